This is an optimization exercise on Yosys and OpenROAD, whose aim is small area, not a production implementation.
Where RTL was checked, it was by simulation tests only, not by an equivalence proof against the original.
The runs stand in the order in which they began. Some may have run side by side, so a run need not build on the results above it, and the first need not be the original design.
Some runs may be left out. An edit can pass the tests and still lose a function that they never use.
Only the layout flow was run in runs 4 to 10, 13 to 15, 18, 24 and 25; the RTL was not checked for function there.

[flow/design.v]
`timescale 1ns / 100ps
module Cordic(clk,rst,phase_step,xin,yin,xout,yout);
parameter IN_WIDTH	= 16; 
parameter EXTRA_BITS	= 6; 
localparam WI			= IN_WIDTH;
localparam WXY			= IN_WIDTH+EXTRA_BITS; 
localparam STG			= WXY; 
input clk;
input rst; 
input signed  [31:0]    phase_step; 
input signed  [WI-1:0]  xin,yin;
output signed [WXY-1:0] xout,yout;
wire signed [31:0] atan_table [0:31];
                 assign atan_table[00] = 32'b0010_0000_0000_0000_0000_0000_0000_0000;
						assign atan_table[01] = 32'b0001_0010_1110_0100_0000_0101_0001_1110;
						assign atan_table[02] = 32'b0000_1001_1111_1011_0011_1000_0101_1011;
						assign atan_table[03] = 32'b0000_0101_0001_0001_0001_0001_1101_0100;
						assign atan_table[04] = 32'b0000_0010_1000_1011_0000_1101_0100_0011;
						assign atan_table[05] = 32'b0000_0001_0100_0101_1101_0111_1110_0001;
						assign atan_table[06] = 32'b0000_0000_1010_0010_1111_0110_0001_1110;
						assign atan_table[07] = 32'b0000_0000_0101_0001_0111_1100_0101_0101;
						assign atan_table[08] = 32'b0000_0000_0010_1000_1011_1110_0101_0011;
						assign atan_table[09] = 32'b0000_0000_0001_0100_0101_1111_0010_1111;
						assign atan_table[10] = 32'b0000_0000_0000_1010_0010_1111_1001_1000;
						assign atan_table[11] = 32'b0000_0000_0000_0101_0001_0111_1100_1100;
						assign atan_table[12] = 32'b0000_0000_0000_0010_1000_1011_1110_0110;
						assign atan_table[13] = 32'b0000_0000_0000_0001_0100_0101_1111_0011;
						assign atan_table[14] = 32'b0000_0000_0000_0000_1010_0010_1111_1010;
						assign atan_table[15] = 32'b0000_0000_0000_0000_0101_0001_0111_1101;
						assign atan_table[16] = 32'b0000_0000_0000_0000_0010_1000_1011_1110;
						assign atan_table[17] = 32'b0000_0000_0000_0000_0001_0100_0101_1111;
						assign atan_table[18] = 32'b0000_0000_0000_0000_0000_1010_0011_0000;
						assign atan_table[19] = 32'b0000_0000_0000_0000_0000_0101_0001_1000;
						assign atan_table[20] = 32'b0000_0000_0000_0000_0000_0010_1000_1100;
						assign atan_table[21] = 32'b0000_0000_0000_0000_0000_0001_0100_0110;
						assign atan_table[22] = 32'b0000_0000_0000_0000_0000_0000_1010_0011;
						assign atan_table[23] = 32'b0000_0000_0000_0000_0000_0000_0101_0001;
						assign atan_table[24] = 32'b0000_0000_0000_0000_0000_0000_0010_1001;
						assign atan_table[25] = 32'b0000_0000_0000_0000_0000_0000_0001_0100;
						assign atan_table[26] = 32'b0000_0000_0000_0000_0000_0000_0000_1010;
						assign atan_table[27] = 32'b0000_0000_0000_0000_0000_0000_0000_0101;
						assign atan_table[28] = 32'b0000_0000_0000_0000_0000_0000_0000_0011;
						assign atan_table[29] = 32'b0000_0000_0000_0000_0000_0000_0000_0010;
						assign atan_table[30] = 32'b0000_0000_0000_0000_0000_0000_0000_0001;
						assign atan_table[31] = 32'b0000_0000_0000_0000_0000_0000_0000_0000;
reg signed [WXY-1:0] X [0:STG-1];
reg signed [WXY-1:0] Y [0:STG-1];
reg signed [31:0]    Z [0:STG-1]; 
reg [31:0] phase_acc;
wire [1:0]  quadrant = phase_acc [31:30]; 
wire signed [WI-1:0] nxin,nyin;
assign nxin = -xin;
assign nyin = -yin;
always @(posedge clk)
	begin
		case(quadrant)
			2'b00,2'b11: 
				begin  
					X[0] <= {xin[WI-1],xin}<<{EXTRA_BITS-1};
					Y[0] <= {yin[WI-1],yin}<<{EXTRA_BITS-1};
					Z[0] <= phase_acc ;
				end
			2'b01:
				begin
					X[0] <= {nyin[WI-1],nyin}<<{EXTRA_BITS-1};
					Y[0] <= {xin[WI-1],xin}<<{EXTRA_BITS-1};
					Z[0] <= {2'b00,phase_acc[29:0]}; 
				end
			2'b10:
				begin
					X[0] <= {yin[WI-1],yin}<<{EXTRA_BITS-1};
					Y[0] <= {nxin[WI-1],nxin}<<{EXTRA_BITS-1};
					Z[0] <= {2'b11,phase_acc[29:0]};
				end
			default:;
		endcase
		if(rst) phase_acc<=32'd0; else phase_acc<=phase_acc+phase_step;
	end
genvar i;
generate
	for(i=0;i<(STG-1);i=i+1)
	begin:ITERATION
	wire z_sign;
	wire signed [WXY-1:0] x_shr,y_shr;
	assign x_shr=X[i]>>>i;
	assign y_shr=Y[i]>>>i;
	assign z_sign=Z[i][31];
	always @ (posedge clk)
			begin
				X[i+1] <= z_sign?(X[i]+y_shr):(X[i]-y_shr);
				Y[i+1] <= z_sign?(Y[i]-x_shr):(Y[i]+x_shr);
				Z[i+1] <= z_sign?(Z[i]+atan_table[i]):(Z[i]-atan_table[i]);
				end
	end
endgenerate
assign xout	=	X[STG-1];
assign yout	=	Y[STG-1];
endmodule
[flow/run.sh]
#!/bin/bash
# synth_recipe.tcl (not shown) runs the flow's synth.tcl, then flattens the netlist and writes it again
# the make line also repeats each setting of config.mk as NAME=value (left out here)
make -C /OpenROAD-flow-scripts/flow DESIGN_CONFIG=/design/flow/config.mk WORK_HOME=/design/flow/orfs CLKGATE_MAP_FILE= SYNTH_SCRIPT=/design/flow/synth_recipe.tcl finish
[flow/config.mk]
export PLATFORM = sky130hd
export DESIGN_NAME = Cordic
export DESIGN_NICKNAME = Cordic
export VERILOG_FILES = /design/flow/design.v
export SDC_FILE = /design/flow/constraint.sdc
export NUM_CORES = 4
export LEC_CHECK = 0
export CAP_MARGIN = 20
export CORE_MARGIN = 2
export CORE_UTILIZATION = 40
export SLEW_MARGIN = 20
[flow/constraint.sdc]
create_clock -name core_clock -period 5.0 [get_ports {clk}]
set_input_delay 1.0000 -clock core_clock [delete_from_list [all_inputs] [get_ports {clk}]]
set_output_delay 1.0000 -clock core_clock [all_outputs]
set_load 0.01 [all_outputs]
==> results of run 1 <==
==> sequential cells by signal, summed over array words and instances (netlist names) <==
register   count
phase_acc     32
X            466
Z            635
Y            465
==> per-layer routing <==
| layer | track usage | part of all wire | vias to the layer above |
|---|---|---|---|
| met1 | 0.2275 | 0.48 | 38680 |
| met4 | 0.05076 | 0.029 | 0 |
| li1 | - | - | 45610 |
| met5 | 0 | 0 | - |
| met2 | 0.2949 | 0.46 | 1314 |
| met3 | 0.02080 | 0.035 | 373 |
==> worst paths after layout <==
| check | startpoint | endpoint | slack, ns | depth (start not counted) |
|---|---|---|---|---|
| worst max-delay path | Z[12][31] | Z[13][31] | 0.75 | 12 |
| worst min-delay path | Z[0][23] | Z[1][23] | 0.33 | 0 |
| worst max register to register | Z[12][31] | Z[13][31] | 0.75 | 12 |
| worst min register to register | Z[0][23] | Z[1][23] | 0.33 | 0 |
==> kinds of logic (layout without fill, tap and decap cells) <==
logic type                 count (synthesis)  count (layout)  share of synthesized area
adders and majority gates               1655            1655                     0.1920
and+or+nand+nor                         2925            2925                     0.1282
buffers and inverters                    824            1178                    0.02808
other                                      0               9                          0
AOI/OAI and AO/OA                       3827            3827                     0.2201
xor gates and xnor gates                1638            1638                     0.1305
DFF                                     1598            1598                     0.2905
muxes                                    111             111                    0.01066
==> synthesized netlist by cell type, types with 91 or more instances <==
| cell type | n | area [µm²] |
|---|---|---|
| sky130_fd_sc_hd__xor2_1 | 516 | 4519 |
| sky130_fd_sc_hd__dfxtp_1 | 1598 | 31990 |
| sky130_fd_sc_hd__inv_1 | 645 | 2421 |
| sky130_fd_sc_hd__nand4_1 | 91 | 569.3 |
| sky130_fd_sc_hd__clkbuf_1 | 161 | 604.3 |
| sky130_fd_sc_hd__xnor2_1 | 1120 | 9809 |
| sky130_fd_sc_hd__o21a_1 | 214 | 1607 |
| sky130_fd_sc_hd__nor2b_1 | 189 | 1182 |
| sky130_fd_sc_hd__o21bai_1 | 194 | 1456 |
| sky130_fd_sc_hd__nand3_1 | 208 | 1041 |
| sky130_fd_sc_hd__nand2_1 | 588 | 2207 |
| sky130_fd_sc_hd__a21o_1 | 623 | 4677 |
| sky130_fd_sc_hd__nor2_1 | 930 | 3491 |
| sky130_fd_sc_hd__a211oi_1 | 97 | 728.2 |
| sky130_fd_sc_hd__ha_1 | 1596 | 19970 |
| sky130_fd_sc_hd__nor3_1 | 303 | 1516 |
| sky130_fd_sc_hd__nand2b_1 | 199 | 1245 |
| sky130_fd_sc_hd__a31oi_1 | 116 | 725.7 |
| sky130_fd_sc_hd__o21ai_0 | 596 | 2983 |
| sky130_fd_sc_hd__a21oi_1 | 1338 | 6696 |
==> per-stage QoR <==
stage	hold slack [ns]	cells
after floorplan	0.3096	12580
after global routing	0.3300	16530
after global placement	0.3111	16180
after CTS	0.3256	16520
after detailed placement	0.3121	16180
final	0.3251	16530
==> worst max-delay path, delay by kind of cell (launching register included) <==
kind | cells | cell delay, ns
adders and majority gates | 1 | 0.38
and+or+nand+nor | 1 | 0.10
buffers and inverters | 2 | 0.76
AOI/OAI and AO/OA | 8 | 2.23
DFF | 1 | 0.58
==> layout by cell type (no fill, tap or decap), types with 59 or more instances in the layout <==
cell type,Yosys,final
sky130_fd_sc_hd__ha_1,1596,1596
sky130_fd_sc_hd__dfxtp_1,1598,1586
sky130_fd_sc_hd__a21oi_1,1338,1338
sky130_fd_sc_hd__xnor2_1,1120,1120
sky130_fd_sc_hd__nor2_1,930,930
sky130_fd_sc_hd__inv_1,645,645
sky130_fd_sc_hd__a21o_1,623,623
sky130_fd_sc_hd__o21ai_0,596,596
sky130_fd_sc_hd__nand2_1,588,588
sky130_fd_sc_hd__xor2_1,516,516
sky130_fd_sc_hd__nor3_1,303,303
sky130_fd_sc_hd__o21a_1,214,214
sky130_fd_sc_hd__nand3_1,208,208
sky130_fd_sc_hd__nand2b_1,199,199
sky130_fd_sc_hd__o21bai_1,194,194
sky130_fd_sc_hd__clkbuf_16,0,194
sky130_fd_sc_hd__nor2b_1,189,189
sky130_fd_sc_hd__a31oi_1,116,116
sky130_fd_sc_hd__clkdlybuf4s50_1,0,109
sky130_fd_sc_hd__a211oi_1,97,97
sky130_fd_sc_hd__nand4_1,91,91
sky130_fd_sc_hd__and3_1,82,82
sky130_fd_sc_hd__o21ai_1,80,80
sky130_fd_sc_hd__buf_4,0,79
sky130_fd_sc_hd__or3_1,73,73
sky130_fd_sc_hd__mux2i_1,61,60
sky130_fd_sc_hd__fa_1,59,59
==> cell type report <==
class / instances / share of cell area
antenna: 9 / 0.0001843
clock buffer: 260 / 0.04469
clock inverter: 81 / 0.008486
inverter: 647 / 0.01987
multi-input combinational: 10160 / 0.6141
sequential: 1598 / 0.2619
tap: 3589 / 0.03674
timing repair buffer: 190 / 0.01411
==> out/results.txt, run 1 <==
The run finished with no timing, DRC or antenna violations. The floorplan step defined a core boundary enclosing 0.2739 mm². The layout has 26.98k filler cells. The via density per instance is 5.202, and the area used by sequential logic in the layout is 0.03201 mm². Setup violations remaining at the end of the flow were counted as 0.

Setup repair after global routing left no endpoint under its margin. The launching element type of the critical path is a flop. The die footprint is 0.2796 mm².

The total overflow left after global routing is 0. The number of antenna violations at the first check in global routing is 8, and the sequential cell area fraction in the yosys report is 0.2905. Before CTS, the worst setup slack after placement is 0.7007 ns. The maximum single-stage delay on the critical path was 0.58 ns. The via count was 85.98k. The biggest fanout along the worst timing path works out to 20. The largest individual stage delay along the critical path comes from the cell sky130_fd_sc_hd__dfxtp_2. The root buffer cell was sky130_fd_sc_hd__clkbuf_16. Post-CTS timing repair inserted 0 buffers for setup. The number of placement rows was 192; the count of flip-flops with a built-in enable after synthesis was 0.

The per-cell routed wire length came out at 14.99 µm. TritonCTS built the clock tree. The cts-stage hold buffer count is 0. The min-delay analysis places its worst path in the category reg -> reg.

Summed over all layers, the routed wires come to 247800 µm. The final design utilization was 0.4463. After layout, the worst setup slack is 0.7519 ns. The buffer levels on the longest clock path is 4.

After clock tree synthesis, the clock-pin slew on the worst setup and hold paths is 0.06 ns. For the pin with the worst max-slew slack, the measured transition is 1.022 ns. The path type of the worst setup path is reg -> reg.

Cell count after synthesis: 12.58k. A synthesized cell averages 8.756 µm². The tools report the area after detailed placement as 0.1157 mm².

Total track usage: 0.1730. For the number of max-slew violations in the final report, the log shows 0. The clock latency of the later-clocked register in the worst-skew pair is 0.89 ns, and the async set-or-reset flop fraction in the synthesized netlist is 0. In this run, distinct cell masters in the synthesized netlist total 96. The tools report the cell area after technology mapping as 0.1101 mm². The most common flop cell mapped by yosys is sky130_fd_sc_hd__dfxtp_1. The portion of the clock cycle consumed by the worst path in the final layout was 0.8496. For this run, design rule violations remaining after detail routing come to 0. The vertical die dimension came out at 528.7 µm. The share of cells above drive strength 1 was 0.04299; the total iterations of the first detailed-routing run was 6. The count of buffers added on input and output ports is 109. The setup skew after layout is 0.09374 ns. The area taken by multi-input logic gates was 0.07505 mm². The worst setup path is captured at a flop.

For this run, the number of Yosys warnings is 4. Weighted congestion at the end of routability-driven global placement: 0.8731. The critical path goes through inv_1 -> buf_4 -> ha_1 -> o21ai_0 -> nand2b_1 -> a21oi_1 -> o2111ai_1 -> a41o_1 -> o41ai_2 -> o21ba_2 -> o211ai_1 -> a21oi_1. Entering global routing, the biggest net connects 53 pins. Based on the critical path, the design can be clocked at up to 235.4 MHz.

From synthesis to final layout, the design area changed by 10.98%. The via count of the first global-routing pass is 82.10k. The final layout contains 14.51k nets.

Detailed placement ended at an HPWL of 198800 µm. The hold violation count in the final report is 0. Post-CTS repair changed the size of 0 cells. The boundary pin count came out at 110. The tightest slew margin relative to the limit was 0.3177. Once detail routing completed, the nets flagged for antenna violations numbered 0. The synthesized design contains 1598 register bits. The initial core utilization was 0.4022. At the worst endpoint, the arrival time is 4.93 ns.

The tools report the max-cap violation count as 0. For the total non-filler cell area in the finished layout, the log shows 0.1222 mm². In this design, the critical path's most frequently occurring cell is sky130_fd_sc_hd__a21oi_1. The die is 528.7 µm wide.

The worst path needs 4.248 ns of the cycle, external delays included. In the final timing run, aggregate negative setup slack is 0 ns. CTS built an H-tree with a depth of 4. In this run, CTS created clock tree buffers numbering 191. The count of routing violations after the opening detailed-route iteration was 4232; the critical path data required time was 5.69 ns. The global-route wire length before repair is 410200 µm. Number of clock sinks: 1598.
Power of run 1 is not shown: default switching activity piles up to over one toggle a cycle in this logic, so the estimate is an artifact.
==> inputs of run 2 (changes only) <==
==> flow/design.v (replaced) <==
module Cordic(clk,rst,phase_step,xin,yin,xout,yout);
input clk;
input rst;
input signed [31:0] phase_step;
input signed [15:0] xin,yin;
output signed [21:0] xout,yout;
reg [31:0] phase_acc;
always @(posedge clk) if (rst) phase_acc <= 32'd0; else phase_acc <= phase_acc + phase_step;
wire [15:0] nxin = -xin;
wire [15:0] nyin = -yin;
reg [21:0] X0, Y0;
reg [21:0] X1, Y1;
reg [21:0] X2, Y2;
reg [21:0] X3, Y3;
reg [21:0] X4, Y4;
reg [21:0] X5, Y5;
reg [21:0] X6, Y6;
reg [21:0] X7, Y7;
reg [21:0] X8, Y8;
reg [21:0] X9, Y9;
reg [21:0] X10, Y10;
reg [21:0] X11, Y11;
reg [21:0] X12, Y12;
reg [21:0] X13, Y13;
reg [21:0] X14, Y14;
reg [21:0] X15, Y15;
reg [21:0] X16, Y16;
reg [21:0] X17, Y17;
reg [21:0] X18, Y18;
reg [21:0] X19, Y19;
reg [21:0] X20, Y20;
reg [21:0] X21, Y21;
reg [30:0] Z0;
reg [29:0] Z1;
reg [29:0] Z2;
reg [28:0] Z3;
reg [27:0] Z4;
reg [26:0] Z5;
reg [25:0] Z6;
reg [24:0] Z7;
reg [23:0] Z8;
reg [22:0] Z9;
reg [21:0] Z10;
reg [20:0] Z11;
reg [19:0] Z12;
reg [18:0] Z13;
reg [17:0] Z14;
reg [16:0] Z15;
reg [15:0] Z16;
reg [14:0] Z17;
reg [13:0] Z18;
reg [12:0] Z19;
reg [11:0] Z20;
always @(posedge clk) begin
  case (phase_acc[31:30])
    2'b01: begin X0 <= {{6{nyin[15]}},nyin}<<5; Y0 <= {{6{xin[15]}},xin}<<5; end
    2'b10: begin X0 <= {{6{yin[15]}},yin}<<5; Y0 <= {{6{nxin[15]}},nxin}<<5; end
    default: begin X0 <= {{6{xin[15]}},xin}<<5; Y0 <= {{6{yin[15]}},yin}<<5; end
  endcase
  Z0 <= {phase_acc[31],phase_acc[29:0]};
end
wire d0 = Z0[30];
wire [21:0] ax0_s;
assign ax0_s = {X0[21] ,X0[20] ,X0[19] ,X0[18] ,X0[17] ,X0[16] ,X0[15] ,X0[14] ,X0[13] ,X0[12] ,X0[11] ,X0[10] ,X0[9] ,X0[8] ,X0[7] ,X0[6] ,X0[5] ,X0[4] ,X0[3] ,X0[2] ,X0[1] ,X0[0]} + {(Y0[21] ^ ~d0),(Y0[20] ^ ~d0),(Y0[19] ^ ~d0),(Y0[18] ^ ~d0),(Y0[17] ^ ~d0),(Y0[16] ^ ~d0),(Y0[15] ^ ~d0),(Y0[14] ^ ~d0),(Y0[13] ^ ~d0),(Y0[12] ^ ~d0),(Y0[11] ^ ~d0),(Y0[10] ^ ~d0),(Y0[9] ^ ~d0),(Y0[8] ^ ~d0),(Y0[7] ^ ~d0),(Y0[6] ^ ~d0),(Y0[5] ^ ~d0),(Y0[4] ^ ~d0),(Y0[3] ^ ~d0),(Y0[2] ^ ~d0),(Y0[1] ^ ~d0),(Y0[0] ^ ~d0)} + {~d0};
wire [21:0] ay0_s;
assign ay0_s = {Y0[21] ,Y0[20] ,Y0[19] ,Y0[18] ,Y0[17] ,Y0[16] ,Y0[15] ,Y0[14] ,Y0[13] ,Y0[12] ,Y0[11] ,Y0[10] ,Y0[9] ,Y0[8] ,Y0[7] ,Y0[6] ,Y0[5] ,Y0[4] ,Y0[3] ,Y0[2] ,Y0[1] ,Y0[0]} + {(X0[21] ^ d0),(X0[20] ^ d0),(X0[19] ^ d0),(X0[18] ^ d0),(X0[17] ^ d0),(X0[16] ^ d0),(X0[15] ^ d0),(X0[14] ^ d0),(X0[13] ^ d0),(X0[12] ^ d0),(X0[11] ^ d0),(X0[10] ^ d0),(X0[9] ^ d0),(X0[8] ^ d0),(X0[7] ^ d0),(X0[6] ^ d0),(X0[5] ^ d0),(X0[4] ^ d0),(X0[3] ^ d0),(X0[2] ^ d0),(X0[1] ^ d0),(X0[0] ^ d0)} + {d0};
always @(posedge clk) begin X1 <= ax0_s; Y1 <= ay0_s; end
wire [30:0] az0_s;
assign az0_s = {Z0[30] ,Z0[29] ,Z0[28] ,Z0[27] ,Z0[26] ,Z0[25] ,Z0[24] ,Z0[23] ,Z0[22] ,Z0[21] ,Z0[20] ,Z0[19] ,Z0[18] ,Z0[17] ,Z0[16] ,Z0[15] ,Z0[14] ,Z0[13] ,Z0[12] ,Z0[11] ,Z0[10] ,Z0[9] ,Z0[8] ,Z0[7] ,Z0[6] ,Z0[5] ,Z0[4] ,Z0[3] ,Z0[2] ,Z0[1] ,Z0[0]} + {~d0,d0,~d0,~d0,~d0,~d0,~d0,~d0,~d0,~d0,~d0,~d0,~d0,~d0,~d0,~d0,~d0,~d0,~d0,~d0,~d0,~d0,~d0,~d0,~d0,~d0,~d0,~d0,~d0,~d0,~d0} + {~d0};
always @(posedge clk) Z1 <= az0_s[29:0];
wire d1 = Z1[29];
wire [21:0] ax1_s;
assign ax1_s = {X1[21] ,X1[20] ,X1[19] ,X1[18] ,X1[17] ,X1[16] ,X1[15] ,X1[14] ,X1[13] ,X1[12] ,X1[11] ,X1[10] ,X1[9] ,X1[8] ,X1[7] ,X1[6] ,X1[5] ,X1[4] ,X1[3] ,X1[2] ,X1[1] ,X1[0]} + {(Y1[21] ^ ~d1),(Y1[21] ^ ~d1),(Y1[20] ^ ~d1),(Y1[19] ^ ~d1),(Y1[18] ^ ~d1),(Y1[17] ^ ~d1),(Y1[16] ^ ~d1),(Y1[15] ^ ~d1),(Y1[14] ^ ~d1),(Y1[13] ^ ~d1),(Y1[12] ^ ~d1),(Y1[11] ^ ~d1),(Y1[10] ^ ~d1),(Y1[9] ^ ~d1),(Y1[8] ^ ~d1),(Y1[7] ^ ~d1),(Y1[6] ^ ~d1),(Y1[5] ^ ~d1),(Y1[4] ^ ~d1),(Y1[3] ^ ~d1),(Y1[2] ^ ~d1),(Y1[1] ^ ~d1)} + {~d1};
wire [21:0] ay1_s;
assign ay1_s = {Y1[21] ,Y1[20] ,Y1[19] ,Y1[18] ,Y1[17] ,Y1[16] ,Y1[15] ,Y1[14] ,Y1[13] ,Y1[12] ,Y1[11] ,Y1[10] ,Y1[9] ,Y1[8] ,Y1[7] ,Y1[6] ,Y1[5] ,Y1[4] ,Y1[3] ,Y1[2] ,Y1[1] ,Y1[0]} + {(X1[21] ^ d1),(X1[21] ^ d1),(X1[20] ^ d1),(X1[19] ^ d1),(X1[18] ^ d1),(X1[17] ^ d1),(X1[16] ^ d1),(X1[15] ^ d1),(X1[14] ^ d1),(X1[13] ^ d1),(X1[12] ^ d1),(X1[11] ^ d1),(X1[10] ^ d1),(X1[9] ^ d1),(X1[8] ^ d1),(X1[7] ^ d1),(X1[6] ^ d1),(X1[5] ^ d1),(X1[4] ^ d1),(X1[3] ^ d1),(X1[2] ^ d1),(X1[1] ^ d1)} + {d1};
always @(posedge clk) begin X2 <= ax1_s; Y2 <= ay1_s; end
wire [29:0] az1_s;
assign az1_s = {Z1[29] ,Z1[28] ,Z1[27] ,Z1[26] ,Z1[25] ,Z1[24] ,Z1[23] ,Z1[22] ,Z1[21] ,Z1[20] ,Z1[19] ,Z1[18] ,Z1[17] ,Z1[16] ,Z1[15] ,Z1[14] ,Z1[13] ,Z1[12] ,Z1[11] ,Z1[10] ,Z1[9] ,Z1[8] ,Z1[7] ,Z1[6] ,Z1[5] ,Z1[4] ,Z1[3] ,Z1[2] ,Z1[1] ,Z1[0]} + {~d1,d1,~d1,~d1,d1,~d1,d1,d1,d1,~d1,~d1,d1,~d1,~d1,~d1,~d1,~d1,~d1,~d1,d1,~d1,d1,~d1,~d1,~d1,d1,d1,d1,d1,~d1} + {~d1};
always @(posedge clk) Z2 <= az1_s[29:0];
wire d2 = Z2[29];
wire [21:0] ax2_s;
assign ax2_s = {X2[21] ,X2[20] ,X2[19] ,X2[18] ,X2[17] ,X2[16] ,X2[15] ,X2[14] ,X2[13] ,X2[12] ,X2[11] ,X2[10] ,X2[9] ,X2[8] ,X2[7] ,X2[6] ,X2[5] ,X2[4] ,X2[3] ,X2[2] ,X2[1] ,X2[0]} + {(Y2[21] ^ ~d2),(Y2[21] ^ ~d2),(Y2[21] ^ ~d2),(Y2[20] ^ ~d2),(Y2[19] ^ ~d2),(Y2[18] ^ ~d2),(Y2[17] ^ ~d2),(Y2[16] ^ ~d2),(Y2[15] ^ ~d2),(Y2[14] ^ ~d2),(Y2[13] ^ ~d2),(Y2[12] ^ ~d2),(Y2[11] ^ ~d2),(Y2[10] ^ ~d2),(Y2[9] ^ ~d2),(Y2[8] ^ ~d2),(Y2[7] ^ ~d2),(Y2[6] ^ ~d2),(Y2[5] ^ ~d2),(Y2[4] ^ ~d2),(Y2[3] ^ ~d2),(Y2[2] ^ ~d2)} + {~d2};
wire [21:0] ay2_s;
assign ay2_s = {Y2[21] ,Y2[20] ,Y2[19] ,Y2[18] ,Y2[17] ,Y2[16] ,Y2[15] ,Y2[14] ,Y2[13] ,Y2[12] ,Y2[11] ,Y2[10] ,Y2[9] ,Y2[8] ,Y2[7] ,Y2[6] ,Y2[5] ,Y2[4] ,Y2[3] ,Y2[2] ,Y2[1] ,Y2[0]} + {(X2[21] ^ d2),(X2[21] ^ d2),(X2[21] ^ d2),(X2[20] ^ d2),(X2[19] ^ d2),(X2[18] ^ d2),(X2[17] ^ d2),(X2[16] ^ d2),(X2[15] ^ d2),(X2[14] ^ d2),(X2[13] ^ d2),(X2[12] ^ d2),(X2[11] ^ d2),(X2[10] ^ d2),(X2[9] ^ d2),(X2[8] ^ d2),(X2[7] ^ d2),(X2[6] ^ d2),(X2[5] ^ d2),(X2[4] ^ d2),(X2[3] ^ d2),(X2[2] ^ d2)} + {d2};
always @(posedge clk) begin X3 <= ax2_s; Y3 <= ay2_s; end
wire [29:0] az2_s;
assign az2_s = {Z2[29] ,Z2[28] ,Z2[27] ,Z2[26] ,Z2[25] ,Z2[24] ,Z2[23] ,Z2[22] ,Z2[21] ,Z2[20] ,Z2[19] ,Z2[18] ,Z2[17] ,Z2[16] ,Z2[15] ,Z2[14] ,Z2[13] ,Z2[12] ,Z2[11] ,Z2[10] ,Z2[9] ,Z2[8] ,Z2[7] ,Z2[6] ,Z2[5] ,Z2[4] ,Z2[3] ,Z2[2] ,Z2[1] ,Z2[0]} + {~d2,~d2,d2,~d2,~d2,d2,d2,d2,d2,d2,d2,~d2,d2,d2,~d2,~d2,d2,d2,d2,~d2,~d2,~d2,~d2,d2,~d2,d2,d2,~d2,d2,d2} + {~d2};
always @(posedge clk) Z3 <= az2_s[28:0];
wire d3 = Z3[28];
wire [21:0] ax3_s;
assign ax3_s = {X3[21] ,X3[20] ,X3[19] ,X3[18] ,X3[17] ,X3[16] ,X3[15] ,X3[14] ,X3[13] ,X3[12] ,X3[11] ,X3[10] ,X3[9] ,X3[8] ,X3[7] ,X3[6] ,X3[5] ,X3[4] ,X3[3] ,X3[2] ,X3[1] ,X3[0]} + {(Y3[21] ^ ~d3),(Y3[21] ^ ~d3),(Y3[21] ^ ~d3),(Y3[21] ^ ~d3),(Y3[20] ^ ~d3),(Y3[19] ^ ~d3),(Y3[18] ^ ~d3),(Y3[17] ^ ~d3),(Y3[16] ^ ~d3),(Y3[15] ^ ~d3),(Y3[14] ^ ~d3),(Y3[13] ^ ~d3),(Y3[12] ^ ~d3),(Y3[11] ^ ~d3),(Y3[10] ^ ~d3),(Y3[9] ^ ~d3),(Y3[8] ^ ~d3),(Y3[7] ^ ~d3),(Y3[6] ^ ~d3),(Y3[5] ^ ~d3),(Y3[4] ^ ~d3),(Y3[3] ^ ~d3)} + {~d3};
wire [21:0] ay3_s;
assign ay3_s = {Y3[21] ,Y3[20] ,Y3[19] ,Y3[18] ,Y3[17] ,Y3[16] ,Y3[15] ,Y3[14] ,Y3[13] ,Y3[12] ,Y3[11] ,Y3[10] ,Y3[9] ,Y3[8] ,Y3[7] ,Y3[6] ,Y3[5] ,Y3[4] ,Y3[3] ,Y3[2] ,Y3[1] ,Y3[0]} + {(X3[21] ^ d3),(X3[21] ^ d3),(X3[21] ^ d3),(X3[21] ^ d3),(X3[20] ^ d3),(X3[19] ^ d3),(X3[18] ^ d3),(X3[17] ^ d3),(X3[16] ^ d3),(X3[15] ^ d3),(X3[14] ^ d3),(X3[13] ^ d3),(X3[12] ^ d3),(X3[11] ^ d3),(X3[10] ^ d3),(X3[9] ^ d3),(X3[8] ^ d3),(X3[7] ^ d3),(X3[6] ^ d3),(X3[5] ^ d3),(X3[4] ^ d3),(X3[3] ^ d3)} + {d3};
always @(posedge clk) begin X4 <= ax3_s; Y4 <= ay3_s; end
wire [28:0] az3_s;
assign az3_s = {Z3[28] ,Z3[27] ,Z3[26] ,Z3[25] ,Z3[24] ,Z3[23] ,Z3[22] ,Z3[21] ,Z3[20] ,Z3[19] ,Z3[18] ,Z3[17] ,Z3[16] ,Z3[15] ,Z3[14] ,Z3[13] ,Z3[12] ,Z3[11] ,Z3[10] ,Z3[9] ,Z3[8] ,Z3[7] ,Z3[6] ,Z3[5] ,Z3[4] ,Z3[3] ,Z3[2] ,Z3[1] ,Z3[0]} + {~d3,~d3,d3,~d3,d3,~d3,~d3,~d3,d3,~d3,~d3,~d3,d3,~d3,~d3,~d3,d3,~d3,~d3,~d3,d3,d3,d3,~d3,d3,~d3,d3,~d3,~d3} + {~d3};
always @(posedge clk) Z4 <= az3_s[27:0];
wire d4 = Z4[27];
wire [21:0] ax4_s;
assign ax4_s = {X4[21] ,X4[20] ,X4[19] ,X4[18] ,X4[17] ,X4[16] ,X4[15] ,X4[14] ,X4[13] ,X4[12] ,X4[11] ,X4[10] ,X4[9] ,X4[8] ,X4[7] ,X4[6] ,X4[5] ,X4[4] ,X4[3] ,X4[2] ,X4[1] ,X4[0]} + {(Y4[21] ^ ~d4),(Y4[21] ^ ~d4),(Y4[21] ^ ~d4),(Y4[21] ^ ~d4),(Y4[21] ^ ~d4),(Y4[20] ^ ~d4),(Y4[19] ^ ~d4),(Y4[18] ^ ~d4),(Y4[17] ^ ~d4),(Y4[16] ^ ~d4),(Y4[15] ^ ~d4),(Y4[14] ^ ~d4),(Y4[13] ^ ~d4),(Y4[12] ^ ~d4),(Y4[11] ^ ~d4),(Y4[10] ^ ~d4),(Y4[9] ^ ~d4),(Y4[8] ^ ~d4),(Y4[7] ^ ~d4),(Y4[6] ^ ~d4),(Y4[5] ^ ~d4),(Y4[4] ^ ~d4)} + {~d4};
wire [21:0] ay4_s;
assign ay4_s = {Y4[21] ,Y4[20] ,Y4[19] ,Y4[18] ,Y4[17] ,Y4[16] ,Y4[15] ,Y4[14] ,Y4[13] ,Y4[12] ,Y4[11] ,Y4[10] ,Y4[9] ,Y4[8] ,Y4[7] ,Y4[6] ,Y4[5] ,Y4[4] ,Y4[3] ,Y4[2] ,Y4[1] ,Y4[0]} + {(X4[21] ^ d4),(X4[21] ^ d4),(X4[21] ^ d4),(X4[21] ^ d4),(X4[21] ^ d4),(X4[20] ^ d4),(X4[19] ^ d4),(X4[18] ^ d4),(X4[17] ^ d4),(X4[16] ^ d4),(X4[15] ^ d4),(X4[14] ^ d4),(X4[13] ^ d4),(X4[12] ^ d4),(X4[11] ^ d4),(X4[10] ^ d4),(X4[9] ^ d4),(X4[8] ^ d4),(X4[7] ^ d4),(X4[6] ^ d4),(X4[5] ^ d4),(X4[4] ^ d4)} + {d4};
always @(posedge clk) begin X5 <= ax4_s; Y5 <= ay4_s; end
wire [27:0] az4_s;
assign az4_s = {Z4[27] ,Z4[26] ,Z4[25] ,Z4[24] ,Z4[23] ,Z4[22] ,Z4[21] ,Z4[20] ,Z4[19] ,Z4[18] ,Z4[17] ,Z4[16] ,Z4[15] ,Z4[14] ,Z4[13] ,Z4[12] ,Z4[11] ,Z4[10] ,Z4[9] ,Z4[8] ,Z4[7] ,Z4[6] ,Z4[5] ,Z4[4] ,Z4[3] ,Z4[2] ,Z4[1] ,Z4[0]} + {~d4,~d4,d4,~d4,d4,~d4,~d4,~d4,d4,~d4,d4,d4,~d4,~d4,~d4,~d4,d4,d4,~d4,d4,~d4,d4,~d4,~d4,~d4,~d4,d4,d4} + {~d4};
always @(posedge clk) Z5 <= az4_s[26:0];
wire d5 = Z5[26];
wire [21:0] ax5_s;
assign ax5_s = {X5[21] ,X5[20] ,X5[19] ,X5[18] ,X5[17] ,X5[16] ,X5[15] ,X5[14] ,X5[13] ,X5[12] ,X5[11] ,X5[10] ,X5[9] ,X5[8] ,X5[7] ,X5[6] ,X5[5] ,X5[4] ,X5[3] ,X5[2] ,X5[1] ,X5[0]} + {(Y5[21] ^ ~d5),(Y5[21] ^ ~d5),(Y5[21] ^ ~d5),(Y5[21] ^ ~d5),(Y5[21] ^ ~d5),(Y5[21] ^ ~d5),(Y5[20] ^ ~d5),(Y5[19] ^ ~d5),(Y5[18] ^ ~d5),(Y5[17] ^ ~d5),(Y5[16] ^ ~d5),(Y5[15] ^ ~d5),(Y5[14] ^ ~d5),(Y5[13] ^ ~d5),(Y5[12] ^ ~d5),(Y5[11] ^ ~d5),(Y5[10] ^ ~d5),(Y5[9] ^ ~d5),(Y5[8] ^ ~d5),(Y5[7] ^ ~d5),(Y5[6] ^ ~d5),(Y5[5] ^ ~d5)} + {~d5};
wire [21:0] ay5_s;
assign ay5_s = {Y5[21] ,Y5[20] ,Y5[19] ,Y5[18] ,Y5[17] ,Y5[16] ,Y5[15] ,Y5[14] ,Y5[13] ,Y5[12] ,Y5[11] ,Y5[10] ,Y5[9] ,Y5[8] ,Y5[7] ,Y5[6] ,Y5[5] ,Y5[4] ,Y5[3] ,Y5[2] ,Y5[1] ,Y5[0]} + {(X5[21] ^ d5),(X5[21] ^ d5),(X5[21] ^ d5),(X5[21] ^ d5),(X5[21] ^ d5),(X5[21] ^ d5),(X5[20] ^ d5),(X5[19] ^ d5),(X5[18] ^ d5),(X5[17] ^ d5),(X5[16] ^ d5),(X5[15] ^ d5),(X5[14] ^ d5),(X5[13] ^ d5),(X5[12] ^ d5),(X5[11] ^ d5),(X5[10] ^ d5),(X5[9] ^ d5),(X5[8] ^ d5),(X5[7] ^ d5),(X5[6] ^ d5),(X5[5] ^ d5)} + {d5};
always @(posedge clk) begin X6 <= ax5_s; Y6 <= ay5_s; end
wire [26:0] az5_s;
assign az5_s = {Z5[26] ,Z5[25] ,Z5[24] ,Z5[23] ,Z5[22] ,Z5[21] ,Z5[20] ,Z5[19] ,Z5[18] ,Z5[17] ,Z5[16] ,Z5[15] ,Z5[14] ,Z5[13] ,Z5[12] ,Z5[11] ,Z5[10] ,Z5[9] ,Z5[8] ,Z5[7] ,Z5[6] ,Z5[5] ,Z5[4] ,Z5[3] ,Z5[2] ,Z5[1] ,Z5[0]} + {~d5,~d5,d5,~d5,d5,~d5,~d5,~d5,d5,~d5,d5,d5,d5,~d5,d5,~d5,d5,d5,d5,d5,d5,d5,~d5,~d5,~d5,~d5,d5} + {~d5};
always @(posedge clk) Z6 <= az5_s[25:0];
wire d6 = Z6[25];
wire [21:0] ax6_s;
assign ax6_s = {X6[21] ,X6[20] ,X6[19] ,X6[18] ,X6[17] ,X6[16] ,X6[15] ,X6[14] ,X6[13] ,X6[12] ,X6[11] ,X6[10] ,X6[9] ,X6[8] ,X6[7] ,X6[6] ,X6[5] ,X6[4] ,X6[3] ,X6[2] ,X6[1] ,X6[0]} + {(Y6[21] ^ ~d6),(Y6[21] ^ ~d6),(Y6[21] ^ ~d6),(Y6[21] ^ ~d6),(Y6[21] ^ ~d6),(Y6[21] ^ ~d6),(Y6[21] ^ ~d6),(Y6[20] ^ ~d6),(Y6[19] ^ ~d6),(Y6[18] ^ ~d6),(Y6[17] ^ ~d6),(Y6[16] ^ ~d6),(Y6[15] ^ ~d6),(Y6[14] ^ ~d6),(Y6[13] ^ ~d6),(Y6[12] ^ ~d6),(Y6[11] ^ ~d6),(Y6[10] ^ ~d6),(Y6[9] ^ ~d6),(Y6[8] ^ ~d6),(Y6[7] ^ ~d6),(Y6[6] ^ ~d6)} + {~d6};
wire [21:0] ay6_s;
assign ay6_s = {Y6[21] ,Y6[20] ,Y6[19] ,Y6[18] ,Y6[17] ,Y6[16] ,Y6[15] ,Y6[14] ,Y6[13] ,Y6[12] ,Y6[11] ,Y6[10] ,Y6[9] ,Y6[8] ,Y6[7] ,Y6[6] ,Y6[5] ,Y6[4] ,Y6[3] ,Y6[2] ,Y6[1] ,Y6[0]} + {(X6[21] ^ d6),(X6[21] ^ d6),(X6[21] ^ d6),(X6[21] ^ d6),(X6[21] ^ d6),(X6[21] ^ d6),(X6[21] ^ d6),(X6[20] ^ d6),(X6[19] ^ d6),(X6[18] ^ d6),(X6[17] ^ d6),(X6[16] ^ d6),(X6[15] ^ d6),(X6[14] ^ d6),(X6[13] ^ d6),(X6[12] ^ d6),(X6[11] ^ d6),(X6[10] ^ d6),(X6[9] ^ d6),(X6[8] ^ d6),(X6[7] ^ d6),(X6[6] ^ d6)} + {d6};
always @(posedge clk) begin X7 <= ax6_s; Y7 <= ay6_s; end
wire [25:0] az6_s;
assign az6_s = {Z6[25] ,Z6[24] ,Z6[23] ,Z6[22] ,Z6[21] ,Z6[20] ,Z6[19] ,Z6[18] ,Z6[17] ,Z6[16] ,Z6[15] ,Z6[14] ,Z6[13] ,Z6[12] ,Z6[11] ,Z6[10] ,Z6[9] ,Z6[8] ,Z6[7] ,Z6[6] ,Z6[5] ,Z6[4] ,Z6[3] ,Z6[2] ,Z6[1] ,Z6[0]} + {~d6,~d6,d6,~d6,d6,~d6,~d6,~d6,d6,~d6,d6,d6,d6,d6,~d6,d6,d6,~d6,~d6,~d6,~d6,d6,d6,d6,d6,~d6} + {~d6};
always @(posedge clk) Z7 <= az6_s[24:0];
wire d7 = Z7[24];
wire [21:0] ax7_s;
assign ax7_s = {X7[21] ,X7[20] ,X7[19] ,X7[18] ,X7[17] ,X7[16] ,X7[15] ,X7[14] ,X7[13] ,X7[12] ,X7[11] ,X7[10] ,X7[9] ,X7[8] ,X7[7] ,X7[6] ,X7[5] ,X7[4] ,X7[3] ,X7[2] ,X7[1] ,X7[0]} + {(Y7[21] ^ ~d7),(Y7[21] ^ ~d7),(Y7[21] ^ ~d7),(Y7[21] ^ ~d7),(Y7[21] ^ ~d7),(Y7[21] ^ ~d7),(Y7[21] ^ ~d7),(Y7[21] ^ ~d7),(Y7[20] ^ ~d7),(Y7[19] ^ ~d7),(Y7[18] ^ ~d7),(Y7[17] ^ ~d7),(Y7[16] ^ ~d7),(Y7[15] ^ ~d7),(Y7[14] ^ ~d7),(Y7[13] ^ ~d7),(Y7[12] ^ ~d7),(Y7[11] ^ ~d7),(Y7[10] ^ ~d7),(Y7[9] ^ ~d7),(Y7[8] ^ ~d7),(Y7[7] ^ ~d7)} + {~d7};
wire [21:0] ay7_s;
assign ay7_s = {Y7[21] ,Y7[20] ,Y7[19] ,Y7[18] ,Y7[17] ,Y7[16] ,Y7[15] ,Y7[14] ,Y7[13] ,Y7[12] ,Y7[11] ,Y7[10] ,Y7[9] ,Y7[8] ,Y7[7] ,Y7[6] ,Y7[5] ,Y7[4] ,Y7[3] ,Y7[2] ,Y7[1] ,Y7[0]} + {(X7[21] ^ d7),(X7[21] ^ d7),(X7[21] ^ d7),(X7[21] ^ d7),(X7[21] ^ d7),(X7[21] ^ d7),(X7[21] ^ d7),(X7[21] ^ d7),(X7[20] ^ d7),(X7[19] ^ d7),(X7[18] ^ d7),(X7[17] ^ d7),(X7[16] ^ d7),(X7[15] ^ d7),(X7[14] ^ d7),(X7[13] ^ d7),(X7[12] ^ d7),(X7[11] ^ d7),(X7[10] ^ d7),(X7[9] ^ d7),(X7[8] ^ d7),(X7[7] ^ d7)} + {d7};
always @(posedge clk) begin X8 <= ax7_s; Y8 <= ay7_s; end
wire [24:0] az7_s;
assign az7_s = {Z7[24] ,Z7[23] ,Z7[22] ,Z7[21] ,Z7[20] ,Z7[19] ,Z7[18] ,Z7[17] ,Z7[16] ,Z7[15] ,Z7[14] ,Z7[13] ,Z7[12] ,Z7[11] ,Z7[10] ,Z7[9] ,Z7[8] ,Z7[7] ,Z7[6] ,Z7[5] ,Z7[4] ,Z7[3] ,Z7[2] ,Z7[1] ,Z7[0]} + {~d7,~d7,d7,~d7,d7,~d7,~d7,~d7,d7,~d7,d7,d7,d7,d7,d7,~d7,~d7,~d7,d7,~d7,d7,~d7,d7,~d7,d7} + {~d7};
always @(posedge clk) Z8 <= az7_s[23:0];
wire d8 = Z8[23];
wire [21:0] ax8_s;
assign ax8_s = {X8[21] ,X8[20] ,X8[19] ,X8[18] ,X8[17] ,X8[16] ,X8[15] ,X8[14] ,X8[13] ,X8[12] ,X8[11] ,X8[10] ,X8[9] ,X8[8] ,X8[7] ,X8[6] ,X8[5] ,X8[4] ,X8[3] ,X8[2] ,X8[1] ,X8[0]} + {(Y8[21] ^ ~d8),(Y8[21] ^ ~d8),(Y8[21] ^ ~d8),(Y8[21] ^ ~d8),(Y8[21] ^ ~d8),(Y8[21] ^ ~d8),(Y8[21] ^ ~d8),(Y8[21] ^ ~d8),(Y8[21] ^ ~d8),(Y8[20] ^ ~d8),(Y8[19] ^ ~d8),(Y8[18] ^ ~d8),(Y8[17] ^ ~d8),(Y8[16] ^ ~d8),(Y8[15] ^ ~d8),(Y8[14] ^ ~d8),(Y8[13] ^ ~d8),(Y8[12] ^ ~d8),(Y8[11] ^ ~d8),(Y8[10] ^ ~d8),(Y8[9] ^ ~d8),(Y8[8] ^ ~d8)} + {~d8};
wire [21:0] ay8_s;
assign ay8_s = {Y8[21] ,Y8[20] ,Y8[19] ,Y8[18] ,Y8[17] ,Y8[16] ,Y8[15] ,Y8[14] ,Y8[13] ,Y8[12] ,Y8[11] ,Y8[10] ,Y8[9] ,Y8[8] ,Y8[7] ,Y8[6] ,Y8[5] ,Y8[4] ,Y8[3] ,Y8[2] ,Y8[1] ,Y8[0]} + {(X8[21] ^ d8),(X8[21] ^ d8),(X8[21] ^ d8),(X8[21] ^ d8),(X8[21] ^ d8),(X8[21] ^ d8),(X8[21] ^ d8),(X8[21] ^ d8),(X8[21] ^ d8),(X8[20] ^ d8),(X8[19] ^ d8),(X8[18] ^ d8),(X8[17] ^ d8),(X8[16] ^ d8),(X8[15] ^ d8),(X8[14] ^ d8),(X8[13] ^ d8),(X8[12] ^ d8),(X8[11] ^ d8),(X8[10] ^ d8),(X8[9] ^ d8),(X8[8] ^ d8)} + {d8};
always @(posedge clk) begin X9 <= ax8_s; Y9 <= ay8_s; end
wire [23:0] az8_s;
assign az8_s = {Z8[23] ,Z8[22] ,Z8[21] ,Z8[20] ,Z8[19] ,Z8[18] ,Z8[17] ,Z8[16] ,Z8[15] ,Z8[14] ,Z8[13] ,Z8[12] ,Z8[11] ,Z8[10] ,Z8[9] ,Z8[8] ,Z8[7] ,Z8[6] ,Z8[5] ,Z8[4] ,Z8[3] ,Z8[2] ,Z8[1] ,Z8[0]} + {~d8,~d8,d8,~d8,d8,~d8,~d8,~d8,d8,~d8,d8,d8,d8,d8,d8,~d8,~d8,d8,~d8,d8,~d8,~d8,d8,d8} + {~d8};
always @(posedge clk) Z9 <= az8_s[22:0];
wire d9 = Z9[22];
wire [21:0] ax9_s;
assign ax9_s = {X9[21] ,X9[20] ,X9[19] ,X9[18] ,X9[17] ,X9[16] ,X9[15] ,X9[14] ,X9[13] ,X9[12] ,X9[11] ,X9[10] ,X9[9] ,X9[8] ,X9[7] ,X9[6] ,X9[5] ,X9[4] ,X9[3] ,X9[2] ,X9[1] ,X9[0]} + {(Y9[21] ^ ~d9),(Y9[21] ^ ~d9),(Y9[21] ^ ~d9),(Y9[21] ^ ~d9),(Y9[21] ^ ~d9),(Y9[21] ^ ~d9),(Y9[21] ^ ~d9),(Y9[21] ^ ~d9),(Y9[21] ^ ~d9),(Y9[21] ^ ~d9),(Y9[20] ^ ~d9),(Y9[19] ^ ~d9),(Y9[18] ^ ~d9),(Y9[17] ^ ~d9),(Y9[16] ^ ~d9),(Y9[15] ^ ~d9),(Y9[14] ^ ~d9),(Y9[13] ^ ~d9),(Y9[12] ^ ~d9),(Y9[11] ^ ~d9),(Y9[10] ^ ~d9),(Y9[9] ^ ~d9)} + {~d9};
wire [21:0] ay9_s;
assign ay9_s = {Y9[21] ,Y9[20] ,Y9[19] ,Y9[18] ,Y9[17] ,Y9[16] ,Y9[15] ,Y9[14] ,Y9[13] ,Y9[12] ,Y9[11] ,Y9[10] ,Y9[9] ,Y9[8] ,Y9[7] ,Y9[6] ,Y9[5] ,Y9[4] ,Y9[3] ,Y9[2] ,Y9[1] ,Y9[0]} + {(X9[21] ^ d9),(X9[21] ^ d9),(X9[21] ^ d9),(X9[21] ^ d9),(X9[21] ^ d9),(X9[21] ^ d9),(X9[21] ^ d9),(X9[21] ^ d9),(X9[21] ^ d9),(X9[21] ^ d9),(X9[20] ^ d9),(X9[19] ^ d9),(X9[18] ^ d9),(X9[17] ^ d9),(X9[16] ^ d9),(X9[15] ^ d9),(X9[14] ^ d9),(X9[13] ^ d9),(X9[12] ^ d9),(X9[11] ^ d9),(X9[10] ^ d9),(X9[9] ^ d9)} + {d9};
always @(posedge clk) begin X10 <= ax9_s; Y10 <= ay9_s; end
wire [22:0] az9_s;
assign az9_s = {Z9[22] ,Z9[21] ,Z9[20] ,Z9[19] ,Z9[18] ,Z9[17] ,Z9[16] ,Z9[15] ,Z9[14] ,Z9[13] ,Z9[12] ,Z9[11] ,Z9[10] ,Z9[9] ,Z9[8] ,Z9[7] ,Z9[6] ,Z9[5] ,Z9[4] ,Z9[3] ,Z9[2] ,Z9[1] ,Z9[0]} + {~d9,~d9,d9,~d9,d9,~d9,~d9,~d9,d9,~d9,d9,d9,d9,d9,d9,~d9,~d9,d9,~d9,d9,d9,d9,d9} + {~d9};
always @(posedge clk) Z10 <= az9_s[21:0];
wire d10 = Z10[21];
wire [21:0] ax10_s;
assign ax10_s = {X10[21] ,X10[20] ,X10[19] ,X10[18] ,X10[17] ,X10[16] ,X10[15] ,X10[14] ,X10[13] ,X10[12] ,X10[11] ,X10[10] ,X10[9] ,X10[8] ,X10[7] ,X10[6] ,X10[5] ,X10[4] ,X10[3] ,X10[2] ,X10[1] ,X10[0]} + {(Y10[21] ^ ~d10),(Y10[21] ^ ~d10),(Y10[21] ^ ~d10),(Y10[21] ^ ~d10),(Y10[21] ^ ~d10),(Y10[21] ^ ~d10),(Y10[21] ^ ~d10),(Y10[21] ^ ~d10),(Y10[21] ^ ~d10),(Y10[21] ^ ~d10),(Y10[21] ^ ~d10),(Y10[20] ^ ~d10),(Y10[19] ^ ~d10),(Y10[18] ^ ~d10),(Y10[17] ^ ~d10),(Y10[16] ^ ~d10),(Y10[15] ^ ~d10),(Y10[14] ^ ~d10),(Y10[13] ^ ~d10),(Y10[12] ^ ~d10),(Y10[11] ^ ~d10),(Y10[10] ^ ~d10)} + {~d10};
wire [21:0] ay10_s;
assign ay10_s = {Y10[21] ,Y10[20] ,Y10[19] ,Y10[18] ,Y10[17] ,Y10[16] ,Y10[15] ,Y10[14] ,Y10[13] ,Y10[12] ,Y10[11] ,Y10[10] ,Y10[9] ,Y10[8] ,Y10[7] ,Y10[6] ,Y10[5] ,Y10[4] ,Y10[3] ,Y10[2] ,Y10[1] ,Y10[0]} + {(X10[21] ^ d10),(X10[21] ^ d10),(X10[21] ^ d10),(X10[21] ^ d10),(X10[21] ^ d10),(X10[21] ^ d10),(X10[21] ^ d10),(X10[21] ^ d10),(X10[21] ^ d10),(X10[21] ^ d10),(X10[21] ^ d10),(X10[20] ^ d10),(X10[19] ^ d10),(X10[18] ^ d10),(X10[17] ^ d10),(X10[16] ^ d10),(X10[15] ^ d10),(X10[14] ^ d10),(X10[13] ^ d10),(X10[12] ^ d10),(X10[11] ^ d10),(X10[10] ^ d10)} + {d10};
always @(posedge clk) begin X11 <= ax10_s; Y11 <= ay10_s; end
wire [21:0] az10_s;
assign az10_s = {Z10[21] ,Z10[20] ,Z10[19] ,Z10[18] ,Z10[17] ,Z10[16] ,Z10[15] ,Z10[14] ,Z10[13] ,Z10[12] ,Z10[11] ,Z10[10] ,Z10[9] ,Z10[8] ,Z10[7] ,Z10[6] ,Z10[5] ,Z10[4] ,Z10[3] ,Z10[2] ,Z10[1] ,Z10[0]} + {~d10,~d10,d10,~d10,d10,~d10,~d10,~d10,d10,~d10,d10,d10,d10,d10,d10,~d10,~d10,d10,d10,~d10,~d10,~d10} + {~d10};
always @(posedge clk) Z11 <= az10_s[20:0];
wire d11 = Z11[20];
wire [21:0] ax11_s;
assign ax11_s = {X11[21] ,X11[20] ,X11[19] ,X11[18] ,X11[17] ,X11[16] ,X11[15] ,X11[14] ,X11[13] ,X11[12] ,X11[11] ,X11[10] ,X11[9] ,X11[8] ,X11[7] ,X11[6] ,X11[5] ,X11[4] ,X11[3] ,X11[2] ,X11[1] ,X11[0]} + {(Y11[21] ^ ~d11),(Y11[21] ^ ~d11),(Y11[21] ^ ~d11),(Y11[21] ^ ~d11),(Y11[21] ^ ~d11),(Y11[21] ^ ~d11),(Y11[21] ^ ~d11),(Y11[21] ^ ~d11),(Y11[21] ^ ~d11),(Y11[21] ^ ~d11),(Y11[21] ^ ~d11),(Y11[21] ^ ~d11),(Y11[20] ^ ~d11),(Y11[19] ^ ~d11),(Y11[18] ^ ~d11),(Y11[17] ^ ~d11),(Y11[16] ^ ~d11),(Y11[15] ^ ~d11),(Y11[14] ^ ~d11),(Y11[13] ^ ~d11),(Y11[12] ^ ~d11),(Y11[11] ^ ~d11)} + {~d11};
wire [21:0] ay11_s;
assign ay11_s = {Y11[21] ,Y11[20] ,Y11[19] ,Y11[18] ,Y11[17] ,Y11[16] ,Y11[15] ,Y11[14] ,Y11[13] ,Y11[12] ,Y11[11] ,Y11[10] ,Y11[9] ,Y11[8] ,Y11[7] ,Y11[6] ,Y11[5] ,Y11[4] ,Y11[3] ,Y11[2] ,Y11[1] ,Y11[0]} + {(X11[21] ^ d11),(X11[21] ^ d11),(X11[21] ^ d11),(X11[21] ^ d11),(X11[21] ^ d11),(X11[21] ^ d11),(X11[21] ^ d11),(X11[21] ^ d11),(X11[21] ^ d11),(X11[21] ^ d11),(X11[21] ^ d11),(X11[21] ^ d11),(X11[20] ^ d11),(X11[19] ^ d11),(X11[18] ^ d11),(X11[17] ^ d11),(X11[16] ^ d11),(X11[15] ^ d11),(X11[14] ^ d11),(X11[13] ^ d11),(X11[12] ^ d11),(X11[11] ^ d11)} + {d11};
always @(posedge clk) begin X12 <= ax11_s; Y12 <= ay11_s; end
wire [20:0] az11_s;
assign az11_s = {Z11[20] ,Z11[19] ,Z11[18] ,Z11[17] ,Z11[16] ,Z11[15] ,Z11[14] ,Z11[13] ,Z11[12] ,Z11[11] ,Z11[10] ,Z11[9] ,Z11[8] ,Z11[7] ,Z11[6] ,Z11[5] ,Z11[4] ,Z11[3] ,Z11[2] ,Z11[1] ,Z11[0]} + {~d11,~d11,d11,~d11,d11,~d11,~d11,~d11,d11,~d11,d11,d11,d11,d11,d11,~d11,~d11,d11,d11,~d11,~d11} + {~d11};
always @(posedge clk) Z12 <= az11_s[19:0];
wire d12 = Z12[19];
wire [21:0] ax12_s;
assign ax12_s = {X12[21] ,X12[20] ,X12[19] ,X12[18] ,X12[17] ,X12[16] ,X12[15] ,X12[14] ,X12[13] ,X12[12] ,X12[11] ,X12[10] ,X12[9] ,X12[8] ,X12[7] ,X12[6] ,X12[5] ,X12[4] ,X12[3] ,X12[2] ,X12[1] ,X12[0]} + {(Y12[21] ^ ~d12),(Y12[21] ^ ~d12),(Y12[21] ^ ~d12),(Y12[21] ^ ~d12),(Y12[21] ^ ~d12),(Y12[21] ^ ~d12),(Y12[21] ^ ~d12),(Y12[21] ^ ~d12),(Y12[21] ^ ~d12),(Y12[21] ^ ~d12),(Y12[21] ^ ~d12),(Y12[21] ^ ~d12),(Y12[21] ^ ~d12),(Y12[20] ^ ~d12),(Y12[19] ^ ~d12),(Y12[18] ^ ~d12),(Y12[17] ^ ~d12),(Y12[16] ^ ~d12),(Y12[15] ^ ~d12),(Y12[14] ^ ~d12),(Y12[13] ^ ~d12),(Y12[12] ^ ~d12)} + {~d12};
wire [21:0] ay12_s;
assign ay12_s = {Y12[21] ,Y12[20] ,Y12[19] ,Y12[18] ,Y12[17] ,Y12[16] ,Y12[15] ,Y12[14] ,Y12[13] ,Y12[12] ,Y12[11] ,Y12[10] ,Y12[9] ,Y12[8] ,Y12[7] ,Y12[6] ,Y12[5] ,Y12[4] ,Y12[3] ,Y12[2] ,Y12[1] ,Y12[0]} + {(X12[21] ^ d12),(X12[21] ^ d12),(X12[21] ^ d12),(X12[21] ^ d12),(X12[21] ^ d12),(X12[21] ^ d12),(X12[21] ^ d12),(X12[21] ^ d12),(X12[21] ^ d12),(X12[21] ^ d12),(X12[21] ^ d12),(X12[21] ^ d12),(X12[21] ^ d12),(X12[20] ^ d12),(X12[19] ^ d12),(X12[18] ^ d12),(X12[17] ^ d12),(X12[16] ^ d12),(X12[15] ^ d12),(X12[14] ^ d12),(X12[13] ^ d12),(X12[12] ^ d12)} + {d12};
always @(posedge clk) begin X13 <= ax12_s; Y13 <= ay12_s; end
wire [19:0] az12_s;
assign az12_s = {Z12[19] ,Z12[18] ,Z12[17] ,Z12[16] ,Z12[15] ,Z12[14] ,Z12[13] ,Z12[12] ,Z12[11] ,Z12[10] ,Z12[9] ,Z12[8] ,Z12[7] ,Z12[6] ,Z12[5] ,Z12[4] ,Z12[3] ,Z12[2] ,Z12[1] ,Z12[0]} + {~d12,~d12,d12,~d12,d12,~d12,~d12,~d12,d12,~d12,d12,d12,d12,d12,d12,~d12,~d12,d12,d12,~d12} + {~d12};
always @(posedge clk) Z13 <= az12_s[18:0];
wire d13 = Z13[18];
wire [21:0] ax13_s;
assign ax13_s = {X13[21] ,X13[20] ,X13[19] ,X13[18] ,X13[17] ,X13[16] ,X13[15] ,X13[14] ,X13[13] ,X13[12] ,X13[11] ,X13[10] ,X13[9] ,X13[8] ,X13[7] ,X13[6] ,X13[5] ,X13[4] ,X13[3] ,X13[2] ,X13[1] ,X13[0]} + {(Y13[21] ^ ~d13),(Y13[21] ^ ~d13),(Y13[21] ^ ~d13),(Y13[21] ^ ~d13),(Y13[21] ^ ~d13),(Y13[21] ^ ~d13),(Y13[21] ^ ~d13),(Y13[21] ^ ~d13),(Y13[21] ^ ~d13),(Y13[21] ^ ~d13),(Y13[21] ^ ~d13),(Y13[21] ^ ~d13),(Y13[21] ^ ~d13),(Y13[21] ^ ~d13),(Y13[20] ^ ~d13),(Y13[19] ^ ~d13),(Y13[18] ^ ~d13),(Y13[17] ^ ~d13),(Y13[16] ^ ~d13),(Y13[15] ^ ~d13),(Y13[14] ^ ~d13),(Y13[13] ^ ~d13)} + {~d13};
wire [21:0] ay13_s;
assign ay13_s = {Y13[21] ,Y13[20] ,Y13[19] ,Y13[18] ,Y13[17] ,Y13[16] ,Y13[15] ,Y13[14] ,Y13[13] ,Y13[12] ,Y13[11] ,Y13[10] ,Y13[9] ,Y13[8] ,Y13[7] ,Y13[6] ,Y13[5] ,Y13[4] ,Y13[3] ,Y13[2] ,Y13[1] ,Y13[0]} + {(X13[21] ^ d13),(X13[21] ^ d13),(X13[21] ^ d13),(X13[21] ^ d13),(X13[21] ^ d13),(X13[21] ^ d13),(X13[21] ^ d13),(X13[21] ^ d13),(X13[21] ^ d13),(X13[21] ^ d13),(X13[21] ^ d13),(X13[21] ^ d13),(X13[21] ^ d13),(X13[21] ^ d13),(X13[20] ^ d13),(X13[19] ^ d13),(X13[18] ^ d13),(X13[17] ^ d13),(X13[16] ^ d13),(X13[15] ^ d13),(X13[14] ^ d13),(X13[13] ^ d13)} + {d13};
always @(posedge clk) begin X14 <= ax13_s; Y14 <= ay13_s; end
wire [18:0] az13_s;
assign az13_s = {Z13[18] ,Z13[17] ,Z13[16] ,Z13[15] ,Z13[14] ,Z13[13] ,Z13[12] ,Z13[11] ,Z13[10] ,Z13[9] ,Z13[8] ,Z13[7] ,Z13[6] ,Z13[5] ,Z13[4] ,Z13[3] ,Z13[2] ,Z13[1] ,Z13[0]} + {~d13,~d13,d13,~d13,d13,~d13,~d13,~d13,d13,~d13,d13,d13,d13,d13,d13,~d13,~d13,d13,d13} + {~d13};
always @(posedge clk) Z14 <= az13_s[17:0];
wire d14 = Z14[17];
wire [21:0] ax14_s;
assign ax14_s = {X14[21] ,X14[20] ,X14[19] ,X14[18] ,X14[17] ,X14[16] ,X14[15] ,X14[14] ,X14[13] ,X14[12] ,X14[11] ,X14[10] ,X14[9] ,X14[8] ,X14[7] ,X14[6] ,X14[5] ,X14[4] ,X14[3] ,X14[2] ,X14[1] ,X14[0]} + {(Y14[21] ^ ~d14),(Y14[21] ^ ~d14),(Y14[21] ^ ~d14),(Y14[21] ^ ~d14),(Y14[21] ^ ~d14),(Y14[21] ^ ~d14),(Y14[21] ^ ~d14),(Y14[21] ^ ~d14),(Y14[21] ^ ~d14),(Y14[21] ^ ~d14),(Y14[21] ^ ~d14),(Y14[21] ^ ~d14),(Y14[21] ^ ~d14),(Y14[21] ^ ~d14),(Y14[21] ^ ~d14),(Y14[20] ^ ~d14),(Y14[19] ^ ~d14),(Y14[18] ^ ~d14),(Y14[17] ^ ~d14),(Y14[16] ^ ~d14),(Y14[15] ^ ~d14),(Y14[14] ^ ~d14)} + {~d14};
wire [21:0] ay14_s;
assign ay14_s = {Y14[21] ,Y14[20] ,Y14[19] ,Y14[18] ,Y14[17] ,Y14[16] ,Y14[15] ,Y14[14] ,Y14[13] ,Y14[12] ,Y14[11] ,Y14[10] ,Y14[9] ,Y14[8] ,Y14[7] ,Y14[6] ,Y14[5] ,Y14[4] ,Y14[3] ,Y14[2] ,Y14[1] ,Y14[0]} + {(X14[21] ^ d14),(X14[21] ^ d14),(X14[21] ^ d14),(X14[21] ^ d14),(X14[21] ^ d14),(X14[21] ^ d14),(X14[21] ^ d14),(X14[21] ^ d14),(X14[21] ^ d14),(X14[21] ^ d14),(X14[21] ^ d14),(X14[21] ^ d14),(X14[21] ^ d14),(X14[21] ^ d14),(X14[21] ^ d14),(X14[20] ^ d14),(X14[19] ^ d14),(X14[18] ^ d14),(X14[17] ^ d14),(X14[16] ^ d14),(X14[15] ^ d14),(X14[14] ^ d14)} + {d14};
always @(posedge clk) begin X15 <= ax14_s; Y15 <= ay14_s; end
wire [17:0] az14_s;
assign az14_s = {Z14[17] ,Z14[16] ,Z14[15] ,Z14[14] ,Z14[13] ,Z14[12] ,Z14[11] ,Z14[10] ,Z14[9] ,Z14[8] ,Z14[7] ,Z14[6] ,Z14[5] ,Z14[4] ,Z14[3] ,Z14[2] ,Z14[1] ,Z14[0]} + {~d14,~d14,d14,~d14,d14,~d14,~d14,~d14,d14,~d14,d14,d14,d14,d14,d14,~d14,d14,~d14} + {~d14};
always @(posedge clk) Z15 <= az14_s[16:0];
wire d15 = Z15[16];
wire [21:0] ax15_s;
assign ax15_s = {X15[21] ,X15[20] ,X15[19] ,X15[18] ,X15[17] ,X15[16] ,X15[15] ,X15[14] ,X15[13] ,X15[12] ,X15[11] ,X15[10] ,X15[9] ,X15[8] ,X15[7] ,X15[6] ,X15[5] ,X15[4] ,X15[3] ,X15[2] ,X15[1] ,X15[0]} + {(Y15[21] ^ ~d15),(Y15[21] ^ ~d15),(Y15[21] ^ ~d15),(Y15[21] ^ ~d15),(Y15[21] ^ ~d15),(Y15[21] ^ ~d15),(Y15[21] ^ ~d15),(Y15[21] ^ ~d15),(Y15[21] ^ ~d15),(Y15[21] ^ ~d15),(Y15[21] ^ ~d15),(Y15[21] ^ ~d15),(Y15[21] ^ ~d15),(Y15[21] ^ ~d15),(Y15[21] ^ ~d15),(Y15[21] ^ ~d15),(Y15[20] ^ ~d15),(Y15[19] ^ ~d15),(Y15[18] ^ ~d15),(Y15[17] ^ ~d15),(Y15[16] ^ ~d15),(Y15[15] ^ ~d15)} + {~d15};
wire [21:0] ay15_s;
assign ay15_s = {Y15[21] ,Y15[20] ,Y15[19] ,Y15[18] ,Y15[17] ,Y15[16] ,Y15[15] ,Y15[14] ,Y15[13] ,Y15[12] ,Y15[11] ,Y15[10] ,Y15[9] ,Y15[8] ,Y15[7] ,Y15[6] ,Y15[5] ,Y15[4] ,Y15[3] ,Y15[2] ,Y15[1] ,Y15[0]} + {(X15[21] ^ d15),(X15[21] ^ d15),(X15[21] ^ d15),(X15[21] ^ d15),(X15[21] ^ d15),(X15[21] ^ d15),(X15[21] ^ d15),(X15[21] ^ d15),(X15[21] ^ d15),(X15[21] ^ d15),(X15[21] ^ d15),(X15[21] ^ d15),(X15[21] ^ d15),(X15[21] ^ d15),(X15[21] ^ d15),(X15[21] ^ d15),(X15[20] ^ d15),(X15[19] ^ d15),(X15[18] ^ d15),(X15[17] ^ d15),(X15[16] ^ d15),(X15[15] ^ d15)} + {d15};
always @(posedge clk) begin X16 <= ax15_s; Y16 <= ay15_s; end
wire [16:0] az15_s;
assign az15_s = {Z15[16] ,Z15[15] ,Z15[14] ,Z15[13] ,Z15[12] ,Z15[11] ,Z15[10] ,Z15[9] ,Z15[8] ,Z15[7] ,Z15[6] ,Z15[5] ,Z15[4] ,Z15[3] ,Z15[2] ,Z15[1] ,Z15[0]} + {~d15,~d15,d15,~d15,d15,~d15,~d15,~d15,d15,~d15,d15,d15,d15,d15,d15,~d15,d15} + {~d15};
always @(posedge clk) Z16 <= az15_s[15:0];
wire d16 = Z16[15];
wire [21:0] ax16_s;
assign ax16_s = {X16[21] ,X16[20] ,X16[19] ,X16[18] ,X16[17] ,X16[16] ,X16[15] ,X16[14] ,X16[13] ,X16[12] ,X16[11] ,X16[10] ,X16[9] ,X16[8] ,X16[7] ,X16[6] ,X16[5] ,X16[4] ,X16[3] ,X16[2] ,X16[1] ,X16[0]} + {(Y16[21] ^ ~d16),(Y16[21] ^ ~d16),(Y16[21] ^ ~d16),(Y16[21] ^ ~d16),(Y16[21] ^ ~d16),(Y16[21] ^ ~d16),(Y16[21] ^ ~d16),(Y16[21] ^ ~d16),(Y16[21] ^ ~d16),(Y16[21] ^ ~d16),(Y16[21] ^ ~d16),(Y16[21] ^ ~d16),(Y16[21] ^ ~d16),(Y16[21] ^ ~d16),(Y16[21] ^ ~d16),(Y16[21] ^ ~d16),(Y16[21] ^ ~d16),(Y16[20] ^ ~d16),(Y16[19] ^ ~d16),(Y16[18] ^ ~d16),(Y16[17] ^ ~d16),(Y16[16] ^ ~d16)} + {~d16};
wire [21:0] ay16_s;
assign ay16_s = {Y16[21] ,Y16[20] ,Y16[19] ,Y16[18] ,Y16[17] ,Y16[16] ,Y16[15] ,Y16[14] ,Y16[13] ,Y16[12] ,Y16[11] ,Y16[10] ,Y16[9] ,Y16[8] ,Y16[7] ,Y16[6] ,Y16[5] ,Y16[4] ,Y16[3] ,Y16[2] ,Y16[1] ,Y16[0]} + {(X16[21] ^ d16),(X16[21] ^ d16),(X16[21] ^ d16),(X16[21] ^ d16),(X16[21] ^ d16),(X16[21] ^ d16),(X16[21] ^ d16),(X16[21] ^ d16),(X16[21] ^ d16),(X16[21] ^ d16),(X16[21] ^ d16),(X16[21] ^ d16),(X16[21] ^ d16),(X16[21] ^ d16),(X16[21] ^ d16),(X16[21] ^ d16),(X16[21] ^ d16),(X16[20] ^ d16),(X16[19] ^ d16),(X16[18] ^ d16),(X16[17] ^ d16),(X16[16] ^ d16)} + {d16};
always @(posedge clk) begin X17 <= ax16_s; Y17 <= ay16_s; end
wire [15:0] az16_s;
assign az16_s = {Z16[15] ,Z16[14] ,Z16[13] ,Z16[12] ,Z16[11] ,Z16[10] ,Z16[9] ,Z16[8] ,Z16[7] ,Z16[6] ,Z16[5] ,Z16[4] ,Z16[3] ,Z16[2] ,Z16[1] ,Z16[0]} + {~d16,~d16,d16,~d16,d16,~d16,~d16,~d16,d16,~d16,d16,d16,d16,d16,d16,~d16} + {~d16};
always @(posedge clk) Z17 <= az16_s[14:0];
wire d17 = Z17[14];
wire [21:0] ax17_s;
assign ax17_s = {X17[21] ,X17[20] ,X17[19] ,X17[18] ,X17[17] ,X17[16] ,X17[15] ,X17[14] ,X17[13] ,X17[12] ,X17[11] ,X17[10] ,X17[9] ,X17[8] ,X17[7] ,X17[6] ,X17[5] ,X17[4] ,X17[3] ,X17[2] ,X17[1] ,X17[0]} + {(Y17[21] ^ ~d17),(Y17[21] ^ ~d17),(Y17[21] ^ ~d17),(Y17[21] ^ ~d17),(Y17[21] ^ ~d17),(Y17[21] ^ ~d17),(Y17[21] ^ ~d17),(Y17[21] ^ ~d17),(Y17[21] ^ ~d17),(Y17[21] ^ ~d17),(Y17[21] ^ ~d17),(Y17[21] ^ ~d17),(Y17[21] ^ ~d17),(Y17[21] ^ ~d17),(Y17[21] ^ ~d17),(Y17[21] ^ ~d17),(Y17[21] ^ ~d17),(Y17[21] ^ ~d17),(Y17[20] ^ ~d17),(Y17[19] ^ ~d17),(Y17[18] ^ ~d17),(Y17[17] ^ ~d17)} + {~d17};
wire [21:0] ay17_s;
assign ay17_s = {Y17[21] ,Y17[20] ,Y17[19] ,Y17[18] ,Y17[17] ,Y17[16] ,Y17[15] ,Y17[14] ,Y17[13] ,Y17[12] ,Y17[11] ,Y17[10] ,Y17[9] ,Y17[8] ,Y17[7] ,Y17[6] ,Y17[5] ,Y17[4] ,Y17[3] ,Y17[2] ,Y17[1] ,Y17[0]} + {(X17[21] ^ d17),(X17[21] ^ d17),(X17[21] ^ d17),(X17[21] ^ d17),(X17[21] ^ d17),(X17[21] ^ d17),(X17[21] ^ d17),(X17[21] ^ d17),(X17[21] ^ d17),(X17[21] ^ d17),(X17[21] ^ d17),(X17[21] ^ d17),(X17[21] ^ d17),(X17[21] ^ d17),(X17[21] ^ d17),(X17[21] ^ d17),(X17[21] ^ d17),(X17[21] ^ d17),(X17[20] ^ d17),(X17[19] ^ d17),(X17[18] ^ d17),(X17[17] ^ d17)} + {d17};
always @(posedge clk) begin X18 <= ax17_s; Y18 <= ay17_s; end
wire [14:0] az17_s;
assign az17_s = {Z17[14] ,Z17[13] ,Z17[12] ,Z17[11] ,Z17[10] ,Z17[9] ,Z17[8] ,Z17[7] ,Z17[6] ,Z17[5] ,Z17[4] ,Z17[3] ,Z17[2] ,Z17[1] ,Z17[0]} + {~d17,~d17,d17,~d17,d17,~d17,~d17,~d17,d17,~d17,d17,d17,d17,d17,d17} + {~d17};
always @(posedge clk) Z18 <= az17_s[13:0];
wire d18 = Z18[13];
wire [21:0] ax18_s;
assign ax18_s = {X18[21] ,X18[20] ,X18[19] ,X18[18] ,X18[17] ,X18[16] ,X18[15] ,X18[14] ,X18[13] ,X18[12] ,X18[11] ,X18[10] ,X18[9] ,X18[8] ,X18[7] ,X18[6] ,X18[5] ,X18[4] ,X18[3] ,X18[2] ,X18[1] ,X18[0]} + {(Y18[21] ^ ~d18),(Y18[21] ^ ~d18),(Y18[21] ^ ~d18),(Y18[21] ^ ~d18),(Y18[21] ^ ~d18),(Y18[21] ^ ~d18),(Y18[21] ^ ~d18),(Y18[21] ^ ~d18),(Y18[21] ^ ~d18),(Y18[21] ^ ~d18),(Y18[21] ^ ~d18),(Y18[21] ^ ~d18),(Y18[21] ^ ~d18),(Y18[21] ^ ~d18),(Y18[21] ^ ~d18),(Y18[21] ^ ~d18),(Y18[21] ^ ~d18),(Y18[21] ^ ~d18),(Y18[21] ^ ~d18),(Y18[20] ^ ~d18),(Y18[19] ^ ~d18),(Y18[18] ^ ~d18)} + {~d18};
wire [21:0] ay18_s;
assign ay18_s = {Y18[21] ,Y18[20] ,Y18[19] ,Y18[18] ,Y18[17] ,Y18[16] ,Y18[15] ,Y18[14] ,Y18[13] ,Y18[12] ,Y18[11] ,Y18[10] ,Y18[9] ,Y18[8] ,Y18[7] ,Y18[6] ,Y18[5] ,Y18[4] ,Y18[3] ,Y18[2] ,Y18[1] ,Y18[0]} + {(X18[21] ^ d18),(X18[21] ^ d18),(X18[21] ^ d18),(X18[21] ^ d18),(X18[21] ^ d18),(X18[21] ^ d18),(X18[21] ^ d18),(X18[21] ^ d18),(X18[21] ^ d18),(X18[21] ^ d18),(X18[21] ^ d18),(X18[21] ^ d18),(X18[21] ^ d18),(X18[21] ^ d18),(X18[21] ^ d18),(X18[21] ^ d18),(X18[21] ^ d18),(X18[21] ^ d18),(X18[21] ^ d18),(X18[20] ^ d18),(X18[19] ^ d18),(X18[18] ^ d18)} + {d18};
always @(posedge clk) begin X19 <= ax18_s; Y19 <= ay18_s; end
wire [13:0] az18_s;
assign az18_s = {Z18[13] ,Z18[12] ,Z18[11] ,Z18[10] ,Z18[9] ,Z18[8] ,Z18[7] ,Z18[6] ,Z18[5] ,Z18[4] ,Z18[3] ,Z18[2] ,Z18[1] ,Z18[0]} + {~d18,~d18,d18,~d18,d18,~d18,~d18,~d18,d18,d18,~d18,~d18,~d18,~d18} + {~d18};
always @(posedge clk) Z19 <= az18_s[12:0];
wire d19 = Z19[12];
wire [21:0] ax19_s;
assign ax19_s = {X19[21] ,X19[20] ,X19[19] ,X19[18] ,X19[17] ,X19[16] ,X19[15] ,X19[14] ,X19[13] ,X19[12] ,X19[11] ,X19[10] ,X19[9] ,X19[8] ,X19[7] ,X19[6] ,X19[5] ,X19[4] ,X19[3] ,X19[2] ,X19[1] ,X19[0]} + {(Y19[21] ^ ~d19),(Y19[21] ^ ~d19),(Y19[21] ^ ~d19),(Y19[21] ^ ~d19),(Y19[21] ^ ~d19),(Y19[21] ^ ~d19),(Y19[21] ^ ~d19),(Y19[21] ^ ~d19),(Y19[21] ^ ~d19),(Y19[21] ^ ~d19),(Y19[21] ^ ~d19),(Y19[21] ^ ~d19),(Y19[21] ^ ~d19),(Y19[21] ^ ~d19),(Y19[21] ^ ~d19),(Y19[21] ^ ~d19),(Y19[21] ^ ~d19),(Y19[21] ^ ~d19),(Y19[21] ^ ~d19),(Y19[21] ^ ~d19),(Y19[20] ^ ~d19),(Y19[19] ^ ~d19)} + {~d19};
wire [21:0] ay19_s;
assign ay19_s = {Y19[21] ,Y19[20] ,Y19[19] ,Y19[18] ,Y19[17] ,Y19[16] ,Y19[15] ,Y19[14] ,Y19[13] ,Y19[12] ,Y19[11] ,Y19[10] ,Y19[9] ,Y19[8] ,Y19[7] ,Y19[6] ,Y19[5] ,Y19[4] ,Y19[3] ,Y19[2] ,Y19[1] ,Y19[0]} + {(X19[21] ^ d19),(X19[21] ^ d19),(X19[21] ^ d19),(X19[21] ^ d19),(X19[21] ^ d19),(X19[21] ^ d19),(X19[21] ^ d19),(X19[21] ^ d19),(X19[21] ^ d19),(X19[21] ^ d19),(X19[21] ^ d19),(X19[21] ^ d19),(X19[21] ^ d19),(X19[21] ^ d19),(X19[21] ^ d19),(X19[21] ^ d19),(X19[21] ^ d19),(X19[21] ^ d19),(X19[21] ^ d19),(X19[21] ^ d19),(X19[20] ^ d19),(X19[19] ^ d19)} + {d19};
always @(posedge clk) begin X20 <= ax19_s; Y20 <= ay19_s; end
wire [12:0] az19_s;
assign az19_s = {Z19[12] ,Z19[11] ,Z19[10] ,Z19[9] ,Z19[8] ,Z19[7] ,Z19[6] ,Z19[5] ,Z19[4] ,Z19[3] ,Z19[2] ,Z19[1] ,Z19[0]} + {~d19,~d19,d19,~d19,d19,~d19,~d19,~d19,d19,d19,~d19,~d19,~d19} + {~d19};
always @(posedge clk) Z20 <= az19_s[11:0];
wire d20 = Z20[11];
wire [21:0] ax20_s;
assign ax20_s = {X20[21] ,X20[20] ,X20[19] ,X20[18] ,X20[17] ,X20[16] ,X20[15] ,X20[14] ,X20[13] ,X20[12] ,X20[11] ,X20[10] ,X20[9] ,X20[8] ,X20[7] ,X20[6] ,X20[5] ,X20[4] ,X20[3] ,X20[2] ,X20[1] ,X20[0]} + {(Y20[21] ^ ~d20),(Y20[21] ^ ~d20),(Y20[21] ^ ~d20),(Y20[21] ^ ~d20),(Y20[21] ^ ~d20),(Y20[21] ^ ~d20),(Y20[21] ^ ~d20),(Y20[21] ^ ~d20),(Y20[21] ^ ~d20),(Y20[21] ^ ~d20),(Y20[21] ^ ~d20),(Y20[21] ^ ~d20),(Y20[21] ^ ~d20),(Y20[21] ^ ~d20),(Y20[21] ^ ~d20),(Y20[21] ^ ~d20),(Y20[21] ^ ~d20),(Y20[21] ^ ~d20),(Y20[21] ^ ~d20),(Y20[21] ^ ~d20),(Y20[21] ^ ~d20),(Y20[20] ^ ~d20)} + {~d20};
wire [21:0] ay20_s;
assign ay20_s = {Y20[21] ,Y20[20] ,Y20[19] ,Y20[18] ,Y20[17] ,Y20[16] ,Y20[15] ,Y20[14] ,Y20[13] ,Y20[12] ,Y20[11] ,Y20[10] ,Y20[9] ,Y20[8] ,Y20[7] ,Y20[6] ,Y20[5] ,Y20[4] ,Y20[3] ,Y20[2] ,Y20[1] ,Y20[0]} + {(X20[21] ^ d20),(X20[21] ^ d20),(X20[21] ^ d20),(X20[21] ^ d20),(X20[21] ^ d20),(X20[21] ^ d20),(X20[21] ^ d20),(X20[21] ^ d20),(X20[21] ^ d20),(X20[21] ^ d20),(X20[21] ^ d20),(X20[21] ^ d20),(X20[21] ^ d20),(X20[21] ^ d20),(X20[21] ^ d20),(X20[21] ^ d20),(X20[21] ^ d20),(X20[21] ^ d20),(X20[21] ^ d20),(X20[21] ^ d20),(X20[21] ^ d20),(X20[20] ^ d20)} + {d20};
always @(posedge clk) begin X21 <= ax20_s; Y21 <= ay20_s; end
assign xout = X21;
assign yout = Y21;
endmodule
==> run 2 against run 1 <==
  * Final area down 15%
  * Synthesized cell count decreased by 19%
  * Global-route usage is 0.074 points lower
  * Via count fell by 16%
  * Routed wire length is 16% lower
  * Clock skew fell by 0.049 ns
  * First-iteration DRC count fell by 26%
  * Sequential share of layout area grew 0.95 points
  * Die area decreased by 15%
  * Area after synthesis down 15%
  * Fmax grew 2.2%
==> out/results.txt, run 2 <==
The root buffer cell is sky130_fd_sc_hd__clkbuf_16 (unchanged). The tools report the post-CTS setup repair buffer count as 0 (unchanged). Path type of the worst setup path: reg -> reg (unchanged). The average size of a mapped cell is 9.133 µm² (was 8.756 µm²), and the sum of overflow across all layers after global routing is 0 (unchanged). The worst-case reg-to-reg path depth is 12 (unchanged), and the buffer levels on the longest clock path is 3 (was 4).

For the setup slack after placement, the log shows 0.5084 ns (was 0.7007 ns). Largest registers: phase_acc: 32 flops, Z0: 31 flops (was Z: 635 flops, X: 466 flops, Y: 465 flops). For the count of unresolved DRC violations after routing, the log shows 0 (unchanged). The share of cells above drive strength 1 was 0.04454 (was 0.04299).

Via count of the first global-routing pass: 71.77k (was 82.10k). Maximum single-stage delay on the critical path: 0.79 ns (was 0.58 ns). The run gives 0.8433 ns (was 0.7519 ns) as the worst setup margin.

The biggest fanout along the worst timing path is 13 (was 20). The slew at the pin closest to its max-slew limit is 0.9808 ns (was 1.022 ns). TritonCTS built the clock tree. Most common library cells after synthesis: sky130_fd_sc_hd__dfxtp_1 (1414), sky130_fd_sc_hd__ha_1 (1369), sky130_fd_sc_hd__xnor2_1 (1022), sky130_fd_sc_hd__a21oi_1 (846), sky130_fd_sc_hd__nor2_1 (765) (was sky130_fd_sc_hd__dfxtp_1 (1598), sky130_fd_sc_hd__ha_1 (1596), sky130_fd_sc_hd__a21oi_1 (1338), sky130_fd_sc_hd__xnor2_1 (1120), sky130_fd_sc_hd__nor2_1 (930)). The tools report the critical path endpoint as Y17[20] (was Z[13][31]).

The data arrival time of the worst path is 4.86 ns (was 4.93 ns), and the flip-flop count of the largest register after layout is 32 (was 635). The run gives 0 ns (unchanged) as the final setup TNS. The number of clock sinks came out at 1414 (was 1598). Vertical die dimension: 486.8 µm (was 528.7 µm).

The logs give 1 (was 4) for the number of synthesis warnings and 0.8560 (was 0.8731) for the weighted congestion at the end of routability-driven global placement. The run finished with no timing, DRC or antenna violations. Post-cts repair resize count: 0 (unchanged).

The clock latency of the later-clocked register in the worst-skew pair was 0.84 ns (was 0.89 ns). The portion of the clock cycle consumed by the worst path in the final layout works out to 0.8313 (was 0.8496). The tools report the hold violation count in the final report as 0 (unchanged).

The total track usage was 0.1723 (was 0.1730). Most common cell after layout, fill and taps aside: sky130_fd_sc_hd__dfxtp_1 (was sky130_fd_sc_hd__ha_1). The logs give 0.2370 mm² (was 0.2796 mm²) for the die footprint and 0 (unchanged) for the setup-violating endpoint count in the final report. The tools report the startpoint of the most critical register-to-register path as Z16[15] (was Z[12][31]). The wire length after detailed routing came out at 209000 µm (was 247800 µm).

The worst hold path class was reg -> reg (unchanged). The most common cell in the netlist was sky130_fd_sc_hd__dfxtp_1 (unchanged). The tools report the tightest slew margin relative to the limit as 0.3439 (was 0.3177). The half-perimeter wire length after placement is 166100 µm (was 198800 µm). The cts-stage hold buffer count is 0 (unchanged), and the number of placement rows is 177 (was 192). The via density per instance came out at 5.288 (was 5.202). The number of nets in the final layout came out at 11.92k (was 14.51k).

For the floorplan core area, the log shows 0.2321 mm² (was 0.2739 mm²). The timing startpoint of the critical path was Z16[15] (was Z[12][31]). For the maximum level of the CTS H-tree, the log shows 4 (unchanged). The setup skew after layout is 0.04502 ns (was 0.09374 ns).

Cell with the largest stage delay on the worst path: sky130_fd_sc_hd__dfxtp_1 (was sky130_fd_sc_hd__dfxtp_2). The boundary pin count is 110 (unchanged). The global-route wire length before repair was 347000 µm (was 410200 µm); the die width was 486.8 µm (was 528.7 µm). The destination of the worst register-to-register timing path is Y17[20] (was Z[13][31]). Setup repair after global routing left no endpoint under its margin.

The logs give 80 (was 96) for the count of different cell masters after synthesis and 1 (was 8) for the number of antenna violations at the first check in global routing. The top register by number of flip-flops was phase_acc (was Z). For the slack of the worst reg-to-reg path, the log shows 0.84 ns (was 0.75 ns).

The initial core utilization came out at 0.4017 (was 0.4022). The logs give 3130 (was 4232) for the count of routing violations after the opening detailed-route iteration and 0 (unchanged) for the number of antenna-violating nets in the routed design. The tools report the number of max-slew violations in the final report as 0 (unchanged). The cell count after synthesis was 10.21k (was 12.58k); the per-cell routed wire length was 15.35 µm (was 14.99 µm).

The count of flip-flops with a built-in enable after synthesis came out at 0 (unchanged). The total of buffers placed on input and output ports works out to 109 (unchanged). The proportion of netlist area held by the largest area contributor came out at 0.3036 (was 0.2905). The run gives 0 (unchanged) as the max-cap violation count. Top cells by area, synth: sky130_fd_sc_hd__dfxtp_1 (30%), sky130_fd_sc_hd__ha_1 (18%), sky130_fd_sc_hd__xnor2_1 (9.6%) (was sky130_fd_sc_hd__dfxtp_1 (29%), sky130_fd_sc_hd__ha_1 (18%), sky130_fd_sc_hd__xnor2_1 (8.9%)). The critical path data required time is 5.71 ns (was 5.69 ns).

The logs give 6 (unchanged) for the total iterations of the first detailed-routing run and 64 (was 53) for the pin count of the biggest net entering global routing. The clock slew at the register clock pins of the worst setup and hold paths is 0.06 ns (about the same), and the number of fillers in the final layout is 22.16k (was 26.98k). The sequential cell area fraction in the yosys report is 0.3036 (was 0.2905).

The most common flop cell mapped by yosys is sky130_fd_sc_hd__dfxtp_1 (unchanged). The synthesis-stage register bit count was 1414 (was 1598). Library cell occupying the most area in the post-synthesis netlist: sky130_fd_sc_hd__dfxtp_1 (unchanged). The tools report the launching element type of the critical path as a flop (unchanged). Commonest non-fill, non-tap cells in the layout: sky130_fd_sc_hd__dfxtp_1 (1401), sky130_fd_sc_hd__ha_1 (1369), sky130_fd_sc_hd__xnor2_1 (1020), sky130_fd_sc_hd__a21oi_1 (846), sky130_fd_sc_hd__nor2_1 (765) (was sky130_fd_sc_hd__ha_1 (1596), sky130_fd_sc_hd__dfxtp_1 (1586), sky130_fd_sc_hd__a21oi_1 (1338), sky130_fd_sc_hd__xnor2_1 (1120), sky130_fd_sc_hd__nor2_1 (930)).

Crit-path cells: xor2_1 -> fa_1 -> a21o_1 -> a21oi_1 -> o21bai_1 -> a21oi_1 -> nor2b_1 -> o41ai_1 -> o31ai_1 -> o41ai_1 -> nor3_1 -> a311o_1 (was inv_1 -> buf_4 -> ha_1 -> o21ai_0 -> nand2b_1 -> a21oi_1 -> o2111ai_1 -> a41o_1 -> o41ai_2 -> o21ba_2 -> o211ai_1 -> a21oi_1). The tools report the nature of the critical path endpoint as a flop (unchanged). The number of buffers created by CTS came out at 168 (was 191). The logs give 72.02k (was 85.98k) for the via count and 0.09323 mm² (was 0.1101 mm²) for the cell area after technology mapping. The async set-or-reset flop fraction in the synthesized netlist is 0 (unchanged), and the area growth from synthesis to layout is 11.96% (was 10.98%).

The clock period minus final worst setup slack is 4.157 ns (was 4.248 ns). The run gives 240.6 MHz (was 235.4 MHz) as the achievable clock frequency.
run 2: final cells by class:
| cell class | instances | area, µm² | area share |
|---|---|---|---|
| clock buffers | 219 | 4687 | 0.04490 |
| well taps | 3043 | 3807 | 0.03648 |
| clock inverters | 93 | 1511 | 0.01448 |
| flip-flops and latches | 1414 | 28320 | 0.2713 |
| multi-input cells | 8389 | 63410 | 0.6075 |
| diodes | 2 | 5.005 | 0.00004795 |
| inverters | 291 | 1092 | 0.01046 |
| repair buffers | 169 | 1541 | 0.01477 |
run 2: kinds of logic (layout without fill, tap and decap cells):
group,count (synthesis),in the layout,synth area share
AOI/OAI and AO/OA,2931,2931,0.2052
xor gates and xnor gates,1608,1608,0.1511
adders and majority gates,1416,1416,0.1938
buffers and inverters,405,772,0.01643
DFF,1414,1414,0.3036
muxes,32,32,0.003650
other,0,2,0
and+or+nand+nor,2402,2402,0.1262
run 2: how the worst min path moves through the flow:
stage                             start  endpoint  slack (ns)  depth (start not counted)
after floorplan            phase_acc[0]     Z0[0]        0.33                          0
after global placement    phase_acc[23]    Z0[23]        0.35                          0
after detailed placement   phase_acc[0]     Z0[0]        0.35                          0
after CTS                 phase_acc[20]    Z0[20]        0.36                          0
after global routing      phase_acc[20]    Z0[20]        0.36                          0
final                     phase_acc[20]    Z0[20]        0.36                          0
run 2: per-layer routing:
| layer | routed length (µm) | share of wire | global-route usage | vias up |
|---|---|---|---|---|
| met2 | 103300 | 0.49 | 0.3169 | 1063 |
| li1 | - | - | - | 37310 |
| met3 | 6220 | 0.030 | 0.02241 | 325 |
| met4 | 5872 | 0.028 | 0.05424 | 0 |
| met1 | 93630 | 0.45 | 0.2057 | 33330 |
| met5 | 0 | 0 | 0 | - |
run 2: critical path: cells and delay by family, from the launching register on:
kind | cells | cell delay (ns)
AO/OA/AOI/OAI | 8 | 2.37
XOR/XNOR | 1 | 0.22
adder cells (fa/ha/maj) | 1 | 0.45
flip-flops | 1 | 0.79
AND/OR/NAND/NOR | 2 | 0.21
run 2: metrics by stage:
step / instance area, µm² / std cells / hold WS (ns) / util
after floorplan: 93230 / 10210 / 0.3345 / -
after global placement: 98170 / 13310 / 0.3533 / 0.4230
after detailed placement: 98170 / 13310 / 0.3550 / 0.4230
after CTS: 104400 / 13620 / 0.3595 / 0.4497
after global routing: 104400 / 13620 / 0.3605 / 0.4497
final: 104400 / 13620 / 0.3622 / 0.4497
Power of run 2 is left out for the same reason.
--- run 3: outline of the changes from run 2 ---
flow/design.v: 250 -> 4882 lines; modules unchanged: 0
  Cordic: edited, 250 -> 4882 lines, not shown
==> run 3 against run 2 <==
  * Setup slack worse by 0.58 ns
  * Clock skew is 0.0071 ns lower
  * Die area is 8.3% lower
  * Sequential share of layout area is 2.2 points higher
  * Synthesized cell count is 25% lower
  * Worst hold slack worse by 0.00088 ns
  * Non-clock buffer count is 74 higher
  * Critical path depth is 2 higher
  * First-iteration DRC count is 61% lower
==> out/results.txt, run 3 <==
The number of antenna violations at the first check in global routing was 0 (was 1); the number of antenna repair diodes was 0 (was 2). The run finished with no timing, DRC or antenna violations. Number of antenna-violating nets in the routed design: 0 (unchanged). The pin count of the biggest net entering global routing is 65 (was 64), and the count of flip-flops with a built-in enable after synthesis is 0 (unchanged).

The clock period minus final worst setup slack works out to 4.738 ns (was 4.157 ns). The hold violation count in the final report is 0 (unchanged). The tools report the buffer levels on the longest clock path as 3 (unchanged).

Total of buffers placed on input and output ports: 109 (unchanged). The hold path startpoint is phase_acc[29] (was phase_acc[20]). For the initial core utilization, the log shows 0.4025 (was 0.4017).

The max-cap violation count is 0 (unchanged). Sequential cell area fraction in the yosys report: 0.3313 (was 0.3036). The number of max-slew violations in the final report was 0 (unchanged); the clock latency of the later-clocked register in the worst-skew pair was 0.80 ns (was 0.84 ns). Worst-case reg-to-reg path depth: 14 (was 12). The most common flop cell mapped by yosys was sky130_fd_sc_hd__dfxtp_1 (unchanged). The synthesis-stage register bit count works out to 1414 (unchanged). For the die footprint, the log shows 0.2173 mm² (was 0.2370 mm²).

The worst hold path class was reg -> reg (unchanged). Commonest non-fill, non-tap cells in the layout: sky130_fd_sc_hd__inv_1 (1508), sky130_fd_sc_hd__dfxtp_1 (1392), sky130_fd_sc_hd__fa_1 (1052), sky130_fd_sc_hd__ha_1 (784), sky130_fd_sc_hd__xor2_1 (720) (was sky130_fd_sc_hd__dfxtp_1 (1401), sky130_fd_sc_hd__ha_1 (1369), sky130_fd_sc_hd__xnor2_1 (1020), sky130_fd_sc_hd__a21oi_1 (846), sky130_fd_sc_hd__nor2_1 (765)). Count of routing violations after the opening detailed-route iteration: 1227 (was 3130).

Proportion of netlist area held by the largest area contributor: 0.3313 (was 0.3036). The setup skew after layout was 0.03795 ns (was 0.04502 ns). The critical path data required time was 5.66 ns (was 5.71 ns); the async set-or-reset flop fraction in the synthesized netlist was 0 (unchanged).

Setup repair after global routing left no endpoint under its margin. The cell area after technology mapping is 0.08545 mm² (was 0.09323 mm²), and the number of placement rows is 169 (was 177). The clock slew at the register clock pins of the worst setup and hold paths works out to 0.06 ns (about the same).

The most common cell after layout, fill and taps aside was sky130_fd_sc_hd__inv_1 (was sky130_fd_sc_hd__dfxtp_1). The global-route wire length before repair is 253100 µm (was 347000 µm). The weighted congestion at the end of routability-driven global placement was 0.8703 (was 0.8560). The tightest slew margin relative to the limit is 0.3867 (was 0.3439). The number of clock sinks was 1414 (unchanged); the die width was 466.2 µm (was 486.8 µm). The per-cell routed wire length is 13.70 µm (was 15.35 µm), and the cell count after synthesis is 7616 (was 10.21k). The floorplan core area was 0.2123 mm² (was 0.2321 mm²).

The startpoint of the most critical register-to-register path was Z7[24] (was Z16[15]). The achievable clock frequency came out at 211.0 MHz (was 240.6 MHz). The portion of the clock cycle consumed by the worst path in the final layout came out at 0.9477 (was 0.8313). Largest registers: phase_acc: 32 flops, Z0: 31 flops (unchanged).

The launching element type of the critical path was a flop (unchanged). The flip-flop count of the largest register after layout is 32 (unchanged). The area growth from synthesis to layout is 13.34% (was 11.96%).

For the slack of the worst reg-to-reg path, the log shows 0.26 ns (was 0.84 ns). The path type of the worst setup path is reg -> reg (unchanged). Data arrival time of the worst path: 5.40 ns (was 4.86 ns). TritonCTS built the clock tree. The average size of a mapped cell works out to 11.22 µm² (was 9.133 µm²). The share of cells above drive strength 1 was 0.06477 (was 0.04454).

The root buffer cell is sky130_fd_sc_hd__clkbuf_16 (unchanged). The final worst hold slack came out at 0.3613 ns (was 0.3622 ns). The slew at the pin closest to its max-slew limit is 0.9168 ns (was 0.9808 ns). Total non-filler cell area in the finished layout: 0.09685 mm² (was 0.1044 mm²). Vertical die dimension: 466.2 µm (was 486.8 µm). The number of buffers created by CTS is 160 (was 168).

The boundary pin count is 110 (unchanged). Most common library cells after synthesis: sky130_fd_sc_hd__inv_1 (1524), sky130_fd_sc_hd__dfxtp_1 (1414), sky130_fd_sc_hd__fa_1 (1074), sky130_fd_sc_hd__ha_1 (797), sky130_fd_sc_hd__xor2_1 (735) (was sky130_fd_sc_hd__dfxtp_1 (1414), sky130_fd_sc_hd__ha_1 (1369), sky130_fd_sc_hd__xnor2_1 (1022), sky130_fd_sc_hd__a21oi_1 (846), sky130_fd_sc_hd__nor2_1 (765)). Instance count along the most critical hold path: 0 (unchanged). The most common cell in the netlist is sky130_fd_sc_hd__inv_1 (was sky130_fd_sc_hd__dfxtp_1).

The via density per instance was 4.336 (was 5.288). The library cell occupying the most area in the post-synthesis netlist is sky130_fd_sc_hd__dfxtp_1 (unchanged). The nature of the critical path endpoint was a flop (unchanged). The destination of the worst register-to-register timing path was Y8[21] (was Y17[20]). The count of unresolved DRC violations after routing was 0 (unchanged); the area after detailed placement was 0.09126 mm² (was 0.09817 mm²). The maximum level of the CTS H-tree is 4 (unchanged). For the number of nets in the final layout, the log shows 9874 (was 11.92k). For the wire length after detailed routing, the log shows 149100 µm (was 209000 µm). The run gives 47.18k (was 72.02k) as the via count. Top cells by area, synth: sky130_fd_sc_hd__dfxtp_1 (33%), sky130_fd_sc_hd__fa_1 (25%), sky130_fd_sc_hd__ha_1 (12%) (was sky130_fd_sc_hd__dfxtp_1 (30%), sky130_fd_sc_hd__ha_1 (18%), sky130_fd_sc_hd__xnor2_1 (9.6%)). The number of synthesis warnings was 1 (unchanged); the setup-violating endpoint count in the final report was 0 (unchanged).

Biggest fanout along the worst timing path: 10 (was 13). The run gives 72 (was 80) as the count of different cell masters after synthesis. The top register by number of flip-flops was phase_acc (unchanged).

The tools report the worst hold path endpoint as Z0[29] (was Z0[20]). The via count of the first global-routing pass is 51.95k (was 71.77k), and the sum of overflow across all layers after global routing is 0 (unchanged). The total iterations of the first detailed-routing run is 5 (was 6), and the half-perimeter wire length after placement is 123700 µm (was 166100 µm).

The run gives 0.1429 (was 0.1723) as the total track usage.
-- run 3: cell count changes in the layout (fill, tap and decap cells not counted), sizes merged, moves of 149 or more --
cell	previous run	this run
a21o	480	60
a21oi	846	54
fa	47	1074
ha	1369	797
inv	299	1517
nand2b	190	8
nor2	765	139
nor2b	188	15
nor3	231	37
o21a	246	18
o21ai	471	63
xnor2	1022	669
xor2	586	735
-- run 3: cell type report --
cell class / count / area [µm²]
Tap cell: 2821 / 3530
Inverter: 1524 / 5781
Clock inverter: 69 / 1056
Clock buffer: 215 / 4471
Sequential cell: 1414 / 28360
Multi-Input combinational cell: 4594 / 51530
Timing Repair Buffer: 243 / 2126
Fill cell: 19620 / 115400
-- run 3: how the worst max path moves through the flow --
stage,slack (ns),startpoint,cells past startpoint,end
after floorplan,-0.23,Z0[30],17,Z1[28]
after global placement,0.23,Z15[16],14,Y16[21]
after detailed placement,0.17,Z17[14],14,Y18[21]
after CTS,0.17,Z17[14],14,Y18[21]
after global routing,0.02,Z19[12],15,Y20[21]
final,0.26,Z7[24],14,Y8[21]
-- run 3: kinds of logic after synthesis --
| group | after synthesis | synth area share |
|---|---|---|
| adders and majority gates | 1871 | 0.3683 |
| buffers and inverters | 1608 | 0.07071 |
| DFF | 1414 | 0.3313 |
| xor gates and xnor gates | 1404 | 0.1439 |
| and+or+nand+nor | 1022 | 0.06135 |
| AOI/OAI and AO/OA | 268 | 0.02098 |
| muxes | 29 | 0.003470 |
-- run 3: timing repair --
action                                  in CTS  in global routing
endpoints found under the setup margin       0                  3
setup buffers                                0                  7
hold buffers                                 0                  0
gates resized for setup                      0                  2
-- run 3: metrics by stage --
step	TNS, ns	utilization	instances	worst slack [ns]
2_1_floorplan	-1.150	-	7616	-0.2303
6_report	0	0.4562	10880	0.2617
3_5_place_dp	0	0.4299	10590	0.1730
5_1_grt	0	0.4562	10880	0.01717
3_3_place_gp	0	0.4299	10590	0.2293
4_1_cts	0	0.4559	10870	0.1664
-- run 3: worst max-delay path: stages (launching register included) --
cell,delay (ns)
sky130_fd_sc_hd__dfxtp_2,0.49
sky130_fd_sc_hd__xnor2_1,0.14
sky130_fd_sc_hd__fa_1,0.41
sky130_fd_sc_hd__fa_1,0.39
sky130_fd_sc_hd__fa_1,0.39
sky130_fd_sc_hd__fa_1,0.40
sky130_fd_sc_hd__fa_1,0.40
sky130_fd_sc_hd__fa_1,0.43
sky130_fd_sc_hd__nor4_1,0.44
sky130_fd_sc_hd__a21o_1,0.27
sky130_fd_sc_hd__and3_1,0.21
sky130_fd_sc_hd__and2_1,0.17
sky130_fd_sc_hd__and3_1,0.22
sky130_fd_sc_hd__nand3_1,0.11
sky130_fd_sc_hd__xnor2_1,0.13
-- run 3: routing by layer --
metal / vias up / global-route usage / share of wire
met5: - / 0 / 0
met4: 0 / 0.05168 / 0.036
met3: 296 / 0.02248 / 0.027
met2: 482 / 0.2780 / 0.54
met1: 22870 / 0.1538 / 0.39
li1: 23530 / - / -
Power of run 3 is left out for the same reason.
--- run 4: outline of the changes from run 3 ---
flow/design.v: 4882 -> 4687 lines; modules unchanged: 0
  Cordic: edited, 4882 -> 4675 lines, not shown
  FA: new, 6 lines
  HA: new, 6 lines
==> module FA as of run 4 <==
module FA(a,b,c,s,co);
input a,b,c;
output s,co;
assign s = a ^ b ^ c;
assign co = (a & b) | (c & (a ^ b));
endmodule
==> module HA as of run 4 <==
module HA(a,b,s,co);
input a,b;
output s,co;
assign s = a ^ b;
assign co = a & b;
endmodule
--- a/flow/config.mk
+++ b/flow/config.mk
@@ -10,2 +10,4 @@
 export CORE_UTILIZATION = 40
 export SLEW_MARGIN = 20
+export SYNTH_HIERARCHICAL = 1
+export SYNTH_MINIMUM_KEEP_SIZE = 0
==> run 4 against run 3 <==
  * The layout now fails its checks (negative setup slack)
  * Core utilization is 5.4 points higher
  * Die area is 13% lower
  * Clock skew is 0.0062 ns lower
  * Register-to-register slack worse by 0.37 ns
  * Highest routed layer unchanged
  * Worst hold slack hardly changed
  * Non-clock buffer count is 220 higher
==> out/results.txt, run 4 <==
The portion of the clock cycle consumed by the worst path in the final layout came out at 1.022 (was 0.9477). The setup-violating endpoint count in the final report was 5 (was 0); the per-cell routed wire length was 16.59 µm (was 13.70 µm). The slack of the worst reg-to-reg path was -0.11 ns (was 0.26 ns). The number of antenna-violating nets in the routed design is 0 (unchanged). Timing startpoint of the critical path: Z14[17] (was Z7[24]). Final setup TNS: -0.1762 ns (was 0 ns).

The total iterations of the first detailed-routing run was 5 (unchanged); the die width was 434.8 µm (was 466.2 µm). The vertical die dimension was 434.8 µm (was 466.2 µm); the via count of the first global-routing pass was 44.87k (was 51.95k). Pin count of the biggest net entering global routing: 66 (was 65). TritonCTS built the clock tree.

The run gives 1415 (was 1414) as the number of clock sinks. The sequential cell area fraction in the yosys report was 0.3816 (was 0.3313). The run gives 0 (unchanged) as the hold violation count in the final report. The total of buffers placed on input and output ports was 109 (unchanged); the number of fillers in the final layout was 15.45k (was 19.62k). The critical path endpoint was Y15[21] (was Y8[21]). The logs give 110 (unchanged) for the boundary pin count and 0.09429 mm² (was 0.09685 mm²) for the total non-filler cell area in the finished layout.

For the achievable clock frequency, the log shows 195.7 MHz (was 211.0 MHz). Most common flop cell mapped by yosys: sky130_fd_sc_hd__dfxtp_1 (unchanged). The worst hold path class is reg -> reg (unchanged). Setup slack after placement: -0.2580 ns (was 0.1730 ns). The launching element type of the critical path is a flop (unchanged). The most common cell after layout, fill and taps aside is sky130_fd_sc_hd__dfxtp_1 (was sky130_fd_sc_hd__inv_1). Count of flip-flops with a built-in enable after synthesis: 0 (unchanged). The tools report the number of placement rows as 158 (was 169). Number of synthesis warnings: 7 (was 1). The run finished, with violations left.

The half-perimeter wire length after placement came out at 111200 µm (was 123700 µm). For the total track usage, the log shows 0.1521 (was 0.1429). The buffer levels on the longest clock path was 3 (unchanged).

The clock slew at the register clock pins of the worst setup and hold paths came out at 0.06 ns (about the same). The initial core utilization is 0.4017 (was 0.4025). The sum of overflow across all layers after global routing is 0 (unchanged), and the cell count after synthesis is 5122 (was 7616). The area taken by multi-input logic gates is 0.05251 mm² (was 0.05153 mm²), and the data arrival time of the worst path is 5.76 ns (was 5.40 ns).

The floorplan core area came out at 0.1848 mm² (was 0.2123 mm²). Most common library cells after synthesis: sky130_fd_sc_hd__dfxtp_1 (1415), sky130_fd_sc_hd__fa_1 (1144), sky130_fd_sc_hd__ha_1 (926), sky130_fd_sc_hd__xnor2_1 (380), sky130_fd_sc_hd__xor2_1 (363) (was sky130_fd_sc_hd__inv_1 (1524), sky130_fd_sc_hd__dfxtp_1 (1414), sky130_fd_sc_hd__fa_1 (1074), sky130_fd_sc_hd__ha_1 (797), sky130_fd_sc_hd__xor2_1 (735)). Share of cells above drive strength 1: 0.3196 (was 0.06477). The library cell occupying the most area in the post-synthesis netlist was sky130_fd_sc_hd__dfxtp_1 (unchanged). Maximum level of the CTS H-tree: 4 (unchanged). The setup skew after layout was 0.03174 ns (was 0.03795 ns). Slew at the pin closest to its max-slew limit: 0.8851 ns (was 0.9168 ns). Root buffer cell: sky130_fd_sc_hd__clkbuf_16 (unchanged).

Startpoint of the most critical register-to-register path: Z14[17] (was Z7[24]). For the area used by sequential logic in the layout, the log shows 0.02841 mm² (was 0.02836 mm²). The tools report the critical path data required time as 5.65 ns (was 5.66 ns). The top register by number of flip-flops was phase_acc (unchanged). The cell area after technology mapping is 0.07424 mm² (was 0.08545 mm²).

Number of placed instances with taps included: 7876 (was 10.59k). The global-route wire length before repair is 231600 µm (was 253100 µm). The number of max-slew violations in the final report came out at 0 (unchanged). The layout checks failed on negative setup slack.

The weighted congestion at the end of routability-driven global placement was 0.8273 (was 0.8703). The biggest fanout along the worst timing path works out to 4 (was 10). The worst setup margin was -0.1089 ns (was 0.2617 ns); the worst-case reg-to-reg path depth was 20 (was 14).

The number of antenna repair diodes was 0 (unchanged). The nature of the critical path endpoint was a flop (unchanged). The max-cap violation count was 0 (unchanged).

The tightest slew margin relative to the limit was 0.4057 (was 0.3867); the flip-flop count of the largest register after layout was 32 (unchanged). The count of routing violations after the opening detailed-route iteration is 1104 (was 1227), and the number of nets in the final layout is 7796 (was 9874). The area growth from synthesis to layout is 27.01% (was 13.34%). The clock latency of the later-clocked register in the worst-skew pair was 0.79 ns (was 0.80 ns).

Via count: 38.32k (was 47.18k). The die footprint is 0.1891 mm² (was 0.2173 mm²), and the average size of a mapped cell is 14.49 µm² (was 11.22 µm²). The tools report the number of buffers created by CTS as 163 (was 160).

The logs give 8277 (was 10.88k) for the number of standard cells in the layout, taps in and fillers out and 66 (was 72) for the count of different cell masters after synthesis. Setup repair after global routing could not meet its margin everywhere. Top cells by area, synth: sky130_fd_sc_hd__dfxtp_1 (38%), sky130_fd_sc_hd__fa_1 (31%), sky130_fd_sc_hd__ha_1 (16%) (was sky130_fd_sc_hd__dfxtp_1 (33%), sky130_fd_sc_hd__fa_1 (25%), sky130_fd_sc_hd__ha_1 (12%)).

Proportion of netlist area held by the largest area contributor: 0.3816 (was 0.3313). The async set-or-reset flop fraction in the synthesized netlist works out to 0 (unchanged). Destination of the worst register-to-register timing path: Y15[21] (was Y8[21]).

The number of antenna violations at the first check in global routing is 0 (unchanged), and the synthesis-stage register bit count is 1415 (was 1414). The path type of the worst setup path was reg -> reg (unchanged). The wire length after detailed routing is 137300 µm (was 149100 µm), and the clock period minus final worst setup slack is 5.109 ns (was 4.738 ns).

Most common cell in the netlist: sky130_fd_sc_hd__dfxtp_1 (was sky130_fd_sc_hd__inv_1). The area after detailed placement came out at 0.08636 mm² (was 0.09126 mm²). Largest registers: phase_acc: 32 flops, Z0: 31 flops (unchanged). The via density per instance is 4.629 (was 4.336). The run gives 0 (unchanged) as the count of unresolved DRC violations after routing.

Commonest non-fill, non-tap cells in the layout: sky130_fd_sc_hd__dfxtp_1 (1390), sky130_fd_sc_hd__fa_2 (589), sky130_fd_sc_hd__fa_1 (555), sky130_fd_sc_hd__ha_1 (448), sky130_fd_sc_hd__ha_4 (362) (was sky130_fd_sc_hd__inv_1 (1508), sky130_fd_sc_hd__dfxtp_1 (1392), sky130_fd_sc_hd__fa_1 (1052), sky130_fd_sc_hd__ha_1 (784), sky130_fd_sc_hd__xor2_1 (720)). The instance count along the most critical hold path works out to 0 (unchanged).
[run 4: final cells by class]
cell class | count | area share
tap | 2480 | 0.03291
inverter | 53 | 0.003145
timing repair buffer | 463 | 0.04535
clock buffer | 250 | 0.05305
clock inverter | 52 | 0.007378
multi-input combinational | 3564 | 0.5569
sequential | 1415 | 0.3013
[run 4: per-module statistics from Yosys, one instance, submodules excluded]
module / cell area (µm²) / cells inside / flops+latches / copies in the design
Cordic: 49780 / 3853 / 1415 / 1
FA: 20.02 / 1 / 0 / 1143
HA: 12.51 / 1 / 0 / 126
[run 4: timing repair]
item                                    in CTS  in global routing
pin swaps                                   15                 58
buffers inserted                            26                 73
hold buffers                                 0                  0
endpoints found under the setup margin      46                 70
resized for setup                          102                240
gates cloned                                 0                  2
[run 4: how the worst min path moves through the flow]
stage | from | end | slack (ns)
floorplan | phase_acc[0] | Z0[0] | 0.33
global placement | phase_acc[0] | Z0[0] | 0.35
detailed placement | phase_acc[4] | Z0[4] | 0.35
CTS | phase_acc[4] | Z0[4] | 0.36
global route | phase_acc[5] | Z0[5] | 0.37
finish | phase_acc[12] | Z0[12] | 0.36
[run 4: worst max-delay path, cell delays in order, from the launching register on]
cell and delay [ns]:
sky130_fd_sc_hd__dfxtp_4 0.35, sky130_fd_sc_hd__buf_12 0.14, sky130_fd_sc_hd__xor2_2 0.15, sky130_fd_sc_hd__fa_2 0.36, sky130_fd_sc_hd__fa_2 0.41, sky130_fd_sc_hd__fa_2 0.41
sky130_fd_sc_hd__fa_2 0.41, sky130_fd_sc_hd__fa_2 0.40, sky130_fd_sc_hd__fa_2 0.41, sky130_fd_sc_hd__fa_2 0.40, sky130_fd_sc_hd__inv_2 0.07, sky130_fd_sc_hd__o21bai_4 0.08
sky130_fd_sc_hd__ha_4 0.18, sky130_fd_sc_hd__ha_4 0.16, sky130_fd_sc_hd__ha_4 0.15, sky130_fd_sc_hd__ha_4 0.15, sky130_fd_sc_hd__ha_4 0.16, sky130_fd_sc_hd__ha_4 0.15
sky130_fd_sc_hd__ha_4 0.15, sky130_fd_sc_hd__xor2_1 0.14, sky130_fd_sc_hd__xnor2_1 0.13
[run 4: cell families (layout without fill, tap and decap cells)]
family                     after synthesis  in the layout  share of synthesized area
AOI/OAI and AO/OA                      382            382                    0.03325
xor gates and xnor gates               743            743                    0.08765
buffers and inverters                  152            818                   0.007837
other                                    1             10                 0.00005051
adders and majority gates             2070           2070                     0.4645
and+or+nand+nor                        354            354                    0.02437
muxes                                    5              5                  0.0007415
DFF                                   1415           1415                     0.3816
[run 4: metrics by stage]
step | util | hold WS, ns
detailed placement | 0.4672 | 0.3533
finish | 0.5101 | 0.3609
global route | 0.5101 | 0.3688
floorplan | - | 0.3345
global placement | 0.4672 | 0.3459
CTS | 0.5013 | 0.3626
[run 4: layer usage]
metal	track usage	routed length [µm]	vias up
li1	-	-	18250
met1	0.1654	52140	19360
met3	0.02404	4007	239
met5	0	0	-
met2	0.2965	77260	473
met4	0.04895	3913	0
Power of run 4 is left out for the same reason.
## Run 5: large edit since run 4, in outline
flow/design.v: 4687 -> 6230 lines; modules unchanged: 2
  Cordic: edited, 4675 -> 6213 lines, not shown
  XO: new, 5 lines
==> module XO as of run 5 <==
module XO(a,b,y);
input a,b;
output y;
assign y = a ^ b;
endmodule
--- a/flow/config.mk
+++ b/flow/config.mk
@@ -9,4 +9,6 @@
 export CORE_MARGIN = 2
 export CORE_UTILIZATION = 40
+export CTS_BUF_LIST = sky130_fd_sc_hd__clkbuf_4 sky130_fd_sc_hd__clkbuf_8
+export CTS_CLUSTER_SIZE = 40
 export SLEW_MARGIN = 20
 export SYNTH_HIERARCHICAL = 1
==> run 5 against run 4 <==
  * Now clean on timing, DRC and antenna
  * Count of clock-buffer cells in the layout up 120
  * First-iteration DRC count up 5.4%
  * Via count up 11%
  * Critical path depth is 6 lower
  * Core utilization shrank 4.6 points
  * Die area rose by 4.0%
  * Area after synthesis up 4.0%
  * Sequential share of layout area up 1.7 points
  * Setup slack improved by 0.23 ns
  * Final area decreased by 5.4%
  * Largest cell class unchanged
  * Highest routed layer unchanged
==> out/results.txt, run 5 <==
Largest registers: phase_acc: 32 flops, Z0: 31 flops (unchanged). The critical path data required time is 5.82 ns (was 5.65 ns), and the weighted congestion at the end of routability-driven global placement is 0.8541 (was 0.8273). The met1 routing resource usage after global routing is 0.1314 (was 0.1654), and the number of nets in the final layout is 7899 (was 7796). The clock latency of the later-clocked register in the worst-skew pair came out at 0.98 ns (was 0.79 ns). Worst-case reg-to-reg path depth: 14 (was 20). The async set-or-reset flop fraction in the synthesized netlist works out to 0 (unchanged). The tools report the cts-stage hold buffer count as 0 (unchanged). Number of clock sinks: 1415 (unchanged). The tightest slew margin relative to the limit is 0.3399 (was 0.4057).

The tools report the sequential cell area fraction in the yosys report as 0.3669 (was 0.3816). The tools report the met3 usage in global routing as 0.02415 (was 0.02404). The count of flip-flops with a built-in enable after synthesis is 0 (unchanged), and the number of placed instances with taps included is 8792 (was 7876). The run gives 7 (unchanged) as the number of synthesis warnings. Setup repair after global routing left no endpoint under its margin. The top register by number of flip-flops was phase_acc (unchanged). The slack of the worst reg-to-reg path is 0.12 ns (was -0.11 ns), and the number of buffers created by CTS is 234 (was 163). Hold path startpoint: phase_acc[0] (was phase_acc[12]). The launching element type of the critical path was a flop (unchanged).

The floorplan core area is 0.1922 mm² (was 0.1848 mm²), and the number of antenna-violating nets in the routed design is 0 (unchanged). The average size of a mapped cell was 12.70 µm² (was 14.49 µm²); the clock slew at the register clock pins of the worst setup and hold paths was 0.06 ns (about the same). The via density per instance was 4.609 (was 4.629); the setup skew after layout was 0.08884 ns (was 0.03174 ns). Total iterations of the first detailed-routing run: 5 (unchanged). Root buffer cell: sky130_fd_sc_hd__clkbuf_8 (was sky130_fd_sc_hd__clkbuf_16). The tools report the die footprint as 0.1965 mm² (was 0.1891 mm²). The proportion of netlist area held by the largest area contributor came out at 0.3669 (was 0.3816). Vertical die dimension: 443.3 µm (was 434.8 µm). The startpoint of the most critical register-to-register path is Z8[23] (was Z14[17]). The most common cell after layout, fill and taps aside is sky130_fd_sc_hd__dfxtp_1 (unchanged).

The run gives 0.04881 mm² (was 0.05251 mm²) as the area taken by multi-input logic gates. The total of buffers placed on input and output ports is 109 (unchanged), and the number of antenna violations at the first check in global routing is 2 (was 0). The synthesis-stage register bit count was 1415 (unchanged). The per-cell routed wire length is 14.56 µm (was 16.59 µm), and the area growth from synthesis to layout is 15.54% (was 27.01%). The tools report the via count of the first global-routing pass as 47.31k (was 44.87k).

The number of standard cells in the layout, taps in and fillers out was 9260 (was 8277). For the half-perimeter wire length after placement, the log shows 110800 µm (was 111200 µm). The tools report the sum of overflow across all layers after global routing as 0 (unchanged). The most common flop cell mapped by yosys is sky130_fd_sc_hd__dfxtp_1 (unchanged). The number of placement rows was 161 (was 158); the via count was 42.68k (was 38.32k). Commonest non-fill, non-tap cells in the layout: sky130_fd_sc_hd__dfxtp_1 (1391), sky130_fd_sc_hd__xor2_1 (1162), sky130_fd_sc_hd__fa_1 (1039), sky130_fd_sc_hd__and2_1 (374), sky130_fd_sc_hd__and3_1 (346) (was sky130_fd_sc_hd__dfxtp_1 (1390), sky130_fd_sc_hd__fa_2 (589), sky130_fd_sc_hd__fa_1 (555), sky130_fd_sc_hd__ha_1 (448), sky130_fd_sc_hd__ha_4 (362)). The maximum level of the CTS H-tree is 4 (unchanged), and the achievable clock frequency is 205.0 MHz (was 195.7 MHz).

The count of unresolved DRC violations after routing was 0 (unchanged); the met2 track demand over resource in global routing was 0.2982 (was 0.2965). For the max-cap violation count, the log shows 0 (unchanged). Slew at the pin closest to its max-slew limit: 0.9902 ns (was 0.8851 ns).

Top cells by area, synth: sky130_fd_sc_hd__dfxtp_1 (37%), sky130_fd_sc_hd__fa_1 (30%), sky130_fd_sc_hd__xor2_1 (13%) (was sky130_fd_sc_hd__dfxtp_1 (38%), sky130_fd_sc_hd__fa_1 (31%), sky130_fd_sc_hd__ha_1 (16%)). The boundary pin count was 110 (unchanged); the share of cells above drive strength 1 was 0.1275 (was 0.3196). The destination of the worst register-to-register timing path was Y9[21] (was Y15[21]). Library cell occupying the most area in the post-synthesis netlist: sky130_fd_sc_hd__dfxtp_1 (unchanged). TritonCTS built the clock tree. Cell with the largest stage delay on the worst path: sky130_fd_sc_hd__fa_1 (was sky130_fd_sc_hd__fa_2). The hold violation count in the final report was 0 (unchanged). The pin count of the biggest net entering global routing was 62 (was 66).

Most common cell in the netlist: sky130_fd_sc_hd__dfxtp_1 (unchanged). The biggest fanout along the worst timing path was 6 (was 4). The flow ran to the end and the layout has no timing, DRC or antenna violations. The tools report the final design utilization as 0.4642 (was 0.5101).

Total track usage: 0.1420 (was 0.1521). Number of max-slew violations in the final report: 0 (unchanged). The worst hold path class is reg -> reg (unchanged).

The logs give 5.70 ns (was 5.76 ns) for the data arrival time of the worst path and 227200 µm (was 231600 µm) for the global-route wire length before repair. The tools report the cell count after synthesis as 6078 (was 5122). The portion of the clock cycle consumed by the worst path in the final layout is 0.9755 (was 1.022). The final setup TNS is 0 ns (was -0.1762 ns), and the area used by sequential logic in the layout is 0.02841 mm² (about the same). The instance count along the most critical hold path works out to 0 (unchanged). In this design, the critical path's most frequently occurring cell is sky130_fd_sc_hd__fa_1.

The most used routing layer in global routing is met2 (unchanged). For the number of fillers in the final layout, the log shows 17.34k (was 15.45k). Most common library cells after synthesis: sky130_fd_sc_hd__dfxtp_1 (1415), sky130_fd_sc_hd__xor2_1 (1179), sky130_fd_sc_hd__fa_1 (1144), sky130_fd_sc_hd__and2_1 (381), sky130_fd_sc_hd__and3_1 (361) (was sky130_fd_sc_hd__dfxtp_1 (1415), sky130_fd_sc_hd__fa_1 (1144), sky130_fd_sc_hd__ha_1 (926), sky130_fd_sc_hd__xnor2_1 (380), sky130_fd_sc_hd__xor2_1 (363)). The run gives 134800 µm (was 137300 µm) as the wire length after detailed routing.

Nature of the critical path endpoint: a flop (unchanged). The flip-flop count of the largest register after layout is 32 (unchanged), and the maximum single-stage delay on the critical path is 0.53 ns (was 0.41 ns). The cell area after technology mapping came out at 0.07721 mm² (was 0.07424 mm²). Crit-path cells: xor2_1 -> fa_1 -> fa_1 -> fa_1 -> fa_1 -> fa_1 -> fa_1 -> fa_1 -> o21ai_0 -> o21bai_1 -> and4_1 -> and4_1 -> and2_1 -> xor2_1 (was buf_12 -> xor2_2 -> fa_2 -> fa_2 -> fa_2 -> fa_2 -> fa_2 -> fa_2 -> fa_2 -> inv_2 -> o21bai_4 -> ha_4 -> ha_4 -> ha_4 -> ha_4 -> ha_4 -> ha_4 -> ha_4 -> xor2_1 -> xnor2_1). The die width was 443.3 µm (was 434.8 µm). Path type of the worst setup path: reg -> reg (unchanged).

For the count of different cell masters after synthesis, the log shows 65 (was 66). The buffer levels on the longest clock path is 3 (unchanged), and the setup-violating endpoint count in the final report is 0 (was 5). Worst hold path endpoint: Z0[0] (was Z0[12]).

The initial core utilization is 0.4017 (about the same), and the clock period minus final worst setup slack is 4.877 ns (was 5.109 ns). The count of routing violations after the opening detailed-route iteration is 1164 (was 1104).
[run 5: cell types whose count changed in the layout (fill, tap and decap cells not counted), sizes merged, moves of 112 or more]
cell,delta
xor2,+816
inv,+112
clkbuf,+119
ha,-765
buf,-167
and3,+357
and2,+378
[run 5: worst max path at each step]
| stage | from | endpoint | slack, ns |
|---|---|---|---|
| CTS | Z9[22] | Y10[21] | 0.01 |
| floorplan | Z0[30] | Z1[29] | -0.29 |
| global route | Z15[16] | Y16[21] | 0.002 |
| detailed placement | X9[9] | Y10[21] | -0.35 |
| finish | Z8[23] | Y9[21] | 0.12 |
| global placement | X9[9] | Y10[21] | -0.33 |
[run 5: metal layers]
| layer | up-vias | share of wire | wire length (µm) |
|---|---|---|---|
| met5 | - | 0 | 0 |
| met4 | 0 | 0.034 | 4582 |
| met3 | 296 | 0.029 | 3941 |
| met2 | 576 | 0.59 | 79560 |
| met1 | 21010 | 0.35 | 46700 |
| li1 | 20800 | - | - |
[run 5: layout make-up]
cell class / count / area share
inverters: 151 / 0.006985
diodes: 2 / 0.00005611
repair buffers: 295 / 0.02863
multi-input cells: 4431 / 0.5472
well taps: 2526 / 0.03543
clock buffers: 370 / 0.05302
flip-flops and latches: 1415 / 0.3185
clock inverters: 70 / 0.01021
[run 5: what timing repair did]
action	CTS	global route
pin swaps	0	1
cloned	0	0
resized for setup	5	15
setup endpoints to repair	6	23
hold endpoints to repair	0	0
buffers inserted	2	24
[run 5: per-stage QoR]
stage	instance area (µm²)	hold WS, ns	setup WS, ns
6_report	89200	0.3593	0.1226
5_1_grt	89200	0.3666	0.002132
4_1_cts	88940	0.3600	0.01153
3_5_place_dp	83260	0.3492	-0.3528
3_3_place_gp	83260	0.3423	-0.3297
2_1_floorplan	78340	0.3345	-0.2852
[run 5: modules after synthesis, one instance, submodules excluded]
module | flip-flops and latches | area (µm²) | times used | cells
Cordic | 1415 | 44930 | 1 | 3916
FA | 0 | 20.02 | 1143 | 1
HA | 0 | 12.51 | 126 | 1
XO | 0 | 8.758 | 893 | 1
[run 5: cells by family (layout without fill, tap and decap cells)]
logic type      after synthesis  count (layout)  synth area share
fa+ha+maj                  1305            1305            0.3227
buf+inv                     241             886           0.01191
xor+xnor                   1496            1496            0.1697
compound gates              465             465           0.03917
other cells                   1              12        0.00004857
flops                      1415            1415            0.3669
mux                          10              10          0.001459
simple gates               1145            1145           0.08806
[run 5: worst max-delay path, delay by kind of cell (launching register included)]
kind / cells / cell delay (ns)
flops: 1 / 0.41
xor+xnor: 2 / 0.34
simple gates: 3 / 0.71
compound gates: 2 / 0.36
fa+ha+maj: 7 / 2.95
Power of run 5 is left out for the same reason.
==> inputs of run 6 (changes only) <==
--- a/flow/config.mk
+++ b/flow/config.mk
@@ -9,6 +9,4 @@
 export CORE_MARGIN = 2
 export CORE_UTILIZATION = 40
-export CTS_BUF_LIST = sky130_fd_sc_hd__clkbuf_4 sky130_fd_sc_hd__clkbuf_8
-export CTS_CLUSTER_SIZE = 40
 export SLEW_MARGIN = 20
 export SYNTH_HIERARCHICAL = 1
==> run 6 against run 5 <==
  * Core utilization shrank 0.13 points
  * First-iteration DRC count shrank 3.6%
  * Sequential cell count unchanged
  * Count of clock-buffer cells in the layout down 144
  * Setup slack improved by 0.032 ns
  * Non-clock buffer count up 5
  * Final area is 0.29% lower
  * Area after synthesis is the same
  * Routed wire length shrank 0.78%
  * Via count fell by 1.1%
  * Clock skew down 0.041 ns
  * Critical path type unchanged
  * Largest cell class unchanged
  * Highest routed layer unchanged
==> out/results.txt, run 6 <==
Share of cells above drive strength 1: 0.1027 (was 0.1275). The tools report the number of fillers in the final layout as 17.28k (was 17.34k). The root buffer cell is sky130_fd_sc_hd__clkbuf_16 (was sky130_fd_sc_hd__clkbuf_8).

Weighted congestion at the end of routability-driven global placement: 0.8541 (unchanged). The floorplan core area came out at 0.1922 mm² (unchanged). Commonest non-fill, non-tap cells in the layout: sky130_fd_sc_hd__dfxtp_1 (1391), sky130_fd_sc_hd__xor2_1 (1162), sky130_fd_sc_hd__fa_1 (1037), sky130_fd_sc_hd__and2_1 (374), sky130_fd_sc_hd__and3_1 (346) (was sky130_fd_sc_hd__dfxtp_1 (1391), sky130_fd_sc_hd__xor2_1 (1162), sky130_fd_sc_hd__fa_1 (1039), sky130_fd_sc_hd__and2_1 (374), sky130_fd_sc_hd__and3_1 (346)).

Tightest slew margin relative to the limit: 0.3258 (was 0.3399). The flow ran to the end and the layout has no timing, DRC or antenna violations. The tools report the hold path startpoint as phase_acc[4] (was phase_acc[0]). The run gives 0.3669 (unchanged) as the sequential cell area fraction in the yosys report. The worst hold path class was reg -> reg (unchanged). Launching element type of the critical path: a flop (unchanged). The via count is 42.21k (was 42.68k), and the setup-violating endpoint count in the final report is 0 (unchanged). Async set-or-reset flop fraction in the synthesized netlist: 0 (unchanged). Maximum single-stage delay on the critical path: 0.51 ns (was 0.53 ns). The global-route wire length before repair was 225500 µm (was 227200 µm). The die width was 443.3 µm (unchanged).

The critical path data required time was 5.67 ns (was 5.82 ns); the average size of a mapped cell was 12.70 µm² (unchanged). The tools report the total track usage as 0.1411 (was 0.1420). Uppermost layer routed: met4 (unchanged).

The most common flop cell mapped by yosys was sky130_fd_sc_hd__dfxtp_1 (unchanged). The vertical die dimension was 443.3 µm (unchanged). The pin count of the biggest net entering global routing was 62 (unchanged).

The run gives 8792 (unchanged) as the number of placed instances with taps included. The cell count after synthesis came out at 6078 (unchanged). The tools report the count of unresolved DRC violations after routing as 0 (unchanged). Top cells by area, synth: sky130_fd_sc_hd__dfxtp_1 (37%), sky130_fd_sc_hd__fa_1 (30%), sky130_fd_sc_hd__xor2_1 (13%) (unchanged). Largest registers: phase_acc: 32 flops, Z0: 31 flops (unchanged).

Most common library cells after synthesis: sky130_fd_sc_hd__dfxtp_1 (1415), sky130_fd_sc_hd__xor2_1 (1179), sky130_fd_sc_hd__fa_1 (1144), sky130_fd_sc_hd__and2_1 (381), sky130_fd_sc_hd__and3_1 (361) (unchanged). The worst-case reg-to-reg path depth came out at 14 (unchanged). The count of flip-flops with a built-in enable after synthesis was 0 (unchanged); the sum of overflow across all layers after global routing was 0 (unchanged). The library cell occupying the most area in the post-synthesis netlist was sky130_fd_sc_hd__dfxtp_1 (unchanged).

The biggest fanout along the worst timing path was 6 (unchanged); the area growth from synthesis to layout was 15.21% (was 15.54%). The tools report the slack of the worst reg-to-reg path as 0.15 ns (was 0.12 ns). TritonCTS built the clock tree. The number of antenna violations at the first check in global routing came out at 1 (was 2). The cell area after technology mapping was 0.07721 mm² (unchanged); the instance count along the most critical hold path was 0 (unchanged).

Nature of the critical path endpoint: a flop (unchanged). Setup repair after global routing left no endpoint under its margin. The max-cap violation count came out at 0 (unchanged). The clock period minus final worst setup slack came out at 4.845 ns (was 4.877 ns). The most common cell after layout, fill and taps aside was sky130_fd_sc_hd__dfxtp_1 (unchanged). The slew at the pin closest to its max-slew limit works out to 1.011 ns (was 0.9902 ns). The tools report the number of standard cells in the layout, taps in and fillers out as 9109 (was 9260).

The top register by number of flip-flops is phase_acc (unchanged). The logs give 1122 (was 1164) for the count of routing violations after the opening detailed-route iteration and 5.52 ns (was 5.70 ns) for the data arrival time of the worst path. The startpoint of the most critical register-to-register path was Z11[20] (was Z8[23]). The met3 wire length came out at 3704 µm (was 3941 µm). Cell with the largest stage delay on the worst path: sky130_fd_sc_hd__fa_1 (unchanged). The number of antenna-violating nets in the routed design came out at 0 (unchanged). The clock latency of the later-clocked register in the worst-skew pair is 0.78 ns (was 0.98 ns). The worst setup margin came out at 0.1549 ns (was 0.1226 ns). The most common cell in the netlist is sky130_fd_sc_hd__dfxtp_1 (unchanged). Number of max-slew violations in the final report: 0 (unchanged).

The run gives 0.04766 ns (was 0.08884 ns) as the setup skew after layout. The via count of the first global-routing pass was 46.48k (was 47.31k); the clock slew at the register clock pins of the worst setup and hold paths was 0.06 ns (about the same). Crit-path cells: buf_4 -> xnor2_1 -> fa_1 -> fa_1 -> fa_1 -> fa_1 -> fa_1 -> fa_1 -> fa_1 -> a31oi_1 -> nor2_1 -> and3_1 -> and2_1 -> xor2_1 (was xor2_1 -> fa_1 -> fa_1 -> fa_1 -> fa_1 -> fa_1 -> fa_1 -> fa_1 -> o21ai_0 -> o21bai_1 -> and4_1 -> and4_1 -> and2_1 -> xor2_1). Worst hold path endpoint: Z0[4] (was Z0[0]).

The cell occurring most often along the worst timing path is sky130_fd_sc_hd__fa_1 (unchanged). The logs give 79190 µm (was 79560 µm) for the total met2 wirelength after detailed routing and 46480 µm (was 46700 µm) for the routed metal-1 wirelength. The total of buffers placed on input and output ports was 109 (unchanged).

The buffer levels on the longest clock path is 3 (unchanged). The number of buffers created by CTS was 158 (was 234). Number of synthesis warnings: 7 (unchanged).

The tools report the half-perimeter wire length after placement as 110800 µm (unchanged). For the hold violation count in the final report, the log shows 0 (unchanged). The count of different cell masters after synthesis was 65 (unchanged); the portion of the clock cycle consumed by the worst path in the final layout was 0.9690 (was 0.9755). The setup slack after placement is -0.3528 ns (unchanged), and the maximum level of the CTS H-tree is 4 (unchanged). The path type of the worst setup path was reg -> reg (unchanged). The number of clock sinks is 1415 (unchanged).

Die footprint: 0.1965 mm² (unchanged). Per-cell routed wire length: 14.68 µm (was 14.56 µm). The proportion of netlist area held by the largest area contributor was 0.3669 (unchanged). The flip-flop count of the largest register after layout is 32 (unchanged). The wire length after detailed routing was 133700 µm (was 134800 µm); the initial core utilization was 0.4017 (unchanged). The run gives 7828 (was 7899) as the number of nets in the final layout. The total iterations of the first detailed-routing run came out at 5 (unchanged).

The number of placement rows was 161 (unchanged); the boundary pin count was 110 (unchanged). The destination of the worst register-to-register timing path was X12[19] (was Y9[21]). The via density per instance came out at 4.634 (was 4.609). For the achievable clock frequency, the log shows 206.4 MHz (was 205.0 MHz). The run gives 0 (unchanged) as the cts-stage hold buffer count. The synthesis-stage register bit count works out to 1415 (unchanged).
run 6: cell counts after synthesis:
Identical to the previous run, type by type.
run 6: routing by layer:
layer / GRT usage / up-vias
met1: 0.1324 / 20860
met3: 0.02367 / 266
li1: - / 20600
met4: 0.04789 / 0
met5: 0 / -
met2: 0.2975 / 488
run 6: how the worst max path moves through the flow:
stage / from / end / cells after the start
after CTS: Z9[22] / X10[21] / 15
after global placement: X9[9] / Y10[21] / 15
final: Z11[20] / X12[19] / 14
after floorplan: Z0[30] / Z1[29] / 15
after global routing: Z13[18] / X14[21] / 15
after detailed placement: X9[9] / Y10[21] / 15
run 6: final cells by class:
type                       instances  area (µm²)  share of cell area
timing repair buffer             300        2601             0.02925
multi-input combinational       4431       48820              0.5489
tap                             2526        3161             0.03553
clock buffer                     226        4573             0.05142
clock inverter                    59       757.0            0.008511
sequential                      1415       28410              0.3194
inverter                         151       623.1            0.007005
antenna                            1       2.502          0.00002813
run 6: modules after synthesis, one instance, submodules excluded:
module,flops+latches,cells,cell area [µm²]
Cordic,1415,3916,44930
FA,0,1,20.02
HA,0,1,12.51
XO,0,1,8.758
run 6: through the flow:
step	hold WS, ns	utilization	setup TNS (ns)	cell area [µm²]
2_1_floorplan	0.3345	-	-1.950	78340
3_5_place_dp	0.3492	0.4332	-0.8736	83260
3_3_place_gp	0.3423	0.4332	-0.8370	83260
5_1_grt	0.3665	0.4628	0	88950
6_report	0.3607	0.4628	0	88950
4_1_cts	0.3599	0.4612	0	88630
run 6: critical path, delay by kind of cell (launching register included):
kind,cells,cell delay (ns)
xor gates and xnor gates,2,0.30
DFF,1,0.34
adders and majority gates,7,2.96
and+or+nand+nor,3,0.56
AOI/OAI and AO/OA,1,0.37
buffers and inverters,1,0.17
run 6: kinds of logic (layout without fill, tap and decap cells):
kind of cell | Yosys count | in the layout | synth area share
xor+xnor | 1496 | 1496 | 0.1697
compound gates | 465 | 465 | 0.03917
fa+ha+maj | 1305 | 1305 | 0.3227
mux | 10 | 10 | 0.001459
buf+inv | 241 | 736 | 0.01191
other cells | 1 | 11 | 0.00004857
flops | 1415 | 1415 | 0.3669
simple gates | 1145 | 1145 | 0.08806
run 6: repair_timing:
action                     CTS  global route
buffers inserted             2            29
pin swaps                    0             1
setup endpoints to repair    6            23
gates resized for setup      6            17
Power of run 6 is left out for the same reason.
==> inputs of run 7 (changes only) <==
--- a/flow/config.mk
+++ b/flow/config.mk
@@ -9,4 +9,6 @@
 export CORE_MARGIN = 2
 export CORE_UTILIZATION = 40
+export CTS_CLUSTER_DIAMETER = 100
+export CTS_CLUSTER_SIZE = 30
 export SLEW_MARGIN = 20
 export SYNTH_HIERARCHICAL = 1
==> run 7 against run 6 <==
  * Non-clock buffer count is 3 lower
  * Core utilization is 1.6 points lower
  * Register-to-register slack hardly changed
  * Via count is 1.7% lower
  * Critical endpoint is now Y15[21]
==> out/results.txt, run 7 <==
The setup-violating endpoint count in the final report is 0 (unchanged), and the boundary pin count is 110 (unchanged). The die width is 443.3 µm (unchanged), and the half-perimeter wire length after placement is 110800 µm (unchanged). Commonest non-fill, non-tap cells in the layout: sky130_fd_sc_hd__dfxtp_1 (1389), sky130_fd_sc_hd__xor2_1 (1162), sky130_fd_sc_hd__fa_1 (1036), sky130_fd_sc_hd__and2_1 (374), sky130_fd_sc_hd__and3_1 (346) (was sky130_fd_sc_hd__dfxtp_1 (1391), sky130_fd_sc_hd__xor2_1 (1162), sky130_fd_sc_hd__fa_1 (1037), sky130_fd_sc_hd__and2_1 (374), sky130_fd_sc_hd__and3_1 (346)). The worst hold path class was reg -> reg (unchanged). Area used by sequential logic in the layout: 0.02841 mm² (about the same). The achievable clock frequency was 206.0 MHz (was 206.4 MHz). The proportion of netlist area held by the largest area contributor came out at 0.3669 (unchanged). The run gives 0 (unchanged) as the count of unresolved DRC violations after routing. The vertical die dimension is 443.3 µm (unchanged), and the portion of the clock cycle consumed by the worst path in the final layout is 0.9709 (was 0.9690). The tightest slew margin relative to the limit is 0.3366 (was 0.3258), and the cell area after technology mapping is 0.07721 mm² (unchanged). The flip-flop count of the largest register after layout came out at 32 (unchanged).

The cell with the largest stage delay on the worst path was sky130_fd_sc_hd__dfxtp_4 (was sky130_fd_sc_hd__fa_1). The logs give 0 (unchanged) for the max-cap violation count and 0 (was 1) for the number of antenna violations at the first check in global routing. The run gives 66 (was 158) as the number of buffers created by CTS.

The run finished with no timing, DRC or antenna violations. Via count of the first global-routing pass: 45.59k (was 46.48k). For the data arrival time of the worst path, the log shows 5.47 ns (was 5.52 ns).

For the via count, the log shows 41.49k (was 42.21k). Most common cell after layout, fill and taps aside: sky130_fd_sc_hd__dfxtp_1 (unchanged). The sequential cell area fraction in the yosys report is 0.3669 (unchanged). The total iterations of the first detailed-routing run was 7 (was 5); the number of antenna-violating nets in the routed design was 0 (unchanged).

The run gives 0.4469 (was 0.4628) as the final design utilization. Synthesis-stage register bit count: 1415 (unchanged). The share of cells above drive strength 1 is 0.08288 (was 0.1027), and the critical path data required time is 5.61 ns (was 5.67 ns). Async set-or-reset flop fraction in the synthesized netlist: 0 (unchanged). The initial core utilization was 0.4017 (unchanged); the floorplan core area was 0.1922 mm² (unchanged). The tools report the sum of overflow across all layers after global routing as 0 (unchanged). Per-cell routed wire length: 14.75 µm (was 14.68 µm). The run gives 7 (unchanged) as the number of synthesis warnings. The wire length after detailed routing is 131800 µm (was 133700 µm), and the area growth from synthesis to layout is 11.23% (was 15.21%). Largest registers: phase_acc: 32 flops, Z0: 31 flops (unchanged).

Number of standard cells in the layout, taps in and fillers out: 8933 (was 9109). Most common library cells after synthesis: sky130_fd_sc_hd__dfxtp_1 (1415), sky130_fd_sc_hd__xor2_1 (1179), sky130_fd_sc_hd__fa_1 (1144), sky130_fd_sc_hd__and2_1 (381), sky130_fd_sc_hd__and3_1 (361) (unchanged). The setup skew after layout was 0.04299 ns (was 0.04766 ns); the maximum level of the CTS H-tree was 3 (was 4). The number of clock sinks was 1415 (unchanged).

The logs give 0.72 ns (was 0.78 ns) for the clock latency of the later-clocked register in the worst-skew pair and 0.8541 (unchanged) for the weighted congestion at the end of routability-driven global placement. The total track usage came out at 0.1384 (was 0.1411). TritonCTS built the clock tree.

The number of placed instances with taps included was 8792 (unchanged); the clock slew at the register clock pins of the worst setup and hold paths was 0.11 ns (was 0.06 ns). The total of buffers placed on input and output ports was 109 (unchanged); the maximum single-stage delay on the critical path was 0.42 ns (was 0.51 ns). The run gives 0.1965 mm² (unchanged) as the die footprint. Hold violation count in the final report: 0 (unchanged). The count of buffering cells on the critical path with inverters included is 3 (was 1). The root buffer cell was sky130_fd_sc_hd__clkbuf_16 (unchanged).

The kind of cell adding the most delay to the critical path was adder cells (unchanged). The most common cell in the netlist is sky130_fd_sc_hd__dfxtp_1 (unchanged). Top cells by area, synth: sky130_fd_sc_hd__dfxtp_1 (37%), sky130_fd_sc_hd__fa_1 (30%), sky130_fd_sc_hd__xor2_1 (13%) (unchanged).

Nature of the critical path endpoint: a flop (unchanged). The path type of the worst setup path is reg -> reg (unchanged). The count of routing violations after the opening detailed-route iteration is 1195 (was 1122).

The cell count after synthesis is 6078 (unchanged). The instance count along the most critical hold path is 0 (unchanged), and the clock period minus final worst setup slack is 4.855 ns (was 4.845 ns). The area taken by multi-input logic gates is 0.04883 mm² (was 0.04882 mm²). Number of max-slew violations in the final report: 0 (unchanged). The number of placement rows is 161 (unchanged), and the number of antenna repair diodes is 0 (was 1). The tools report the number of fillers in the final layout as 17.54k (was 17.28k). Setup repair after global routing could not meet its margin everywhere.

The tools report the number of nets in the final layout as 7733 (was 7828). The cell occurring most often along the worst timing path was sky130_fd_sc_hd__fa_1 (unchanged). The number of logic stages on the critical path including buffering came out at 16 (was 14). The count of flip-flops with a built-in enable after synthesis works out to 0 (unchanged). Top register by number of flip-flops: phase_acc (unchanged). The library cell occupying the most area in the post-synthesis netlist was sky130_fd_sc_hd__dfxtp_1 (unchanged).

The pin count of the biggest net entering global routing is 62 (unchanged), and the buffer levels on the longest clock path is 3 (unchanged). Crit-path cells: clkbuf_4 -> buf_4 -> fa_1 -> fa_1 -> fa_1 -> fa_1 -> fa_1 -> fa_1 -> fa_2 -> inv_1 -> o21bai_1 -> and3_1 -> and3_1 -> and3_1 -> and2_1 -> xor2_1 (was buf_4 -> xnor2_1 -> fa_1 -> fa_1 -> fa_1 -> fa_1 -> fa_1 -> fa_1 -> fa_1 -> a31oi_1 -> nor2_1 -> and3_1 -> and2_1 -> xor2_1). Via density per instance: 4.645 (was 4.634). The launching element type of the critical path is a flop (unchanged).

Worst-case reg-to-reg path depth: 16 (was 14). The slew at the pin closest to its max-slew limit came out at 0.9951 ns (was 1.011 ns). The global-route wire length before repair is 222200 µm (was 225500 µm), and the average size of a mapped cell is 12.70 µm² (unchanged). For the count of different cell masters after synthesis, the log shows 65 (unchanged).

The most common flop cell mapped by yosys was sky130_fd_sc_hd__dfxtp_1 (unchanged). The biggest fanout along the worst timing path came out at 7 (was 6).
==> run 7: cell counts after synthesis <==
Identical to the previous run, type by type.
==> run 7: area by class of cell <==
class                      count  share of cell area
clock buffer                  78             0.02011
clock inverter                35            0.006687
inverter                     151            0.007256
multi-input combinational   4431              0.5686
sequential                  1415              0.3308
tap                         2526             0.03680
timing repair buffer         297             0.02974
==> run 7: final timing paths <==
path,slack (ns),endpoint,start
max reg2reg,0.15,Y15[21],Z14[17]
min reg2reg,0.35,Z0[2],phase_acc[2]
min,0.35,Z0[2],phase_acc[2]
max,0.15,Y15[21],Z14[17]
==> run 7: kinds of logic (layout without fill, tap and decap cells) <==
logic type	Yosys count	in the layout	synth area share
XOR/XNOR	1496	1496	0.1697
adder cells (fa/ha/maj)	1305	1305	0.3227
multiplexers	10	10	0.001459
AND/OR/NAND/NOR	1145	1145	0.08806
AO/OA/AOI/OAI	465	465	0.03917
other	1	10	0.00004857
buffers and inverters	241	561	0.01191
flip-flops	1415	1415	0.3669
==> run 7: worst register-to-register path, delay by kind of cell, from the launching register on <==
kind | cells | cell delay, ns
xor+xnor | 1 | 0.15
compound gates | 1 | 0.11
simple gates | 4 | 0.84
flops | 1 | 0.42
buf+inv | 3 | 0.45
fa+ha+maj | 7 | 2.80
==> run 7: per-layer routing <==
layer	up-vias	GRT usage	wire length, µm
met2	412	0.2973	78940
met5	-	0	0
li1	20320	-	-
met1	20590	0.1327	46530
met3	176	0.01653	2717
met4	0	0.03884	3587
==> run 7: metrics by stage <==
stage / setup WS [ns] / setup TNS, ns / instance area (µm²) / hold slack (ns)
after CTS: 0.01575 / 0 / 85610 / 0.3535
after floorplan: -0.2852 / -1.950 / 78340 / 0.3345
final: 0.1453 / 0 / 85880 / 0.3462
after global placement: -0.3297 / -0.8370 / 83260 / 0.3423
after global routing: -0.03939 / -0.03939 / 85880 / 0.3666
after detailed placement: -0.3528 / -0.8736 / 83260 / 0.3492
==> run 7: timing repair <==
action                     CTS  global route
resized for setup            7            20
setup endpoints to repair    7            28
buffers inserted             2            26
hold buffers                 0             0
pin swaps                    0             1
==> run 7: modules after synthesis (local to each module, per instance) <==
module | flip-flops and latches | cell area (µm²)
HA | 0 | 12.51
XO | 0 | 8.758
FA | 0 | 20.02
Cordic | 1415 | 44930
Power of run 7 is left out for the same reason.
==> inputs of run 8 (changes only) <==
--- a/flow/config.mk
+++ b/flow/config.mk
@@ -8,5 +8,5 @@
 export CAP_MARGIN = 20
 export CORE_MARGIN = 2
-export CORE_UTILIZATION = 40
+export CORE_UTILIZATION = 60
 export CTS_CLUSTER_DIAMETER = 100
 export CTS_CLUSTER_SIZE = 30
==> run 8 against run 7 <==
  * Still clean
  * Via count is 0.36% higher
  * Sequential cell count stayed put
  * Sequential share of layout area is 0.75 points higher
  * Area after synthesis stayed put
  * First-iteration DRC count is 35% higher
  * Clock skew is 0.014 ns lower
  * Critical path type unchanged
==> out/results.txt, run 8 <==
The run finished with no timing, DRC or antenna violations. Cell with the largest stage delay on the worst path: sky130_fd_sc_hd__fa_1 (was sky130_fd_sc_hd__dfxtp_4). The tools report the number of fillers in the final layout as 9762 (was 17.54k). The logs give 0.6575 (was 0.4469) for the final design utilization and 5.59 ns (was 5.61 ns) for the critical path data required time. The portion of the clock cycle consumed by the worst path in the final layout was 0.9694 (was 0.9709); the area used by sequential logic in the layout was 0.02840 mm² (was 0.02841 mm²).

The tools report the launching element type of the critical path as a flop (unchanged). Commonest non-fill, non-tap cells in the layout: sky130_fd_sc_hd__dfxtp_1 (1395), sky130_fd_sc_hd__xor2_1 (1163), sky130_fd_sc_hd__fa_1 (1038), sky130_fd_sc_hd__and2_1 (374), sky130_fd_sc_hd__and3_1 (345) (was sky130_fd_sc_hd__dfxtp_1 (1389), sky130_fd_sc_hd__xor2_1 (1162), sky130_fd_sc_hd__fa_1 (1036), sky130_fd_sc_hd__and2_1 (374), sky130_fd_sc_hd__and3_1 (346)). The count of flip-flops with a built-in enable after synthesis works out to 0 (unchanged). Library cell occupying the most area in the post-synthesis netlist: sky130_fd_sc_hd__dfxtp_1 (unchanged). The cell count after synthesis is 6078 (unchanged), and the synthesis-stage register bit count is 1415 (unchanged).

The flip-flop count of the largest register after layout was 32 (unchanged). The setup-violating endpoint count in the final report was 0 (unchanged). The die width is 362.7 µm (was 443.3 µm), and the cell area after technology mapping is 0.07721 mm² (unchanged). The data arrival time of the worst path came out at 5.44 ns (was 5.47 ns).

The tools report the wire length after detailed routing as 139300 µm (was 131800 µm). The slew at the pin closest to its max-slew limit was 0.9631 ns (was 0.9951 ns); the number of antenna-violating nets in the routed design was 0 (unchanged). The compound-cell area share of the yosys netlist was 0.03917 (unchanged); the maximum single-stage delay on the critical path was 0.49 ns (was 0.42 ns). Path type of the worst setup path: reg -> reg (unchanged). The per-cell routed wire length was 17.39 µm (was 14.75 µm); the number of buffers created by CTS was 55 (was 66). The via count was 41.64k (was 41.49k); the final worst hold slack was 0.3660 ns (was 0.3462 ns). The number of nets in the final layout came out at 7696 (was 7733).

Main combinational cell family by area after synthesis: adder cells (unchanged). The tools report the via count of the first global-routing pass as 45.94k (was 45.59k). The top register by number of flip-flops is phase_acc (unchanged). The number of antenna violations at the first check in global routing was 1 (was 0); the async set-or-reset flop fraction in the synthesized netlist was 0 (unchanged). For the setup skew after layout, the log shows 0.02948 ns (was 0.04299 ns). Count of buffering cells on the critical path with inverters included: 1 (was 3).

The half-perimeter wire length after placement was 115400 µm (was 110800 µm). Largest registers: phase_acc: 32 flops, Z0: 31 flops (unchanged). Crit-path cells: clkinvlp_4 -> fa_1 -> fa_1 -> fa_1 -> fa_1 -> fa_1 -> fa_1 -> fa_1 -> o21ai_0 -> o21bai_1 -> and3_1 -> and4_1 -> and2_1 -> xor2_1 (was clkbuf_4 -> buf_4 -> fa_1 -> fa_1 -> fa_1 -> fa_1 -> fa_1 -> fa_1 -> fa_2 -> inv_1 -> o21bai_1 -> and3_1 -> and3_1 -> and3_1 -> and2_1 -> xor2_1). For the total iterations of the first detailed-routing run, the log shows 5 (was 7). The sequential cell area fraction in the yosys report was 0.3669 (unchanged); the instance count along the most critical hold path was 0 (unchanged).

The share of cells above drive strength 1 was 0.07246 (was 0.08288); the number of antenna repair diodes was 0 (unchanged). The startpoint of the most critical register-to-register path is Z6[25] (was Z14[17]). The tools report the timing startpoint of the critical path as Z6[25] (was Z14[17]). The tools report the slack of the worst reg-to-reg path as 0.15 ns (about the same). The most common flop cell mapped by yosys is sky130_fd_sc_hd__dfxtp_1 (unchanged). The total of buffers placed on input and output ports was 109 (unchanged). The worst-case reg-to-reg path depth was 14 (was 16). The run gives 0.2226 (was 0.1384) as the total track usage. The most common cell after layout, fill and taps aside is sky130_fd_sc_hd__dfxtp_1 (unchanged). The tools report the global-route wire length before repair as 235600 µm (was 222200 µm).

Root buffer cell: sky130_fd_sc_hd__clkbuf_16 (unchanged). Vertical die dimension: 362.7 µm (was 443.3 µm). Number of clock sinks: 1415 (unchanged).

The via density per instance is 5.199 (was 4.645), and the buffer levels on the longest clock path is 3 (unchanged). The tools report the pin count of the biggest net entering global routing as 62 (unchanged). The run gives 0.1316 mm² (was 0.1965 mm²) as the die footprint. For the number of standard cells in the layout, taps in and fillers out, the log shows 8010 (was 8933). Setup repair after global routing left no endpoint under its margin. The worst hold path class was reg -> reg (unchanged).

The proportion of netlist area held by the largest area contributor is 0.3669 (unchanged), and the initial core utilization is 0.6047 (was 0.4017). The count of unresolved DRC violations after routing was 0 (unchanged). The number of logic stages on the critical path including buffering was 14 (was 16).

The max-cap violation count is 0 (unchanged), and the area growth from synthesis to layout is 8.733% (was 11.23%). The kind of cell adding the most delay to the critical path is adder cells (unchanged). The clock slew at the register clock pins of the worst setup and hold paths was 0.11 ns (about the same). Top cells by area, synth: sky130_fd_sc_hd__dfxtp_1 (37%), sky130_fd_sc_hd__fa_1 (30%), sky130_fd_sc_hd__xor2_1 (13%) (unchanged). The hold violation count in the final report was 0 (unchanged); the number of max-slew violations in the final report was 0 (unchanged). The cell occurring most often along the worst timing path was sky130_fd_sc_hd__fa_1 (unchanged). For the boundary pin count, the log shows 110 (unchanged).

The count of routing violations after the opening detailed-route iteration was 1615 (was 1195). The nature of the critical path endpoint was a flop (unchanged). The synthesized-area fraction occupied by and/or/nand/nor cells was 0.08806 (unchanged); the tightest slew margin relative to the limit was 0.3559 (was 0.3366). The adder-cell share of the synthesized area was 0.3227 (unchanged); the biggest fanout along the worst timing path was 6 (was 7).

The sum of overflow across all layers after global routing is 0 (unchanged), and the post-synthesis share of cell area spent on xor and xnor gates is 0.1697 (unchanged). TritonCTS built the clock tree. The maximum level of the CTS H-tree is 2 (was 3), and the number of placement rows is 131 (was 161). The number of placed instances with taps included came out at 7900 (was 8792). The most common cell in the netlist was sky130_fd_sc_hd__dfxtp_1 (unchanged). The hold path startpoint is phase_acc[22] (was phase_acc[2]). The clock period minus final worst setup slack is 4.847 ns (was 4.855 ns). The number of synthesis warnings is 7 (unchanged). The area taken by multi-input logic gates was 0.04880 mm² (was 0.04883 mm²); the floorplan core area was 0.1277 mm² (was 0.1922 mm²).

The average size of a mapped cell works out to 12.70 µm² (unchanged). The multiplexer share of the synthesized area was 0.001459 (unchanged); the count of different cell masters after synthesis was 65 (unchanged). The achievable clock frequency came out at 206.3 MHz (was 206.0 MHz).

Most common library cells after synthesis: sky130_fd_sc_hd__dfxtp_1 (1415), sky130_fd_sc_hd__xor2_1 (1179), sky130_fd_sc_hd__fa_1 (1144), sky130_fd_sc_hd__and2_1 (381), sky130_fd_sc_hd__and3_1 (361) (unchanged). Weighted congestion at the end of routability-driven global placement: 0.8815 (was 0.8541). The tools report the clock latency of the later-clocked register in the worst-skew pair as 0.70 ns (was 0.72 ns).
-- run 8: layout make-up --
| type | instances | area share |
|---|---|---|
| tap | 1662 | 0.02477 |
| multi-input combinational | 4431 | 0.5813 |
| sequential | 1415 | 0.3383 |
| clock inverter | 8 | 0.001401 |
| timing repair buffer | 271 | 0.02862 |
| inverter | 151 | 0.007378 |
| clock buffer | 72 | 0.01826 |
-- run 8: final timing paths --
| kind | end |
|---|---|
| hold reg to reg | Z0[22] |
| setup reg to reg | X7[21] |
| hold / removal | Z0[22] |
| setup / recovery | X7[21] |
-- run 8: through the flow --
stage,cell area [µm²],setup TNS (ns),setup WS [ns]
2_1_floorplan,78340,-1.950,-0.2852
3_3_place_gp,81980,0,0.03963
3_5_place_dp,81980,-0.004376,-0.004376
4_1_cts,83650,0,0.03484
5_1_grt,83950,0,0.007088
6_report,83950,0,0.1530
-- run 8: what timing repair did --
action,4_1_cts,5_1_grt
setup endpoints to repair,1,36
resized for setup,0,16
hold buffers,0,0
setup buffers,2,27
pin swaps,0,0
endpoints found under the hold margin,0,0
cloned,0,1
-- run 8: per-layer routing --
metal,vias up,track usage,share of wire
li1,20150,-,-
met3,155,0.01969,0.023
met5,-,0,0
met2,449,0.4084,0.52
met1,20890,0.2843,0.43
met4,0,0.05313,0.024
-- run 8: kinds of logic after synthesis --
logic type               count (synthesis)
flip-flops                            1415
multiplexers                            10
AO/OA/AOI/OAI                          465
other                                    1
adder cells (fa/ha/maj)               1305
AND/OR/NAND/NOR                       1145
XOR/XNOR                              1496
buffers and inverters                  241
-- run 8: worst register-to-register path: stages (launching register included) --
cell	delay, ns
sky130_fd_sc_hd__dfxtp_4	0.44
sky130_fd_sc_hd__clkinvlp_4	0.23
sky130_fd_sc_hd__fa_1	0.44
sky130_fd_sc_hd__fa_1	0.39
sky130_fd_sc_hd__fa_1	0.39
sky130_fd_sc_hd__fa_1	0.38
sky130_fd_sc_hd__fa_1	0.39
sky130_fd_sc_hd__fa_1	0.39
sky130_fd_sc_hd__fa_1	0.49
sky130_fd_sc_hd__o21ai_0	0.15
sky130_fd_sc_hd__o21bai_1	0.20
sky130_fd_sc_hd__and3_1	0.29
sky130_fd_sc_hd__and4_1	0.23
sky130_fd_sc_hd__and2_1	0.17
sky130_fd_sc_hd__xor2_1	0.17
-- run 8: Yosys stat by module (local to each module, per instance) --
| module | copies in the design | flip-flops and latches | cells inside |
|---|---|---|---|
| Cordic | 1 | 1415 | 3916 |
| FA | 1143 | 0 | 1 |
| XO | 893 | 0 | 1 |
| HA | 126 | 0 | 1 |
Power of run 8 is left out for the same reason.
--- run 9: outline of the changes from run 8 ---
flow/design.v: 6230 -> 5191 lines; modules unchanged: 3
  Cordic: edited, 6213 -> 5174 lines, not shown
==> run 9 against run 8 <==
  * Clock skew shrank 0.0013 ns
  * Core utilization barely moved
  * Routed wire length is 0.17% lower
  * First-iteration DRC count increased by 36%
  * Via count rose by 7.4%
  * Cell count rose by 5.2%
  * Global-route usage rose by 0.22 points
  * Die area is 4.1% lower
  * Setup slack lost 0.0082 ns
  * Worst hold slack worse by 0.062 ns
  * Synthesized cell count rose by 8.2%
  * Register-to-register slack hardly changed
==> out/results.txt, run 9 <==
The achievable clock frequency was 206.0 MHz (was 206.3 MHz). Synthesis-stage register bit count: 1415 (unchanged). The number of buffers created by CTS was 54 (was 55); the via count of the first global-routing pass was 45.81k (was 45.94k). The run gives 0.6578 (was 0.6575) as the final design utilization. Sum of overflow across all layers after global routing: 0 (unchanged). The number of antenna repair diodes was 0 (unchanged); the cell count after synthesis was 6574 (was 6078).

The portion of the clock cycle consumed by the worst path in the final layout works out to 0.9710 (was 0.9694). Most common library cells after synthesis: sky130_fd_sc_hd__dfxtp_1 (1415), sky130_fd_sc_hd__xor2_1 (1218), sky130_fd_sc_hd__fa_1 (802), sky130_fd_sc_hd__xnor2_1 (355), sky130_fd_sc_hd__inv_1 (274) (was sky130_fd_sc_hd__dfxtp_1 (1415), sky130_fd_sc_hd__xor2_1 (1179), sky130_fd_sc_hd__fa_1 (1144), sky130_fd_sc_hd__and2_1 (381), sky130_fd_sc_hd__and3_1 (361)). The tools report the hold path startpoint as Z0[11] (was phase_acc[22]).

Top cells by area, synth: sky130_fd_sc_hd__dfxtp_1 (38%), sky130_fd_sc_hd__fa_1 (22%), sky130_fd_sc_hd__xor2_1 (14%) (was sky130_fd_sc_hd__dfxtp_1 (37%), sky130_fd_sc_hd__fa_1 (30%), sky130_fd_sc_hd__xor2_1 (13%)). The wire length after detailed routing was 139100 µm (was 139300 µm). The boundary pin count came out at 110 (unchanged).

The data arrival time of the worst path was 5.49 ns (was 5.44 ns); the via density per instance was 5.309 (was 5.199). The path type of the worst setup path was reg -> reg (unchanged). The die footprint is 0.1262 mm² (was 0.1316 mm²), and the critical path data required time is 5.64 ns (was 5.59 ns).

The root buffer cell is sky130_fd_sc_hd__clkbuf_16 (unchanged). The tools report the worst hold path endpoint as Z1[11] (was Z0[22]). For the number of clock sinks, the log shows 1415 (unchanged).

The maximum single-stage delay on the critical path works out to 0.44 ns (was 0.49 ns). The run gives 0 (unchanged) as the max-cap violation count. The tools report the buffer levels on the longest clock path as 3 (unchanged). The count of unresolved DRC violations after routing is 0 (unchanged).

The share of cells above drive strength 1 is 0.07015 (was 0.07246). The setup skew after layout is 0.02823 ns (was 0.02948 ns), and the hold violation count in the final report is 0 (unchanged). The global-route wire length before repair was 231800 µm (was 235600 µm). The async set-or-reset flop fraction in the synthesized netlist works out to 0 (unchanged).

The tools report the destination of the worst register-to-register timing path as Y6[20] (was X7[21]). The tools report the half-perimeter wire length after placement as 110900 µm (was 115400 µm). The tools report the launching element type of the critical path as a flop (unchanged). The tools report the nature of the critical path endpoint as a flop (unchanged).

The run gives 80 (was 65) as the count of different cell masters after synthesis. The vertical die dimension works out to 355.2 µm (was 362.7 µm). The flow ran to the end and the layout has no timing, DRC or antenna violations. The count of flip-flops with a built-in enable after synthesis was 0 (unchanged). Top register by number of flip-flops: phase_acc (unchanged). The logs give 0.6064 (was 0.6047) for the initial core utilization and 128 (was 131) for the number of placement rows. The area growth from synthesis to layout is 8.470% (was 8.733%), and the clock slew at the register clock pins of the worst setup and hold paths is 0.11 ns (about the same). The average size of a mapped cell works out to 11.26 µm² (was 12.70 µm²). The biggest fanout along the worst timing path was 8 (was 6). The clock latency of the later-clocked register in the worst-skew pair was 0.71 ns (was 0.70 ns). Pin count of the biggest net entering global routing: 63 (was 62).

The cell occurring most often along the worst timing path is sky130_fd_sc_hd__fa_1 (unchanged). Number of synthesis warnings: 7 (unchanged). The floorplan core area was 0.1220 mm² (was 0.1277 mm²); the worst-case reg-to-reg path depth was 13 (was 14).

The weighted congestion at the end of routability-driven global placement was 0.8643 (was 0.8815). The number of antenna violations at the first check in global routing came out at 0 (was 1). The startpoint of the most critical register-to-register path is Z5[26] (was Z6[25]).

Cell with the largest stage delay on the worst path: sky130_fd_sc_hd__fa_1 (unchanged). The most common cell in the netlist was sky130_fd_sc_hd__dfxtp_1 (unchanged). The count of routing violations after the opening detailed-route iteration is 2190 (was 1615). Commonest non-fill, non-tap cells in the layout: sky130_fd_sc_hd__dfxtp_1 (1394), sky130_fd_sc_hd__xor2_1 (1216), sky130_fd_sc_hd__fa_1 (703), sky130_fd_sc_hd__xnor2_1 (353), sky130_fd_sc_hd__nor2_1 (265) (was sky130_fd_sc_hd__dfxtp_1 (1395), sky130_fd_sc_hd__xor2_1 (1163), sky130_fd_sc_hd__fa_1 (1038), sky130_fd_sc_hd__and2_1 (374), sky130_fd_sc_hd__and3_1 (345)). TritonCTS built the clock tree.

The tools report the slack of the worst reg-to-reg path as 0.14 ns (was 0.15 ns). Crit-path cells: xor2_1 -> fa_1 -> fa_1 -> fa_1 -> fa_1 -> fa_1 -> fa_1 -> fa_1 -> o21ai_0 -> o311ai_0 -> or3_1 -> o21ai_0 -> xor2_1 (was clkinvlp_4 -> fa_1 -> fa_1 -> fa_1 -> fa_1 -> fa_1 -> fa_1 -> fa_1 -> o21ai_0 -> o21bai_1 -> and3_1 -> and4_1 -> and2_1 -> xor2_1). The cell area after technology mapping was 0.07400 mm² (was 0.07721 mm²). The worst hold path class was reg -> reg (unchanged).

The setup-violating endpoint count in the final report is 0 (unchanged), and the instance count along the most critical hold path is 0 (unchanged). The maximum level of the CTS H-tree came out at 2 (unchanged). The proportion of netlist area held by the largest area contributor is 0.3828 (was 0.3669), and the sequential cell area fraction in the yosys report is 0.3828 (was 0.3669). For the final worst hold slack, the log shows 0.3040 ns (was 0.3660 ns). The run gives 0.3227 (was 0.3559) as the tightest slew margin relative to the limit.

The total track usage was 0.2248 (was 0.2226). Largest registers: phase_acc: 32 flops, Z0: 31 flops (unchanged). The clock period minus final worst setup slack came out at 4.855 ns (was 4.847 ns). The count of buffering cells on the critical path with inverters included came out at 0 (was 1). The flip-flop count of the largest register after layout works out to 32 (unchanged). The number of logic stages on the critical path including buffering was 13 (was 14).

The area after detailed placement came out at 0.07822 mm² (was 0.08198 mm²). Library cell occupying the most area in the post-synthesis netlist: sky130_fd_sc_hd__dfxtp_1 (unchanged). The total iterations of the first detailed-routing run is 5 (unchanged), and the number of antenna-violating nets in the routed design is 0 (unchanged). The number of max-slew violations in the final report was 0 (unchanged); the total non-filler cell area in the finished layout was 0.08027 mm² (was 0.08395 mm²). The per-cell routed wire length came out at 16.51 µm (was 17.39 µm). The kind of cell adding the most delay to the critical path is adder cells (unchanged). For the via count, the log shows 44.73k (was 41.64k). The slew at the pin closest to its max-slew limit was 1.016 ns (was 0.9631 ns). The die width is 355.2 µm (was 362.7 µm), and the number of nets in the final layout is 7741 (was 7696).

The most common flop cell mapped by yosys is sky130_fd_sc_hd__dfxtp_1 (unchanged). The total of buffers placed on input and output ports works out to 109 (unchanged). The most common cell after layout, fill and taps aside was sky130_fd_sc_hd__dfxtp_1 (unchanged).
[run 9: worst max path at each step]
stage / from / to / slack [ns]
6_report: Z5[26] / Y6[20] / 0.14
3_3_place_gp: phase_step[11] / phase_acc[31] / -0.49
3_5_place_dp: phase_step[18] / phase_acc[31] / -0.53
4_1_cts: Z9[22] / Z10[21] / 0.03
2_1_floorplan: Z5[26] / X6[21] / -0.14
5_1_grt: Z9[22] / X10[20] / -0.03
[run 9: worst register-to-register path, stage by stage (launching register included)]
cell and delay (ns):
sky130_fd_sc_hd__dfxtp_4 0.41, sky130_fd_sc_hd__xor2_1 0.19, sky130_fd_sc_hd__fa_1 0.41, sky130_fd_sc_hd__fa_1 0.40, sky130_fd_sc_hd__fa_1 0.39, sky130_fd_sc_hd__fa_1 0.41
sky130_fd_sc_hd__fa_1 0.40, sky130_fd_sc_hd__fa_1 0.39, sky130_fd_sc_hd__fa_1 0.44, sky130_fd_sc_hd__o21ai_0 0.24, sky130_fd_sc_hd__o311ai_0 0.35, sky130_fd_sc_hd__or3_1 0.43
sky130_fd_sc_hd__o21ai_0 0.13, sky130_fd_sc_hd__xor2_1 0.20
[run 9: kinds of logic after synthesis]
family                   share of synthesized area
AND/OR/NAND/NOR                             0.1173
XOR/XNOR                                    0.1864
flip-flops                                  0.3828
adder cells (fa/ha/maj)                     0.2327
AO/OA/AOI/OAI                              0.05424
buffers and inverters                      0.02117
multiplexers                              0.005444
other                                   0.00005067
[run 9: repair_timing]
action | in CTS | in global routing
hold buffers | 0 | 0
resized for setup | 0 | 44
buffers inserted | 0 | 40
setup endpoints to repair | 0 | 73
[run 9: area by class of cell]
cell class              instances  area [µm²]
clock buffers                  70        1495
clock inverters                 6       80.08
fillers                      9662       41760
inverters                     279        1092
multi-input cells            4757       44790
flip-flops and latches       1415       28390
well taps                    1625        2033
repair buffers                273        2392
[run 9: metrics by stage]
stage	setup TNS (ns)	cells	worst slack, ns
floorplan	-0.9817	6584	-0.1410
global placement	-2.251	8309	-0.4921
detailed placement	-2.627	8309	-0.5285
CTS	0	8385	0.02506
global route	-0.09737	8425	-0.03165
finish	0	8425	0.1448
[run 9: Yosys stat by module, one instance, submodules excluded]
module / copies in the design / flops+latches
HA: 89 / 0
FA: 802 / 0
Cordic: 1 / 1415
XO: 927 / 0
[run 9: routing by layer]
layer / up-vias / track usage / share of wire
met2: 618 / 0.3946 / 0.50
li1: 22010 / - / -
met4: 0 / 0.05017 / 0.021
met5: - / 0 / 0
met1: 21960 / 0.3002 / 0.45
met3: 145 / 0.02426 / 0.033
Power of run 9 is left out for the same reason.
==> inputs of run 10 (changes only) <==
--- a/flow/config.mk
+++ b/flow/config.mk
@@ -8,7 +8,7 @@
 export CAP_MARGIN = 20
 export CORE_MARGIN = 2
-export CORE_UTILIZATION = 60
-export CTS_CLUSTER_DIAMETER = 100
-export CTS_CLUSTER_SIZE = 30
+export CORE_UTILIZATION = 70
+export CTS_CLUSTER_DIAMETER = 80
+export CTS_CLUSTER_SIZE = 25
 export SLEW_MARGIN = 20
 export SYNTH_HIERARCHICAL = 1
==> run 10 against run 9 <==
  * Area after synthesis unchanged
  * Core utilization up 10 points
  * Fmax down 0.73%
  * Routed wire length up 0.80%
  * Global-route usage up 4.1 points
  * Count of clock-buffer cells in the layout up 14
  * Via count up 1.8%
  * Final area down 0.12%
  * Worst hold slack better by 0.028 ns
  * Setup slack worse by 0.036 ns
  * Sequential cell count unchanged
==> out/results.txt, run 10 <==
The worst hold path class is reg -> reg (unchanged). The number of clock sinks came out at 1415 (unchanged). The max-cap violation count was 0 (unchanged). The buffer levels on the longest clock path is 3 (unchanged), and the via count of the first global-routing pass is 46.94k (was 45.81k). The number of nets in the final layout was 7734 (was 7741); the number of placement rows was 119 (was 128). The tools report the total non-filler cell area in the finished layout as 0.08018 mm² (was 0.08027 mm²). Most common flop cell mapped by yosys: sky130_fd_sc_hd__dfxtp_1 (unchanged).

Half-perimeter wire length after placement: 111300 µm (was 110900 µm). The proportion of netlist area held by the largest area contributor was 0.3828 (unchanged); the number of placed instances with taps included was 8069 (was 8309). The count of flip-flops with a built-in enable after synthesis came out at 0 (unchanged). The per-cell routed wire length was 17.12 µm (was 16.51 µm); the number of standard cells in the layout, taps in and fillers out was 8188 (was 8425). The wire length after detailed routing is 140200 µm (was 139100 µm), and the total iterations of the first detailed-routing run is 7 (was 5). The die footprint is 0.1083 mm² (was 0.1262 mm²), and the data arrival time of the worst path is 5.48 ns (was 5.49 ns). The logs give 0 (unchanged) for the sum of overflow across all layers after global routing and 0 (unchanged) for the number of antenna-violating nets in the routed design.

The number of antenna violations at the first check in global routing was 0 (unchanged). The tools report the timing startpoint of the critical path as Z7[24] (was Z5[26]). The kind of cell adding the most delay to the critical path was adder cells (unchanged). The clock period minus final worst setup slack is 4.891 ns (was 4.855 ns). The cell count after synthesis was 6574 (unchanged).

The logs give 0.7040 (was 0.6064) for the initial core utilization and 0.3049 (was 0.3227) for the tightest slew margin relative to the limit. Total track usage: 0.2659 (was 0.2248). The number of logic stages on the critical path including buffering works out to 14 (was 13).

The vertical die dimension was 329.1 µm (was 355.2 µm). The maximum single-stage delay on the critical path came out at 0.52 ns (was 0.44 ns). The clock slew at the register clock pins of the worst setup and hold paths works out to 0.09 ns (was 0.11 ns). The startpoint of the most critical register-to-register path was Z7[24] (was Z5[26]). The boundary pin count is 110 (unchanged), and the setup skew after layout is 0.02810 ns (was 0.02823 ns). The run gives 5.59 ns (was 5.64 ns) as the critical path data required time.

The area after detailed placement came out at 0.07789 mm² (was 0.07822 mm²). Destination of the worst register-to-register timing path: Y8[20] (was Y6[20]). Most common cell in the netlist: sky130_fd_sc_hd__dfxtp_1 (unchanged). TritonCTS built the clock tree.

The flow ran to the end and the layout has no timing, DRC or antenna violations. Largest registers: phase_acc: 32 flops, Z0: 31 flops (unchanged). The tools report the number of synthesis warnings as 7 (unchanged). The tools report the setup-violating endpoint count in the final report as 0 (unchanged). The share of cells above drive strength 1 is 0.06856 (was 0.07015). Pin count of the biggest net entering global routing: 63 (unchanged).

Critical path endpoint: Y8[20] (was Y6[20]). Most common cell after layout, fill and taps aside: sky130_fd_sc_hd__dfxtp_1 (unchanged). The biggest fanout along the worst timing path came out at 9 (was 8). The number of buffers created by CTS is 68 (was 54). Weighted congestion at the end of routability-driven global placement: 0.8960 (was 0.8643). The final design utilization is 0.7628 (was 0.6578), and the cts-stage hold buffer count is 0 (unchanged). Average size of a mapped cell: 11.26 µm² (unchanged).

The tools report the maximum level of the CTS H-tree as 3 (was 2). Setup repair after global routing could not meet its margin everywhere. The total of buffers placed on input and output ports is 109 (unchanged). Worst-case reg-to-reg path depth: 14 (was 13).

The launching element type of the critical path is a flop (unchanged). The clock latency of the later-clocked register in the worst-skew pair came out at 0.68 ns (was 0.71 ns). The cell occurring most often along the worst timing path is sky130_fd_sc_hd__fa_1 (unchanged).

The slew at the pin closest to its max-slew limit came out at 1.043 ns (was 1.016 ns). Commonest non-fill, non-tap cells in the layout: sky130_fd_sc_hd__dfxtp_1 (1391), sky130_fd_sc_hd__xor2_1 (1217), sky130_fd_sc_hd__fa_1 (711), sky130_fd_sc_hd__xnor2_1 (353), sky130_fd_sc_hd__nor2_1 (265) (was sky130_fd_sc_hd__dfxtp_1 (1394), sky130_fd_sc_hd__xor2_1 (1216), sky130_fd_sc_hd__fa_1 (703), sky130_fd_sc_hd__xnor2_1 (353), sky130_fd_sc_hd__nor2_1 (265)). The achievable clock frequency came out at 204.5 MHz (was 206.0 MHz). The run gives 0 (unchanged) as the hold violation count in the final report.

Via density per instance: 5.561 (was 5.309). The async set-or-reset flop fraction in the synthesized netlist was 0 (unchanged). The nature of the critical path endpoint is a flop (unchanged). Count of routing violations after the opening detailed-route iteration: 2553 (was 2190).

The count of unresolved DRC violations after routing was 0 (unchanged). Crit-path cells: xor2_1 -> fa_1 -> fa_1 -> fa_1 -> fa_1 -> fa_1 -> fa_1 -> fa_2 -> o21ai_0 -> o21bai_2 -> or4_4 -> o32ai_4 -> a21boi_2 -> xor2_1 (was xor2_1 -> fa_1 -> fa_1 -> fa_1 -> fa_1 -> fa_1 -> fa_1 -> fa_1 -> o21ai_0 -> o311ai_0 -> or3_1 -> o21ai_0 -> xor2_1). Portion of the clock cycle consumed by the worst path in the final layout: 0.9782 (was 0.9710). Top register by number of flip-flops: phase_acc (unchanged). The slack of the worst reg-to-reg path is 0.11 ns (was 0.14 ns). The library cell occupying the most area in the post-synthesis netlist is sky130_fd_sc_hd__dfxtp_1 (unchanged).

The sequential cell area fraction in the yosys report is 0.3828 (unchanged), and the count of buffering cells on the critical path with inverters included is 0 (unchanged). Path type of the worst setup path: reg -> reg (unchanged). The cell area after technology mapping is 0.07400 mm² (unchanged), and the area growth from synthesis to layout is 8.344% (was 8.470%). The logs give 0.1051 mm² (was 0.1220 mm²) for the floorplan core area and 80 (unchanged) for the count of different cell masters after synthesis. Most common library cells after synthesis: sky130_fd_sc_hd__dfxtp_1 (1415), sky130_fd_sc_hd__xor2_1 (1218), sky130_fd_sc_hd__fa_1 (802), sky130_fd_sc_hd__xnor2_1 (355), sky130_fd_sc_hd__inv_1 (274) (unchanged). The synthesis-stage register bit count works out to 1415 (unchanged).

The number of max-slew violations in the final report is 0 (unchanged). Root buffer cell: sky130_fd_sc_hd__clkbuf_16 (unchanged). Top cells by area, synth: sky130_fd_sc_hd__dfxtp_1 (38%), sky130_fd_sc_hd__fa_1 (22%), sky130_fd_sc_hd__xor2_1 (14%) (unchanged). The via count was 45.54k (was 44.73k); the final worst hold slack was 0.3322 ns (was 0.3040 ns). The tools report the global-route wire length before repair as 234200 µm (was 231800 µm). The die width works out to 329.1 µm (was 355.2 µm). Cell with the largest stage delay on the worst path: sky130_fd_sc_hd__or4_4 (was sky130_fd_sc_hd__fa_1). The number of antenna repair diodes came out at 0 (unchanged). The flip-flop count of the largest register after layout works out to 32 (unchanged).
## run 10: cell count changes in the layout (fill, tap and decap cells not counted), moves of 3 or more
cell                        before   now
sky130_fd_sc_hd__fa_2           99    91
sky130_fd_sc_hd__fa_1          703   711
sky130_fd_sc_hd__dfxtp_2         6     9
sky130_fd_sc_hd__buf_4         154   137
sky130_fd_sc_hd__dfxtp_1      1394  1391
sky130_fd_sc_hd__buf_6           4     0
sky130_fd_sc_hd__clkbuf_16      57    71
## run 10: logic make-up after synthesis
kind of cell | synth area share
other | 0.00005067
flip-flops | 0.3828
AND/OR/NAND/NOR | 0.1173
multiplexers | 0.005444
AO/OA/AOI/OAI | 0.05424
buffers and inverters | 0.02117
XOR/XNOR | 0.1864
adder cells (fa/ha/maj) | 0.2327
## run 10: worst min-delay path by stage
stage	startpoint	cells after the start	endpoint	slack (ns)
finish	Z0[18]	0	Z1[18]	0.33
global route	Z0[18]	0	Z1[18]	0.34
CTS	Z0[7]	0	Z1[7]	0.33
detailed placement	Z0[14]	0	Z1[14]	0.31
global placement	Z0[14]	0	Z1[14]	0.31
floorplan	Z0[0]	0	Z1[0]	0.31
## run 10: modules after synthesis, one instance, submodules excluded
module / cells / times used / flip-flops and latches / cell area (µm²)
XO: 1 / 927 / 0 / 8.758
HA: 1 / 89 / 0 / 12.51
FA: 1 / 802 / 0 / 20.02
Cordic: 4756 / 1 / 1415 / 48720
## run 10: metrics by stage
step / worst slack (ns) / TNS [ns]
floorplan: -0.1410 / -0.9817
global placement: -0.4507 / -1.906
detailed placement: -0.4437 / -2.035
CTS: 0.01115 / 0
global route: -0.05572 / -0.1243
finish: 0.1091 / 0
## run 10: timing repair
item | in CTS | in global routing
resized for setup | 1 | 28
pin swaps | 1 | 4
setup buffers | 1 | 24
endpoints found under the setup margin | 1 | 59
## run 10: layout make-up
| type | count | area [µm²] |
|---|---|---|
| Tap cell | 1391 | 1740 |
| Multi-Input combinational cell | 4757 | 44720 |
| Fill cell | 7115 | 24940 |
| Inverter | 279 | 1092 |
| Timing Repair Buffer | 252 | 2235 |
| Clock buffer | 84 | 1866 |
| Sequential cell | 1415 | 28390 |
| Clock inverter | 10 | 127.6 |
## run 10: worst reg2reg max path, delay by kind of cell (launching register included)
family	cells	cell delay (ns)
adder cells (fa/ha/maj)	7	2.87
AO/OA/AOI/OAI	4	0.68
AND/OR/NAND/NOR	1	0.53
flip-flops	1	0.41
XOR/XNOR	2	0.36
## run 10: layer usage
| metal | share of wire | track usage | wire length, µm | vias to the layer above |
|---|---|---|---|---|
| li1 | - | - | - | 22020 |
| met1 | 0.43 | 0.3476 | 60690 | 22470 |
| met2 | 0.51 | 0.4747 | 71370 | 847 |
| met3 | 0.036 | 0.02776 | 5087 | 201 |
| met4 | 0.022 | 0.06759 | 3037 | 0 |
| met5 | 0 | 0 | 0 | - |
Power of run 10 is left out for the same reason.
==> run 11: too many edits to list; what changed since run 10 <==
flow/design.v: 5191 -> 5161 lines; modules unchanged: 3
  Cordic: edited, 5174 -> 5144 lines, not shown
==> run 11 against run 10 <==
  * Register-to-register slack better by 0.03 ns
  * Fmax is 0.54% higher
  * Non-clock buffer count stayed put
  * Via count is 2.8% lower
  * Sequential cell count is 3 lower
  * Synthesized cell count is 5.2% lower
  * Setup slack better by 0.026 ns
  * Core utilization is 0.075 points higher
  * Sequential share of layout area is 0.39 points higher
  * Final area is 1.3% lower
  * Cell count is 4.3% lower
  * Clock skew is 0.0040 ns lower
==> out/results.txt, run 11 <==
The run gives 0.67 ns (was 0.68 ns) as the clock latency of the later-clocked register in the worst-skew pair. The run gives 0 (unchanged) as the count of unresolved DRC violations after routing. Number of buffers created by CTS: 68 (unchanged). Crit-path cells: xnor2_1 -> fa_2 -> fa_1 -> fa_1 -> fa_1 -> fa_1 -> fa_1 -> fa_2 -> o221ai_1 -> o21bai_2 -> or2_2 -> or3_1 -> a21o_1 -> inv_1 -> xor2_1 (was xor2_1 -> fa_1 -> fa_1 -> fa_1 -> fa_1 -> fa_1 -> fa_1 -> fa_2 -> o21ai_0 -> o21bai_2 -> or4_4 -> o32ai_4 -> a21boi_2 -> xor2_1). The via count was 44.26k (was 45.54k); the die footprint was 0.1071 mm² (was 0.1083 mm²). Count of flip-flops with a built-in enable after synthesis: 0 (unchanged). The multiplexer share of the synthesized area is 0.005079 (was 0.005444). The die width was 327.3 µm (was 329.1 µm); the setup-violating endpoint count in the final report was 0 (unchanged). The area taken by multi-input logic gates is 0.04374 mm² (was 0.04472 mm²), and the slew at the pin closest to its max-slew limit is 0.7833 ns (was 1.043 ns).

Top cells by area, synth: sky130_fd_sc_hd__dfxtp_1 (39%), sky130_fd_sc_hd__fa_1 (22%), sky130_fd_sc_hd__xor2_1 (11%) (was sky130_fd_sc_hd__dfxtp_1 (38%), sky130_fd_sc_hd__fa_1 (22%), sky130_fd_sc_hd__xor2_1 (14%)). Commonest non-fill, non-tap cells in the layout: sky130_fd_sc_hd__dfxtp_1 (1390), sky130_fd_sc_hd__xor2_1 (914), sky130_fd_sc_hd__fa_1 (759), sky130_fd_sc_hd__ha_1 (388), sky130_fd_sc_hd__xnor2_1 (350) (was sky130_fd_sc_hd__dfxtp_1 (1391), sky130_fd_sc_hd__xor2_1 (1217), sky130_fd_sc_hd__fa_1 (711), sky130_fd_sc_hd__xnor2_1 (353), sky130_fd_sc_hd__nor2_1 (265)). The number of placement rows is 118 (was 119).

The number of placed instances with taps included is 7702 (was 8069). The compound-cell area share of the yosys netlist came out at 0.05467 (was 0.05424). The synthesis-stage register bit count was 1412 (was 1415). Clock period minus final worst setup slack: 4.865 ns (was 4.891 ns).

The cell occurring most often along the worst timing path was sky130_fd_sc_hd__fa_1 (unchanged). The global-route wire length before repair came out at 231700 µm (was 234200 µm). Main combinational cell family by area after synthesis: adder cells (unchanged). The slack of the worst reg-to-reg path came out at 0.14 ns (was 0.11 ns).

The most common flop cell mapped by yosys is sky130_fd_sc_hd__dfxtp_1 (unchanged). The logs give 0.3863 (was 0.3828) for the sequential cell area fraction in the yosys report and 6229 (was 6574) for the cell count after synthesis. The tools report the number of fillers in the final layout as 7024 (was 7115). The logs give 0 (unchanged) for the hold violation count in the final report and 2696 (was 2553) for the count of routing violations after the opening detailed-route iteration. The root buffer cell is sky130_fd_sc_hd__clkbuf_16 (unchanged).

The run gives 0.3200 ns (was 0.3322 ns) as the final worst hold slack. The startpoint of the most critical register-to-register path is Z11[20] (was Z7[24]). The clock slew at the register clock pins of the worst setup and hold paths is 0.10 ns (was 0.09 ns), and the achievable clock frequency is 205.6 MHz (was 204.5 MHz).

Destination of the worst register-to-register timing path: X12[18] (was Y8[20]). Tightest slew margin relative to the limit: 0.4643 (was 0.3049). Largest registers: phase_acc: 32 flops, Z0: 31 flops (unchanged). For the final setup TNS, the log shows 0 ns (unchanged). The tools report the number of nets in the final layout as 7684 (was 7734). The synthesized-area fraction occupied by and/or/nand/nor cells works out to 0.09552 (was 0.1173). Cell area after technology mapping: 0.07317 mm² (was 0.07400 mm²). The portion of the clock cycle consumed by the worst path in the final layout is 0.9730 (was 0.9782), and the data arrival time of the worst path is 5.44 ns (was 5.48 ns). The post-synthesis share of cell area spent on xor and xnor gates works out to 0.1531 (was 0.1864). The tools report the total track usage as 0.2680 (was 0.2659).

Count of different cell masters after synthesis: 79 (was 80). The vertical die dimension came out at 327.3 µm (was 329.1 µm). The average size of a mapped cell is 11.75 µm² (was 11.26 µm²).

The tools report the floorplan core area as 0.1036 mm² (was 0.1051 mm²). The critical path endpoint was X12[18] (was Y8[20]). Top register by number of flip-flops: phase_acc (unchanged). The per-cell routed wire length is 17.82 µm (was 17.12 µm). Most common cell in the netlist: sky130_fd_sc_hd__dfxtp_1 (unchanged).

The library cell occupying the most area in the post-synthesis netlist is sky130_fd_sc_hd__dfxtp_1 (unchanged). The weighted congestion at the end of routability-driven global placement came out at 0.9019 (was 0.8960). The number of antenna repair diodes came out at 0 (unchanged). Critical path data required time: 5.58 ns (was 5.59 ns). The final design utilization was 0.7635 (was 0.7628). The biggest fanout along the worst timing path was 7 (was 9); the number of clock sinks was 1412 (was 1415). For the half-perimeter wire length after placement, the log shows 110900 µm (was 111300 µm). The flip-flop count of the largest register after layout was 32 (unchanged); the setup skew after layout was 0.02414 ns (was 0.02810 ns). Worst hold path class: reg -> reg (unchanged). The initial core utilization is 0.7059 (was 0.7040), and the max-cap violation count is 0 (unchanged). The share of cells above drive strength 1 is 0.06007 (was 0.06856), and the adder-cell share of the synthesized area is 0.2837 (was 0.2327).

The logs give 139700 µm (was 140200 µm) for the wire length after detailed routing and 110 (unchanged) for the boundary pin count. The proportion of netlist area held by the largest area contributor is 0.3863 (was 0.3828). The nature of the critical path endpoint is a flop (unchanged). TritonCTS built the clock tree.

The via count of the first global-routing pass is 45.59k (was 46.94k). The sum of overflow across all layers after global routing is 0 (unchanged). The run gives 3 (unchanged) as the buffer levels on the longest clock path. Most common cell after layout, fill and taps aside: sky130_fd_sc_hd__dfxtp_1 (unchanged). Maximum level of the CTS H-tree: 3 (unchanged). The number of synthesis warnings was 7 (unchanged); the maximum single-stage delay on the critical path was 0.41 ns (was 0.52 ns). The run gives 7839 (was 8188) as the number of standard cells in the layout, taps in and fillers out. The run finished with no timing, DRC or antenna violations.

The area growth from synthesis to layout works out to 8.155% (was 8.344%). The total of buffers placed on input and output ports was 109 (unchanged); the async set-or-reset flop fraction in the synthesized netlist was 0 (unchanged). The number of antenna violations at the first check in global routing was 0 (unchanged). The cell with the largest stage delay on the worst path is sky130_fd_sc_hd__dfxtp_4 (was sky130_fd_sc_hd__or4_4).

The path type of the worst setup path was reg -> reg (unchanged). For the number of antenna-violating nets in the routed design, the log shows 0 (unchanged). Setup repair after global routing could not meet its margin everywhere.

The launching element type of the critical path was a flop (unchanged). The timing startpoint of the critical path was Z11[20] (was Z7[24]). Most common library cells after synthesis: sky130_fd_sc_hd__dfxtp_1 (1412), sky130_fd_sc_hd__xor2_1 (916), sky130_fd_sc_hd__fa_1 (792), sky130_fd_sc_hd__ha_1 (392), sky130_fd_sc_hd__xnor2_1 (357) (was sky130_fd_sc_hd__dfxtp_1 (1415), sky130_fd_sc_hd__xor2_1 (1218), sky130_fd_sc_hd__fa_1 (802), sky130_fd_sc_hd__xnor2_1 (355), sky130_fd_sc_hd__inv_1 (274)). The number of max-slew violations in the final report came out at 0 (unchanged). The via density per instance is 5.645 (was 5.561). The area used by sequential logic in the layout was 0.02833 mm² (was 0.02839 mm²).

The worst-case reg-to-reg path depth is 15 (was 14), and the total iterations of the first detailed-routing run is 6 (was 7). For the pin count of the biggest net entering global routing, the log shows 65 (was 63).
## run 11: metrics by stage
step           setup slack (ns)  cell area [µm²]
6_report                 0.1352            79130
3_5_place_dp            -0.3887            76610
5_1_grt                -0.03740            79130
2_1_floorplan          0.002601            73730
4_1_cts                0.006510            78650
3_3_place_gp            -0.3368            76610
## run 11: cells by family (layout without fill, tap and decap cells)
logic type               count (synthesis)  count (layout)
AO/OA/AOI/OAI                          629             629
XOR/XNOR                              1275            1275
adder cells (fa/ha/maj)               1184            1184
buffers and inverters                  402             622
flip-flops                            1412            1412
multiplexers                            36              36
other                                    1              11
AND/OR/NAND/NOR                       1290            1290
## run 11: per-layer routing
layer / vias up / wire length, µm / global-route usage
met5: - / 0 / 0
met1: 21780 / 62850 / 0.3737
met4: 0 / 4387 / 0.08367
met2: 984 / 66000 / 0.4398
met3: 221 / 6479 / 0.03518
li1: 21270 / - / -
## run 11: worst max-delay path: cells and delay by family, from the launching register on
kind                     cells  cell delay (ns)
buffers and inverters        1             0.11
AO/OA/AOI/OAI                3             0.48
AND/OR/NAND/NOR              2             0.64
flip-flops                   1             0.41
XOR/XNOR                     2             0.39
adder cells (fa/ha/maj)      7             2.75
## run 11: modules after synthesis (local to each module, per instance)
module / cell area (µm²) / cells / copies in the design / flip-flops and latches
FA: 20.02 / 1 / 792 / 0
HA: 12.51 / 1 / 388 / 0
XO: 8.758 / 1 / 626 / 0
Cordic: 46970 / 4423 / 1 / 1412
## run 11: cell type report
| cell class | count | area share |
|---|---|---|
| Clock buffer | 87 | 0.02441 |
| Clock inverter | 8 | 0.0009171 |
| Inverter | 275 | 0.01352 |
| Multi-Input combinational cell | 4425 | 0.5527 |
| Sequential cell | 1412 | 0.3580 |
| Tap cell | 1380 | 0.02182 |
| Timing Repair Buffer | 252 | 0.02859 |
## run 11: worst min path at each step
stage                     cells after the start  slack, ns      to   start
after floorplan                               0       0.31   Z1[0]   Z0[0]
after global placement                        0       0.31  Z1[16]  Z0[16]
after detailed placement                      0       0.31   Z1[7]   Z0[7]
after CTS                                     0       0.32  Z1[18]  Z0[18]
after global routing                          0       0.32  Z1[13]  Z0[13]
final                                         0       0.32  Z1[27]  Z0[27]
## run 11: timing repair
action | 4_1_cts | 5_1_grt
pin swaps | 0 | 7
hold buffers | 0 | 0
gates resized for setup | 1 | 52
endpoints found under the setup margin | 3 | 99
setup buffers | 3 | 39
Power of run 11 is left out for the same reason.
==> inputs of run 12 (changes only) <==
--- a/flow/config.mk
+++ b/flow/config.mk
@@ -9,6 +9,6 @@
 export CORE_MARGIN = 2
 export CORE_UTILIZATION = 70
-export CTS_CLUSTER_DIAMETER = 80
-export CTS_CLUSTER_SIZE = 25
+export CTS_CLUSTER_DIAMETER = 100
+export CTS_CLUSTER_SIZE = 30
 export SLEW_MARGIN = 20
 export SYNTH_HIERARCHICAL = 1
==> run 12 against run 11 <==
  * Global-route usage decreased by 0.21 points
  * Final area decreased by 0.59%
  * Largest cell class unchanged
  * Critical path depth increased by 1
  * Worst hold slack improved by 0.0045 ns
  * Critical path type unchanged
  * Still clean
  * Fmax decreased by 0.36%
  * Die area unchanged
==> out/results.txt, run 12 <==
The via count of the first global-routing pass was 45.34k (was 45.59k); the final design utilization was 0.7590 (was 0.7635). The tools report the launching element type of the critical path as a flop (unchanged). The run finished with no timing, DRC or antenna violations. The vertical die dimension works out to 327.3 µm (unchanged).

The die footprint was 0.1071 mm² (unchanged). The data arrival time of the worst path came out at 5.51 ns (was 5.44 ns). The tools report the sequential cell area fraction in the yosys report as 0.3863 (unchanged). For the maximum level of the CTS H-tree, the log shows 2 (was 3).

The tools report the number of antenna-violating nets in the routed design as 0 (unchanged). The top register by number of flip-flops is phase_acc (unchanged). The tools report the cell area after technology mapping as 0.07317 mm² (unchanged).

The per-cell routed wire length came out at 17.79 µm (was 17.82 µm). For the number of max-slew violations in the final report, the log shows 0 (unchanged). The tools report the number of antenna repair diodes as 0 (unchanged).

The path type of the worst setup path was reg -> reg (unchanged). The async set-or-reset flop fraction in the synthesized netlist was 0 (unchanged). The tools report the hold violation count in the final report as 0 (unchanged).

The root buffer cell was sky130_fd_sc_hd__clkbuf_16 (unchanged). The setup-violating endpoint count in the final report was 0 (unchanged). Most common flop cell mapped by yosys: sky130_fd_sc_hd__dfxtp_1 (unchanged). The final worst hold slack is 0.3245 ns (was 0.3200 ns). The library cell occupying the most area in the post-synthesis netlist was sky130_fd_sc_hd__dfxtp_1 (unchanged).

Most common library cells after synthesis: sky130_fd_sc_hd__dfxtp_1 (1412), sky130_fd_sc_hd__xor2_1 (916), sky130_fd_sc_hd__fa_1 (792), sky130_fd_sc_hd__ha_1 (392), sky130_fd_sc_hd__xnor2_1 (357) (unchanged). The slew at the pin closest to its max-slew limit was 0.8617 ns (was 0.7833 ns). Clock slew at the register clock pins of the worst setup and hold paths: 0.11 ns (was 0.10 ns).

The clock period minus final worst setup slack was 4.882 ns (was 4.865 ns); the flip-flop count of the largest register after layout was 32 (unchanged). The via density per instance came out at 5.623 (was 5.645). The portion of the clock cycle consumed by the worst path in the final layout was 0.9764 (was 0.9730). The weighted congestion at the end of routability-driven global placement was 0.9019 (unchanged); the wire length after detailed routing was 139000 µm (was 139700 µm). The total of buffers placed on input and output ports came out at 109 (unchanged).

Top cells by area, synth: sky130_fd_sc_hd__dfxtp_1 (39%), sky130_fd_sc_hd__fa_1 (22%), sky130_fd_sc_hd__xor2_1 (11%) (unchanged). The pin count of the biggest net entering global routing is 65 (unchanged), and the biggest fanout along the worst timing path is 4 (was 7). The buffer levels on the longest clock path was 3 (unchanged); the number of fillers in the final layout was 7101 (was 7024).

Number of placement rows: 118 (unchanged). The cell count after synthesis is 6229 (unchanged), and the synthesis-stage register bit count is 1412 (unchanged). The total track usage was 0.2659 (was 0.2680); the worst setup margin was 0.1179 ns (was 0.1352 ns).

The share of cells above drive strength 1 works out to 0.05844 (was 0.06007). Setup repair after global routing could not meet its margin everywhere. The setup skew after layout came out at 0.02407 ns (was 0.02414 ns). The logs give 0 (unchanged) for the cts-stage hold buffer count and 43.94k (was 44.26k) for the via count. Most common cell in the netlist: sky130_fd_sc_hd__dfxtp_1 (unchanged). The logs give 0 (unchanged) for the number of antenna violations at the first check in global routing and 0 (unchanged) for the sum of overflow across all layers after global routing. The die width was 327.3 µm (unchanged).

Most common cell after layout, fill and taps aside: sky130_fd_sc_hd__dfxtp_1 (unchanged). Commonest non-fill, non-tap cells in the layout: sky130_fd_sc_hd__dfxtp_1 (1389), sky130_fd_sc_hd__xor2_1 (914), sky130_fd_sc_hd__fa_1 (757), sky130_fd_sc_hd__ha_1 (388), sky130_fd_sc_hd__xnor2_1 (349) (was sky130_fd_sc_hd__dfxtp_1 (1390), sky130_fd_sc_hd__xor2_1 (914), sky130_fd_sc_hd__fa_1 (759), sky130_fd_sc_hd__ha_1 (388), sky130_fd_sc_hd__xnor2_1 (350)). The tools report the achievable clock frequency as 204.8 MHz (was 205.6 MHz). Count of different cell masters after synthesis: 79 (unchanged). The boundary pin count came out at 110 (unchanged).

The number of buffers created by CTS came out at 53 (was 68). The global-route wire length before repair was 231200 µm (was 231700 µm); the number of synthesis warnings was 7 (unchanged). The average size of a mapped cell came out at 11.75 µm² (unchanged). TritonCTS built the clock tree. The worst hold path class was reg -> reg (unchanged). The count of flip-flops with a built-in enable after synthesis is 0 (unchanged), and the total iterations of the first detailed-routing run is 6 (unchanged). The tools report the clock latency of the later-clocked register in the worst-skew pair as 0.70 ns (was 0.67 ns).

The run gives 0 (unchanged) as the count of unresolved DRC violations after routing. The area growth from synthesis to layout is 7.517% (was 8.155%). The number of nets in the final layout is 7668 (was 7684), and the max-cap violation count is 0 (unchanged). The proportion of netlist area held by the largest area contributor is 0.3863 (unchanged), and the setup slack after placement is -0.3887 ns (unchanged). The half-perimeter wire length after placement came out at 110900 µm (unchanged).

Largest registers: phase_acc: 32 flops, Z0: 31 flops (unchanged). The floorplan core area was 0.1036 mm² (unchanged). The tightest slew margin relative to the limit came out at 0.4236 (was 0.4643). The final setup TNS is 0 ns (unchanged). The tools report the nature of the critical path endpoint as a flop (unchanged).

The tools report the initial core utilization as 0.7059 (unchanged). The count of routing violations after the opening detailed-route iteration is 2673 (was 2696), and the number of clock sinks is 1412 (unchanged). For the critical path data required time, the log shows 5.62 ns (was 5.58 ns).
## run 12: metrics by stage
| step | instances | cell area [µm²] |
|---|---|---|
| 3_3_place_gp | 7702 | 76610 |
| 2_1_floorplan | 6239 | 73730 |
| 3_5_place_dp | 7702 | 76610 |
| 6_report | 7814 | 78670 |
| 4_1_cts | 7774 | 78100 |
| 5_1_grt | 7814 | 78670 |
## run 12: cells by family after synthesis
family / share of synthesized area
XOR/XNOR: 0.1531
multiplexers: 0.005079
buffers and inverters: 0.02146
adder cells (fa/ha/maj): 0.2837
flip-flops: 0.3863
AO/OA/AOI/OAI: 0.05467
AND/OR/NAND/NOR: 0.09552
other: 0.00005125
## run 12: final cells by class
| cell class | instances | area (µm²) | share of cell area |
|---|---|---|---|
| clock buffer | 67 | 1421 | 0.01807 |
| clock inverter | 4 | 42.54 | 0.0005408 |
| inverter | 275 | 1070 | 0.01360 |
| multi-input combinational | 4425 | 43810 | 0.5569 |
| sequential | 1412 | 28330 | 0.3601 |
| tap | 1380 | 1727 | 0.02195 |
| timing repair buffer | 251 | 2267 | 0.02882 |
## run 12: final timing paths
kind | start | end | slack [ns] | cells after the start
max | Z14[17] | Y15[18] | 0.12 | 16
min reg2reg | Z0[11] | Z1[11] | 0.32 | 0
min | Z0[11] | Z1[11] | 0.32 | 0
max reg2reg | Z14[17] | Y15[18] | 0.12 | 16
## run 12: critical path, cell delays in order (launching register included)
cell,delay [ns]
sky130_fd_sc_hd__dfxtp_4,0.39
sky130_fd_sc_hd__xor2_1,0.19
sky130_fd_sc_hd__fa_1,0.43
sky130_fd_sc_hd__fa_1,0.39
sky130_fd_sc_hd__fa_1,0.39
sky130_fd_sc_hd__fa_1,0.39
sky130_fd_sc_hd__fa_1,0.38
sky130_fd_sc_hd__fa_1,0.41
sky130_fd_sc_hd__fa_2,0.43
sky130_fd_sc_hd__nor4_4,0.31
sky130_fd_sc_hd__a21oi_2,0.07
sky130_fd_sc_hd__or2_2,0.34
sky130_fd_sc_hd__inv_1,0.12
sky130_fd_sc_hd__o21ai_2,0.09
sky130_fd_sc_hd__a21o_1,0.20
sky130_fd_sc_hd__nor2_1,0.13
sky130_fd_sc_hd__xor2_1,0.15
## run 12: per-layer routing
metal | wire [µm] | vias to the layer above | track usage
li1 | - | 21220 | -
met1 | 63750 | 21650 | 0.3768
met2 | 66560 | 892 | 0.4446
met3 | 5402 | 177 | 0.02634
met4 | 3337 | 0 | 0.06502
met5 | 0 | - | 0
## run 12: timing repair
action | 4_1_cts | 5_1_grt
pin swaps | 1 | 11
buffers inserted | 1 | 40
setup endpoints to repair | 2 | 109
endpoints found under the hold margin | 0 | 0
gates resized for setup | 4 | 65
## run 12: Yosys stat by module (local to each module, per instance)
module / copies in the design / flops+latches / area [µm²] / cells
Cordic: 1 / 1412 / 46970 / 4423
FA: 792 / 0 / 20.02 / 1
HA: 388 / 0 / 12.51 / 1
XO: 626 / 0 / 8.758 / 1
Power of run 12 is left out for the same reason.
==> inputs of run 13 (changes only) <==
--- a/flow/design.v
+++ b/flow/design.v
@@ -3960,10 +3960,7 @@
 wire ax14_c7;
 FA ax14_f6 (.a(X14[6]), .b(~(Y14[20] ^ d14)), .c(ax14_c6), .s(ax14_s[6]), .co(ax14_c7));
-wire ax14_z7;
-wire ax14_k8;
-HA ax14_h7 (.a(X14[7]), .b(~(Y14[21] ^ d14)), .s(ax14_z7), .co(ax14_k8));
-XO ax14_x7 (.a(ax14_z7), .b(ax14_c7), .y(ax14_s[7]));
-wire ax14_bc1 = ax14_k8 | (ax14_c7 & (X14[7] | ~(Y14[21] ^ d14)));
-wire ax14_g = ax14_bc1 ^ ~(Y14[21] ^ d14);
+wire ax14_c8;
+FA ax14_f7 (.a(X14[7]), .b(~(Y14[21] ^ d14)), .c(ax14_c7), .s(ax14_s[7]), .co(ax14_c8));
+wire ax14_g = ax14_c8 ^ ~(Y14[21] ^ d14);
 XO ax14_x8 (.a(X14[8]), .b(ax14_g), .y(ax14_s[8]));
 wire ax14_W9 = X14[8] ^ ~(Y14[21] ^ d14);
@@ -4021,10 +4018,7 @@
 wire ay14_c7;
 FA ay14_f6 (.a(Y14[6]), .b((X14[20] ^ d14)), .c(ay14_c6), .s(ay14_s[6]), .co(ay14_c7));
-wire ay14_z7;
-wire ay14_k8;
-HA ay14_h7 (.a(Y14[7]), .b((X14[21] ^ d14)), .s(ay14_z7), .co(ay14_k8));
-XO ay14_x7 (.a(ay14_z7), .b(ay14_c7), .y(ay14_s[7]));
-wire ay14_bc1 = ay14_k8 | (ay14_c7 & (Y14[7] | (X14[21] ^ d14)));
-wire ay14_g = ay14_bc1 ^ (X14[21] ^ d14);
+wire ay14_c8;
+FA ay14_f7 (.a(Y14[7]), .b((X14[21] ^ d14)), .c(ay14_c7), .s(ay14_s[7]), .co(ay14_c8));
+wire ay14_g = ay14_c8 ^ (X14[21] ^ d14);
 XO ay14_x8 (.a(Y14[8]), .b(ay14_g), .y(ay14_s[8]));
 wire ay14_W9 = Y14[8] ^ (X14[21] ^ d14);
@@ -4157,10 +4151,9 @@
 wire ax15_c7;
 FA ax15_f6 (.a(X15[6]), .b(~(Y15[21] ^ d15)), .c(ax15_c6), .s(ax15_s[6]), .co(ax15_c7));
-wire ax15_g = ax15_c7 ^ ~(Y15[21] ^ d15);
-XO ax15_x7 (.a(X15[7]), .b(ax15_g), .y(ax15_s[7]));
-wire ax15_W8 = X15[7] ^ ~(Y15[21] ^ d15);
-wire ax15_f8 = ax15_g & ax15_W8;
-XO ax15_x8 (.a(X15[8]), .b(ax15_f8), .y(ax15_s[8]));
-wire ax15_W9 = ax15_W8 & (X15[8] ^ ~(Y15[21] ^ d15));
+wire ax15_c8;
+FA ax15_f7 (.a(X15[7]), .b(~(Y15[21] ^ d15)), .c(ax15_c7), .s(ax15_s[7]), .co(ax15_c8));
+wire ax15_g = ax15_c8 ^ ~(Y15[21] ^ d15);
+XO ax15_x8 (.a(X15[8]), .b(ax15_g), .y(ax15_s[8]));
+wire ax15_W9 = X15[8] ^ ~(Y15[21] ^ d15);
 wire ax15_f9 = ax15_g & ax15_W9;
 XO ax15_x9 (.a(X15[9]), .b(ax15_f9), .y(ax15_s[9]));
@@ -4216,10 +4209,9 @@
 wire ay15_c7;
 FA ay15_f6 (.a(Y15[6]), .b((X15[21] ^ d15)), .c(ay15_c6), .s(ay15_s[6]), .co(ay15_c7));
-wire ay15_g = ay15_c7 ^ (X15[21] ^ d15);
-XO ay15_x7 (.a(Y15[7]), .b(ay15_g), .y(ay15_s[7]));
-wire ay15_W8 = Y15[7] ^ (X15[21] ^ d15);
-wire ay15_f8 = ay15_g & ay15_W8;
-XO ay15_x8 (.a(Y15[8]), .b(ay15_f8), .y(ay15_s[8]));
-wire ay15_W9 = ay15_W8 & (Y15[8] ^ (X15[21] ^ d15));
+wire ay15_c8;
+FA ay15_f7 (.a(Y15[7]), .b((X15[21] ^ d15)), .c(ay15_c7), .s(ay15_s[7]), .co(ay15_c8));
+wire ay15_g = ay15_c8 ^ (X15[21] ^ d15);
+XO ay15_x8 (.a(Y15[8]), .b(ay15_g), .y(ay15_s[8]));
+wire ay15_W9 = Y15[8] ^ (X15[21] ^ d15);
 wire ay15_f9 = ay15_g & ay15_W9;
 XO ay15_x9 (.a(Y15[9]), .b(ay15_f9), .y(ay15_s[9]));
@@ -4342,13 +4334,11 @@
 wire ax16_c6;
 FA ax16_f5 (.a(X16[5]), .b(~(Y16[21] ^ d16)), .c(ax16_c5), .s(ax16_s[5]), .co(ax16_c6));
-wire ax16_g = ax16_c6 ^ ~(Y16[21] ^ d16);
-XO ax16_x6 (.a(X16[6]), .b(ax16_g), .y(ax16_s[6]));
-wire ax16_W7 = X16[6] ^ ~(Y16[21] ^ d16);
-wire ax16_f7 = ax16_g & ax16_W7;
-XO ax16_x7 (.a(X16[7]), .b(ax16_f7), .y(ax16_s[7]));
-wire ax16_W8 = ax16_W7 & (X16[7] ^ ~(Y16[21] ^ d16));
-wire ax16_f8 = ax16_g & ax16_W8;
-XO ax16_x8 (.a(X16[8]), .b(ax16_f8), .y(ax16_s[8]));
-wire ax16_W9 = ax16_W8 & (X16[8] ^ ~(Y16[21] ^ d16));
+wire ax16_c7;
+FA ax16_f6 (.a(X16[6]), .b(~(Y16[21] ^ d16)), .c(ax16_c6), .s(ax16_s[6]), .co(ax16_c7));
+wire ax16_c8;
+FA ax16_f7 (.a(X16[7]), .b(~(Y16[21] ^ d16)), .c(ax16_c7), .s(ax16_s[7]), .co(ax16_c8));
+wire ax16_g = ax16_c8 ^ ~(Y16[21] ^ d16);
+XO ax16_x8 (.a(X16[8]), .b(ax16_g), .y(ax16_s[8]));
+wire ax16_W9 = X16[8] ^ ~(Y16[21] ^ d16);
 wire ax16_f9 = ax16_g & ax16_W9;
 XO ax16_x9 (.a(X16[9]), .b(ax16_f9), .y(ax16_s[9]));
@@ -4402,13 +4392,11 @@
 wire ay16_c6;
 FA ay16_f5 (.a(Y16[5]), .b((X16[21] ^ d16)), .c(ay16_c5), .s(ay16_s[5]), .co(ay16_c6));
-wire ay16_g = ay16_c6 ^ (X16[21] ^ d16);
-XO ay16_x6 (.a(Y16[6]), .b(ay16_g), .y(ay16_s[6]));
-wire ay16_W7 = Y16[6] ^ (X16[21] ^ d16);
-wire ay16_f7 = ay16_g & ay16_W7;
-XO ay16_x7 (.a(Y16[7]), .b(ay16_f7), .y(ay16_s[7]));
-wire ay16_W8 = ay16_W7 & (Y16[7] ^ (X16[21] ^ d16));
-wire ay16_f8 = ay16_g & ay16_W8;
-XO ay16_x8 (.a(Y16[8]), .b(ay16_f8), .y(ay16_s[8]));
-wire ay16_W9 = ay16_W8 & (Y16[8] ^ (X16[21] ^ d16));
+wire ay16_c7;
+FA ay16_f6 (.a(Y16[6]), .b((X16[21] ^ d16)), .c(ay16_c6), .s(ay16_s[6]), .co(ay16_c7));
+wire ay16_c8;
+FA ay16_f7 (.a(Y16[7]), .b((X16[21] ^ d16)), .c(ay16_c7), .s(ay16_s[7]), .co(ay16_c8));
+wire ay16_g = ay16_c8 ^ (X16[21] ^ d16);
+XO ay16_x8 (.a(Y16[8]), .b(ay16_g), .y(ay16_s[8]));
+wire ay16_W9 = Y16[8] ^ (X16[21] ^ d16);
 wire ay16_f9 = ay16_g & ay16_W9;
 XO ay16_x9 (.a(Y16[9]), .b(ay16_f9), .y(ay16_s[9]));
@@ -4524,16 +4512,13 @@
 wire ax17_c5;
 FA ax17_f4 (.a(X17[4]), .b(~(Y17[21] ^ d17)), .c(ax17_c4), .s(ax17_s[4]), .co(ax17_c5));
-wire ax17_g = ax17_c5 ^ ~(Y17[21] ^ d17);
-XO ax17_x5 (.a(X17[5]), .b(ax17_g), .y(ax17_s[5]));
-wire ax17_W6 = X17[5] ^ ~(Y17[21] ^ d17);
-wire ax17_f6 = ax17_g & ax17_W6;
-XO ax17_x6 (.a(X17[6]), .b(ax17_f6), .y(ax17_s[6]));
-wire ax17_W7 = ax17_W6 & (X17[6] ^ ~(Y17[21] ^ d17));
-wire ax17_f7 = ax17_g & ax17_W7;
-XO ax17_x7 (.a(X17[7]), .b(ax17_f7), .y(ax17_s[7]));
-wire ax17_W8 = ax17_W7 & (X17[7] ^ ~(Y17[21] ^ d17));
-wire ax17_f8 = ax17_g & ax17_W8;
-XO ax17_x8 (.a(X17[8]), .b(ax17_f8), .y(ax17_s[8]));
-wire ax17_W9 = ax17_W8 & (X17[8] ^ ~(Y17[21] ^ d17));
+wire ax17_c6;
+FA ax17_f5 (.a(X17[5]), .b(~(Y17[21] ^ d17)), .c(ax17_c5), .s(ax17_s[5]), .co(ax17_c6));
+wire ax17_c7;
+FA ax17_f6 (.a(X17[6]), .b(~(Y17[21] ^ d17)), .c(ax17_c6), .s(ax17_s[6]), .co(ax17_c7));
+wire ax17_c8;
+FA ax17_f7 (.a(X17[7]), .b(~(Y17[21] ^ d17)), .c(ax17_c7), .s(ax17_s[7]), .co(ax17_c8));
+wire ax17_g = ax17_c8 ^ ~(Y17[21] ^ d17);
+XO ax17_x8 (.a(X17[8]), .b(ax17_g), .y(ax17_s[8]));
+wire ax17_W9 = X17[8] ^ ~(Y17[21] ^ d17);
 wire ax17_f9 = ax17_g & ax17_W9;
 XO ax17_x9 (.a(X17[9]), .b(ax17_f9), .y(ax17_s[9]));
@@ -4585,16 +4570,13 @@
 wire ay17_c5;
 FA ay17_f4 (.a(Y17[4]), .b((X17[21] ^ d17)), .c(ay17_c4), .s(ay17_s[4]), .co(ay17_c5));
-wire ay17_g = ay17_c5 ^ (X17[21] ^ d17);
-XO ay17_x5 (.a(Y17[5]), .b(ay17_g), .y(ay17_s[5]));
-wire ay17_W6 = Y17[5] ^ (X17[21] ^ d17);
-wire ay17_f6 = ay17_g & ay17_W6;
-XO ay17_x6 (.a(Y17[6]), .b(ay17_f6), .y(ay17_s[6]));
-wire ay17_W7 = ay17_W6 & (Y17[6] ^ (X17[21] ^ d17));
-wire ay17_f7 = ay17_g & ay17_W7;
-XO ay17_x7 (.a(Y17[7]), .b(ay17_f7), .y(ay17_s[7]));
-wire ay17_W8 = ay17_W7 & (Y17[7] ^ (X17[21] ^ d17));
-wire ay17_f8 = ay17_g & ay17_W8;
-XO ay17_x8 (.a(Y17[8]), .b(ay17_f8), .y(ay17_s[8]));
-wire ay17_W9 = ay17_W8 & (Y17[8] ^ (X17[21] ^ d17));
+wire ay17_c6;
+FA ay17_f5 (.a(Y17[5]), .b((X17[21] ^ d17)), .c(ay17_c5), .s(ay17_s[5]), .co(ay17_c6));
+wire ay17_c7;
+FA ay17_f6 (.a(Y17[6]), .b((X17[21] ^ d17)), .c(ay17_c6), .s(ay17_s[6]), .co(ay17_c7));
+wire ay17_c8;
+FA ay17_f7 (.a(Y17[7]), .b((X17[21] ^ d17)), .c(ay17_c7), .s(ay17_s[7]), .co(ay17_c8));
+wire ay17_g = ay17_c8 ^ (X17[21] ^ d17);
+XO ay17_x8 (.a(Y17[8]), .b(ay17_g), .y(ay17_s[8]));
+wire ay17_W9 = Y17[8] ^ (X17[21] ^ d17);
 wire ay17_f9 = ay17_g & ay17_W9;
 XO ay17_x9 (.a(Y17[9]), .b(ay17_f9), .y(ay17_s[9]));
@@ -4702,19 +4684,15 @@
 wire ax18_c4;
 FA ax18_f3 (.a(X18[3]), .b(~(Y18[21] ^ d18)), .c(ax18_c3), .s(ax18_s[3]), .co(ax18_c4));
-wire ax18_g = ax18_c4 ^ ~(Y18[21] ^ d18);
-XO ax18_x4 (.a(X18[4]), .b(ax18_g), .y(ax18_s[4]));
-wire ax18_W5 = X18[4] ^ ~(Y18[21] ^ d18);
-wire ax18_f5 = ax18_g & ax18_W5;
-XO ax18_x5 (.a(X18[5]), .b(ax18_f5), .y(ax18_s[5]));
-wire ax18_W6 = ax18_W5 & (X18[5] ^ ~(Y18[21] ^ d18));
-wire ax18_f6 = ax18_g & ax18_W6;
-XO ax18_x6 (.a(X18[6]), .b(ax18_f6), .y(ax18_s[6]));
-wire ax18_W7 = ax18_W6 & (X18[6] ^ ~(Y18[21] ^ d18));
-wire ax18_f7 = ax18_g & ax18_W7;
-XO ax18_x7 (.a(X18[7]), .b(ax18_f7), .y(ax18_s[7]));
-wire ax18_W8 = ax18_W7 & (X18[7] ^ ~(Y18[21] ^ d18));
-wire ax18_f8 = ax18_g & ax18_W8;
-XO ax18_x8 (.a(X18[8]), .b(ax18_f8), .y(ax18_s[8]));
-wire ax18_W9 = ax18_W8 & (X18[8] ^ ~(Y18[21] ^ d18));
+wire ax18_c5;
+FA ax18_f4 (.a(X18[4]), .b(~(Y18[21] ^ d18)), .c(ax18_c4), .s(ax18_s[4]), .co(ax18_c5));
+wire ax18_c6;
+FA ax18_f5 (.a(X18[5]), .b(~(Y18[21] ^ d18)), .c(ax18_c5), .s(ax18_s[5]), .co(ax18_c6));
+wire ax18_c7;
+FA ax18_f6 (.a(X18[6]), .b(~(Y18[21] ^ d18)), .c(ax18_c6), .s(ax18_s[6]), .co(ax18_c7));
+wire ax18_c8;
+FA ax18_f7 (.a(X18[7]), .b(~(Y18[21] ^ d18)), .c(ax18_c7), .s(ax18_s[7]), .co(ax18_c8));
+wire ax18_g = ax18_c8 ^ ~(Y18[21] ^ d18);
+XO ax18_x8 (.a(X18[8]), .b(ax18_g), .y(ax18_s[8]));
+wire ax18_W9 = X18[8] ^ ~(Y18[21] ^ d18);
 wire ax18_f9 = ax18_g & ax18_W9;
 XO ax18_x9 (.a(X18[9]), .b(ax18_f9), .y(ax18_s[9]));
@@ -4764,19 +4742,15 @@
 wire ay18_c4;
 FA ay18_f3 (.a(Y18[3]), .b((X18[21] ^ d18)), .c(ay18_c3), .s(ay18_s[3]), .co(ay18_c4));
-wire ay18_g = ay18_c4 ^ (X18[21] ^ d18);
-XO ay18_x4 (.a(Y18[4]), .b(ay18_g), .y(ay18_s[4]));
-wire ay18_W5 = Y18[4] ^ (X18[21] ^ d18);
-wire ay18_f5 = ay18_g & ay18_W5;
-XO ay18_x5 (.a(Y18[5]), .b(ay18_f5), .y(ay18_s[5]));
-wire ay18_W6 = ay18_W5 & (Y18[5] ^ (X18[21] ^ d18));
-wire ay18_f6 = ay18_g & ay18_W6;
-XO ay18_x6 (.a(Y18[6]), .b(ay18_f6), .y(ay18_s[6]));
-wire ay18_W7 = ay18_W6 & (Y18[6] ^ (X18[21] ^ d18));
-wire ay18_f7 = ay18_g & ay18_W7;
-XO ay18_x7 (.a(Y18[7]), .b(ay18_f7), .y(ay18_s[7]));
-wire ay18_W8 = ay18_W7 & (Y18[7] ^ (X18[21] ^ d18));
-wire ay18_f8 = ay18_g & ay18_W8;
-XO ay18_x8 (.a(Y18[8]), .b(ay18_f8), .y(ay18_s[8]));
-wire ay18_W9 = ay18_W8 & (Y18[8] ^ (X18[21] ^ d18));
+wire ay18_c5;
+FA ay18_f4 (.a(Y18[4]), .b((X18[21] ^ d18)), .c(ay18_c4), .s(ay18_s[4]), .co(ay18_c5));
+wire ay18_c6;
+FA ay18_f5 (.a(Y18[5]), .b((X18[21] ^ d18)), .c(ay18_c5), .s(ay18_s[5]), .co(ay18_c6));
+wire ay18_c7;
+FA ay18_f6 (.a(Y18[6]), .b((X18[21] ^ d18)), .c(ay18_c6), .s(ay18_s[6]), .co(ay18_c7));
+wire ay18_c8;
+FA ay18_f7 (.a(Y18[7]), .b((X18[21] ^ d18)), .c(ay18_c7), .s(ay18_s[7]), .co(ay18_c8));
+wire ay18_g = ay18_c8 ^ (X18[21] ^ d18);
+XO ay18_x8 (.a(Y18[8]), .b(ay18_g), .y(ay18_s[8]));
+wire ay18_W9 = Y18[8] ^ (X18[21] ^ d18);
 wire ay18_f9 = ay18_g & ay18_W9;
 XO ay18_x9 (.a(Y18[9]), .b(ay18_f9), .y(ay18_s[9]));
@@ -4876,22 +4850,17 @@
 wire ax19_c3;
 FA ax19_f2 (.a(X19[2]), .b(~(Y19[21] ^ d19)), .c(ax19_c2), .s(ax19_s[2]), .co(ax19_c3));
-wire ax19_g = ax19_c3 ^ ~(Y19[21] ^ d19);
-XO ax19_x3 (.a(X19[3]), .b(ax19_g), .y(ax19_s[3]));
-wire ax19_W4 = X19[3] ^ ~(Y19[21] ^ d19);
-wire ax19_f4 = ax19_g & ax19_W4;
-XO ax19_x4 (.a(X19[4]), .b(ax19_f4), .y(ax19_s[4]));
-wire ax19_W5 = ax19_W4 & (X19[4] ^ ~(Y19[21] ^ d19));
-wire ax19_f5 = ax19_g & ax19_W5;
-XO ax19_x5 (.a(X19[5]), .b(ax19_f5), .y(ax19_s[5]));
-wire ax19_W6 = ax19_W5 & (X19[5] ^ ~(Y19[21] ^ d19));
-wire ax19_f6 = ax19_g & ax19_W6;
-XO ax19_x6 (.a(X19[6]), .b(ax19_f6), .y(ax19_s[6]));
-wire ax19_W7 = ax19_W6 & (X19[6] ^ ~(Y19[21] ^ d19));
-wire ax19_f7 = ax19_g & ax19_W7;
-XO ax19_x7 (.a(X19[7]), .b(ax19_f7), .y(ax19_s[7]));
-wire ax19_W8 = ax19_W7 & (X19[7] ^ ~(Y19[21] ^ d19));
-wire ax19_f8 = ax19_g & ax19_W8;
-XO ax19_x8 (.a(X19[8]), .b(ax19_f8), .y(ax19_s[8]));
-wire ax19_W9 = ax19_W8 & (X19[8] ^ ~(Y19[21] ^ d19));
+wire ax19_c4;
+FA ax19_f3 (.a(X19[3]), .b(~(Y19[21] ^ d19)), .c(ax19_c3), .s(ax19_s[3]), .co(ax19_c4));
+wire ax19_c5;
+FA ax19_f4 (.a(X19[4]), .b(~(Y19[21] ^ d19)), .c(ax19_c4), .s(ax19_s[4]), .co(ax19_c5));
+wire ax19_c6;
+FA ax19_f5 (.a(X19[5]), .b(~(Y19[21] ^ d19)), .c(ax19_c5), .s(ax19_s[5]), .co(ax19_c6));
+wire ax19_c7;
+FA ax19_f6 (.a(X19[6]), .b(~(Y19[21] ^ d19)), .c(ax19_c6), .s(ax19_s[6]), .co(ax19_c7));
+wire ax19_c8;
+FA ax19_f7 (.a(X19[7]), .b(~(Y19[21] ^ d19)), .c(ax19_c7), .s(ax19_s[7]), .co(ax19_c8));
+wire ax19_g = ax19_c8 ^ ~(Y19[21] ^ d19);
+XO ax19_x8 (.a(X19[8]), .b(ax19_g), .y(ax19_s[8]));
+wire ax19_W9 = X19[8] ^ ~(Y19[21] ^ d19);
 wire ax19_f9 = ax19_g & ax19_W9;
 XO ax19_x9 (.a(X19[9]), .b(ax19_f9), .y(ax19_s[9]));
@@ -4939,22 +4908,17 @@
 wire ay19_c3;
 FA ay19_f2 (.a(Y19[2]), .b((X19[21] ^ d19)), .c(ay19_c2), .s(ay19_s[2]), .co(ay19_c3));
-wire ay19_g = ay19_c3 ^ (X19[21] ^ d19);
-XO ay19_x3 (.a(Y19[3]), .b(ay19_g), .y(ay19_s[3]));
-wire ay19_W4 = Y19[3] ^ (X19[21] ^ d19);
-wire ay19_f4 = ay19_g & ay19_W4;
-XO ay19_x4 (.a(Y19[4]), .b(ay19_f4), .y(ay19_s[4]));
-wire ay19_W5 = ay19_W4 & (Y19[4] ^ (X19[21] ^ d19));
-wire ay19_f5 = ay19_g & ay19_W5;
-XO ay19_x5 (.a(Y19[5]), .b(ay19_f5), .y(ay19_s[5]));
-wire ay19_W6 = ay19_W5 & (Y19[5] ^ (X19[21] ^ d19));
-wire ay19_f6 = ay19_g & ay19_W6;
-XO ay19_x6 (.a(Y19[6]), .b(ay19_f6), .y(ay19_s[6]));
-wire ay19_W7 = ay19_W6 & (Y19[6] ^ (X19[21] ^ d19));
-wire ay19_f7 = ay19_g & ay19_W7;
-XO ay19_x7 (.a(Y19[7]), .b(ay19_f7), .y(ay19_s[7]));
-wire ay19_W8 = ay19_W7 & (Y19[7] ^ (X19[21] ^ d19));
-wire ay19_f8 = ay19_g & ay19_W8;
-XO ay19_x8 (.a(Y19[8]), .b(ay19_f8), .y(ay19_s[8]));
-wire ay19_W9 = ay19_W8 & (Y19[8] ^ (X19[21] ^ d19));
+wire ay19_c4;
+FA ay19_f3 (.a(Y19[3]), .b((X19[21] ^ d19)), .c(ay19_c3), .s(ay19_s[3]), .co(ay19_c4));
+wire ay19_c5;
+FA ay19_f4 (.a(Y19[4]), .b((X19[21] ^ d19)), .c(ay19_c4), .s(ay19_s[4]), .co(ay19_c5));
+wire ay19_c6;
+FA ay19_f5 (.a(Y19[5]), .b((X19[21] ^ d19)), .c(ay19_c5), .s(ay19_s[5]), .co(ay19_c6));
+wire ay19_c7;
+FA ay19_f6 (.a(Y19[6]), .b((X19[21] ^ d19)), .c(ay19_c6), .s(ay19_s[6]), .co(ay19_c7));
+wire ay19_c8;
+FA ay19_f7 (.a(Y19[7]), .b((X19[21] ^ d19)), .c(ay19_c7), .s(ay19_s[7]), .co(ay19_c8));
+wire ay19_g = ay19_c8 ^ (X19[21] ^ d19);
+XO ay19_x8 (.a(Y19[8]), .b(ay19_g), .y(ay19_s[8]));
+wire ay19_W9 = Y19[8] ^ (X19[21] ^ d19);
 wire ay19_f9 = ay19_g & ay19_W9;
 XO ay19_x9 (.a(Y19[9]), .b(ay19_f9), .y(ay19_s[9]));
@@ -5016,25 +4980,19 @@
 wire ax20_c2;
 FA ax20_f1 (.a(X20[1]), .b(~(Y20[21] ^ d20)), .c(ax20_c1), .s(ax20_s[1]), .co(ax20_c2));
-wire ax20_g = ax20_c2 ^ ~(Y20[21] ^ d20);
-XO ax20_x2 (.a(X20[2]), .b(ax20_g), .y(ax20_s[2]));
-wire ax20_W3 = X20[2] ^ ~(Y20[21] ^ d20);
-wire ax20_f3 = ax20_g & ax20_W3;
-XO ax20_x3 (.a(X20[3]), .b(ax20_f3), .y(ax20_s[3]));
-wire ax20_W4 = ax20_W3 & (X20[3] ^ ~(Y20[21] ^ d20));
-wire ax20_f4 = ax20_g & ax20_W4;
-XO ax20_x4 (.a(X20[4]), .b(ax20_f4), .y(ax20_s[4]));
-wire ax20_W5 = ax20_W4 & (X20[4] ^ ~(Y20[21] ^ d20));
-wire ax20_f5 = ax20_g & ax20_W5;
-XO ax20_x5 (.a(X20[5]), .b(ax20_f5), .y(ax20_s[5]));
-wire ax20_W6 = ax20_W5 & (X20[5] ^ ~(Y20[21] ^ d20));
-wire ax20_f6 = ax20_g & ax20_W6;
-XO ax20_x6 (.a(X20[6]), .b(ax20_f6), .y(ax20_s[6]));
-wire ax20_W7 = ax20_W6 & (X20[6] ^ ~(Y20[21] ^ d20));
-wire ax20_f7 = ax20_g & ax20_W7;
-XO ax20_x7 (.a(X20[7]), .b(ax20_f7), .y(ax20_s[7]));
-wire ax20_W8 = ax20_W7 & (X20[7] ^ ~(Y20[21] ^ d20));
-wire ax20_f8 = ax20_g & ax20_W8;
-XO ax20_x8 (.a(X20[8]), .b(ax20_f8), .y(ax20_s[8]));
-wire ax20_W9 = ax20_W8 & (X20[8] ^ ~(Y20[21] ^ d20));
+wire ax20_c3;
+FA ax20_f2 (.a(X20[2]), .b(~(Y20[21] ^ d20)), .c(ax20_c2), .s(ax20_s[2]), .co(ax20_c3));
+wire ax20_c4;
+FA ax20_f3 (.a(X20[3]), .b(~(Y20[21] ^ d20)), .c(ax20_c3), .s(ax20_s[3]), .co(ax20_c4));
+wire ax20_c5;
+FA ax20_f4 (.a(X20[4]), .b(~(Y20[21] ^ d20)), .c(ax20_c4), .s(ax20_s[4]), .co(ax20_c5));
+wire ax20_c6;
+FA ax20_f5 (.a(X20[5]), .b(~(Y20[21] ^ d20)), .c(ax20_c5), .s(ax20_s[5]), .co(ax20_c6));
+wire ax20_c7;
+FA ax20_f6 (.a(X20[6]), .b(~(Y20[21] ^ d20)), .c(ax20_c6), .s(ax20_s[6]), .co(ax20_c7));
+wire ax20_c8;
+FA ax20_f7 (.a(X20[7]), .b(~(Y20[21] ^ d20)), .c(ax20_c7), .s(ax20_s[7]), .co(ax20_c8));
+wire ax20_g = ax20_c8 ^ ~(Y20[21] ^ d20);
+XO ax20_x8 (.a(X20[8]), .b(ax20_g), .y(ax20_s[8]));
+wire ax20_W9 = X20[8] ^ ~(Y20[21] ^ d20);
 wire ax20_f9 = ax20_g & ax20_W9;
 XO ax20_x9 (.a(X20[9]), .b(ax20_f9), .y(ax20_s[9]));
@@ -5080,25 +5038,19 @@
 wire ay20_c2;
 FA ay20_f1 (.a(Y20[1]), .b((X20[21] ^ d20)), .c(ay20_c1), .s(ay20_s[1]), .co(ay20_c2));
-wire ay20_g = ay20_c2 ^ (X20[21] ^ d20);
-XO ay20_x2 (.a(Y20[2]), .b(ay20_g), .y(ay20_s[2]));
-wire ay20_W3 = Y20[2] ^ (X20[21] ^ d20);
-wire ay20_f3 = ay20_g & ay20_W3;
-XO ay20_x3 (.a(Y20[3]), .b(ay20_f3), .y(ay20_s[3]));
-wire ay20_W4 = ay20_W3 & (Y20[3] ^ (X20[21] ^ d20));
-wire ay20_f4 = ay20_g & ay20_W4;
-XO ay20_x4 (.a(Y20[4]), .b(ay20_f4), .y(ay20_s[4]));
-wire ay20_W5 = ay20_W4 & (Y20[4] ^ (X20[21] ^ d20));
-wire ay20_f5 = ay20_g & ay20_W5;
-XO ay20_x5 (.a(Y20[5]), .b(ay20_f5), .y(ay20_s[5]));
-wire ay20_W6 = ay20_W5 & (Y20[5] ^ (X20[21] ^ d20));
-wire ay20_f6 = ay20_g & ay20_W6;
-XO ay20_x6 (.a(Y20[6]), .b(ay20_f6), .y(ay20_s[6]));
-wire ay20_W7 = ay20_W6 & (Y20[6] ^ (X20[21] ^ d20));
-wire ay20_f7 = ay20_g & ay20_W7;
-XO ay20_x7 (.a(Y20[7]), .b(ay20_f7), .y(ay20_s[7]));
-wire ay20_W8 = ay20_W7 & (Y20[7] ^ (X20[21] ^ d20));
-wire ay20_f8 = ay20_g & ay20_W8;
-XO ay20_x8 (.a(Y20[8]), .b(ay20_f8), .y(ay20_s[8]));
-wire ay20_W9 = ay20_W8 & (Y20[8] ^ (X20[21] ^ d20));
+wire ay20_c3;
+FA ay20_f2 (.a(Y20[2]), .b((X20[21] ^ d20)), .c(ay20_c2), .s(ay20_s[2]), .co(ay20_c3));
+wire ay20_c4;
+FA ay20_f3 (.a(Y20[3]), .b((X20[21] ^ d20)), .c(ay20_c3), .s(ay20_s[3]), .co(ay20_c4));
+wire ay20_c5;
+FA ay20_f4 (.a(Y20[4]), .b((X20[21] ^ d20)), .c(ay20_c4), .s(ay20_s[4]), .co(ay20_c5));
+wire ay20_c6;
+FA ay20_f5 (.a(Y20[5]), .b((X20[21] ^ d20)), .c(ay20_c5), .s(ay20_s[5]), .co(ay20_c6));
+wire ay20_c7;
+FA ay20_f6 (.a(Y20[6]), .b((X20[21] ^ d20)), .c(ay20_c6), .s(ay20_s[6]), .co(ay20_c7));
+wire ay20_c8;
+FA ay20_f7 (.a(Y20[7]), .b((X20[21] ^ d20)), .c(ay20_c7), .s(ay20_s[7]), .co(ay20_c8));
+wire ay20_g = ay20_c8 ^ (X20[21] ^ d20);
+XO ay20_x8 (.a(Y20[8]), .b(ay20_g), .y(ay20_s[8]));
+wire ay20_W9 = Y20[8] ^ (X20[21] ^ d20);
 wire ay20_f9 = ay20_g & ay20_W9;
 XO ay20_x9 (.a(Y20[9]), .b(ay20_f9), .y(ay20_s[9]));
==> run 13 against run 12 <==
  * Sequential share of layout area decreased by 0.069 points
  * Clock skew decreased by 0.0066 ns
  * Area after synthesis decreased by 0.18%
  * Global-route usage about the same
  * Synthesized cell count decreased by 1.8%
  * Die area decreased by 0.18%
  * Non-clock buffer count increased by 20
  * Worst hold slack improved by 0.0084 ns
  * Critical path depth decreased by 3
==> out/results.txt, run 13 <==
The area growth from synthesis to layout is 8.004% (was 7.517%). The cell count after synthesis was 6115 (was 6229); the pin count of the biggest net entering global routing was 64 (was 65). The count of different cell masters after synthesis is 83 (was 79), and the number of antenna repair diodes is 0 (unchanged).

The proportion of netlist area held by the largest area contributor works out to 0.3871 (was 0.3863). The share of cells above drive strength 1 is 0.07236 (was 0.05844). The run finished with no timing, DRC or antenna violations. The total non-filler cell area in the finished layout is 0.07888 mm² (was 0.07867 mm²). The biggest fanout along the worst timing path came out at 8 (was 4). The maximum level of the CTS H-tree came out at 2 (unchanged). The tools report the cell area after technology mapping as 0.07303 mm² (was 0.07317 mm²). For the number of synthesis warnings, the log shows 7 (unchanged). The setup skew after layout is 0.01743 ns (was 0.02407 ns). The count of flip-flops with a built-in enable after synthesis is 0 (unchanged), and the clock latency of the later-clocked register in the worst-skew pair is 0.71 ns (was 0.70 ns). The vertical die dimension works out to 327 µm (was 327.3 µm).

The area after detailed placement came out at 0.07681 mm² (was 0.07661 mm²). Top cells by area, synth: sky130_fd_sc_hd__dfxtp_1 (39%), sky130_fd_sc_hd__fa_1 (23%), sky130_fd_sc_hd__xor2_1 (10%) (was sky130_fd_sc_hd__dfxtp_1 (39%), sky130_fd_sc_hd__fa_1 (22%), sky130_fd_sc_hd__xor2_1 (11%)). Die footprint: 0.1069 mm² (was 0.1071 mm²). Path type of the worst setup path: reg -> reg (unchanged).

The slack of the worst reg-to-reg path was 0.13 ns (was 0.12 ns); the global-route wire length before repair was 231600 µm (was 231200 µm). Flip-flop count of the largest register after layout: 32 (unchanged). Hold violation count in the final report: 0 (unchanged).

The worst hold path class is reg -> reg (unchanged). Top register by number of flip-flops: phase_acc (unchanged). The number of antenna violations at the first check in global routing was 1 (was 0).

The run gives 0 (unchanged) as the cts-stage hold buffer count. The async set-or-reset flop fraction in the synthesized netlist is 0 (unchanged), and the number of nets in the final layout is 7617 (was 7668). The tools report the number of clock sinks as 1412 (unchanged).

Largest registers: phase_acc: 32 flops, Z0: 31 flops (unchanged). The weighted congestion at the end of routability-driven global placement came out at 0.8699 (was 0.9019). The most common cell after layout, fill and taps aside is sky130_fd_sc_hd__dfxtp_1 (unchanged). The logs give 53 (unchanged) for the number of buffers created by CTS and 205.3 MHz (was 204.8 MHz) for the achievable clock frequency.

The die width is 327 µm (was 327.3 µm). Total of buffers placed on input and output ports: 109 (unchanged). The clock slew at the register clock pins of the worst setup and hold paths was 0.11 ns (about the same); the tightest slew margin relative to the limit was 0.2890 (was 0.4236). The run gives 5.62 ns (about the same) as the critical path data required time.

The via count of the first global-routing pass is 45.63k (was 45.34k), and the count of unresolved DRC violations after routing is 0 (unchanged). For the total iterations of the first detailed-routing run, the log shows 5 (was 6). TritonCTS built the clock tree. The tools report the half-perimeter wire length after placement as 110400 µm (was 110900 µm). For the wire length after detailed routing, the log shows 138000 µm (was 139000 µm). The instance count along the most critical hold path was 0 (unchanged); the slew at the pin closest to its max-slew limit was 1.059 ns (was 0.8617 ns).

The boundary pin count is 110 (unchanged), and the clock period minus final worst setup slack is 4.872 ns (was 4.882 ns). The via density per instance came out at 5.633 (was 5.623). The data arrival time of the worst path came out at 5.49 ns (was 5.51 ns). Root buffer cell: sky130_fd_sc_hd__clkbuf_16 (unchanged). The number of max-slew violations in the final report was 0 (unchanged). The initial core utilization is 0.7056 (was 0.7059). The run gives 0.1035 mm² (was 0.1036 mm²) as the floorplan core area. The run gives 3 (unchanged) as the buffer levels on the longest clock path.

The tools report the setup-violating endpoint count in the final report as 0 (unchanged). The sum of overflow across all layers after global routing is 0 (unchanged). Most common library cells after synthesis: sky130_fd_sc_hd__dfxtp_1 (1412), sky130_fd_sc_hd__xor2_1 (863), sky130_fd_sc_hd__fa_1 (836), sky130_fd_sc_hd__ha_1 (390), sky130_fd_sc_hd__xnor2_1 (349) (was sky130_fd_sc_hd__dfxtp_1 (1412), sky130_fd_sc_hd__xor2_1 (916), sky130_fd_sc_hd__fa_1 (792), sky130_fd_sc_hd__ha_1 (392), sky130_fd_sc_hd__xnor2_1 (357)).

The per-cell routed wire length works out to 17.86 µm (was 17.79 µm). Number of antenna-violating nets in the routed design: 0 (unchanged). The portion of the clock cycle consumed by the worst path in the final layout was 0.9744 (was 0.9764); the max-cap violation count was 0 (unchanged).

The average size of a mapped cell was 11.94 µm² (was 11.75 µm²). Worst-case reg-to-reg path depth: 13 (was 16). The synthesis-stage register bit count was 1412 (unchanged). The nature of the critical path endpoint is a flop (unchanged).

The count of routing violations after the opening detailed-route iteration is 2774 (was 2673). Most common flop cell mapped by yosys: sky130_fd_sc_hd__dfxtp_1 (unchanged). The run gives 43.51k (was 43.94k) as the via count. The launching element type of the critical path is a flop (unchanged).

The most common cell in the netlist was sky130_fd_sc_hd__dfxtp_1 (unchanged). The total track usage is 0.2663 (was 0.2659). Commonest non-fill, non-tap cells in the layout: sky130_fd_sc_hd__dfxtp_1 (1384), sky130_fd_sc_hd__xor2_1 (862), sky130_fd_sc_hd__fa_1 (762), sky130_fd_sc_hd__ha_1 (386), sky130_fd_sc_hd__xnor2_1 (349) (was sky130_fd_sc_hd__dfxtp_1 (1389), sky130_fd_sc_hd__xor2_1 (914), sky130_fd_sc_hd__fa_1 (757), sky130_fd_sc_hd__ha_1 (388), sky130_fd_sc_hd__xnor2_1 (349)).

The sequential cell area fraction in the yosys report came out at 0.3871 (was 0.3863). The number of placement rows was 118 (unchanged). The library cell occupying the most area in the post-synthesis netlist is sky130_fd_sc_hd__dfxtp_1 (unchanged).
run 13: changes by cell type in the layout (fill, tap and decap cells not counted), sizes merged, moves of 14 or more:
cell / change
a21oi: -17
nor4: -14
nor2: -24
buf: +20
inv: -20
xor2: -53
nor3: +16
nand3: -19
fa: +44
nand4: +14
or3: -27
run 13: per-layer routing:
metal / track usage / vias to the layer above / wire, µm
met2: 0.4463 / 926 / 66750
met3: 0.03070 / 171 / 5726
met1: 0.3727 / 21500 / 62020
met5: 0 / - / 0
li1: - / 20910 / -
met4: 0.06741 / 0 / 3469
run 13: kinds of logic after synthesis:
family	count (synthesis)	share of synthesized area
fa+ha+maj	1226	0.2960
buf+inv	385	0.02047
simple gates	1209	0.09030
mux	32	0.004506
xor+xnor	1214	0.1460
other cells	1	0.00005135
compound gates	636	0.05568
flops	1412	0.3871
run 13: path summary, 6_finish.rpt:
| check | from | to |
|---|---|---|
| min | Z0[11] | Z1[11] |
| max | Z9[22] | X10[21] |
| max reg2reg | Z9[22] | X10[21] |
| min reg2reg | Z0[11] | Z1[11] |
run 13: per-stage QoR:
step / cells / setup TNS (ns) / hold WS [ns] / utilization / setup WS (ns)
2_1_floorplan: 6125 / -0.1068 / 0.3096 / - / -0.08561
3_3_place_gp: 7621 / -1.564 / 0.3107 / 0.7422 / -0.3554
3_5_place_dp: 7621 / -3.206 / 0.3121 / 0.7422 / -0.3987
4_1_cts: 7700 / 0 / 0.3341 / 0.7575 / 0.0004334
5_1_grt: 7723 / -0.2618 / 0.3403 / 0.7621 / -0.06845
6_report: 7723 / 0 / 0.3329 / 0.7621 / 0.1280
run 13: Yosys stat by module (local to each module, per instance):
module / cells inside / copies in the design
FA: 1 / 836
HA: 1 / 386
XO: 1 / 582
Cordic: 4311 / 1
run 13: layout make-up:
class	instances	area [µm²]
Inverter	259	1022
Tap cell	1380	1727
Fill cell	6867	24620
Clock buffer	68	1425
Multi-Input combinational cell	4328	43870
Clock inverter	5	71.32
Timing Repair Buffer	271	2414
Sequential cell	1412	28350
run 13: repair_timing:
item | in CTS | in global routing
endpoints found under the hold margin | 0 | 0
setup endpoints to repair | 26 | 127
buffers inserted | 6 | 23
pin swaps | 1 | 15
gates resized for setup | 12 | 90
run 13: worst max-delay path, stage by stage, from the launching register on:
cell	delay [ns]
sky130_fd_sc_hd__dfxtp_4	0.46
sky130_fd_sc_hd__inv_1	0.21
sky130_fd_sc_hd__fa_1	0.44
sky130_fd_sc_hd__fa_2	0.35
sky130_fd_sc_hd__fa_2	0.35
sky130_fd_sc_hd__fa_2	0.38
sky130_fd_sc_hd__fa_2	0.35
sky130_fd_sc_hd__fa_2	0.37
sky130_fd_sc_hd__fa_2	0.44
sky130_fd_sc_hd__a31o_4	0.28
sky130_fd_sc_hd__or2_1	0.29
sky130_fd_sc_hd__or4_4	0.45
sky130_fd_sc_hd__o32ai_2	0.24
sky130_fd_sc_hd__xor2_1	0.20
Power of run 13 is left out for the same reason.
==> inputs of run 14 (changes only) <==
--- a/flow/design.v
+++ b/flow/design.v
@@ -51,5 +51,5 @@
 wire ap_T10 = ap_T9 & ap_z9;
 XO ap_x10 (.a(ap_z10), .b(ap_u10), .y(ap_s[10]));
-wire ap_bc1 = ap_k11 | (ap_c5 & (phase_acc[5] | phase_step[5]) & (phase_acc[6] | phase_step[6]) & (phase_acc[7] | phase_step[7]) & (phase_acc[8] | phase_step[8]) & (phase_acc[9] | phase_step[9]) & (phase_acc[10] | phase_step[10]));
+wire ap_bc1 = ap_k11 | (ap_c5 & ap_z5 & ap_z6 & ap_z7 & ap_z8 & ap_z9 & ap_z10);
 wire ap_z11;
 wire ap_k12;
@@ -92,5 +92,5 @@
 wire ap_u17 = ap_bc1 & ap_T17;
 XO ap_x17 (.a(ap_z17), .b(ap_u17), .y(ap_s[17]));
-wire ap_bc2 = ap_k18 | (ap_bc1 & (phase_acc[11] | phase_step[11]) & (phase_acc[12] | phase_step[12]) & (phase_acc[13] | phase_step[13]) & (phase_acc[14] | phase_step[14]) & (phase_acc[15] | phase_step[15]) & (phase_acc[16] | phase_step[16]) & (phase_acc[17] | phase_step[17]));
+wire ap_bc2 = ap_k18 | (ap_bc1 & ap_z11 & ap_z12 & ap_z13 & ap_z14 & ap_z15 & ap_z16 & ap_z17);
 wire ap_z18;
 wire ap_k19;
@@ -133,5 +133,5 @@
 wire ap_u24 = ap_bc2 & ap_T24;
 XO ap_x24 (.a(ap_z24), .b(ap_u24), .y(ap_s[24]));
-wire ap_bc3 = ap_k25 | (ap_bc2 & (phase_acc[18] | phase_step[18]) & (phase_acc[19] | phase_step[19]) & (phase_acc[20] | phase_step[20]) & (phase_acc[21] | phase_step[21]) & (phase_acc[22] | phase_step[22]) & (phase_acc[23] | phase_step[23]) & (phase_acc[24] | phase_step[24]));
+wire ap_bc3 = ap_k25 | (ap_bc2 & ap_z18 & ap_z19 & ap_z20 & ap_z21 & ap_z22 & ap_z23 & ap_z24);
 wire ap_z25;
 wire ap_k26;
@@ -285,5 +285,5 @@
 wire ax0_u18 = ax0_c12 & ax0_T18;
 XO ax0_x18 (.a(ax0_z18), .b(ax0_u18), .y(ax0_s[18]));
-wire ax0_bc1 = ax0_k19 | (ax0_c12 & (X0[12] | ~(Y0[12] ^ d0)) & (X0[13] | ~(Y0[13] ^ d0)) & (X0[14] | ~(Y0[14] ^ d0)) & (X0[15] | ~(Y0[15] ^ d0)) & (X0[16] | ~(Y0[16] ^ d0)) & (X0[17] | ~(Y0[17] ^ d0)) & (X0[18] | ~(Y0[18] ^ d0)));
+wire ax0_bc1 = ax0_k19 | (ax0_c12 & ax0_z12 & ax0_z13 & ax0_z14 & ax0_z15 & ax0_z16 & ax0_z17 & ax0_z18);
 wire ax0_z19;
 wire ax0_k20;
@@ -357,5 +357,5 @@
 wire ay0_u18 = ay0_c12 & ay0_T18;
 XO ay0_x18 (.a(ay0_z18), .b(ay0_u18), .y(ay0_s[18]));
-wire ay0_bc1 = ay0_k19 | (ay0_c12 & (Y0[12] | (X0[12] ^ d0)) & (Y0[13] | (X0[13] ^ d0)) & (Y0[14] | (X0[14] ^ d0)) & (Y0[15] | (X0[15] ^ d0)) & (Y0[16] | (X0[16] ^ d0)) & (Y0[17] | (X0[17] ^ d0)) & (Y0[18] | (X0[18] ^ d0)));
+wire ay0_bc1 = ay0_k19 | (ay0_c12 & ay0_z12 & ay0_z13 & ay0_z14 & ay0_z15 & ay0_z16 & ay0_z17 & ay0_z18);
 wire ay0_z19;
 wire ay0_k20;
@@ -433,5 +433,5 @@
 wire ax1_u17 = ax1_c11 & ax1_T17;
 XO ax1_x17 (.a(ax1_z17), .b(ax1_u17), .y(ax1_s[17]));
-wire ax1_bc1 = ax1_k18 | (ax1_c11 & (X1[11] | ~(Y1[12] ^ d1)) & (X1[12] | ~(Y1[13] ^ d1)) & (X1[13] | ~(Y1[14] ^ d1)) & (X1[14] | ~(Y1[15] ^ d1)) & (X1[15] | ~(Y1[16] ^ d1)) & (X1[16] | ~(Y1[17] ^ d1)) & (X1[17] | ~(Y1[18] ^ d1)));
+wire ax1_bc1 = ax1_k18 | (ax1_c11 & ax1_z11 & ax1_z12 & ax1_z13 & ax1_z14 & ax1_z15 & ax1_z16 & ax1_z17);
 wire ax1_z18;
 wire ax1_k19;
@@ -511,5 +511,5 @@
 wire ay1_u17 = ay1_c11 & ay1_T17;
 XO ay1_x17 (.a(ay1_z17), .b(ay1_u17), .y(ay1_s[17]));
-wire ay1_bc1 = ay1_k18 | (ay1_c11 & (Y1[11] | (X1[12] ^ d1)) & (Y1[12] | (X1[13] ^ d1)) & (Y1[13] | (X1[14] ^ d1)) & (Y1[14] | (X1[15] ^ d1)) & (Y1[15] | (X1[16] ^ d1)) & (Y1[16] | (X1[17] ^ d1)) & (Y1[17] | (X1[18] ^ d1)));
+wire ay1_bc1 = ay1_k18 | (ay1_c11 & ay1_z11 & ay1_z12 & ay1_z13 & ay1_z14 & ay1_z15 & ay1_z16 & ay1_z17);
 wire ay1_z18;
 wire ay1_k19;
@@ -595,5 +595,5 @@
 wire az1_T14 = az1_T13 & az1_z13;
 XO az1_x14 (.a(az1_z14), .b(az1_u14), .y(az1_s[14]));
-wire az1_bc1 = az1_k15 | (az1_c7 & (Z1[7] | nd1) & (Z1[8] | d1) & (Z1[9] | nd1) & (Z1[10] | d1) & (Z1[11] | nd1) & (Z1[12] | nd1) & (Z1[13] | nd1) & (Z1[14] | nd1));
+wire az1_bc1 = az1_k15 | (az1_c7 & az1_z7 & az1_z8 & az1_z9 & az1_z10 & az1_z11 & az1_z12 & az1_z13 & az1_z14);
 wire az1_z15;
 wire az1_k16;
@@ -642,5 +642,5 @@
 wire az1_T22 = az1_T21 & az1_z21;
 XO az1_x22 (.a(az1_z22), .b(az1_u22), .y(az1_s[22]));
-wire az1_bc2 = az1_k23 | (az1_bc1 & (Z1[15] | nd1) & (Z1[16] | nd1) & (Z1[17] | nd1) & (Z1[18] | d1) & (Z1[19] | nd1) & (Z1[20] | nd1) & (Z1[21] | d1) & (Z1[22] | d1));
+wire az1_bc2 = az1_k23 | (az1_bc1 & az1_z15 & az1_z16 & az1_z17 & az1_z18 & az1_z19 & az1_z20 & az1_z21 & az1_z22);
 wire az1_z23;
 wire az1_k24;
@@ -741,5 +741,5 @@
 wire ax2_u15 = ax2_c9 & ax2_T15;
 XO ax2_x15 (.a(ax2_z15), .b(ax2_u15), .y(ax2_s[15]));
-wire ax2_bc1 = ax2_k16 | (ax2_c9 & (X2[9] | ~(Y2[11] ^ d2)) & (X2[10] | ~(Y2[12] ^ d2)) & (X2[11] | ~(Y2[13] ^ d2)) & (X2[12] | ~(Y2[14] ^ d2)) & (X2[13] | ~(Y2[15] ^ d2)) & (X2[14] | ~(Y2[16] ^ d2)) & (X2[15] | ~(Y2[17] ^ d2)));
+wire ax2_bc1 = ax2_k16 | (ax2_c9 & ax2_z9 & ax2_z10 & ax2_z11 & ax2_z12 & ax2_z13 & ax2_z14 & ax2_z15);
 wire ax2_z16;
 wire ax2_k17;
@@ -764,5 +764,5 @@
 wire ax2_u19 = ax2_bc1 & ax2_T19;
 XO ax2_x19 (.a(ax2_z19), .b(ax2_u19), .y(ax2_s[19]));
-wire ax2_bc2 = ax2_k20 | (ax2_bc1 & (X2[16] | ~(Y2[18] ^ d2)) & (X2[17] | ~(Y2[19] ^ d2)) & (X2[18] | ~(Y2[20] ^ d2)) & (X2[19] | ~(Y2[21] ^ d2)));
+wire ax2_bc2 = ax2_k20 | (ax2_bc1 & ax2_z16 & ax2_z17 & ax2_z18 & ax2_z19);
 wire ax2_g = ax2_bc2 ^ ~(Y2[21] ^ d2);
 XO ax2_x20 (.a(X2[20]), .b(ax2_g), .y(ax2_s[20]));
@@ -826,5 +826,5 @@
 wire ay2_u15 = ay2_c9 & ay2_T15;
 XO ay2_x15 (.a(ay2_z15), .b(ay2_u15), .y(ay2_s[15]));
-wire ay2_bc1 = ay2_k16 | (ay2_c9 & (Y2[9] | (X2[11] ^ d2)) & (Y2[10] | (X2[12] ^ d2)) & (Y2[11] | (X2[13] ^ d2)) & (Y2[12] | (X2[14] ^ d2)) & (Y2[13] | (X2[15] ^ d2)) & (Y2[14] | (X2[16] ^ d2)) & (Y2[15] | (X2[17] ^ d2)));
+wire ay2_bc1 = ay2_k16 | (ay2_c9 & ay2_z9 & ay2_z10 & ay2_z11 & ay2_z12 & ay2_z13 & ay2_z14 & ay2_z15);
 wire ay2_z16;
 wire ay2_k17;
@@ -849,5 +849,5 @@
 wire ay2_u19 = ay2_bc1 & ay2_T19;
 XO ay2_x19 (.a(ay2_z19), .b(ay2_u19), .y(ay2_s[19]));
-wire ay2_bc2 = ay2_k20 | (ay2_bc1 & (Y2[16] | (X2[18] ^ d2)) & (Y2[17] | (X2[19] ^ d2)) & (Y2[18] | (X2[20] ^ d2)) & (Y2[19] | (X2[21] ^ d2)));
+wire ay2_bc2 = ay2_k20 | (ay2_bc1 & ay2_z16 & ay2_z17 & ay2_z18 & ay2_z19);
 wire ay2_g = ay2_bc2 ^ (X2[21] ^ d2);
 XO ay2_x20 (.a(Y2[20]), .b(ay2_g), .y(ay2_s[20]));
@@ -917,5 +917,5 @@
 wire az2_T14 = az2_T13 & az2_z13;
 XO az2_x14 (.a(az2_z14), .b(az2_u14), .y(az2_s[14]));
-wire az2_bc1 = az2_k15 | (az2_c7 & (Z2[7] | nd2) & (Z2[8] | nd2) & (Z2[9] | nd2) & (Z2[10] | nd2) & (Z2[11] | d2) & (Z2[12] | d2) & (Z2[13] | d2) & (Z2[14] | nd2));
+wire az2_bc1 = az2_k15 | (az2_c7 & az2_z7 & az2_z8 & az2_z9 & az2_z10 & az2_z11 & az2_z12 & az2_z13 & az2_z14);
 wire az2_z15;
 wire az2_k16;
@@ -964,5 +964,5 @@
 wire az2_T22 = az2_T21 & az2_z21;
 XO az2_x22 (.a(az2_z22), .b(az2_u22), .y(az2_s[22]));
-wire az2_bc2 = az2_k23 | (az2_bc1 & (Z2[15] | nd2) & (Z2[16] | d2) & (Z2[17] | d2) & (Z2[18] | nd2) & (Z2[19] | d2) & (Z2[20] | d2) & (Z2[21] | d2) & (Z2[22] | d2));
+wire az2_bc2 = az2_k23 | (az2_bc1 & az2_z15 & az2_z16 & az2_z17 & az2_z18 & az2_z19 & az2_z20 & az2_z21 & az2_z22);
 wire az2_z23;
 wire az2_k24;
@@ -1056,5 +1056,5 @@
 wire ax3_u13 = ax3_c7 & ax3_T13;
 XO ax3_x13 (.a(ax3_z13), .b(ax3_u13), .y(ax3_s[13]));
-wire ax3_bc1 = ax3_k14 | (ax3_c7 & (X3[7] | ~(Y3[10] ^ d3)) & (X3[8] | ~(Y3[11] ^ d3)) & (X3[9] | ~(Y3[12] ^ d3)) & (X3[10] | ~(Y3[13] ^ d3)) & (X3[11] | ~(Y3[14] ^ d3)) & (X3[12] | ~(Y3[15] ^ d3)) & (X3[13] | ~(Y3[16] ^ d3)));
+wire ax3_bc1 = ax3_k14 | (ax3_c7 & ax3_z7 & ax3_z8 & ax3_z9 & ax3_z10 & ax3_z11 & ax3_z12 & ax3_z13);
 wire ax3_z14;
 wire ax3_k15;
@@ -1085,5 +1085,5 @@
 wire ax3_T18 = ax3_T17 & ax3_z17;
 XO ax3_x18 (.a(ax3_z18), .b(ax3_u18), .y(ax3_s[18]));
-wire ax3_bc2 = ax3_k19 | (ax3_bc1 & (X3[14] | ~(Y3[17] ^ d3)) & (X3[15] | ~(Y3[18] ^ d3)) & (X3[16] | ~(Y3[19] ^ d3)) & (X3[17] | ~(Y3[20] ^ d3)) & (X3[18] | ~(Y3[21] ^ d3)));
+wire ax3_bc2 = ax3_k19 | (ax3_bc1 & ax3_z14 & ax3_z15 & ax3_z16 & ax3_z17 & ax3_z18);
 wire ax3_g = ax3_bc2 ^ ~(Y3[21] ^ d3);
 XO ax3_x19 (.a(X3[19]), .b(ax3_g), .y(ax3_s[19]));
@@ -1149,5 +1149,5 @@
 wire ay3_u13 = ay3_c7 & ay3_T13;
 XO ay3_x13 (.a(ay3_z13), .b(ay3_u13), .y(ay3_s[13]));
-wire ay3_bc1 = ay3_k14 | (ay3_c7 & (Y3[7] | (X3[10] ^ d3)) & (Y3[8] | (X3[11] ^ d3)) & (Y3[9] | (X3[12] ^ d3)) & (Y3[10] | (X3[13] ^ d3)) & (Y3[11] | (X3[14] ^ d3)) & (Y3[12] | (X3[15] ^ d3)) & (Y3[13] | (X3[16] ^ d3)));
+wire ay3_bc1 = ay3_k14 | (ay3_c7 & ay3_z7 & ay3_z8 & ay3_z9 & ay3_z10 & ay3_z11 & ay3_z12 & ay3_z13);
 wire ay3_z14;
 wire ay3_k15;
@@ -1178,5 +1178,5 @@
 wire ay3_T18 = ay3_T17 & ay3_z17;
 XO ay3_x18 (.a(ay3_z18), .b(ay3_u18), .y(ay3_s[18]));
-wire ay3_bc2 = ay3_k19 | (ay3_bc1 & (Y3[14] | (X3[17] ^ d3)) & (Y3[15] | (X3[18] ^ d3)) & (Y3[16] | (X3[19] ^ d3)) & (Y3[17] | (X3[20] ^ d3)) & (Y3[18] | (X3[21] ^ d3)));
+wire ay3_bc2 = ay3_k19 | (ay3_bc1 & ay3_z14 & ay3_z15 & ay3_z16 & ay3_z17 & ay3_z18);
 wire ay3_g = ay3_bc2 ^ (X3[21] ^ d3);
 XO ay3_x19 (.a(Y3[19]), .b(ay3_g), .y(ay3_s[19]));
@@ -1249,5 +1249,5 @@
 wire az3_T14 = az3_T13 & az3_z13;
 XO az3_x14 (.a(az3_z14), .b(az3_u14), .y(az3_s[14]));
-wire az3_bc1 = az3_k15 | (az3_c7 & (Z3[7] | d3) & (Z3[8] | d3) & (Z3[9] | nd3) & (Z3[10] | nd3) & (Z3[11] | nd3) & (Z3[12] | d3) & (Z3[13] | nd3) & (Z3[14] | nd3));
+wire az3_bc1 = az3_k15 | (az3_c7 & az3_z7 & az3_z8 & az3_z9 & az3_z10 & az3_z11 & az3_z12 & az3_z13 & az3_z14);
 wire az3_z15;
 wire az3_k16;
@@ -1296,5 +1296,5 @@
 wire az3_T22 = az3_T21 & az3_z21;
 XO az3_x22 (.a(az3_z22), .b(az3_u22), .y(az3_s[22]));
-wire az3_bc2 = az3_k23 | (az3_bc1 & (Z3[15] | nd3) & (Z3[16] | d3) & (Z3[17] | nd3) & (Z3[18] | nd3) & (Z3[19] | nd3) & (Z3[20] | d3) & (Z3[21] | nd3) & (Z3[22] | nd3));
+wire az3_bc2 = az3_k23 | (az3_bc1 & az3_z15 & az3_z16 & az3_z17 & az3_z18 & az3_z19 & az3_z20 & az3_z21 & az3_z22);
 wire az3_z23;
 wire az3_k24;
@@ -1382,5 +1382,5 @@
 wire ax4_u13 = ax4_c7 & ax4_T13;
 XO ax4_x13 (.a(ax4_z13), .b(ax4_u13), .y(ax4_s[13]));
-wire ax4_bc1 = ax4_k14 | (ax4_c7 & (X4[7] | ~(Y4[11] ^ d4)) & (X4[8] | ~(Y4[12] ^ d4)) & (X4[9] | ~(Y4[13] ^ d4)) & (X4[10] | ~(Y4[14] ^ d4)) & (X4[11] | ~(Y4[15] ^ d4)) & (X4[12] | ~(Y4[16] ^ d4)) & (X4[13] | ~(Y4[17] ^ d4)));
+wire ax4_bc1 = ax4_k14 | (ax4_c7 & ax4_z7 & ax4_z8 & ax4_z9 & ax4_z10 & ax4_z11 & ax4_z12 & ax4_z13);
 wire ax4_z14;
 wire ax4_k15;
@@ -1405,5 +1405,5 @@
 wire ax4_u17 = ax4_bc1 & ax4_T17;
 XO ax4_x17 (.a(ax4_z17), .b(ax4_u17), .y(ax4_s[17]));
-wire ax4_bc2 = ax4_k18 | (ax4_bc1 & (X4[14] | ~(Y4[18] ^ d4)) & (X4[15] | ~(Y4[19] ^ d4)) & (X4[16] | ~(Y4[20] ^ d4)) & (X4[17] | ~(Y4[21] ^ d4)));
+wire ax4_bc2 = ax4_k18 | (ax4_bc1 & ax4_z14 & ax4_z15 & ax4_z16 & ax4_z17);
 wire ax4_g = ax4_bc2 ^ ~(Y4[21] ^ d4);
 XO ax4_x18 (.a(X4[18]), .b(ax4_g), .y(ax4_s[18]));
@@ -1472,5 +1472,5 @@
 wire ay4_u13 = ay4_c7 & ay4_T13;
 XO ay4_x13 (.a(ay4_z13), .b(ay4_u13), .y(ay4_s[13]));
-wire ay4_bc1 = ay4_k14 | (ay4_c7 & (Y4[7] | (X4[11] ^ d4)) & (Y4[8] | (X4[12] ^ d4)) & (Y4[9] | (X4[13] ^ d4)) & (Y4[10] | (X4[14] ^ d4)) & (Y4[11] | (X4[15] ^ d4)) & (Y4[12] | (X4[16] ^ d4)) & (Y4[13] | (X4[17] ^ d4)));
+wire ay4_bc1 = ay4_k14 | (ay4_c7 & ay4_z7 & ay4_z8 & ay4_z9 & ay4_z10 & ay4_z11 & ay4_z12 & ay4_z13);
 wire ay4_z14;
 wire ay4_k15;
@@ -1495,5 +1495,5 @@
 wire ay4_u17 = ay4_bc1 & ay4_T17;
 XO ay4_x17 (.a(ay4_z17), .b(ay4_u17), .y(ay4_s[17]));
-wire ay4_bc2 = ay4_k18 | (ay4_bc1 & (Y4[14] | (X4[18] ^ d4)) & (Y4[15] | (X4[19] ^ d4)) & (Y4[16] | (X4[20] ^ d4)) & (Y4[17] | (X4[21] ^ d4)));
+wire ay4_bc2 = ay4_k18 | (ay4_bc1 & ay4_z14 & ay4_z15 & ay4_z16 & ay4_z17);
 wire ay4_g = ay4_bc2 ^ (X4[21] ^ d4);
 XO ay4_x18 (.a(Y4[18]), .b(ay4_g), .y(ay4_s[18]));
@@ -1569,5 +1569,5 @@
 wire az4_T14 = az4_T13 & az4_z13;
 XO az4_x14 (.a(az4_z14), .b(az4_u14), .y(az4_s[14]));
-wire az4_bc1 = az4_k15 | (az4_c7 & (Z4[7] | nd4) & (Z4[8] | d4) & (Z4[9] | nd4) & (Z4[10] | d4) & (Z4[11] | d4) & (Z4[12] | nd4) & (Z4[13] | nd4) & (Z4[14] | nd4));
+wire az4_bc1 = az4_k15 | (az4_c7 & az4_z7 & az4_z8 & az4_z9 & az4_z10 & az4_z11 & az4_z12 & az4_z13 & az4_z14);
 wire az4_z15;
 wire az4_k16;
@@ -1616,5 +1616,5 @@
 wire az4_T22 = az4_T21 & az4_z21;
 XO az4_x22 (.a(az4_z22), .b(az4_u22), .y(az4_s[22]));
-wire az4_bc2 = az4_k23 | (az4_bc1 & (Z4[15] | nd4) & (Z4[16] | d4) & (Z4[17] | d4) & (Z4[18] | nd4) & (Z4[19] | d4) & (Z4[20] | nd4) & (Z4[21] | nd4) & (Z4[22] | nd4));
+wire az4_bc2 = az4_k23 | (az4_bc1 & az4_z15 & az4_z16 & az4_z17 & az4_z18 & az4_z19 & az4_z20 & az4_z21 & az4_z22);
 wire az4_z23;
 wire az4_k24;
@@ -1696,5 +1696,5 @@
 wire ax5_u13 = ax5_c7 & ax5_T13;
 XO ax5_x13 (.a(ax5_z13), .b(ax5_u13), .y(ax5_s[13]));
-wire ax5_bc1 = ax5_k14 | (ax5_c7 & (X5[7] | ~(Y5[12] ^ d5)) & (X5[8] | ~(Y5[13] ^ d5)) & (X5[9] | ~(Y5[14] ^ d5)) & (X5[10] | ~(Y5[15] ^ d5)) & (X5[11] | ~(Y5[16] ^ d5)) & (X5[12] | ~(Y5[17] ^ d5)) & (X5[13] | ~(Y5[18] ^ d5)));
+wire ax5_bc1 = ax5_k14 | (ax5_c7 & ax5_z7 & ax5_z8 & ax5_z9 & ax5_z10 & ax5_z11 & ax5_z12 & ax5_z13);
 wire ax5_z14;
 wire ax5_k15;
@@ -1713,5 +1713,5 @@
 wire ax5_T16 = ax5_T15 & ax5_z15;
 XO ax5_x16 (.a(ax5_z16), .b(ax5_u16), .y(ax5_s[16]));
-wire ax5_bc2 = ax5_k17 | (ax5_bc1 & (X5[14] | ~(Y5[19] ^ d5)) & (X5[15] | ~(Y5[20] ^ d5)) & (X5[16] | ~(Y5[21] ^ d5)));
+wire ax5_bc2 = ax5_k17 | (ax5_bc1 & ax5_z14 & ax5_z15 & ax5_z16);
 wire ax5_g = ax5_bc2 ^ ~(Y5[21] ^ d5);
 XO ax5_x17 (.a(X5[17]), .b(ax5_g), .y(ax5_s[17]));
@@ -1783,5 +1783,5 @@
 wire ay5_u13 = ay5_c7 & ay5_T13;
 XO ay5_x13 (.a(ay5_z13), .b(ay5_u13), .y(ay5_s[13]));
-wire ay5_bc1 = ay5_k14 | (ay5_c7 & (Y5[7] | (X5[12] ^ d5)) & (Y5[8] | (X5[13] ^ d5)) & (Y5[9] | (X5[14] ^ d5)) & (Y5[10] | (X5[15] ^ d5)) & (Y5[11] | (X5[16] ^ d5)) & (Y5[12] | (X5[17] ^ d5)) & (Y5[13] | (X5[18] ^ d5)));
+wire ay5_bc1 = ay5_k14 | (ay5_c7 & ay5_z7 & ay5_z8 & ay5_z9 & ay5_z10 & ay5_z11 & ay5_z12 & ay5_z13);
 wire ay5_z14;
 wire ay5_k15;
@@ -1800,5 +1800,5 @@
 wire ay5_T16 = ay5_T15 & ay5_z15;
 XO ay5_x16 (.a(ay5_z16), .b(ay5_u16), .y(ay5_s[16]));
-wire ay5_bc2 = ay5_k17 | (ay5_bc1 & (Y5[14] | (X5[19] ^ d5)) & (Y5[15] | (X5[20] ^ d5)) & (Y5[16] | (X5[21] ^ d5)));
+wire ay5_bc2 = ay5_k17 | (ay5_bc1 & ay5_z14 & ay5_z15 & ay5_z16);
 wire ay5_g = ay5_bc2 ^ (X5[21] ^ d5);
 XO ay5_x17 (.a(Y5[17]), .b(ay5_g), .y(ay5_s[17]));
@@ -1877,5 +1877,5 @@
 wire az5_T14 = az5_T13 & az5_z13;
 XO az5_x14 (.a(az5_z14), .b(az5_u14), .y(az5_s[14]));
-wire az5_bc1 = az5_k15 | (az5_c7 & (Z5[7] | d5) & (Z5[8] | d5) & (Z5[9] | d5) & (Z5[10] | d5) & (Z5[11] | nd5) & (Z5[12] | d5) & (Z5[13] | nd5) & (Z5[14] | d5));
+wire az5_bc1 = az5_k15 | (az5_c7 & az5_z7 & az5_z8 & az5_z9 & az5_z10 & az5_z11 & az5_z12 & az5_z13 & az5_z14);
 wire az5_z15;
 wire az5_k16;
@@ -1924,5 +1924,5 @@
 wire az5_T22 = az5_T21 & az5_z21;
 XO az5_x22 (.a(az5_z22), .b(az5_u22), .y(az5_s[22]));
-wire az5_bc2 = az5_k23 | (az5_bc1 & (Z5[15] | d5) & (Z5[16] | d5) & (Z5[17] | nd5) & (Z5[18] | d5) & (Z5[19] | nd5) & (Z5[20] | nd5) & (Z5[21] | nd5) & (Z5[22] | d5));
+wire az5_bc2 = az5_k23 | (az5_bc1 & az5_z15 & az5_z16 & az5_z17 & az5_z18 & az5_z19 & az5_z20 & az5_z21 & az5_z22);
 wire az5_z23;
 wire az5_k24;
@@ -1998,5 +1998,5 @@
 wire ax6_u13 = ax6_c7 & ax6_T13;
 XO ax6_x13 (.a(ax6_z13), .b(ax6_u13), .y(ax6_s[13]));
-wire ax6_bc1 = ax6_k14 | (ax6_c7 & (X6[7] | ~(Y6[13] ^ d6)) & (X6[8] | ~(Y6[14] ^ d6)) & (X6[9] | ~(Y6[15] ^ d6)) & (X6[10] | ~(Y6[16] ^ d6)) & (X6[11] | ~(Y6[17] ^ d6)) & (X6[12] | ~(Y6[18] ^ d6)) & (X6[13] | ~(Y6[19] ^ d6)));
+wire ax6_bc1 = ax6_k14 | (ax6_c7 & ax6_z7 & ax6_z8 & ax6_z9 & ax6_z10 & ax6_z11 & ax6_z12 & ax6_z13);
 wire ax6_z14;
 wire ax6_k15;
@@ -2009,5 +2009,5 @@
 wire ax6_T15 = ax6_z14;
 XO ax6_x15 (.a(ax6_z15), .b(ax6_u15), .y(ax6_s[15]));
-wire ax6_bc2 = ax6_k16 | (ax6_bc1 & (X6[14] | ~(Y6[20] ^ d6)) & (X6[15] | ~(Y6[21] ^ d6)));
+wire ax6_bc2 = ax6_k16 | (ax6_bc1 & ax6_z14 & ax6_z15);
 wire ax6_g = ax6_bc2 ^ ~(Y6[21] ^ d6);
 XO ax6_x16 (.a(X6[16]), .b(ax6_g), .y(ax6_s[16]));
@@ -2082,5 +2082,5 @@
 wire ay6_u13 = ay6_c7 & ay6_T13;
 XO ay6_x13 (.a(ay6_z13), .b(ay6_u13), .y(ay6_s[13]));
-wire ay6_bc1 = ay6_k14 | (ay6_c7 & (Y6[7] | (X6[13] ^ d6)) & (Y6[8] | (X6[14] ^ d6)) & (Y6[9] | (X6[15] ^ d6)) & (Y6[10] | (X6[16] ^ d6)) & (Y6[11] | (X6[17] ^ d6)) & (Y6[12] | (X6[18] ^ d6)) & (Y6[13] | (X6[19] ^ d6)));
+wire ay6_bc1 = ay6_k14 | (ay6_c7 & ay6_z7 & ay6_z8 & ay6_z9 & ay6_z10 & ay6_z11 & ay6_z12 & ay6_z13);
 wire ay6_z14;
 wire ay6_k15;
@@ -2093,5 +2093,5 @@
 wire ay6_T15 = ay6_z14;
 XO ay6_x15 (.a(ay6_z15), .b(ay6_u15), .y(ay6_s[15]));
-wire ay6_bc2 = ay6_k16 | (ay6_bc1 & (Y6[14] | (X6[20] ^ d6)) & (Y6[15] | (X6[21] ^ d6)));
+wire ay6_bc2 = ay6_k16 | (ay6_bc1 & ay6_z14 & ay6_z15);
 wire ay6_g = ay6_bc2 ^ (X6[21] ^ d6);
 XO ay6_x16 (.a(Y6[16]), .b(ay6_g), .y(ay6_s[16]));
@@ -2173,5 +2173,5 @@
 wire az6_T14 = az6_T13 & az6_z13;
 XO az6_x14 (.a(az6_z14), .b(az6_u14), .y(az6_s[14]));
-wire az6_bc1 = az6_k15 | (az6_c7 & (Z6[7] | nd6) & (Z6[8] | nd6) & (Z6[9] | d6) & (Z6[10] | d6) & (Z6[11] | nd6) & (Z6[12] | d6) & (Z6[13] | d6) & (Z6[14] | d6));
+wire az6_bc1 = az6_k15 | (az6_c7 & az6_z7 & az6_z8 & az6_z9 & az6_z10 & az6_z11 & az6_z12 & az6_z13 & az6_z14);
 wire az6_z15;
 wire az6_k16;
@@ -2220,5 +2220,5 @@
 wire az6_T22 = az6_T21 & az6_z21;
 XO az6_x22 (.a(az6_z22), .b(az6_u22), .y(az6_s[22]));
-wire az6_bc2 = az6_k23 | (az6_bc1 & (Z6[15] | d6) & (Z6[16] | nd6) & (Z6[17] | d6) & (Z6[18] | nd6) & (Z6[19] | nd6) & (Z6[20] | nd6) & (Z6[21] | d6) & (Z6[22] | nd6));
+wire az6_bc2 = az6_k23 | (az6_bc1 & az6_z15 & az6_z16 & az6_z17 & az6_z18 & az6_z19 & az6_z20 & az6_z21 & az6_z22);
 wire az6_z23;
 wire az6_k24;
@@ -2288,10 +2288,10 @@
 wire ax7_u13 = ax7_c7 & ax7_T13;
 XO ax7_x13 (.a(ax7_z13), .b(ax7_u13), .y(ax7_s[13]));
-wire ax7_bc1 = ax7_k14 | (ax7_c7 & (X7[7] | ~(Y7[14] ^ d7)) & (X7[8] | ~(Y7[15] ^ d7)) & (X7[9] | ~(Y7[16] ^ d7)) & (X7[10] | ~(Y7[17] ^ d7)) & (X7[11] | ~(Y7[18] ^ d7)) & (X7[12] | ~(Y7[19] ^ d7)) & (X7[13] | ~(Y7[20] ^ d7)));
+wire ax7_bc1 = ax7_k14 | (ax7_c7 & ax7_z7 & ax7_z8 & ax7_z9 & ax7_z10 & ax7_z11 & ax7_z12 & ax7_z13);
 wire ax7_z14;
 wire ax7_k15;
 HA ax7_h14 (.a(X7[14]), .b(~(Y7[21] ^ d7)), .s(ax7_z14), .co(ax7_k15));
 XO ax7_x14 (.a(ax7_z14), .b(ax7_bc1), .y(ax7_s[14]));
-wire ax7_bc2 = ax7_k15 | (ax7_bc1 & (X7[14] | ~(Y7[21] ^ d7)));
+wire ax7_bc2 = ax7_k15 | (ax7_bc1 & ax7_z14);
 wire ax7_g = ax7_bc2 ^ ~(Y7[21] ^ d7);
 XO ax7_x15 (.a(X7[15]), .b(ax7_g), .y(ax7_s[15]));
@@ -2369,10 +2369,10 @@
 wire ay7_u13 = ay7_c7 & ay7_T13;
 XO ay7_x13 (.a(ay7_z13), .b(ay7_u13), .y(ay7_s[13]));
-wire ay7_bc1 = ay7_k14 | (ay7_c7 & (Y7[7] | (X7[14] ^ d7)) & (Y7[8] | (X7[15] ^ d7)) & (Y7[9] | (X7[16] ^ d7)) & (Y7[10] | (X7[17] ^ d7)) & (Y7[11] | (X7[18] ^ d7)) & (Y7[12] | (X7[19] ^ d7)) & (Y7[13] | (X7[20] ^ d7)));
+wire ay7_bc1 = ay7_k14 | (ay7_c7 & ay7_z7 & ay7_z8 & ay7_z9 & ay7_z10 & ay7_z11 & ay7_z12 & ay7_z13);
 wire ay7_z14;
 wire ay7_k15;
 HA ay7_h14 (.a(Y7[14]), .b((X7[21] ^ d7)), .s(ay7_z14), .co(ay7_k15));
 XO ay7_x14 (.a(ay7_z14), .b(ay7_bc1), .y(ay7_s[14]));
-wire ay7_bc2 = ay7_k15 | (ay7_bc1 & (Y7[14] | (X7[21] ^ d7)));
+wire ay7_bc2 = ay7_k15 | (ay7_bc1 & ay7_z14);
 wire ay7_g = ay7_bc2 ^ (X7[21] ^ d7);
 XO ay7_x15 (.a(Y7[15]), .b(ay7_g), .y(ay7_s[15]));
@@ -2457,5 +2457,5 @@
 wire az7_T14 = az7_T13 & az7_z13;
 XO az7_x14 (.a(az7_z14), .b(az7_u14), .y(az7_s[14]));
-wire az7_bc1 = az7_k15 | (az7_c7 & (Z7[7] | nd7) & (Z7[8] | nd7) & (Z7[9] | nd7) & (Z7[10] | d7) & (Z7[11] | d7) & (Z7[12] | d7) & (Z7[13] | d7) & (Z7[14] | d7));
+wire az7_bc1 = az7_k15 | (az7_c7 & az7_z7 & az7_z8 & az7_z9 & az7_z10 & az7_z11 & az7_z12 & az7_z13 & az7_z14);
 wire az7_z15;
 wire az7_k16;
@@ -2504,5 +2504,5 @@
 wire az7_T22 = az7_T21 & az7_z21;
 XO az7_x22 (.a(az7_z22), .b(az7_u22), .y(az7_s[22]));
-wire az7_bc2 = az7_k23 | (az7_bc1 & (Z7[15] | nd7) & (Z7[16] | d7) & (Z7[17] | nd7) & (Z7[18] | nd7) & (Z7[19] | nd7) & (Z7[20] | d7) & (Z7[21] | nd7) & (Z7[22] | d7));
+wire az7_bc2 = az7_k23 | (az7_bc1 & az7_z15 & az7_z16 & az7_z17 & az7_z18 & az7_z19 & az7_z20 & az7_z21 & az7_z22);
 wire az7_z23;
 assign az7_z23 = Z7[23] ^ nd7;
@@ -2566,5 +2566,5 @@
 wire ax8_u13 = ax8_c7 & ax8_T13;
 XO ax8_x13 (.a(ax8_z13), .b(ax8_u13), .y(ax8_s[13]));
-wire ax8_bc1 = ax8_k14 | (ax8_c7 & (X8[7] | ~(Y8[15] ^ d8)) & (X8[8] | ~(Y8[16] ^ d8)) & (X8[9] | ~(Y8[17] ^ d8)) & (X8[10] | ~(Y8[18] ^ d8)) & (X8[11] | ~(Y8[19] ^ d8)) & (X8[12] | ~(Y8[20] ^ d8)) & (X8[13] | ~(Y8[21] ^ d8)));
+wire ax8_bc1 = ax8_k14 | (ax8_c7 & ax8_z7 & ax8_z8 & ax8_z9 & ax8_z10 & ax8_z11 & ax8_z12 & ax8_z13);
 wire ax8_g = ax8_bc1 ^ ~(Y8[21] ^ d8);
 XO ax8_x14 (.a(X8[14]), .b(ax8_g), .y(ax8_s[14]));
@@ -2645,5 +2645,5 @@
 wire ay8_u13 = ay8_c7 & ay8_T13;
 XO ay8_x13 (.a(ay8_z13), .b(ay8_u13), .y(ay8_s[13]));
-wire ay8_bc1 = ay8_k14 | (ay8_c7 & (Y8[7] | (X8[15] ^ d8)) & (Y8[8] | (X8[16] ^ d8)) & (Y8[9] | (X8[17] ^ d8)) & (Y8[10] | (X8[18] ^ d8)) & (Y8[11] | (X8[19] ^ d8)) & (Y8[12] | (X8[20] ^ d8)) & (Y8[13] | (X8[21] ^ d8)));
+wire ay8_bc1 = ay8_k14 | (ay8_c7 & ay8_z7 & ay8_z8 & ay8_z9 & ay8_z10 & ay8_z11 & ay8_z12 & ay8_z13);
 wire ay8_g = ay8_bc1 ^ (X8[21] ^ d8);
 XO ay8_x14 (.a(Y8[14]), .b(ay8_g), .y(ay8_s[14]));
@@ -2731,5 +2731,5 @@
 wire az8_T14 = az8_T13 & az8_z13;
 XO az8_x14 (.a(az8_z14), .b(az8_u14), .y(az8_s[14]));
-wire az8_bc1 = az8_k15 | (az8_c7 & (Z8[7] | nd8) & (Z8[8] | nd8) & (Z8[9] | d8) & (Z8[10] | d8) & (Z8[11] | d8) & (Z8[12] | d8) & (Z8[13] | d8) & (Z8[14] | nd8));
+wire az8_bc1 = az8_k15 | (az8_c7 & az8_z7 & az8_z8 & az8_z9 & az8_z10 & az8_z11 & az8_z12 & az8_z13 & az8_z14);
 wire az8_z15;
 wire az8_k16;
@@ -2829,5 +2829,5 @@
 wire ax9_T12 = ax9_T11 & ax9_z11;
 XO ax9_x12 (.a(ax9_z12), .b(ax9_u12), .y(ax9_s[12]));
-wire ax9_bc1 = ax9_k13 | (ax9_c7 & (X9[7] | ~(Y9[16] ^ d9)) & (X9[8] | ~(Y9[17] ^ d9)) & (X9[9] | ~(Y9[18] ^ d9)) & (X9[10] | ~(Y9[19] ^ d9)) & (X9[11] | ~(Y9[20] ^ d9)) & (X9[12] | ~(Y9[21] ^ d9)));
+wire ax9_bc1 = ax9_k13 | (ax9_c7 & ax9_z7 & ax9_z8 & ax9_z9 & ax9_z10 & ax9_z11 & ax9_z12);
 wire ax9_g = ax9_bc1 ^ ~(Y9[21] ^ d9);
 XO ax9_x13 (.a(X9[13]), .b(ax9_g), .y(ax9_s[13]));
@@ -2905,5 +2905,5 @@
 wire ay9_T12 = ay9_T11 & ay9_z11;
 XO ay9_x12 (.a(ay9_z12), .b(ay9_u12), .y(ay9_s[12]));
-wire ay9_bc1 = ay9_k13 | (ay9_c7 & (Y9[7] | (X9[16] ^ d9)) & (Y9[8] | (X9[17] ^ d9)) & (Y9[9] | (X9[18] ^ d9)) & (Y9[10] | (X9[19] ^ d9)) & (Y9[11] | (X9[20] ^ d9)) & (Y9[12] | (X9[21] ^ d9)));
+wire ay9_bc1 = ay9_k13 | (ay9_c7 & ay9_z7 & ay9_z8 & ay9_z9 & ay9_z10 & ay9_z11 & ay9_z12);
 wire ay9_g = ay9_bc1 ^ (X9[21] ^ d9);
 XO ay9_x13 (.a(Y9[13]), .b(ay9_g), .y(ay9_s[13]));
@@ -2994,5 +2994,5 @@
 wire az9_T14 = az9_T13 & az9_z13;
 XO az9_x14 (.a(az9_z14), .b(az9_u14), .y(az9_s[14]));
-wire az9_bc1 = az9_k15 | (az9_c7 & (Z9[7] | nd9) & (Z9[8] | d9) & (Z9[9] | d9) & (Z9[10] | d9) & (Z9[11] | d9) & (Z9[12] | d9) & (Z9[13] | nd9) & (Z9[14] | d9));
+wire az9_bc1 = az9_k15 | (az9_c7 & az9_z7 & az9_z8 & az9_z9 & az9_z10 & az9_z11 & az9_z12 & az9_z13 & az9_z14);
 wire az9_z15;
 wire az9_k16;
@@ -3080,5 +3080,5 @@
 wire ax10_T11 = ax10_T10 & ax10_z10;
 XO ax10_x11 (.a(ax10_z11), .b(ax10_u11), .y(ax10_s[11]));
-wire ax10_bc1 = ax10_k12 | (ax10_c7 & (X10[7] | ~(Y10[17] ^ d10)) & (X10[8] | ~(Y10[18] ^ d10)) & (X10[9] | ~(Y10[19] ^ d10)) & (X10[10] | ~(Y10[20] ^ d10)) & (X10[11] | ~(Y10[21] ^ d10)));
+wire ax10_bc1 = ax10_k12 | (ax10_c7 & ax10_z7 & ax10_z8 & ax10_z9 & ax10_z10 & ax10_z11);
 wire ax10_g = ax10_bc1 ^ ~(Y10[21] ^ d10);
 XO ax10_x12 (.a(X10[12]), .b(ax10_g), .y(ax10_s[12]));
@@ -3153,5 +3153,5 @@
 wire ay10_T11 = ay10_T10 & ay10_z10;
 XO ay10_x11 (.a(ay10_z11), .b(ay10_u11), .y(ay10_s[11]));
-wire ay10_bc1 = ay10_k12 | (ay10_c7 & (Y10[7] | (X10[17] ^ d10)) & (Y10[8] | (X10[18] ^ d10)) & (Y10[9] | (X10[19] ^ d10)) & (Y10[10] | (X10[20] ^ d10)) & (Y10[11] | (X10[21] ^ d10)));
+wire ay10_bc1 = ay10_k12 | (ay10_c7 & ay10_z7 & ay10_z8 & ay10_z9 & ay10_z10 & ay10_z11);
 wire ay10_g = ay10_bc1 ^ (X10[21] ^ d10);
 XO ay10_x12 (.a(Y10[12]), .b(ay10_g), .y(ay10_s[12]));
@@ -3245,5 +3245,5 @@
 wire az10_T14 = az10_T13 & az10_z13;
 XO az10_x14 (.a(az10_z14), .b(az10_u14), .y(az10_s[14]));
-wire az10_bc1 = az10_k15 | (az10_c7 & (Z10[7] | d10) & (Z10[8] | d10) & (Z10[9] | d10) & (Z10[10] | d10) & (Z10[11] | d10) & (Z10[12] | nd10) & (Z10[13] | d10) & (Z10[14] | nd10));
+wire az10_bc1 = az10_k15 | (az10_c7 & az10_z7 & az10_z8 & az10_z9 & az10_z10 & az10_z11 & az10_z12 & az10_z13 & az10_z14);
 wire az10_z15;
 wire az10_k16;
@@ -3319,5 +3319,5 @@
 wire ax11_u10 = ax11_c7 & ax11_T10;
 XO ax11_x10 (.a(ax11_z10), .b(ax11_u10), .y(ax11_s[10]));
-wire ax11_bc1 = ax11_k11 | (ax11_c7 & (X11[7] | ~(Y11[18] ^ d11)) & (X11[8] | ~(Y11[19] ^ d11)) & (X11[9] | ~(Y11[20] ^ d11)) & (X11[10] | ~(Y11[21] ^ d11)));
+wire ax11_bc1 = ax11_k11 | (ax11_c7 & ax11_z7 & ax11_z8 & ax11_z9 & ax11_z10);
 wire ax11_g = ax11_bc1 ^ ~(Y11[21] ^ d11);
 XO ax11_x11 (.a(X11[11]), .b(ax11_g), .y(ax11_s[11]));
@@ -3389,5 +3389,5 @@
 wire ay11_u10 = ay11_c7 & ay11_T10;
 XO ay11_x10 (.a(ay11_z10), .b(ay11_u10), .y(ay11_s[10]));
-wire ay11_bc1 = ay11_k11 | (ay11_c7 & (Y11[7] | (X11[18] ^ d11)) & (Y11[8] | (X11[19] ^ d11)) & (Y11[9] | (X11[20] ^ d11)) & (Y11[10] | (X11[21] ^ d11)));
+wire ay11_bc1 = ay11_k11 | (ay11_c7 & ay11_z7 & ay11_z8 & ay11_z9 & ay11_z10);
 wire ay11_g = ay11_bc1 ^ (X11[21] ^ d11);
 XO ay11_x11 (.a(Y11[11]), .b(ay11_g), .y(ay11_s[11]));
@@ -3484,5 +3484,5 @@
 wire az11_T14 = az11_T13 & az11_z13;
 XO az11_x14 (.a(az11_z14), .b(az11_u14), .y(az11_s[14]));
-wire az11_bc1 = az11_k15 | (az11_c7 & (Z11[7] | d11) & (Z11[8] | d11) & (Z11[9] | d11) & (Z11[10] | d11) & (Z11[11] | nd11) & (Z11[12] | d11) & (Z11[13] | nd11) & (Z11[14] | nd11));
+wire az11_bc1 = az11_k15 | (az11_c7 & az11_z7 & az11_z8 & az11_z9 & az11_z10 & az11_z11 & az11_z12 & az11_z13 & az11_z14);
 wire az11_z15;
 wire az11_k16;
@@ -3546,5 +3546,5 @@
 wire ax12_T9 = ax12_T8 & ax12_z8;
 XO ax12_x9 (.a(ax12_z9), .b(ax12_u9), .y(ax12_s[9]));
-wire ax12_bc1 = ax12_k10 | (ax12_c7 & (X12[7] | ~(Y12[19] ^ d12)) & (X12[8] | ~(Y12[20] ^ d12)) & (X12[9] | ~(Y12[21] ^ d12)));
+wire ax12_bc1 = ax12_k10 | (ax12_c7 & ax12_z7 & ax12_z8 & ax12_z9);
 wire ax12_g = ax12_bc1 ^ ~(Y12[21] ^ d12);
 XO ax12_x10 (.a(X12[10]), .b(ax12_g), .y(ax12_s[10]));
@@ -3613,5 +3613,5 @@
 wire ay12_T9 = ay12_T8 & ay12_z8;
 XO ay12_x9 (.a(ay12_z9), .b(ay12_u9), .y(ay12_s[9]));
-wire ay12_bc1 = ay12_k10 | (ay12_c7 & (Y12[7] | (X12[19] ^ d12)) & (Y12[8] | (X12[20] ^ d12)) & (Y12[9] | (X12[21] ^ d12)));
+wire ay12_bc1 = ay12_k10 | (ay12_c7 & ay12_z7 & ay12_z8 & ay12_z9);
 wire ay12_g = ay12_bc1 ^ (X12[21] ^ d12);
 XO ay12_x10 (.a(Y12[10]), .b(ay12_g), .y(ay12_s[10]));
@@ -3711,5 +3711,5 @@
 wire az12_T14 = az12_T13 & az12_z13;
 XO az12_x14 (.a(az12_z14), .b(az12_u14), .y(az12_s[14]));
-wire az12_bc1 = az12_k15 | (az12_c7 & (Z12[7] | d12) & (Z12[8] | d12) & (Z12[9] | d12) & (Z12[10] | nd12) & (Z12[11] | d12) & (Z12[12] | nd12) & (Z12[13] | nd12) & (Z12[14] | nd12));
+wire az12_bc1 = az12_k15 | (az12_c7 & az12_z7 & az12_z8 & az12_z9 & az12_z10 & az12_z11 & az12_z12 & az12_z13 & az12_z14);
 wire az12_z15;
 wire az12_k16;
@@ -3761,5 +3761,5 @@
 wire ax13_T8 = ax13_z7;
 XO ax13_x8 (.a(ax13_z8), .b(ax13_u8), .y(ax13_s[8]));
-wire ax13_bc1 = ax13_k9 | (ax13_c7 & (X13[7] | ~(Y13[20] ^ d13)) & (X13[8] | ~(Y13[21] ^ d13)));
+wire ax13_bc1 = ax13_k9 | (ax13_c7 & ax13_z7 & ax13_z8);
 wire ax13_g = ax13_bc1 ^ ~(Y13[21] ^ d13);
 XO ax13_x9 (.a(X13[9]), .b(ax13_g), .y(ax13_s[9]));
@@ -3825,5 +3825,5 @@
 wire ay13_T8 = ay13_z7;
 XO ay13_x8 (.a(ay13_z8), .b(ay13_u8), .y(ay13_s[8]));
-wire ay13_bc1 = ay13_k9 | (ay13_c7 & (Y13[7] | (X13[20] ^ d13)) & (Y13[8] | (X13[21] ^ d13)));
+wire ay13_bc1 = ay13_k9 | (ay13_c7 & ay13_z7 & ay13_z8);
 wire ay13_g = ay13_bc1 ^ (X13[21] ^ d13);
 XO ay13_x9 (.a(Y13[9]), .b(ay13_g), .y(ay13_s[9]));
@@ -3926,5 +3926,5 @@
 wire az13_T14 = az13_T13 & az13_z13;
 XO az13_x14 (.a(az13_z14), .b(az13_u14), .y(az13_s[14]));
-wire az13_bc1 = az13_k15 | (az13_c7 & (Z13[7] | d13) & (Z13[8] | d13) & (Z13[9] | nd13) & (Z13[10] | d13) & (Z13[11] | nd13) & (Z13[12] | nd13) & (Z13[13] | nd13) & (Z13[14] | d13));
+wire az13_bc1 = az13_k15 | (az13_c7 & az13_z7 & az13_z8 & az13_z9 & az13_z10 & az13_z11 & az13_z12 & az13_z13 & az13_z14);
 wire az13_z15;
 wire az13_k16;
@@ -4123,5 +4123,5 @@
 wire az14_T14 = az14_T13 & az14_z13;
 XO az14_x14 (.a(az14_z14), .b(az14_u14), .y(az14_s[14]));
-wire az14_bc1 = az14_k15 | (az14_c7 & (Z14[7] | d14) & (Z14[8] | nd14) & (Z14[9] | d14) & (Z14[10] | nd14) & (Z14[11] | nd14) & (Z14[12] | nd14) & (Z14[13] | d14) & (Z14[14] | nd14));
+wire az14_bc1 = az14_k15 | (az14_c7 & az14_z7 & az14_z8 & az14_z9 & az14_z10 & az14_z11 & az14_z12 & az14_z13 & az14_z14);
 wire az14_z15;
 wire az14_k16;
@@ -4314,5 +4314,5 @@
 wire az15_T14 = az15_T13 & az15_z13;
 XO az15_x14 (.a(az15_z14), .b(az15_u14), .y(az15_s[14]));
-wire az15_bc1 = az15_k15 | (az15_c7 & (Z15[7] | nd15) & (Z15[8] | d15) & (Z15[9] | nd15) & (Z15[10] | nd15) & (Z15[11] | nd15) & (Z15[12] | d15) & (Z15[13] | nd15) & (Z15[14] | d15));
+wire az15_bc1 = az15_k15 | (az15_c7 & az15_z7 & az15_z8 & az15_z9 & az15_z10 & az15_z11 & az15_z12 & az15_z13 & az15_z14);
 wire az15_z15;
 assign az15_z15 = Z15[15] ^ nd15;
--- a/flow/config.mk
+++ b/flow/config.mk
@@ -9,6 +9,6 @@
 export CORE_MARGIN = 2
 export CORE_UTILIZATION = 70
-export CTS_CLUSTER_DIAMETER = 100
-export CTS_CLUSTER_SIZE = 30
+export CTS_CLUSTER_DIAMETER = 80
+export CTS_CLUSTER_SIZE = 25
 export SLEW_MARGIN = 20
 export SYNTH_HIERARCHICAL = 1
==> run 14 against run 13 <==
  * Critical path depth is 1 higher
  * Sequential share of layout area rose by 0.18 points
  * Sequential cell count did not move
  * First-iteration DRC count fell by 30%
  * Count of clock-buffer cells in the layout increased by 26
  * Via count down 7.6%
  * Register-to-register slack got worse by 0.05 ns
==> out/results.txt, run 14 <==
Top cells by area, synth: sky130_fd_sc_hd__dfxtp_1 (40%), sky130_fd_sc_hd__fa_1 (24%), sky130_fd_sc_hd__xor2_1 (11%) (was sky130_fd_sc_hd__dfxtp_1 (39%), sky130_fd_sc_hd__fa_1 (23%), sky130_fd_sc_hd__xor2_1 (10%)). The via count of the first global-routing pass came out at 42.83k (was 45.63k). The area taken by multi-input logic gates is 0.04290 mm² (was 0.04387 mm²), and the critical path data required time is 5.59 ns (was 5.62 ns). The half-perimeter wire length after placement is 103100 µm (was 110400 µm). The proportion of netlist area held by the largest area contributor was 0.3994 (was 0.3871); the total of buffers placed on input and output ports was 109 (unchanged). The count of flip-flops with a built-in enable after synthesis was 0 (unchanged); the boundary pin count was 110 (unchanged). Sequential cell area fraction in the yosys report: 0.3994 (was 0.3871). The path type of the worst setup path is reg -> reg (unchanged). The run gives 0 (unchanged) as the number of antenna-violating nets in the routed design.

The tools report the achievable clock frequency as 203.4 MHz (was 205.3 MHz). Number of clock sinks: 1412 (unchanged). The library cell occupying the most area in the post-synthesis netlist is sky130_fd_sc_hd__dfxtp_1 (unchanged). The timing startpoint of the critical path was Z14[17] (was Z9[22]). The root buffer cell was sky130_fd_sc_hd__clkbuf_16 (unchanged).

Commonest non-fill, non-tap cells in the layout: sky130_fd_sc_hd__dfxtp_1 (1389), sky130_fd_sc_hd__xor2_1 (871), sky130_fd_sc_hd__fa_1 (601), sky130_fd_sc_hd__ha_1 (361), sky130_fd_sc_hd__xnor2_1 (316) (was sky130_fd_sc_hd__dfxtp_1 (1384), sky130_fd_sc_hd__xor2_1 (862), sky130_fd_sc_hd__fa_1 (762), sky130_fd_sc_hd__ha_1 (386), sky130_fd_sc_hd__xnor2_1 (349)). Initial core utilization: 0.7067 (was 0.7056). Largest registers: phase_acc: 32 flops, Z0: 31 flops (unchanged). Number of synthesis warnings: 7 (unchanged). The tools report the pin count of the biggest net entering global routing as 33 (was 64). The portion of the clock cycle consumed by the worst path in the final layout was 0.9834 (was 0.9744); the cell area after technology mapping was 0.07077 mm² (was 0.07303 mm²). The run finished with no timing, DRC or antenna violations. The tools report the number of max-slew violations in the final report as 0 (unchanged). The die width is 322.0 µm (was 327 µm), and the flip-flop count of the largest register after layout is 32 (unchanged). The number of antenna repair diodes is 0 (unchanged). Most common flop cell mapped by yosys: sky130_fd_sc_hd__dfxtp_1 (unchanged).

The tools report the maximum level of the CTS H-tree as 3 (was 2). The tools report the hold path startpoint as Z0[3] (was Z0[11]). The run gives 0.1001 mm² (was 0.1035 mm²) as the floorplan core area.

The buffer levels on the longest clock path was 3 (unchanged). The total iterations of the first detailed-routing run was 5 (unchanged). The clock slew at the register clock pins of the worst setup and hold paths was 0.10 ns (was 0.11 ns). The worst setup margin is 0.08280 ns (was 0.1280 ns), and the setup-violating endpoint count in the final report is 0 (unchanged). The tools report the sum of overflow across all layers after global routing as 0 (unchanged). For the wire length after detailed routing, the log shows 130500 µm (was 138000 µm). The logs give 1943 (was 2774) for the count of routing violations after the opening detailed-route iteration and 0.8573 (was 0.8699) for the weighted congestion at the end of routability-driven global placement.

The most common cell after layout, fill and taps aside is sky130_fd_sc_hd__dfxtp_1 (unchanged). The hold violation count in the final report is 0 (unchanged). The tightest slew margin relative to the limit is 0.3631 (was 0.2890), and the clock period minus final worst setup slack is 4.917 ns (was 4.872 ns). The area used by sequential logic in the layout was 0.02834 mm² (was 0.02835 mm²); the biggest fanout along the worst timing path was 7 (was 8).

The count of unresolved DRC violations after routing was 0 (unchanged). Most common library cells after synthesis: sky130_fd_sc_hd__dfxtp_1 (1412), sky130_fd_sc_hd__xor2_1 (873), sky130_fd_sc_hd__fa_1 (836), sky130_fd_sc_hd__ha_1 (390), sky130_fd_sc_hd__xnor2_1 (319) (was sky130_fd_sc_hd__dfxtp_1 (1412), sky130_fd_sc_hd__xor2_1 (863), sky130_fd_sc_hd__fa_1 (836), sky130_fd_sc_hd__ha_1 (390), sky130_fd_sc_hd__xnor2_1 (349)). TritonCTS built the clock tree. The max-cap violation count is 0 (unchanged).

Share of cells above drive strength 1: 0.1366 (was 0.07236). The logs give 5.51 ns (was 5.49 ns) for the data arrival time of the worst path and 116 (was 118) for the number of placement rows. Launching element type of the critical path: a flop (unchanged). The async set-or-reset flop fraction in the synthesized netlist came out at 0 (unchanged). The slew at the pin closest to its max-slew limit works out to 0.9485 ns (was 1.059 ns). The vertical die dimension was 322.0 µm (was 327 µm). For the number of fillers in the final layout, the log shows 6264 (was 6867). Via density per instance: 5.507 (was 5.633).

The cell count after synthesis is 5691 (was 6115). The run gives 0.1037 mm² (was 0.1069 mm²) as the die footprint. Most common cell in the netlist: sky130_fd_sc_hd__dfxtp_1 (unchanged). Synthesis-stage register bit count: 1412 (unchanged). The run gives -0.7314 ns (was -0.3987 ns) as the setup slack after placement. The run gives 2 (was 1) as the number of antenna violations at the first check in global routing. For the number of buffers created by CTS, the log shows 68 (was 53). Startpoint of the most critical register-to-register path: Z14[17] (was Z9[22]). Nature of the critical path endpoint: a flop (unchanged). The logs give 40.22k (was 43.51k) for the via count and 0.02254 ns (was 0.01743 ns) for the setup skew after layout. Total track usage: 0.2610 (was 0.2663).

Top register by number of flip-flops: phase_acc (unchanged). The worst hold path class was reg -> reg (unchanged). The final setup TNS was 0 ns (unchanged). The count of different cell masters after synthesis is 91 (was 83).

The total non-filler cell area in the finished layout was 0.07846 mm² (was 0.07888 mm²); the clock latency of the later-clocked register in the worst-skew pair was 0.66 ns (was 0.71 ns). The per-cell routed wire length works out to 17.87 µm (was 17.86 µm). Setup repair after global routing could not meet its margin everywhere. Average size of a mapped cell: 12.44 µm² (was 11.94 µm²). The cts-stage hold buffer count came out at 0 (unchanged). The logs give 0.07552 mm² (was 0.07681 mm²) for the area after detailed placement and 216300 µm (was 231600 µm) for the global-route wire length before repair. The area growth from synthesis to layout is 10.86% (was 8.004%), and the number of nets in the final layout is 7262 (was 7617).
## run 14: changes by cell type in the layout (fill, tap and decap cells not counted), moves of 21 or more
cell | previous run | this run
sky130_fd_sc_hd__and4_1 | 116 | 68
sky130_fd_sc_hd__xnor2_1 | 349 | 316
sky130_fd_sc_hd__buf_4 | 151 | 187
sky130_fd_sc_hd__nand2_1 | 167 | 134
sky130_fd_sc_hd__a21o_1 | 39 | 18
sky130_fd_sc_hd__ha_1 | 386 | 361
sky130_fd_sc_hd__inv_1 | 242 | 147
sky130_fd_sc_hd__o22ai_1 | 119 | 14
sky130_fd_sc_hd__fa_2 | 74 | 235
sky130_fd_sc_hd__fa_1 | 762 | 601
sky130_fd_sc_hd__nor3_1 | 126 | 96
sky130_fd_sc_hd__o21ai_0 | 106 | 37
sky130_fd_sc_hd__nand4_1 | 86 | 47
## run 14: cells by family (layout without fill, tap and decap cells)
group                    count (synthesis)  count (layout)  share of synthesized area
flip-flops                            1412            1412                     0.3994
adder cells (fa/ha/maj)               1226            1226                     0.3054
XOR/XNOR                              1203            1203                     0.1502
buffers and inverters                  292             596                    0.01718
AO/OA/AOI/OAI                          373             373                    0.03467
multiplexers                            39              39                   0.005958
other                                    1              11                 0.00005299
AND/OR/NAND/NOR                       1145            1145                    0.08712
## run 14: through the flow
| step | utilization | std cells | hold WS (ns) |
|---|---|---|---|
| after global routing | 0.7835 | 7303 | 0.3288 |
| final | 0.7835 | 7303 | 0.3320 |
| after detailed placement | 0.7541 | 7165 | 0.3121 |
| after CTS | 0.7753 | 7271 | 0.3291 |
| after global placement | 0.7541 | 7165 | 0.3097 |
| after floorplan | - | 5701 | 0.3096 |
## run 14: path summary, 6_finish.rpt
| kind | endpoint | slack (ns) | cells after the start |
|---|---|---|---|
| max reg2reg | X15[21] | 0.08 | 14 |
| min | Z1[3] | 0.33 | 0 |
| min reg2reg | Z1[3] | 0.33 | 0 |
| max | X15[21] | 0.08 | 14 |
## run 14: what timing repair did
| item | in CTS | in global routing |
|---|---|---|
| hold endpoints to repair | 0 | 0 |
| pin swaps | 7 | 36 |
| cloned | 0 | 1 |
| setup endpoints to repair | 27 | 185 |
| setup buffers | 1 | 31 |
| resized for setup | 19 | 132 |
## run 14: per-module statistics from Yosys (local to each module, per instance)
module / cells / flops+latches / cell area, µm² / copies in the design
Cordic: 3887 / 1412 / 44110 / 1
FA: 1 / 0 / 20.02 / 836
HA: 1 / 0 / 12.51 / 386
XO: 1 / 0 / 8.758 / 582
## run 14: area by class of cell
cell class / count / share of cell area
clock inverter: 11 / 0.0008930
multi-input combinational: 3997 / 0.5468
inverter: 176 / 0.009233
sequential: 1412 / 0.3612
tap: 1298 / 0.02070
clock buffer: 94 / 0.02518
timing repair buffer: 315 / 0.03594
## run 14: metal layers
metal  routed length (µm)  GRT usage  vias to the layer above
li1                     -          -                    19360
met1                55670     0.3409                    20020
met2                67030     0.4611                      631
met3                 4254    0.03213                      201
met4                 3519    0.06947                        2
met5                   13          0                        -
## run 14: critical path: stages (launching register included)
cell and delay [ns]:
sky130_fd_sc_hd__dfxtp_4 0.47, sky130_fd_sc_hd__xnor2_1 0.12, sky130_fd_sc_hd__fa_1 0.44, sky130_fd_sc_hd__fa_1 0.40
sky130_fd_sc_hd__fa_1 0.39, sky130_fd_sc_hd__fa_1 0.41, sky130_fd_sc_hd__fa_1 0.39, sky130_fd_sc_hd__fa_1 0.40
sky130_fd_sc_hd__fa_2 0.41, sky130_fd_sc_hd__fa_1 0.45, sky130_fd_sc_hd__nor4_1 0.28, sky130_fd_sc_hd__a21oi_1 0.11
sky130_fd_sc_hd__a211oi_1 0.25, sky130_fd_sc_hd__buf_4 0.18, sky130_fd_sc_hd__xor2_1 0.13
Power of run 14 is left out for the same reason.
==> inputs of run 15 (changes only) <==
--- a/flow/design.v
+++ b/flow/design.v
@@ -3960,7 +3960,10 @@
 wire ax14_c7;
 FA ax14_f6 (.a(X14[6]), .b(~(Y14[20] ^ d14)), .c(ax14_c6), .s(ax14_s[6]), .co(ax14_c7));
-wire ax14_c8;
-FA ax14_f7 (.a(X14[7]), .b(~(Y14[21] ^ d14)), .c(ax14_c7), .s(ax14_s[7]), .co(ax14_c8));
-wire ax14_g = ax14_c8 ^ ~(Y14[21] ^ d14);
+wire ax14_z7;
+wire ax14_k8;
+HA ax14_h7 (.a(X14[7]), .b(~(Y14[21] ^ d14)), .s(ax14_z7), .co(ax14_k8));
+XO ax14_x7 (.a(ax14_z7), .b(ax14_c7), .y(ax14_s[7]));
+wire ax14_bc1 = ax14_k8 | (ax14_c7 & ax14_z7);
+wire ax14_g = ax14_bc1 ^ ~(Y14[21] ^ d14);
 XO ax14_x8 (.a(X14[8]), .b(ax14_g), .y(ax14_s[8]));
 wire ax14_W9 = X14[8] ^ ~(Y14[21] ^ d14);
@@ -4018,7 +4021,10 @@
 wire ay14_c7;
 FA ay14_f6 (.a(Y14[6]), .b((X14[20] ^ d14)), .c(ay14_c6), .s(ay14_s[6]), .co(ay14_c7));
-wire ay14_c8;
-FA ay14_f7 (.a(Y14[7]), .b((X14[21] ^ d14)), .c(ay14_c7), .s(ay14_s[7]), .co(ay14_c8));
-wire ay14_g = ay14_c8 ^ (X14[21] ^ d14);
+wire ay14_z7;
+wire ay14_k8;
+HA ay14_h7 (.a(Y14[7]), .b((X14[21] ^ d14)), .s(ay14_z7), .co(ay14_k8));
+XO ay14_x7 (.a(ay14_z7), .b(ay14_c7), .y(ay14_s[7]));
+wire ay14_bc1 = ay14_k8 | (ay14_c7 & ay14_z7);
+wire ay14_g = ay14_bc1 ^ (X14[21] ^ d14);
 XO ay14_x8 (.a(Y14[8]), .b(ay14_g), .y(ay14_s[8]));
 wire ay14_W9 = Y14[8] ^ (X14[21] ^ d14);
@@ -4151,9 +4157,10 @@
 wire ax15_c7;
 FA ax15_f6 (.a(X15[6]), .b(~(Y15[21] ^ d15)), .c(ax15_c6), .s(ax15_s[6]), .co(ax15_c7));
-wire ax15_c8;
-FA ax15_f7 (.a(X15[7]), .b(~(Y15[21] ^ d15)), .c(ax15_c7), .s(ax15_s[7]), .co(ax15_c8));
-wire ax15_g = ax15_c8 ^ ~(Y15[21] ^ d15);
-XO ax15_x8 (.a(X15[8]), .b(ax15_g), .y(ax15_s[8]));
-wire ax15_W9 = X15[8] ^ ~(Y15[21] ^ d15);
+wire ax15_g = ax15_c7 ^ ~(Y15[21] ^ d15);
+XO ax15_x7 (.a(X15[7]), .b(ax15_g), .y(ax15_s[7]));
+wire ax15_W8 = X15[7] ^ ~(Y15[21] ^ d15);
+wire ax15_f8 = ax15_g & ax15_W8;
+XO ax15_x8 (.a(X15[8]), .b(ax15_f8), .y(ax15_s[8]));
+wire ax15_W9 = ax15_W8 & (X15[8] ^ ~(Y15[21] ^ d15));
 wire ax15_f9 = ax15_g & ax15_W9;
 XO ax15_x9 (.a(X15[9]), .b(ax15_f9), .y(ax15_s[9]));
@@ -4209,9 +4216,10 @@
 wire ay15_c7;
 FA ay15_f6 (.a(Y15[6]), .b((X15[21] ^ d15)), .c(ay15_c6), .s(ay15_s[6]), .co(ay15_c7));
-wire ay15_c8;
-FA ay15_f7 (.a(Y15[7]), .b((X15[21] ^ d15)), .c(ay15_c7), .s(ay15_s[7]), .co(ay15_c8));
-wire ay15_g = ay15_c8 ^ (X15[21] ^ d15);
-XO ay15_x8 (.a(Y15[8]), .b(ay15_g), .y(ay15_s[8]));
-wire ay15_W9 = Y15[8] ^ (X15[21] ^ d15);
+wire ay15_g = ay15_c7 ^ (X15[21] ^ d15);
+XO ay15_x7 (.a(Y15[7]), .b(ay15_g), .y(ay15_s[7]));
+wire ay15_W8 = Y15[7] ^ (X15[21] ^ d15);
+wire ay15_f8 = ay15_g & ay15_W8;
+XO ay15_x8 (.a(Y15[8]), .b(ay15_f8), .y(ay15_s[8]));
+wire ay15_W9 = ay15_W8 & (Y15[8] ^ (X15[21] ^ d15));
 wire ay15_f9 = ay15_g & ay15_W9;
 XO ay15_x9 (.a(Y15[9]), .b(ay15_f9), .y(ay15_s[9]));
@@ -4336,9 +4344,10 @@
 wire ax16_c7;
 FA ax16_f6 (.a(X16[6]), .b(~(Y16[21] ^ d16)), .c(ax16_c6), .s(ax16_s[6]), .co(ax16_c7));
-wire ax16_c8;
-FA ax16_f7 (.a(X16[7]), .b(~(Y16[21] ^ d16)), .c(ax16_c7), .s(ax16_s[7]), .co(ax16_c8));
-wire ax16_g = ax16_c8 ^ ~(Y16[21] ^ d16);
-XO ax16_x8 (.a(X16[8]), .b(ax16_g), .y(ax16_s[8]));
-wire ax16_W9 = X16[8] ^ ~(Y16[21] ^ d16);
+wire ax16_g = ax16_c7 ^ ~(Y16[21] ^ d16);
+XO ax16_x7 (.a(X16[7]), .b(ax16_g), .y(ax16_s[7]));
+wire ax16_W8 = X16[7] ^ ~(Y16[21] ^ d16);
+wire ax16_f8 = ax16_g & ax16_W8;
+XO ax16_x8 (.a(X16[8]), .b(ax16_f8), .y(ax16_s[8]));
+wire ax16_W9 = ax16_W8 & (X16[8] ^ ~(Y16[21] ^ d16));
 wire ax16_f9 = ax16_g & ax16_W9;
 XO ax16_x9 (.a(X16[9]), .b(ax16_f9), .y(ax16_s[9]));
@@ -4394,9 +4403,10 @@
 wire ay16_c7;
 FA ay16_f6 (.a(Y16[6]), .b((X16[21] ^ d16)), .c(ay16_c6), .s(ay16_s[6]), .co(ay16_c7));
-wire ay16_c8;
-FA ay16_f7 (.a(Y16[7]), .b((X16[21] ^ d16)), .c(ay16_c7), .s(ay16_s[7]), .co(ay16_c8));
-wire ay16_g = ay16_c8 ^ (X16[21] ^ d16);
-XO ay16_x8 (.a(Y16[8]), .b(ay16_g), .y(ay16_s[8]));
-wire ay16_W9 = Y16[8] ^ (X16[21] ^ d16);
+wire ay16_g = ay16_c7 ^ (X16[21] ^ d16);
+XO ay16_x7 (.a(Y16[7]), .b(ay16_g), .y(ay16_s[7]));
+wire ay16_W8 = Y16[7] ^ (X16[21] ^ d16);
+wire ay16_f8 = ay16_g & ay16_W8;
+XO ay16_x8 (.a(Y16[8]), .b(ay16_f8), .y(ay16_s[8]));
+wire ay16_W9 = ay16_W8 & (Y16[8] ^ (X16[21] ^ d16));
 wire ay16_f9 = ay16_g & ay16_W9;
 XO ay16_x9 (.a(Y16[9]), .b(ay16_f9), .y(ay16_s[9]));
@@ -4516,9 +4526,10 @@
 wire ax17_c7;
 FA ax17_f6 (.a(X17[6]), .b(~(Y17[21] ^ d17)), .c(ax17_c6), .s(ax17_s[6]), .co(ax17_c7));
-wire ax17_c8;
-FA ax17_f7 (.a(X17[7]), .b(~(Y17[21] ^ d17)), .c(ax17_c7), .s(ax17_s[7]), .co(ax17_c8));
-wire ax17_g = ax17_c8 ^ ~(Y17[21] ^ d17);
-XO ax17_x8 (.a(X17[8]), .b(ax17_g), .y(ax17_s[8]));
-wire ax17_W9 = X17[8] ^ ~(Y17[21] ^ d17);
+wire ax17_g = ax17_c7 ^ ~(Y17[21] ^ d17);
+XO ax17_x7 (.a(X17[7]), .b(ax17_g), .y(ax17_s[7]));
+wire ax17_W8 = X17[7] ^ ~(Y17[21] ^ d17);
+wire ax17_f8 = ax17_g & ax17_W8;
+XO ax17_x8 (.a(X17[8]), .b(ax17_f8), .y(ax17_s[8]));
+wire ax17_W9 = ax17_W8 & (X17[8] ^ ~(Y17[21] ^ d17));
 wire ax17_f9 = ax17_g & ax17_W9;
 XO ax17_x9 (.a(X17[9]), .b(ax17_f9), .y(ax17_s[9]));
@@ -4574,9 +4585,10 @@
 wire ay17_c7;
 FA ay17_f6 (.a(Y17[6]), .b((X17[21] ^ d17)), .c(ay17_c6), .s(ay17_s[6]), .co(ay17_c7));
-wire ay17_c8;
-FA ay17_f7 (.a(Y17[7]), .b((X17[21] ^ d17)), .c(ay17_c7), .s(ay17_s[7]), .co(ay17_c8));
-wire ay17_g = ay17_c8 ^ (X17[21] ^ d17);
-XO ay17_x8 (.a(Y17[8]), .b(ay17_g), .y(ay17_s[8]));
-wire ay17_W9 = Y17[8] ^ (X17[21] ^ d17);
+wire ay17_g = ay17_c7 ^ (X17[21] ^ d17);
+XO ay17_x7 (.a(Y17[7]), .b(ay17_g), .y(ay17_s[7]));
+wire ay17_W8 = Y17[7] ^ (X17[21] ^ d17);
+wire ay17_f8 = ay17_g & ay17_W8;
+XO ay17_x8 (.a(Y17[8]), .b(ay17_f8), .y(ay17_s[8]));
+wire ay17_W9 = ay17_W8 & (Y17[8] ^ (X17[21] ^ d17));
 wire ay17_f9 = ay17_g & ay17_W9;
 XO ay17_x9 (.a(Y17[9]), .b(ay17_f9), .y(ay17_s[9]));
@@ -4690,9 +4702,10 @@
 wire ax18_c7;
 FA ax18_f6 (.a(X18[6]), .b(~(Y18[21] ^ d18)), .c(ax18_c6), .s(ax18_s[6]), .co(ax18_c7));
-wire ax18_c8;
-FA ax18_f7 (.a(X18[7]), .b(~(Y18[21] ^ d18)), .c(ax18_c7), .s(ax18_s[7]), .co(ax18_c8));
-wire ax18_g = ax18_c8 ^ ~(Y18[21] ^ d18);
-XO ax18_x8 (.a(X18[8]), .b(ax18_g), .y(ax18_s[8]));
-wire ax18_W9 = X18[8] ^ ~(Y18[21] ^ d18);
+wire ax18_g = ax18_c7 ^ ~(Y18[21] ^ d18);
+XO ax18_x7 (.a(X18[7]), .b(ax18_g), .y(ax18_s[7]));
+wire ax18_W8 = X18[7] ^ ~(Y18[21] ^ d18);
+wire ax18_f8 = ax18_g & ax18_W8;
+XO ax18_x8 (.a(X18[8]), .b(ax18_f8), .y(ax18_s[8]));
+wire ax18_W9 = ax18_W8 & (X18[8] ^ ~(Y18[21] ^ d18));
 wire ax18_f9 = ax18_g & ax18_W9;
 XO ax18_x9 (.a(X18[9]), .b(ax18_f9), .y(ax18_s[9]));
@@ -4748,9 +4761,10 @@
 wire ay18_c7;
 FA ay18_f6 (.a(Y18[6]), .b((X18[21] ^ d18)), .c(ay18_c6), .s(ay18_s[6]), .co(ay18_c7));
-wire ay18_c8;
-FA ay18_f7 (.a(Y18[7]), .b((X18[21] ^ d18)), .c(ay18_c7), .s(ay18_s[7]), .co(ay18_c8));
-wire ay18_g = ay18_c8 ^ (X18[21] ^ d18);
-XO ay18_x8 (.a(Y18[8]), .b(ay18_g), .y(ay18_s[8]));
-wire ay18_W9 = Y18[8] ^ (X18[21] ^ d18);
+wire ay18_g = ay18_c7 ^ (X18[21] ^ d18);
+XO ay18_x7 (.a(Y18[7]), .b(ay18_g), .y(ay18_s[7]));
+wire ay18_W8 = Y18[7] ^ (X18[21] ^ d18);
+wire ay18_f8 = ay18_g & ay18_W8;
+XO ay18_x8 (.a(Y18[8]), .b(ay18_f8), .y(ay18_s[8]));
+wire ay18_W9 = ay18_W8 & (Y18[8] ^ (X18[21] ^ d18));
 wire ay18_f9 = ay18_g & ay18_W9;
 XO ay18_x9 (.a(Y18[9]), .b(ay18_f9), .y(ay18_s[9]));
@@ -4858,9 +4872,10 @@
 wire ax19_c7;
 FA ax19_f6 (.a(X19[6]), .b(~(Y19[21] ^ d19)), .c(ax19_c6), .s(ax19_s[6]), .co(ax19_c7));
-wire ax19_c8;
-FA ax19_f7 (.a(X19[7]), .b(~(Y19[21] ^ d19)), .c(ax19_c7), .s(ax19_s[7]), .co(ax19_c8));
-wire ax19_g = ax19_c8 ^ ~(Y19[21] ^ d19);
-XO ax19_x8 (.a(X19[8]), .b(ax19_g), .y(ax19_s[8]));
-wire ax19_W9 = X19[8] ^ ~(Y19[21] ^ d19);
+wire ax19_g = ax19_c7 ^ ~(Y19[21] ^ d19);
+XO ax19_x7 (.a(X19[7]), .b(ax19_g), .y(ax19_s[7]));
+wire ax19_W8 = X19[7] ^ ~(Y19[21] ^ d19);
+wire ax19_f8 = ax19_g & ax19_W8;
+XO ax19_x8 (.a(X19[8]), .b(ax19_f8), .y(ax19_s[8]));
+wire ax19_W9 = ax19_W8 & (X19[8] ^ ~(Y19[21] ^ d19));
 wire ax19_f9 = ax19_g & ax19_W9;
 XO ax19_x9 (.a(X19[9]), .b(ax19_f9), .y(ax19_s[9]));
@@ -4916,9 +4931,10 @@
 wire ay19_c7;
 FA ay19_f6 (.a(Y19[6]), .b((X19[21] ^ d19)), .c(ay19_c6), .s(ay19_s[6]), .co(ay19_c7));
-wire ay19_c8;
-FA ay19_f7 (.a(Y19[7]), .b((X19[21] ^ d19)), .c(ay19_c7), .s(ay19_s[7]), .co(ay19_c8));
-wire ay19_g = ay19_c8 ^ (X19[21] ^ d19);
-XO ay19_x8 (.a(Y19[8]), .b(ay19_g), .y(ay19_s[8]));
-wire ay19_W9 = Y19[8] ^ (X19[21] ^ d19);
+wire ay19_g = ay19_c7 ^ (X19[21] ^ d19);
+XO ay19_x7 (.a(Y19[7]), .b(ay19_g), .y(ay19_s[7]));
+wire ay19_W8 = Y19[7] ^ (X19[21] ^ d19);
+wire ay19_f8 = ay19_g & ay19_W8;
+XO ay19_x8 (.a(Y19[8]), .b(ay19_f8), .y(ay19_s[8]));
+wire ay19_W9 = ay19_W8 & (Y19[8] ^ (X19[21] ^ d19));
 wire ay19_f9 = ay19_g & ay19_W9;
 XO ay19_x9 (.a(Y19[9]), .b(ay19_f9), .y(ay19_s[9]));
@@ -4990,9 +5006,10 @@
 wire ax20_c7;
 FA ax20_f6 (.a(X20[6]), .b(~(Y20[21] ^ d20)), .c(ax20_c6), .s(ax20_s[6]), .co(ax20_c7));
-wire ax20_c8;
-FA ax20_f7 (.a(X20[7]), .b(~(Y20[21] ^ d20)), .c(ax20_c7), .s(ax20_s[7]), .co(ax20_c8));
-wire ax20_g = ax20_c8 ^ ~(Y20[21] ^ d20);
-XO ax20_x8 (.a(X20[8]), .b(ax20_g), .y(ax20_s[8]));
-wire ax20_W9 = X20[8] ^ ~(Y20[21] ^ d20);
+wire ax20_g = ax20_c7 ^ ~(Y20[21] ^ d20);
+XO ax20_x7 (.a(X20[7]), .b(ax20_g), .y(ax20_s[7]));
+wire ax20_W8 = X20[7] ^ ~(Y20[21] ^ d20);
+wire ax20_f8 = ax20_g & ax20_W8;
+XO ax20_x8 (.a(X20[8]), .b(ax20_f8), .y(ax20_s[8]));
+wire ax20_W9 = ax20_W8 & (X20[8] ^ ~(Y20[21] ^ d20));
 wire ax20_f9 = ax20_g & ax20_W9;
 XO ax20_x9 (.a(X20[9]), .b(ax20_f9), .y(ax20_s[9]));
@@ -5048,9 +5065,10 @@
 wire ay20_c7;
 FA ay20_f6 (.a(Y20[6]), .b((X20[21] ^ d20)), .c(ay20_c6), .s(ay20_s[6]), .co(ay20_c7));
-wire ay20_c8;
-FA ay20_f7 (.a(Y20[7]), .b((X20[21] ^ d20)), .c(ay20_c7), .s(ay20_s[7]), .co(ay20_c8));
-wire ay20_g = ay20_c8 ^ (X20[21] ^ d20);
-XO ay20_x8 (.a(Y20[8]), .b(ay20_g), .y(ay20_s[8]));
-wire ay20_W9 = Y20[8] ^ (X20[21] ^ d20);
+wire ay20_g = ay20_c7 ^ (X20[21] ^ d20);
+XO ay20_x7 (.a(Y20[7]), .b(ay20_g), .y(ay20_s[7]));
+wire ay20_W8 = Y20[7] ^ (X20[21] ^ d20);
+wire ay20_f8 = ay20_g & ay20_W8;
+XO ay20_x8 (.a(Y20[8]), .b(ay20_f8), .y(ay20_s[8]));
+wire ay20_W9 = ay20_W8 & (Y20[8] ^ (X20[21] ^ d20));
 wire ay20_f9 = ay20_g & ay20_W9;
 XO ay20_x9 (.a(Y20[9]), .b(ay20_f9), .y(ay20_s[9]));
==> run 15 against run 14 <==
  * Still clean
  * Global-route usage down 0.11 points
  * Critical path depth up 2
  * Synthesized cell count up 0.21%
  * Critical path type unchanged
  * Critical endpoint is now Y3[21]
  * Die area down 0.12%
  * Worst hold slack worse by 0.0022 ns
==> out/results.txt, run 15 <==
The run finished with no timing, DRC or antenna violations. The run gives 215800 µm (was 216300 µm) as the global-route wire length before repair. The data arrival time of the worst path is 5.48 ns (was 5.51 ns). The tools report the number of nets in the final layout as 7267 (was 7262). Root buffer cell: sky130_fd_sc_hd__clkbuf_16 (unchanged). Worst hold path class: reg -> reg (unchanged). The logs give 103200 µm (was 103100 µm) for the half-perimeter wire length after placement and 0.8732 (was 0.8573) for the weighted congestion at the end of routability-driven global placement.

The number of buffers created by CTS came out at 68 (unchanged). The clock period minus final worst setup slack was 4.886 ns (was 4.917 ns). The total track usage was 0.2599 (was 0.2610); the max-cap violation count was 0 (unchanged). Via count of the first global-routing pass: 42.51k (was 42.83k).

Top register by number of flip-flops: phase_acc (unchanged). The count of flip-flops with a built-in enable after synthesis was 0 (unchanged). Top cells by area, synth: sky130_fd_sc_hd__dfxtp_1 (40%), sky130_fd_sc_hd__fa_1 (23%), sky130_fd_sc_hd__xor2_1 (11%) (was sky130_fd_sc_hd__dfxtp_1 (40%), sky130_fd_sc_hd__fa_1 (24%), sky130_fd_sc_hd__xor2_1 (11%)). Most common library cells after synthesis: sky130_fd_sc_hd__dfxtp_1 (1412), sky130_fd_sc_hd__xor2_1 (865), sky130_fd_sc_hd__fa_1 (822), sky130_fd_sc_hd__ha_1 (392), sky130_fd_sc_hd__xnor2_1 (355) (was sky130_fd_sc_hd__dfxtp_1 (1412), sky130_fd_sc_hd__xor2_1 (873), sky130_fd_sc_hd__fa_1 (836), sky130_fd_sc_hd__ha_1 (390), sky130_fd_sc_hd__xnor2_1 (319)). Commonest non-fill, non-tap cells in the layout: sky130_fd_sc_hd__dfxtp_1 (1390), sky130_fd_sc_hd__xor2_1 (863), sky130_fd_sc_hd__fa_1 (654), sky130_fd_sc_hd__ha_1 (364), sky130_fd_sc_hd__xnor2_1 (352) (was sky130_fd_sc_hd__dfxtp_1 (1389), sky130_fd_sc_hd__xor2_1 (871), sky130_fd_sc_hd__fa_1 (601), sky130_fd_sc_hd__ha_1 (361), sky130_fd_sc_hd__xnor2_1 (316)). The number of antenna violations at the first check in global routing came out at 0 (was 2).

Largest registers: phase_acc: 32 flops, Z0: 31 flops (unchanged). The run gives 3 (unchanged) as the maximum level of the CTS H-tree. Path type of the worst setup path: reg -> reg (unchanged). The area growth from synthesis to layout is 10.31% (was 10.86%), and the boundary pin count is 110 (unchanged). Library cell occupying the most area in the post-synthesis netlist: sky130_fd_sc_hd__dfxtp_1 (unchanged).

Synthesis-stage register bit count: 1412 (unchanged). The cell with the largest stage delay on the worst path is sky130_fd_sc_hd__fa_1 (was sky130_fd_sc_hd__dfxtp_4). The tools report the number of placement rows as 116 (unchanged). The achievable clock frequency is 204.7 MHz (was 203.4 MHz).

The most common cell after layout, fill and taps aside is sky130_fd_sc_hd__dfxtp_1 (unchanged). The cell occurring most often along the worst timing path was sky130_fd_sc_hd__fa_1 (unchanged). The logs give 0 (unchanged) for the setup-violating endpoint count in the final report and 85 (was 91) for the count of different cell masters after synthesis. The tools report the floorplan core area as 0.1001 mm² (unchanged). The final design utilization was 0.7786 (was 0.7835). The average size of a mapped cell works out to 12.40 µm² (was 12.44 µm²). The setup skew after layout was 0.02861 ns (was 0.02254 ns).

Crit-path cells: buf_4 -> buf_4 -> fa_1 -> fa_1 -> fa_1 -> fa_1 -> fa_1 -> fa_1 -> fa_1 -> and4_1 -> a31oi_2 -> buf_4 -> nor2_1 -> a21oi_2 -> mux2i_1 -> xor2_1 (was xnor2_1 -> fa_1 -> fa_1 -> fa_1 -> fa_1 -> fa_1 -> fa_1 -> fa_2 -> fa_1 -> nor4_1 -> a21oi_1 -> a211oi_1 -> buf_4 -> xor2_1). The maximum single-stage delay on the critical path came out at 0.43 ns (was 0.47 ns). The total iterations of the first detailed-routing run came out at 5 (unchanged). The async set-or-reset flop fraction in the synthesized netlist is 0 (unchanged), and the final setup TNS is 0 ns (unchanged). The number of max-slew violations in the final report was 0 (unchanged); the number of antenna repair diodes was 0 (unchanged). The run gives 5703 (was 5691) as the cell count after synthesis. The die footprint is 0.1035 mm² (was 0.1037 mm²). The logs give 7 (unchanged) for the number of synthesis warnings and 3 (unchanged) for the buffer levels on the longest clock path. The tools report the sum of overflow across all layers after global routing as 0 (unchanged). The per-cell routed wire length was 17.72 µm (was 17.87 µm); the clock latency of the later-clocked register in the worst-skew pair was 0.68 ns (was 0.66 ns). The proportion of netlist area held by the largest area contributor came out at 0.3999 (was 0.3994). The run gives 0 (unchanged) as the count of unresolved DRC violations after routing. For the initial core utilization, the log shows 0.7059 (was 0.7067). The kind of cell adding the most delay to the critical path is adder cells (unchanged).

The cell area after technology mapping is 0.07069 mm² (was 0.07077 mm²). Number of clock sinks: 1412 (unchanged). The run gives 40.23k (was 40.22k) as the via count. The tools report the critical path data required time as 5.59 ns (about the same). For the pin count of the biggest net entering global routing, the log shows 33 (unchanged). The vertical die dimension works out to 321.8 µm (was 322.0 µm). The run gives 0.3999 (was 0.3994) as the sequential cell area fraction in the yosys report. Most common cell in the netlist: sky130_fd_sc_hd__dfxtp_1 (unchanged). The flip-flop count of the largest register after layout is 32 (unchanged). Count of buffering cells on the critical path with inverters included: 3 (was 1). The launching element type of the critical path is a flop (unchanged). The number of antenna-violating nets in the routed design is 0 (unchanged), and the count of routing violations after the opening detailed-route iteration is 2104 (was 1943). The tools report the nature of the critical path endpoint as a flop (unchanged).

The most common flop cell mapped by yosys was sky130_fd_sc_hd__dfxtp_1 (unchanged). The portion of the clock cycle consumed by the worst path in the final layout works out to 0.9771 (was 0.9834). The share of cells above drive strength 1 works out to 0.1141 (was 0.1366). The tightest slew margin relative to the limit is 0.3447 (was 0.3631), and the setup slack after placement is -0.7322 ns (was -0.7314 ns).

The biggest fanout along the worst timing path came out at 5 (was 7). The slew at the pin closest to its max-slew limit is 0.9759 ns (was 0.9485 ns), and the hold violation count in the final report is 0 (unchanged). The tools report the wire length after detailed routing as 129500 µm (was 130500 µm). The worst setup margin came out at 0.1145 ns (was 0.08280 ns). TritonCTS built the clock tree. The total of buffers placed on input and output ports is 109 (unchanged).

The clock slew at the register clock pins of the worst setup and hold paths was 0.09 ns (was 0.10 ns). The via density per instance is 5.504 (was 5.507), and the die width is 321.8 µm (was 322.0 µm).
==> run 15: changes by cell type in the layout (fill, tap and decap cells not counted), moves of 11 or more <==
| cell | change |
|---|---|
| sky130_fd_sc_hd__nor3_2 | -11 |
| sky130_fd_sc_hd__or4_1 | +12 |
| sky130_fd_sc_hd__a21oi_1 | +27 |
| sky130_fd_sc_hd__nor2_1 | -14 |
| sky130_fd_sc_hd__nand3_1 | +11 |
| sky130_fd_sc_hd__fa_1 | +53 |
| sky130_fd_sc_hd__nand4_1 | +14 |
| sky130_fd_sc_hd__fa_2 | -67 |
| sky130_fd_sc_hd__a21oi_2 | -12 |
| sky130_fd_sc_hd__xnor2_1 | +36 |
==> run 15: path summary, 6_finish.rpt <==
| check | from | to | slack, ns | depth (start not counted) |
|---|---|---|---|---|
| min reg2reg | Z0[13] | Z1[13] | 0.33 | 0 |
| max reg2reg | Z2[29] | Y3[21] | 0.11 | 16 |
| max | Z2[29] | Y3[21] | 0.11 | 16 |
| min | Z0[13] | Z1[13] | 0.33 | 0 |
==> run 15: per-layer routing <==
layer  global-route usage  part of all wire  vias up
li1                     -                 -    19450
met1               0.3458              0.44    20010
met2               0.4582              0.51      582
met3              0.02798             0.031      186
met4              0.06231             0.024        0
met5                    0                 0        -
==> run 15: per-stage QoR <==
stage | hold WS (ns) | instance area [µm²] | instances
after floorplan | 0.3096 | 72040 | 5713
after global placement | 0.3101 | 75190 | 7160
after detailed placement | 0.3121 | 75190 | 7160
after CTS | 0.3336 | 77300 | 7264
after global routing | 0.3390 | 77970 | 7310
final | 0.3298 | 77970 | 7310
==> run 15: cell families (layout without fill, tap and decap cells) <==
logic type / count (synthesis) / after routing / synth area share
and+or+nand+nor: 1122 / 1122 / 0.08657
AOI/OAI and AO/OA: 394 / 394 / 0.03577
other: 1 / 11 / 0.00005305
buffers and inverters: 292 / 591 / 0.01655
muxes: 40 / 40 / 0.006000
adders and majority gates: 1214 / 1214 / 0.3022
xor gates and xnor gates: 1228 / 1228 / 0.1530
DFF: 1412 / 1412 / 0.3999
==> run 15: area by class of cell <==
cell class | count | area [µm²]
inverters | 179 | 724.4
repair buffers | 317 | 2789
well taps | 1298 | 1624
clock buffers | 85 | 1871
fillers | 6408 | 22170
flip-flops and latches | 1412 | 28330
clock inverters | 10 | 130.1
multi-input cells | 4009 | 42500
==> run 15: worst register-to-register path, delay by kind of cell (launching register included) <==
| family | cells | cell delay [ns] |
|---|---|---|
| adder cells (fa/ha/maj) | 7 | 2.83 |
| AO/OA/AOI/OAI | 2 | 0.43 |
| buffers and inverters | 3 | 0.42 |
| flip-flops | 1 | 0.39 |
| AND/OR/NAND/NOR | 2 | 0.34 |
| multiplexers | 1 | 0.25 |
| XOR/XNOR | 1 | 0.16 |
==> run 15: per-module statistics from Yosys (local to each module, per instance) <==
module | cells inside | flip-flops and latches | copies in the design
HA | 1 | 0 | 388
XO | 1 | 0 | 596
FA | 1 | 0 | 822
Cordic | 3897 | 1412 | 1
==> run 15: what timing repair did <==
item                       4_1_cts  5_1_grt
setup endpoints to repair       15      128
gates resized for setup          6       72
hold buffers                     0        0
gates cloned                     0        1
setup buffers                    9       45
pin swaps                        0       16
Power of run 15 is left out for the same reason.
--- run 16: outline of the changes from run 15 ---
flow/design.v: 5131 -> 5249 lines; modules unchanged: 3
  Cordic: edited, 5114 -> 5232 lines, not shown
--- a/flow/config.mk
+++ b/flow/config.mk
@@ -11,4 +11,5 @@
 export CTS_CLUSTER_DIAMETER = 80
 export CTS_CLUSTER_SIZE = 25
+export GPL_TIMING_DRIVEN = 0
 export SLEW_MARGIN = 20
 export SYNTH_HIERARCHICAL = 1
==> run 16 against run 15 <==
  * Critical path depth unchanged
  * Global-route usage increased by 2.3 points
  * Cell count increased by 1.8%
  * Clock skew decreased by 0.0043 ns
  * Final area increased by 1.7%
  * Sequential cell count unchanged
  * Setup slack got worse by 0.073 ns
  * Register-to-register slack got worse by 0.07 ns
  * Non-clock buffer count increased by 40
  * Via count increased by 3.8%
  * First-iteration DRC count increased by 22%
  * Highest routed layer is now met5
==> out/results.txt, run 16 <==
Tightest slew margin relative to the limit: 0.3608 (was 0.3447). Worst setup margin: 0.04136 ns (was 0.1145 ns). The library cell occupying the most area in the post-synthesis netlist was sky130_fd_sc_hd__dfxtp_1 (unchanged).

The most common cell after layout, fill and taps aside was sky130_fd_sc_hd__dfxtp_1 (unchanged). The clock slew at the register clock pins of the worst setup and hold paths is 0.10 ns (was 0.09 ns), and the async set-or-reset flop fraction in the synthesized netlist is 0 (unchanged). Most common cell in the netlist: sky130_fd_sc_hd__dfxtp_1 (unchanged).

The worst hold path class is reg -> reg (unchanged). The floorplan core area came out at 0.1004 mm² (was 0.1001 mm²). The portion of the clock cycle consumed by the worst path in the final layout is 0.9917 (was 0.9771). The clock latency of the later-clocked register in the worst-skew pair is 0.67 ns (was 0.68 ns), and the synthesis-stage register bit count is 1412 (unchanged).

The number of fillers in the final layout was 6230 (was 6408); the total iterations of the first detailed-routing run was 6 (was 5). The via count of the first global-routing pass is 43.49k (was 42.51k). The number of placement rows came out at 116 (unchanged).

The count of routing violations after the opening detailed-route iteration is 2565 (was 2104). The area growth from synthesis to layout was 11.56% (was 10.31%). The via density per instance was 5.610 (was 5.504); the max-cap violation count was 0 (unchanged). The number of buffers created by CTS was 67 (was 68).

The average size of a mapped cell came out at 12.37 µm² (was 12.40 µm²). The number of clock sinks came out at 1412 (unchanged). The half-perimeter wire length after placement was 109600 µm (was 103200 µm); the slew at the pin closest to its max-slew limit was 0.9519 ns (was 0.9759 ns).

The critical path data required time came out at 5.58 ns (was 5.59 ns). TritonCTS built the clock tree. The tools report the via count as 41.75k (was 40.23k).

The clock period minus final worst setup slack came out at 4.959 ns (was 4.886 ns). Top register by number of flip-flops: phase_acc (unchanged). Top cells by area, synth: sky130_fd_sc_hd__dfxtp_1 (40%), sky130_fd_sc_hd__fa_1 (23%), sky130_fd_sc_hd__xor2_1 (11%) (unchanged). The cell area after technology mapping was 0.07108 mm² (was 0.07069 mm²); the setup slack after placement was -1.208 ns (was -0.7322 ns). The buffer levels on the longest clock path came out at 3 (unchanged).

Number of synthesis warnings: 7 (unchanged). The tools report the cts-stage hold buffer count as 0 (unchanged). The tools report the sequential cell area fraction in the yosys report as 0.3977 (was 0.3999). The nature of the critical path endpoint is a flop (unchanged).

The biggest fanout along the worst timing path was 8 (was 5). The launching element type of the critical path was a flop (unchanged). For the count of different cell masters after synthesis, the log shows 78 (was 85).

The total of buffers placed on input and output ports came out at 108 (was 109). The achievable clock frequency is 201.7 MHz (was 204.7 MHz). For the number of antenna-violating nets in the routed design, the log shows 0 (unchanged). Most common library cells after synthesis: sky130_fd_sc_hd__dfxtp_1 (1412), sky130_fd_sc_hd__xor2_1 (880), sky130_fd_sc_hd__fa_1 (820), sky130_fd_sc_hd__ha_1 (414), sky130_fd_sc_hd__xnor2_1 (358) (was sky130_fd_sc_hd__dfxtp_1 (1412), sky130_fd_sc_hd__xor2_1 (865), sky130_fd_sc_hd__fa_1 (822), sky130_fd_sc_hd__ha_1 (392), sky130_fd_sc_hd__xnor2_1 (355)). For the global-route wire length before repair, the log shows 230800 µm (was 215800 µm). The boundary pin count was 110 (unchanged). For the wire length after detailed routing, the log shows 143800 µm (was 129500 µm). The run gives 2 (was 0) as the number of antenna violations at the first check in global routing. Largest registers: phase_acc: 32 flops, Z0: 31 flops (unchanged). Setup repair after global routing could not meet its margin everywhere. The hold violation count in the final report came out at 0 (unchanged). The tools report the weighted congestion at the end of routability-driven global placement as 0.9155 (was 0.8732).

The run finished with no timing, DRC or antenna violations. The setup skew after layout came out at 0.02426 ns (was 0.02861 ns). The maximum level of the CTS H-tree was 3 (unchanged). Die footprint: 0.1041 mm² (was 0.1035 mm²). The per-cell routed wire length was 19.32 µm (was 17.72 µm); the sum of overflow across all layers after global routing was 0 (unchanged). The vertical die dimension is 322.7 µm (was 321.8 µm). The number of nets in the final layout is 7364 (was 7267). The logs give 27 (was 33) for the pin count of the biggest net entering global routing and 0.07929 mm² (was 0.07797 mm²) for the total non-filler cell area in the finished layout. Cell count after synthesis: 5744 (was 5703). The data arrival time of the worst path came out at 5.54 ns (was 5.48 ns). The most common flop cell mapped by yosys was sky130_fd_sc_hd__dfxtp_1 (unchanged). The total track usage was 0.2831 (was 0.2599). The initial core utilization is 0.7077 (was 0.7059), and the area after detailed placement is 0.07500 mm² (was 0.07519 mm²). Proportion of netlist area held by the largest area contributor: 0.3977 (was 0.3999). Commonest non-fill, non-tap cells in the layout: sky130_fd_sc_hd__dfxtp_1 (1391), sky130_fd_sc_hd__xor2_1 (874), sky130_fd_sc_hd__fa_1 (618), sky130_fd_sc_hd__ha_1 (382), sky130_fd_sc_hd__xnor2_1 (354) (was sky130_fd_sc_hd__dfxtp_1 (1390), sky130_fd_sc_hd__xor2_1 (863), sky130_fd_sc_hd__fa_1 (654), sky130_fd_sc_hd__ha_1 (364), sky130_fd_sc_hd__xnor2_1 (352)).

The root buffer cell was sky130_fd_sc_hd__clkbuf_16 (unchanged). The flip-flop count of the largest register after layout was 32 (unchanged). Die width: 322.7 µm (was 321.8 µm). The number of max-slew violations in the final report was 0 (unchanged); the setup-violating endpoint count in the final report was 0 (unchanged).

The count of unresolved DRC violations after routing is 0 (unchanged), and the share of cells above drive strength 1 is 0.1259 (was 0.1141). The path type of the worst setup path was reg -> reg (unchanged). The run gives 0 (unchanged) as the number of antenna repair diodes. The count of flip-flops with a built-in enable after synthesis came out at 0 (unchanged).
[run 16: cell count changes in the layout (fill, tap and decap cells not counted), sizes merged, moves of 14 or more]
cell,change
o21ai,+14
a21oi,-15
buf,-16
ha,+22
nor4,-20
nor3,-17
inv,-21
clkbuf,+55
[run 16: per-layer routing]
metal,vias to the layer above,GRT usage,part of all wire
met5,-,0,0.000090
met4,2,0.07287,0.028
met3,194,0.03409,0.045
met2,888,0.4805,0.49
met1,20910,0.3893,0.44
li1,19760,-,-
[run 16: cells by family after synthesis]
group | share of synthesized area
muxes | 0.006496
DFF | 0.3977
xor gates and xnor gates | 0.1530
buffers and inverters | 0.01554
AOI/OAI and AO/OA | 0.03677
adders and majority gates | 0.3038
and+or+nand+nor | 0.08658
other | 0.00005276
[run 16: what timing repair did]
item                                    CTS  global route
endpoints found under the hold margin     0             0
cloned                                    1             0
setup buffers                            78            66
pin swaps                                18            72
endpoints found under the setup margin  589           234
resized for setup                       151           211
[run 16: metrics by stage]
step | utilization | TNS [ns] | hold slack [ns] | instances
after floorplan | - | -5.607 | 0.3096 | 5754
final | 0.7895 | 0 | 0.3247 | 7443
after global placement | 0.7468 | -188.91 | 0.3102 | 7219
after CTS | 0.7777 | 0 | 0.3266 | 7384
after detailed placement | 0.7468 | -223.31 | 0.3121 | 7219
after global routing | 0.7895 | -0.1566 | 0.3340 | 7443
[run 16: critical path: stages, from the launching register on]
cell,delay [ns]
sky130_fd_sc_hd__dfxtp_4,0.39
sky130_fd_sc_hd__clkbuf_16,0.17
sky130_fd_sc_hd__clkbuf_16,0.16
sky130_fd_sc_hd__clkinvlp_4,0.20
sky130_fd_sc_hd__buf_6,0.19
sky130_fd_sc_hd__fa_2,0.38
sky130_fd_sc_hd__fa_2,0.34
sky130_fd_sc_hd__fa_2,0.34
sky130_fd_sc_hd__fa_2,0.34
sky130_fd_sc_hd__fa_2,0.35
sky130_fd_sc_hd__fa_2,0.37
sky130_fd_sc_hd__and4_2,0.23
sky130_fd_sc_hd__a31o_4,0.26
sky130_fd_sc_hd__a311o_1,0.34
sky130_fd_sc_hd__or4_4,0.50
sky130_fd_sc_hd__o21ai_0,0.12
sky130_fd_sc_hd__xor2_1,0.18
[run 16: final timing paths]
kind | startpoint | endpoint | slack, ns | cells past startpoint
worst max-delay path | Z5[26] | X6[20] | 0.04 | 16
worst min-delay path | Z0[16] | Z1[16] | 0.32 | 0
worst max register to register | Z5[26] | X6[20] | 0.04 | 16
worst min register to register | Z0[16] | Z1[16] | 0.32 | 0
[run 16: per-module statistics from Yosys (local to each module, per instance)]
module / cell area (µm²) / cells inside / copies in the design / flops+latches
FA: 20.02 / 1 / 820 / 0
HA: 12.51 / 1 / 410 / 0
XO: 8.758 / 1 / 606 / 0
Cordic: 44220 / 3908 / 1 / 1412
[run 16: final cells by class]
class / instances / area [µm²] / share of cell area
clock buffers: 84 / 1813 / 0.02287
clock inverters: 7 / 83.83 / 0.001057
repair buffers: 252 / 2257 / 0.02847
repair inverters: 1 / 5.005 / 0.00006312
flip-flops and latches: 1412 / 28340 / 0.3574
inverters: 167 / 710.7 / 0.008963
multi-input cells: 4058 / 43450 / 0.5480
plain buffers: 105 / 933.4 / 0.01177
well taps: 1357 / 1698 / 0.02141
Power of run 16 is left out for the same reason.
==> inputs of run 17 (changes only) <==
==> flow/flow/run.sh (new file) <==
#!/bin/bash
# Standard layout, but remove the synthesis buffers at floorplan instead of running the
# floorplan-stage timing repair (which upsizes cells against an unplaced, unbuffered netlist).
set -euo pipefail
bash standard.sh REMOVE_ABC_BUFFERS=1 finish > flow_make.log 2>&1
==> flow/standard.sh (new file) <==
#!/bin/bash
# synth_recipe.tcl (not shown) runs the flow's synth.tcl, then flattens the netlist and writes it again
# the make line also repeats each setting of config.mk as NAME=value (left out here)
make -C /OpenROAD-flow-scripts/flow DESIGN_CONFIG=/design/flow/config.mk WORK_HOME=/design/flow/orfs CLKGATE_MAP_FILE= SYNTH_SCRIPT=/design/flow/synth_recipe.tcl "${@:-finish}"
--- a/flow/config.mk
+++ b/flow/config.mk
@@ -11,5 +11,4 @@
 export CTS_CLUSTER_DIAMETER = 80
 export CTS_CLUSTER_SIZE = 25
-export GPL_TIMING_DRIVEN = 0
 export SLEW_MARGIN = 20
 export SYNTH_HIERARCHICAL = 1
removed: flow/run.sh
==> run 17 against run 16 <==
  * Still clean
  * Worst hold slack better by 0.0078 ns
  * Clock skew shrank 0.0035 ns
  * Synthesized cell count unchanged
  * Critical path depth fell by 1
  * Final area fell by 2.4%
  * Critical path type unchanged
  * Critical endpoint is now Z7[24]
==> out/results.txt, run 17 <==
The via density per instance was 5.503 (was 5.610). TritonCTS built the clock tree. The number of buffers created by CTS is 68 (was 67). The tools report the buffer levels on the longest clock path as 3 (unchanged).

The launching element type of the critical path is a flop (unchanged). The cell area after technology mapping was 0.07108 mm² (unchanged). The top register by number of flip-flops is phase_acc (unchanged). The number of nets in the final layout came out at 7312 (was 7364). The half-perimeter wire length after placement was 103600 µm (was 109600 µm). The tightest slew margin relative to the limit is 0.5173 (was 0.3608).

The count of unresolved DRC violations after routing came out at 0 (unchanged). The flow ran to the end and the layout has no timing, DRC or antenna violations. The die width came out at 322.7 µm (unchanged). The worst hold path class is reg -> reg (unchanged). The per-cell routed wire length works out to 17.55 µm (was 19.32 µm).

The wire length after detailed routing came out at 129600 µm (was 143800 µm). The portion of the clock cycle consumed by the worst path in the final layout was 0.9885 (was 0.9917); the clock slew at the register clock pins of the worst setup and hold paths was 0.09 ns (was 0.10 ns). The root buffer cell is sky130_fd_sc_hd__clkbuf_16 (unchanged).

The library cell occupying the most area in the post-synthesis netlist is sky130_fd_sc_hd__dfxtp_1 (unchanged). The setup skew after layout was 0.02080 ns (was 0.02426 ns). The average size of a mapped cell is 12.37 µm² (unchanged), and the proportion of netlist area held by the largest area contributor is 0.3977 (unchanged). The synthesis-stage register bit count was 1412 (unchanged). The total iterations of the first detailed-routing run is 7 (was 6), and the number of max-slew violations in the final report is 0 (unchanged). The multiplexer share of the synthesized area was 0.006496 (unchanged). The most common cell after layout, fill and taps aside is sky130_fd_sc_hd__dfxtp_1 (unchanged).

The run gives 0 (was 2) as the number of antenna violations at the first check in global routing. The logs give 215900 µm (was 230800 µm) for the global-route wire length before repair and 0.66 ns (was 0.67 ns) for the clock latency of the later-clocked register in the worst-skew pair. The slew at the pin closest to its max-slew limit is 0.7240 ns (was 0.9519 ns). The run gives 40.65k (was 41.75k) as the via count. Nature of the critical path endpoint: a flop (unchanged). The area growth from synthesis to layout was 8.874% (was 11.56%); the number of synthesis warnings was 7 (unchanged). Most common library cells after synthesis: sky130_fd_sc_hd__dfxtp_1 (1412), sky130_fd_sc_hd__xor2_1 (880), sky130_fd_sc_hd__fa_1 (820), sky130_fd_sc_hd__ha_1 (414), sky130_fd_sc_hd__xnor2_1 (358) (unchanged). The via count of the first global-routing pass is 43.33k (was 43.49k). The run gives 5.49 ns (was 5.54 ns) as the data arrival time of the worst path. The area after detailed placement is 0.07490 mm² (was 0.07500 mm²), and the hold violation count in the final report is 0 (unchanged). The post-synthesis share of cell area spent on xor and xnor gates came out at 0.1530 (unchanged). The number of placement rows came out at 116 (unchanged). The final setup TNS is 0 ns (unchanged). Setup repair after global routing could not meet its margin everywhere.

For the total non-filler cell area in the finished layout, the log shows 0.07738 mm² (was 0.07929 mm²). The worst setup margin is 0.05763 ns (was 0.04136 ns), and the total of buffers placed on input and output ports is 109 (was 108). The compound-cell area share of the yosys netlist is 0.03677 (unchanged).

The initial core utilization came out at 0.7077 (unchanged). Largest registers: phase_acc: 32 flops, Z0: 31 flops (unchanged). The cell count after synthesis is 5744 (unchanged). The number of antenna repair diodes was 0 (unchanged). The total track usage was 0.2587 (was 0.2831).

The boundary pin count was 110 (unchanged). The count of flip-flops with a built-in enable after synthesis is 0 (unchanged), and the vertical die dimension is 322.7 µm (unchanged). The async set-or-reset flop fraction in the synthesized netlist is 0 (unchanged). Setup-violating endpoint count in the final report: 0 (unchanged). The run gives 1412 (unchanged) as the number of clock sinks. The pin count of the biggest net entering global routing was 52 (was 27); the floorplan core area was 0.1004 mm² (unchanged). The synthesized-area fraction occupied by and/or/nand/nor cells came out at 0.08658 (unchanged).

The run gives 78 (unchanged) as the count of different cell masters after synthesis. Critical path data required time: 5.54 ns (was 5.58 ns). The path type of the worst setup path is reg -> reg (unchanged). The tools report the max-cap violation count as 0 (unchanged). The biggest fanout along the worst timing path works out to 10 (was 8).

Commonest non-fill, non-tap cells in the layout: sky130_fd_sc_hd__dfxtp_1 (1393), sky130_fd_sc_hd__xor2_1 (879), sky130_fd_sc_hd__fa_1 (785), sky130_fd_sc_hd__ha_1 (414), sky130_fd_sc_hd__xnor2_1 (356) (was sky130_fd_sc_hd__dfxtp_1 (1391), sky130_fd_sc_hd__xor2_1 (874), sky130_fd_sc_hd__fa_1 (618), sky130_fd_sc_hd__ha_1 (382), sky130_fd_sc_hd__xnor2_1 (354)). Die footprint: 0.1041 mm² (unchanged). The most common flop cell mapped by yosys was sky130_fd_sc_hd__dfxtp_1 (unchanged). Top cells by area, synth: sky130_fd_sc_hd__dfxtp_1 (40%), sky130_fd_sc_hd__fa_1 (23%), sky130_fd_sc_hd__xor2_1 (11%) (unchanged). The flip-flop count of the largest register after layout works out to 32 (unchanged). For the count of routing violations after the opening detailed-route iteration, the log shows 1831 (was 2565). Main combinational cell family by area after synthesis: adder cells (unchanged). The share of cells above drive strength 1 is 0.07396 (was 0.1259), and the achievable clock frequency is 202.3 MHz (was 201.7 MHz). The sequential cell area fraction in the yosys report came out at 0.3977 (unchanged).

The run gives 0.8601 (was 0.9155) as the weighted congestion at the end of routability-driven global placement. The clock period minus final worst setup slack is 4.942 ns (was 4.959 ns). The tools report the sum of overflow across all layers after global routing as 0 (unchanged).

The most common cell in the netlist is sky130_fd_sc_hd__dfxtp_1 (unchanged). The adder-cell share of the synthesized area is 0.3038 (unchanged), and the maximum level of the CTS H-tree is 3 (unchanged). For the cts-stage hold buffer count, the log shows 0 (unchanged).

The number of antenna-violating nets in the routed design is 0 (unchanged). The tools report the setup slack after placement as -0.8015 ns (was -1.208 ns).
==> run 17: changes by cell type in the layout (fill, tap and decap cells not counted), sizes merged <==
cell,delta
clkinv,+5
clkinvlp,-20
clkbuf,-63
bufinv,+1
buf,+3
inv,+18
==> run 17: layout make-up <==
cell class,count,area (µm²)
multi-input combinational,4058,42050
sequential,1412,28320
fill,6598,23050
timing repair buffer,305,2743
clock buffer,76,1805
tap,1357,1698
inverter,167,626.9
clock inverter,12,140.1
==> run 17: what timing repair did <==
item | 4_1_cts | 5_1_grt
pin swaps | 2 | 9
setup buffers | 0 | 11
cloned | 0 | 2
setup endpoints to repair | 38 | 141
gates resized for setup | 21 | 99
==> run 17: final timing paths <==
check | end | depth (start not counted) | slack (ns) | start
max reg2reg | Z7[24] | 15 | 0.06 | Z6[25]
min reg2reg | Z1[20] | 0 | 0.33 | Z0[20]
min | Z1[20] | 0 | 0.33 | Z0[20]
max | Z7[24] | 15 | 0.06 | Z6[25]
==> run 17: stage by stage <==
step,utilization,instances,hold WS (ns)
2_1_floorplan,-,5637,0.3096
3_3_place_gp,0.7458,7286,0.3100
3_5_place_dp,0.7458,7286,0.3121
4_1_cts,0.7659,7374,0.3331
5_1_grt,0.7705,7387,0.3390
6_report,0.7705,7387,0.3325
==> run 17: logic make-up after synthesis <==
logic type	after synthesis
buf+inv	284
flops	1412
simple gates	1129
mux	44
xor+xnor	1240
other cells	1
compound gates	400
fa+ha+maj	1234
==> run 17: worst max-delay path, stage by stage, from the launching register on <==
cell and delay (ns):
sky130_fd_sc_hd__dfxtp_2 0.41, sky130_fd_sc_hd__inv_1 0.18, sky130_fd_sc_hd__buf_4 0.25, sky130_fd_sc_hd__fa_1 0.42, sky130_fd_sc_hd__fa_1 0.40, sky130_fd_sc_hd__fa_1 0.39
sky130_fd_sc_hd__fa_1 0.39, sky130_fd_sc_hd__fa_1 0.39, sky130_fd_sc_hd__fa_1 0.39, sky130_fd_sc_hd__fa_1 0.49, sky130_fd_sc_hd__a41oi_2 0.22, sky130_fd_sc_hd__nor2_1 0.09
sky130_fd_sc_hd__and4_1 0.22, sky130_fd_sc_hd__a31o_2 0.25, sky130_fd_sc_hd__ha_1 0.18, sky130_fd_sc_hd__xor2_1 0.16
==> run 17: per-module statistics from Yosys (local to each module, per instance) <==
module / area (µm²) / copies in the design / cells inside
HA: 12.51 / 410 / 1
XO: 8.758 / 606 / 1
FA: 20.02 / 820 / 1
Cordic: 44220 / 1 / 3908
==> run 17: layer usage <==
layer / up-vias / routed length (µm) / global-route usage
li1: 19630 / - / -
met5: - / 0 / 0
met1: 20140 / 53160 / 0.3175
met2: 649 / 68450 / 0.4802
met3: 228 / 4105 / 0.02976
met4: 0 / 3893 / 0.07183
Power of run 17 is left out for the same reason.
==> run 18: too many edits to list; what changed since run 17 <==
flow/design.v: 5249 -> 5339 lines; modules unchanged: 3
  Cordic: edited, 5232 -> 5322 lines, not shown
removed: flow/flow/run.sh
removed: flow/standard.sh
==> flow/run.sh (new file) <==
#!/bin/bash
# synth_recipe.tcl (not shown) runs the flow's synth.tcl, then flattens the netlist and writes it again
# the make line also repeats each setting of config.mk as NAME=value (left out here)
make -C /OpenROAD-flow-scripts/flow DESIGN_CONFIG=/design/flow/config.mk WORK_HOME=/design/flow/orfs CLKGATE_MAP_FILE= SYNTH_SCRIPT=/design/flow/synth_recipe.tcl finish
==> run 18 against run 17 <==
  * Area after synthesis grew 0.82%
  * Core utilization shrank 0.32 points
  * Critical endpoint is now DX6
  * Routed wire length shrank 2.8%
  * Synthesized cell count grew 1.0%
  * Setup slack gained 0.088 ns
  * Critical path depth is the same
  * Still clean
  * Die area grew 0.81%
==> out/results.txt, run 18 <==
The run finished with no timing, DRC or antenna violations. TritonCTS built the clock tree. The flip-flop count of the largest register after layout was 32 (unchanged). The launching element type of the critical path was a flop (unchanged).

The nature of the critical path endpoint is a flop (unchanged). The logs give 79 (was 78) for the count of different cell masters after synthesis and 210500 µm (was 215900 µm) for the global-route wire length before repair. For the maximum level of the CTS H-tree, the log shows 3 (unchanged).

The path type of the worst setup path is reg -> reg (unchanged). Crit-path cells: ha_1 -> fa_1 -> fa_2 -> fa_1 -> fa_1 -> fa_1 -> fa_1 -> fa_1 -> a41oi_2 -> nor2_1 -> and4_1 -> a31o_2 -> ha_1 -> ha_2 -> xor2_1 (was inv_1 -> buf_4 -> fa_1 -> fa_1 -> fa_1 -> fa_1 -> fa_1 -> fa_1 -> fa_1 -> a41oi_2 -> nor2_1 -> and4_1 -> a31o_2 -> ha_1 -> xor2_1). The count of flip-flops with a built-in enable after synthesis was 0 (unchanged).

The logs give 0.07570 mm² (was 0.07490 mm²) for the area after detailed placement and 0 (unchanged) for the number of max-slew violations in the final report. The cts-stage hold buffer count was 0 (unchanged); the clock slew at the register clock pins of the worst setup and hold paths was 0.10 ns (was 0.09 ns). The instance count along the most critical hold path is 0 (unchanged). The tools report the half-perimeter wire length after placement as 102700 µm (was 103600 µm). The worst hold path class was reg -> reg (unchanged). The logs give 0.2993 (was 0.3175) for the met1 routing resource usage after global routing and 0 (unchanged) for the number of antenna repair diodes. The number of buffers created by CTS came out at 68 (unchanged). The compound-cell area share of the yosys netlist was 0.03782 (was 0.03677); the sum of overflow across all layers after global routing was 0 (unchanged). The die footprint was 0.1049 mm² (was 0.1041 mm²); the data arrival time of the worst path was 5.39 ns (was 5.49 ns). Slack of the worst reg-to-reg path: 0.15 ns (was 0.06 ns). The tools report the destination of the worst register-to-register timing path as DX6 (was Z7[24]). The biggest fanout along the worst timing path is 5 (was 10), and the clock period minus final worst setup slack is 4.855 ns (was 4.942 ns). The die width is 324.0 µm (was 322.7 µm), and the number of logic stages on the critical path including buffering is 15 (unchanged). The proportion of netlist area held by the largest area contributor came out at 0.3995 (was 0.3977). The number of placed instances with taps included was 7329 (was 7286).

Worst-case reg-to-reg path depth: 15 (unchanged). The kind of cell adding the most delay to the critical path was adder cells (unchanged). For the final worst hold slack, the log shows 0.3326 ns (was 0.3325 ns).

The share of cells above drive strength 1 came out at 0.07926 (was 0.07396). The tools report the number of antenna violations at the first check in global routing as 0 (unchanged). The tools report the final design utilization as 0.7673 (was 0.7705). Number of antenna-violating nets in the routed design: 0 (unchanged). Top cells by area, synth: sky130_fd_sc_hd__dfxtp_1 (40%), sky130_fd_sc_hd__fa_1 (23%), sky130_fd_sc_hd__xor2_1 (11%) (unchanged). The per-cell routed wire length works out to 16.94 µm (was 17.55 µm). The run gives 0.1016 mm² (was 0.1004 mm²) as the floorplan core area.

The synthesis-stage register bit count came out at 1430 (was 1412). The tightest slew margin relative to the limit came out at 0.3804 (was 0.5173). The total non-filler cell area in the finished layout was 0.07795 mm² (was 0.07738 mm²); the initial core utilization was 0.7053 (was 0.7077). The async set-or-reset flop fraction in the synthesized netlist came out at 0 (unchanged). The most common flop cell mapped by yosys was sky130_fd_sc_hd__dfxtp_1 (unchanged). Post-synthesis share of cell area spent on xor and xnor gates: 0.1530 (about the same).

For the number of synthesis warnings, the log shows 7 (unchanged). The boundary pin count was 110 (unchanged); the adder-cell share of the synthesized area was 0.3014 (was 0.3038). Sequential cell area fraction in the yosys report: 0.3995 (was 0.3977). The vertical die dimension is 324.0 µm (was 322.7 µm). Critical path data required time: 5.54 ns (about the same). Number of fillers in the final layout: 6664 (was 6598). The tools report the setup-violating endpoint count in the final report as 0 (unchanged). The cell occurring most often along the worst timing path is sky130_fd_sc_hd__fa_1 (unchanged).

The run gives 7437 (was 7387) as the number of standard cells in the layout, taps in and fillers out. The area growth from synthesis to layout was 8.784% (was 8.874%). The tools report the number of clock sinks as 1430 (was 1412). Maximum single-stage delay on the critical path: 0.53 ns (was 0.49 ns). The wire length after detailed routing was 126000 µm (was 129600 µm). The tools report the met3 usage in global routing as 0.02516 (was 0.02976). Total track usage: 0.2515 (was 0.2587).

The top register by number of flip-flops is phase_acc (unchanged). The count of routing violations after the opening detailed-route iteration is 1664 (was 1831). The startpoint of the most critical register-to-register path is Z5[26] (was Z6[25]).

For the buffer levels on the longest clock path, the log shows 3 (unchanged). Most common library cells after synthesis: sky130_fd_sc_hd__dfxtp_1 (1430), sky130_fd_sc_hd__xor2_1 (888), sky130_fd_sc_hd__fa_1 (820), sky130_fd_sc_hd__ha_1 (414), sky130_fd_sc_hd__xnor2_1 (355) (was sky130_fd_sc_hd__dfxtp_1 (1412), sky130_fd_sc_hd__xor2_1 (880), sky130_fd_sc_hd__fa_1 (820), sky130_fd_sc_hd__ha_1 (414), sky130_fd_sc_hd__xnor2_1 (358)). The library cell occupying the most area in the post-synthesis netlist is sky130_fd_sc_hd__dfxtp_1 (unchanged).

Root buffer cell: sky130_fd_sc_hd__clkbuf_16 (unchanged). The hold violation count in the final report came out at 0 (unchanged). The number of placement rows came out at 117 (was 116). Cell area after technology mapping: 0.07166 mm² (was 0.07108 mm²).

The average size of a mapped cell was 12.35 µm² (was 12.37 µm²). The multiplexer share of the synthesized area works out to 0.005413 (was 0.006496). The tools report the via count of the first global-routing pass as 42.71k (was 43.33k). Most common cell in the netlist: sky130_fd_sc_hd__dfxtp_1 (unchanged). The count of unresolved DRC violations after routing is 0 (unchanged), and the achievable clock frequency is 206.0 MHz (was 202.3 MHz).

The critical path endpoint is DX6 (was Z7[24]). The max-cap violation count is 0 (unchanged), and the portion of the clock cycle consumed by the worst path in the final layout is 0.9709 (was 0.9885). The via density per instance was 5.415 (was 5.503). Synthesized-area fraction occupied by and/or/nand/nor cells: 0.08641 (was 0.08658). The cell with the largest stage delay on the worst path is sky130_fd_sc_hd__fa_1 (unchanged). The met2 track demand over resource in global routing is 0.4747 (was 0.4802). The clock latency of the later-clocked register in the worst-skew pair came out at 0.67 ns (was 0.66 ns). The main combinational cell family by area after synthesis is adder cells (unchanged). Commonest non-fill, non-tap cells in the layout: sky130_fd_sc_hd__dfxtp_1 (1402), sky130_fd_sc_hd__xor2_1 (886), sky130_fd_sc_hd__fa_1 (753), sky130_fd_sc_hd__ha_1 (398), sky130_fd_sc_hd__xnor2_1 (353) (was sky130_fd_sc_hd__dfxtp_1 (1393), sky130_fd_sc_hd__xor2_1 (879), sky130_fd_sc_hd__fa_1 (785), sky130_fd_sc_hd__ha_1 (414), sky130_fd_sc_hd__xnor2_1 (356)).

The setup skew after layout is 0.02246 ns (was 0.02080 ns). Count of buffering cells on the critical path with inverters included: 0 (was 2). The total of buffers placed on input and output ports was 109 (unchanged); the cell count after synthesis was 5804 (was 5744). Most common cell after layout, fill and taps aside: sky130_fd_sc_hd__dfxtp_1 (unchanged). The total iterations of the first detailed-routing run was 5 (was 7). Slew at the pin closest to its max-slew limit: 0.9294 ns (was 0.7240 ns).

The via count came out at 40.28k (was 40.65k). For the pin count of the biggest net entering global routing, the log shows 50 (was 52). Largest registers: phase_acc: 32 flops, Z0: 31 flops (unchanged). The tools report the weighted congestion at the end of routability-driven global placement as 0.8733 (was 0.8601).

The tools report the number of nets in the final layout as 7346 (was 7312). The most used routing layer in global routing was met2 (unchanged). Timing startpoint of the critical path: Z5[26] (was Z6[25]).
-- run 18: changes by cell type in the layout (fill, tap and decap cells not counted), sizes merged, moves of 10 or more --
cell	change
buf	-26
clkinvlp	+13
dfxtp	+18
inv	+10
nand4	-13
nor3	+23
or4	-16
-- run 18: timing repair --
| item | in CTS | in global routing |
|---|---|---|
| buffers inserted | 0 | 15 |
| pin swaps | 0 | 6 |
| setup endpoints to repair | 5 | 81 |
| gates resized for setup | 4 | 39 |
-- run 18: how the worst min path moves through the flow --
stage / from / endpoint
after floorplan: Z0[0] / Z1[0]
after global placement: Z0[19] / Z1[19]
after detailed placement: Z0[5] / Z1[5]
after CTS: Z0[22] / Z1[22]
after global routing: Z0[17] / Z1[17]
final: Z0[2] / Z1[2]
-- run 18: final cells by class --
type / count / area, µm² / share of cell area
Clock buffer: 83 / 1874 / 0.02404
Clock inverter: 10 / 110.1 / 0.001412
Inverter: 186 / 743.2 / 0.009534
Multi-Input combinational cell: 4083 / 42400 / 0.5438
Sequential cell: 1430 / 28700 / 0.3681
Tap cell: 1368 / 1712 / 0.02196
Timing Repair Buffer: 277 / 2422 / 0.03107
-- run 18: cells by family (layout without fill, tap and decap cells) --
| kind of cell | Yosys count | in the layout |
|---|---|---|
| fa+ha+maj | 1234 | 1234 |
| mux | 37 | 37 |
| other cells | 1 | 11 |
| xor+xnor | 1247 | 1247 |
| compound gates | 416 | 416 |
| flops | 1430 | 1430 |
| buf+inv | 301 | 556 |
| simple gates | 1138 | 1138 |
-- run 18: through the flow --
step | setup TNS (ns) | worst slack, ns
after floorplan | -3.615 | -0.4558
after global placement | -5.311 | -0.6524
after detailed placement | -5.945 | -0.7196
after CTS | 0 | 0.009099
after global routing | -0.009250 | -0.005313
final | 0 | 0.1454
-- run 18: Yosys stat by module, one instance, submodules excluded --
module	flops+latches	cell area (µm²)	times used
FA	0	20.02	820
XO	0	8.758	624
HA	0	12.51	410
Cordic	1430	44650	1
-- run 18: worst register-to-register path: stages, from the launching register on --
cell,delay (ns)
sky130_fd_sc_hd__dfxtp_4,0.37
sky130_fd_sc_hd__ha_1,0.19
sky130_fd_sc_hd__fa_1,0.39
sky130_fd_sc_hd__fa_2,0.36
sky130_fd_sc_hd__fa_1,0.40
sky130_fd_sc_hd__fa_1,0.40
sky130_fd_sc_hd__fa_1,0.39
sky130_fd_sc_hd__fa_1,0.40
sky130_fd_sc_hd__fa_1,0.53
sky130_fd_sc_hd__a41oi_2,0.19
sky130_fd_sc_hd__nor2_1,0.09
sky130_fd_sc_hd__and4_1,0.22
sky130_fd_sc_hd__a31o_2,0.24
sky130_fd_sc_hd__ha_1,0.19
sky130_fd_sc_hd__ha_2,0.19
sky130_fd_sc_hd__xor2_1,0.17
-- run 18: metal layers --
layer  share of wire  vias to the layer above
met2            0.54                      574
met1            0.41                    19780
met3           0.026                      201
met4           0.031                        0
li1                -                    19720
met5               0                        -
Power of run 18 is left out for the same reason.
==> inputs of run 19 (changes only) <==
==> flow/design.v: back to that of run 16 <==
==> run 19 against run 18 <==
  * Core utilization is 0.84 points higher
  * Critical path type unchanged
  * Sequential share of layout area shrank 0.44 points
  * Register-to-register slack gained 0.02 ns
  * Final area is essentially flat
  * Critical path depth shrank 1
  * Count of clock-buffer cells in the layout is 1 higher
  * Synthesized cell count fell by 1.0%
  * Die area decreased by 0.80%
==> out/results.txt, run 19 <==
The cell count after synthesis is 5744 (was 5804). The worst hold path class is reg -> reg (unchanged). The half-perimeter wire length after placement was 103600 µm (was 102700 µm).

The tools report the launching element type of the critical path as a flop (unchanged). The run gives 6515 (was 6664) as the number of fillers in the final layout. For the number of clock sinks, the log shows 1412 (was 1430).

Library cell occupying the most area in the post-synthesis netlist: sky130_fd_sc_hd__dfxtp_1 (unchanged). The via count was 40.55k (was 40.28k). The via density per instance works out to 5.482 (was 5.415). The worst setup margin is 0.1623 ns (was 0.1454 ns), and the area growth from synthesis to layout is 9.619% (was 8.784%). The area used by sequential logic in the layout is 0.02834 mm² (was 0.02870 mm²). The boundary pin count came out at 110 (unchanged). The global-route wire length before repair is 216400 µm (was 210500 µm). The achievable clock frequency came out at 206.7 MHz (was 206.0 MHz). The setup slack after placement is -0.7412 ns (was -0.7196 ns), and the per-cell routed wire length is 17.53 µm (was 16.94 µm). The root buffer cell is sky130_fd_sc_hd__clkbuf_16 (unchanged). For the count of unresolved DRC violations after routing, the log shows 0 (unchanged). The number of antenna-violating nets in the routed design was 0 (unchanged); the count of flip-flops with a built-in enable after synthesis was 0 (unchanged). The area taken by multi-input logic gates is 0.04257 mm² (was 0.04240 mm²). Synthesis-stage register bit count: 1412 (was 1430). Slew at the pin closest to its max-slew limit: 0.7498 ns (was 0.9294 ns). Most common cell in the netlist: sky130_fd_sc_hd__dfxtp_1 (unchanged). Proportion of netlist area held by the largest area contributor: 0.3977 (was 0.3995). The cell area after technology mapping is 0.07108 mm² (was 0.07166 mm²).

Clock slew at the register clock pins of the worst setup and hold paths: 0.09 ns (was 0.10 ns). The vertical die dimension was 322.7 µm (was 324.0 µm). The flip-flop count of the largest register after layout was 32 (unchanged); the number of antenna repair diodes was 0 (unchanged). Setup skew after layout: 0.02106 ns (was 0.02246 ns). The tools report the number of max-slew violations in the final report as 0 (unchanged). Most common library cells after synthesis: sky130_fd_sc_hd__dfxtp_1 (1412), sky130_fd_sc_hd__xor2_1 (880), sky130_fd_sc_hd__fa_1 (820), sky130_fd_sc_hd__ha_1 (414), sky130_fd_sc_hd__xnor2_1 (358) (was sky130_fd_sc_hd__dfxtp_1 (1430), sky130_fd_sc_hd__xor2_1 (888), sky130_fd_sc_hd__fa_1 (820), sky130_fd_sc_hd__ha_1 (414), sky130_fd_sc_hd__xnor2_1 (355)). Data arrival time of the worst path: 5.44 ns (was 5.39 ns).

The weighted congestion at the end of routability-driven global placement was 0.8768 (was 0.8733); the async set-or-reset flop fraction in the synthesized netlist was 0 (unchanged). The via count of the first global-routing pass was 42.59k (was 42.71k). The most common flop cell mapped by yosys is sky130_fd_sc_hd__dfxtp_1 (unchanged). The setup-violating endpoint count in the final report was 0 (unchanged).

TritonCTS built the clock tree. Top cells by area, synth: sky130_fd_sc_hd__dfxtp_1 (40%), sky130_fd_sc_hd__fa_1 (23%), sky130_fd_sc_hd__xor2_1 (11%) (unchanged). Commonest non-fill, non-tap cells in the layout: sky130_fd_sc_hd__dfxtp_1 (1388), sky130_fd_sc_hd__xor2_1 (880), sky130_fd_sc_hd__fa_1 (689), sky130_fd_sc_hd__ha_1 (382), sky130_fd_sc_hd__xnor2_1 (357) (was sky130_fd_sc_hd__dfxtp_1 (1402), sky130_fd_sc_hd__xor2_1 (886), sky130_fd_sc_hd__fa_1 (753), sky130_fd_sc_hd__ha_1 (398), sky130_fd_sc_hd__xnor2_1 (353)).

The max-cap violation count is 0 (unchanged), and the total of buffers placed on input and output ports is 109 (unchanged). The clock period minus final worst setup slack was 4.838 ns (was 4.855 ns); the average size of a mapped cell was 12.37 µm² (was 12.35 µm²). The sequential cell area fraction in the yosys report was 0.3977 (was 0.3995).

Initial core utilization: 0.7077 (was 0.7053). The clock latency of the later-clocked register in the worst-skew pair came out at 0.67 ns (about the same). The tools report the nature of the critical path endpoint as a flop (unchanged). The tools report the buffer levels on the longest clock path as 3 (unchanged). The count of different cell masters after synthesis is 78 (was 79). Largest registers: phase_acc: 32 flops, Z0: 31 flops (unchanged). The wire length after detailed routing is 129700 µm (was 126000 µm), and the floorplan core area is 0.1004 mm² (was 0.1016 mm²). The logs give 0 (unchanged) for the hold violation count in the final report and 0 (unchanged) for the sum of overflow across all layers after global routing.

The number of buffers created by CTS came out at 67 (was 68). The logs give 6 (was 5) for the total iterations of the first detailed-routing run and 1867 (was 1664) for the count of routing violations after the opening detailed-route iteration. The run gives 116 (was 117) as the number of placement rows.

The tightest slew margin relative to the limit came out at 0.4956 (was 0.3804). The die footprint came out at 0.1041 mm² (was 0.1049 mm²). The most common cell after layout, fill and taps aside is sky130_fd_sc_hd__dfxtp_1 (unchanged). The path type of the worst setup path is reg -> reg (unchanged). For the pin count of the biggest net entering global routing, the log shows 52 (was 50). The flow ran to the end and the layout has no timing, DRC or antenna violations.

The portion of the clock cycle consumed by the worst path in the final layout was 0.9675 (was 0.9709); the die width was 322.7 µm (was 324.0 µm). The top register by number of flip-flops is phase_acc (unchanged). The total track usage was 0.2592 (was 0.2515). The biggest fanout along the worst timing path was 5 (unchanged); the share of cells above drive strength 1 was 0.09702 (was 0.07926). Setup repair after global routing could not meet its margin everywhere.

The maximum level of the CTS H-tree was 3 (unchanged); the number of nets in the final layout was 7314 (was 7346). The number of antenna violations at the first check in global routing is 1 (was 0). Number of synthesis warnings: 7 (unchanged). The run gives 0 (unchanged) as the cts-stage hold buffer count.

For the critical path data required time, the log shows 5.60 ns (was 5.54 ns).
-- run 19: cell types whose count changed after synthesis, moves of 7 or more --
cell,delta
sky130_fd_sc_hd__nor4_1,-9
sky130_fd_sc_hd__dfxtp_1,-18
sky130_fd_sc_hd__or2_2,-7
sky130_fd_sc_hd__inv_1,-19
sky130_fd_sc_hd__o31ai_1,+7
sky130_fd_sc_hd__a31oi_1,-9
sky130_fd_sc_hd__or4_1,+17
sky130_fd_sc_hd__nand4_1,+13
sky130_fd_sc_hd__nand3_1,+8
sky130_fd_sc_hd__nor3_1,-24
sky130_fd_sc_hd__xor2_1,-8
sky130_fd_sc_hd__a21o_1,-7
-- run 19: timing repair --
action / CTS / global route
buffers inserted: 6 / 36
pin swaps: 0 / 9
endpoints found under the setup margin: 2 / 100
gates cloned: 0 / 0
gates resized for setup: 0 / 44
-- run 19: layout make-up --
class,instances,share of cell area
Clock buffer,84,0.02287
Tap cell,1357,0.02179
Inverter,167,0.008816
Multi-Input combinational cell,4058,0.5464
Clock inverter,11,0.001654
Timing Repair Buffer,308,0.03470
Sequential cell,1412,0.3637
-- run 19: per-stage QoR --
stage | utilization | hold WS (ns) | setup TNS [ns] | instances | cell area [µm²]
6_report | 0.7757 | 0.3322 | 0 | 7397 | 77910
5_1_grt | 0.7757 | 0.3393 | -0.02920 | 7397 | 77910
4_1_cts | 0.7712 | 0.3331 | 0 | 7361 | 77450
3_5_place_dp | 0.7517 | 0.3121 | -6.445 | 7260 | 75500
3_3_place_gp | 0.7517 | 0.3099 | -6.092 | 7260 | 75500
2_1_floorplan | - | 0.3096 | -5.607 | 5754 | 72230
-- run 19: logic make-up (layout without fill, tap and decap cells) --
| group | Yosys count | after routing | share of synthesized area |
|---|---|---|---|
| other cells | 1 | 11 | 0.00005276 |
| xor+xnor | 1240 | 1240 | 0.1530 |
| compound gates | 400 | 400 | 0.03677 |
| simple gates | 1129 | 1129 | 0.08658 |
| mux | 44 | 44 | 0.006496 |
| fa+ha+maj | 1234 | 1234 | 0.3038 |
| buf+inv | 284 | 570 | 0.01554 |
| flops | 1412 | 1412 | 0.3977 |
-- run 19: per-module statistics from Yosys, one instance, submodules excluded --
module  times used  cell area (µm²)  flops+latches
HA             410            12.51              0
FA             820            20.02              0
XO             606            8.758              0
Cordic           1            44220           1412
-- run 19: final timing paths --
path / start / to / slack (ns) / cells past startpoint
max: Z17[14] / Y18[15] / 0.16 / 14
min: Z0[21] / Z1[21] / 0.33 / 0
max reg2reg: Z17[14] / Y18[15] / 0.16 / 14
min reg2reg: Z0[21] / Z1[21] / 0.33 / 0
-- run 19: routing by layer --
layer,up-vias,share of wire,global-route usage
li1,19650,-,-
met1,20140,0.44,0.3469
met2,606,0.50,0.4552
met3,153,0.032,0.02913
met4,0,0.023,0.05964
met5,-,0,0
-- run 19: worst max-delay path, cell delays in order, from the launching register on --
cell and delay [ns]:
sky130_fd_sc_hd__dfxtp_4 0.41, sky130_fd_sc_hd__xor2_1 0.21, sky130_fd_sc_hd__fa_1 0.44, sky130_fd_sc_hd__fa_1 0.39
sky130_fd_sc_hd__fa_1 0.40, sky130_fd_sc_hd__fa_1 0.41, sky130_fd_sc_hd__fa_1 0.40, sky130_fd_sc_hd__fa_1 0.40
sky130_fd_sc_hd__fa_1 0.48, sky130_fd_sc_hd__or3_1 0.39, sky130_fd_sc_hd__and2_1 0.18, sky130_fd_sc_hd__inv_1 0.09
sky130_fd_sc_hd__nand2_1 0.12, sky130_fd_sc_hd__nor3b_1 0.26, sky130_fd_sc_hd__xor2_1 0.19
Power of run 19 is left out for the same reason.
==> inputs of run 20 (changes only) <==
--- a/flow/design.v
+++ b/flow/design.v
@@ -550,27 +550,27 @@
 XO ay1_x21 (.a(ay1_z21), .b(ay1_u21), .y(ay1_s[21]));
 always @(posedge clk) begin X2 <= ax1_s; Y2 <= ay1_s; end
-wire [29:0] az1_s;
+wire [28:0] az1_s;
 wire az1_c1;
-FA az1_f0 (.a(Z1[0]), .b(nd1), .c(nd1), .s(az1_s[0]), .co(az1_c1));
+FA az1_f0 (.a(Z1[1]), .b(d1), .c(nd1), .s(az1_s[0]), .co(az1_c1));
 wire az1_c2;
-FA az1_f1 (.a(Z1[1]), .b(d1), .c(az1_c1), .s(az1_s[1]), .co(az1_c2));
+FA az1_f1 (.a(Z1[2]), .b(d1), .c(az1_c1), .s(az1_s[1]), .co(az1_c2));
 wire az1_c3;
-FA az1_f2 (.a(Z1[2]), .b(d1), .c(az1_c2), .s(az1_s[2]), .co(az1_c3));
+FA az1_f2 (.a(Z1[3]), .b(d1), .c(az1_c2), .s(az1_s[2]), .co(az1_c3));
 wire az1_c4;
-FA az1_f3 (.a(Z1[3]), .b(d1), .c(az1_c3), .s(az1_s[3]), .co(az1_c4));
+FA az1_f3 (.a(Z1[4]), .b(d1), .c(az1_c3), .s(az1_s[3]), .co(az1_c4));
 wire az1_c5;
-FA az1_f4 (.a(Z1[4]), .b(d1), .c(az1_c4), .s(az1_s[4]), .co(az1_c5));
+FA az1_f4 (.a(Z1[5]), .b(nd1), .c(az1_c4), .s(az1_s[4]), .co(az1_c5));
 wire az1_c6;
-FA az1_f5 (.a(Z1[5]), .b(nd1), .c(az1_c5), .s(az1_s[5]), .co(az1_c6));
+FA az1_f5 (.a(Z1[6]), .b(nd1), .c(az1_c5), .s(az1_s[5]), .co(az1_c6));
 wire az1_c7;
-FA az1_f6 (.a(Z1[6]), .b(nd1), .c(az1_c6), .s(az1_s[6]), .co(az1_c7));
+FA az1_f6 (.a(Z1[7]), .b(nd1), .c(az1_c6), .s(az1_s[6]), .co(az1_c7));
 wire az1_z7;
 wire az1_k8;
-HA az1_h7 (.a(Z1[7]), .b(nd1), .s(az1_z7), .co(az1_k8));
+HA az1_h7 (.a(Z1[8]), .b(d1), .s(az1_z7), .co(az1_k8));
 wire az1_u8;
 HA az1_hi7 (.a(az1_z7), .b(az1_c7), .s(az1_s[7]), .co(az1_u8));
 wire az1_z8;
 wire az1_k9;
-FA az1_f8 (.a(Z1[8]), .b(d1), .c(az1_k8), .s(az1_z8), .co(az1_k9));
+FA az1_f8 (.a(Z1[9]), .b(nd1), .c(az1_k8), .s(az1_z8), .co(az1_k9));
 wire az1_T8 = az1_z7;
 wire az1_u9;
@@ -578,10 +578,10 @@
 wire az1_z9;
 wire az1_k10;
-FA az1_f9 (.a(Z1[9]), .b(nd1), .c(az1_k9), .s(az1_z9), .co(az1_k10));
+FA az1_f9 (.a(Z1[10]), .b(d1), .c(az1_k9), .s(az1_z9), .co(az1_k10));
 wire az1_T9 = az1_T8 & az1_z8;
 XO az1_x9 (.a(az1_z9), .b(az1_u9), .y(az1_s[9]));
 wire az1_z10;
 wire az1_k11;
-FA az1_f10 (.a(Z1[10]), .b(d1), .c(az1_k10), .s(az1_z10), .co(az1_k11));
+FA az1_f10 (.a(Z1[11]), .b(nd1), .c(az1_k10), .s(az1_z10), .co(az1_k11));
 wire az1_T10 = az1_T9 & az1_z9;
 wire az1_u10 = az1_c7 & az1_T10;
@@ -590,5 +590,5 @@
 wire az1_z11;
 wire az1_k12;
-FA az1_f11 (.a(Z1[11]), .b(nd1), .c(az1_k11), .s(az1_z11), .co(az1_k12));
+FA az1_f11 (.a(Z1[12]), .b(nd1), .c(az1_k11), .s(az1_z11), .co(az1_k12));
 wire az1_T11 = az1_T10 & az1_z10;
 wire az1_u12;
@@ -596,10 +596,10 @@
 wire az1_z12;
 wire az1_k13;
-FA az1_f12 (.a(Z1[12]), .b(nd1), .c(az1_k12), .s(az1_z12), .co(az1_k13));
+FA az1_f12 (.a(Z1[13]), .b(nd1), .c(az1_k12), .s(az1_z12), .co(az1_k13));
 wire az1_T12 = az1_T11 & az1_z11;
 XO az1_x12 (.a(az1_z12), .b(az1_u12), .y(az1_s[12]));
 wire az1_z13;
 wire az1_k14;
-FA az1_f13 (.a(Z1[13]), .b(nd1), .c(az1_k13), .s(az1_z13), .co(az1_k14));
+FA az1_f13 (.a(Z1[14]), .b(nd1), .c(az1_k13), .s(az1_z13), .co(az1_k14));
 wire az1_T13 = az1_T12 & az1_z12;
 wire az1_u13 = az1_c7 & az1_T13;
@@ -608,5 +608,5 @@
 wire az1_z14;
 wire az1_k15;
-FA az1_f14 (.a(Z1[14]), .b(nd1), .c(az1_k14), .s(az1_z14), .co(az1_k15));
+FA az1_f14 (.a(Z1[15]), .b(nd1), .c(az1_k14), .s(az1_z14), .co(az1_k15));
 wire az1_T14 = az1_T13 & az1_z13;
 XO az1_x14 (.a(az1_z14), .b(az1_u14), .y(az1_s[14]));
@@ -614,10 +614,10 @@
 wire az1_z15;
 wire az1_k16;
-HA az1_h15 (.a(Z1[15]), .b(nd1), .s(az1_z15), .co(az1_k16));
+HA az1_h15 (.a(Z1[16]), .b(nd1), .s(az1_z15), .co(az1_k16));
 wire az1_u16;
 HA az1_hi15 (.a(az1_z15), .b(az1_bc1), .s(az1_s[15]), .co(az1_u16));
 wire az1_z16;
 wire az1_k17;
-FA az1_f16 (.a(Z1[16]), .b(nd1), .c(az1_k16), .s(az1_z16), .co(az1_k17));
+FA az1_f16 (.a(Z1[17]), .b(nd1), .c(az1_k16), .s(az1_z16), .co(az1_k17));
 wire az1_T16 = az1_z15;
 wire az1_u17;
@@ -625,10 +625,10 @@
 wire az1_z17;
 wire az1_k18;
-FA az1_f17 (.a(Z1[17]), .b(nd1), .c(az1_k17), .s(az1_z17), .co(az1_k18));
+FA az1_f17 (.a(Z1[18]), .b(d1), .c(az1_k17), .s(az1_z17), .co(az1_k18));
 wire az1_T17 = az1_T16 & az1_z16;
 XO az1_x17 (.a(az1_z17), .b(az1_u17), .y(az1_s[17]));
 wire az1_z18;
 wire az1_k19;
-FA az1_f18 (.a(Z1[18]), .b(d1), .c(az1_k18), .s(az1_z18), .co(az1_k19));
+FA az1_f18 (.a(Z1[19]), .b(nd1), .c(az1_k18), .s(az1_z18), .co(az1_k19));
 wire az1_T18 = az1_T17 & az1_z17;
 wire az1_u18 = az1_bc1 & az1_T18;
@@ -637,5 +637,5 @@
 wire az1_z19;
 wire az1_k20;
-FA az1_f19 (.a(Z1[19]), .b(nd1), .c(az1_k19), .s(az1_z19), .co(az1_k20));
+FA az1_f19 (.a(Z1[20]), .b(nd1), .c(az1_k19), .s(az1_z19), .co(az1_k20));
 wire az1_T19 = az1_T18 & az1_z18;
 wire az1_u20;
@@ -643,10 +643,10 @@
 wire az1_z20;
 wire az1_k21;
-FA az1_f20 (.a(Z1[20]), .b(nd1), .c(az1_k20), .s(az1_z20), .co(az1_k21));
+FA az1_f20 (.a(Z1[21]), .b(d1), .c(az1_k20), .s(az1_z20), .co(az1_k21));
 wire az1_T20 = az1_T19 & az1_z19;
 XO az1_x20 (.a(az1_z20), .b(az1_u20), .y(az1_s[20]));
 wire az1_z21;
 wire az1_k22;
-FA az1_f21 (.a(Z1[21]), .b(d1), .c(az1_k21), .s(az1_z21), .co(az1_k22));
+FA az1_f21 (.a(Z1[22]), .b(d1), .c(az1_k21), .s(az1_z21), .co(az1_k22));
 wire az1_T21 = az1_T20 & az1_z20;
 wire az1_u21 = az1_bc1 & az1_T21;
@@ -655,5 +655,5 @@
 wire az1_z22;
 wire az1_k23;
-FA az1_f22 (.a(Z1[22]), .b(d1), .c(az1_k22), .s(az1_z22), .co(az1_k23));
+FA az1_f22 (.a(Z1[23]), .b(d1), .c(az1_k22), .s(az1_z22), .co(az1_k23));
 wire az1_T22 = az1_T21 & az1_z21;
 XO az1_x22 (.a(az1_z22), .b(az1_u22), .y(az1_s[22]));
@@ -661,10 +661,10 @@
 wire az1_z23;
 wire az1_k24;
-HA az1_h23 (.a(Z1[23]), .b(d1), .s(az1_z23), .co(az1_k24));
+HA az1_h23 (.a(Z1[24]), .b(nd1), .s(az1_z23), .co(az1_k24));
 wire az1_u24;
 HA az1_hi23 (.a(az1_z23), .b(az1_bc2), .s(az1_s[23]), .co(az1_u24));
 wire az1_z24;
 wire az1_k25;
-FA az1_f24 (.a(Z1[24]), .b(nd1), .c(az1_k24), .s(az1_z24), .co(az1_k25));
+FA az1_f24 (.a(Z1[25]), .b(d1), .c(az1_k24), .s(az1_z24), .co(az1_k25));
 wire az1_T24 = az1_z23;
 wire az1_u25;
@@ -672,10 +672,10 @@
 wire az1_z25;
 wire az1_k26;
-FA az1_f25 (.a(Z1[25]), .b(d1), .c(az1_k25), .s(az1_z25), .co(az1_k26));
+FA az1_f25 (.a(Z1[26]), .b(nd1), .c(az1_k25), .s(az1_z25), .co(az1_k26));
 wire az1_T25 = az1_T24 & az1_z24;
 XO az1_x25 (.a(az1_z25), .b(az1_u25), .y(az1_s[25]));
 wire az1_z26;
 wire az1_k27;
-FA az1_f26 (.a(Z1[26]), .b(nd1), .c(az1_k26), .s(az1_z26), .co(az1_k27));
+FA az1_f26 (.a(Z1[27]), .b(nd1), .c(az1_k26), .s(az1_z26), .co(az1_k27));
 wire az1_T26 = az1_T25 & az1_z25;
 wire az1_u26 = az1_bc2 & az1_T26;
@@ -684,19 +684,13 @@
 wire az1_z27;
 wire az1_k28;
-FA az1_f27 (.a(Z1[27]), .b(nd1), .c(az1_k27), .s(az1_z27), .co(az1_k28));
+FA az1_f27 (.a(Z1[28]), .b(d1), .c(az1_k27), .s(az1_z27), .co(az1_k28));
 wire az1_T27 = az1_T26 & az1_z26;
 wire az1_u28;
 HA az1_hi27 (.a(az1_z27), .b(az1_u27), .s(az1_s[27]), .co(az1_u28));
 wire az1_z28;
-wire az1_k29;
-FA az1_f28 (.a(Z1[28]), .b(d1), .c(az1_k28), .s(az1_z28), .co(az1_k29));
+assign az1_z28 = Z1[29] ^ nd1 ^ az1_k28;
 wire az1_T28 = az1_T27 & az1_z27;
 XO az1_x28 (.a(az1_z28), .b(az1_u28), .y(az1_s[28]));
-wire az1_z29;
-assign az1_z29 = Z1[29] ^ nd1 ^ az1_k29;
-wire az1_T29 = az1_T28 & az1_z28;
-wire az1_u29 = az1_bc2 & az1_T29;
-XO az1_x29 (.a(az1_z29), .b(az1_u29), .y(az1_s[29]));
-always @(posedge clk) Z2 <= az1_s;
+always @(posedge clk) Z2 <= {az1_s, Z1[0:0]};
 wire d2 = Z2[29];
 wire nd2 = ~d2;
@@ -1220,27 +1214,27 @@
 XO ay3_x21 (.a(Y3[21]), .b(ay3_f21), .y(ay3_s[21]));
 always @(posedge clk) begin X4 <= ax3_s; Y4 <= ay3_s; end
-wire [27:0] az3_s;
+wire [25:0] az3_s;
 wire az3_c1;
-FA az3_f0 (.a(Z3[0]), .b(nd3), .c(nd3), .s(az3_s[0]), .co(az3_c1));
+FA az3_f0 (.a(Z3[2]), .b(d3), .c(nd3), .s(az3_s[0]), .co(az3_c1));
 wire az3_c2;
-FA az3_f1 (.a(Z3[1]), .b(nd3), .c(az3_c1), .s(az3_s[1]), .co(az3_c2));
+FA az3_f1 (.a(Z3[3]), .b(nd3), .c(az3_c1), .s(az3_s[1]), .co(az3_c2));
 wire az3_c3;
-FA az3_f2 (.a(Z3[2]), .b(d3), .c(az3_c2), .s(az3_s[2]), .co(az3_c3));
+FA az3_f2 (.a(Z3[4]), .b(d3), .c(az3_c2), .s(az3_s[2]), .co(az3_c3));
 wire az3_c4;
-FA az3_f3 (.a(Z3[3]), .b(nd3), .c(az3_c3), .s(az3_s[3]), .co(az3_c4));
+FA az3_f3 (.a(Z3[5]), .b(nd3), .c(az3_c3), .s(az3_s[3]), .co(az3_c4));
 wire az3_c5;
-FA az3_f4 (.a(Z3[4]), .b(d3), .c(az3_c4), .s(az3_s[4]), .co(az3_c5));
+FA az3_f4 (.a(Z3[6]), .b(d3), .c(az3_c4), .s(az3_s[4]), .co(az3_c5));
 wire az3_c6;
-FA az3_f5 (.a(Z3[5]), .b(nd3), .c(az3_c5), .s(az3_s[5]), .co(az3_c6));
+FA az3_f5 (.a(Z3[7]), .b(d3), .c(az3_c5), .s(az3_s[5]), .co(az3_c6));
 wire az3_c7;
-FA az3_f6 (.a(Z3[6]), .b(d3), .c(az3_c6), .s(az3_s[6]), .co(az3_c7));
+FA az3_f6 (.a(Z3[8]), .b(d3), .c(az3_c6), .s(az3_s[6]), .co(az3_c7));
 wire az3_z7;
 wire az3_k8;
-HA az3_h7 (.a(Z3[7]), .b(d3), .s(az3_z7), .co(az3_k8));
+HA az3_h7 (.a(Z3[9]), .b(nd3), .s(az3_z7), .co(az3_k8));
 wire az3_u8;
 HA az3_hi7 (.a(az3_z7), .b(az3_c7), .s(az3_s[7]), .co(az3_u8));
 wire az3_z8;
 wire az3_k9;
-FA az3_f8 (.a(Z3[8]), .b(d3), .c(az3_k8), .s(az3_z8), .co(az3_k9));
+FA az3_f8 (.a(Z3[10]), .b(nd3), .c(az3_k8), .s(az3_z8), .co(az3_k9));
 wire az3_T8 = az3_z7;
 wire az3_u9;
@@ -1248,10 +1242,10 @@
 wire az3_z9;
 wire az3_k10;
-FA az3_f9 (.a(Z3[9]), .b(nd3), .c(az3_k9), .s(az3_z9), .co(az3_k10));
+FA az3_f9 (.a(Z3[11]), .b(nd3), .c(az3_k9), .s(az3_z9), .co(az3_k10));
 wire az3_T9 = az3_T8 & az3_z8;
 XO az3_x9 (.a(az3_z9), .b(az3_u9), .y(az3_s[9]));
 wire az3_z10;
 wire az3_k11;
-FA az3_f10 (.a(Z3[10]), .b(nd3), .c(az3_k10), .s(az3_z10), .co(az3_k11));
+FA az3_f10 (.a(Z3[12]), .b(d3), .c(az3_k10), .s(az3_z10), .co(az3_k11));
 wire az3_T10 = az3_T9 & az3_z9;
 wire az3_u10 = az3_c7 & az3_T10;
@@ -1260,5 +1254,5 @@
 wire az3_z11;
 wire az3_k12;
-FA az3_f11 (.a(Z3[11]), .b(nd3), .c(az3_k11), .s(az3_z11), .co(az3_k12));
+FA az3_f11 (.a(Z3[13]), .b(nd3), .c(az3_k11), .s(az3_z11), .co(az3_k12));
 wire az3_T11 = az3_T10 & az3_z10;
 wire az3_u12;
@@ -1266,10 +1260,10 @@
 wire az3_z12;
 wire az3_k13;
-FA az3_f12 (.a(Z3[12]), .b(d3), .c(az3_k12), .s(az3_z12), .co(az3_k13));
+FA az3_f12 (.a(Z3[14]), .b(nd3), .c(az3_k12), .s(az3_z12), .co(az3_k13));
 wire az3_T12 = az3_T11 & az3_z11;
 XO az3_x12 (.a(az3_z12), .b(az3_u12), .y(az3_s[12]));
 wire az3_z13;
 wire az3_k14;
-FA az3_f13 (.a(Z3[13]), .b(nd3), .c(az3_k13), .s(az3_z13), .co(az3_k14));
+FA az3_f13 (.a(Z3[15]), .b(nd3), .c(az3_k13), .s(az3_z13), .co(az3_k14));
 wire az3_T13 = az3_T12 & az3_z12;
 wire az3_u13 = az3_c7 & az3_T13;
@@ -1278,5 +1272,5 @@
 wire az3_z14;
 wire az3_k15;
-FA az3_f14 (.a(Z3[14]), .b(nd3), .c(az3_k14), .s(az3_z14), .co(az3_k15));
+FA az3_f14 (.a(Z3[16]), .b(d3), .c(az3_k14), .s(az3_z14), .co(az3_k15));
 wire az3_T14 = az3_T13 & az3_z13;
 XO az3_x14 (.a(az3_z14), .b(az3_u14), .y(az3_s[14]));
@@ -1284,10 +1278,10 @@
 wire az3_z15;
 wire az3_k16;
-HA az3_h15 (.a(Z3[15]), .b(nd3), .s(az3_z15), .co(az3_k16));
+HA az3_h15 (.a(Z3[17]), .b(nd3), .s(az3_z15), .co(az3_k16));
 wire az3_u16;
 HA az3_hi15 (.a(az3_z15), .b(az3_bc1), .s(az3_s[15]), .co(az3_u16));
 wire az3_z16;
 wire az3_k17;
-FA az3_f16 (.a(Z3[16]), .b(d3), .c(az3_k16), .s(az3_z16), .co(az3_k17));
+FA az3_f16 (.a(Z3[18]), .b(nd3), .c(az3_k16), .s(az3_z16), .co(az3_k17));
 wire az3_T16 = az3_z15;
 wire az3_u17;
@@ -1295,10 +1289,10 @@
 wire az3_z17;
 wire az3_k18;
-FA az3_f17 (.a(Z3[17]), .b(nd3), .c(az3_k17), .s(az3_z17), .co(az3_k18));
+FA az3_f17 (.a(Z3[19]), .b(nd3), .c(az3_k17), .s(az3_z17), .co(az3_k18));
 wire az3_T17 = az3_T16 & az3_z16;
 XO az3_x17 (.a(az3_z17), .b(az3_u17), .y(az3_s[17]));
 wire az3_z18;
 wire az3_k19;
-FA az3_f18 (.a(Z3[18]), .b(nd3), .c(az3_k18), .s(az3_z18), .co(az3_k19));
+FA az3_f18 (.a(Z3[20]), .b(d3), .c(az3_k18), .s(az3_z18), .co(az3_k19));
 wire az3_T18 = az3_T17 & az3_z17;
 wire az3_u18 = az3_bc1 & az3_T18;
@@ -1307,5 +1301,5 @@
 wire az3_z19;
 wire az3_k20;
-FA az3_f19 (.a(Z3[19]), .b(nd3), .c(az3_k19), .s(az3_z19), .co(az3_k20));
+FA az3_f19 (.a(Z3[21]), .b(nd3), .c(az3_k19), .s(az3_z19), .co(az3_k20));
 wire az3_T19 = az3_T18 & az3_z18;
 wire az3_u20;
@@ -1313,10 +1307,10 @@
 wire az3_z20;
 wire az3_k21;
-FA az3_f20 (.a(Z3[20]), .b(d3), .c(az3_k20), .s(az3_z20), .co(az3_k21));
+FA az3_f20 (.a(Z3[22]), .b(nd3), .c(az3_k20), .s(az3_z20), .co(az3_k21));
 wire az3_T20 = az3_T19 & az3_z19;
 XO az3_x20 (.a(az3_z20), .b(az3_u20), .y(az3_s[20]));
 wire az3_z21;
 wire az3_k22;
-FA az3_f21 (.a(Z3[21]), .b(nd3), .c(az3_k21), .s(az3_z21), .co(az3_k22));
+FA az3_f21 (.a(Z3[23]), .b(nd3), .c(az3_k21), .s(az3_z21), .co(az3_k22));
 wire az3_T21 = az3_T20 & az3_z20;
 wire az3_u21 = az3_bc1 & az3_T21;
@@ -1325,5 +1319,5 @@
 wire az3_z22;
 wire az3_k23;
-FA az3_f22 (.a(Z3[22]), .b(nd3), .c(az3_k22), .s(az3_z22), .co(az3_k23));
+FA az3_f22 (.a(Z3[24]), .b(d3), .c(az3_k22), .s(az3_z22), .co(az3_k23));
 wire az3_T22 = az3_T21 & az3_z21;
 XO az3_x22 (.a(az3_z22), .b(az3_u22), .y(az3_s[22]));
@@ -1331,30 +1325,18 @@
 wire az3_z23;
 wire az3_k24;
-HA az3_h23 (.a(Z3[23]), .b(nd3), .s(az3_z23), .co(az3_k24));
+HA az3_h23 (.a(Z3[25]), .b(nd3), .s(az3_z23), .co(az3_k24));
 wire az3_u24;
 HA az3_hi23 (.a(az3_z23), .b(az3_bc2), .s(az3_s[23]), .co(az3_u24));
 wire az3_z24;
 wire az3_k25;
-FA az3_f24 (.a(Z3[24]), .b(d3), .c(az3_k24), .s(az3_z24), .co(az3_k25));
+FA az3_f24 (.a(Z3[26]), .b(d3), .c(az3_k24), .s(az3_z24), .co(az3_k25));
 wire az3_T24 = az3_z23;
 wire az3_u25;
 HA az3_hi24 (.a(az3_z24), .b(az3_u24), .s(az3_s[24]), .co(az3_u25));
 wire az3_z25;
-wire az3_k26;
-FA az3_f25 (.a(Z3[25]), .b(nd3), .c(az3_k25), .s(az3_z25), .co(az3_k26));
+assign az3_z25 = Z3[27] ^ nd3 ^ az3_k25;
 wire az3_T25 = az3_T24 & az3_z24;
 XO az3_x25 (.a(az3_z25), .b(az3_u25), .y(az3_s[25]));
-wire az3_z26;
-wire az3_k27;
-FA az3_f26 (.a(Z3[26]), .b(d3), .c(az3_k26), .s(az3_z26), .co(az3_k27));
-wire az3_T26 = az3_T25 & az3_z25;
-wire az3_u26 = az3_bc2 & az3_T26;
-wire az3_u27;
-HA az3_hi26 (.a(az3_z26), .b(az3_u26), .s(az3_s[26]), .co(az3_u27));
-wire az3_z27;
-assign az3_z27 = Z3[27] ^ nd3 ^ az3_k27;
-wire az3_T27 = az3_T26 & az3_z26;
-XO az3_x27 (.a(az3_z27), .b(az3_u27), .y(az3_s[27]));
-always @(posedge clk) Z4 <= az3_s;
+always @(posedge clk) Z4 <= {az3_s, Z3[1:0]};
 wire d4 = Z4[27];
 wire nd4 = ~d4;
@@ -2168,27 +2150,27 @@
 XO ay6_x21 (.a(Y6[21]), .b(ay6_f21), .y(ay6_s[21]));
 always @(posedge clk) begin X7 <= ax6_s; Y7 <= ay6_s; end
-wire [24:0] az6_s;
+wire [23:0] az6_s;
 wire az6_c1;
-FA az6_f0 (.a(Z6[0]), .b(nd6), .c(nd6), .s(az6_s[0]), .co(az6_c1));
+FA az6_f0 (.a(Z6[1]), .b(d6), .c(nd6), .s(az6_s[0]), .co(az6_c1));
 wire az6_c2;
-FA az6_f1 (.a(Z6[1]), .b(d6), .c(az6_c1), .s(az6_s[1]), .co(az6_c2));
+FA az6_f1 (.a(Z6[2]), .b(d6), .c(az6_c1), .s(az6_s[1]), .co(az6_c2));
 wire az6_c3;
-FA az6_f2 (.a(Z6[2]), .b(d6), .c(az6_c2), .s(az6_s[2]), .co(az6_c3));
+FA az6_f2 (.a(Z6[3]), .b(d6), .c(az6_c2), .s(az6_s[2]), .co(az6_c3));
 wire az6_c4;
-FA az6_f3 (.a(Z6[3]), .b(d6), .c(az6_c3), .s(az6_s[3]), .co(az6_c4));
+FA az6_f3 (.a(Z6[4]), .b(d6), .c(az6_c3), .s(az6_s[3]), .co(az6_c4));
 wire az6_c5;
-FA az6_f4 (.a(Z6[4]), .b(d6), .c(az6_c4), .s(az6_s[4]), .co(az6_c5));
+FA az6_f4 (.a(Z6[5]), .b(nd6), .c(az6_c4), .s(az6_s[4]), .co(az6_c5));
 wire az6_c6;
-FA az6_f5 (.a(Z6[5]), .b(nd6), .c(az6_c5), .s(az6_s[5]), .co(az6_c6));
+FA az6_f5 (.a(Z6[6]), .b(nd6), .c(az6_c5), .s(az6_s[5]), .co(az6_c6));
 wire az6_c7;
-FA az6_f6 (.a(Z6[6]), .b(nd6), .c(az6_c6), .s(az6_s[6]), .co(az6_c7));
+FA az6_f6 (.a(Z6[7]), .b(nd6), .c(az6_c6), .s(az6_s[6]), .co(az6_c7));
 wire az6_z7;
 wire az6_k8;
-HA az6_h7 (.a(Z6[7]), .b(nd6), .s(az6_z7), .co(az6_k8));
+HA az6_h7 (.a(Z6[8]), .b(nd6), .s(az6_z7), .co(az6_k8));
 wire az6_u8;
 HA az6_hi7 (.a(az6_z7), .b(az6_c7), .s(az6_s[7]), .co(az6_u8));
 wire az6_z8;
 wire az6_k9;
-FA az6_f8 (.a(Z6[8]), .b(nd6), .c(az6_k8), .s(az6_z8), .co(az6_k9));
+FA az6_f8 (.a(Z6[9]), .b(d6), .c(az6_k8), .s(az6_z8), .co(az6_k9));
 wire az6_T8 = az6_z7;
 wire az6_u9;
@@ -2196,10 +2178,10 @@
 wire az6_z9;
 wire az6_k10;
-FA az6_f9 (.a(Z6[9]), .b(d6), .c(az6_k9), .s(az6_z9), .co(az6_k10));
+FA az6_f9 (.a(Z6[10]), .b(d6), .c(az6_k9), .s(az6_z9), .co(az6_k10));
 wire az6_T9 = az6_T8 & az6_z8;
 XO az6_x9 (.a(az6_z9), .b(az6_u9), .y(az6_s[9]));
 wire az6_z10;
 wire az6_k11;
-FA az6_f10 (.a(Z6[10]), .b(d6), .c(az6_k10), .s(az6_z10), .co(az6_k11));
+FA az6_f10 (.a(Z6[11]), .b(nd6), .c(az6_k10), .s(az6_z10), .co(az6_k11));
 wire az6_T10 = az6_T9 & az6_z9;
 wire az6_u10 = az6_c7 & az6_T10;
@@ -2208,5 +2190,5 @@
 wire az6_z11;
 wire az6_k12;
-FA az6_f11 (.a(Z6[11]), .b(nd6), .c(az6_k11), .s(az6_z11), .co(az6_k12));
+FA az6_f11 (.a(Z6[12]), .b(d6), .c(az6_k11), .s(az6_z11), .co(az6_k12));
 wire az6_T11 = az6_T10 & az6_z10;
 wire az6_u12;
@@ -2214,10 +2196,10 @@
 wire az6_z12;
 wire az6_k13;
-FA az6_f12 (.a(Z6[12]), .b(d6), .c(az6_k12), .s(az6_z12), .co(az6_k13));
+FA az6_f12 (.a(Z6[13]), .b(d6), .c(az6_k12), .s(az6_z12), .co(az6_k13));
 wire az6_T12 = az6_T11 & az6_z11;
 XO az6_x12 (.a(az6_z12), .b(az6_u12), .y(az6_s[12]));
 wire az6_z13;
 wire az6_k14;
-FA az6_f13 (.a(Z6[13]), .b(d6), .c(az6_k13), .s(az6_z13), .co(az6_k14));
+FA az6_f13 (.a(Z6[14]), .b(d6), .c(az6_k13), .s(az6_z13), .co(az6_k14));
 wire az6_T13 = az6_T12 & az6_z12;
 wire az6_u13 = az6_c7 & az6_T13;
@@ -2226,5 +2208,5 @@
 wire az6_z14;
 wire az6_k15;
-FA az6_f14 (.a(Z6[14]), .b(d6), .c(az6_k14), .s(az6_z14), .co(az6_k15));
+FA az6_f14 (.a(Z6[15]), .b(d6), .c(az6_k14), .s(az6_z14), .co(az6_k15));
 wire az6_T14 = az6_T13 & az6_z13;
 XO az6_x14 (.a(az6_z14), .b(az6_u14), .y(az6_s[14]));
@@ -2232,10 +2214,10 @@
 wire az6_z15;
 wire az6_k16;
-HA az6_h15 (.a(Z6[15]), .b(d6), .s(az6_z15), .co(az6_k16));
+HA az6_h15 (.a(Z6[16]), .b(nd6), .s(az6_z15), .co(az6_k16));
 wire az6_u16;
 HA az6_hi15 (.a(az6_z15), .b(az6_bc1), .s(az6_s[15]), .co(az6_u16));
 wire az6_z16;
 wire az6_k17;
-FA az6_f16 (.a(Z6[16]), .b(nd6), .c(az6_k16), .s(az6_z16), .co(az6_k17));
+FA az6_f16 (.a(Z6[17]), .b(d6), .c(az6_k16), .s(az6_z16), .co(az6_k17));
 wire az6_T16 = az6_z15;
 wire az6_u17;
@@ -2243,10 +2225,10 @@
 wire az6_z17;
 wire az6_k18;
-FA az6_f17 (.a(Z6[17]), .b(d6), .c(az6_k17), .s(az6_z17), .co(az6_k18));
+FA az6_f17 (.a(Z6[18]), .b(nd6), .c(az6_k17), .s(az6_z17), .co(az6_k18));
 wire az6_T17 = az6_T16 & az6_z16;
 XO az6_x17 (.a(az6_z17), .b(az6_u17), .y(az6_s[17]));
 wire az6_z18;
 wire az6_k19;
-FA az6_f18 (.a(Z6[18]), .b(nd6), .c(az6_k18), .s(az6_z18), .co(az6_k19));
+FA az6_f18 (.a(Z6[19]), .b(nd6), .c(az6_k18), .s(az6_z18), .co(az6_k19));
 wire az6_T18 = az6_T17 & az6_z17;
 wire az6_u18 = az6_bc1 & az6_T18;
@@ -2255,5 +2237,5 @@
 wire az6_z19;
 wire az6_k20;
-FA az6_f19 (.a(Z6[19]), .b(nd6), .c(az6_k19), .s(az6_z19), .co(az6_k20));
+FA az6_f19 (.a(Z6[20]), .b(nd6), .c(az6_k19), .s(az6_z19), .co(az6_k20));
 wire az6_T19 = az6_T18 & az6_z18;
 wire az6_u20;
@@ -2261,10 +2243,10 @@
 wire az6_z20;
 wire az6_k21;
-FA az6_f20 (.a(Z6[20]), .b(nd6), .c(az6_k20), .s(az6_z20), .co(az6_k21));
+FA az6_f20 (.a(Z6[21]), .b(d6), .c(az6_k20), .s(az6_z20), .co(az6_k21));
 wire az6_T20 = az6_T19 & az6_z19;
 XO az6_x20 (.a(az6_z20), .b(az6_u20), .y(az6_s[20]));
 wire az6_z21;
 wire az6_k22;
-FA az6_f21 (.a(Z6[21]), .b(d6), .c(az6_k21), .s(az6_z21), .co(az6_k22));
+FA az6_f21 (.a(Z6[22]), .b(nd6), .c(az6_k21), .s(az6_z21), .co(az6_k22));
 wire az6_T21 = az6_T20 & az6_z20;
 wire az6_u21 = az6_bc1 & az6_T21;
@@ -2273,18 +2255,12 @@
 wire az6_z22;
 wire az6_k23;
-FA az6_f22 (.a(Z6[22]), .b(nd6), .c(az6_k22), .s(az6_z22), .co(az6_k23));
+FA az6_f22 (.a(Z6[23]), .b(d6), .c(az6_k22), .s(az6_z22), .co(az6_k23));
 wire az6_T22 = az6_T21 & az6_z21;
 XO az6_x22 (.a(az6_z22), .b(az6_u22), .y(az6_s[22]));
 wire az6_bc2 = az6_k23 | (az6_bc1 & az6_z15 & az6_z16 & az6_z17 & az6_z18 & az6_z19 & az6_z20 & az6_z21 & az6_z22);
 wire az6_z23;
-wire az6_k24;
-HA az6_h23 (.a(Z6[23]), .b(d6), .s(az6_z23), .co(az6_k24));
-wire az6_u24;
-HA az6_hi23 (.a(az6_z23), .b(az6_bc2), .s(az6_s[23]), .co(az6_u24));
-wire az6_z24;
-assign az6_z24 = Z6[24] ^ nd6 ^ az6_k24;
-wire az6_T24 = az6_z23;
-XO az6_x24 (.a(az6_z24), .b(az6_u24), .y(az6_s[24]));
-always @(posedge clk) Z7 <= az6_s;
+assign az6_z23 = Z6[24] ^ nd6;
+XO az6_x23 (.a(az6_z23), .b(az6_bc2), .y(az6_s[23]));
+always @(posedge clk) Z7 <= {az6_s, Z6[0:0]};
 wire d7 = Z7[24];
 wire nd7 = ~d7;
@@ -3270,27 +3246,27 @@
 XO ay10_x21 (.a(Y10[21]), .b(ay10_f21), .y(ay10_s[21]));
 always @(posedge clk) begin X11 <= ax10_s; Y11 <= ay10_s; end
-wire [20:0] az10_s;
+wire [17:0] az10_s;
 wire az10_c1;
-FA az10_f0 (.a(Z10[0]), .b(nd10), .c(nd10), .s(az10_s[0]), .co(az10_c1));
+FA az10_f0 (.a(Z10[3]), .b(d10), .c(nd10), .s(az10_s[0]), .co(az10_c1));
 wire az10_c2;
-FA az10_f1 (.a(Z10[1]), .b(nd10), .c(az10_c1), .s(az10_s[1]), .co(az10_c2));
+FA az10_f1 (.a(Z10[4]), .b(d10), .c(az10_c1), .s(az10_s[1]), .co(az10_c2));
 wire az10_c3;
-FA az10_f2 (.a(Z10[2]), .b(nd10), .c(az10_c2), .s(az10_s[2]), .co(az10_c3));
+FA az10_f2 (.a(Z10[5]), .b(nd10), .c(az10_c2), .s(az10_s[2]), .co(az10_c3));
 wire az10_c4;
-FA az10_f3 (.a(Z10[3]), .b(d10), .c(az10_c3), .s(az10_s[3]), .co(az10_c4));
+FA az10_f3 (.a(Z10[6]), .b(nd10), .c(az10_c3), .s(az10_s[3]), .co(az10_c4));
 wire az10_c5;
-FA az10_f4 (.a(Z10[4]), .b(d10), .c(az10_c4), .s(az10_s[4]), .co(az10_c5));
+FA az10_f4 (.a(Z10[7]), .b(d10), .c(az10_c4), .s(az10_s[4]), .co(az10_c5));
 wire az10_c6;
-FA az10_f5 (.a(Z10[5]), .b(nd10), .c(az10_c5), .s(az10_s[5]), .co(az10_c6));
+FA az10_f5 (.a(Z10[8]), .b(d10), .c(az10_c5), .s(az10_s[5]), .co(az10_c6));
 wire az10_c7;
-FA az10_f6 (.a(Z10[6]), .b(nd10), .c(az10_c6), .s(az10_s[6]), .co(az10_c7));
+FA az10_f6 (.a(Z10[9]), .b(d10), .c(az10_c6), .s(az10_s[6]), .co(az10_c7));
 wire az10_z7;
 wire az10_k8;
-HA az10_h7 (.a(Z10[7]), .b(d10), .s(az10_z7), .co(az10_k8));
+HA az10_h7 (.a(Z10[10]), .b(d10), .s(az10_z7), .co(az10_k8));
 wire az10_u8;
 HA az10_hi7 (.a(az10_z7), .b(az10_c7), .s(az10_s[7]), .co(az10_u8));
 wire az10_z8;
 wire az10_k9;
-FA az10_f8 (.a(Z10[8]), .b(d10), .c(az10_k8), .s(az10_z8), .co(az10_k9));
+FA az10_f8 (.a(Z10[11]), .b(d10), .c(az10_k8), .s(az10_z8), .co(az10_k9));
 wire az10_T8 = az10_z7;
 wire az10_u9;
@@ -3298,10 +3274,10 @@
 wire az10_z9;
 wire az10_k10;
-FA az10_f9 (.a(Z10[9]), .b(d10), .c(az10_k9), .s(az10_z9), .co(az10_k10));
+FA az10_f9 (.a(Z10[12]), .b(nd10), .c(az10_k9), .s(az10_z9), .co(az10_k10));
 wire az10_T9 = az10_T8 & az10_z8;
 XO az10_x9 (.a(az10_z9), .b(az10_u9), .y(az10_s[9]));
 wire az10_z10;
 wire az10_k11;
-FA az10_f10 (.a(Z10[10]), .b(d10), .c(az10_k10), .s(az10_z10), .co(az10_k11));
+FA az10_f10 (.a(Z10[13]), .b(d10), .c(az10_k10), .s(az10_z10), .co(az10_k11));
 wire az10_T10 = az10_T9 & az10_z9;
 wire az10_u10 = az10_c7 & az10_T10;
@@ -3310,5 +3286,5 @@
 wire az10_z11;
 wire az10_k12;
-FA az10_f11 (.a(Z10[11]), .b(d10), .c(az10_k11), .s(az10_z11), .co(az10_k12));
+FA az10_f11 (.a(Z10[14]), .b(nd10), .c(az10_k11), .s(az10_z11), .co(az10_k12));
 wire az10_T11 = az10_T10 & az10_z10;
 wire az10_u12;
@@ -3316,10 +3292,10 @@
 wire az10_z12;
 wire az10_k13;
-FA az10_f12 (.a(Z10[12]), .b(nd10), .c(az10_k12), .s(az10_z12), .co(az10_k13));
+FA az10_f12 (.a(Z10[15]), .b(nd10), .c(az10_k12), .s(az10_z12), .co(az10_k13));
 wire az10_T12 = az10_T11 & az10_z11;
 XO az10_x12 (.a(az10_z12), .b(az10_u12), .y(az10_s[12]));
 wire az10_z13;
 wire az10_k14;
-FA az10_f13 (.a(Z10[13]), .b(d10), .c(az10_k13), .s(az10_z13), .co(az10_k14));
+FA az10_f13 (.a(Z10[16]), .b(nd10), .c(az10_k13), .s(az10_z13), .co(az10_k14));
 wire az10_T13 = az10_T12 & az10_z12;
 wire az10_u13 = az10_c7 & az10_T13;
@@ -3328,5 +3304,5 @@
 wire az10_z14;
 wire az10_k15;
-FA az10_f14 (.a(Z10[14]), .b(nd10), .c(az10_k14), .s(az10_z14), .co(az10_k15));
+FA az10_f14 (.a(Z10[17]), .b(d10), .c(az10_k14), .s(az10_z14), .co(az10_k15));
 wire az10_T14 = az10_T13 & az10_z13;
 XO az10_x14 (.a(az10_z14), .b(az10_u14), .y(az10_s[14]));
@@ -3334,36 +3310,18 @@
 wire az10_z15;
 wire az10_k16;
-HA az10_h15 (.a(Z10[15]), .b(nd10), .s(az10_z15), .co(az10_k16));
+HA az10_h15 (.a(Z10[18]), .b(nd10), .s(az10_z15), .co(az10_k16));
 wire az10_u16;
 HA az10_hi15 (.a(az10_z15), .b(az10_bc1), .s(az10_s[15]), .co(az10_u16));
 wire az10_z16;
 wire az10_k17;
-FA az10_f16 (.a(Z10[16]), .b(nd10), .c(az10_k16), .s(az10_z16), .co(az10_k17));
+FA az10_f16 (.a(Z10[19]), .b(d10), .c(az10_k16), .s(az10_z16), .co(az10_k17));
 wire az10_T16 = az10_z15;
 wire az10_u17;
 HA az10_hi16 (.a(az10_z16), .b(az10_u16), .s(az10_s[16]), .co(az10_u17));
 wire az10_z17;
-wire az10_k18;
-FA az10_f17 (.a(Z10[17]), .b(d10), .c(az10_k17), .s(az10_z17), .co(az10_k18));
+assign az10_z17 = Z10[20] ^ nd10 ^ az10_k17;
 wire az10_T17 = az10_T16 & az10_z16;
 XO az10_x17 (.a(az10_z17), .b(az10_u17), .y(az10_s[17]));
-wire az10_z18;
-wire az10_k19;
-FA az10_f18 (.a(Z10[18]), .b(nd10), .c(az10_k18), .s(az10_z18), .co(az10_k19));
-wire az10_T18 = az10_T17 & az10_z17;
-wire az10_u18 = az10_bc1 & az10_T18;
-wire az10_u19;
-HA az10_hi18 (.a(az10_z18), .b(az10_u18), .s(az10_s[18]), .co(az10_u19));
-wire az10_z19;
-wire az10_k20;
-FA az10_f19 (.a(Z10[19]), .b(d10), .c(az10_k19), .s(az10_z19), .co(az10_k20));
-wire az10_T19 = az10_T18 & az10_z18;
-wire az10_u20;
-HA az10_hi19 (.a(az10_z19), .b(az10_u19), .s(az10_s[19]), .co(az10_u20));
-wire az10_z20;
-assign az10_z20 = Z10[20] ^ nd10 ^ az10_k20;
-wire az10_T20 = az10_T19 & az10_z19;
-XO az10_x20 (.a(az10_z20), .b(az10_u20), .y(az10_s[20]));
-always @(posedge clk) Z11 <= az10_s;
+always @(posedge clk) Z11 <= {az10_s, Z10[2:0]};
 wire d11 = Z11[20];
 wire nd11 = ~d11;
@@ -3517,27 +3475,27 @@
 XO ay11_x21 (.a(Y11[21]), .b(ay11_f21), .y(ay11_s[21]));
 always @(posedge clk) begin X12 <= ax11_s; Y12 <= ay11_s; end
-wire [19:0] az11_s;
+wire [17:0] az11_s;
 wire az11_c1;
-FA az11_f0 (.a(Z11[0]), .b(nd11), .c(nd11), .s(az11_s[0]), .co(az11_c1));
+FA az11_f0 (.a(Z11[2]), .b(d11), .c(nd11), .s(az11_s[0]), .co(az11_c1));
 wire az11_c2;
-FA az11_f1 (.a(Z11[1]), .b(nd11), .c(az11_c1), .s(az11_s[1]), .co(az11_c2));
+FA az11_f1 (.a(Z11[3]), .b(d11), .c(az11_c1), .s(az11_s[1]), .co(az11_c2));
 wire az11_c3;
-FA az11_f2 (.a(Z11[2]), .b(d11), .c(az11_c2), .s(az11_s[2]), .co(az11_c3));
+FA az11_f2 (.a(Z11[4]), .b(nd11), .c(az11_c2), .s(az11_s[2]), .co(az11_c3));
 wire az11_c4;
-FA az11_f3 (.a(Z11[3]), .b(d11), .c(az11_c3), .s(az11_s[3]), .co(az11_c4));
+FA az11_f3 (.a(Z11[5]), .b(nd11), .c(az11_c3), .s(az11_s[3]), .co(az11_c4));
 wire az11_c5;
-FA az11_f4 (.a(Z11[4]), .b(nd11), .c(az11_c4), .s(az11_s[4]), .co(az11_c5));
+FA az11_f4 (.a(Z11[6]), .b(d11), .c(az11_c4), .s(az11_s[4]), .co(az11_c5));
 wire az11_c6;
-FA az11_f5 (.a(Z11[5]), .b(nd11), .c(az11_c5), .s(az11_s[5]), .co(az11_c6));
+FA az11_f5 (.a(Z11[7]), .b(d11), .c(az11_c5), .s(az11_s[5]), .co(az11_c6));
 wire az11_c7;
-FA az11_f6 (.a(Z11[6]), .b(d11), .c(az11_c6), .s(az11_s[6]), .co(az11_c7));
+FA az11_f6 (.a(Z11[8]), .b(d11), .c(az11_c6), .s(az11_s[6]), .co(az11_c7));
 wire az11_z7;
 wire az11_k8;
-HA az11_h7 (.a(Z11[7]), .b(d11), .s(az11_z7), .co(az11_k8));
+HA az11_h7 (.a(Z11[9]), .b(d11), .s(az11_z7), .co(az11_k8));
 wire az11_u8;
 HA az11_hi7 (.a(az11_z7), .b(az11_c7), .s(az11_s[7]), .co(az11_u8));
 wire az11_z8;
 wire az11_k9;
-FA az11_f8 (.a(Z11[8]), .b(d11), .c(az11_k8), .s(az11_z8), .co(az11_k9));
+FA az11_f8 (.a(Z11[10]), .b(d11), .c(az11_k8), .s(az11_z8), .co(az11_k9));
 wire az11_T8 = az11_z7;
 wire az11_u9;
@@ -3545,10 +3503,10 @@
 wire az11_z9;
 wire az11_k10;
-FA az11_f9 (.a(Z11[9]), .b(d11), .c(az11_k9), .s(az11_z9), .co(az11_k10));
+FA az11_f9 (.a(Z11[11]), .b(nd11), .c(az11_k9), .s(az11_z9), .co(az11_k10));
 wire az11_T9 = az11_T8 & az11_z8;
 XO az11_x9 (.a(az11_z9), .b(az11_u9), .y(az11_s[9]));
 wire az11_z10;
 wire az11_k11;
-FA az11_f10 (.a(Z11[10]), .b(d11), .c(az11_k10), .s(az11_z10), .co(az11_k11));
+FA az11_f10 (.a(Z11[12]), .b(d11), .c(az11_k10), .s(az11_z10), .co(az11_k11));
 wire az11_T10 = az11_T9 & az11_z9;
 wire az11_u10 = az11_c7 & az11_T10;
@@ -3557,5 +3515,5 @@
 wire az11_z11;
 wire az11_k12;
-FA az11_f11 (.a(Z11[11]), .b(nd11), .c(az11_k11), .s(az11_z11), .co(az11_k12));
+FA az11_f11 (.a(Z11[13]), .b(nd11), .c(az11_k11), .s(az11_z11), .co(az11_k12));
 wire az11_T11 = az11_T10 & az11_z10;
 wire az11_u12;
@@ -3563,10 +3521,10 @@
 wire az11_z12;
 wire az11_k13;
-FA az11_f12 (.a(Z11[12]), .b(d11), .c(az11_k12), .s(az11_z12), .co(az11_k13));
+FA az11_f12 (.a(Z11[14]), .b(nd11), .c(az11_k12), .s(az11_z12), .co(az11_k13));
 wire az11_T12 = az11_T11 & az11_z11;
 XO az11_x12 (.a(az11_z12), .b(az11_u12), .y(az11_s[12]));
 wire az11_z13;
 wire az11_k14;
-FA az11_f13 (.a(Z11[13]), .b(nd11), .c(az11_k13), .s(az11_z13), .co(az11_k14));
+FA az11_f13 (.a(Z11[15]), .b(nd11), .c(az11_k13), .s(az11_z13), .co(az11_k14));
 wire az11_T13 = az11_T12 & az11_z12;
 wire az11_u13 = az11_c7 & az11_T13;
@@ -3575,5 +3533,5 @@
 wire az11_z14;
 wire az11_k15;
-FA az11_f14 (.a(Z11[14]), .b(nd11), .c(az11_k14), .s(az11_z14), .co(az11_k15));
+FA az11_f14 (.a(Z11[16]), .b(d11), .c(az11_k14), .s(az11_z14), .co(az11_k15));
 wire az11_T14 = az11_T13 & az11_z13;
 XO az11_x14 (.a(az11_z14), .b(az11_u14), .y(az11_s[14]));
@@ -3581,30 +3539,18 @@
 wire az11_z15;
 wire az11_k16;
-HA az11_h15 (.a(Z11[15]), .b(nd11), .s(az11_z15), .co(az11_k16));
+HA az11_h15 (.a(Z11[17]), .b(nd11), .s(az11_z15), .co(az11_k16));
 wire az11_u16;
 HA az11_hi15 (.a(az11_z15), .b(az11_bc1), .s(az11_s[15]), .co(az11_u16));
 wire az11_z16;
 wire az11_k17;
-FA az11_f16 (.a(Z11[16]), .b(d11), .c(az11_k16), .s(az11_z16), .co(az11_k17));
+FA az11_f16 (.a(Z11[18]), .b(d11), .c(az11_k16), .s(az11_z16), .co(az11_k17));
 wire az11_T16 = az11_z15;
 wire az11_u17;
 HA az11_hi16 (.a(az11_z16), .b(az11_u16), .s(az11_s[16]), .co(az11_u17));
 wire az11_z17;
-wire az11_k18;
-FA az11_f17 (.a(Z11[17]), .b(nd11), .c(az11_k17), .s(az11_z17), .co(az11_k18));
+assign az11_z17 = Z11[19] ^ nd11 ^ az11_k17;
 wire az11_T17 = az11_T16 & az11_z16;
 XO az11_x17 (.a(az11_z17), .b(az11_u17), .y(az11_s[17]));
-wire az11_z18;
-wire az11_k19;
-FA az11_f18 (.a(Z11[18]), .b(d11), .c(az11_k18), .s(az11_z18), .co(az11_k19));
-wire az11_T18 = az11_T17 & az11_z17;
-wire az11_u18 = az11_bc1 & az11_T18;
-wire az11_u19;
-HA az11_hi18 (.a(az11_z18), .b(az11_u18), .s(az11_s[18]), .co(az11_u19));
-wire az11_z19;
-assign az11_z19 = Z11[19] ^ nd11 ^ az11_k19;
-wire az11_T19 = az11_T18 & az11_z18;
-XO az11_x19 (.a(az11_z19), .b(az11_u19), .y(az11_s[19]));
-always @(posedge clk) Z12 <= az11_s;
+always @(posedge clk) Z12 <= {az11_s, Z11[1:0]};
 wire d12 = Z12[19];
 wire nd12 = ~d12;
@@ -3752,27 +3698,27 @@
 XO ay12_x21 (.a(Y12[21]), .b(ay12_f21), .y(ay12_s[21]));
 always @(posedge clk) begin X13 <= ax12_s; Y13 <= ay12_s; end
-wire [18:0] az12_s;
+wire [17:0] az12_s;
 wire az12_c1;
-FA az12_f0 (.a(Z12[0]), .b(nd12), .c(nd12), .s(az12_s[0]), .co(az12_c1));
+FA az12_f0 (.a(Z12[1]), .b(d12), .c(nd12), .s(az12_s[0]), .co(az12_c1));
 wire az12_c2;
-FA az12_f1 (.a(Z12[1]), .b(d12), .c(az12_c1), .s(az12_s[1]), .co(az12_c2));
+FA az12_f1 (.a(Z12[2]), .b(d12), .c(az12_c1), .s(az12_s[1]), .co(az12_c2));
 wire az12_c3;
-FA az12_f2 (.a(Z12[2]), .b(d12), .c(az12_c2), .s(az12_s[2]), .co(az12_c3));
+FA az12_f2 (.a(Z12[3]), .b(nd12), .c(az12_c2), .s(az12_s[2]), .co(az12_c3));
 wire az12_c4;
-FA az12_f3 (.a(Z12[3]), .b(nd12), .c(az12_c3), .s(az12_s[3]), .co(az12_c4));
+FA az12_f3 (.a(Z12[4]), .b(nd12), .c(az12_c3), .s(az12_s[3]), .co(az12_c4));
 wire az12_c5;
-FA az12_f4 (.a(Z12[4]), .b(nd12), .c(az12_c4), .s(az12_s[4]), .co(az12_c5));
+FA az12_f4 (.a(Z12[5]), .b(d12), .c(az12_c4), .s(az12_s[4]), .co(az12_c5));
 wire az12_c6;
-FA az12_f5 (.a(Z12[5]), .b(d12), .c(az12_c5), .s(az12_s[5]), .co(az12_c6));
+FA az12_f5 (.a(Z12[6]), .b(d12), .c(az12_c5), .s(az12_s[5]), .co(az12_c6));
 wire az12_c7;
-FA az12_f6 (.a(Z12[6]), .b(d12), .c(az12_c6), .s(az12_s[6]), .co(az12_c7));
+FA az12_f6 (.a(Z12[7]), .b(d12), .c(az12_c6), .s(az12_s[6]), .co(az12_c7));
 wire az12_z7;
 wire az12_k8;
-HA az12_h7 (.a(Z12[7]), .b(d12), .s(az12_z7), .co(az12_k8));
+HA az12_h7 (.a(Z12[8]), .b(d12), .s(az12_z7), .co(az12_k8));
 wire az12_u8;
 HA az12_hi7 (.a(az12_z7), .b(az12_c7), .s(az12_s[7]), .co(az12_u8));
 wire az12_z8;
 wire az12_k9;
-FA az12_f8 (.a(Z12[8]), .b(d12), .c(az12_k8), .s(az12_z8), .co(az12_k9));
+FA az12_f8 (.a(Z12[9]), .b(d12), .c(az12_k8), .s(az12_z8), .co(az12_k9));
 wire az12_T8 = az12_z7;
 wire az12_u9;
@@ -3780,10 +3726,10 @@
 wire az12_z9;
 wire az12_k10;
-FA az12_f9 (.a(Z12[9]), .b(d12), .c(az12_k9), .s(az12_z9), .co(az12_k10));
+FA az12_f9 (.a(Z12[10]), .b(nd12), .c(az12_k9), .s(az12_z9), .co(az12_k10));
 wire az12_T9 = az12_T8 & az12_z8;
 XO az12_x9 (.a(az12_z9), .b(az12_u9), .y(az12_s[9]));
 wire az12_z10;
 wire az12_k11;
-FA az12_f10 (.a(Z12[10]), .b(nd12), .c(az12_k10), .s(az12_z10), .co(az12_k11));
+FA az12_f10 (.a(Z12[11]), .b(d12), .c(az12_k10), .s(az12_z10), .co(az12_k11));
 wire az12_T10 = az12_T9 & az12_z9;
 wire az12_u10 = az12_c7 & az12_T10;
@@ -3792,5 +3738,5 @@
 wire az12_z11;
 wire az12_k12;
-FA az12_f11 (.a(Z12[11]), .b(d12), .c(az12_k11), .s(az12_z11), .co(az12_k12));
+FA az12_f11 (.a(Z12[12]), .b(nd12), .c(az12_k11), .s(az12_z11), .co(az12_k12));
 wire az12_T11 = az12_T10 & az12_z10;
 wire az12_u12;
@@ -3798,10 +3744,10 @@
 wire az12_z12;
 wire az12_k13;
-FA az12_f12 (.a(Z12[12]), .b(nd12), .c(az12_k12), .s(az12_z12), .co(az12_k13));
+FA az12_f12 (.a(Z12[13]), .b(nd12), .c(az12_k12), .s(az12_z12), .co(az12_k13));
 wire az12_T12 = az12_T11 & az12_z11;
 XO az12_x12 (.a(az12_z12), .b(az12_u12), .y(az12_s[12]));
 wire az12_z13;
 wire az12_k14;
-FA az12_f13 (.a(Z12[13]), .b(nd12), .c(az12_k13), .s(az12_z13), .co(az12_k14));
+FA az12_f13 (.a(Z12[14]), .b(nd12), .c(az12_k13), .s(az12_z13), .co(az12_k14));
 wire az12_T13 = az12_T12 & az12_z12;
 wire az12_u13 = az12_c7 & az12_T13;
@@ -3810,5 +3756,5 @@
 wire az12_z14;
 wire az12_k15;
-FA az12_f14 (.a(Z12[14]), .b(nd12), .c(az12_k14), .s(az12_z14), .co(az12_k15));
+FA az12_f14 (.a(Z12[15]), .b(d12), .c(az12_k14), .s(az12_z14), .co(az12_k15));
 wire az12_T14 = az12_T13 & az12_z13;
 XO az12_x14 (.a(az12_z14), .b(az12_u14), .y(az12_s[14]));
@@ -3816,24 +3762,18 @@
 wire az12_z15;
 wire az12_k16;
-HA az12_h15 (.a(Z12[15]), .b(d12), .s(az12_z15), .co(az12_k16));
+HA az12_h15 (.a(Z12[16]), .b(nd12), .s(az12_z15), .co(az12_k16));
 wire az12_u16;
 HA az12_hi15 (.a(az12_z15), .b(az12_bc1), .s(az12_s[15]), .co(az12_u16));
 wire az12_z16;
 wire az12_k17;
-FA az12_f16 (.a(Z12[16]), .b(nd12), .c(az12_k16), .s(az12_z16), .co(az12_k17));
+FA az12_f16 (.a(Z12[17]), .b(d12), .c(az12_k16), .s(az12_z16), .co(az12_k17));
 wire az12_T16 = az12_z15;
 wire az12_u17;
 HA az12_hi16 (.a(az12_z16), .b(az12_u16), .s(az12_s[16]), .co(az12_u17));
 wire az12_z17;
-wire az12_k18;
-FA az12_f17 (.a(Z12[17]), .b(d12), .c(az12_k17), .s(az12_z17), .co(az12_k18));
+assign az12_z17 = Z12[18] ^ nd12 ^ az12_k17;
 wire az12_T17 = az12_T16 & az12_z16;
 XO az12_x17 (.a(az12_z17), .b(az12_u17), .y(az12_s[17]));
-wire az12_z18;
-assign az12_z18 = Z12[18] ^ nd12 ^ az12_k18;
-wire az12_T18 = az12_T17 & az12_z17;
-wire az12_u18 = az12_bc1 & az12_T18;
-XO az12_x18 (.a(az12_z18), .b(az12_u18), .y(az12_s[18]));
-always @(posedge clk) Z13 <= az12_s;
+always @(posedge clk) Z13 <= {az12_s, Z12[0:0]};
 wire d13 = Z13[18];
 wire nd13 = ~d13;
@@ -4186,27 +4126,27 @@
 XO ay14_x21 (.a(Y14[21]), .b(ay14_f21), .y(ay14_s[21]));
 always @(posedge clk) begin X15 <= ax14_s; Y15 <= ay14_s; end
-wire [16:0] az14_s;
+wire [15:0] az14_s;
 wire az14_c1;
-FA az14_f0 (.a(Z14[0]), .b(nd14), .c(nd14), .s(az14_s[0]), .co(az14_c1));
+FA az14_f0 (.a(Z14[1]), .b(d14), .c(nd14), .s(az14_s[0]), .co(az14_c1));
 wire az14_c2;
-FA az14_f1 (.a(Z14[1]), .b(d14), .c(az14_c1), .s(az14_s[1]), .co(az14_c2));
+FA az14_f1 (.a(Z14[2]), .b(nd14), .c(az14_c1), .s(az14_s[1]), .co(az14_c2));
 wire az14_c3;
-FA az14_f2 (.a(Z14[2]), .b(nd14), .c(az14_c2), .s(az14_s[2]), .co(az14_c3));
+FA az14_f2 (.a(Z14[3]), .b(d14), .c(az14_c2), .s(az14_s[2]), .co(az14_c3));
 wire az14_c4;
-FA az14_f3 (.a(Z14[3]), .b(d14), .c(az14_c3), .s(az14_s[3]), .co(az14_c4));
+FA az14_f3 (.a(Z14[4]), .b(d14), .c(az14_c3), .s(az14_s[3]), .co(az14_c4));
 wire az14_c5;
-FA az14_f4 (.a(Z14[4]), .b(d14), .c(az14_c4), .s(az14_s[4]), .co(az14_c5));
+FA az14_f4 (.a(Z14[5]), .b(d14), .c(az14_c4), .s(az14_s[4]), .co(az14_c5));
 wire az14_c6;
-FA az14_f5 (.a(Z14[5]), .b(d14), .c(az14_c5), .s(az14_s[5]), .co(az14_c6));
+FA az14_f5 (.a(Z14[6]), .b(d14), .c(az14_c5), .s(az14_s[5]), .co(az14_c6));
 wire az14_c7;
-FA az14_f6 (.a(Z14[6]), .b(d14), .c(az14_c6), .s(az14_s[6]), .co(az14_c7));
+FA az14_f6 (.a(Z14[7]), .b(d14), .c(az14_c6), .s(az14_s[6]), .co(az14_c7));
 wire az14_z7;
 wire az14_k8;
-HA az14_h7 (.a(Z14[7]), .b(d14), .s(az14_z7), .co(az14_k8));
+HA az14_h7 (.a(Z14[8]), .b(nd14), .s(az14_z7), .co(az14_k8));
 wire az14_u8;
 HA az14_hi7 (.a(az14_z7), .b(az14_c7), .s(az14_s[7]), .co(az14_u8));
 wire az14_z8;
 wire az14_k9;
-FA az14_f8 (.a(Z14[8]), .b(nd14), .c(az14_k8), .s(az14_z8), .co(az14_k9));
+FA az14_f8 (.a(Z14[9]), .b(d14), .c(az14_k8), .s(az14_z8), .co(az14_k9));
 wire az14_T8 = az14_z7;
 wire az14_u9;
@@ -4214,10 +4154,10 @@
 wire az14_z9;
 wire az14_k10;
-FA az14_f9 (.a(Z14[9]), .b(d14), .c(az14_k9), .s(az14_z9), .co(az14_k10));
+FA az14_f9 (.a(Z14[10]), .b(nd14), .c(az14_k9), .s(az14_z9), .co(az14_k10));
 wire az14_T9 = az14_T8 & az14_z8;
 XO az14_x9 (.a(az14_z9), .b(az14_u9), .y(az14_s[9]));
 wire az14_z10;
 wire az14_k11;
-FA az14_f10 (.a(Z14[10]), .b(nd14), .c(az14_k10), .s(az14_z10), .co(az14_k11));
+FA az14_f10 (.a(Z14[11]), .b(nd14), .c(az14_k10), .s(az14_z10), .co(az14_k11));
 wire az14_T10 = az14_T9 & az14_z9;
 wire az14_u10 = az14_c7 & az14_T10;
@@ -4226,5 +4166,5 @@
 wire az14_z11;
 wire az14_k12;
-FA az14_f11 (.a(Z14[11]), .b(nd14), .c(az14_k11), .s(az14_z11), .co(az14_k12));
+FA az14_f11 (.a(Z14[12]), .b(nd14), .c(az14_k11), .s(az14_z11), .co(az14_k12));
 wire az14_T11 = az14_T10 & az14_z10;
 wire az14_u12;
@@ -4232,10 +4172,10 @@
 wire az14_z12;
 wire az14_k13;
-FA az14_f12 (.a(Z14[12]), .b(nd14), .c(az14_k12), .s(az14_z12), .co(az14_k13));
+FA az14_f12 (.a(Z14[13]), .b(d14), .c(az14_k12), .s(az14_z12), .co(az14_k13));
 wire az14_T12 = az14_T11 & az14_z11;
 XO az14_x12 (.a(az14_z12), .b(az14_u12), .y(az14_s[12]));
 wire az14_z13;
 wire az14_k14;
-FA az14_f13 (.a(Z14[13]), .b(d14), .c(az14_k13), .s(az14_z13), .co(az14_k14));
+FA az14_f13 (.a(Z14[14]), .b(nd14), .c(az14_k13), .s(az14_z13), .co(az14_k14));
 wire az14_T13 = az14_T12 & az14_z12;
 wire az14_u13 = az14_c7 & az14_T13;
@@ -4244,18 +4184,12 @@
 wire az14_z14;
 wire az14_k15;
-FA az14_f14 (.a(Z14[14]), .b(nd14), .c(az14_k14), .s(az14_z14), .co(az14_k15));
+FA az14_f14 (.a(Z14[15]), .b(d14), .c(az14_k14), .s(az14_z14), .co(az14_k15));
 wire az14_T14 = az14_T13 & az14_z13;
 XO az14_x14 (.a(az14_z14), .b(az14_u14), .y(az14_s[14]));
 wire az14_bc1 = az14_k15 | (az14_c7 & az14_z7 & az14_z8 & az14_z9 & az14_z10 & az14_z11 & az14_z12 & az14_z13 & az14_z14);
 wire az14_z15;
-wire az14_k16;
-HA az14_h15 (.a(Z14[15]), .b(d14), .s(az14_z15), .co(az14_k16));
-wire az14_u16;
-HA az14_hi15 (.a(az14_z15), .b(az14_bc1), .s(az14_s[15]), .co(az14_u16));
-wire az14_z16;
-assign az14_z16 = Z14[16] ^ nd14 ^ az14_k16;
-wire az14_T16 = az14_z15;
-XO az14_x16 (.a(az14_z16), .b(az14_u16), .y(az14_s[16]));
-always @(posedge clk) Z15 <= az14_s;
+assign az14_z15 = Z14[16] ^ nd14;
+XO az14_x15 (.a(az14_z15), .b(az14_bc1), .y(az14_s[15]));
+always @(posedge clk) Z15 <= {az14_s, Z14[0:0]};
 wire d15 = Z15[16];
 wire nd15 = ~d15;
@@ -4566,27 +4500,27 @@
 XO ay16_x21 (.a(Y16[21]), .b(ay16_f21), .y(ay16_s[21]));
 always @(posedge clk) begin X17 <= ax16_s; Y17 <= ay16_s; end
-wire [14:0] az16_s;
+wire [13:0] az16_s;
 wire az16_c1;
-FA az16_f0 (.a(Z16[0]), .b(nd16), .c(nd16), .s(az16_s[0]), .co(az16_c1));
+FA az16_f0 (.a(Z16[1]), .b(d16), .c(nd16), .s(az16_s[0]), .co(az16_c1));
 wire az16_c2;
-FA az16_f1 (.a(Z16[1]), .b(d16), .c(az16_c1), .s(az16_s[1]), .co(az16_c2));
+FA az16_f1 (.a(Z16[2]), .b(d16), .c(az16_c1), .s(az16_s[1]), .co(az16_c2));
 wire az16_c3;
-FA az16_f2 (.a(Z16[2]), .b(d16), .c(az16_c2), .s(az16_s[2]), .co(az16_c3));
+FA az16_f2 (.a(Z16[3]), .b(d16), .c(az16_c2), .s(az16_s[2]), .co(az16_c3));
 wire az16_c4;
-FA az16_f3 (.a(Z16[3]), .b(d16), .c(az16_c3), .s(az16_s[3]), .co(az16_c4));
+FA az16_f3 (.a(Z16[4]), .b(d16), .c(az16_c3), .s(az16_s[3]), .co(az16_c4));
 wire az16_c5;
-FA az16_f4 (.a(Z16[4]), .b(d16), .c(az16_c4), .s(az16_s[4]), .co(az16_c5));
+FA az16_f4 (.a(Z16[5]), .b(d16), .c(az16_c4), .s(az16_s[4]), .co(az16_c5));
 wire az16_c6;
-FA az16_f5 (.a(Z16[5]), .b(d16), .c(az16_c5), .s(az16_s[5]), .co(az16_c6));
+FA az16_f5 (.a(Z16[6]), .b(nd16), .c(az16_c5), .s(az16_s[5]), .co(az16_c6));
 wire az16_c7;
-FA az16_f6 (.a(Z16[6]), .b(nd16), .c(az16_c6), .s(az16_s[6]), .co(az16_c7));
+FA az16_f6 (.a(Z16[7]), .b(d16), .c(az16_c6), .s(az16_s[6]), .co(az16_c7));
 wire az16_z7;
 wire az16_k8;
-HA az16_h7 (.a(Z16[7]), .b(d16), .s(az16_z7), .co(az16_k8));
+HA az16_h7 (.a(Z16[8]), .b(nd16), .s(az16_z7), .co(az16_k8));
 wire az16_u8;
 HA az16_hi7 (.a(az16_z7), .b(az16_c7), .s(az16_s[7]), .co(az16_u8));
 wire az16_z8;
 wire az16_k9;
-FA az16_f8 (.a(Z16[8]), .b(nd16), .c(az16_k8), .s(az16_z8), .co(az16_k9));
+FA az16_f8 (.a(Z16[9]), .b(nd16), .c(az16_k8), .s(az16_z8), .co(az16_k9));
 wire az16_T8 = az16_z7;
 wire az16_u9;
@@ -4594,10 +4528,10 @@
 wire az16_z9;
 wire az16_k10;
-FA az16_f9 (.a(Z16[9]), .b(nd16), .c(az16_k9), .s(az16_z9), .co(az16_k10));
+FA az16_f9 (.a(Z16[10]), .b(nd16), .c(az16_k9), .s(az16_z9), .co(az16_k10));
 wire az16_T9 = az16_T8 & az16_z8;
 XO az16_x9 (.a(az16_z9), .b(az16_u9), .y(az16_s[9]));
 wire az16_z10;
 wire az16_k11;
-FA az16_f10 (.a(Z16[10]), .b(nd16), .c(az16_k10), .s(az16_z10), .co(az16_k11));
+FA az16_f10 (.a(Z16[11]), .b(d16), .c(az16_k10), .s(az16_z10), .co(az16_k11));
 wire az16_T10 = az16_T9 & az16_z9;
 wire az16_u10 = az16_c7 & az16_T10;
@@ -4606,5 +4540,5 @@
 wire az16_z11;
 wire az16_k12;
-FA az16_f11 (.a(Z16[11]), .b(d16), .c(az16_k11), .s(az16_z11), .co(az16_k12));
+FA az16_f11 (.a(Z16[12]), .b(nd16), .c(az16_k11), .s(az16_z11), .co(az16_k12));
 wire az16_T11 = az16_T10 & az16_z10;
 wire az16_u12;
@@ -4612,19 +4546,13 @@
 wire az16_z12;
 wire az16_k13;
-FA az16_f12 (.a(Z16[12]), .b(nd16), .c(az16_k12), .s(az16_z12), .co(az16_k13));
+FA az16_f12 (.a(Z16[13]), .b(d16), .c(az16_k12), .s(az16_z12), .co(az16_k13));
 wire az16_T12 = az16_T11 & az16_z11;
 XO az16_x12 (.a(az16_z12), .b(az16_u12), .y(az16_s[12]));
 wire az16_z13;
-wire az16_k14;
-FA az16_f13 (.a(Z16[13]), .b(d16), .c(az16_k13), .s(az16_z13), .co(az16_k14));
+assign az16_z13 = Z16[14] ^ nd16 ^ az16_k13;
 wire az16_T13 = az16_T12 & az16_z12;
 wire az16_u13 = az16_c7 & az16_T13;
-wire az16_u14;
-HA az16_hi13 (.a(az16_z13), .b(az16_u13), .s(az16_s[13]), .co(az16_u14));
-wire az16_z14;
-assign az16_z14 = Z16[14] ^ nd16 ^ az16_k14;
-wire az16_T14 = az16_T13 & az16_z13;
-XO az16_x14 (.a(az16_z14), .b(az16_u14), .y(az16_s[14]));
-always @(posedge clk) Z17 <= az16_s;
+XO az16_x13 (.a(az16_z13), .b(az16_u13), .y(az16_s[13]));
+always @(posedge clk) Z17 <= {az16_s, Z16[0:0]};
 wire d17 = Z17[14];
 wire nd17 = ~d17;
@@ -4924,53 +4852,29 @@
 XO ay18_x21 (.a(Y18[21]), .b(ay18_f21), .y(ay18_s[21]));
 always @(posedge clk) begin X19 <= ax18_s; Y19 <= ay18_s; end
-wire [12:0] az18_s;
+wire [8:0] az18_s;
 wire az18_c1;
-FA az18_f0 (.a(Z18[0]), .b(nd18), .c(nd18), .s(az18_s[0]), .co(az18_c1));
+FA az18_f0 (.a(Z18[4]), .b(d18), .c(nd18), .s(az18_s[0]), .co(az18_c1));
 wire az18_c2;
-FA az18_f1 (.a(Z18[1]), .b(nd18), .c(az18_c1), .s(az18_s[1]), .co(az18_c2));
+FA az18_f1 (.a(Z18[5]), .b(d18), .c(az18_c1), .s(az18_s[1]), .co(az18_c2));
 wire az18_c3;
-FA az18_f2 (.a(Z18[2]), .b(nd18), .c(az18_c2), .s(az18_s[2]), .co(az18_c3));
+FA az18_f2 (.a(Z18[6]), .b(nd18), .c(az18_c2), .s(az18_s[2]), .co(az18_c3));
 wire az18_c4;
-FA az18_f3 (.a(Z18[3]), .b(nd18), .c(az18_c3), .s(az18_s[3]), .co(az18_c4));
+FA az18_f3 (.a(Z18[7]), .b(nd18), .c(az18_c3), .s(az18_s[3]), .co(az18_c4));
 wire az18_c5;
-FA az18_f4 (.a(Z18[4]), .b(d18), .c(az18_c4), .s(az18_s[4]), .co(az18_c5));
+FA az18_f4 (.a(Z18[8]), .b(nd18), .c(az18_c4), .s(az18_s[4]), .co(az18_c5));
 wire az18_c6;
-FA az18_f5 (.a(Z18[5]), .b(d18), .c(az18_c5), .s(az18_s[5]), .co(az18_c6));
+FA az18_f5 (.a(Z18[9]), .b(d18), .c(az18_c5), .s(az18_s[5]), .co(az18_c6));
 wire az18_c7;
-FA az18_f6 (.a(Z18[6]), .b(nd18), .c(az18_c6), .s(az18_s[6]), .co(az18_c7));
+FA az18_f6 (.a(Z18[10]), .b(nd18), .c(az18_c6), .s(az18_s[6]), .co(az18_c7));
 wire az18_z7;
 wire az18_k8;
-HA az18_h7 (.a(Z18[7]), .b(nd18), .s(az18_z7), .co(az18_k8));
+HA az18_h7 (.a(Z18[11]), .b(d18), .s(az18_z7), .co(az18_k8));
 wire az18_u8;
 HA az18_hi7 (.a(az18_z7), .b(az18_c7), .s(az18_s[7]), .co(az18_u8));
 wire az18_z8;
-wire az18_k9;
-FA az18_f8 (.a(Z18[8]), .b(nd18), .c(az18_k8), .s(az18_z8), .co(az18_k9));
+assign az18_z8 = Z18[12] ^ nd18 ^ az18_k8;
 wire az18_T8 = az18_z7;
-wire az18_u9;
-HA az18_hi8 (.a(az18_z8), .b(az18_u8), .s(az18_s[8]), .co(az18_u9));
-wire az18_z9;
-wire az18_k10;
-FA az18_f9 (.a(Z18[9]), .b(d18), .c(az18_k9), .s(az18_z9), .co(az18_k10));
-wire az18_T9 = az18_T8 & az18_z8;
-XO az18_x9 (.a(az18_z9), .b(az18_u9), .y(az18_s[9]));
-wire az18_z10;
-wire az18_k11;
-FA az18_f10 (.a(Z18[10]), .b(nd18), .c(az18_k10), .s(az18_z10), .co(az18_k11));
-wire az18_T10 = az18_T9 & az18_z9;
-wire az18_u10 = az18_c7 & az18_T10;
-wire az18_u11;
-HA az18_hi10 (.a(az18_z10), .b(az18_u10), .s(az18_s[10]), .co(az18_u11));
-wire az18_z11;
-wire az18_k12;
-FA az18_f11 (.a(Z18[11]), .b(d18), .c(az18_k11), .s(az18_z11), .co(az18_k12));
-wire az18_T11 = az18_T10 & az18_z10;
-wire az18_u12;
-HA az18_hi11 (.a(az18_z11), .b(az18_u11), .s(az18_s[11]), .co(az18_u12));
-wire az18_z12;
-assign az18_z12 = Z18[12] ^ nd18 ^ az18_k12;
-wire az18_T12 = az18_T11 & az18_z11;
-XO az18_x12 (.a(az18_z12), .b(az18_u12), .y(az18_s[12]));
-always @(posedge clk) Z19 <= az18_s;
+XO az18_x8 (.a(az18_z8), .b(az18_u8), .y(az18_s[8]));
+always @(posedge clk) Z19 <= {az18_s, Z18[3:0]};
 wire d19 = Z19[12];
 wire nd19 = ~d19;
==> flow/flow/run.sh (new file) <==
#!/bin/bash
# The standard layout (standard.sh, standard synthesis) with two changes to how
# cells are sized: the synthesis buffers are removed at floorplan instead of running the
# floorplan-stage timing repair on the unplaced netlist, and after global routing cells on
# paths with positive slack are downsized again (RECOVER_POWER). ORFS writes each step's
# full log under orfs/logs; make's own output goes to flow_make.log here.
set -euo pipefail
bash standard.sh REMOVE_ABC_BUFFERS=1 RECOVER_POWER=100 finish > flow_make.log 2>&1
==> flow/standard.sh (new file) <==
#!/bin/bash
# synth_recipe.tcl (not shown) runs the flow's synth.tcl, then flattens the netlist and writes it again
# the make line also repeats each setting of config.mk as NAME=value (left out here)
make -C /OpenROAD-flow-scripts/flow DESIGN_CONFIG=/design/flow/config.mk WORK_HOME=/design/flow/orfs CLKGATE_MAP_FILE= SYNTH_SCRIPT=/design/flow/synth_recipe.tcl "${@:-finish}"
removed: flow/run.sh
==> run 20 against run 19 <==
  * Still clean on timing, DRC and antenna
  * Fmax down 0.90%
  * First-iteration DRC count up 3.9%
  * Via count is 1.3% lower
  * Count of clock-buffer cells in the layout down 7
  * Sequential cell count down 3
  * Critical path depth grew 1
  * Synthesized cell count shrank 0.61%
  * Worst hold slack worse by 0.0025 ns
  * Setup slack worse by 0.044 ns
  * Routed wire length down 1.6%
  * Area after synthesis down 0.75%
  * Largest cell class unchanged
  * Highest routed layer is now met5
==> out/results.txt, run 20 <==
The number of buffers created by CTS is 67 (unchanged), and the clock period minus final worst setup slack is 4.882 ns (was 4.838 ns). Slew at the pin closest to its max-slew limit: 1.208 ns (was 0.7498 ns). Total track usage: 0.2567 (was 0.2592). The tools report the setup skew after layout as 0.02277 ns (was 0.02106 ns). The timing startpoint of the critical path was Z1[29] (was Z17[14]). The adder-cell share of the synthesized area was 0.3000 (was 0.3038); the via density per instance was 5.493 (was 5.482). The share of cells above drive strength 1 was 0.06694 (was 0.09702); the number of standard cells in the layout, taps in and fillers out was 7288 (was 7397). The number of max-slew violations in the final report was 0 (unchanged). The count of flip-flops with a built-in enable after synthesis is 0 (unchanged).

The worst setup margin is 0.1185 ns (was 0.1623 ns). For the via count, the log shows 40.03k (was 40.55k). The run gives -0.6460 ns (was -0.7412 ns) as the setup slack after placement. The async set-or-reset flop fraction in the synthesized netlist is 0 (unchanged).

The boundary pin count is 110 (unchanged). The worst hold path class was reg -> reg (unchanged). Most common cell in the netlist: sky130_fd_sc_hd__dfxtp_1 (unchanged).

The count of routing violations after the opening detailed-route iteration was 1939 (was 1867); the total of buffers placed on input and output ports was 109 (unchanged). The multiplexer share of the synthesized area is 0.006403 (was 0.006496), and the tightest slew margin relative to the limit is 0.1948 (was 0.4956). The portion of the clock cycle consumed by the worst path in the final layout is 0.9763 (was 0.9675). The via count of the first global-routing pass was 42.46k (was 42.59k); the synthesis-stage register bit count was 1409 (was 1412). The nature of the critical path endpoint was a flop (unchanged). The worst-case reg-to-reg path depth was 15 (was 14); the total iterations of the first detailed-routing run was 5 (was 6).

The logs give 0 (unchanged) for the cts-stage hold buffer count and 81 (was 78) for the count of different cell masters after synthesis. The tools report the destination of the worst register-to-register timing path as Z2[29] (was Y18[15]). The logs give 5709 (was 5744) for the cell count after synthesis and 0.12 ns (was 0.16 ns) for the slack of the worst reg-to-reg path. The area after detailed placement was 0.07423 mm² (was 0.07550 mm²); the vertical die dimension was 321.5 µm (was 322.7 µm). The run gives 3 (unchanged) as the maximum level of the CTS H-tree. Number of clock sinks: 1409 (was 1412). The number of placement rows was 116 (unchanged); the data arrival time of the worst path was 5.43 ns (was 5.44 ns). The flip-flop count of the largest register after layout was 32 (unchanged); the post-synthesis share of cell area spent on xor and xnor gates was 0.1540 (was 0.1530).

The library cell occupying the most area in the post-synthesis netlist was sky130_fd_sc_hd__dfxtp_1 (unchanged). Setup repair after global routing left no endpoint under its margin. The number of synthesis warnings was 7 (unchanged).

The flow ran to the end and the layout has no timing, DRC or antenna violations. Half-perimeter wire length after placement: 102500 µm (was 103600 µm). Synthesized-area fraction occupied by and/or/nand/nor cells: 0.08794 (was 0.08658). The count of unresolved DRC violations after routing was 0 (unchanged). The critical path data required time came out at 5.55 ns (was 5.60 ns).

The top register by number of flip-flops was phase_acc (unchanged). The run gives 0.07054 mm² (was 0.07108 mm²) as the cell area after technology mapping. Largest registers: phase_acc: 32 flops, Z0: 31 flops (unchanged).

The die width is 321.5 µm (was 322.7 µm). Startpoint of the most critical register-to-register path: Z1[29] (was Z17[14]). Commonest non-fill, non-tap cells in the layout: sky130_fd_sc_hd__dfxtp_1 (1388), sky130_fd_sc_hd__xor2_1 (877), sky130_fd_sc_hd__fa_1 (770), sky130_fd_sc_hd__ha_1 (401), sky130_fd_sc_hd__xnor2_1 (345) (was sky130_fd_sc_hd__dfxtp_1 (1388), sky130_fd_sc_hd__xor2_1 (880), sky130_fd_sc_hd__fa_1 (689), sky130_fd_sc_hd__ha_1 (382), sky130_fd_sc_hd__xnor2_1 (357)). The hold violation count in the final report is 0 (unchanged).

The die footprint was 0.1033 mm² (was 0.1041 mm²). The most common cell after layout, fill and taps aside is sky130_fd_sc_hd__dfxtp_1 (unchanged). Most common library cells after synthesis: sky130_fd_sc_hd__dfxtp_1 (1409), sky130_fd_sc_hd__xor2_1 (877), sky130_fd_sc_hd__fa_1 (806), sky130_fd_sc_hd__ha_1 (402), sky130_fd_sc_hd__xnor2_1 (347) (was sky130_fd_sc_hd__dfxtp_1 (1412), sky130_fd_sc_hd__xor2_1 (880), sky130_fd_sc_hd__fa_1 (820), sky130_fd_sc_hd__ha_1 (414), sky130_fd_sc_hd__xnor2_1 (358)).

For the number of antenna-violating nets in the routed design, the log shows 0 (unchanged). The sum of overflow across all layers after global routing was 0 (unchanged); the per-cell routed wire length was 17.51 µm (was 17.53 µm). The logs give 0.07640 mm² (was 0.07791 mm²) for the total non-filler cell area in the finished layout and 3 (unchanged) for the buffer levels on the longest clock path. The logs give 0.3999 (was 0.3977) for the sequential cell area fraction in the yosys report and 0 (unchanged) for the max-cap violation count. Final design utilization: 0.7640 (was 0.7757).

TritonCTS built the clock tree. Setup-violating endpoint count in the final report: 0 (unchanged). For the pin count of the biggest net entering global routing, the log shows 49 (was 52). Most common flop cell mapped by yosys: sky130_fd_sc_hd__dfxtp_1 (unchanged). The tools report the critical path endpoint as Z2[29] (was Y18[15]). The number of antenna repair diodes was 0 (unchanged). The weighted congestion at the end of routability-driven global placement was 0.8810 (was 0.8768); the proportion of netlist area held by the largest area contributor was 0.3999 (was 0.3977). The clock latency of the later-clocked register in the worst-skew pair is 0.67 ns (about the same). The launching element type of the critical path was a flop (unchanged).

The root buffer cell was sky130_fd_sc_hd__clkbuf_16 (unchanged). The biggest fanout along the worst timing path is 6 (was 5), and the initial core utilization is 0.7054 (was 0.7077). The number of nets in the final layout is 7249 (was 7314), and the compound-cell area share of the yosys netlist is 0.03514 (was 0.03677). The average size of a mapped cell was 12.36 µm² (was 12.37 µm²). Path type of the worst setup path: reg -> reg (unchanged). For the wire length after detailed routing, the log shows 127600 µm (was 129700 µm). The number of fillers in the final layout was 6684 (was 6515). The clock slew at the register clock pins of the worst setup and hold paths was 0.09 ns (about the same).

The area growth from synthesis to layout came out at 8.308% (was 9.619%). Top cells by area, synth: sky130_fd_sc_hd__dfxtp_1 (40%), sky130_fd_sc_hd__fa_1 (23%), sky130_fd_sc_hd__xor2_1 (11%) (unchanged). The number of placed instances with taps included is 7188 (was 7260), and the floorplan core area is 0.1000 mm² (was 0.1004 mm²). The tools report the number of antenna violations at the first check in global routing as 2 (was 1).

The achievable clock frequency was 204.9 MHz (was 206.7 MHz). The main combinational cell family by area after synthesis was adder cells (unchanged). The run gives 211800 µm (was 216400 µm) as the global-route wire length before repair.
[run 20: cell count changes after synthesis, sizes merged, moves of 12 or more]
| cell | delta |
|---|---|
| and3 | -13 |
| fa | -14 |
| ha | -12 |
| inv | +15 |
| nor2 | +20 |
| nor4 | +16 |
[run 20: worst max-delay path, stage by stage (launching register included)]
cell and delay (ns):
sky130_fd_sc_hd__dfxtp_4 0.39, sky130_fd_sc_hd__inv_1 0.07, sky130_fd_sc_hd__buf_4 0.18, sky130_fd_sc_hd__ha_1 0.21, sky130_fd_sc_hd__fa_1 0.38, sky130_fd_sc_hd__fa_1 0.40
sky130_fd_sc_hd__fa_1 0.39, sky130_fd_sc_hd__fa_1 0.39, sky130_fd_sc_hd__fa_1 0.40, sky130_fd_sc_hd__fa_1 0.42, sky130_fd_sc_hd__fa_1 0.49, sky130_fd_sc_hd__a31o_2 0.29
sky130_fd_sc_hd__and4_1 0.22, sky130_fd_sc_hd__ha_1 0.19, sky130_fd_sc_hd__ha_1 0.19, sky130_fd_sc_hd__xor2_1 0.15
[run 20: metrics by stage]
step | hold slack [ns] | TNS (ns)
after floorplan | 0.3096 | -607.57
after global placement | 0.3103 | -5.014
after detailed placement | 0.3121 | -6.063
after CTS | 0.3326 | -0.05514
after global routing | 0.3375 | 0
final | 0.3297 | 0
[run 20: logic make-up (layout without fill, tap and decap cells)]
group | after synthesis | in the layout
DFF | 1409 | 1409
xor gates and xnor gates | 1233 | 1233
adders and majority gates | 1208 | 1208
and+or+nand+nor | 1138 | 1138
AOI/OAI and AO/OA | 384 | 384
buffers and inverters | 293 | 564
muxes | 43 | 43
other | 1 | 11
[run 20: how the worst min path moves through the flow]
stage                       from     end  slack (ns)  cells past startpoint
after floorplan           Z10[0]  Z11[0]        0.31                      0
after detailed placement  Z12[0]  Z13[0]        0.31                      0
after global routing      Z12[0]  Z13[0]        0.34                      0
final                     Z0[19]  Z1[19]        0.33                      0
after CTS                  Z0[9]   Z1[9]        0.33                      0
after global placement     Z0[9]   Z1[9]        0.31                      0
[run 20: modules after synthesis, one instance, submodules excluded]
| module | area (µm²) | cells | flops+latches | copies in the design |
|---|---|---|---|---|
| HA | 12.51 | 1 | 0 | 398 |
| Cordic | 44170 | 3905 | 1409 | 1 |
| XO | 8.758 | 1 | 0 | 600 |
| FA | 20.02 | 1 | 0 | 806 |
[run 20: final cells by class]
class                      instances  area (µm²)  area share
timing repair buffer             302        2537     0.03321
tap                             1298        1624     0.02126
inverter                         178       671.9    0.008794
clock buffer                      77        1819     0.02381
clock inverter                     7       55.05   0.0007205
sequential                      1409       28260      0.3699
multi-input combinational       4017       41440      0.5423
[run 20: what timing repair did]
item                       4_1_cts  5_1_grt
buffers inserted                 5       11
resized for setup               15       83
cloned                           0        0
pin swaps                        2       14
setup endpoints to repair       11       93
[run 20: routing by layer]
metal	part of all wire	GRT usage	up-vias
met5	0.00021	0	-
met4	0.033	0.08162	4
met3	0.035	0.03232	237
met2	0.52	0.4693	656
met1	0.41	0.3150	19700
li1	-	-	19440
Power of run 20 is left out for the same reason.
==> inputs of run 21 (changes only) <==
==> flow/run.sh (new file) <==
#!/bin/bash
# synth_recipe.tcl (not shown) runs the flow's synth.tcl, then flattens the netlist and writes it again
# the make line also repeats each setting of config.mk as NAME=value (left out here)
make -C /OpenROAD-flow-scripts/flow DESIGN_CONFIG=/design/flow/config.mk WORK_HOME=/design/flow/orfs CLKGATE_MAP_FILE= SYNTH_SCRIPT=/design/flow/synth_recipe.tcl finish
removed: flow/flow/run.sh
removed: flow/standard.sh
==> run 21 against run 20 <==
  * Final area increased by 0.94%
  * Synthesized cell count stayed put
  * Global-route usage is 0.26 points higher
  * Fmax is 0.39% higher
  * Count of clock-buffer cells in the layout grew 6
  * Core utilization is 0.72 points higher
  * Setup slack gained 0.019 ns
  * Die area is the same
  * Sequential cell count unchanged
  * Critical endpoint is now X18[21]
  * Highest routed layer is now met4
  * Routed wire length up 1.1%
  * Cell count about the same
==> out/results.txt, run 21 <==
The run gives 68 (was 67) as the number of buffers created by CTS. The synthesis-stage register bit count is 1409 (unchanged). For the cell area after technology mapping, the log shows 0.07054 mm² (unchanged). Top cells by area, synth: sky130_fd_sc_hd__dfxtp_1 (40%), sky130_fd_sc_hd__fa_1 (23%), sky130_fd_sc_hd__xor2_1 (11%) (unchanged). The total iterations of the first detailed-routing run was 6 (was 5); the average size of a mapped cell was 12.36 µm² (unchanged). Weighted congestion at the end of routability-driven global placement: 0.8908 (was 0.8810).

The tools report the number of clock sinks as 1409 (unchanged). The library cell occupying the most area in the post-synthesis netlist is sky130_fd_sc_hd__dfxtp_1 (unchanged). The top register by number of flip-flops was phase_acc (unchanged).

The sequential cell area fraction in the yosys report is 0.3999 (unchanged), and the total of buffers placed on input and output ports is 109 (unchanged). Root buffer cell: sky130_fd_sc_hd__clkbuf_16 (unchanged). The per-cell routed wire length was 17.71 µm (was 17.51 µm); the cell count after synthesis was 5709 (unchanged).

The total met2 wirelength after detailed routing is 64360 µm (was 66410 µm). Number of fillers in the final layout: 6469 (was 6684). The boundary pin count was 110 (unchanged); the share of cells above drive strength 1 was 0.09622 (was 0.06694).

The clock period minus final worst setup slack is 4.863 ns (was 4.882 ns), and the count of flip-flops with a built-in enable after synthesis is 0 (unchanged). The run gives 0 (unchanged) as the max-cap violation count. The number of max-slew violations in the final report came out at 0 (unchanged). The run gives 0 (was 2) as the number of antenna violations at the first check in global routing. The tools report the number of nets in the final layout as 7236 (was 7249). The run gives 102800 µm (was 102500 µm) as the half-perimeter wire length after placement. The nature of the critical path endpoint was a flop (unchanged). The run gives 0.66 ns (was 0.67 ns) as the clock latency of the later-clocked register in the worst-skew pair. Number of antenna-violating nets in the routed design: 0 (unchanged).

The async set-or-reset flop fraction in the synthesized netlist is 0 (unchanged), and the buffer levels on the longest clock path is 3 (unchanged). The count of different cell masters after synthesis is 81 (unchanged). The most common flop cell mapped by yosys was sky130_fd_sc_hd__dfxtp_1 (unchanged). The total track usage was 0.2593 (was 0.2567). The run gives 0.7054 (unchanged) as the initial core utilization.

The via count was 39.96k (was 40.03k). For the data arrival time of the worst path, the log shows 5.45 ns (was 5.43 ns). The pin count of the biggest net entering global routing was 60 (was 49); the routed metal-1 wirelength was 55890 µm (was 52570 µm). The flip-flop count of the largest register after layout is 32 (unchanged). The path type of the worst setup path was reg -> reg (unchanged). The floorplan core area was 0.1000 mm² (unchanged). Commonest non-fill, non-tap cells in the layout: sky130_fd_sc_hd__dfxtp_1 (1385), sky130_fd_sc_hd__xor2_1 (877), sky130_fd_sc_hd__fa_1 (679), sky130_fd_sc_hd__ha_1 (377), sky130_fd_sc_hd__xnor2_1 (343) (was sky130_fd_sc_hd__dfxtp_1 (1388), sky130_fd_sc_hd__xor2_1 (877), sky130_fd_sc_hd__fa_1 (770), sky130_fd_sc_hd__ha_1 (401), sky130_fd_sc_hd__xnor2_1 (345)).

For the setup skew after layout, the log shows 0.02473 ns (was 0.02277 ns). The via count of the first global-routing pass was 42.26k (was 42.46k). TritonCTS built the clock tree.

The number of placement rows came out at 116 (unchanged). The number of placed instances with taps included came out at 7158 (was 7188). Most common cell after layout, fill and taps aside: sky130_fd_sc_hd__dfxtp_1 (unchanged). The tightest slew margin relative to the limit came out at 0.3507 (was 0.1948). Setup-violating endpoint count in the final report: 0 (unchanged).

The area growth from synthesis to layout is 9.322% (was 8.308%), and the met3 wire length is 5251 µm (was 4447 µm). The tools report the count of routing violations after the opening detailed-route iteration as 2053 (was 1939). Achievable clock frequency: 205.6 MHz (was 204.9 MHz). Count of unresolved DRC violations after routing: 0 (unchanged). The worst hold path class is reg -> reg (unchanged). The portion of the clock cycle consumed by the worst path in the final layout is 0.9725 (was 0.9763), and the hold violation count in the final report is 0 (unchanged).

Most common library cells after synthesis: sky130_fd_sc_hd__dfxtp_1 (1409), sky130_fd_sc_hd__xor2_1 (877), sky130_fd_sc_hd__fa_1 (806), sky130_fd_sc_hd__ha_1 (402), sky130_fd_sc_hd__xnor2_1 (347) (unchanged). The via density per instance was 5.485 (was 5.493). The uppermost layer routed is met4 (was met5). The die width is 321.5 µm (unchanged).

Largest registers: phase_acc: 32 flops, Z0: 31 flops (unchanged). The sum of overflow across all layers after global routing was 0 (unchanged). Launching element type of the critical path: a flop (unchanged).

The clock slew at the register clock pins of the worst setup and hold paths came out at 0.09 ns (about the same). The number of synthesis warnings is 7 (unchanged), and the biggest fanout along the worst timing path is 7 (was 6). The wire length after detailed routing is 129000 µm (was 127600 µm). The slew at the pin closest to its max-slew limit is 0.9707 ns (was 1.208 ns). The run gives 0.1033 mm² (unchanged) as the die footprint.

Most common cell in the netlist: sky130_fd_sc_hd__dfxtp_1 (unchanged). The vertical die dimension came out at 321.5 µm (unchanged). The tools report the maximum level of the CTS H-tree as 3 (unchanged). The flow ran to the end and the layout has no timing, DRC or antenna violations. The proportion of netlist area held by the largest area contributor was 0.3999 (unchanged); the critical path data required time was 5.59 ns (was 5.55 ns). The run gives 214200 µm (was 211800 µm) as the global-route wire length before repair.

The number of standard cells in the layout, taps in and fillers out came out at 7285 (was 7288).
-- run 21: area by class of cell --
cell class / count / area (µm²) / share of cell area
flip-flops and latches: 1409 / 28280 / 0.3668
multi-input cells: 4017 / 42010 / 0.5448
clock inverters: 11 / 91.34 / 0.001184
clock buffers: 83 / 1832 / 0.02375
inverters: 178 / 724.4 / 0.009394
repair buffers: 288 / 2549 / 0.03305
well taps: 1298 / 1624 / 0.02106
diodes: 1 / 2.502 / 0.00003245
-- run 21: per-stage QoR --
| step | utilization | cell area [µm²] | TNS [ns] | hold slack (ns) | worst slack [ns] |
|---|---|---|---|---|---|
| 2_1_floorplan | - | 71590 | -3.888 | 0.3096 | -0.4080 |
| 3_3_place_gp | 0.7465 | 74650 | -6.286 | 0.3096 | -0.7388 |
| 3_5_place_dp | 0.7465 | 74650 | -6.380 | 0.3121 | -0.7326 |
| 4_1_cts | 0.7661 | 76610 | 0 | 0.3288 | 0.006158 |
| 5_1_grt | 0.7712 | 77120 | -0.02214 | 0.3332 | -0.01149 |
| 6_report | 0.7712 | 77120 | 0 | 0.3239 | 0.1373 |
-- run 21: Yosys stat by module (local to each module, per instance) --
module	cells	flops+latches
Cordic	3905	1409
FA	1	0
XO	1	0
HA	1	0
-- run 21: critical path, cell delays in order, from the launching register on --
cell	delay, ns
sky130_fd_sc_hd__dfxtp_4	0.48
sky130_fd_sc_hd__xnor2_2	0.19
sky130_fd_sc_hd__fa_1	0.44
sky130_fd_sc_hd__fa_1	0.38
sky130_fd_sc_hd__fa_1	0.38
sky130_fd_sc_hd__fa_1	0.38
sky130_fd_sc_hd__fa_1	0.39
sky130_fd_sc_hd__fa_1	0.38
sky130_fd_sc_hd__fa_1	0.42
sky130_fd_sc_hd__or3_1	0.38
sky130_fd_sc_hd__nor3_1	0.14
sky130_fd_sc_hd__a31oi_1	0.09
sky130_fd_sc_hd__a2111oi_2	0.41
sky130_fd_sc_hd__buf_4	0.19
sky130_fd_sc_hd__xor2_1	0.12
-- run 21: metal layers --
layer	global-route usage	up-vias
met4	0.07300	0
met1	0.3453	19690
met3	0.03138	175
met2	0.4492	677
li1	-	19420
met5	0	-
-- run 21: repair_timing --
item	4_1_cts	5_1_grt
setup buffers	2	28
setup endpoints to repair	14	123
hold endpoints to repair	0	0
hold buffers	0	0
gates cloned	0	2
resized for setup	6	50
pin swaps	0	11
-- run 21: cells by family after synthesis --
group           Yosys count  synth area share
xor+xnor               1233            0.1540
compound gates          384           0.03514
simple gates           1138           0.08794
buf+inv                 293           0.01655
flops                  1409            0.3999
mux                      43          0.006403
other cells               1        0.00005316
fa+ha+maj              1208            0.3000
-- run 21: worst paths after layout --
| check | startpoint | end | slack (ns) | cells past startpoint |
|---|---|---|---|---|
| max reg2reg | Z17[14] | X18[21] | 0.14 | 14 |
| min reg2reg | Z0[13] | Z1[13] | 0.32 | 0 |
| max | Z17[14] | X18[21] | 0.14 | 14 |
| min | Z0[13] | Z1[13] | 0.32 | 0 |
Power of run 21 is left out for the same reason.
## Run 22: large edit since run 21, in outline
flow/design.v: 5153 -> 5234 lines; modules unchanged: 3
  Cordic: edited, 5136 -> 5217 lines, not shown
removed: flow/run.sh
==> flow/flow/run.sh (new file) <==
#!/bin/bash
# The standard layout (standard.sh, standard synthesis) with two changes to how
# cells are sized: the synthesis buffers are removed at floorplan instead of running the
# floorplan-stage timing repair on the unplaced netlist, and after global routing cells on
# paths with positive slack are downsized again (RECOVER_POWER). ORFS writes each step's
# full log under orfs/logs; make's own output goes to flow_make.log here.
set -euo pipefail
bash standard.sh REMOVE_ABC_BUFFERS=1 RECOVER_POWER=100 finish > flow_make.log 2>&1
==> flow/standard.sh (new file) <==
#!/bin/bash
# synth_recipe.tcl (not shown) runs the flow's synth.tcl, then flattens the netlist and writes it again
# the make line also repeats each setting of config.mk as NAME=value (left out here)
make -C /OpenROAD-flow-scripts/flow DESIGN_CONFIG=/design/flow/config.mk WORK_HOME=/design/flow/orfs CLKGATE_MAP_FILE= SYNTH_SCRIPT=/design/flow/synth_recipe.tcl "${@:-finish}"
==> run 22 against run 21 <==
  * Clock skew down 0.0032 ns
  * Routed wire length down 1.6%
  * Count of clock-buffer cells in the layout down 3
  * Synthesized cell count down 0.19%
  * Final area down 1.6%
  * Non-clock buffer count down 9
  * Cell count down 0.32%
  * Setup slack worse by 0.0094 ns
  * Register-to-register slack about the same
  * Still clean
  * Critical path depth up 3
  * Global-route usage up 0.11 points
==> out/results.txt, run 22 <==
The total iterations of the first detailed-routing run is 5 (was 6), and the count of flip-flops with a built-in enable after synthesis is 0 (unchanged). The slew at the pin closest to its max-slew limit was 0.9082 ns (was 0.9707 ns); the share of cells above drive strength 1 was 0.06798 (was 0.09622). The boundary pin count is 110 (unchanged). The logs give 3 (unchanged) for the maximum level of the CTS H-tree and 1399 (was 1409) for the number of clock sinks. The run gives 67 (was 68) as the number of buffers created by CTS. The per-cell routed wire length is 17.49 µm (was 17.71 µm).

The biggest fanout along the worst timing path is 3 (was 7). The flow ran to the end and the layout has no timing, DRC or antenna violations. The async set-or-reset flop fraction in the synthesized netlist works out to 0 (unchanged). The run gives 0 (unchanged) as the cts-stage hold buffer count. The cell count after synthesis came out at 5698 (was 5709). Startpoint of the most critical register-to-register path: ZL1[29] (was Z17[14]). Cell occurring most often along the worst timing path: sky130_fd_sc_hd__fa_1 (unchanged). The synthesis-stage register bit count works out to 1399 (was 1409).

The worst hold path endpoint is ZL12[0] (was Z1[13]). Vertical die dimension: 320.7 µm (was 321.5 µm). TritonCTS built the clock tree. Root buffer cell: sky130_fd_sc_hd__clkbuf_16 (unchanged). The tools report the hold path startpoint as ZL11[0] (was Z0[13]).

The logs give 0 (unchanged) for the hold violation count in the final report and 205.2 MHz (was 205.6 MHz) for the achievable clock frequency. The post-synthesis share of cell area spent on xor and xnor gates was 0.1531 (was 0.1540). The die width is 320.7 µm (was 321.5 µm). The number of nets in the final layout came out at 7215 (was 7236). Most common library cells after synthesis: sky130_fd_sc_hd__dfxtp_1 (1399), sky130_fd_sc_hd__xor2_1 (868), sky130_fd_sc_hd__fa_1 (806), sky130_fd_sc_hd__ha_1 (402), sky130_fd_sc_hd__xnor2_1 (348) (was sky130_fd_sc_hd__dfxtp_1 (1409), sky130_fd_sc_hd__xor2_1 (877), sky130_fd_sc_hd__fa_1 (806), sky130_fd_sc_hd__ha_1 (402), sky130_fd_sc_hd__xnor2_1 (347)).

Crit-path cells: buf_4 -> fa_1 -> fa_1 -> fa_1 -> fa_1 -> fa_2 -> fa_1 -> fa_1 -> and4_1 -> a41oi_2 -> buf_4 -> nor3_2 -> a31o_2 -> and4_1 -> ha_1 -> ha_1 -> xor2_1 (was xnor2_2 -> fa_1 -> fa_1 -> fa_1 -> fa_1 -> fa_1 -> fa_1 -> fa_1 -> or3_1 -> nor3_1 -> a31oi_1 -> a2111oi_2 -> buf_4 -> xor2_1). The critical path data required time was 5.52 ns (was 5.59 ns). The clock latency of the later-clocked register in the worst-skew pair came out at 0.66 ns (about the same).

The run gives 0.3989 (was 0.3999) as the sequential cell area fraction in the yosys report. The clock slew at the register clock pins of the worst setup and hold paths works out to 0.10 ns (was 0.09 ns). The nature of the critical path endpoint was a flop (unchanged). The pin count of the biggest net entering global routing is 52 (was 60). The max-cap violation count is 0 (unchanged). The slack of the worst reg-to-reg path is 0.13 ns (was 0.14 ns). The run gives 0.1029 mm² (was 0.1033 mm²) as the die footprint. For the count of routing violations after the opening detailed-route iteration, the log shows 2006 (was 2053).

The synthesized-area fraction occupied by and/or/nand/nor cells was 0.08609 (was 0.08794); the total of buffers placed on input and output ports was 109 (unchanged). The area growth from synthesis to layout came out at 8.117% (was 9.322%). The multiplexer share of the synthesized area came out at 0.005863 (was 0.006403).

The setup skew after layout was 0.02150 ns (was 0.02473 ns); the via density per instance was 5.429 (was 5.485). The cell area after technology mapping was 0.07021 mm² (was 0.07054 mm²). The top register by number of flip-flops was phase_acc (unchanged). Largest registers: phase_acc: 32 flops, ZL0: 30 flops, ZL1: 30 flops (was phase_acc: 32 flops, Z0: 31 flops).

The adder-cell share of the synthesized area came out at 0.3014 (was 0.3000). The logs give 3 (unchanged) for the buffer levels on the longest clock path and 116 (unchanged) for the number of placement rows. The portion of the clock cycle consumed by the worst path in the final layout came out at 0.9744 (was 0.9725). The tools report the number of max-slew violations in the final report as 0 (unchanged). Library cell occupying the most area in the post-synthesis netlist: sky130_fd_sc_hd__dfxtp_1 (unchanged). The tools report the weighted congestion at the end of routability-driven global placement as 0.8805 (was 0.8908). The tightest slew margin relative to the limit is 0.3925 (was 0.3507). The destination of the worst register-to-register timing path was ZL2[28] (was X18[21]). For the number of synthesis warnings, the log shows 7 (unchanged).

The cell with the largest stage delay on the worst path was sky130_fd_sc_hd__fa_1 (was sky130_fd_sc_hd__dfxtp_4). The proportion of netlist area held by the largest area contributor is 0.3989 (was 0.3999). The clock period minus final worst setup slack is 4.872 ns (was 4.863 ns).

The logs give 14 (was 0) for the number of antenna violations at the first check in global routing and 0 (unchanged) for the count of unresolved DRC violations after routing. The instance count along the most critical hold path came out at 0 (unchanged). Launching element type of the critical path: a flop (unchanged). The worst hold path class is reg -> reg (unchanged). Half-perimeter wire length after placement: 101100 µm (was 102800 µm). The logs give 5.39 ns (was 5.45 ns) for the data arrival time of the worst path and 0.2604 (was 0.2593) for the total track usage. The via count was 39.43k (was 39.96k).

The final setup TNS was 0 ns (unchanged). The number of antenna-violating nets in the routed design is 0 (unchanged), and the compound-cell area share of the yosys netlist is 0.03746 (was 0.03514). Top cells by area, synth: sky130_fd_sc_hd__dfxtp_1 (40%), sky130_fd_sc_hd__fa_1 (23%), sky130_fd_sc_hd__xor2_1 (11%) (unchanged).

The sum of overflow across all layers after global routing is 0 (unchanged). For the via count of the first global-routing pass, the log shows 42.00k (was 42.26k). The path type of the worst setup path is reg -> reg (unchanged). The floorplan core area came out at 0.09971 mm² (was 0.1000 mm²). Most common cell in the netlist: sky130_fd_sc_hd__dfxtp_1 (unchanged). The worst-case reg-to-reg path depth works out to 17 (was 14).

The most common cell after layout, fill and taps aside is sky130_fd_sc_hd__dfxtp_1 (unchanged). The main combinational cell family by area after synthesis is adder cells (unchanged). The global-route wire length before repair came out at 213800 µm (was 214200 µm).

Initial core utilization: 0.7042 (was 0.7054). The run gives 77 (was 81) as the count of different cell masters after synthesis. The flip-flop count of the largest register after layout is 32 (unchanged), and the maximum single-stage delay on the critical path is 0.40 ns (was 0.48 ns). Setup-violating endpoint count in the final report: 0 (unchanged).

The wire length after detailed routing was 127000 µm (was 129000 µm); the average size of a mapped cell was 12.32 µm² (was 12.36 µm²). Most common flop cell mapped by yosys: sky130_fd_sc_hd__dfxtp_1 (unchanged). Commonest non-fill, non-tap cells in the layout: sky130_fd_sc_hd__dfxtp_1 (1376), sky130_fd_sc_hd__xor2_1 (868), sky130_fd_sc_hd__fa_1 (781), sky130_fd_sc_hd__ha_1 (402), sky130_fd_sc_hd__xnor2_1 (348) (was sky130_fd_sc_hd__dfxtp_1 (1385), sky130_fd_sc_hd__xor2_1 (877), sky130_fd_sc_hd__fa_1 (679), sky130_fd_sc_hd__ha_1 (377), sky130_fd_sc_hd__xnor2_1 (343)).
## run 22: changes by cell type in the layout (fill, tap and decap cells not counted), sizes merged, moves of 10 or more
cell      change
nor2         -21
inv          +19
nor3         +17
clkinvlp     -15
xor2         -11
dfxtp        -10
## run 22: what timing repair did
action | CTS | global route
setup buffers | 0 | 3
gates resized for setup | 12 | 64
hold endpoints to repair | 0 | 0
setup endpoints to repair | 8 | 84
pin swaps | 0 | 9
## run 22: cell families (layout without fill, tap and decap cells)
group                    after synthesis  count (layout)
flip-flops                          1399            1399
XOR/XNOR                            1222            1222
adder cells (fa/ha/maj)             1208            1208
AND/OR/NAND/NOR                     1117            1117
AO/OA/AOI/OAI                        410             410
buffers and inverters                302             552
multiplexers                          39              39
other                                  1              17
## run 22: worst max-delay path by stage
| stage | start | end |
|---|---|---|
| after CTS | ZL1[29] | ZL2[28] |
| after global placement | phase_step[11] | phase_acc[30] |
| after global routing | ZL1[29] | ZL2[28] |
| after detailed placement | phase_step[11] | phase_acc[30] |
| final | ZL1[29] | ZL2[28] |
| after floorplan | ZL1[29] | ZL2[28] |
## run 22: area by class of cell
cell class	count	area, µm²
antenna	6	15.01
clock buffer	80	1841
clock inverter	6	62.56
fill	6588	23800
inverter	187	701.9
multi-input combinational	4007	41230
sequential	1399	28050
tap	1298	1624
timing repair buffer	279	2387
## run 22: through the flow
stage | setup slack (ns) | util | cells | area (µm²) | hold slack [ns]
floorplan | -1.061 | - | 5593 | 69750 | 0.3096
global placement | -0.6524 | 0.7397 | 7167 | 73750 | 0.3119
detailed placement | -0.7015 | 0.7397 | 7167 | 73750 | 0.3138
CTS | 0.005326 | 0.7592 | 7253 | 75700 | 0.3317
global route | -0.03838 | 0.7612 | 7258 | 75900 | 0.3358
finish | 0.1279 | 0.7613 | 7262 | 75910 | 0.3295
## run 22: critical path, delay by kind of cell, from the launching register on
family	cells	cell delay, ns
fa+ha+maj	9	3.03
xor+xnor	1	0.16
buf+inv	2	0.30
flops	1	0.34
simple gates	3	0.45
compound gates	2	0.43
## run 22: modules after synthesis, one instance, submodules excluded
module  flip-flops and latches  cells inside  cell area (µm²)  copies in the design
XO                           0             1            8.758                   600
HA                           0             1            12.51                   398
Cordic                    1399          3894            43840                     1
FA                           0             1            20.02                   806
## run 22: metal layers
layer / up-vias / GRT usage / part of all wire
met5: - / 0 / 0.00039
met4: 8 / 0.06980 / 0.028
met3: 208 / 0.04199 / 0.041
met2: 644 / 0.4291 / 0.47
met1: 19230 / 0.3607 / 0.46
li1: 19340 / - / -
Power of run 22 is left out for the same reason.
==> inputs of run 23 (changes only) <==
==> flow/run.sh (new file) <==
#!/bin/bash
# synth_recipe.tcl (not shown) runs the flow's synth.tcl, then flattens the netlist and writes it again
# the make line also repeats each setting of config.mk as NAME=value (left out here)
make -C /OpenROAD-flow-scripts/flow DESIGN_CONFIG=/design/flow/config.mk WORK_HOME=/design/flow/orfs CLKGATE_MAP_FILE= SYNTH_SCRIPT=/design/flow/synth_recipe.tcl finish
removed: flow/flow/run.sh
removed: flow/standard.sh
==> run 23 against run 22 <==
  * Sequential cell count did not move
  * Highest routed layer unchanged
  * Routed wire length grew 0.37%
  * Die area is the same
  * Critical path type unchanged
  * Synthesized cell count stayed put
==> out/results.txt, run 23 <==
The run gives 110 (unchanged) as the boundary pin count. The top register by number of flip-flops was phase_acc (unchanged). The worst hold path class is reg -> reg (unchanged).

The destination of the worst register-to-register timing path is ZL9[20] (was ZL2[28]). The setup-violating endpoint count in the final report is 0 (unchanged). The tools report the buffer levels on the longest clock path as 3 (unchanged). The most common cell after layout, fill and taps aside was sky130_fd_sc_hd__dfxtp_1 (unchanged). The worst-case reg-to-reg path depth is 15 (was 17). Library cell occupying the most area in the post-synthesis netlist: sky130_fd_sc_hd__dfxtp_1 (unchanged). TritonCTS built the clock tree. The data arrival time of the worst path was 5.41 ns (was 5.39 ns).

The worst hold path endpoint is ZL14[0] (was ZL12[0]). The tools report the number of nets in the final layout as 7203 (was 7215). The tools report the floorplan core area as 0.09971 mm² (unchanged). The logs give 77 (unchanged) for the count of different cell masters after synthesis and 0 (unchanged) for the number of antenna-violating nets in the routed design. The vertical die dimension works out to 320.7 µm (unchanged). The startpoint of the most critical register-to-register path was ZL8[22] (was ZL1[29]). The clock slew at the register clock pins of the worst setup and hold paths is 0.09 ns (was 0.10 ns). The tools report the root buffer cell as sky130_fd_sc_hd__clkbuf_16 (unchanged).

The number of fillers in the final layout is 6559 (was 6588). The initial core utilization is 0.7042 (unchanged), and the critical path data required time is 5.54 ns (was 5.52 ns). The logs give 0.1029 mm² (unchanged) for the die footprint and 5698 (unchanged) for the cell count after synthesis. Largest registers: phase_acc: 32 flops, ZL0: 30 flops, ZL1: 30 flops (unchanged).

The synthesis-stage register bit count is 1399 (unchanged), and the async set-or-reset flop fraction in the synthesized netlist is 0 (unchanged). The via density per instance is 5.476 (was 5.429). The count of unresolved DRC violations after routing came out at 0 (unchanged).

The die width is 320.7 µm (unchanged). The logs give 1399 (unchanged) for the number of clock sinks and 127500 µm (was 127000 µm) for the wire length after detailed routing. The weighted congestion at the end of routability-driven global placement was 0.8822 (was 0.8805); the pin count of the biggest net entering global routing was 52 (unchanged). The tools report the number of antenna violations at the first check in global routing as 6 (was 14).

The sequential cell area fraction in the yosys report is 0.3989 (unchanged), and the compound-cell area share of the yosys netlist is 0.03746 (unchanged). The total of buffers placed on input and output ports is 109 (unchanged), and the via count of the first global-routing pass is 41.43k (was 42.00k). Most common library cells after synthesis: sky130_fd_sc_hd__dfxtp_1 (1399), sky130_fd_sc_hd__xor2_1 (868), sky130_fd_sc_hd__fa_1 (806), sky130_fd_sc_hd__ha_1 (402), sky130_fd_sc_hd__xnor2_1 (348) (unchanged). The average size of a mapped cell is 12.32 µm² (unchanged), and the synthesized-area fraction occupied by and/or/nand/nor cells is 0.08609 (unchanged). The multiplexer share of the synthesized area was 0.005863 (unchanged). The hold violation count in the final report is 0 (unchanged), and the slew at the pin closest to its max-slew limit is 0.8829 ns (was 0.9082 ns). Most common flop cell mapped by yosys: sky130_fd_sc_hd__dfxtp_1 (unchanged). Timing startpoint of the critical path: ZL8[22] (was ZL1[29]). The tools report the nature of the critical path endpoint as a flop (unchanged). The number of max-slew violations in the final report was 0 (unchanged). The path type of the worst setup path is reg -> reg (unchanged). The run gives 0 ns (unchanged) as the final setup TNS.

The count of routing violations after the opening detailed-route iteration came out at 2002 (was 2006). Clock latency of the later-clocked register in the worst-skew pair: 0.66 ns (about the same). The tools report the number of synthesis warnings as 7 (unchanged). The tightest slew margin relative to the limit is 0.4094 (was 0.3925). The total iterations of the first detailed-routing run is 5 (unchanged). The main combinational cell family by area after synthesis is adder cells (unchanged). The run gives 0.07021 mm² (unchanged) as the cell area after technology mapping. The tools report the hold path startpoint as ZL13[0] (was ZL11[0]). The tools report the setup skew after layout as 0.02208 ns (was 0.02150 ns).

For the area after detailed placement, the log shows 0.07389 mm² (was 0.07375 mm²). The run gives 0.2592 (was 0.2604) as the total track usage. The area growth from synthesis to layout is 8.359% (was 8.117%).

The run gives 205.3 MHz (was 205.2 MHz) as the achievable clock frequency. The run gives 0.07608 mm² (was 0.07591 mm²) as the total non-filler cell area in the finished layout. The post-synthesis share of cell area spent on xor and xnor gates came out at 0.1531 (unchanged). Clock period minus final worst setup slack: 4.872 ns (about the same). The per-cell routed wire length came out at 17.58 µm (was 17.49 µm). Top cells by area, synth: sky130_fd_sc_hd__dfxtp_1 (40%), sky130_fd_sc_hd__fa_1 (23%), sky130_fd_sc_hd__xor2_1 (11%) (unchanged).

The number of placement rows was 116 (unchanged). The flow ran to the end and the layout has no timing, DRC or antenna violations. Sum of overflow across all layers after global routing: 0 (unchanged). The biggest fanout along the worst timing path is 4 (was 3). Count of flip-flops with a built-in enable after synthesis: 0 (unchanged). The proportion of netlist area held by the largest area contributor is 0.3989 (unchanged), and the via count is 39.71k (was 39.43k). The share of cells above drive strength 1 came out at 0.07426 (was 0.06798). The cts-stage hold buffer count is 0 (unchanged). The instance count along the most critical hold path came out at 0 (unchanged).

The portion of the clock cycle consumed by the worst path in the final layout is 0.9743 (was 0.9744), and the global-route wire length before repair is 211800 µm (was 213800 µm). The flip-flop count of the largest register after layout is 32 (unchanged), and the half-perimeter wire length after placement is 103200 µm (was 101100 µm). For the max-cap violation count, the log shows 0 (unchanged). The tools report the launching element type of the critical path as a flop (unchanged).

The maximum level of the CTS H-tree came out at 3 (unchanged). The run gives 67 (unchanged) as the number of buffers created by CTS. Commonest non-fill, non-tap cells in the layout: sky130_fd_sc_hd__dfxtp_1 (1375), sky130_fd_sc_hd__xor2_1 (868), sky130_fd_sc_hd__fa_1 (745), sky130_fd_sc_hd__ha_1 (395), sky130_fd_sc_hd__xnor2_1 (348) (was sky130_fd_sc_hd__dfxtp_1 (1376), sky130_fd_sc_hd__xor2_1 (868), sky130_fd_sc_hd__fa_1 (781), sky130_fd_sc_hd__ha_1 (402), sky130_fd_sc_hd__xnor2_1 (348)). The adder-cell share of the synthesized area is 0.3014 (unchanged).

The slack of the worst reg-to-reg path came out at 0.13 ns (about the same). The most common cell in the netlist is sky130_fd_sc_hd__dfxtp_1 (unchanged).
## run 23: cell counts after synthesis
Identical to the previous run, type by type.
## run 23: how the worst max path moves through the flow
stage | slack (ns) | depth (start not counted) | to
after global placement | -0.70 | 18 | phase_acc[30]
after global routing | -0.01 | 16 | ZL2[28]
final | 0.13 | 15 | ZL9[20]
after detailed placement | -0.72 | 18 | phase_acc[30]
after floorplan | -0.17 | 16 | ZL2[28]
after CTS | 0.004 | 16 | ZL2[28]
## run 23: timing repair
item,in CTS,in global routing
buffers inserted,0,18
endpoints found under the setup margin,1,51
pin swaps,0,6
resized for setup,1,27
## run 23: logic make-up (layout without fill, tap and decap cells)
group                      count (synthesis)  in the layout
muxes                                     39             39
xor gates and xnor gates                1222           1222
buffers and inverters                    302            546
DFF                                     1399           1399
other                                      1             12
and+or+nand+nor                         1117           1117
AOI/OAI and AO/OA                        410            410
adders and majority gates               1208           1208
## run 23: metrics by stage
stage | hold WS (ns) | cells | worst slack [ns] | util
after CTS | 0.3328 | 7232 | 0.004377 | 0.7607
after detailed placement | 0.3121 | 7140 | -0.7248 | 0.7411
final | 0.3320 | 7251 | 0.1283 | 0.7631
after global placement | 0.3121 | 7140 | -0.7033 | 0.7411
after global routing | 0.3415 | 7250 | -0.01168 | 0.7630
after floorplan | 0.3096 | 5708 | -0.1715 | -
## run 23: per-module statistics from Yosys, one instance, submodules excluded
| module | flops+latches | times used |
|---|---|---|
| Cordic | 1399 | 1 |
| FA | 0 | 806 |
| HA | 0 | 398 |
| XO | 0 | 600 |
## run 23: layout make-up
cell class                      count  area, µm²  area share
Multi-Input combinational cell   4007      41390      0.5440
Sequential cell                  1399      28070      0.3689
Timing Repair Buffer              267       2317     0.03046
Clock buffer                       84       1856     0.02439
Tap cell                         1298       1624     0.02135
Inverter                          187      735.7    0.009670
Clock inverter                      8      93.84    0.001233
Antenna cell                        1      2.502  0.00003289
## run 23: worst max-delay path, cell delays in order, from the launching register on
cell                         delay (ns)
sky130_fd_sc_hd__dfxtp_4           0.39
sky130_fd_sc_hd__clkinvlp_4        0.12
sky130_fd_sc_hd__fa_2              0.35
sky130_fd_sc_hd__fa_1              0.41
sky130_fd_sc_hd__fa_1              0.39
sky130_fd_sc_hd__fa_1              0.38
sky130_fd_sc_hd__fa_1              0.39
sky130_fd_sc_hd__fa_1              0.39
sky130_fd_sc_hd__fa_1              0.43
sky130_fd_sc_hd__and4_1            0.25
sky130_fd_sc_hd__and4_1            0.22
sky130_fd_sc_hd__a31o_2            0.27
sky130_fd_sc_hd__and4_1            0.22
sky130_fd_sc_hd__ha_1              0.20
sky130_fd_sc_hd__ha_1              0.19
sky130_fd_sc_hd__xor2_1            0.16
## run 23: routing by layer
layer / routed length, µm / global-route usage / up-vias
met5: 26 / 0 / -
met4: 2991 / 0.06218 / 4
met3: 4763 / 0.03359 / 185
met2: 65070 / 0.4619 / 629
met1: 54640 / 0.3366 / 19560
li1: - / - / 19330
Power of run 23 is left out for the same reason.
## Run 24: large edit since run 23, in outline
flow/design.v: 5234 -> 5116 lines; modules unchanged: 3
  Cordic: edited, 5217 -> 5099 lines, not shown
==> run 24 against run 23 <==
  * Still clean on timing, DRC and antenna
  * Sequential share of layout area decreased by 0.057 points
  * Sequential cell count is the same
  * Fmax is essentially flat
  * Die area fell by 0.35%
  * Global-route usage decreased by 0.97 points
  * Non-clock buffer count rose by 30
  * Clock skew increased by 0.012 ns
  * Critical path depth grew 2
  * Critical path type unchanged
  * Highest routed layer is now met4
==> out/results.txt, run 24 <==
The number of antenna-violating nets in the routed design was 0 (unchanged); the number of nets in the final layout was 7182 (was 7203). The hold path startpoint is ZL10[0] (was ZL13[0]). For the global-route wire length before repair, the log shows 207000 µm (was 211800 µm). The worst hold path class is reg -> reg (unchanged). The met1 routing resource usage after global routing was 0.2997 (was 0.3366). Commonest non-fill, non-tap cells in the layout: sky130_fd_sc_hd__dfxtp_1 (1363), sky130_fd_sc_hd__xor2_1 (875), sky130_fd_sc_hd__fa_1 (741), sky130_fd_sc_hd__ha_1 (373), sky130_fd_sc_hd__xnor2_1 (334) (was sky130_fd_sc_hd__dfxtp_1 (1375), sky130_fd_sc_hd__xor2_1 (868), sky130_fd_sc_hd__fa_1 (745), sky130_fd_sc_hd__ha_1 (395), sky130_fd_sc_hd__xnor2_1 (348)). The top register by number of flip-flops is phase_acc (unchanged).

The multiplexer share of the synthesized area was 0.005544 (was 0.005863). The slew at the pin closest to its max-slew limit came out at 1.076 ns (was 0.8829 ns). The sequential cell area fraction in the yosys report was 0.4003 (was 0.3989); the data arrival time of the worst path was 5.41 ns (about the same). The count of unresolved DRC violations after routing was 0 (unchanged). The flip-flop count of the largest register after layout is 32 (unchanged), and the number of clock sinks is 1399 (unchanged). The count of flip-flops with a built-in enable after synthesis is 0 (unchanged), and the count of routing violations after the opening detailed-route iteration is 1738 (was 2002). Number of antenna violations at the first check in global routing: 0 (was 6).

The run gives 0.1025 mm² (was 0.1029 mm²) as the die footprint. The clock latency of the later-clocked register in the worst-skew pair was 0.66 ns (about the same). The tools report the met2 track demand over resource in global routing as 0.4768 (was 0.4619). Pin count of the biggest net entering global routing: 44 (was 52). The cts-stage hold buffer count was 0 (unchanged); the initial core utilization was 0.7088 (was 0.7042). The run gives 0.2495 (was 0.2592) as the total track usage. The wire length after detailed routing is 121600 µm (was 127500 µm), and the setup-violating endpoint count in the final report is 0 (unchanged). TritonCTS built the clock tree. The sum of overflow across all layers after global routing is 0 (unchanged), and the compound-cell area share of the yosys netlist is 0.03672 (was 0.03746). The setup skew after layout came out at 0.03427 ns (was 0.02208 ns). Number of buffers created by CTS: 68 (was 67). The via count was 39.66k (was 39.71k); the hold violation count in the final report was 0 (unchanged).

The count of different cell masters after synthesis came out at 86 (was 77). The clock period minus final worst setup slack is 4.872 ns (about the same). The tools report the boundary pin count as 110 (unchanged). The synthesized-area fraction occupied by and/or/nand/nor cells was 0.08790 (was 0.08609); the synthesis-stage register bit count was 1399 (unchanged). Biggest fanout along the worst timing path: 10 (was 4).

The per-cell routed wire length works out to 16.80 µm (was 17.58 µm). The nature of the critical path endpoint was a flop (unchanged). The total iterations of the first detailed-routing run came out at 5 (unchanged). The buffer levels on the longest clock path was 3 (unchanged); the adder-cell share of the synthesized area was 0.2992 (was 0.3014). The die width was 320.1 µm (was 320.7 µm). The clock slew at the register clock pins of the worst setup and hold paths came out at 0.10 ns (was 0.09 ns).

The main combinational cell family by area after synthesis was adder cells (unchanged). The tools report the via count of the first global-routing pass as 42.22k (was 41.43k). The library cell occupying the most area in the post-synthesis netlist was sky130_fd_sc_hd__dfxtp_1 (unchanged). The max-cap violation count was 0 (unchanged). The run gives 205.3 MHz (about the same) as the achievable clock frequency.

Critical path data required time: 5.54 ns (about the same). The launching element type of the critical path was a flop (unchanged). The half-perimeter wire length after placement came out at 99180 µm (was 103200 µm).

Top cells by area, synth: sky130_fd_sc_hd__dfxtp_1 (40%), sky130_fd_sc_hd__fa_1 (23%), sky130_fd_sc_hd__xor2_1 (11%) (unchanged). The most used routing layer in global routing is met2 (unchanged). Post-synthesis share of cell area spent on xor and xnor gates: 0.1527 (was 0.1531). The tools report the timing startpoint of the critical path as ZL1[29] (was ZL8[22]).

The maximum level of the CTS H-tree is 3 (unchanged). The number of antenna repair diodes was 0 (was 1); the cell area after technology mapping was 0.06996 mm² (was 0.07021 mm²). The run finished with no timing, DRC or antenna violations. Startpoint of the most critical register-to-register path: ZL1[29] (was ZL8[22]). The average size of a mapped cell is 12.34 µm² (was 12.32 µm²). The via density per instance was 5.481 (was 5.476). Most common flop cell mapped by yosys: sky130_fd_sc_hd__dfxtp_1 (unchanged).

The area growth from synthesis to layout was 8.987% (was 8.359%). The number of synthesis warnings was 7 (unchanged). Most common library cells after synthesis: sky130_fd_sc_hd__dfxtp_1 (1399), sky130_fd_sc_hd__xor2_1 (876), sky130_fd_sc_hd__fa_1 (808), sky130_fd_sc_hd__ha_1 (380), sky130_fd_sc_hd__xnor2_1 (335) (was sky130_fd_sc_hd__dfxtp_1 (1399), sky130_fd_sc_hd__xor2_1 (868), sky130_fd_sc_hd__fa_1 (806), sky130_fd_sc_hd__ha_1 (402), sky130_fd_sc_hd__xnor2_1 (348)).

The most common cell after layout, fill and taps aside was sky130_fd_sc_hd__dfxtp_1 (unchanged). The tightest slew margin relative to the limit was 0.2830 (was 0.4094); the portion of the clock cycle consumed by the worst path in the final layout was 0.9744 (was 0.9743). The proportion of netlist area held by the largest area contributor was 0.4003 (was 0.3989); the cell count after synthesis was 5671 (was 5698). Path type of the worst setup path: reg -> reg (unchanged).

The weighted congestion at the end of routability-driven global placement came out at 0.8793 (was 0.8822). Number of placement rows: 115 (was 116). Largest registers: phase_acc: 32 flops, ZL0: 30 flops, ZL1: 30 flops (unchanged).

The met3 usage in global routing was 0.02652 (was 0.03359). The run gives 0 (unchanged) as the number of max-slew violations in the final report. Root buffer cell: sky130_fd_sc_hd__clkbuf_16 (unchanged). The vertical die dimension came out at 320.1 µm (was 320.7 µm). The final worst hold slack came out at 0.3300 ns (was 0.3320 ns).

The most common cell in the netlist is sky130_fd_sc_hd__dfxtp_1 (unchanged). Total of buffers placed on input and output ports: 109 (unchanged). The async set-or-reset flop fraction in the synthesized netlist is 0 (unchanged), and the floorplan core area is 0.09871 mm² (was 0.09971 mm²).

Share of cells above drive strength 1: 0.08640 (was 0.07426).
[run 24: cell types whose count changed in the layout (fill, tap and decap cells not counted), moves of 8 or more]
cell | previous run | this run
sky130_fd_sc_hd__xnor2_1 | 348 | 334
sky130_fd_sc_hd__buf_4 | 153 | 178
sky130_fd_sc_hd__and2_1 | 57 | 47
sky130_fd_sc_hd__or4_1 | 28 | 36
sky130_fd_sc_hd__dfxtp_1 | 1375 | 1363
sky130_fd_sc_hd__and3_1 | 56 | 70
sky130_fd_sc_hd__dfxtp_2 | 12 | 23
sky130_fd_sc_hd__nor4_1 | 31 | 23
sky130_fd_sc_hd__ha_1 | 395 | 373
sky130_fd_sc_hd__o21ai_0 | 61 | 46
sky130_fd_sc_hd__a21oi_2 | 1 | 9
sky130_fd_sc_hd__nand2_1 | 135 | 122
[run 24: cells by family after synthesis]
group | Yosys count
buffers and inverters | 309
other | 1
flip-flops | 1399
multiplexers | 37
AND/OR/NAND/NOR | 1124
adder cells (fa/ha/maj) | 1188
AO/OA/AOI/OAI | 398
XOR/XNOR | 1215
[run 24: path summary, 6_finish.rpt]
kind,endpoint,slack (ns),cells after the start
max,ZL2[28],0.13,17
min,ZL11[0],0.33,0
max reg2reg,ZL2[28],0.13,17
min reg2reg,ZL11[0],0.33,0
[run 24: area by class of cell]
type | instances | area (µm²)
clock inverters | 11 | 111.4
multi-input cells | 3973 | 41300
repair buffers | 297 | 2587
clock buffers | 80 | 1810
inverters | 189 | 743.2
well taps | 1287 | 1610
fillers | 6359 | 22460
flip-flops and latches | 1399 | 28080
[run 24: worst max-delay path, cell delays in order, from the launching register on]
cell and delay [ns]:
sky130_fd_sc_hd__dfxtp_4 0.38, sky130_fd_sc_hd__clkinvlp_4 0.08, sky130_fd_sc_hd__buf_6 0.16, sky130_fd_sc_hd__ha_4 0.17, sky130_fd_sc_hd__fa_2 0.33, sky130_fd_sc_hd__fa_2 0.35
sky130_fd_sc_hd__fa_2 0.36, sky130_fd_sc_hd__fa_2 0.34, sky130_fd_sc_hd__fa_2 0.34, sky130_fd_sc_hd__fa_2 0.34, sky130_fd_sc_hd__fa_1 0.52, sky130_fd_sc_hd__a41oi_2 0.14
sky130_fd_sc_hd__nor3_2 0.26, sky130_fd_sc_hd__a31o_2 0.20, sky130_fd_sc_hd__and4_1 0.20, sky130_fd_sc_hd__ha_2 0.17, sky130_fd_sc_hd__ha_1 0.17, sky130_fd_sc_hd__xor2_1 0.24
[run 24: metal layers]
metal	part of all wire	wire length [µm]
met4	0.024	2884
met5	0	0
met2	0.54	66250
met3	0.023	2857
met1	0.41	49610
[run 24: timing repair]
action,4_1_cts,5_1_grt
hold endpoints to repair,0,0
pin swaps,1,9
setup endpoints to repair,4,153
buffers inserted,1,21
resized for setup,2,74
[run 24: stage by stage]
stage	setup slack (ns)	std cells	TNS, ns	cell area [µm²]	utilization
global placement	-0.6283	7123	-4.958	73870	0.7484
floorplan	-0.1715	5681	-0.5672	70460	-
CTS	0.009436	7215	0	75800	0.7679
finish	0.1280	7236	0	76250	0.7725
global route	-0.08350	7236	-0.09087	76250	0.7725
detailed placement	-0.6535	7123	-5.552	73870	0.7483
[run 24: Yosys stat by module, one instance, submodules excluded]
module | times used | flip-flops and latches
HA | 376 | 0
FA | 808 | 0
Cordic | 1 | 1399
XO | 590 | 0
Power of run 24 is left out for the same reason.
==> run 25: too many edits to list; what changed since run 24 <==
flow/design.v: 5116 -> 5166 lines; modules unchanged: 3
  Cordic: edited, 5099 -> 5149 lines, not shown
==> run 25 against run 24 <==
  * Global-route usage up 0.26 points
  * Cell count up 0.66%
  * Critical path depth down 1
  * Routed wire length up 1.4%
  * Final area up 0.21%
  * Count of clock-buffer cells in the layout up 4
  * Synthesized cell count up 0.72%
  * Critical path type unchanged
==> out/results.txt, run 25 <==
The share of cells above drive strength 1 is 0.08236 (was 0.08640). The half-perimeter wire length after placement is 100400 µm (was 99180 µm), and the number of antenna repair diodes is 0 (unchanged). For the cell count after synthesis, the log shows 5712 (was 5671).

The tools report the boundary pin count as 110 (unchanged). The die width works out to 320.5 µm (was 320.1 µm). Synthesis-stage register bit count: 1399 (unchanged).

For the number of placed instances with taps included, the log shows 7167 (was 7123). Commonest non-fill, non-tap cells in the layout: sky130_fd_sc_hd__dfxtp_1 (1372), sky130_fd_sc_hd__xor2_1 (863), sky130_fd_sc_hd__fa_1 (723), sky130_fd_sc_hd__ha_1 (377), sky130_fd_sc_hd__xnor2_1 (347) (was sky130_fd_sc_hd__dfxtp_1 (1363), sky130_fd_sc_hd__xor2_1 (875), sky130_fd_sc_hd__fa_1 (741), sky130_fd_sc_hd__ha_1 (373), sky130_fd_sc_hd__xnor2_1 (334)). The weighted congestion at the end of routability-driven global placement is 0.8770 (was 0.8793). The run gives 7 (unchanged) as the number of synthesis warnings.

The critical path data required time is 5.56 ns (was 5.54 ns), and the buffer levels on the longest clock path is 3 (unchanged). The count of flip-flops with a built-in enable after synthesis is 0 (unchanged), and the clock slew at the register clock pins of the worst setup and hold paths is 0.09 ns (was 0.10 ns). Top cells by area, synth: sky130_fd_sc_hd__dfxtp_1 (40%), sky130_fd_sc_hd__fa_1 (23%), sky130_fd_sc_hd__xor2_1 (11%) (unchanged). For the number of antenna violations at the first check in global routing, the log shows 0 (unchanged). The most common cell after layout, fill and taps aside is sky130_fd_sc_hd__dfxtp_1 (unchanged). The number of clock sinks was 1399 (unchanged).

The via density per instance was 5.449 (was 5.481). TritonCTS built the clock tree. Most common flop cell mapped by yosys: sky130_fd_sc_hd__dfxtp_1 (unchanged).

For the count of different cell masters after synthesis, the log shows 80 (was 86). The sum of overflow across all layers after global routing came out at 0 (unchanged). Largest registers: phase_acc: 32 flops, ZL0: 30 flops, ZL1: 30 flops (unchanged).

Kind of cell adding the most delay to the critical path: adder cells (unchanged). The achievable clock frequency was 206.0 MHz (was 205.3 MHz). The count of unresolved DRC violations after routing is 0 (unchanged), and the average size of a mapped cell is 12.27 µm² (was 12.34 µm²).

The run gives 5.42 ns (was 5.41 ns) as the data arrival time of the worst path. Slew at the pin closest to its max-slew limit: 1.008 ns (was 1.076 ns). The tools report the sequential cell area fraction in the yosys report as 0.3995 (was 0.4003).

The top register by number of flip-flops was phase_acc (unchanged). The count of buffering cells on the critical path with inverters included came out at 1 (was 2). The clock period minus final worst setup slack was 4.855 ns (was 4.872 ns). The total of buffers placed on input and output ports works out to 109 (unchanged). The logs give 0.3342 ns (was 0.3300 ns) for the final worst hold slack and 123300 µm (was 121600 µm) for the wire length after detailed routing.

The tools report the initial core utilization as 0.7031 (was 0.7088). The flip-flop count of the largest register after layout was 32 (unchanged); the number of antenna-violating nets in the routed design was 0 (unchanged). The area growth from synthesis to layout was 8.999% (was 8.987%). For the max-cap violation count, the log shows 0 (unchanged). The path type of the worst setup path is reg -> reg (unchanged). The maximum single-stage delay on the critical path works out to 0.41 ns (was 0.52 ns). The number of placement rows is 116 (was 115).

Most common cell in the netlist: sky130_fd_sc_hd__dfxtp_1 (unchanged). The portion of the clock cycle consumed by the worst path in the final layout is 0.9709 (was 0.9744). The run gives 0.1027 mm² (was 0.1025 mm²) as the die footprint. The proportion of netlist area held by the largest area contributor is 0.3995 (was 0.4003).

The biggest fanout along the worst timing path is 6 (was 10). Via count: 39.69k (was 39.66k). The run gives 0.66 ns (about the same) as the clock latency of the later-clocked register in the worst-skew pair. The number of standard cells in the layout, taps in and fillers out came out at 7284 (was 7236).

The pin count of the biggest net entering global routing came out at 42 (was 44). The run gives 0.07010 mm² (was 0.06996 mm²) as the cell area after technology mapping. Worst hold path class: reg -> reg (unchanged).

The logs give 42.00k (was 42.22k) for the via count of the first global-routing pass and 3 (unchanged) for the maximum level of the CTS H-tree. The logs give 7227 (was 7182) for the number of nets in the final layout and 0 (unchanged) for the cts-stage hold buffer count. For the setup skew after layout, the log shows 0.02636 ns (was 0.03427 ns). The count of routing violations after the opening detailed-route iteration was 1614 (was 1738). The library cell occupying the most area in the post-synthesis netlist was sky130_fd_sc_hd__dfxtp_1 (unchanged). The root buffer cell is sky130_fd_sc_hd__clkbuf_16 (unchanged).

Global-route wire length before repair: 207800 µm (was 207000 µm). The flow ran to the end and the layout has no timing, DRC or antenna violations. The per-cell routed wire length came out at 16.93 µm (was 16.80 µm). The cell with the largest stage delay on the worst path is sky130_fd_sc_hd__fa_2 (was sky130_fd_sc_hd__fa_1).

The run gives 0 (unchanged) as the setup-violating endpoint count in the final report. The tools report the nature of the critical path endpoint as a flop (unchanged). The cell occurring most often along the worst timing path is sky130_fd_sc_hd__fa_2 (unchanged).

The run gives 0.2521 (was 0.2495) as the total track usage. Crit-path cells: clkinvlp_4 -> fa_2 -> fa_2 -> fa_2 -> fa_2 -> fa_2 -> fa_2 -> fa_2 -> fa_2 -> and4_1 -> a41oi_2 -> nor3_2 -> a31o_2 -> and4_1 -> ha_1 -> xor2_1 (was clkinvlp_4 -> buf_6 -> ha_4 -> fa_2 -> fa_2 -> fa_2 -> fa_2 -> fa_2 -> fa_2 -> fa_1 -> a41oi_2 -> nor3_2 -> a31o_2 -> and4_1 -> ha_2 -> ha_1 -> xor2_1). Most common library cells after synthesis: sky130_fd_sc_hd__dfxtp_1 (1399), sky130_fd_sc_hd__xor2_1 (863), sky130_fd_sc_hd__fa_1 (807), sky130_fd_sc_hd__ha_1 (391), sky130_fd_sc_hd__xnor2_1 (347) (was sky130_fd_sc_hd__dfxtp_1 (1399), sky130_fd_sc_hd__xor2_1 (876), sky130_fd_sc_hd__fa_1 (808), sky130_fd_sc_hd__ha_1 (380), sky130_fd_sc_hd__xnor2_1 (335)). Number of max-slew violations in the final report: 0 (unchanged). Tightest slew margin relative to the limit: 0.3278 (was 0.2830).

The launching element type of the critical path is a flop (unchanged). The hold violation count in the final report was 0 (unchanged); the async set-or-reset flop fraction in the synthesized netlist was 0 (unchanged). The tools report the number of buffers created by CTS as 68 (unchanged). The floorplan core area was 0.09971 mm² (was 0.09871 mm²).

The run gives 6538 (was 6359) as the number of fillers in the final layout. The total iterations of the first detailed-routing run is 6 (was 5), and the vertical die dimension is 320.5 µm (was 320.1 µm).
-- run 25: cell count changes after synthesis, moves of 8 or more --
cell                      delta
sky130_fd_sc_hd__nor2_1     +15
sky130_fd_sc_hd__or2_2       -9
sky130_fd_sc_hd__nand2_1    +28
sky130_fd_sc_hd__xnor2_1    +12
sky130_fd_sc_hd__ha_1       +11
sky130_fd_sc_hd__nor3_1     -14
sky130_fd_sc_hd__xor2_1     -13
sky130_fd_sc_hd__and2_1      +8
sky130_fd_sc_hd__o21ai_0     +9
-- run 25: timing repair --
action | 4_1_cts | 5_1_grt
setup buffers | 0 | 24
pin swaps | 0 | 5
endpoints found under the setup margin | 2 | 88
gates resized for setup | 1 | 48
-- run 25: final timing paths --
check / from / end / slack (ns) / depth (start not counted)
max: ZL0[29] / ZL1[29] / 0.15 / 16
min: ZL10[1] / ZL11[1] / 0.33 / 0
max reg2reg: ZL0[29] / ZL1[29] / 0.15 / 16
min reg2reg: ZL10[1] / ZL11[1] / 0.33 / 0
-- run 25: kinds of logic (layout without fill, tap and decap cells) --
logic type,after synthesis,count (layout),share of synthesized area
DFF,1399,1399,0.3995
xor gates and xnor gates,1212,1212,0.1516
adders and majority gates,1198,1198,0.3002
and+or+nand+nor,1145,1145,0.08819
AOI/OAI and AO/OA,401,401,0.03659
buffers and inverters,315,579,0.01765
muxes,41,41,0.006122
other,1,11,0.00005349
-- run 25: Yosys stat by module, one instance, submodules excluded --
module	flip-flops and latches	times used	cells inside	cell area, µm²
Cordic	1399	1	3926	43920
FA	0	807	1	20.02
HA	0	387	1	12.51
XO	0	592	1	8.758
-- run 25: metal layers --
layer  part of all wire  global-route usage  vias up
li1                   -                   -    19380
met1               0.41              0.3025    19590
met2               0.54              0.4775      533
met3              0.028             0.02898      190
met4              0.026             0.06594        0
met5                  0                   0        -
-- run 25: cell type report --
class                           instances  area, µm²  area share
Tap cell                             1298       1624     0.02125
Timing Repair Buffer                  291       2492     0.03262
Clock inverter                          9      107.6    0.001408
Multi-Input combinational cell       4008      41440      0.5423
Clock buffer                           84       1908     0.02497
Inverter                              195      765.7     0.01002
Sequential cell                      1399      28080      0.3674
-- run 25: per-stage QoR --
stage	area, µm²	util	setup slack, ns	setup TNS, ns
3_5_place_dp	74040	0.7425	-0.7536	-6.217
5_1_grt	76410	0.7663	-0.02214	-0.02214
2_1_floorplan	70620	-	-0.2541	-3.056
6_report	76410	0.7663	0.1455	0
3_3_place_gp	74040	0.7425	-0.6604	-4.897
4_1_cts	76060	0.7628	0.005022	0
Power of run 25 is left out for the same reason.
==> inputs of run 26 (changes only) <==
==> flow/design.v: back to that of run 22 <==
--- a/flow/config.mk
+++ b/flow/config.mk
@@ -8,5 +8,5 @@
 export CAP_MARGIN = 20
 export CORE_MARGIN = 2
-export CORE_UTILIZATION = 70
+export CORE_UTILIZATION = 80
 export CTS_CLUSTER_DIAMETER = 80
 export CTS_CLUSTER_SIZE = 25
==> run 26 against run 25 <==
  * Still clean on timing, DRC and antenna
  * Worst hold slack improved by 0.0010 ns
  * Cell count decreased by 2.4%
  * Sequential cell count unchanged
  * Die area shrank 12%
  * Routed wire length increased by 16%
  * Non-clock buffer count decreased by 21
  * Count of clock-buffer cells in the layout is 6 lower
  * Register-to-register slack worse by 0.05 ns
  * Critical path depth decreased by 1
  * Fmax fell by 1.0%
  * Critical endpoint is now ZL8[22]
==> out/results.txt, run 26 <==
The run gives 110 (unchanged) as the boundary pin count. The maximum level of the CTS H-tree came out at 3 (unchanged). The via density per instance works out to 5.894 (was 5.449). For the area taken by multi-input logic gates, the log shows 0.04147 mm² (was 0.04144 mm²). Via count of the first global-routing pass: 45.81k (was 42.00k).

The vertical die dimension is 300.3 µm (was 320.5 µm), and the count of routing violations after the opening detailed-route iteration is 2519 (was 1614). The logs give -0.7810 ns (was -0.7536 ns) for the setup slack after placement and 0.08689 mm² (was 0.09971 mm²) for the floorplan core area. The critical path data required time is 5.53 ns (was 5.56 ns). The area used by sequential logic in the layout is 0.02808 mm² (about the same), and the portion of the clock cycle consumed by the worst path in the final layout is 0.9812 (was 0.9709).

The tools report the hold path startpoint as ZL9[1] (was ZL10[1]). Most common cell in the netlist: sky130_fd_sc_hd__dfxtp_1 (unchanged). The synthesis-stage register bit count was 1399 (unchanged); the final design utilization was 0.8735 (was 0.7663). Clock latency of the later-clocked register in the worst-skew pair: 0.65 ns (was 0.66 ns).

Top register by number of flip-flops: phase_acc (unchanged). The die width was 300.3 µm (was 320.5 µm). Path type of the worst setup path: reg -> reg (unchanged). The hold violation count in the final report came out at 0 (unchanged). The count of unresolved DRC violations after routing is 0 (unchanged). The tools report the final worst hold slack as 0.3352 ns (was 0.3342 ns).

The most common flop cell mapped by yosys is sky130_fd_sc_hd__dfxtp_1 (unchanged). The run gives 7 (was 0) as the number of antenna violations at the first check in global routing. The instance count along the most critical hold path works out to 0 (unchanged).

The tools report the cts-stage hold buffer count as 0 (unchanged). The count of different cell masters after synthesis is 77 (was 80), and the async set-or-reset flop fraction in the synthesized netlist is 0 (unchanged). Crit-path cells: clkinvlp_4 -> fa_2 -> fa_1 -> fa_2 -> fa_2 -> fa_2 -> fa_1 -> fa_1 -> and4_1 -> and4_1 -> a31o_2 -> and4_1 -> and4_1 -> ha_1 -> xor2_1 (was clkinvlp_4 -> fa_2 -> fa_2 -> fa_2 -> fa_2 -> fa_2 -> fa_2 -> fa_2 -> fa_2 -> and4_1 -> a41oi_2 -> nor3_2 -> a31o_2 -> and4_1 -> ha_1 -> xor2_1). The tools report the nature of the critical path endpoint as a flop (unchanged). The total iterations of the first detailed-routing run was 6 (unchanged).

The launching element type of the critical path is a flop (unchanged). The flip-flop count of the largest register after layout was 32 (unchanged). The number of buffers created by CTS was 66 (was 68).

The logs give 231100 µm (was 207800 µm) for the global-route wire length before repair and 1399 (unchanged) for the number of clock sinks. The number of fillers in the final layout was 4103 (was 6538); the via count was 41.89k (was 39.69k). The flow ran to the end and the layout has no timing, DRC or antenna violations. The achievable clock frequency came out at 203.8 MHz (was 206.0 MHz). Setup repair after global routing could not meet its margin everywhere. The logs give 0.8081 (was 0.7031) for the initial core utilization and 0 (unchanged) for the number of max-slew violations in the final report. The maximum single-stage delay on the critical path came out at 0.40 ns (was 0.41 ns).

Worst hold path class: reg -> reg (unchanged). Number of nets in the final layout: 7205 (was 7227). For the total track usage, the log shows 0.3225 (was 0.2521). The worst setup margin came out at 0.09405 ns (was 0.1455 ns).

Commonest non-fill, non-tap cells in the layout: sky130_fd_sc_hd__dfxtp_1 (1369), sky130_fd_sc_hd__xor2_1 (867), sky130_fd_sc_hd__fa_1 (738), sky130_fd_sc_hd__ha_1 (395), sky130_fd_sc_hd__xnor2_1 (348) (was sky130_fd_sc_hd__dfxtp_1 (1372), sky130_fd_sc_hd__xor2_1 (863), sky130_fd_sc_hd__fa_1 (723), sky130_fd_sc_hd__ha_1 (377), sky130_fd_sc_hd__xnor2_1 (347)). The cell with the largest stage delay on the worst path is sky130_fd_sc_hd__dfxtp_4 (was sky130_fd_sc_hd__fa_2). The data arrival time of the worst path is 5.43 ns (was 5.42 ns), and the buffer levels on the longest clock path is 3 (unchanged). Startpoint of the most critical register-to-register path: ZL7[23] (was ZL0[29]). For the pin count of the biggest net entering global routing, the log shows 52 (was 42). For the wire length after detailed routing, the log shows 142800 µm (was 123300 µm). The final setup TNS was 0 ns (unchanged); the number of synthesis warnings was 7 (unchanged). The average size of a mapped cell is 12.32 µm² (was 12.27 µm²).

Timing startpoint of the critical path: ZL7[23] (was ZL0[29]). The kind of cell adding the most delay to the critical path is adder cells (unchanged). The number of placement rows is 108 (was 116), and the share of cells above drive strength 1 is 0.07837 (was 0.08236).

The biggest fanout along the worst timing path works out to 3 (was 6). The tools report the max-cap violation count as 0 (unchanged). The library cell occupying the most area in the post-synthesis netlist was sky130_fd_sc_hd__dfxtp_1 (unchanged).

The number of antenna-violating nets in the routed design is 0 (unchanged), and the sequential cell area fraction in the yosys report is 0.3989 (was 0.3995). The area growth from synthesis to layout works out to 8.095% (was 8.999%). The per-cell routed wire length came out at 20.09 µm (was 16.93 µm).

The destination of the worst register-to-register timing path was ZL8[22] (was ZL1[29]). The weighted congestion at the end of routability-driven global placement was 0.8957 (was 0.8770); the count of flip-flops with a built-in enable after synthesis was 0 (unchanged). The tools report the setup-violating endpoint count in the final report as 0 (unchanged). The count of buffering cells on the critical path with inverters included came out at 1 (unchanged). Root buffer cell: sky130_fd_sc_hd__clkbuf_16 (unchanged).

For the die footprint, the log shows 0.09015 mm² (was 0.1027 mm²). The clock period minus final worst setup slack came out at 4.906 ns (was 4.855 ns). Most common library cells after synthesis: sky130_fd_sc_hd__dfxtp_1 (1399), sky130_fd_sc_hd__xor2_1 (868), sky130_fd_sc_hd__fa_1 (806), sky130_fd_sc_hd__ha_1 (402), sky130_fd_sc_hd__xnor2_1 (348) (was sky130_fd_sc_hd__dfxtp_1 (1399), sky130_fd_sc_hd__xor2_1 (863), sky130_fd_sc_hd__fa_1 (807), sky130_fd_sc_hd__ha_1 (391), sky130_fd_sc_hd__xnor2_1 (347)). The worst-case reg-to-reg path depth is 15 (was 16). TritonCTS built the clock tree.

The tools report the setup skew after layout as 0.03363 ns (was 0.02636 ns). The total of buffers placed on input and output ports was 109 (unchanged). The clock slew at the register clock pins of the worst setup and hold paths works out to 0.10 ns (was 0.09 ns). Slew at the pin closest to its max-slew limit: 1.049 ns (was 1.008 ns). For the sum of overflow across all layers after global routing, the log shows 0 (unchanged). Half-perimeter wire length after placement: 108600 µm (was 100400 µm). Largest registers: phase_acc: 32 flops, ZL0: 30 flops, ZL1: 30 flops (unchanged). Top cells by area, synth: sky130_fd_sc_hd__dfxtp_1 (40%), sky130_fd_sc_hd__fa_1 (23%), sky130_fd_sc_hd__xor2_1 (11%) (unchanged). The tools report the tightest slew margin relative to the limit as 0.3010 (was 0.3278). Most common cell after layout, fill and taps aside: sky130_fd_sc_hd__dfxtp_1 (unchanged).

The worst hold path endpoint was ZL10[1] (was ZL11[1]). Cell area after technology mapping: 0.07021 mm² (was 0.07010 mm²). The cell count after synthesis was 5698 (was 5712); the proportion of netlist area held by the largest area contributor was 0.3989 (was 0.3995). The slack of the worst reg-to-reg path is 0.09 ns (was 0.15 ns).
run 26: changes by cell type in the layout (fill, tap and decap cells not counted), sizes merged, moves of 10 or more:
cell / change
buf: -21
nand2: -16
nor2: -14
inv: -13
and3: -11
ha: +11
nor3: +10
run 26: per-stage QoR:
step,std cells,instance area (µm²)
global route,7107,75900
CTS,7077,75510
floorplan,5708,70600
global placement,6989,73630
detailed placement,6989,73630
finish,7108,75900
run 26: layer usage:
metal | share of wire | global-route usage | up-vias
li1 | - | - | 19340
met1 | 0.37 | 0.3705 | 21100
met2 | 0.55 | 0.6133 | 1086
met3 | 0.036 | 0.03432 | 366
met4 | 0.040 | 0.1257 | 0
met5 | 0 | 0 | -
run 26: worst max path at each step:
| stage | slack [ns] | depth (start not counted) | to |
|---|---|---|---|
| 2_1_floorplan | -0.17 | 16 | ZL2[28] |
| 3_3_place_gp | -0.62 | 18 | phase_acc[30] |
| 3_5_place_dp | -0.78 | 18 | phase_acc[30] |
| 4_1_cts | 0.003 | 14 | ZL7[23] |
| 5_1_grt | -0.07 | 13 | X21[17] |
| 6_report | 0.09 | 15 | ZL8[22] |
run 26: repair_timing:
action | CTS | global route
pin swaps | 0 | 8
endpoints found under the setup margin | 12 | 84
resized for setup | 6 | 55
setup buffers | 5 | 24
gates cloned | 0 | 0
run 26: logic make-up after synthesis:
group,share of synthesized area
multiplexers,0.005863
flip-flops,0.3989
adder cells (fa/ha/maj),0.3014
buffers and inverters,0.01716
AO/OA/AOI/OAI,0.03746
other,0.00005341
AND/OR/NAND/NOR,0.08609
XOR/XNOR,0.1531
run 26: per-module statistics from Yosys, one instance, submodules excluded:
module	cells inside	area, µm²
FA	1	20.02
HA	1	12.51
Cordic	3894	43840
XO	1	8.758
run 26: final cells by class:
class | count | share of cell area
multi-input combinational | 4007 | 0.5464
clock inverter | 5 | 0.0006759
timing repair buffer | 270 | 0.03050
sequential | 1399 | 0.3700
tap | 1155 | 0.01904
clock buffer | 78 | 0.02347
antenna | 7 | 0.0002308
inverter | 187 | 0.009693
Power of run 26 is left out for the same reason.
==> inputs of run 27 (changes only) <==
--- a/flow/config.mk
+++ b/flow/config.mk
@@ -8,7 +8,7 @@
 export CAP_MARGIN = 20
 export CORE_MARGIN = 2
-export CORE_UTILIZATION = 80
-export CTS_CLUSTER_DIAMETER = 80
-export CTS_CLUSTER_SIZE = 25
+export CORE_UTILIZATION = 70
+export CTS_CLUSTER_DIAMETER = 90
+export CTS_CLUSTER_SIZE = 30
 export SLEW_MARGIN = 20
 export SYNTH_HIERARCHICAL = 1
==> run 27 against run 26 <==
  * First-iteration DRC count is 27% lower
  * Area after synthesis stayed put
  * Critical path depth stayed put
  * Global-route usage is 6.5 points lower
  * Final area is 0.22% lower
  * Synthesized cell count stayed put
  * Sequential cell count stayed put
  * Register-to-register slack better by 0.05 ns
  * Die area is 14% higher
==> out/results.txt, run 27 <==
The count of unresolved DRC violations after routing is 0 (unchanged). The clock slew at the register clock pins of the worst setup and hold paths came out at 0.11 ns (was 0.10 ns). For the total non-filler cell area in the finished layout, the log shows 0.07574 mm² (was 0.07590 mm²). Commonest non-fill, non-tap cells in the layout: sky130_fd_sc_hd__dfxtp_1 (1375), sky130_fd_sc_hd__xor2_1 (868), sky130_fd_sc_hd__fa_1 (744), sky130_fd_sc_hd__ha_1 (395), sky130_fd_sc_hd__xnor2_1 (348) (was sky130_fd_sc_hd__dfxtp_1 (1369), sky130_fd_sc_hd__xor2_1 (867), sky130_fd_sc_hd__fa_1 (738), sky130_fd_sc_hd__ha_1 (395), sky130_fd_sc_hd__xnor2_1 (348)).

For the max-cap violation count, the log shows 0 (unchanged). The half-perimeter wire length after placement is 103200 µm (was 108600 µm). The portion of the clock cycle consumed by the worst path in the final layout was 0.9704 (was 0.9812); the number of synthesis warnings was 7 (unchanged). For the hold violation count in the final report, the log shows 0 (unchanged).

The run gives 77 (unchanged) as the count of different cell masters after synthesis. The tools report the nature of the critical path endpoint as a flop (unchanged). The tools report the cell area after technology mapping as 0.07021 mm² (unchanged).

Area growth from synthesis to layout: 7.862% (was 8.095%). The most common flop cell mapped by yosys was sky130_fd_sc_hd__dfxtp_1 (unchanged). The share of cells above drive strength 1 is 0.07291 (was 0.07837), and the area used by sequential logic in the layout is 0.02807 mm² (was 0.02808 mm²). TritonCTS built the clock tree. Largest registers: phase_acc: 32 flops, ZL0: 30 flops, ZL1: 30 flops (unchanged). The clock latency of the later-clocked register in the worst-skew pair came out at 0.71 ns (was 0.65 ns). The global-route wire length before repair is 210600 µm (was 231100 µm), and the slew at the pin closest to its max-slew limit is 0.8907 ns (was 1.049 ns).

Top cells by area, synth: sky130_fd_sc_hd__dfxtp_1 (40%), sky130_fd_sc_hd__fa_1 (23%), sky130_fd_sc_hd__xor2_1 (11%) (unchanged). The vertical die dimension works out to 320.7 µm (was 300.3 µm). Boundary pin count: 110 (unchanged). The tools report the buffer levels on the longest clock path as 3 (unchanged).

Via count: 39.61k (was 41.89k). Setup repair after global routing left no endpoint under its margin. The die width is 320.7 µm (was 300.3 µm). Sequential cell area fraction in the yosys report: 0.3989 (unchanged).

The number of buffers created by CTS came out at 54 (was 66). Most common library cells after synthesis: sky130_fd_sc_hd__dfxtp_1 (1399), sky130_fd_sc_hd__xor2_1 (868), sky130_fd_sc_hd__fa_1 (806), sky130_fd_sc_hd__ha_1 (402), sky130_fd_sc_hd__xnor2_1 (348) (unchanged). The tools report the number of placement rows as 116 (was 108).

Path type of the worst setup path: reg -> reg (unchanged). The setup skew after layout is 0.02520 ns (was 0.03363 ns). The run gives 0.7042 (was 0.8081) as the initial core utilization. The flow ran to the end and the layout has no timing, DRC or antenna violations. The top register by number of flip-flops was phase_acc (unchanged).

Worst hold path class: reg -> reg (unchanged). The pin count of the biggest net entering global routing was 52 (unchanged). The number of antenna violations at the first check in global routing is 8 (was 7), and the clock period minus final worst setup slack is 4.852 ns (was 4.906 ns).

The root buffer cell is sky130_fd_sc_hd__clkbuf_16 (unchanged). The run gives 206.1 MHz (was 203.8 MHz) as the achievable clock frequency. The final setup TNS came out at 0 ns (unchanged).

The total iterations of the first detailed-routing run is 7 (was 6). The total track usage was 0.2576 (was 0.3225); the average size of a mapped cell was 12.32 µm² (unchanged). Via count of the first global-routing pass: 41.25k (was 45.81k). The floorplan core area was 0.09971 mm² (was 0.08689 mm²); the cell count after synthesis was 5698 (unchanged).

The logs give 6600 (was 4103) for the number of fillers in the final layout and 1399 (unchanged) for the number of clock sinks. The async set-or-reset flop fraction in the synthesized netlist came out at 0 (unchanged). The proportion of netlist area held by the largest area contributor is 0.3989 (unchanged), and the total of buffers placed on input and output ports is 109 (unchanged). The via density per instance is 5.473 (was 5.894), and the count of flip-flops with a built-in enable after synthesis is 0 (unchanged). The run gives 0.8822 (was 0.8957) as the weighted congestion at the end of routability-driven global placement.

The run gives 0 (unchanged) as the setup-violating endpoint count in the final report. The run gives 0.4042 (was 0.3010) as the tightest slew margin relative to the limit. The flip-flop count of the largest register after layout was 32 (unchanged). The synthesis-stage register bit count is 1399 (unchanged). The data arrival time of the worst path is 5.44 ns (was 5.43 ns). The number of antenna repair diodes is 0 (was 7), and the maximum level of the CTS H-tree is 2 (was 3).

The area after detailed placement was 0.07389 mm² (was 0.07363 mm²); the biggest fanout along the worst timing path was 3 (unchanged). The run gives 0 (unchanged) as the number of max-slew violations in the final report. The sum of overflow across all layers after global routing was 0 (unchanged). The per-cell routed wire length came out at 17.58 µm (was 20.09 µm). The critical path data required time is 5.59 ns (was 5.53 ns).

Launching element type of the critical path: a flop (unchanged). The run gives 0.1029 mm² (was 0.09015 mm²) as the die footprint. The count of routing violations after the opening detailed-route iteration came out at 1850 (was 2519). Wire length after detailed routing: 127200 µm (was 142800 µm). The area taken by multi-input logic gates was 0.04138 mm² (was 0.04147 mm²). The tools report the number of antenna-violating nets in the routed design as 0 (unchanged).

Library cell occupying the most area in the post-synthesis netlist: sky130_fd_sc_hd__dfxtp_1 (unchanged). The most common cell after layout, fill and taps aside is sky130_fd_sc_hd__dfxtp_1 (unchanged). Most common cell in the netlist: sky130_fd_sc_hd__dfxtp_1 (unchanged). For the number of nets in the final layout, the log shows 7192 (was 7205).
-- run 27: cell counts after synthesis --
No cell type changed its count.
-- run 27: layout make-up --
class	instances	share of cell area
Multi-Input combinational cell	4007	0.5464
Clock buffer	66	0.01954
Timing Repair Buffer	269	0.03079
Inverter	187	0.009714
Clock inverter	11	0.001503
Tap cell	1298	0.02144
Sequential cell	1399	0.3706
-- run 27: final timing paths --
kind | from | to | slack, ns | cells after the start
max | ZL8[22] | ZL9[20] | 0.15 | 15
min | ZL9[0] | ZL10[0] | 0.34 | 0
max reg2reg | ZL8[22] | ZL9[20] | 0.15 | 15
min reg2reg | ZL9[0] | ZL10[0] | 0.34 | 0
-- run 27: timing repair --
item | in CTS | in global routing
pin swaps | 0 | 6
endpoints found under the setup margin | 3 | 48
gates resized for setup | 0 | 28
buffers inserted | 3 | 17
hold buffers | 0 | 0
-- run 27: per-module statistics from Yosys, one instance, submodules excluded --
module,flops+latches,cell area (µm²),cells inside
XO,0,8.758,1
FA,0,20.02,1
HA,0,12.51,1
Cordic,1399,43840,3894
-- run 27: routing by layer --
metal | part of all wire | GRT usage | vias up | wire (µm)
li1 | - | - | 19300 | -
met1 | 0.42 | 0.3323 | 19420 | 54010
met2 | 0.51 | 0.4574 | 688 | 64290
met3 | 0.042 | 0.03334 | 185 | 5387
met4 | 0.028 | 0.07094 | 4 | 3513
met5 | 0.00020 | 0 | - | 26
-- run 27: worst max-delay path: stages (launching register included) --
cell and delay, ns:
sky130_fd_sc_hd__dfxtp_4 0.40, sky130_fd_sc_hd__clkinvlp_4 0.10, sky130_fd_sc_hd__fa_2 0.34, sky130_fd_sc_hd__fa_1 0.40, sky130_fd_sc_hd__fa_1 0.39, sky130_fd_sc_hd__fa_1 0.41
sky130_fd_sc_hd__fa_2 0.37, sky130_fd_sc_hd__fa_1 0.39, sky130_fd_sc_hd__fa_1 0.44, sky130_fd_sc_hd__and4_1 0.25, sky130_fd_sc_hd__and4_1 0.23, sky130_fd_sc_hd__a31o_2 0.26
sky130_fd_sc_hd__and4_1 0.22, sky130_fd_sc_hd__ha_1 0.20, sky130_fd_sc_hd__ha_1 0.19, sky130_fd_sc_hd__xor2_1 0.15
-- run 27: cell families (layout without fill, tap and decap cells) --
| family | count (synthesis) | after routing | share of synthesized area |
|---|---|---|---|
| fa+ha+maj | 1208 | 1208 | 0.3014 |
| xor+xnor | 1222 | 1222 | 0.1531 |
| simple gates | 1117 | 1117 | 0.08609 |
| mux | 39 | 39 | 0.005863 |
| other cells | 1 | 11 | 0.00005341 |
| compound gates | 410 | 410 | 0.03746 |
| flops | 1399 | 1399 | 0.3989 |
| buf+inv | 302 | 533 | 0.01716 |
-- run 27: through the flow --
step / std cells / hold slack, ns / utilization / worst slack, ns
floorplan: 5708 / 0.3096 / - / -0.1715
global placement: 7140 / 0.3121 / 0.7411 / -0.7033
detailed placement: 7140 / 0.3121 / 0.7411 / -0.7248
CTS: 7220 / 0.3339 / 0.7573 / 0.04869
global route: 7237 / 0.3456 / 0.7595 / 0.0007234
finish: 7237 / 0.3363 / 0.7595 / 0.1479
Power of run 27 is left out for the same reason.
==> inputs of run 28 (changes only) <==
==> flow/flow/run.sh (new file) <==
#!/bin/bash
# The standard layout (standard.sh, standard synthesis) with two changes to how
# cells are sized: the synthesis buffers are removed at floorplan instead of running the
# floorplan-stage timing repair on the unplaced netlist, and after global routing cells on
# paths with positive slack are downsized again (RECOVER_POWER). ORFS writes each step's
# full log under orfs/logs; make's own output goes to flow_make.log here.
set -euo pipefail
bash standard.sh REMOVE_ABC_BUFFERS=1 RECOVER_POWER=100 finish > flow_make.log 2>&1
==> flow/standard.sh (new file) <==
#!/bin/bash
# synth_recipe.tcl (not shown) runs the flow's synth.tcl, then flattens the netlist and writes it again
# the make line also repeats each setting of config.mk as NAME=value (left out here)
make -C /OpenROAD-flow-scripts/flow DESIGN_CONFIG=/design/flow/config.mk WORK_HOME=/design/flow/orfs CLKGATE_MAP_FILE= SYNTH_SCRIPT=/design/flow/synth_recipe.tcl "${@:-finish}"
removed: flow/run.sh
==> run 28 against run 27 <==
  * Now fails the layout checks on max-capacitance violations, max-slew violations
  * Core utilization fell by 0.16 points
  * Setup slack got worse by 0.011 ns
  * Non-clock buffer count rose by 10
  * Global-route usage rose by 0.061 points
  * Critical path depth rose by 2
  * Synthesized cell count did not move
  * Worst hold slack got worse by 0.0042 ns
  * Clock skew fell by 0.0033 ns
  * First-iteration DRC count rose by 4.2%
  * Die area did not move
  * Cell count rose by 0.14%
  * Register-to-register slack barely moved
  * Critical endpoint is now ZL1[29]
==> out/results.txt, run 28 <==
The flow ran to the end, but the layout failed its checks. The checks that failed were max-capacitance violations, max-slew violations. Cell occurring most often along the worst timing path: sky130_fd_sc_hd__fa_1 (unchanged). The weighted congestion at the end of routability-driven global placement is 0.8805 (was 0.8822). The uppermost layer routed is met5 (unchanged). The count of different cell masters after synthesis is 77 (unchanged). The biggest fanout along the worst timing path is 5 (was 3).

The tools report the clock latency of the later-clocked register in the worst-skew pair as 0.70 ns (was 0.71 ns). The top register by number of flip-flops was phase_acc (unchanged). The tools report the setup slack after placement as -0.7015 ns (was -0.7248 ns). The clock slew at the register clock pins of the worst setup and hold paths works out to 0.11 ns (about the same). The nature of the critical path endpoint is a flop (unchanged). The clock period minus final worst setup slack was 4.863 ns (was 4.852 ns). The most common flop cell mapped by yosys was sky130_fd_sc_hd__dfxtp_1 (unchanged). Crit-path cells: inv_2 -> fa_2 -> fa_1 -> fa_1 -> fa_2 -> fa_2 -> fa_1 -> fa_1 -> and4_1 -> a41oi_2 -> buf_4 -> nor3_4 -> a31o_2 -> and4_1 -> ha_1 -> ha_1 -> xor2_1 (was clkinvlp_4 -> fa_2 -> fa_1 -> fa_1 -> fa_1 -> fa_2 -> fa_1 -> fa_1 -> and4_1 -> and4_1 -> a31o_2 -> and4_1 -> ha_1 -> ha_1 -> xor2_1). The maximum single-stage delay on the critical path is 0.39 ns (was 0.44 ns). The worst hold path class was reg -> reg (unchanged). The most common cell in the netlist was sky130_fd_sc_hd__dfxtp_1 (unchanged). The flip-flop count of the largest register after layout was 32 (unchanged).

The total track usage came out at 0.2582 (was 0.2576). The cell with the largest stage delay on the worst path was sky130_fd_sc_hd__dfxtp_4 (was sky130_fd_sc_hd__fa_1). For the boundary pin count, the log shows 110 (unchanged). Via density per instance: 5.426 (was 5.473).

The per-cell routed wire length was 17.44 µm (was 17.58 µm); the routed metal-1 wirelength was 58180 µm (was 54010 µm). For the area after detailed placement, the log shows 0.07375 mm² (was 0.07389 mm²). The kind of cell adding the most delay to the critical path was adder cells (unchanged).

The worst setup margin is 0.1368 ns (was 0.1479 ns), and the critical path data required time is 5.59 ns (about the same). The tools report the number of antenna violations at the first check in global routing as 13 (was 8). The die width is 320.7 µm (unchanged). Data arrival time of the worst path: 5.45 ns (was 5.44 ns). The most common cell after layout, fill and taps aside was sky130_fd_sc_hd__dfxtp_1 (unchanged).

The initial core utilization was 0.7042 (unchanged); the total non-filler cell area in the finished layout was 0.07558 mm² (was 0.07574 mm²). The path type of the worst setup path was reg -> reg (unchanged). Largest registers: phase_acc: 32 flops, ZL0: 30 flops, ZL1: 30 flops (unchanged). The run gives 126400 µm (was 127200 µm) as the wire length after detailed routing.

The count of routing violations after the opening detailed-route iteration is 1928 (was 1850), and the number of antenna-violating nets in the routed design is 0 (unchanged). Sum of overflow across all layers after global routing: 0 (unchanged). The library cell occupying the most area in the post-synthesis netlist was sky130_fd_sc_hd__dfxtp_1 (unchanged). Launching element type of the critical path: a flop (unchanged). For the pin count of the biggest net entering global routing, the log shows 52 (unchanged).

For the number of max-slew violations in the final report, the log shows 52 (was 0). The tools report the root buffer cell as sky130_fd_sc_hd__clkbuf_16 (unchanged). The met3 wire length came out at 5008 µm (was 5387 µm). The tightest slew margin relative to the limit was -0.3134 (was 0.4042).

The portion of the clock cycle consumed by the worst path in the final layout was 0.9726 (was 0.9704); the average size of a mapped cell was 12.32 µm² (unchanged). The global-route wire length before repair came out at 212700 µm (was 210600 µm). The buffer levels on the longest clock path was 3 (unchanged); the total of buffers placed on input and output ports was 109 (unchanged). Area growth from synthesis to layout: 7.634% (was 7.862%).

The setup skew after layout is 0.02190 ns (was 0.02520 ns). The max-cap violation count was 1 (was 0); the via count of the first global-routing pass was 41.90k (was 41.25k). The count of unresolved DRC violations after routing was 0 (unchanged). Count of buffering cells on the critical path with inverters included: 2 (was 1). The logs give 5 (was 7) for the total iterations of the first detailed-routing run and 39.32k (was 39.61k) for the via count. The async set-or-reset flop fraction in the synthesized netlist was 0 (unchanged); the number of nets in the final layout was 7202 (was 7192). Cell count after synthesis: 5698 (unchanged). The run gives 7 (unchanged) as the number of synthesis warnings. The tools report the floorplan core area as 0.09971 mm² (unchanged). Top cells by area, synth: sky130_fd_sc_hd__dfxtp_1 (40%), sky130_fd_sc_hd__fa_1 (23%), sky130_fd_sc_hd__xor2_1 (11%) (unchanged). The achievable clock frequency came out at 205.6 MHz (was 206.1 MHz). The maximum level of the CTS H-tree is 2 (unchanged), and the count of flip-flops with a built-in enable after synthesis is 0 (unchanged). Setup-violating endpoint count in the final report: 0 (unchanged). The final design utilization came out at 0.7579 (was 0.7595). Most common library cells after synthesis: sky130_fd_sc_hd__dfxtp_1 (1399), sky130_fd_sc_hd__xor2_1 (868), sky130_fd_sc_hd__fa_1 (806), sky130_fd_sc_hd__ha_1 (402), sky130_fd_sc_hd__xnor2_1 (348) (unchanged).

The proportion of netlist area held by the largest area contributor works out to 0.3989 (unchanged). The hold violation count in the final report was 0 (unchanged); the final setup TNS was 0 ns (unchanged). The number of placement rows is 116 (unchanged), and the share of cells above drive strength 1 is 0.06175 (was 0.07291). The tools report the number of clock sinks as 1399 (unchanged). Sequential cell area fraction in the yosys report: 0.3989 (unchanged). The half-perimeter wire length after placement was 101100 µm (was 103200 µm).

The cell area after technology mapping came out at 0.07021 mm² (unchanged). The die footprint was 0.1029 mm² (unchanged); the vertical die dimension was 320.7 µm (unchanged). Commonest non-fill, non-tap cells in the layout: sky130_fd_sc_hd__dfxtp_1 (1377), sky130_fd_sc_hd__xor2_1 (868), sky130_fd_sc_hd__fa_1 (784), sky130_fd_sc_hd__ha_1 (402), sky130_fd_sc_hd__xnor2_1 (349) (was sky130_fd_sc_hd__dfxtp_1 (1375), sky130_fd_sc_hd__xor2_1 (868), sky130_fd_sc_hd__fa_1 (744), sky130_fd_sc_hd__ha_1 (395), sky130_fd_sc_hd__xnor2_1 (348)). TritonCTS built the clock tree. Number of buffers created by CTS: 54 (unchanged). The synthesis-stage register bit count was 1399 (unchanged).

The total met2 wirelength after detailed routing was 59590 µm (was 64290 µm); the slew at the pin closest to its max-slew limit was 1.970 ns (was 0.8907 ns).
-- run 28: per-module statistics from Yosys (local to each module, per instance) --
module | copies in the design | cell area (µm²)
Cordic | 1 | 43840
FA | 806 | 20.02
HA | 398 | 12.51
XO | 600 | 8.758
-- run 28: kinds of logic after synthesis --
group           synth area share
fa+ha+maj                 0.3014
buf+inv                  0.01716
flops                     0.3989
simple gates             0.08609
xor+xnor                  0.1531
mux                     0.005863
other cells           0.00005341
compound gates           0.03746
-- run 28: area by class of cell --
cell class | count | area (µm²)
Sequential cell | 1399 | 28050
Antenna cell | 6 | 15.01
Multi-Input combinational cell | 4007 | 41210
Tap cell | 1298 | 1624
Clock inverter | 10 | 183.9
Clock buffer | 61 | 1471
Fill cell | 6624 | 24140
Inverter | 187 | 701.9
Timing Repair Buffer | 279 | 2316
-- run 28: worst paths after layout --
path | startpoint | endpoint | slack, ns | cells after the start
min | ZL11[0] | ZL12[0] | 0.33 | 0
max reg2reg | ZL0[29] | ZL1[29] | 0.14 | 17
min reg2reg | ZL11[0] | ZL12[0] | 0.33 | 0
max | ZL0[29] | ZL1[29] | 0.14 | 17
-- run 28: per-layer routing --
layer | vias to the layer above | global-route usage
met4 | 6 | 0.06792
met2 | 604 | 0.4272
li1 | 19300 | -
met5 | - | 0
met1 | 19210 | 0.3585
met3 | 200 | 0.03921
-- run 28: per-stage QoR --
step | std cells | hold slack (ns)
4_1_cts | 7238 | 0.3375
5_1_grt | 7242 | 0.3374
3_5_place_dp | 7167 | 0.3138
6_report | 7247 | 0.3322
2_1_floorplan | 5593 | 0.3096
3_3_place_gp | 7167 | 0.3119
-- run 28: repair_timing --
action                                  CTS  global route
hold buffers                              0             0
hold endpoints to repair                  0             0
endpoints found under the setup margin    9            86
setup buffers                             0             3
resized for setup                        12            63
pin swaps                                 0             7
-- run 28: worst reg2reg max path: cells and delay by family, from the launching register on --
kind                     cells  cell delay, ns
adder cells (fa/ha/maj)      9            2.99
buffers and inverters        2            0.25
AO/OA/AOI/OAI                2            0.50
flip-flops                   1            0.39
XOR/XNOR                     1            0.16
AND/OR/NAND/NOR              3            0.49
Power of run 28 is left out for the same reason.
==> inputs of run 29 (changes only) <==
==> flow/flow/run.sh (replaced) <==
#!/bin/bash
# The standard layout (standard.sh, standard synthesis) with one change to how cells
# are sized: the synthesis buffers are removed at floorplan instead of running the
# floorplan-stage timing repair on the unplaced netlist. ORFS writes each step's full log
# under orfs/logs; make's own output goes to flow_make.log here.
set -euo pipefail
bash standard.sh REMOVE_ABC_BUFFERS=1 finish > flow_make.log 2>&1
==> run 29 against run 28 <==
  * Now clean on timing, DRC and antenna
  * Area after synthesis stayed put
  * Sequential cell count stayed put
  * Via count is 0.18% higher
  * First-iteration DRC count is 6.2% higher
  * Worst hold slack hardly changed
  * Largest cell class unchanged
==> out/results.txt, run 29 <==
The flow ran to the end and the layout has no timing, DRC or antenna violations. Top cells by area, synth: sky130_fd_sc_hd__dfxtp_1 (40%), sky130_fd_sc_hd__fa_1 (23%), sky130_fd_sc_hd__xor2_1 (11%) (unchanged). The weighted congestion at the end of routability-driven global placement is 0.8805 (unchanged).

TritonCTS built the clock tree. The logs give 0.1029 mm² (unchanged) for the die footprint and 0.13 ns (was 0.14 ns) for the slack of the worst reg-to-reg path. The sum of overflow across all layers after global routing is 0 (unchanged). The count of different cell masters after synthesis was 77 (unchanged).

The portion of the clock cycle consumed by the worst path in the final layout was 0.9736 (was 0.9726). Commonest non-fill, non-tap cells in the layout: sky130_fd_sc_hd__dfxtp_1 (1375), sky130_fd_sc_hd__xor2_1 (868), sky130_fd_sc_hd__fa_1 (783), sky130_fd_sc_hd__ha_1 (402), sky130_fd_sc_hd__xnor2_1 (348) (was sky130_fd_sc_hd__dfxtp_1 (1377), sky130_fd_sc_hd__xor2_1 (868), sky130_fd_sc_hd__fa_1 (784), sky130_fd_sc_hd__ha_1 (402), sky130_fd_sc_hd__xnor2_1 (349)). The clock slew at the register clock pins of the worst setup and hold paths is 0.11 ns (about the same), and the number of antenna-violating nets in the routed design is 0 (unchanged). The boundary pin count came out at 110 (unchanged).

The run gives 0 (unchanged) as the count of unresolved DRC violations after routing. The cell area after technology mapping is 0.07021 mm² (unchanged), and the tightest slew margin relative to the limit is 0.3991 (was -0.3134). The area growth from synthesis to layout was 7.755% (was 7.634%); the per-cell routed wire length was 17.45 µm (was 17.44 µm).

The total of buffers placed on input and output ports is 109 (unchanged). The count of buffering cells on the critical path with inverters included was 2 (unchanged). The proportion of netlist area held by the largest area contributor came out at 0.3989 (unchanged). The max-cap violation count was 0 (was 1).

The worst hold path class is reg -> reg (unchanged). The total non-filler cell area in the finished layout is 0.07566 mm² (was 0.07558 mm²), and the number of antenna violations at the first check in global routing is 13 (unchanged). The data arrival time of the worst path was 5.46 ns (was 5.45 ns). The tools report the launching element type of the critical path as a flop (unchanged). The buffer levels on the longest clock path was 3 (unchanged); the instance count along the most critical hold path was 0 (unchanged).

The cell with the largest stage delay on the worst path is sky130_fd_sc_hd__dfxtp_4 (unchanged). The kind of cell adding the most delay to the critical path is adder cells (unchanged). Largest registers: phase_acc: 32 flops, ZL0: 30 flops, ZL1: 30 flops (unchanged).

The worst setup margin is 0.1318 ns (was 0.1368 ns). The via density per instance is 5.436 (was 5.426), and the final worst hold slack is 0.3326 ns (was 0.3322 ns). The via count of the first global-routing pass was 41.90k (unchanged). The tools report the nature of the critical path endpoint as a flop (unchanged). The tools report the achievable clock frequency as 205.4 MHz (was 205.6 MHz). Maximum level of the CTS H-tree: 2 (unchanged). Top register by number of flip-flops: phase_acc (unchanged).

For the pin count of the biggest net entering global routing, the log shows 52 (unchanged). The critical path data required time is 5.59 ns (about the same), and the number of nets in the final layout is 7202 (unchanged). The setup skew after layout is 0.02250 ns (was 0.02190 ns). The tools report the via count as 39.39k (was 39.32k). The run gives 5698 (unchanged) as the cell count after synthesis. The run gives 212700 µm (unchanged) as the global-route wire length before repair. The count of flip-flops with a built-in enable after synthesis was 0 (unchanged); the count of routing violations after the opening detailed-route iteration was 2047 (was 1928).

The biggest fanout along the worst timing path is 5 (unchanged). The flip-flop count of the largest register after layout is 32 (unchanged), and the sequential cell area fraction in the yosys report is 0.3989 (unchanged). The hold path startpoint is ZL19 (was ZL11[0]). Clock period minus final worst setup slack: 4.868 ns (was 4.863 ns). Most common cell in the netlist: sky130_fd_sc_hd__dfxtp_1 (unchanged). The wire length after detailed routing was 126500 µm (was 126400 µm). The number of placement rows came out at 116 (unchanged). The total iterations of the first detailed-routing run was 5 (unchanged). The clock latency of the later-clocked register in the worst-skew pair is 0.70 ns (about the same). The tools report the cts-stage hold buffer count as 0 (unchanged).

Slew at the pin closest to its max-slew limit: 0.8983 ns (was 1.970 ns). The run gives 0 (unchanged) as the hold violation count in the final report. The cell occurring most often along the worst timing path was sky130_fd_sc_hd__fa_1 (unchanged).

The tools report the final design utilization as 0.7588 (was 0.7579). The startpoint of the most critical register-to-register path is ZL0[29] (unchanged). The synthesis-stage register bit count works out to 1399 (unchanged). Most common library cells after synthesis: sky130_fd_sc_hd__dfxtp_1 (1399), sky130_fd_sc_hd__xor2_1 (868), sky130_fd_sc_hd__fa_1 (806), sky130_fd_sc_hd__ha_1 (402), sky130_fd_sc_hd__xnor2_1 (348) (unchanged).

Most common flop cell mapped by yosys: sky130_fd_sc_hd__dfxtp_1 (unchanged). The die width was 320.7 µm (unchanged); the area after detailed placement was 0.07375 mm² (unchanged). The most common cell after layout, fill and taps aside is sky130_fd_sc_hd__dfxtp_1 (unchanged). The tools report the setup-violating endpoint count in the final report as 0 (unchanged). The tools report the setup slack after placement as -0.7015 ns (unchanged).

Worst hold path endpoint: D20 (was ZL12[0]). The number of max-slew violations in the final report was 0 (was 52). The initial core utilization is 0.7042 (unchanged). The worst-case reg-to-reg path depth was 17 (unchanged); the half-perimeter wire length after placement was 101100 µm (unchanged).

The vertical die dimension is 320.7 µm (unchanged). The floorplan core area came out at 0.09971 mm² (unchanged). For the number of buffers created by CTS, the log shows 54 (unchanged). Total track usage: 0.2582 (unchanged). The library cell occupying the most area in the post-synthesis netlist was sky130_fd_sc_hd__dfxtp_1 (unchanged).

Destination of the worst register-to-register timing path: ZL1[29] (unchanged). The maximum single-stage delay on the critical path was 0.39 ns (about the same); the async set-or-reset flop fraction in the synthesized netlist was 0 (unchanged). Crit-path cells: inv_2 -> fa_2 -> fa_1 -> fa_1 -> fa_2 -> fa_2 -> fa_1 -> fa_1 -> and4_1 -> a41oi_2 -> buf_4 -> nor3_4 -> a31o_2 -> and4_1 -> ha_1 -> ha_1 -> xor2_1 (unchanged). The number of synthesis warnings was 7 (unchanged). The root buffer cell is sky130_fd_sc_hd__clkbuf_16 (unchanged). The path type of the worst setup path was reg -> reg (unchanged). Share of cells above drive strength 1: 0.06596 (was 0.06175). The average size of a mapped cell came out at 12.32 µm² (unchanged). The number of clock sinks was 1399 (unchanged); the number of logic stages on the critical path including buffering was 17 (unchanged).
[run 29: modules after synthesis (local to each module, per instance)]
module  area [µm²]  cells
XO           8.758      1
Cordic       43840   3894
FA           20.02      1
HA           12.51      1
[run 29: repair_timing]
item	CTS	global route
gates resized for setup	12	63
setup buffers	0	3
pin swaps	0	7
setup endpoints to repair	9	86
[run 29: worst max path at each step]
stage                     to      startpoint
6_report             ZL1[29]         ZL0[29]
5_1_grt              ZL6[24]         ZL5[25]
4_1_cts              ZL2[28]         ZL1[29]
3_5_place_dp   phase_acc[30]  phase_step[11]
3_3_place_gp   phase_acc[30]  phase_step[11]
2_1_floorplan        ZL2[28]         ZL1[29]
[run 29: cells by family (layout without fill, tap and decap cells)]
kind of cell    count (synthesis)  count (layout)  synth area share
compound gates                410             410           0.03746
xor+xnor                     1222            1222            0.1531
fa+ha+maj                    1208            1208            0.3014
buf+inv                       302             537           0.01716
flops                        1399            1399            0.3989
mux                            39              39          0.005863
other cells                     1              17        0.00005341
simple gates                 1117            1117           0.08609
[run 29: final cells by class]
class	instances	area, µm²
Antenna cell	6	15.01
Clock buffer	61	1471
Clock inverter	10	183.9
Fill cell	6599	24050
Inverter	187	701.9
Multi-Input combinational cell	4007	41220
Sequential cell	1399	28060
Tap cell	1298	1624
Timing Repair Buffer	279	2387
[run 29: routing by layer]
metal | vias up | track usage | share of wire
li1 | 19300 | - | -
met1 | 19210 | 0.3585 | 0.46
met2 | 667 | 0.4272 | 0.47
met3 | 208 | 0.03921 | 0.042
met4 | 6 | 0.06792 | 0.029
met5 | - | 0 | 0.00031
[run 29: through the flow]
step                TNS [ns]  instances
detailed placement    -6.285       7167
global route        -0.02206       7242
global placement      -5.149       7167
CTS                        0       7238
floorplan             -66.38       5593
finish                     0       7247
Power of run 29 is left out for the same reason.

-- port drivers added, routing unchanged --
How much do the figures lean on ideal ports? The routed layouts below were timed once more, with nothing changed but the port constraints. Step 1: set_driving_cell puts a clkbuf_16 on clk and a buf_2 on each other input, an assumption about the parent block. Step 2 also shifts input and output timing later by t, the mid clock arrival at the registers, as if the neighbouring blocks saw the same clock. a / b / c = ideal / step 1 / step 2; a / b = the first two.
run	shift t [ns]	setup WS [ns]	worst data-port slew with drivers (ns)
run 1	0.932	0.752 / 0.752 / 0.752	0.11
run 2	0.899	0.843 / 0.843 / 0.508	0.05
run 3	0.869	0.262 / 0.262 / 0.262	0.08
run 4	0.859	-0.109 / -0.109 / -0.109	0.04
run 5	1.010	0.123 / 0.123 / 0.123	0.08
run 6	0.839	0.155 / 0.155 / 0.155	0.09
run 7	0.790	0.145 / 0.145 / 0.145	0.08
run 8	0.768	0.153 / 0.153 / 0.153	0.06
run 9	0.774	0.145 / 0.145 / -0.473	0.04
run 10	0.736	0.109 / 0.109 / -0.337	0.05
run 11	0.728	0.135 / 0.135 / -0.359	0.05
run 12	0.766	0.118 / 0.118 / -0.343	0.05
run 13	0.768	0.128 / 0.128 / -0.355	0.05
run 14	0.728	0.083 / 0.083 / -0.484	0.06
run 15	0.741	0.114 / 0.114 / -0.493	0.06
run 16	0.726	0.041 / 0.041 / -0.466	0.06
run 17	0.726	0.058 / 0.058 / -0.486	0.06
run 18	0.730	0.145 / 0.145 / -0.480	0.08
run 19	0.732	0.162 / 0.162 / -0.503	0.05
run 20	0.730	0.118 / 0.118 / -0.475	0.06
run 21	0.716	0.137 / 0.137 / -0.398	0.06
run 22	0.716	0.128 / 0.128 / -0.472	0.12
run 23	0.720	0.128 / 0.128 / -0.521	0.09
run 24	0.720	0.128 / 0.128 / -0.535	0.06
run 25	0.724	0.145 / 0.145 / -0.471	0.07
run 26	0.707	0.094 / 0.094 / -0.479	0.10
run 27	0.768	0.148 / 0.148 / -0.540	0.09
run 28	0.760	0.137 / 0.137 / -0.563	0.10
run 29	0.758	0.132 / 0.132 / -0.554	0.10
The setup slack of run 28, which loses most, moves by 0.000 ns with the drivers and by -0.700 ns with both steps.
